This is an optimization exercise on Yosys and OpenROAD, whose aim is small area and a short achievable clock period, not a production implementation. RTL that was checked went through simulation tests only; none was proved equivalent to the original. Order is by start time. A run may have started before the one above it ended, and the first run may already hold edits. Not every run is shown, and edits may drop behaviour that the tests do not exercise. Only the layout flow was run in runs 2 to 4, 6, 8, 9, 12 to 14 and 16; the RTL was not checked for function there.

==> flow/design.v <==
module krv_core (
	input  wire        clk,
	input  wire        rstn,
	input  wire        kplic_int,
	input  wire        core_timer_int,
	output wire        wfi,
	output wire        instr_itcm_access,
	output wire [31:0] instr_itcm_addr,
	input  wire [31:0] instr_itcm_read_data,
	input  wire        instr_itcm_read_data_valid,
	output wire        data_dtcm_access,
	input  wire        data_dtcm_ready,
	output wire        data_dtcm_rd0_wr1,
	output wire [3:0]  data_dtcm_byte_strobe,
	output wire [31:0] data_dtcm_write_data,
	output wire [31:0] data_dtcm_addr,
	input  wire [31:0] data_dtcm_read_data,
	input  wire        data_dtcm_read_data_valid,
	output wire        IAHB_access,
	output wire [31:0] IAHB_addr,
	input  wire [31:0] IAHB_read_data,
	input  wire        IAHB_read_data_valid,
	output wire        DAHB_access,
	output wire        DAHB_rd0_wr1,
	output wire [2:0]  DAHB_size,
	output wire [31:0] DAHB_write_data,
	output wire [31:0] DAHB_addr,
	input  wire        DAHB_trans_buffer_full,
	input  wire [31:0] DAHB_read_data,
	input  wire        DAHB_read_data_valid
);
core u_core (
	.cpu_clk                    (clk),
	.cpu_rstn                   (rstn),
	.boot_addr                  (32'h0000_0000),
	.pg_resetn                  (1'b1),
	.wfi                        (wfi),
	.kplic_int                  (kplic_int),
	.core_timer_int             (core_timer_int),
	.instr_itcm_access          (instr_itcm_access),
	.instr_itcm_addr            (instr_itcm_addr),
	.instr_itcm_read_data       (instr_itcm_read_data),
	.instr_itcm_read_data_valid (instr_itcm_read_data_valid),
	.itcm_auto_load             (1'b0),
	.data_dtcm_access           (data_dtcm_access),
	.data_dtcm_ready            (data_dtcm_ready),
	.data_dtcm_rd0_wr1          (data_dtcm_rd0_wr1),
	.data_dtcm_byte_strobe      (data_dtcm_byte_strobe),
	.data_dtcm_write_data       (data_dtcm_write_data),
	.data_dtcm_addr             (data_dtcm_addr),
	.data_dtcm_read_data        (data_dtcm_read_data),
	.data_dtcm_read_data_valid  (data_dtcm_read_data_valid),
	.IAHB_access                (IAHB_access),
	.IAHB_addr                  (IAHB_addr),
	.IAHB_read_data             (IAHB_read_data),
	.IAHB_read_data_valid       (IAHB_read_data_valid),
	.DAHB_access                (DAHB_access),
	.DAHB_rd0_wr1               (DAHB_rd0_wr1),
	.DAHB_size                  (DAHB_size),
	.DAHB_write_data            (DAHB_write_data),
	.DAHB_addr                  (DAHB_addr),
	.DAHB_trans_buffer_full     (DAHB_trans_buffer_full),
	.DAHB_read_data             (DAHB_read_data),
	.DAHB_read_data_valid       (DAHB_read_data_valid)
);
endmodule

module reset_comb (
input wire cpu_rstn,				 
input wire pg_resetn,				 
output wire comb_rstn				 
);
assign comb_rstn = cpu_rstn && pg_resetn;
endmodule
module en_cnt (
input wire clk,
input wire rstn,
input wire en,
output reg [31:0] cnt
);
always @ (posedge clk or negedge rstn)
begin
	if(!rstn)
	begin
		cnt <= 0;
	end
	else
	begin 
		if(en)
		begin
			cnt <= cnt + 1;
		end
	end
end
endmodule
module imem_ctrl (
input wire cpu_clk,					 
input wire cpu_rstn,					 
input wire [32 - 1 : 0] next_pc,			 
input wire [32 - 1 : 0] pc,				 
output wire [32 - 1 : 0] instr_read_data,  	 
output wire instr_read_data_valid,			 
output wire instr_itcm_access,				 
output wire [32 - 1 : 0] instr_itcm_addr,	 
input wire [32 - 1 : 0] instr_itcm_read_data,	 
input wire instr_itcm_read_data_valid,			 
input wire itcm_auto_load,			 
output wire IAHB_access,				 
output wire [32 - 1 : 0] IAHB_addr,		 
input wire [32 - 1 : 0] IAHB_read_data,	 
input wire IAHB_read_data_valid				 
);
wire addr_itcm;
assign addr_itcm =(next_pc >= 32'h0000_0000) && (next_pc < 32'h0000_0000 + 32'h0000_4000);
wire addr_AHB;
assign addr_AHB = ~(addr_itcm);
reg addr_itcm_r;
reg addr_AHB_r;
always @ (posedge cpu_clk or negedge cpu_rstn)
begin
	if(!cpu_rstn)
	begin
		addr_itcm_r <= 1'b0;
		addr_AHB_r <= 1'b0;
	end
	else
	begin
		addr_itcm_r <= addr_itcm;
		addr_AHB_r <= addr_AHB;
	end
end
assign instr_itcm_access = addr_itcm;
assign instr_itcm_addr = next_pc;
assign IAHB_access = addr_AHB_r;
assign IAHB_addr = pc;
assign instr_read_data = ({32{(addr_itcm_r & instr_itcm_read_data_valid)}} & instr_itcm_read_data)
			|({32{(!itcm_auto_load & addr_AHB_r &  IAHB_read_data_valid)}} & IAHB_read_data);
assign instr_read_data_valid = (addr_itcm_r && instr_itcm_read_data_valid) || (!itcm_auto_load && addr_AHB_r && IAHB_read_data_valid);
endmodule
module fetch (
input wire cpu_clk,					 
input wire cpu_rstn,					 
input wire [32 - 1 : 0] boot_addr,		 
input wire jal_dec, 					 
input wire jalr_ex, 					 
input wire fence_dec,					 
output reg [32 - 1 : 0] pc_dec,		 
input wire dec_ready, 					 
output reg if_valid,					 
output reg [32 - 1 : 0] instr_dec,		 
input wire signed [32 - 1 : 0] src_data1_ex,	 
input wire signed [32 - 1 : 0] imm_ex,		 
input wire signed [32 - 1 : 0] imm_dec,	 
input wire [32 - 1 : 0] pc_ex,			 
input wire branch_taken_ex,				 
output reg [32 - 1 : 0] next_pc,		 
input wire instr_read_data_valid,			 
input wire [32 - 1 : 0] instr_read_data, 	 
output reg [32 - 1 : 0] pc,	
input wire mret,					 
output wire pc_misaligned,				 
output wire [32 - 1 : 0] fault_pc,		 
input wire trap,					 
input wire  [32 - 1 : 0] vector_addr,		 
input wire [32 - 1 : 0] mepc			 
);
wire if_bubble;
wire [32 - 1 : 0] addr_adder_res;
wire flush_if_r = 1'b0;
wire jal_dec_r = 1'b0;
wire jalr_ex_r = 1'b0;
wire branch_taken_ex_r = 1'b0;
wire mret_r = 1'b0;
wire fence_dec_r = 1'b0;
wire [32 - 1 : 0] imm_dec_f = imm_dec;
wire  [32 - 1 : 0] addr_adder_res_c = addr_adder_res;
wire if_stall = 1'b0;
assign if_bubble = !instr_read_data_valid || if_stall;
wire flush_if = fence_dec || fence_dec_r || jal_dec_r || jalr_ex_r || branch_taken_ex || branch_taken_ex_r || trap | mret || mret_r
;
wire jump = jal_dec || jalr_ex || ((jal_dec_r || jalr_ex_r) && !instr_read_data_valid);
always @ (posedge cpu_clk or negedge cpu_rstn)
begin
	if (~cpu_rstn)
	begin
		instr_dec <= {32{1'b0}};
		pc_dec <= {32{1'b0}};		 
		if_valid <= 1'b0;
	end
	else
	begin
		if(flush_if || (flush_if_r && !instr_read_data_valid))
		begin
			instr_dec <= {32{1'b0}};
			if_valid <= 1'b0;
		end
		else if(dec_ready)
		begin
			if_valid <= 1'b1;
			if(if_bubble || jump)
			begin
				instr_dec <= {32{1'b0}};
			end
			else
			begin
				instr_dec <= instr_read_data;
				pc_dec <= pc;
			end
		end
	end
end
reg [32 - 1 : 0] addr_adder_src1;
reg [32 - 1 : 0] addr_adder_src2;
assign addr_adder_res = addr_adder_src1 + addr_adder_src2;
always @ *
begin
	if(branch_taken_ex || (branch_taken_ex_r))	 
	begin
		addr_adder_src1 = pc_ex;
		addr_adder_src2 = imm_ex;
	end
	else if(jalr_ex || (jalr_ex_r))			 
	begin
		addr_adder_src1 = src_data1_ex;
		addr_adder_src2 = imm_ex;
	end
	else if(jal_dec || (jal_dec_r))			 
	begin
		addr_adder_src1 = pc_dec;
		addr_adder_src2 = imm_dec_f;
	end
	else						 
	begin
		addr_adder_src1 = pc;
		addr_adder_src2 = 4;
	end
end
wire keep_pc = fence_dec || (fence_dec_r && !instr_read_data_valid) || !dec_ready || !instr_read_data_valid;
always @*
begin
	if(trap)
	begin
		next_pc = vector_addr;
	end
	else if(branch_taken_ex || jalr_ex || jal_dec || ((branch_taken_ex_r || jalr_ex_r || jal_dec_r) && !instr_read_data_valid))
	begin
		next_pc = addr_adder_res_c;
	end
	else if(mret || (mret_r))
	begin
		next_pc = mepc;
	end
	else if (keep_pc)
	begin
		next_pc = pc;
	end
	else
	begin
		next_pc = addr_adder_res_c;
	end
end
always @ (posedge cpu_clk or negedge cpu_rstn)
begin
	if (~cpu_rstn)
	begin
		pc <= {32{1'b0}};		 
	end
	else
	begin
		pc <= next_pc;
	end
end
assign pc_misaligned = (|pc[1:0]);
assign fault_pc = pc_misaligned ? pc : {32{1'b0}};
wire [31:0] branch_taken_ex_cnt;
en_cnt u_branch_taken_ex_cnt (.clk(cpu_clk), .rstn(cpu_rstn), .en(branch_taken_ex), .cnt (branch_taken_ex_cnt));
wire [31:0] jal_dec_cnt;
en_cnt u_jal_dec_cnt (.clk(cpu_clk), .rstn(cpu_rstn), .en(jal_dec), .cnt (jal_dec_cnt));
wire [31:0] jalr_ex_cnt;
en_cnt u_jalr_ex_cnt (.clk(cpu_clk), .rstn(cpu_rstn), .en(jalr_ex), .cnt (jalr_ex_cnt));
endmodule
module imm_gen (
input wire [32 - 1 : 0] instr,	 
input wire imm_is_I_type,			 
input wire imm_is_S_type,			 
input wire imm_is_B_type,			 
input wire imm_is_J_type,			 
input wire imm_is_U_type,			 
output reg [32 - 1 : 0] imm		 
);
wire [4:0] imm_type;
assign imm_type = {imm_is_I_type,imm_is_S_type,imm_is_B_type,imm_is_J_type,imm_is_U_type};
always @ *
begin
	case (imm_type)
	5'b00001: imm = {instr[31:12],12'b0};								 
	5'b00010: imm =	{{12{instr[31]}},instr[19:12],instr[20],instr[30:21],1'b0};	 		 
	5'b00100: imm = {{20{instr[31]}},instr[7],instr[30:25],instr[11:8],1'b0};	 		 
	5'b01000: imm = {{21{instr[31]}},instr[30:25],instr[11:7]};				 	 
	5'b10000: imm = {{21{instr[31]}},instr[30:20]}; 						 
	default : imm = 32'b0;
	endcase
end
endmodule
module gprs (
input cpu_clk,					 
input cpu_rstn,					 
input wr_valid,					 
input [32 - 1 : 0] wr_data, 		 
input [5 - 1 : 0] rd_wb,		 
input [5 - 1 : 0] rs1_dec,		 
output [32 - 1 : 0] gprs_data1,	 
input [5 - 1 : 0] rs2_dec,		 
output [32 - 1 : 0] gprs_data2 	 
);
wire dbg_wr = 1'b0;
wire [16 - 1 : 0]	dbg_regno = 16'h0;
wire [32 - 1 : 0]	dbg_write_data = 32'h0;
wire [32 - 1 : 0] gprs_X [31:0];
reg wr_en [31:1];
integer i;
always @ *
begin
	for(i=1; i<32; i=i+1)
	begin
		wr_en[i] = (wr_valid && (i==rd_wb)) || (dbg_wr && (i==dbg_regno[4:0]));
	end
end
wire [32 - 1 : 0] gprs_wr_data = dbg_wr ? dbg_write_data : wr_data; 		 
genvar gprs_index;
generate 
	for (gprs_index = 0; gprs_index <32; gprs_index = gprs_index + 1)
	begin : GPRS_X
		if (gprs_index == 0)
		begin
		gpr0 u_gpr0 (
			     .rd_data 	(gprs_X[gprs_index])
		);
		end
		else
		begin
		gpr u_gpr (.clk		(cpu_clk),
			   .rstn	(cpu_rstn),
			   .wr_en 	(wr_en[gprs_index]),
			   .wr_data	(gprs_wr_data),
			   .rd_data	(gprs_X[gprs_index])
				);
		end
	end
endgenerate
assign gprs_data1 = gprs_X[rs1_dec];
assign gprs_data2 = gprs_X[rs2_dec];
endmodule
module gpr0 (
output wire [32 - 1 : 0] rd_data
);
assign rd_data = {32 {1'b0}};
endmodule
module gpr (
input clk,
input rstn,
input wr_en,
input [32 - 1 : 0]wr_data,
output reg [32 - 1 : 0] rd_data
);
always @ (posedge clk or negedge rstn)
begin
	if (!rstn)
	begin
		rd_data <= {32 {1'b0}};
	end
	else
	begin
		if (wr_en)
		begin
			rd_data <= wr_data;
		end
	end
end
endmodule
module dec(
input wire cpu_clk,						 
input wire cpu_rstn,						 
input wire if_valid,						 
output wire dec_ready,						 
input wire [32 - 1 : 0] instr_dec,			 
input wire [32 - 1 : 0] pc_dec,			 
output wire fence_dec,						 
output reg jalr_ex,						 
output wire jal_dec,						 
output reg signed [32 - 1 : 0] imm_ex,			 
output wire signed [32 - 1 : 0] imm_dec,		 
output wire mret,						 
output reg dec_valid,
input wire ex_ready,
input wire[32 - 1 : 0]  alu_result_ex,			 
output reg only_src2_used_ex,					 
output reg signed [32 - 1 : 0]  src_data1_ex,		 
output reg signed [32 - 1 : 0]  src_data2_ex,		 
output reg alu_add_ex  ,					 
output reg alu_sub_ex  ,					 
output reg alu_com_ex  ,					 
output reg alu_ucom_ex ,					 
output reg alu_and_ex  ,					 
output reg alu_or_ex   ,					 
output reg alu_xor_ex  ,					 
output reg alu_sll_ex  ,					 
output reg alu_srl_ex  ,					 
output reg alu_sra_ex  ,					 
output reg alu_mul_ex  ,					 
output reg alu_mulh_ex  ,					 
output reg alu_mulhsu_ex  ,					 
output reg alu_mulhu_ex  ,					 
output reg alu_rem_ex  ,					 
output reg alu_remu_ex  ,					 
output reg alu_div_ex  ,					 
output reg alu_divu_ex  ,					 
output reg beq_ex,						 
output reg bne_ex,  						 
output reg blt_ex,  						 
output reg bge_ex,  						 
output reg bltu_ex, 						 
output reg bgeu_ex, 						 
input wire branch_taken_ex,					 
output reg load_ex, 						 
output reg store_ex, 						 
output reg [32 - 1 : 0] store_data_ex,			 
output reg mem_H_ex,						 
output reg mem_B_ex,						 
output reg mem_U_ex,						 
output reg [5:0] rd_ex, 				 
output reg [32 - 1 : 0] pc_ex,				 
output reg [32 - 1 : 0] instr_ex,			 
input wire load_wait_data,
input wire [5:0] rd_mem,				 
input wire[32 - 1 : 0]  data_mem,			 
input wire mem_wb_data_valid,
input wire wr_valid_wb,						 
input wire[32 - 1 : 0]  wr_data_wb,			 
input wire [5:0] rd_wb,					 
input wire valid_interrupt,					 
input wire exception_met,					 
output wire load_x0,						 
output wire ecall,						 
output wire ebreak,						 
output wire instr_illegal,					 
output wire mcsr_rd,						 
output wire mcsr_wr,						 
output wire valid_mcsr_rd,					 
output wire valid_mcsr_wr,					 
output wire mcsr_set,						 
output wire mcsr_clr,						 
output wire [11:0] mcsr_addr,					 
output reg [32 - 1 : 0] mcsr_write_data,		 
input wire [32 - 1 : 0] mcsr_read_data,		 
output reg wfi							 
);
wire [32 - 1 : 0]     valid_instr;
wire [7 - 1 : 0]	funct7;
wire [12 - 1 : 0]	funct12;
wire [5 - 1 : 0]	rs2;
wire [5 - 1 : 0] 	rs1;
wire [5 - 1  : 0] 	rd;
wire [3 - 1 : 0]	funct3;
wire [7 - 1 : 0]	opcode;
assign valid_instr = (if_valid) ? instr_dec : {32{1'b0}};
assign opcode 	= valid_instr[6:0] ;
assign funct3 	= valid_instr[14:12] ;
assign funct7 	= valid_instr[31:25] ;
assign funct12 	= valid_instr[31:20] ;
assign rs1 	= valid_instr[19:15] ;
assign rs2 	= valid_instr[24:20] ;
assign rd 	= valid_instr[11:7] ;
wire instruction_is_lui;
wire instruction_is_auipc;
wire instruction_is_jal; 
wire instruction_is_jalr; 
wire instruction_is_branch;
wire instruction_is_alu_rr;
wire instruction_is_alu_ir;
wire instruction_is_load;
wire instruction_is_store;
wire instruction_is_system;
wire instruction_is_fence;
wire instruction_is_ecall_brk;
assign instruction_is_lui	 = (opcode==7'b0110111);
assign instruction_is_auipc	 = (opcode==7'b0010111);
assign instruction_is_jal	 = (opcode==7'b1101111);
assign instruction_is_jalr	 = (opcode==7'b1100111);
assign instruction_is_branch	 = (opcode==7'b1100011);
assign instruction_is_load	 = (opcode==7'b0000011);
assign instruction_is_store	 = (opcode==7'b0100011);
assign instruction_is_alu_ir	 = (opcode==7'b0010011);
assign instruction_is_alu_rr	 = (opcode==7'b0110011);
assign instruction_is_system	 = (opcode==7'b1110011);
assign instruction_is_fence	 = (opcode==7'b0001111);
assign instruction_is_ecall_brk	 = (opcode==7'b1110011);
wire R_type;
wire I_type;
wire S_type;
wire B_type;
wire J_type;
wire U_type;
assign R_type = instruction_is_alu_rr;
assign I_type = instruction_is_load | instruction_is_alu_ir |
			instruction_is_jalr;
assign S_type = instruction_is_store;
assign B_type = instruction_is_branch;
assign J_type = instruction_is_jal;
assign U_type = instruction_is_lui | instruction_is_auipc;
wire funct3_000;
wire funct3_001;
wire funct3_010;
wire funct3_011;
wire funct3_100;
wire funct3_101;
wire funct3_110;
wire funct3_111;
assign funct3_000 = (funct3 == 3'b000);
assign funct3_001 = (funct3 == 3'b001);
assign funct3_010 = (funct3 == 3'b010);
assign funct3_011 = (funct3 == 3'b011);
assign funct3_100 = (funct3 == 3'b100);
assign funct3_101 = (funct3 == 3'b101);
assign funct3_110 = (funct3 == 3'b110);
assign funct3_111 = (funct3 == 3'b111);
wire funct12_mret;
wire funct12_wfi;
wire funct12_ecall;
wire funct12_ebreak;
assign funct12_mret 	= 	(funct12 == 12'b0011_0000_0010);
assign funct12_wfi	= 	(funct12 == 12'b0001_0000_0101);
assign funct12_ecall	= 	(funct12 == 12'b0000_0000_0000);
assign funct12_ebreak	= 	(funct12 == 12'b0000_0000_0001);
wire funct7_000_0000;
wire funct7_000_0001;
wire funct7_010_0000;
assign funct7_000_0000 = (funct7 == 7'b0000000);
assign funct7_000_0001 = (funct7 == 7'b0000001);
assign funct7_010_0000 = (funct7 == 7'b0100000);
wire alu_add_dec;
wire alu_sub_dec;
wire alu_com_dec;
wire alu_ucom_dec;
wire alu_and_dec;
wire alu_or_dec;
wire alu_xor_dec;
wire alu_sll_dec;
wire alu_srl_dec;
wire alu_sra_dec;
wire alu_mul_dec;
wire alu_mulh_dec;
wire alu_mulhsu_dec;
wire alu_mulhu_dec;
wire alu_div_dec;
wire alu_divu_dec;
wire alu_rem_dec;
wire alu_remu_dec;
assign alu_add_dec = instruction_is_auipc || instruction_is_load || instruction_is_store ||
		   ((instruction_is_alu_ir || (instruction_is_alu_rr && funct7_000_0000)) && funct3_000 );
assign alu_sub_dec = (((instruction_is_alu_rr ) &&
		   funct3_000 && funct7_010_0000)) || (instruction_is_branch && (funct3_000 || funct3_001));
assign alu_com_dec = (instruction_is_branch && (funct3_100 || funct3_101 )) ||
		   ((instruction_is_alu_ir || (instruction_is_alu_rr && funct7_000_0000)) && funct3_010);
assign alu_ucom_dec = (instruction_is_branch && (funct3_110 || funct3_111)) ||
		   ((instruction_is_alu_ir || (instruction_is_alu_rr && funct7_000_0000)) &&
		    funct3_011);
assign alu_and_dec = (instruction_is_alu_ir || (instruction_is_alu_rr && funct7_000_0000))&&   funct3_111;
assign alu_or_dec  = (instruction_is_alu_ir || (instruction_is_alu_rr && funct7_000_0000)) &&
		   funct3_110;
assign alu_xor_dec = (instruction_is_alu_ir || (instruction_is_alu_rr && funct7_000_0000)) &&
		   funct3_100;
assign alu_sll_dec = (instruction_is_alu_ir || (instruction_is_alu_rr && funct7_000_0000)) &&
		   funct3_001;
assign alu_srl_dec = (instruction_is_alu_ir || instruction_is_alu_rr) &&
		   funct3_101 && funct7_000_0000;
assign alu_sra_dec = (instruction_is_alu_ir || instruction_is_alu_rr) &&
		   funct3_101 && funct7_010_0000;
assign alu_mul_dec = instruction_is_alu_rr &&
		   funct3_000 && funct7_000_0001;
assign alu_mulh_dec = instruction_is_alu_rr &&
		   funct3_001 && funct7_000_0001;
assign alu_mulhsu_dec = instruction_is_alu_rr &&
		   funct3_010 && funct7_000_0001;
assign alu_mulhu_dec = instruction_is_alu_rr &&
		   funct3_011 && funct7_000_0001;
assign alu_div_dec = instruction_is_alu_rr &&
		   funct3_100 && funct7_000_0001;
assign alu_divu_dec = instruction_is_alu_rr &&
		   funct3_101 && funct7_000_0001;
assign alu_rem_dec = instruction_is_alu_rr &&
		   funct3_110 && funct7_000_0001;
assign alu_remu_dec = instruction_is_alu_rr &&
		   funct3_111 && funct7_000_0001;
wire[32 - 1 : 0]  gprs_data1;
wire[32 - 1 : 0]  gprs_data2;
gprs u_gprs(
.cpu_clk		(cpu_clk),		 
.cpu_rstn		(cpu_rstn),		 
.wr_valid		(wr_valid_wb),		 
.wr_data		(wr_data_wb), 		 
.rd_wb			(rd_wb[4:0]),		 
.rs1_dec		(rs1),			 
.rs2_dec		(rs2),			 
.gprs_data1		(gprs_data1),		 
.gprs_data2		(gprs_data2)		 
);
imm_gen imm_gen_inst (
.instr 		(valid_instr),
.imm_is_I_type 	(I_type),
.imm_is_S_type 	(S_type),
.imm_is_B_type 	(B_type),
.imm_is_J_type 	(J_type),
.imm_is_U_type 	(U_type),
.imm		(imm_dec)
);
wire alu_use_rs2;
wire alu_use_imm;
assign alu_use_rs2 = R_type || B_type ;
assign alu_use_imm = I_type || S_type || U_type;
reg signed [32 - 1 : 0]  src_data1_dec;	 
reg signed [32 - 1 : 0]  src_data2_dec;	 
wire [5  : 0] 	rs1_dec;
wire [5  : 0]	rs2_dec;
assign rs1_dec = {1'b0,rs1};
assign rs2_dec = {1'b0,rs2};
wire dec_stall;
assign jal_dec = instruction_is_jal && !dec_stall;
wire jalr_dec = instruction_is_jalr && !dec_stall;
wire only_src2_used_dec = instruction_is_lui || mcsr_rd || instruction_is_jal || instruction_is_jalr;  
wire src1_not_used_dec = instruction_is_lui || instruction_is_jal;		   
reg pre_instr_is_load;
reg pre_instr_is_load_r;
always @ *
begin
	if(instruction_is_auipc)
	begin
		src_data1_dec = pc_dec ;
	end
	else
	begin
	  if(!src1_not_used_dec)
		begin
			if(rs1_dec == 0)
			begin
				src_data1_dec = 0;
			end
			else if((!(pre_instr_is_load || pre_instr_is_load_r)) &(rs1_dec == rd_ex))
			begin
				src_data1_dec = alu_result_ex;
			end
			else if (rs1_dec == rd_mem) 
			begin
				src_data1_dec = data_mem;
			end
			else if (rs1_dec == rd_wb)
			begin
				src_data1_dec = wr_data_wb;
			end
			else
			begin
				src_data1_dec = gprs_data1;
			end
		end
	  else  
		begin
			src_data1_dec = 0;
		end
	end
end
reg [32 - 1 : 0]  gprs_data2_mux;	 
always @ *
	begin
		if(rs2_dec == 0)
		begin
			gprs_data2_mux = 0;
		end
		else if(!(pre_instr_is_load || pre_instr_is_load_r) && (rs2_dec == rd_ex))
		begin
			gprs_data2_mux = alu_result_ex;
		end
		else if (rs2_dec == rd_mem)
		begin
			gprs_data2_mux = data_mem;
		end
		else if (rs2_dec == rd_wb)
		begin
			gprs_data2_mux = wr_data_wb;
		end
		else
		begin
			gprs_data2_mux = gprs_data2;
		end
	end
always @ *
begin
	if(instruction_is_jal || instruction_is_jalr)
	begin
		src_data2_dec = pc_dec + 4;
	end
	else if(mcsr_rd)
	begin
		src_data2_dec = (mcsr_read_data
);
	end
	else if (alu_use_rs2)
	begin
		src_data2_dec = gprs_data2_mux;
	end
	else if(alu_use_imm)
	begin
		src_data2_dec = imm_dec;
	end
	else
	begin
		src_data2_dec = 32'h0;
	end
end
wire dec_bubble = !if_valid || dec_stall;
wire flush_dec = branch_taken_ex || jalr_ex || exception_met
;
always @ (posedge cpu_clk or negedge cpu_rstn)
begin
	if (!cpu_rstn)
	begin
		dec_valid    <= 1'b0;
	end
	else
	begin
		if (flush_dec)
		begin
			dec_valid    <= 1'b0;
		end
		else if(ex_ready)
		begin
			dec_valid <= 1'b1;
		end
	end
end
always @ (posedge cpu_clk or negedge cpu_rstn)
begin
	if (!cpu_rstn)
	begin
		src_data1_ex <= {32{1'b0}}; 
		src_data2_ex <= {32{1'b0}}; 
		alu_add_ex <= 1'b0;
		alu_sub_ex <= 1'b0;
		alu_com_ex <= 1'b0;
		alu_ucom_ex <= 1'b0;
		alu_and_ex <= 1'b0;
		alu_or_ex <= 1'b0;
		alu_xor_ex <= 1'b0;
		alu_sll_ex <= 1'b0;
		alu_srl_ex <= 1'b0;
		alu_sra_ex <= 1'b0;
		alu_mul_ex <= 1'b0;
		alu_mulh_ex <= 1'b0;
		alu_mulhsu_ex <= 1'b0;
		alu_mulhu_ex <= 1'b0;
		alu_div_ex <= 1'b0;
		alu_divu_ex <= 1'b0;
		alu_rem_ex <= 1'b0;
		alu_remu_ex <= 1'b0;
	end
	else
	begin
		if (flush_dec)
		begin
			alu_add_ex <= 1'b0;
			alu_sub_ex <= 1'b0;
			alu_com_ex <= 1'b0;
			alu_ucom_ex <= 1'b0;
			alu_and_ex <= 1'b0;
			alu_or_ex <= 1'b0;
			alu_xor_ex <= 1'b0;
			alu_sll_ex <= 1'b0;
			alu_srl_ex <= 1'b0;
			alu_sra_ex <= 1'b0;
			alu_mul_ex <= 1'b0;
			alu_mulh_ex <= 1'b0;
			alu_mulhsu_ex <= 1'b0;
			alu_mulhu_ex <= 1'b0;
			alu_div_ex <= 1'b0;
			alu_divu_ex <= 1'b0;
			alu_rem_ex <= 1'b0;
			alu_remu_ex <= 1'b0;
		end
		else if(ex_ready)
		begin
			if(dec_bubble)
			begin
				src_data1_ex <= {32{1'b0}}; 
				src_data2_ex <= {32{1'b0}}; 
				alu_add_ex <= 1'b0;
				alu_sub_ex <= 1'b0;
				alu_com_ex <= 1'b0;
				alu_ucom_ex <= 1'b0;
				alu_and_ex <= 1'b0;
				alu_or_ex <= 1'b0;
				alu_xor_ex <= 1'b0;
				alu_sll_ex <= 1'b0;
				alu_srl_ex <= 1'b0;
				alu_sra_ex <= 1'b0;
				alu_mul_ex <= 1'b0;
				alu_mulh_ex <= 1'b0;
				alu_mulhsu_ex <= 1'b0;
				alu_mulhu_ex <= 1'b0;
				alu_div_ex <= 1'b0;
				alu_divu_ex <= 1'b0;
				alu_rem_ex <= 1'b0;
				alu_remu_ex <= 1'b0;
			end
			else
			begin
				src_data1_ex <= src_data1_dec; 
				src_data2_ex <= src_data2_dec; 
				alu_add_ex <= alu_add_dec;
				alu_sub_ex <= alu_sub_dec;
				alu_com_ex <= alu_com_dec;
				alu_ucom_ex<= alu_ucom_dec;
				alu_and_ex <= alu_and_dec;
				alu_or_ex  <= alu_or_dec;
				alu_xor_ex <= alu_xor_dec;
				alu_sll_ex <= alu_sll_dec;
				alu_srl_ex <= alu_srl_dec;
				alu_sra_ex <= alu_sra_dec;
				alu_mul_ex <= alu_mul_dec;
				alu_mulh_ex <= alu_mulh_dec;
				alu_mulhsu_ex <= alu_mulhsu_dec;
				alu_mulhu_ex <= alu_mulhu_dec;
				alu_div_ex <= alu_div_dec;
				alu_divu_ex<= alu_divu_dec;
				alu_rem_ex <= alu_rem_dec;
				alu_remu_ex <= alu_remu_dec;
			end
		end
	end
end
always @ (posedge cpu_clk or negedge cpu_rstn)
begin
	if (!cpu_rstn)
	begin
		beq_ex <= 1'b0;
		bne_ex <= 1'b0;
		blt_ex <= 1'b0;
		bge_ex <= 1'b0;
		bltu_ex <= 1'b0;
		bgeu_ex <= 1'b0;
	end
	else
	begin
		if (jalr_ex || exception_met)
			begin
				beq_ex <= 1'b0;
				bne_ex <= 1'b0;
				blt_ex <= 1'b0;
				bge_ex <= 1'b0;
				bltu_ex <= 1'b0;
				bgeu_ex <= 1'b0;
			end
			else if(ex_ready)
			begin
				if(dec_bubble)
				begin
					beq_ex <= 1'b0;
					bne_ex <= 1'b0;
					blt_ex <= 1'b0;
					bge_ex <= 1'b0;
					bltu_ex <= 1'b0;
					bgeu_ex <= 1'b0;
				end
				else
				begin
					beq_ex <= instruction_is_branch && funct3_000;
					bne_ex <= instruction_is_branch && funct3_001;
					blt_ex <= instruction_is_branch && funct3_100;
					bge_ex <= instruction_is_branch && funct3_101;
					bltu_ex <=instruction_is_branch && funct3_110;
					bgeu_ex <=instruction_is_branch && funct3_111;
				end
			end
	end
end
wire use_rd;
assign use_rd = R_type || I_type || U_type || J_type || mcsr_rd;
always @ (posedge cpu_clk or negedge cpu_rstn)
begin
	if(!cpu_rstn)
	begin
		rd_ex <= 32;
	end
	else
	begin
		if(flush_dec)
		begin
			rd_ex <= 32;
		end
		else if(ex_ready)
		begin
			if(dec_bubble || !use_rd)
				rd_ex <= 32;
			else
				rd_ex <= {1'b0,rd};
		end
	end
end
always @ (posedge cpu_clk or negedge cpu_rstn)
begin
	if(!cpu_rstn)
	begin
		store_ex <= 1'b0;
		load_ex <= 1'b0;
		mem_H_ex <= 1'b0;
		mem_B_ex <= 1'b0;
		mem_U_ex <= 1'b0;
		pc_ex <= 0;
		instr_ex <= 0;
		imm_ex <= {32{1'b0}};
		pre_instr_is_load <= 1'b0;
	end
	else
	begin
		if (flush_dec)
		begin
			store_ex <= 1'b0;
			load_ex <= 1'b0;
			pre_instr_is_load <= 1'b0;
			mem_H_ex <= 1'b0;
			mem_B_ex <= 1'b0;
			mem_U_ex <= 1'b0;
		end
		else if(ex_ready)
		begin
			if(dec_bubble)
			begin
				store_ex <= 1'b0;
				load_ex <= 1'b0;
				pre_instr_is_load <= 1'b0;
				mem_H_ex <= 1'b0;
				mem_B_ex <= 1'b0;
				mem_U_ex <= 1'b0;
				pc_ex <= pc_ex;
				instr_ex <= instr_ex;
			end
			else
			begin
				store_ex <= instruction_is_store;
				load_ex <= instruction_is_load;
				pre_instr_is_load <= instruction_is_load;
				mem_H_ex <= (instruction_is_load || instruction_is_store) && (funct3_001 || funct3_101); 
				mem_B_ex <= (instruction_is_load || instruction_is_store) && (funct3_000 || funct3_100); 
				mem_U_ex <= (instruction_is_load || instruction_is_store) && (funct3_101 || funct3_100); 
				pc_ex <= pc_dec;
				instr_ex <= instr_dec;
				imm_ex <= imm_dec;
			end
		end
	end
end
always@(posedge cpu_clk or negedge cpu_rstn)
begin
if(!cpu_rstn)
	begin
		store_data_ex<= {32{1'b0}};
		only_src2_used_ex <= 1'b0;
	end
	else
	begin
		if (flush_dec)
		begin
			store_data_ex<= 0;
			only_src2_used_ex <= 1'b0;
		end
		else if(ex_ready)
		begin
			if(dec_bubble)
			begin
				store_data_ex<= 0;
				only_src2_used_ex <= 1'b0;
			end
			else
			begin
				store_data_ex<= gprs_data2_mux;
				only_src2_used_ex <= only_src2_used_dec || instruction_is_jalr;
			end
		end
	end
end
always@(posedge cpu_clk or negedge cpu_rstn)
begin
if(!cpu_rstn)
	begin
		jalr_ex <= 1'b0;
	end
	else 
	begin
		if(exception_met || branch_taken_ex)
		begin
			jalr_ex <= 1'b0;
		end
		else if(ex_ready)
		begin
			if(dec_bubble)
			begin
				jalr_ex <= 1'b0;
			end
			else
			begin
				jalr_ex <= jalr_dec;
			end
		end
	end
end
assign mret = (instruction_is_system && funct12_mret && funct3_000) && !branch_taken_ex;
wire illegal_dret = 1'b0;
assign instr_illegal = illegal_dret;
assign  ecall = (instruction_is_ecall_brk && funct3_000 && funct12_ecall)
;
assign  ebreak = instruction_is_ecall_brk && funct3_000 && funct12_ebreak;
reg wfi_delay1;
reg wfi_delay2;
reg wfi_stall_delay;
wire wfi_i;
assign wfi_i =  ((instruction_is_system && funct12_wfi && funct3_000) && !branch_taken_ex)
;
always @ (posedge cpu_clk or negedge cpu_rstn)
begin
	if(!cpu_rstn)
	begin
		wfi_delay1 <= 1'b0;
		wfi_delay2 <= 1'b0;
		wfi <= 1'b0;
		wfi_stall_delay <= 1'b0;
	end
	else
	begin
		if(ex_ready)
		begin
			wfi_delay1 <= wfi_i;
			wfi_delay2 <= wfi_delay1;
			wfi <= wfi_delay2;
			wfi_stall_delay <= wfi;
		end
	end
end
assign mcsr_addr = valid_instr [31:20];
assign mcsr_rd = instruction_is_system && (((funct3_001 || funct3_101)&&(rd!=0)) || funct3_010 || funct3_011 || funct3_110 || funct3_111 );
assign mcsr_wr = instruction_is_system && (funct3_001 || funct3_101 || ((funct3_010 || funct3_011 || funct3_110 || funct3_111) && (rs1!=0)));
assign valid_mcsr_rd = (!flush_dec) && (ex_ready) && !dec_bubble && mcsr_rd;
assign valid_mcsr_wr = (!flush_dec) && (ex_ready) && !dec_bubble && mcsr_wr;
always @ *
begin
	if (funct3_001 || funct3_010 || funct3_011)
	begin
 		mcsr_write_data =src_data1_dec;
	end
	else if(funct3_101 || funct3_110 || funct3_111)
	begin
		mcsr_write_data = {27'h0, rs1};
	end
	else
	begin
		mcsr_write_data = 32'h0;
	end
end
assign mcsr_set = funct3_010 || funct3_110;
assign mcsr_clr = funct3_011 || funct3_111;
assign load_x0 = instruction_is_load && (!(|rd));
wire load_hazard_1st;  
wire load_hazard_2nd;  
wire rs1_wait_load_1st = ((!src1_not_used_dec) && (rs1_dec == rd_ex)) && load_ex;
wire rs2_wait_load_1st = (rs2_dec == rd_ex) && load_ex;
wire rs1_wait_load_2nd = ((!src1_not_used_dec) && (rs1_dec == rd_mem)) && load_wait_data;
wire rs2_wait_load_2nd = (rs2_dec == rd_mem) && load_wait_data;
reg load_hazard_1st_r;
reg load_hazard_2nd_r;
wire [5:0] hazard_rd_1st =  (rs1_wait_load_1st ? rs1_dec : (rs2_wait_load_1st ? rs2_dec : 6'h32));
wire [5:0] hazard_rd_2nd =  (rs1_wait_load_2nd ? rs1_dec : (rs2_wait_load_2nd ? rs2_dec : 6'h32));
wire [5:0] hazard_rd = load_hazard_2nd ? hazard_rd_2nd : hazard_rd_1st;
reg [5:0] hazard_rd_1st_r;
reg [5:0] hazard_rd_2nd_r;
wire load_hazard_1st_clr = mem_wb_data_valid && (rd_mem == hazard_rd_1st_r);
wire load_hazard_2nd_clr = mem_wb_data_valid && (rd_mem == hazard_rd_2nd_r);
assign load_hazard_1st =(((rs1_wait_load_1st || rs2_wait_load_1st )) ) && (!mret) && !load_hazard_1st_r && !load_hazard_1st_clr;
assign load_hazard_2nd =(((rs1_wait_load_2nd || rs2_wait_load_2nd )) ) && (!mret) && !load_hazard_2nd_r && !load_hazard_1st_r && !load_hazard_2nd_clr && !load_hazard_1st_clr;
wire load_hazard_stall_1st = (load_hazard_1st || load_hazard_1st_r) && (!load_hazard_1st_clr);
wire load_hazard_stall_2nd = (load_hazard_2nd || load_hazard_2nd_r) && (!load_hazard_2nd_clr);
wire load_hazard_stall;
assign load_hazard_stall = load_hazard_stall_1st || load_hazard_stall_2nd;  
always@(posedge cpu_clk or negedge cpu_rstn)
begin
	if(!cpu_rstn)
	begin
		load_hazard_1st_r <= 1'b0;
		hazard_rd_1st_r <= 6'h32;
	end
	else if(load_hazard_1st_clr)
	begin
		load_hazard_1st_r <= 1'b0;
		hazard_rd_1st_r <= 6'h32;
	end
	else if(load_hazard_1st)
	begin
		load_hazard_1st_r <= 1'b1;
		hazard_rd_1st_r <= hazard_rd_1st;
	end
end
always@(posedge cpu_clk or negedge cpu_rstn)
begin
	if(!cpu_rstn)
	begin
		load_hazard_2nd_r <= 1'b0;
		hazard_rd_2nd_r <= 6'h32;
	end
	else if(load_hazard_2nd_clr)
	begin
		load_hazard_2nd_r <= 1'b0;
		hazard_rd_2nd_r <= 6'h32;
	end
	else if(load_hazard_2nd)
	begin
		load_hazard_2nd_r <= 1'b1;
		hazard_rd_2nd_r <= hazard_rd_2nd;
	end
end
always@(posedge cpu_clk or negedge cpu_rstn)
begin
	if(!cpu_rstn)
	begin
		pre_instr_is_load_r <= 1'b0;
	end
	else if(load_hazard_1st_clr)
	begin
		pre_instr_is_load_r <= 1'b0;
	end
	else if(load_hazard_1st && pre_instr_is_load)
	begin
		pre_instr_is_load_r <= 1'b1;
	end
end
wire wfi_stall;
assign wfi_stall = wfi_i && !valid_interrupt;
wire fence_stall;
assign fence_dec = (instruction_is_fence && (funct3_000 || funct3_001)) && !fence_stall && !fence_d2 && !fence_d3;
reg fence_d1;
reg fence_d2;
reg fence_d3;
reg fence_d4;
reg fence_d5;
reg fence_d6;
always@(posedge cpu_clk or negedge cpu_rstn)
begin
	if(!cpu_rstn)
	begin
		fence_d1 <= 1'b0;
		fence_d2 <= 1'b0;
		fence_d3 <= 1'b0;
		fence_d4 <= 1'b0;
		fence_d5 <= 1'b0;
		fence_d6 <= 1'b0;
	end
	else
	begin
		fence_d1 <= fence_dec;
		fence_d2 <= fence_d1;
		fence_d3 <= fence_d2;
		fence_d4 <= fence_d3;
		fence_d5 <= fence_d4;
		fence_d6 <= fence_d5;
	end
end
assign fence_stall = fence_d1 || fence_d2 || fence_d3 || fence_d4 || fence_d5 ;
assign dec_stall = wfi_stall || load_hazard_stall || fence_stall
;
assign dec_ready = !dec_stall && (ex_ready);
wire [31:0] wfi_stall_cnt;
en_cnt u_wfi_stall_cnt (.clk(cpu_clk), .rstn(cpu_rstn), .en(wfi_stall), .cnt (wfi_stall_cnt));
wire [31:0] load_hazard_stall_cnt;
en_cnt u_load_hazard_stall_cnt (.clk(cpu_clk), .rstn(cpu_rstn), .en(load_hazard_stall), .cnt (load_hazard_stall_cnt));
wire [31:0] fence_stall_cnt;
en_cnt u_fence_stall_cnt (.clk(cpu_clk), .rstn(cpu_rstn), .en(fence_stall), .cnt (fence_stall_cnt));
endmodule
module div_u (
input wire cpu_clk,				 
input wire cpu_rstn,				 
input wire start,				 
output wire done,				 
input wire [32 - 1 : 0] div_src_data1,	 
input wire [32 - 1 : 0] div_src_data2,	 
output wire [32 - 1 : 0] rem_result,	 
output wire [32 - 1 : 0] div_result	 
);
parameter D_DATA_WIDTH = 32 * 2;
reg [D_DATA_WIDTH - 1 : 0] hold_r;
wire data1ltdata2 = div_src_data1 < div_src_data2;
wire data2equ1 = (div_src_data2 == 1);
wire data2equ0 = (div_src_data2 == 0);
wire single_cycle_div =  data1ltdata2 | data2equ1 | data2equ0;
reg start_r;
always @ (posedge cpu_clk or negedge cpu_rstn)
begin
	if(!cpu_rstn)
	begin
		start_r <= 1'b0;
	end
	else
	begin
		start_r <= start;
	end
end
assign start_rising = start && !start_r;
reg [5:0] div_cycle_cnt;
always @ (posedge cpu_clk or negedge cpu_rstn)
begin
	if(!cpu_rstn)
	begin
		div_cycle_cnt <= 5'h0;
	end
	else
	begin
		if(start_rising && (!single_cycle_div))
		begin
			div_cycle_cnt <= 5'h0;
		end
		else if(start)
		begin
			if(div_cycle_cnt == 32)
			begin
				div_cycle_cnt <= 5'h0;
			end
			else
			begin
				div_cycle_cnt <= div_cycle_cnt + 5'h1;
			end
		end
		else
		begin
			div_cycle_cnt <= 5'h0;
		end
	end
end
always @ (posedge cpu_clk or negedge cpu_rstn)
begin
	if(!cpu_rstn)
	begin
		hold_r <= {D_DATA_WIDTH{1'b0}};
	end
	else 
	begin
		if(start_rising && (!single_cycle_div))
		begin
			hold_r[32 : 1] <= div_src_data1[32 - 1 : 0];
		end
		else if(start)
		begin
			if(div_cycle_cnt < 32)
			begin
				if(hold_r[D_DATA_WIDTH - 1 : 32] >= div_src_data2)	
				begin	
					hold_r[0] <= 1'b1;
					hold_r[D_DATA_WIDTH - 1 : 32 + 1] <= hold_r[D_DATA_WIDTH - 1 : 32] - div_src_data2 ;
					hold_r[32 : 1] <= hold_r[32 - 1 : 0];
				end
				else
				begin
					hold_r[0] <= 1'b0;
					hold_r[D_DATA_WIDTH - 1 : 1] <= hold_r[D_DATA_WIDTH - 2 : 0];
				end
			end
		end
		else 
		begin
			hold_r <= 0;
		end
	end
end
assign done = single_cycle_div | (div_cycle_cnt == 32);
assign div_result = data2equ0 ? {32{1'b1}} : (data2equ1 ? div_src_data1 :  (data1ltdata2 ? {32{1'b0}} : (done ? hold_r[32 - 1 : 0] : {32{1'b0}})));
assign rem_result = data2equ1 ? {32{1'b0}} : ((data1ltdata2 | data2equ0) ? div_src_data1 : (done ? {1'b0,hold_r[D_DATA_WIDTH - 1 : 32 + 1]} : {32{1'b0}}));
endmodule
module alu (
input wire cpu_clk,					 
input wire cpu_rstn,					 
input wire dec_valid,
output wire ex_ready,
input wire signed [32 - 1 : 0] src_data1_ex,	 
input wire signed [32 - 1 : 0] src_data2_ex,	 
input wire only_src2_used_ex,				 
input wire alu_add_ex,					 
input wire alu_sub_ex,					 
input wire alu_com_ex,					 
input wire alu_ucom_ex,					 
input wire alu_and_ex,					 
input wire alu_or_ex,					 
input wire alu_xor_ex,					 
input wire alu_sll_ex,					 
input wire alu_srl_ex,					 
input wire alu_sra_ex,					 
input wire alu_mul_ex,					 
input wire alu_mulh_ex,					 
input wire alu_mulhsu_ex,				 
input wire alu_mulhu_ex,				 
input wire alu_rem_ex,					 
input wire alu_remu_ex,					 
input wire alu_div_ex,					 
input wire alu_divu_ex,					 
output wire [32 - 1 : 0] alu_result_ex,	 
input wire beq_ex,					 
input wire bne_ex,					 
input wire blt_ex,					 
input wire bge_ex,					 
input wire bltu_ex,					 
input wire bgeu_ex,					 
output wire branch_taken_ex,				 
input wire load_ex, 	  				 
input wire store_ex, 	    				 
input wire mem_H_ex,					 
input wire mem_B_ex,					 
input wire mem_U_ex,					 
input wire [32 - 1 : 0] store_data_ex, 	 
input wire [5 : 0] rd_ex,			 
output reg ex_valid,					 
input wire mem_ready,					 
output reg [32 - 1 : 0] alu_result_mem,	 
output reg [5:0] rd_mem,			 
output reg load_mem, 					 
output reg store_mem,         				 
output reg mem_H_mem,					 
output reg mem_B_mem,					 
output reg mem_U_mem,					 
output reg [32 - 1 : 0] store_data_mem,	 
output wire [32 - 1 : 0] mem_addr_mem		 
);
wire signed [32 - 1 : 0] adder_src_data1;	 
wire signed [32 - 1 : 0] adder_src_data2;	 
wire signed [32 - 1 : 0] adder_result;		 
assign adder_src_data1 = (alu_add_ex | alu_sub_ex )? src_data1_ex : {32 {1'b0}};
assign adder_src_data2 = alu_add_ex ? src_data2_ex : (alu_sub_ex ? (~src_data2_ex + 32'h1) : {32 {1'b0}});
assign adder_result = adder_src_data1 + adder_src_data2;
wire signed [32 - 1 : 0] com_src_data1;	 
wire signed [32 - 1 : 0] com_src_data2;	 
wire signed [32 - 1 : 0] com_result;		 
assign com_src_data1 = alu_com_ex ? src_data1_ex : {32 {1'b0}};
assign com_src_data2 = alu_com_ex ? src_data2_ex : {32 {1'b0}};
assign com_result = (com_src_data1 < com_src_data2);
wire [32 - 1 : 0] ucom_src_data1;		 
wire [32 - 1 : 0] ucom_src_data2;		 
wire [32 - 1 : 0] ucom_result;			 
assign ucom_src_data1 = alu_ucom_ex ? src_data1_ex : {32 {1'b0}};
assign ucom_src_data2 = alu_ucom_ex ? src_data2_ex : {32 {1'b0}};
assign ucom_result = (ucom_src_data1 < ucom_src_data2);
wire signed [32 - 1 : 0] and_result;		 
assign and_result = alu_and_ex ? src_data1_ex & src_data2_ex : {32{1'b0}};
wire signed [32 - 1 : 0] or_result;		 
assign or_result = alu_or_ex ? src_data1_ex | src_data2_ex : {32{1'b0}};
wire signed [32 - 1 : 0] xor_result;		 
assign xor_result = alu_xor_ex ? src_data1_ex ^ src_data2_ex : {32{1'b0}};
wire [5 - 1 : 0] shamt;
assign shamt = src_data2_ex[5 - 1 : 0];
wire signed [32 - 1 : 0] sll_result;		 
assign sll_result = alu_sll_ex ? src_data1_ex << shamt : {32{1'b0}};
wire signed [32 - 1 : 0] srl_result;		 
assign srl_result = alu_srl_ex ? src_data1_ex >> shamt : {32{1'b0}};
reg signed [32 - 1 : 0] sra_result;		 
always @*
begin
	if(alu_sra_ex)
	begin
		case(shamt)
		5'd0: sra_result = {src_data1_ex};
		5'd1: sra_result = {src_data1_ex[31],src_data1_ex[31:1]};
		5'd2: sra_result = {{2{src_data1_ex[31]}},src_data1_ex[31:2]};
		5'd3: sra_result = {{3{src_data1_ex[31]}},src_data1_ex[31:3]};
		5'd4: sra_result = {{4{src_data1_ex[31]}},src_data1_ex[31:4]};
		5'd5: sra_result = {{5{src_data1_ex[31]}},src_data1_ex[31:5]};
		5'd6: sra_result = {{6{src_data1_ex[31]}},src_data1_ex[31:6]};
		5'd7: sra_result = {{7{src_data1_ex[31]}},src_data1_ex[31:7]};
		5'd8: sra_result = {{8{src_data1_ex[31]}},src_data1_ex[31:8]};
		5'd9: sra_result = {{9{src_data1_ex[31]}},src_data1_ex[31:9]};
		5'd10: sra_result = {{10{src_data1_ex[31]}},src_data1_ex[31:10]};
		5'd11: sra_result = {{11{src_data1_ex[31]}},src_data1_ex[31:11]};
		5'd12: sra_result = {{12{src_data1_ex[31]}},src_data1_ex[31:12]};
		5'd13: sra_result = {{13{src_data1_ex[31]}},src_data1_ex[31:13]};
		5'd14: sra_result = {{14{src_data1_ex[31]}},src_data1_ex[31:14]};
		5'd15: sra_result = {{15{src_data1_ex[31]}},src_data1_ex[31:15]};
		5'd16: sra_result = {{16{src_data1_ex[31]}},src_data1_ex[31:16]};
		5'd17: sra_result = {{17{src_data1_ex[31]}},src_data1_ex[31:17]};
		5'd18: sra_result = {{18{src_data1_ex[31]}},src_data1_ex[31:18]};
		5'd19: sra_result = {{19{src_data1_ex[31]}},src_data1_ex[31:19]};
		5'd20: sra_result = {{20{src_data1_ex[31]}},src_data1_ex[31:20]};
		5'd21: sra_result = {{21{src_data1_ex[31]}},src_data1_ex[31:21]};
		5'd22: sra_result = {{22{src_data1_ex[31]}},src_data1_ex[31:22]};
		5'd23: sra_result = {{23{src_data1_ex[31]}},src_data1_ex[31:23]};
		5'd24: sra_result = {{24{src_data1_ex[31]}},src_data1_ex[31:24]};
		5'd25: sra_result = {{25{src_data1_ex[31]}},src_data1_ex[31:25]};
		5'd26: sra_result = {{26{src_data1_ex[31]}},src_data1_ex[31:26]};
		5'd27: sra_result = {{27{src_data1_ex[31]}},src_data1_ex[31:27]};
		5'd28: sra_result = {{28{src_data1_ex[31]}},src_data1_ex[31:28]};
		5'd29: sra_result = {{29{src_data1_ex[31]}},src_data1_ex[31:29]};
		5'd30: sra_result = {{30{src_data1_ex[31]}},src_data1_ex[31:30]};
		5'd31: sra_result = {{31{src_data1_ex[31]}},src_data1_ex[31:31]};
		endcase
	end
	else
	begin
		sra_result = {32{1'b0}};
	end
end
parameter D_DATA_WIDTH = 2*32;
wire alu_use_mulh = alu_mulh_ex | alu_mulhsu_ex | alu_mulhu_ex;
wire mul_data1_u = alu_mulhu_ex;
wire mul_data2_u = alu_mulhu_ex | alu_mulhsu_ex;
wire mul_data1_s = alu_mul_ex | alu_mulh_ex | alu_mulhsu_ex;
wire mul_data2_s = alu_mul_ex | alu_mulh_ex;
wire [32 - 1 : 0] mul_src_data1_s = mul_data1_s ? (src_data1_ex[31] ? ~(src_data1_ex - 32'h1) : src_data1_ex) : {32 {1'b0}};	 
wire [32 - 1 : 0] mul_src_data2_s = mul_data2_s ? (src_data2_ex[31] ? ~(src_data2_ex - 32'h1) : src_data2_ex) : {32 {1'b0}};	 
wire [32 - 1 : 0] mul_src_data1_u = mul_data1_u ? src_data1_ex : {32 {1'b0}};	 
wire [32 - 1 : 0] mul_src_data2_u = mul_data2_u ? src_data2_ex : {32 {1'b0}};	 
wire [32 - 1 : 0] mul_src_data1 = mul_data1_u ? mul_src_data1_u : mul_src_data1_s;	 
wire [32 - 1 : 0] mul_src_data2 = mul_data2_u ? mul_src_data2_u : mul_src_data2_s;	 
wire [32 - 1 : 0] mul_result_h;	
wire [32 - 1 : 0] mul_result_l;	
assign {mul_result_h,mul_result_l} = (mul_src_data1) * (mul_src_data2);
wire [32 - 1 : 0] mul_result_h_s_i;	
wire [32 - 1 : 0] mul_result_l_s_i;	
assign {mul_result_h_s_i,mul_result_l_s_i} =  ((|src_data1_ex) & (|src_data2_ex) & (src_data1_ex[31] ^ src_data2_ex[31])) ? (~({mul_result_h,mul_result_l}) + 32'h1) : {mul_result_h,mul_result_l};
wire [32 - 1 : 0] mul_result_h_s = alu_mulh_ex ? mul_result_h_s_i : {D_DATA_WIDTH {1'b0}};	
wire [32 - 1 : 0] mul_result_l_s = alu_mul_ex ? mul_result_l_s_i : {D_DATA_WIDTH {1'b0}};	
wire [32 - 1 : 0] mul_result_h_u;	
wire [32 - 1 : 0] mul_result_l_u;	
assign {mul_result_h_u,mul_result_l_u} = alu_mulhu_ex ? {mul_result_h,mul_result_l} : {D_DATA_WIDTH {1'b0}};
wire signed[32 - 1 : 0] mul_result_h_su;	
wire signed[32 - 1 : 0] mul_result_l_su;	
assign {mul_result_h_su,mul_result_l_su} = alu_mulhsu_ex ?  (((|src_data1_ex) & (|src_data2_ex) & (src_data1_ex[31])) ? (~({mul_result_h,mul_result_l}) + 32'h1) : {mul_result_h,mul_result_l}): {D_DATA_WIDTH {1'b0}};
wire alu_use_div_u = alu_divu_ex | alu_remu_ex;
wire [32 - 1 : 0] div_src_data1_u;	 
wire [32 - 1 : 0] div_src_data2_u;	 
assign div_src_data1_u = alu_use_div_u ? src_data1_ex : {32 {1'b0}};
assign div_src_data2_u = alu_use_div_u ? src_data2_ex : 32'h1; 
wire alu_use_div_s = alu_div_ex | alu_rem_ex ;
wire [32 - 1 : 0] div_src_data1_s;	 
wire [32 - 1 : 0] div_src_data2_s;	 
assign div_src_data1_s = alu_use_div_s ? (src_data1_ex[31] ? ~(src_data1_ex - 32'h1) : src_data1_ex) : {32 {1'b0}};
assign div_src_data2_s = alu_use_div_s ? (src_data2_ex[31] ? ~(src_data2_ex - 32'h1) : src_data2_ex) : 32'h1; 
wire [32 - 1 : 0] div_src_data1;	 
wire [32 - 1 : 0] div_src_data2;	 
assign div_src_data1 = alu_use_div_u ? div_src_data1_u : div_src_data1_s;
assign div_src_data2 = alu_use_div_u ? div_src_data2_u : div_src_data2_s;
wire [32 - 1 : 0] div_result;		 
wire [32 - 1 : 0] rem_result;		 
wire div_start = alu_use_div_u | alu_use_div_s;
wire div_done;
div_u u_div_u (
.cpu_clk	(cpu_clk),
.cpu_rstn	(cpu_rstn),
.start		(div_start),
.done		(div_done),
.div_src_data1	(div_src_data1),	
.div_src_data2	(div_src_data2),	
.rem_result	(rem_result),
.div_result	(div_result)
);
wire [32 - 1 : 0] div_result_s_i =  ((|src_data2_ex) && (src_data1_ex[31] ^ src_data2_ex[31])) ? (~div_result + 32'h1) : div_result;
wire [32 - 1 : 0] div_result_s = alu_div_ex ? div_result_s_i : {32 {1'b0}};		
wire [32 - 1 : 0] div_result_u_i =  div_result;
wire [32 - 1 : 0] div_result_u = alu_divu_ex ? div_result_u_i : {32 {1'b0}};		
wire [32 - 1 : 0] rem_result_s_i = src_data1_ex[31] ? (~rem_result + 32'h1) : rem_result;
wire [32 - 1 : 0] rem_result_s = (alu_rem_ex) ? rem_result_s_i : {32 {1'b0}};		 
wire [32 - 1 : 0] rem_result_u_i = rem_result;
wire [32 - 1 : 0] rem_result_u = (alu_remu_ex) ? rem_result_u_i : {32 {1'b0}};		 
wire signed [32 - 1 : 0] alu_result;
assign alu_result = adder_result | com_result | ucom_result | and_result | or_result |
xor_result | sll_result | srl_result | sra_result | mul_result_h_s | mul_result_l_s | mul_result_h_u |  mul_result_h_su |  div_result_u |rem_result_u | div_result_s | rem_result_s; 
assign alu_result_ex = (only_src2_used_ex ? src_data2_ex : alu_result);
wire flush_ex = 1'b0;
wire ex_bubble = !dec_valid || ex_stall;
always@(posedge cpu_clk or negedge cpu_rstn)
begin
	if(!cpu_rstn)
	begin
		alu_result_mem <= {32{1'b0}};
		ex_valid <= 1'b0;
	end
	else
	begin
		if(flush_ex)
		begin
			ex_valid <= 1'b0;
			alu_result_mem <= {32{1'b0}};
		end
	   	else if(mem_ready)
	   	begin
	   	     	ex_valid <= 1'b1;           
			if(ex_bubble)
			begin
				alu_result_mem <= {32{1'b0}};
			end
			else
			begin
	   	     		alu_result_mem <= alu_result_ex;
			end
	   	end
	end
end
assign mem_addr_mem = (load_mem || store_mem ) ? alu_result_mem : {32{1'b0}};
always@(posedge cpu_clk or negedge cpu_rstn)
begin
	if(!cpu_rstn)
	begin
		rd_mem <= 32;
		load_mem <= 1'b0;
		store_mem <= 1'b0;
		mem_H_mem <= 1'b0;
		mem_B_mem <= 1'b0;
		mem_U_mem <= 1'b0;
		store_data_mem <= {32{1'b0}};
	end
	else
	begin
		if(flush_ex)
		begin
			rd_mem <= 32;
			load_mem <= 1'b0;
			store_mem <= 1'b0;
			mem_H_mem <= 1'b0;
			mem_B_mem <= 1'b0;
			mem_U_mem <= 1'b0;
			store_data_mem <= {32{1'b0}};
		end
	   	else if(mem_ready)
	   	begin
	   	     if(ex_bubble)
	   	     begin
	   	     	rd_mem <= 32;
	   	     	load_mem <= 1'b0;
	   	     	store_mem <= 1'b0;
	   	     	mem_H_mem <= 1'b0;
	   	     	mem_B_mem <= 1'b0;
	   	     	mem_U_mem <= 1'b0;
	   	     	store_data_mem <= {32{1'b0}};
	   	     end
	   	     else
	   	     begin
	   	     	rd_mem <= rd_ex;
	   	     	load_mem <= load_ex;
	   	     	store_mem <= store_ex;
	   	     	mem_H_mem <= mem_H_ex;
	   	     	mem_B_mem <= mem_B_ex;
	   	     	mem_U_mem <= mem_U_ex;
	   	     	store_data_mem <= store_data_ex;
	   	     end
	   	end
	end
end
wire adder_res_neq0;
assign adder_res_neq0 = alu_sub_ex && (|adder_result);
wire adder_res_equ0;
assign adder_res_equ0 = ~adder_res_neq0;
wire branch_beq_taken;
wire branch_bne_taken;
wire branch_blt_taken;
wire branch_bge_taken;
wire branch_bltu_taken;
wire branch_bgeu_taken;
assign branch_beq_taken = beq_ex & (adder_res_equ0);
assign branch_bne_taken = bne_ex & (adder_res_neq0);
assign branch_blt_taken = blt_ex & (com_result);
assign branch_bge_taken = bge_ex & (!com_result);
assign branch_bltu_taken = bltu_ex & (ucom_result);
assign branch_bgeu_taken = bgeu_ex & (!ucom_result);
assign branch_taken_ex = branch_beq_taken | branch_bne_taken | branch_blt_taken | branch_bge_taken | branch_bltu_taken | branch_bgeu_taken;
wire ex_stall = (div_start && !div_done) 
;
assign ex_ready = !ex_stall && mem_ready;
wire [31:0] ex_stall_cnt;
en_cnt u_ex_stall_cnt (.clk(cpu_clk), .rstn(cpu_rstn), .en(ex_stall), .cnt (ex_stall_cnt));
endmodule
module dmem_ctrl (
input wire cpu_clk,						 
input wire cpu_rstn,						 
input load_ex,							 
input store_ex,							 
input load_mem,							 
input store_mem,						 
input wire mem_H_mem,						 
input wire mem_B_mem,						 
input wire mem_U_mem,						 
input wire [32 - 1 : 0]  store_data_mem,		 
input wire [32 - 1 : 0] mem_addr_mem,   		 
input wire [5:0] rd_mem,				 
input wire [32 - 1 : 0] alu_result_mem,		 
input wire ex_valid,						 
output wire mem_ready,
output reg [5:0] rd_wb,					 
output reg [32 - 1 : 0] alu_result_wb,			 
output reg alu_result_valid_wb,		       			 
output reg load_wb,						 
output reg [32 - 1 : 0] load_data_wb,			 
output reg load_data_valid_wb,					 
input wire wb_ready,
output wire mem_wb_data_valid,			 		 
output wire [32 - 1 : 0] data_mem,			 
output wire load_wait_data,					 
input wire dtcm_en,						 
input wire [32 - 1 : 0] dtcm_start_addr,		 
output wire data_dtcm_access,					 
input wire data_dtcm_ready,					 
output wire data_dtcm_rd0_wr1,					 
output wire [3:0] data_dtcm_byte_strobe,			 
output wire [32 - 1 : 0]  data_dtcm_write_data,	 
output wire [32 - 1 : 0] data_dtcm_addr,		 
input wire [32 - 1 : 0] data_dtcm_read_data,		 
input wire data_dtcm_read_data_valid,				 
output wire DAHB_access,					 
output wire DAHB_rd0_wr1,					 
output wire [2:0] DAHB_size,					 
output wire [32 - 1 : 0] DAHB_write_data,		 
output wire [32 - 1 : 0] DAHB_addr,			 
input wire DAHB_trans_buffer_full,				 
input wire [32 - 1 : 0] DAHB_read_data,		 
input wire DAHB_read_data_valid					 
);
wire mem_bubble = !ex_valid || dmem_stall;
reg load_mem_r;
always @ (posedge cpu_clk or negedge cpu_rstn)
begin
	if(!cpu_rstn)
	begin
		load_mem_r <= 1'b0;
	end
	else
	begin
		if(!load_stall)
		load_mem_r <= 1'b0;
		else if(load_mem)
		load_mem_r <= 1'b1;
	end
end
wire mem_access;
assign mem_access = (load_mem || store_mem) && (!load_wait_data_r);
wire addr_dtcm;
wire addr_AHB;
assign addr_dtcm = dtcm_en && (mem_addr_mem >= dtcm_start_addr) && (mem_addr_mem < (dtcm_start_addr + 32'h0000_4000));
assign addr_AHB = ~(addr_dtcm );
reg addr_dtcm_r;
reg addr_AHB_r;
always @ (posedge cpu_clk or negedge cpu_rstn)
begin
	if(!cpu_rstn)
	begin
		addr_dtcm_r <= 1'b0;
		addr_AHB_r <= 1'b0;
	end
	else
	begin
		addr_dtcm_r <= addr_dtcm;
		addr_AHB_r <= addr_AHB;
	end
end
wire rd0_wr1;								 
reg [32 - 1 : 0]  mem_write_data;
wire [3:0] mem_byte_strobe;
assign mem_byte_strobe = mem_B_mem ? (4'b0001<<mem_addr_mem[1:0]) : 		 
			(mem_H_mem ? (4'b0011<<{mem_addr_mem[1],1'b0}) : 	 
			4'b1111);				   		 
reg mem_U_mem_r;
reg mem_B_mem_r;
reg mem_H_mem_r;
reg [3:0] mem_byte_strobe_r;
always @ (posedge cpu_clk or negedge cpu_rstn)
begin
	if(!cpu_rstn)
	begin
		mem_byte_strobe_r <= 4'h0;
		mem_U_mem_r <= 1'b0;
		mem_H_mem_r <= 1'b0;
		mem_B_mem_r <= 1'b0;
	end
	else
	begin
		mem_byte_strobe_r <= mem_byte_strobe;
		mem_U_mem_r <= mem_U_mem;
		mem_H_mem_r <= mem_H_mem;
		mem_B_mem_r <= mem_B_mem;
	end
end
assign rd0_wr1 = store_mem;
reg [32 - 1 : 0]  store_data_for_sb;
reg [32 - 1 : 0]  store_data_for_sh;
always @ *
begin
	case (mem_byte_strobe)
		4'b0001:  store_data_for_sb = {24'h0,store_data_mem[7:0]};
		4'b0010:  store_data_for_sb = {16'h0,store_data_mem[7:0], 8'h0};
		4'b0100:  store_data_for_sb = {8'h0,store_data_mem[7:0], 16'h0};
		4'b1000:  store_data_for_sb = {store_data_mem[7:0], 24'h0};
		default:  store_data_for_sb = 32'h0;
	endcase
end
always @ *
begin
	case (mem_byte_strobe)
		4'b0011:  store_data_for_sh = {16'h0,store_data_mem[15:0]};
		4'b1100:  store_data_for_sh = {store_data_mem[15:0], 16'h0};
		default:  store_data_for_sh = 32'h0;
	endcase
end
always @ *
begin
	case ({mem_H_mem,mem_B_mem})
	2'b00: mem_write_data = store_data_mem;	 	  
	2'b01: mem_write_data = store_data_for_sb;	  
	2'b10: mem_write_data = store_data_for_sh;	  
	default: mem_write_data = {32{1'b0}};
	endcase
end
assign data_dtcm_access 	= mem_access && addr_dtcm; 
assign data_dtcm_rd0_wr1 	= rd0_wr1;
assign data_dtcm_write_data 	= mem_write_data;
assign data_dtcm_addr 		= mem_addr_mem - dtcm_start_addr;
assign data_dtcm_byte_strobe 	= mem_byte_strobe;
assign DAHB_access 		= mem_access && addr_AHB; 
assign DAHB_rd0_wr1 		= rd0_wr1;
assign DAHB_write_data 		= mem_write_data;
assign DAHB_addr 		= mem_addr_mem;
assign DAHB_size 		= mem_B_mem ? 3'b000 : (mem_H_mem ? 3'b001 : 3'b010);
wire [32 - 1 : 0] mem_read_data;
assign mem_read_data = data_dtcm_read_data_valid ? data_dtcm_read_data : (DAHB_read_data_valid ? DAHB_read_data : (  {32{1'b0}}));
wire load_data_sign_bit;
assign load_data_sign_bit = mem_byte_strobe_r[3]? mem_read_data[31] : 
			   (mem_byte_strobe_r[2]? mem_read_data[23] : 
			   (mem_byte_strobe_r[1]? mem_read_data[15] :
			    			mem_read_data[7]));
reg [32 - 1 : 0] mem_wb_data;
reg [32 - 1 : 0] mem_wb_data_for_lb;
reg [32 - 1 : 0] mem_wb_data_for_lh;
reg [32 - 1 : 0] mem_wb_data_for_lbu;
reg [32 - 1 : 0] mem_wb_data_for_lhu;
always @ *
begin
	case(mem_byte_strobe_r)
		4'b0001: mem_wb_data_for_lb = {{24{load_data_sign_bit}}, mem_read_data[7:0]};
		4'b0010: mem_wb_data_for_lb = {{24{load_data_sign_bit}}, mem_read_data[15:8]};
		4'b0100: mem_wb_data_for_lb = {{24{load_data_sign_bit}}, mem_read_data[23:16]};
		4'b1000: mem_wb_data_for_lb = {{24{load_data_sign_bit}}, mem_read_data[31:24]};
		default: mem_wb_data_for_lb = {32{1'b0}};
	endcase
end
always @ *
begin
	case(mem_byte_strobe_r)
		4'b0001: mem_wb_data_for_lbu = {{24{1'b0}}, mem_read_data[7:0]};
		4'b0010: mem_wb_data_for_lbu = {{24{1'b0}}, mem_read_data[15:8]};
		4'b0100: mem_wb_data_for_lbu = {{24{1'b0}}, mem_read_data[23:16]};
		4'b1000: mem_wb_data_for_lbu = {{24{1'b0}}, mem_read_data[31:24]};
		default: mem_wb_data_for_lbu = {32{1'b0}};
	endcase
end
always @ *
begin
	case(mem_byte_strobe_r)
		4'b0011: mem_wb_data_for_lh = {{16{load_data_sign_bit}}, mem_read_data[15:0]};
		4'b1100: mem_wb_data_for_lh = {{16{load_data_sign_bit}}, mem_read_data[31:16]};
		default: mem_wb_data_for_lh = {32{1'b0}};
	endcase
end
always @ *
begin
	case(mem_byte_strobe_r)
		4'b0011: mem_wb_data_for_lhu = {{16{1'b0}}, mem_read_data[15:0]};
		4'b1100: mem_wb_data_for_lhu = {{16{1'b0}}, mem_read_data[31:16]};
		default: mem_wb_data_for_lhu = {32{1'b0}};
	endcase
end
always @ *
begin
	if (mem_U_mem_r)
	begin
		case ({mem_H_mem_r,mem_B_mem_r})
		2'b00: mem_wb_data = mem_read_data;		  
		2'b01: mem_wb_data = mem_wb_data_for_lbu;	  
		2'b10: mem_wb_data = mem_wb_data_for_lhu;	  
		default: mem_wb_data = {32{1'b0}};
		endcase
	end
	else
	begin
		case ({mem_H_mem_r,mem_B_mem_r})
		2'b00: mem_wb_data = mem_read_data;		  
		2'b01: mem_wb_data = mem_wb_data_for_lb;	  
		2'b10: mem_wb_data = mem_wb_data_for_lh;	  
		default: mem_wb_data = {32{1'b0}};
		endcase
	end
end
assign mem_wb_data_valid = (addr_dtcm_r && data_dtcm_read_data_valid) | (addr_AHB_r && DAHB_read_data_valid) ;
always@(posedge cpu_clk or negedge cpu_rstn)
begin
	if(~cpu_rstn)
	begin
		alu_result_wb <= {32{1'b0}};
		alu_result_valid_wb <= 1'b0;
		load_data_wb <= {32{1'b0}};
		load_data_valid_wb <= 1'b0;
	end
	else
	begin
		if(mem_bubble)
		begin
			alu_result_wb <= {32{1'b0}};
			alu_result_valid_wb <= 1'b0;
			load_data_wb <= {32{1'b0}};
			load_data_valid_wb <= 1'b0;
		end
		else
		begin
			alu_result_wb <= alu_result_mem;
			alu_result_valid_wb <= !(load_mem || store_mem);
			load_data_wb <= mem_wb_data;
			load_data_valid_wb <= mem_wb_data_valid;
		end
	end
end
always@(posedge cpu_clk or negedge cpu_rstn)
begin
	if(~cpu_rstn)
	begin
		rd_wb <= {1'b1,{5{1'b0}}};
	end
	else
	begin
		if(mem_bubble)
		begin
			rd_wb <= {1'b1,{5{1'b0}}};
		end
		else
		begin
			rd_wb <= rd_mem;
		end
	end
end
always@(posedge cpu_clk or negedge cpu_rstn)
begin
	if(~cpu_rstn)
	begin
		load_wb <= 1'b0;
	end
	else
	begin
		if(mem_bubble)
		begin
			load_wb <= 1'b0;
		end
		else
		begin
			load_wb <= load_mem;
		end
	end
end
assign data_mem = (load_mem || load_mem_r)? mem_wb_data : alu_result_mem;
reg load_wait_data_r;
assign load_wait_data = load_mem || load_wait_data_r;
always@(posedge cpu_clk or negedge cpu_rstn)
begin
	if(~cpu_rstn)
	begin
		load_wait_data_r <= 1'b0;
	end
	else 
	begin
		if(mem_wb_data_valid)
		begin
			load_wait_data_r <= 1'b0;
		end
		else if(load_mem)
		begin
			load_wait_data_r <= 1'b1;
		end
	end
end
wire load_stall = (load_mem & (!mem_wb_data_valid));
wire store_stall = (store_mem && ((addr_AHB && DAHB_trans_buffer_full) || (addr_dtcm && !data_dtcm_ready)));
wire dmem_stall =  (load_stall || store_stall);
assign mem_ready = !dmem_stall && wb_ready;
wire [31:0] load_stall_cnt;
en_cnt u_load_stall_cnt (.clk(cpu_clk), .rstn(cpu_rstn), .en(load_stall), .cnt (load_stall_cnt));
wire [31:0] store_stall_cnt;
en_cnt u_store_stall_cnt (.clk(cpu_clk), .rstn(cpu_rstn), .en(store_stall), .cnt (store_stall_cnt));
endmodule
module wb_ctrl (
input wire cpu_clk,				 
input wire cpu_rstn,				 
input wire [32 - 1 : 0] alu_result_wb,	 
input wire alu_result_valid_wb,		       	 
input load_wb,					 
input wire [32 - 1 : 0] load_data_wb,	 
input wire load_data_valid_wb,			 
output wire wb_ready,
output reg [32 - 1 : 0] wr_data_wb,     
output reg wr_valid_wb				 
);
wire wb_type;
assign wb_type = load_wb;
always @ *
begin
	case (wb_type)
	1'b0: begin					 
		wr_data_wb = alu_result_wb;
		wr_valid_wb = alu_result_valid_wb;
	end
	1'b1: begin					 
		wr_data_wb = load_data_wb;
		wr_valid_wb =load_data_valid_wb;
	end
	default: begin
		wr_data_wb = {32{1'b0}};
		wr_valid_wb = 1'b0;
	end
	endcase
end
assign wb_ready = 1;
endmodule
module mcsr (
input wire cpu_clk,					 
input wire cpu_rstn,					 
input  wire [32 - 1 : 0] instr_dec,		 
input wire [11:0] csr_addr,				 
input wire mcsr_rd,					 
input wire mcsr_wr,					 
input wire valid_mcsr_rd,				 
input wire valid_mcsr_wr,				 
input wire mcsr_set,					 
input wire mcsr_clr,					 
input wire [32 - 1 : 0] write_data,		 
output wire [32 - 1 : 0] read_data,		 
input wire meip,					 
input wire mtip,					 
input wire [32 - 1 : 0] mepc,			 
input wire [32 - 1 : 0] mcause,		 
input wire [32 - 1 : 0] mtval,			 
input wire valid_interrupt,				 
input wire mret,					 
output wire mepc_sel,					 
output wire mcause_sel,					 
output wire mtval_sel,					 
output wire csr_illegal_access,				 
output wire [32 - 1 : 0] illegal_instr,	 
output reg meie,					 
output reg mtie,					 
output reg mstatus_mie,					 
output reg [1:0] mtvec_mode,				 
output reg [31:0] mtvec_base,				 
output reg dtcm_en,					 
output reg [32 - 1 : 0] dtcm_start_addr	 
);
wire dbg_csrs_access = 1'b0;
wire dbg_wr = 1'b0;
wire dbg_rd = 1'b0;
wire [32 - 1 : 0]	dbg_write_data = 32'h0;
wire [11:0] dbg_addr = 12'h0;
wire [11:0] csr_access_addr = dbg_csrs_access ? dbg_addr : csr_addr;
wire mvendorid_sel 	= (csr_access_addr == 12'hF11);
wire marchid_sel 	= (csr_access_addr == 12'hF12);
wire mimpid_sel 	= (csr_access_addr == 12'hF13);
wire mhartid_sel 	= (csr_access_addr == 12'hF14);
wire mstatus_sel 	= (csr_access_addr == 12'h300);
wire misa_sel 		= (csr_access_addr == 12'h301);
wire mie_sel 		= (csr_access_addr == 12'h304);
wire mtvec_sel 		= (csr_access_addr == 12'h305);
assign mepc_sel 		= (csr_access_addr == 12'h341);
assign mcause_sel 	= (csr_access_addr == 12'h342);
assign mtval_sel 		= (csr_access_addr == 12'h343);
wire mip_sel 		= (csr_access_addr == 12'h344);
wire tcm_ctrl_sel	= (csr_access_addr == 12'h500);
wire dtcm_start_addr_sel	= (csr_access_addr == 12'h504);
wire stvec_sel			= (csr_access_addr == 12'h105);
wire satp_sel			= (csr_access_addr == 12'h180);
wire pmpcfg0_sel		= (csr_access_addr == 12'h3a0);
wire pmpaddr0_sel		= (csr_access_addr == 12'h3b0);
wire medeleg_sel		= (csr_access_addr == 12'h302);
wire mideleg_sel		= (csr_access_addr == 12'h303);
wire [20 - 1 : 0] mcsr_sel;
assign mcsr_sel = {mvendorid_sel,marchid_sel,mimpid_sel,mhartid_sel,mstatus_sel,misa_sel,mie_sel,mtvec_sel,mepc_sel,mcause_sel,mtval_sel,mip_sel,tcm_ctrl_sel,dtcm_start_addr_sel,stvec_sel, satp_sel, pmpcfg0_sel, pmpaddr0_sel, medeleg_sel, mideleg_sel};
wire non_exist_csr_access;
assign non_exist_csr_access = (mcsr_rd | mcsr_wr) & (!(|mcsr_sel));
wire wr_ro_csr;
assign wr_ro_csr = (mvendorid_sel | marchid_sel | mimpid_sel | mhartid_sel) & mcsr_wr;
assign csr_illegal_access = non_exist_csr_access | wr_ro_csr;
assign illegal_instr = csr_illegal_access ? instr_dec : {32{1'b0}};
reg [25:0] misa;
always @ (posedge cpu_clk or negedge cpu_rstn)
begin
	if(!cpu_rstn)
	begin
		misa <= 26'h000_0100;
	end
	else
	begin
		if (dbg_wr && misa_sel)
		begin
			misa = dbg_write_data[25:0];
		end
		else if (misa_sel & valid_mcsr_wr)
		begin
			if(mcsr_set)
			begin
				misa <= misa | write_data[25:0];
			end
			else if(mcsr_clr)
			begin
				misa <= misa & (~write_data[25:0]);
			end
			else
			begin
				misa <= write_data[25:0];
			end
		end
		else
		begin
			misa <= misa;
		end
	end
end
wire [32 - 1 : 0] misa_rd_data;
assign misa_rd_data = (misa_sel)? {2'h1,4'h0,misa} : {32{1'b0}};
wire [32 - 1 : 0] mvendorid_rd_data;
assign mvendorid_rd_data = {32{1'b0}};	 
wire [32 - 1 : 0] marchid_rd_data;
assign marchid_rd_data = (marchid_sel) ? {1'h0,31'h0} : {32{1'b0}};  
wire [32 - 1 : 0] mimpid_rd_data;
assign mimpid_rd_data = (mimpid_sel) ? {4'h1,28'h0} : {32{1'b0}};  
wire [32 - 1 : 0] mhartid_rd_data;
assign mhartid_rd_data = {32{1'b0}};
reg is_int;
always @ (posedge cpu_clk or negedge cpu_rstn)
begin
	if(!cpu_rstn)
	begin
		is_int <= 1'b0;
	end
	else
	begin
		if(mret)
		begin
			is_int <= 1'b0;
		end
		else if(valid_interrupt)
		begin
			is_int <= 1'b1;
		end
	end
end
reg mstatus_mpie;
always @ (posedge cpu_clk or negedge cpu_rstn)
begin
	if(!cpu_rstn)
	begin
		mstatus_mpie <= 1'b0;
	end
	else
	begin
		if (dbg_wr && mstatus_sel)
		begin
			mstatus_mpie = dbg_write_data[7];
		end
		else if(mret && is_int)
		begin
			mstatus_mpie <= 1'b1;
		end
		else if(valid_interrupt)
		begin
			mstatus_mpie <= mstatus_mie;
		end
		else if(mstatus_sel & valid_mcsr_wr)
		begin
			if(mcsr_set)
			begin
				mstatus_mpie <= mstatus_mpie | write_data[7];
			end
			else if(mcsr_clr)
			begin
				mstatus_mpie <= mstatus_mpie & (~write_data[7]);
			end
			else
			begin
				mstatus_mpie <= write_data[7];
			end
		end
	end
end
always @ (posedge cpu_clk or negedge cpu_rstn)
begin
	if(!cpu_rstn)
	begin
		mstatus_mie <= 1'b0;
	end
	else
	begin
		if (dbg_wr && mstatus_sel)
		begin
			mstatus_mie = dbg_write_data[3];
		end
		else if(mret && is_int)
		begin
			mstatus_mie <= mstatus_mpie;  
		end
		else if(valid_interrupt)
		begin
			mstatus_mie <= 1'b0;  
		end
		else if(mstatus_sel & valid_mcsr_wr)
		begin
			if(mcsr_set)
			begin
				mstatus_mie <= mstatus_mie | write_data[3];
			end
			else if(mcsr_clr)
			begin
				mstatus_mie <= mstatus_mie & (~write_data[3]);
			end
			else
			begin
				mstatus_mie <= write_data[3];
			end
		end
		else
		begin
			mstatus_mie <= mstatus_mie;
		end
	end
end
wire [32 - 1 : 0] mstatus_rd_data;
assign mstatus_rd_data = (mstatus_sel) ? {24'h0,mstatus_mpie,3'h0,mstatus_mie,3'h0} : {32{1'b0}}; 
always @ (posedge cpu_clk or negedge cpu_rstn)
begin
	if(!cpu_rstn)
	begin
		mtvec_mode <= 2'h0;
		mtvec_base <= 30'h0000_0000;
	end
	else
	begin
		if (dbg_wr && mtvec_sel)
		begin
			mtvec_mode = dbg_write_data[1:0];
			mtvec_base <= {dbg_write_data[31:2],2'h0};
		end
		else if(mtvec_sel & valid_mcsr_wr)
		begin
			if(mcsr_set)
			begin
				mtvec_mode <= mtvec_mode | write_data[1:0];
				mtvec_base <= mtvec_base | write_data[31:2];
			end
			else if(mcsr_clr)
			begin
				mtvec_mode <= mtvec_mode & (~write_data[1:0]);
				mtvec_base <= mtvec_base & (~write_data[31:2]);
			end
			else
			begin
				mtvec_mode <= write_data[1:0];
				mtvec_base <= {write_data[31:2],2'h0};
			end
		end
		else
		begin
			mtvec_mode <= mtvec_mode;
			mtvec_base <= mtvec_base;
		end
	end
end
wire [32 - 1 : 0] mtvec_rd_data;
assign mtvec_rd_data = (mtvec_sel) ? {mtvec_base[31:2], mtvec_mode} : {32{1'b0}}; 
wire [32 - 1 : 0] mip_rd_data;
assign mip_rd_data = (mip_sel) ? {20'h0, meip,3'h0, mtip, 7'h0} : {32{1'b0}}; 
always @ (posedge cpu_clk or negedge cpu_rstn)
begin
	if(!cpu_rstn)
	begin
		meie <= 1'b1;
		mtie <= 1'b1;
	end
	else
	begin
		if (dbg_wr && mie_sel)
		begin
			meie <= dbg_write_data[11];
			mtie <= dbg_write_data[7];
		end
		else if(mie_sel & valid_mcsr_wr)
		begin
			if(mcsr_set)
			begin
				meie <= meie | write_data[11];
				mtie <= mtie | write_data[7];
			end
			else if(mcsr_clr)
			begin
				meie <= meie & (~write_data[11]);
				mtie <= mtie & (~write_data[7]);
			end
			else
			begin
				meie <= write_data[11];
				mtie <= write_data[7];
			end
		end
		else
		begin
			meie <= meie;
			mtie <= mtie;
		end
	end
end
wire [32 - 1 : 0] mie_rd_data;
assign mie_rd_data = (mie_sel) ? {20'h0, meie, 3'h0, mtie, 7'h0} : {32{1'b0}}; 
wire [32 - 1 : 0] mepc_rd_data;
assign mepc_rd_data = (mepc_sel) ? mepc : {32{1'b0}}; 
wire [32 - 1 : 0] mcause_rd_data;
assign mcause_rd_data = (mcause_sel) ? mcause : {32{1'b0}}; 
wire [32 - 1 : 0] mtval_rd_data;
assign mtval_rd_data = (mtval_sel) ? mtval : {32{1'b0}}; 
always @ (posedge cpu_clk or negedge cpu_rstn)
begin
	if(!cpu_rstn)
	begin
		dtcm_start_addr <= 32'h0004_0000;
	end
	else
	begin
		if (dbg_wr && dtcm_start_addr_sel)
		begin
			dtcm_start_addr <= dbg_write_data;
		end
		else if (dtcm_start_addr_sel & valid_mcsr_wr)
		begin
			if(mcsr_set)
			begin
				dtcm_start_addr <= dtcm_start_addr | write_data;
			end
			else if(mcsr_clr)
			begin
				dtcm_start_addr <= dtcm_start_addr & (~write_data);
			end
			else
			begin
				dtcm_start_addr <= write_data;
			end
		end
		else
		begin
			dtcm_start_addr <= dtcm_start_addr;
		end
	end
end
wire [32 - 1 : 0] dtcm_start_addr_rd_data;
assign dtcm_start_addr_rd_data = (dtcm_start_addr_sel)? dtcm_start_addr : {32{1'b0}};
always @ (posedge cpu_clk or negedge cpu_rstn)
begin
	if(!cpu_rstn)
	begin
		dtcm_en <= 1'h1;
	end
	else
	begin
		if (dbg_wr && tcm_ctrl_sel)
		begin
			dtcm_en <= dbg_write_data[0];
		end
		else if (tcm_ctrl_sel & valid_mcsr_wr)
		begin
			if(mcsr_set)
			begin
				dtcm_en <= dtcm_en | write_data[0];
			end
			else if(mcsr_clr)
			begin
				dtcm_en <= dtcm_en & (~write_data[0]);
			end
			else
			begin
				dtcm_en <= write_data[0];
			end
		end
		else
		begin
			dtcm_en <= dtcm_en;
		end
	end
end
wire [32 - 1 : 0] tcm_ctrl_rd_data;
assign tcm_ctrl_rd_data = (tcm_ctrl_sel)? {31'h0, dtcm_en} : {32{1'b0}};
assign read_data = {32{valid_mcsr_rd || dbg_rd}} & 
		       (misa_rd_data |
			mvendorid_rd_data |
			marchid_rd_data |
			mimpid_rd_data |
			mhartid_rd_data |
			mstatus_rd_data |
			mtvec_rd_data |
			mip_rd_data |
			mie_rd_data |
			mepc_rd_data |
			mcause_rd_data |
			mtval_rd_data |
			dtcm_start_addr_rd_data |
			tcm_ctrl_rd_data
	   		);
endmodule
module trap_ctrl (
input wire cpu_clk,					 
input wire cpu_rstn,					 
input wire kplic_int,					 
input wire timer_int,					 
input wire pc_misaligned,				 
input wire [32 - 1 : 0] pc,			 
input wire [32 - 1 : 0] fault_pc,		 
output wire exception_met,				 
output wire trap,					 
output reg  [32 - 1 : 0] vector_addr,		 
input wire load_x0,					 
input wire ecall,
input wire instr_illegal,
input wire valid_mcsr_rd,				 
input wire valid_mcsr_wr,				 
input wire mcsr_set,					 
input wire mcsr_clr,					 
input wire [32 - 1 : 0] write_data,		 
input wire branch_taken_ex,				 
input wire csr_illegal_access,				 
input wire [32 - 1 : 0] illegal_instr,	 
input wire mepc_sel,					 
input wire mcause_sel,					 
input wire mtval_sel,					 
input wire mstatus_mie,					 
input wire meie,					 
input wire mtie,					 
input wire [1:0] mtvec_mode,				 
input wire [31:0] mtvec_base,				 
output wire valid_interrupt,				 
output reg meip,					 
output reg mtip,					 
output reg [32 - 1 : 0] mepc,			 
output reg [32 - 1 : 0] mcause,		 
output reg [32 - 1 : 0] mtval			 
);
wire [32 - 1 : 0]	dbg_write_data = {32{1'b0}};
wire 				dbg_mode = 1'b0;
wire 				dbg_wr = 1'b0;
reg kplic_int_sync1;
reg kplic_int_sync2; 
always @ (posedge cpu_clk or negedge cpu_rstn)
begin
	if (!cpu_rstn)
	begin
		kplic_int_sync1 <= 1'b0;
		kplic_int_sync2 <= 1'b0;
	end
	else
	begin
		kplic_int_sync1 <= kplic_int;
		kplic_int_sync2 <= kplic_int_sync1;
	end
end
always @ (posedge cpu_clk or negedge cpu_rstn)
begin
	if (!cpu_rstn)
	begin
		meip <= 1'b0;
	end
	else
	begin
		meip <= kplic_int_sync2;
	end
end
always @ (posedge cpu_clk or negedge cpu_rstn)
begin
	if (!cpu_rstn)
	begin
		mtip <= 1'b0;
	end
	else
	begin
		mtip <= timer_int;
	end
end
wire valid_wr;
assign valid_wr = valid_mcsr_wr;
wire valid_timer_int;
wire valid_ex_int;
always @ (posedge cpu_clk or negedge cpu_rstn)
begin
	if (!cpu_rstn)
	begin
		mepc <= {32{1'b0}};
	end
	else
	begin
		if (dbg_wr && mepc_sel)
		begin
			mepc = dbg_write_data;
		end
		else if(mepc_sel & valid_wr)	 
		begin
			if(mcsr_set)
			begin
				mepc <= mepc | write_data;
			end
			else if(mcsr_clr)
			begin
				mepc <= mepc & (~write_data);
			end
			else
			begin
				mepc <= write_data;
			end
		end
		else 		 
		begin
			if(exception_met)	 
			begin
				if(ecall)
				begin
					mepc <= pc - 4;
				end
				else
				begin
					mepc <= pc;
				end
			end
			else if (valid_ex_int)
			begin
				mepc <= pc;	 
			end
			else 			 
			begin
				mepc <= mepc;		
			end
		end
	end
end
always @ (posedge cpu_clk or negedge cpu_rstn)
begin
	if (!cpu_rstn)
	begin
		mcause <= {32{1'b1}}; 
	end
	else
	begin
		if (dbg_wr && mcause_sel)
		begin
			mcause = dbg_write_data;
		end
		else if(mcause_sel & valid_wr)	 
		begin
			if(mcsr_set)
			begin
				mcause <= mcause | write_data;
			end
			else if(mcsr_clr)
			begin
				mcause <= mcause & (~write_data);
			end
			else
			begin
				mcause <= write_data;
			end
		end
		else
		begin
			if(exception_met)	 
			begin
				if(pc_misaligned)
				begin
					mcause <= 32'h0;
				end
				else if(load_x0)
				begin
					mcause <= 32'h5;
				end
				else if(csr_illegal_access)
				begin
					mcause <= 32'h2;
				end
				else if(ecall)
				begin
					mcause <= 32'hb;
				end
			end
			else if(valid_timer_int)
			begin
				mcause <= 32'h8000_0007;
			end
			else if(valid_ex_int)
			begin
				mcause <= 32'h8000_000B;
			end
			else
			begin
				mcause <= mcause;
			end
		end
	end
end
always @ (posedge cpu_clk or negedge cpu_rstn)
begin
	if (!cpu_rstn)
	begin
		mtval <= {32{1'b0}}; 
	end
	else
	begin
		if (dbg_wr && mtval_sel)
		begin
			mtval = dbg_write_data;
		end
		else if(mtval_sel & valid_wr)	 
		begin
			if(mcsr_set)
			begin
				mtval <= mtval | write_data;
			end
			else if(mcsr_clr)
			begin
				mtval <= mtval & (~write_data);
			end
			else
			begin
				mtval <= write_data;
			end
		end
		else
		begin
			if(exception_met)	 
			begin
				if(pc_misaligned)
				begin
					mtval <= fault_pc;
				end
				else if(csr_illegal_access)
				begin
					mtval <= illegal_instr;
				end
			end
			else 
			begin
				mtval <= mtval;
			end
		end
	end
end
always @ *
begin
	case (mtvec_mode)
		2'b00: begin
			vector_addr = mtvec_base;
		end
		2'b01: begin
			if(exception_met)						 
			begin
				vector_addr = mtvec_base;
			end
			else								 
			begin
				vector_addr = mtvec_base + (mcause << 2);
			end
		end
		default: begin
			vector_addr = mtvec_base;
		end
	endcase
end
assign valid_interrupt = valid_ex_int || valid_timer_int;
assign valid_ex_int = mstatus_mie && meie && meip;
assign valid_timer_int = mstatus_mie && mtie && mtip;
assign exception_met = pc_misaligned | load_x0 | csr_illegal_access | ecall | instr_illegal;
assign trap = (exception_met | valid_interrupt)
;
endmodule
module core (
	input  wire cpu_clk,						 
	input  wire cpu_rstn,						 
	input  wire [32 - 1 : 0] boot_addr,			 
	input  wire pg_resetn,						 
	output wire wfi,						 
	input  wire kplic_int,						 
	input wire core_timer_int,					 
	output wire instr_itcm_access,					 
	output wire [32 - 1 : 0] instr_itcm_addr,		 
	input  wire [32 - 1 : 0] instr_itcm_read_data,		 
	input  wire instr_itcm_read_data_valid,				 
	input  wire itcm_auto_load,					 
	output wire data_dtcm_access,	      				 
	input  wire data_dtcm_ready,					 
	output wire data_dtcm_rd0_wr1,					 
	output wire [3:0] data_dtcm_byte_strobe,			 
	output wire [32 - 1 : 0]  data_dtcm_write_data,	 
	output wire [32 - 1 : 0] data_dtcm_addr,		 
	input  wire [32 - 1 : 0] data_dtcm_read_data,		 
	input  wire data_dtcm_read_data_valid,				 
	output wire IAHB_access,					 
	output wire [32 - 1 : 0] IAHB_addr,			 
	input  wire [32 - 1 : 0] IAHB_read_data,		 
	input  wire IAHB_read_data_valid,				 
	output wire DAHB_access,					 
	output wire DAHB_rd0_wr1,					 
	output wire [2:0] DAHB_size,					 
	output wire [32 - 1 : 0]  DAHB_write_data,		 
	output wire [32 - 1 : 0] DAHB_addr,			 
	input  wire DAHB_trans_buffer_full,				 
	input  wire [32 - 1 : 0] DAHB_read_data,		 
	input  wire DAHB_read_data_valid				 
);
wire 					jal_dec;
wire 					jalr_ex;
wire 					fence_dec;
wire [32 - 1 : 0] 		pc_dec;
wire [5:0] 			rd_ex;
wire signed [32 - 1 : 0]  	src_data1_ex;	
wire signed [32 - 1 : 0]  	src_data2_ex;	
wire signed [32 - 1 : 0] 	imm_ex;
wire signed [32 - 1 : 0] 	imm_dec;
wire					alu_add_ex  ;
wire					alu_sub_ex  ;
wire					alu_com_ex  ;
wire					alu_ucom_ex ;
wire					alu_and_ex  ;
wire					alu_or_ex   ;
wire					alu_xor_ex  ;
wire					alu_sll_ex  ;
wire					alu_srl_ex  ;
wire					alu_sra_ex  ;
wire					alu_mul_ex  ;
wire					alu_mulh_ex  ;
wire					alu_mulhsu_ex  ;
wire					alu_mulhu_ex  ;
wire					alu_rem_ex  ;
wire					alu_remu_ex  ;
wire					alu_div_ex  ;
wire					alu_divu_ex  ;
wire 					beq_ex;
wire 					bne_ex;
wire 					blt_ex;
wire 					bge_ex;
wire 					bltu_ex;
wire 					bgeu_ex;
wire 					branch_taken_ex;
wire [32 - 1 : 0]		alu_result_ex;				
wire 					load_ex;
wire 					store_ex;
wire 					mem_H_ex;
wire 					mem_B_ex;
wire 					mem_U_ex;
wire [32 - 1 : 0] 		store_data_ex;
wire 					only_src2_used_ex;	
wire [32 - 1 : 0] 		pc_ex;
wire [32 - 1 : 0]		mem_addr_ex;
wire [32 - 1 : 0]		data_mem;				
wire [5:0] 			rd_mem;
wire [32 - 1 : 0]		alu_result_mem;		
wire 					load_mem;
wire 					store_mem;
wire 					mem_H_mem;
wire 					mem_B_mem;
wire 					mem_U_mem;
wire [32 - 1 : 0]		store_data_mem;
wire [32 - 1 : 0]		mem_addr_mem;
wire 					mem_wb_data_valid;
wire 					load_wait_data;
wire [5:0] 			rd_wb;
wire signed [32 - 1 : 0]	wr_data_wb;					
wire 					wr_valid_wb;
wire [32 - 1 : 0]		alu_result_wb;				
wire 					alu_result_valid_wb;
wire 					load_wb;	
wire [32 - 1 : 0] 		load_data_wb;
wire 					load_data_valid_wb;
 wire [11:0] 				mcsr_addr;
 wire 					mcsr_rd;
 wire 					mcsr_wr;
 wire 					valid_mcsr_rd;
 wire 					valid_mcsr_wr;
 wire 					mcsr_set;
 wire 					mcsr_clr;
 wire 					meip;		
 wire 					mtip;		
 wire 					meie;		
 wire 					mtie;		
 wire [32 - 1 : 0] 		mepc;		
 wire [32 - 1 : 0] 		dpc;		
 wire [32 - 1 : 0] 		mcause;	
 wire [32 - 1 : 0] 		mtval;	
 wire [32 - 1 : 0] 		mcsr_write_data;
 wire [32 - 1 : 0] 		mcsr_read_data;
 wire 					dtcm_en;
 wire [32 - 1 : 0] 		dtcm_start_addr;
wire [32 - 1 : 0] 		pc;
wire 					pc_misaligned;
wire 					load_x0;
wire 					csr_illegal_access;
wire [32 - 1 : 0] 		fault_pc;	 
wire 					trap;
wire 					exception_met;
wire 					ecall;
wire 					instr_illegal;
wire 					ebreak;
wire  [32 - 1 : 0] 		vector_addr;
wire 					mret;
wire 					mepc_sel;
wire 					mcause_sel;
wire 					mtval_sel;
wire [32 - 1 : 0] 		illegal_instr;
wire 					valid_interrupt;
wire 					mstatus_mie;
wire [1:0] 				mtvec_mode;
wire [31:0] 				mtvec_base;
wire [32 - 1 : 0] 		instr_dec	;
wire 					instr_read_data_valid;	
wire [32 - 1 : 0] 		instr_read_data;
wire [32 - 1 : 0] 		next_pc;
wire 					if_valid;
wire 					dec_valid;
wire 					ex_valid;
wire 					dec_ready;
wire 					ex_ready;
wire 					mem_ready;
wire 					wb_ready;
wire 					comb_rstn;
reset_comb u_reset_comb (
	.cpu_rstn	(cpu_rstn),
	.pg_resetn	(pg_resetn),
	.comb_rstn	(comb_rstn)
);
imem_ctrl u_imem_ctrl(
.cpu_clk			(cpu_clk),		
.cpu_rstn			(comb_rstn),		
.next_pc			(next_pc),
.pc				(pc),	
.instr_read_data		(instr_read_data),
.instr_read_data_valid		(instr_read_data_valid),
.instr_itcm_access		(instr_itcm_access),	
.instr_itcm_addr		(instr_itcm_addr),
.instr_itcm_read_data		(instr_itcm_read_data),
.instr_itcm_read_data_valid	(instr_itcm_read_data_valid),
.itcm_auto_load			(itcm_auto_load),
.IAHB_access			(IAHB_access),	
.IAHB_addr			(IAHB_addr),
.IAHB_read_data			(IAHB_read_data),
.IAHB_read_data_valid		(IAHB_read_data_valid)
);
fetch u_fetch(
.cpu_clk		(cpu_clk),		
.cpu_rstn		(comb_rstn),		
.boot_addr		(boot_addr),
.next_pc		(next_pc),	
.pc			(pc),	
.instr_read_data	(instr_read_data),
.instr_read_data_valid	(instr_read_data_valid),	
.pc_dec			(pc_dec),
.if_valid		(if_valid ),		
.dec_ready		(dec_ready),		
.instr_dec		(instr_dec ),	
.jal_dec		(jal_dec), 
.jalr_ex		(jalr_ex), 
.fence_dec		(fence_dec),
.pc_ex			(pc_ex),
.branch_taken_ex	(branch_taken_ex),
.src_data1_ex		(src_data1_ex ),
.imm_ex			(imm_ex),
.imm_dec		(imm_dec),
.mret			(mret),
.pc_misaligned 		(pc_misaligned),
.fault_pc		(fault_pc),
.trap			(trap),
.vector_addr		(vector_addr),
.mepc			(mepc)
);
dec u_dec (
.cpu_clk		(cpu_clk ),	
.cpu_rstn		(comb_rstn ),	
.if_valid		(if_valid ),		
.dec_ready		(dec_ready),		
.instr_dec		(instr_dec ),
.pc_dec			(pc_dec),
.jal_dec		(jal_dec), 
.jalr_ex		(jalr_ex), 
.fence_dec		(fence_dec),
.dec_valid		(dec_valid ),		
.ex_ready		(ex_ready),		
.alu_result_ex		(alu_result_ex),
.only_src2_used_ex 	(only_src2_used_ex),
.src_data1_ex		(src_data1_ex ),
.src_data2_ex		(src_data2_ex ),
.alu_add_ex  		(alu_add_ex ),
.alu_sub_ex  		(alu_sub_ex ),
.alu_com_ex  		(alu_com_ex ),
.alu_ucom_ex 		(alu_ucom_ex ),
.alu_and_ex  		(alu_and_ex ),
.alu_or_ex   		(alu_or_ex ),
.alu_xor_ex  		(alu_xor_ex ),
.alu_sll_ex  		(alu_sll_ex ),
.alu_srl_ex  		(alu_srl_ex ),
.alu_sra_ex  		(alu_sra_ex ),
.alu_mul_ex  		(alu_mul_ex ),
.alu_mulh_ex  		(alu_mulh_ex ),
.alu_mulhsu_ex  	(alu_mulhsu_ex ),
.alu_mulhu_ex  		(alu_mulhu_ex ),
.alu_rem_ex  		(alu_rem_ex ),
.alu_remu_ex  		(alu_remu_ex ),
.alu_div_ex  		(alu_div_ex ),
.alu_divu_ex  		(alu_divu_ex ),
.beq_ex			(beq_ex),
.bne_ex			(bne_ex),
.blt_ex			(blt_ex),
.bge_ex			(bge_ex),
.bltu_ex		(bltu_ex),
.bgeu_ex		(bgeu_ex),
.branch_taken_ex	(branch_taken_ex),
.load_ex		(load_ex),
.store_ex		(store_ex),
.mem_H_ex		(mem_H_ex),
.mem_B_ex		(mem_B_ex),
.mem_U_ex		(mem_U_ex),
.store_data_ex		(store_data_ex),
.pc_ex			(pc_ex),
.rd_ex			(rd_ex ), 
.imm_ex			(imm_ex),
.imm_dec		(imm_dec),
.data_mem		(data_mem),
.rd_mem			(rd_mem ),	
.mem_wb_data_valid	(mem_wb_data_valid),
.load_wait_data		(load_wait_data),
.rd_wb			(rd_wb ),	
.wr_valid_wb		(wr_valid_wb ),	
.wr_data_wb		(wr_data_wb),
.mcsr_addr		(mcsr_addr),
.mcsr_rd		(mcsr_rd),
.mcsr_wr		(mcsr_wr),
.valid_mcsr_rd		(valid_mcsr_rd),
.valid_mcsr_wr		(valid_mcsr_wr),
.mcsr_set		(mcsr_set),
.mcsr_clr		(mcsr_clr),
.mcsr_write_data	(mcsr_write_data),
.mcsr_read_data		(mcsr_read_data),
.valid_interrupt	(valid_interrupt),
.exception_met		(exception_met),
.ecall			(ecall),
.ebreak			(ebreak),
.instr_illegal		(instr_illegal),
.load_x0		(load_x0),
.mret			(mret),
.wfi			(wfi)
);
alu u_alu (
.cpu_clk		(cpu_clk ),				
.cpu_rstn		(comb_rstn),				
.alu_result_ex		(alu_result_ex),
.only_src2_used_ex 	(only_src2_used_ex),
.dec_valid		(dec_valid ),		
.ex_ready		(ex_ready),		
.src_data1_ex		(src_data1_ex ),
.src_data2_ex		(src_data2_ex ),	
.alu_add_ex		(alu_add_ex ),				
.alu_sub_ex		(alu_sub_ex ),				
.alu_com_ex		(alu_com_ex ),				
.alu_ucom_ex		(alu_ucom_ex ),				
.alu_and_ex		(alu_and_ex ),				
.alu_or_ex		(alu_or_ex ),				
.alu_xor_ex		(alu_xor_ex ),				
.alu_sll_ex		(alu_sll_ex ),				
.alu_srl_ex		(alu_srl_ex ),				
.alu_sra_ex		(alu_sra_ex ),				
.alu_mul_ex  		(alu_mul_ex ),
.alu_mulh_ex  		(alu_mulh_ex ),
.alu_mulhsu_ex  	(alu_mulhsu_ex ),
.alu_mulhu_ex  		(alu_mulhu_ex ),
.alu_rem_ex  		(alu_rem_ex ),
.alu_remu_ex  		(alu_remu_ex ),
.alu_div_ex  		(alu_div_ex ),
.alu_divu_ex  		(alu_divu_ex ),
.beq_ex			(beq_ex),
.bne_ex			(bne_ex),
.blt_ex			(blt_ex),
.bge_ex			(bge_ex),
.bltu_ex		(bltu_ex),
.bgeu_ex		(bgeu_ex),
.branch_taken_ex	(branch_taken_ex),
.rd_ex			(rd_ex ),			
.load_ex		(load_ex),
.store_ex		(store_ex),
.mem_H_ex		(mem_H_ex),
.mem_B_ex		(mem_B_ex),
.mem_U_ex		(mem_U_ex),
.store_data_ex		(store_data_ex),
.alu_result_mem		(alu_result_mem ),				
.ex_valid		(ex_valid ),				
.mem_ready		(mem_ready),		
.rd_mem			(rd_mem),				
.load_mem		(load_mem),
.store_mem		(store_mem),
.mem_H_mem		(mem_H_mem),
.mem_B_mem		(mem_B_mem),
.mem_U_mem		(mem_U_mem),
.store_data_mem		(store_data_mem),
.mem_addr_mem		(mem_addr_mem)
);
dmem_ctrl u_dmem_ctrl (
.cpu_clk			(cpu_clk ),				
.cpu_rstn			(comb_rstn),				
.load_ex			(load_ex),
.store_ex			(store_ex),
.load_mem			(load_mem),
.store_mem			(store_mem),
.mem_H_mem			(mem_H_mem),
.mem_B_mem			(mem_B_mem),
.mem_U_mem			(mem_U_mem),
.store_data_mem			(store_data_mem),
.mem_addr_mem			(mem_addr_mem),
.alu_result_mem			(alu_result_mem ),		
.ex_valid			(ex_valid ),				
.mem_ready			(mem_ready),		
.data_mem			(data_mem),
.mem_wb_data_valid		(mem_wb_data_valid),
.load_wait_data			(load_wait_data),
.rd_mem				(rd_mem),		
.wb_ready			(wb_ready),		
.load_wb 			(load_wb),			
.alu_result_wb			(alu_result_wb ),				
.alu_result_valid_wb		(alu_result_valid_wb ),				
.load_data_wb			(load_data_wb ),				
.load_data_valid_wb		(load_data_valid_wb ),				
.rd_wb				(rd_wb ),	
.dtcm_en			(dtcm_en),
.dtcm_start_addr		(dtcm_start_addr),
.data_dtcm_access		(data_dtcm_access),
.data_dtcm_ready		(data_dtcm_ready),
.data_dtcm_rd0_wr1		(data_dtcm_rd0_wr1),	
.data_dtcm_byte_strobe		(data_dtcm_byte_strobe),
.data_dtcm_write_data		(data_dtcm_write_data),
.data_dtcm_addr			(data_dtcm_addr),
.data_dtcm_read_data		(data_dtcm_read_data),
.data_dtcm_read_data_valid	(data_dtcm_read_data_valid),
.DAHB_access			(DAHB_access),
.DAHB_rd0_wr1			(DAHB_rd0_wr1),	
.DAHB_size			(DAHB_size),
.DAHB_write_data		(DAHB_write_data),
.DAHB_addr			(DAHB_addr),
.DAHB_trans_buffer_full		(DAHB_trans_buffer_full),
.DAHB_read_data			(DAHB_read_data),
.DAHB_read_data_valid		(DAHB_read_data_valid)
);
wb_ctrl u_wb_ctrl (
.cpu_clk			(cpu_clk ),				
.cpu_rstn			(comb_rstn),				
.wb_ready			(wb_ready),		
.load_wb 			(load_wb),			
.alu_result_wb			(alu_result_wb ),				
.alu_result_valid_wb		(alu_result_valid_wb ),				
.load_data_wb			(load_data_wb ),				
.load_data_valid_wb		(load_data_valid_wb ),	
.wr_valid_wb			(wr_valid_wb ),	
.wr_data_wb			(wr_data_wb)
);
mcsr u_mcsr(
.cpu_clk		(cpu_clk),		
.cpu_rstn		(comb_rstn),	
.instr_dec		(instr_dec ),	
.csr_addr		(mcsr_addr),
.mcsr_rd		(mcsr_rd),
.mcsr_wr		(mcsr_wr),
.valid_mcsr_rd		(valid_mcsr_rd),
.valid_mcsr_wr		(valid_mcsr_wr),
.mcsr_set		(mcsr_set),
.mcsr_clr		(mcsr_clr),
.write_data		(mcsr_write_data),
.read_data		(mcsr_read_data),
.valid_interrupt	(valid_interrupt),
.mret			(mret),
.meip			(meip),		
.mtip			(mtip),		
.mepc			(mepc),	
.mcause			(mcause),	
.mtval			(mtval),	
.mepc_sel		(mepc_sel),
.mcause_sel		(mcause_sel),
.mtval_sel		(mtval_sel),
.csr_illegal_access	(csr_illegal_access),
.illegal_instr		(illegal_instr ),	
.mstatus_mie		(mstatus_mie),
.meie			(meie),
.mtie			(mtie),
.mtvec_mode		(mtvec_mode),
.mtvec_base		(mtvec_base),
.dtcm_en		(dtcm_en),
.dtcm_start_addr	(dtcm_start_addr)
);
trap_ctrl u_trap_ctrl (
.cpu_clk		(cpu_clk),		
.cpu_rstn		(comb_rstn),	
.branch_taken_ex	(branch_taken_ex),
.pc_misaligned 		(pc_misaligned),
.pc			(pc),	
.fault_pc		(fault_pc),
.load_x0		(load_x0),
.csr_illegal_access	(csr_illegal_access),
.illegal_instr		(illegal_instr ),	
.kplic_int		(kplic_int),
.timer_int		(core_timer_int),
.valid_mcsr_rd		(valid_mcsr_rd),
.valid_mcsr_wr		(valid_mcsr_wr),
.mcsr_set		(mcsr_set),
.mcsr_clr		(mcsr_clr),
.write_data		(mcsr_write_data),
.mepc_sel		(mepc_sel),
.mcause_sel		(mcause_sel),
.mtval_sel		(mtval_sel),
.mstatus_mie		(mstatus_mie),
.meie			(meie),
.mtie			(mtie),
.mtvec_mode		(mtvec_mode),
.mtvec_base		(mtvec_base),
.valid_interrupt	(valid_interrupt),
.meip			(meip),				
.mtip			(mtip),		
.mepc			(mepc),
.mcause			(mcause),	
.mtval			(mtval),	
.trap			(trap),
.exception_met		(exception_met),
.ecall			(ecall),
.instr_illegal		(instr_illegal),
.vector_addr		(vector_addr)
);
endmodule
==> flow/run.sh <==
#!/bin/bash
# synth_recipe.tcl (not shown) runs the flow's synth.tcl, then flattens the netlist and writes it again
# the make line also repeats each setting of config.mk as NAME=value (left out here)
make -C /OpenROAD-flow-scripts/flow DESIGN_CONFIG=/design/flow/config.mk WORK_HOME=/design/flow/orfs CLKGATE_MAP_FILE= SYNTH_SCRIPT=/design/flow/synth_recipe.tcl finish
==> flow/config.mk <==
export PLATFORM = sky130hd
export DESIGN_NAME = krv_core
export DESIGN_NICKNAME = krv_core
export VERILOG_FILES = /design/flow/design.v
export SDC_FILE = /design/flow/constraint.sdc
export NUM_CORES = 8
export LEC_CHECK = 0
export CAP_MARGIN = 35
export CORE_MARGIN = 2
export CORE_UTILIZATION = 32
export PLACE_DENSITY = 0.55
export SLEW_MARGIN = 35
==> flow/constraint.sdc <==
create_clock -name core_clock -period 25.0 [get_ports {clk}]
set_input_delay 5.0000 -clock core_clock [delete_from_list [all_inputs] [get_ports {clk}]]
set_output_delay 5.0000 -clock core_clock [all_outputs]
set_load 0.01 [all_outputs]
==> qor.yml, run 1 <==
outcome: "finished clean"
slowest_delay_ps: 660
io_pins: 344
fin_skew_ps: 140
start_util: 0.321
syn_avg_cell_area_um2: 8.20
hold_viol: 0
yosysUniqueCellTypes: 117
finalCritPeriodShare: 0.820
cts_tree: "done"
clkTransAtPathRegs_ps: 70
nets: 19900
drt-total-wl_mm: 963
rsz0062_at_grt: "no"
crit_arrival_ps: 15490
initialDrtViolationCount: 28900
ys_seq_area_frac: 0.289
core_um2: 471000
tns_ps: 0
fin_crit_ps: 20490
synth_area_um2: 151000
grt_overflow: 0
critPathLaunchType: "flop"
path_common_cell: "o21ai_0"
clockBufferDepth: 4
reg2reg_slack_ps: 8670
top_regs: "u_core.u_dec.u_gprs.GPRS_X.genblk1.u_gpr.rd_data (992), u_core.u_alu.u_div_u.hold_r (64)"
synth_edf_count: 0
ys_ff_latch: 1741
largest-register: "u_core.u_dec.u_gprs.GPRS_X.genblk1.u_gpr.rd_data"
cts-buffers-inserted: 201
insertion_delay_ps: 1030
post_cts_resized: 0
report.final.setup_viol: 0
ys_warn_count: 16
clkSinkCount: 1741
synth_top_cell_area_share: 0.281
die_area_um2: 478000
r2r_cells: 42
via_count: 165000
htreeDepth: 4
crit_path_max_fanout: 54
yosys_most_used_dff: "dfrtp_1"
synth-async-reset-ratio: 1.00
ant_nets: 0
drv_slew: 0
dpl.hpwl_mm: 693
worstHoldPathType: "flop to flop"
drive_above_1_share: 0.101
portBuffers: 342
die_h_um: 691
relSlewSlack: 0.185
grtUsageTotal: 0.388
hp-start: "u_core.u_trap_ctrl.kplic_int_sync1$_DFF_PN0_"
cts_setup_buffers: 0
end_kind: "output pin"
worst_pin_slew_ps: 1210
worstReg2RegStart: "u_core.u_dec.src_data2_ex[1]$_DFFE_PN0P_"
dr.pass1.iters: 13
max_freq_ghz: 0.0488
grt_max_degree: 168
grt_pass1_wl_mm: 1300
timing.critical_path.from: "u_core.u_dec.src_data2_ex[1]$_DFFE_PN0P_"
cp_slowest_cell: "nor3_1"
synthCells: 18400
fp-row-count: 252
cts-root-buf: "clkbuf_16"
die_x_um: 691
drc: 0
cap_viol_max_count: 0
viasPerCell: 6.68
routedWlPerCell_um: 38.9
place_congestion: 1.08
synthTopCellsByArea: "dfrtp_1 28%, fa_1 12%, nand2_1 5.9%, nor2_1 5.1%, ha_1 5.0%"
grt_antenna_before_repair: 136
grt_pass1_vias: 154000
cts_hold_buf: 0
area_growth_pct: 14.4
required_ps: 20000
criticalPathCategory: "flop to output pin"
post-synth-top-area-cell: "dfrtp_1"
min_path_cells: 0
largest_reg_flops: 992
[cells by family (layout without fill, tap and decap cells)]
family | after synthesis | after routing | synth area share
other | 1 | 89 | 0.0000248
buffers and inverters | 2666 | 2660 | 0.0676
adder cells (fa/ha/maj) | 1510 | 1510 | 0.170
AND/OR/NAND/NOR | 6119 | 6119 | 0.178
multiplexers | 331 | 331 | 0.0256
AO/OA/AOI/OAI | 5691 | 5691 | 0.249
flip-flops | 1741 | 1741 | 0.289
XOR/XNOR | 364 | 364 | 0.0211
[stage by stage]
stage | setup WS [ps] | hold WS [ps] | cells | util | instance area (um^2)
global route | 3570 | 354 | 24600 | 0.367 | 173000
finish | 4510 | 346 | 24700 | 0.367 | 173000
detailed placement | 5620 | 336 | 24300 | 0.350 | 165000
global placement | 5000 | 339 | 24200 | 0.349 | 164000
floorplan | 8370 | 331 | 18400 | - | 151000
CTS | 4650 | 350 | 24600 | 0.365 | 172000
[worst max-delay path: cells and delay by family, from the launching register on]
| kind | cells | cell delay, ps |
|---|---|---|
| AO/OA/AOI/OAI | 21 | 5230 |
| XOR/XNOR | 1 | 160 |
| adder cells (fa/ha/maj) | 4 | 1240 |
| buffers and inverters | 7 | 2430 |
| flip-flops | 1 | 550 |
| multiplexers | 3 | 920 |
| AND/OR/NAND/NOR | 13 | 3970 |
[Yosys cell counts (all sizes together), types with 67 or more instances]
library cell  count
a211oi          105
a21o            158
a21oi          1336
a221oi          333
a222oi          123
a22o            357
a22oi           672
a31oi           140
and2            184
and3             79
buf             182
clkbuf         1368
dfrtp          1695
fa              901
ha              609
inv            1105
mux2i           232
nand2          2386
nand2b           90
nand3           269
nand4           229
nor2           2046
nor2b            89
nor3            341
nor4             85
o2111ai          78
o211ai          110
o21a             68
o21ai          1371
o22ai           155
o31ai           163
or2              67
or3              96
xnor2           236
xor2            128
[worst paths after layout]
path,end
hold reg to reg,u_core.u_trap_ctrl.kplic_int_sync2$_DFF_PN0_
setup reg to reg,u_core.u_trap_ctrl.mepc[18]$_DFFE_PN0P_
setup / recovery,instr_itcm_access
min in group asynchronous,asynchronous set/reset pin
max in group asynchronous,asynchronous set/reset pin
hold / removal,u_core.u_trap_ctrl.kplic_int_sync2$_DFF_PN0_
[cell usage in the layout, fill, tap and decap left out, types with 63 or more instances in the layout]
cell type	count
nand2_1	2360
nor2_1	1949
dfrtp_1	1675
a21oi_1	1318
o21ai_0	1306
inv_1	1097
fa_1	901
buf_4	768
a22oi_1	667
ha_1	609
a22o_1	351
clkdlybuf4s50_1	340
a221oi_1	326
nor3_1	298
nand3_1	263
xnor2_1	233
nand4_1	229
clkbuf_16	204
mux2i_1	197
and2_1	177
a21o_1	156
o22ai_1	149
a31oi_1	129
o31ai_1	127
xor2_1	126
a222oi_1	123
o211ai_1	110
a211oi_1	95
or3_1	94
nand2b_1	90
diode_2	88
nor2b_1	87
o2111ai_1	78
and3_1	76
nor4_1	68
o21a_1	66
or2_2	63
[area by class of cell]
class                           count  area [um^2]
Clock buffer                      280         5860
Timing Repair Buffer             1173        10200
Sequential cell                  1741        43700
Inverter                         1116         4190
Antenna cell                       88          220
Multi-Input combinational cell  14000        99700
Fill cell                       48900       298000
Tap cell                         6223         7790
Clock inverter                     91         1220
[per-layer routing]
layer | vias to the layer above | routed length (um) | global-route usage
li1 | 65100 | - | -
met1 | 82100 | 357000 | 0.486
met2 | 14200 | 367000 | 0.517
met3 | 3712 | 154000 | 0.189
met4 | 94 | 84200 | 0.267
met5 | - | 959 | 0.00460
Power of run 1 is not shown: the default activity estimate is doubtful for this run.
==> run 2: changes to the inputs <==
==> flow/design.v (replaced) <==
module krv_core (
	input  wire        clk,
	input  wire        rstn,
	input  wire        kplic_int,
	input  wire        core_timer_int,
	output wire        wfi,
	output wire        instr_itcm_access,
	output wire [31:0] instr_itcm_addr,
	input  wire [31:0] instr_itcm_read_data,
	input  wire        instr_itcm_read_data_valid,
	output wire        data_dtcm_access,
	input  wire        data_dtcm_ready,
	output wire        data_dtcm_rd0_wr1,
	output wire [3:0]  data_dtcm_byte_strobe,
	output wire [31:0] data_dtcm_write_data,
	output wire [31:0] data_dtcm_addr,
	input  wire [31:0] data_dtcm_read_data,
	input  wire        data_dtcm_read_data_valid,
	output wire        IAHB_access,
	output wire [31:0] IAHB_addr,
	input  wire [31:0] IAHB_read_data,
	input  wire        IAHB_read_data_valid,
	output wire        DAHB_access,
	output wire        DAHB_rd0_wr1,
	output wire [2:0]  DAHB_size,
	output wire [31:0] DAHB_write_data,
	output wire [31:0] DAHB_addr,
	input  wire        DAHB_trans_buffer_full,
	input  wire [31:0] DAHB_read_data,
	input  wire        DAHB_read_data_valid
);
core u_core (
	.cpu_clk                    (clk),
	.cpu_rstn                   (rstn),
	.boot_addr                  (32'h0000_0000),
	.pg_resetn                  (1'b1),
	.wfi                        (wfi),
	.kplic_int                  (kplic_int),
	.core_timer_int             (core_timer_int),
	.instr_itcm_access          (instr_itcm_access),
	.instr_itcm_addr            (instr_itcm_addr),
	.instr_itcm_read_data       (instr_itcm_read_data),
	.instr_itcm_read_data_valid (instr_itcm_read_data_valid),
	.itcm_auto_load             (1'b0),
	.data_dtcm_access           (data_dtcm_access),
	.data_dtcm_ready            (data_dtcm_ready),
	.data_dtcm_rd0_wr1          (data_dtcm_rd0_wr1),
	.data_dtcm_byte_strobe      (data_dtcm_byte_strobe),
	.data_dtcm_write_data       (data_dtcm_write_data),
	.data_dtcm_addr             (data_dtcm_addr),
	.data_dtcm_read_data        (data_dtcm_read_data),
	.data_dtcm_read_data_valid  (data_dtcm_read_data_valid),
	.IAHB_access                (IAHB_access),
	.IAHB_addr                  (IAHB_addr),
	.IAHB_read_data             (IAHB_read_data),
	.IAHB_read_data_valid       (IAHB_read_data_valid),
	.DAHB_access                (DAHB_access),
	.DAHB_rd0_wr1               (DAHB_rd0_wr1),
	.DAHB_size                  (DAHB_size),
	.DAHB_write_data            (DAHB_write_data),
	.DAHB_addr                  (DAHB_addr),
	.DAHB_trans_buffer_full     (DAHB_trans_buffer_full),
	.DAHB_read_data             (DAHB_read_data),
	.DAHB_read_data_valid       (DAHB_read_data_valid)
);
endmodule

module reset_comb (
input wire cpu_rstn,				 
input wire pg_resetn,				 
output wire comb_rstn				 
);
assign comb_rstn = cpu_rstn && pg_resetn;
endmodule
module en_cnt (
input wire clk,
input wire rstn,
input wire en,
output reg [31:0] cnt
);
always @ (posedge clk or negedge rstn)
begin
	if(!rstn)
	begin
		cnt <= 0;
	end
	else
	begin 
		if(en)
		begin
			cnt <= cnt + 1;
		end
	end
end
endmodule
module imem_ctrl (
input wire cpu_clk,					 
input wire cpu_rstn,					 
input wire [32 - 1 : 0] next_pc,		 
input wire next_pc_itcm,				 
input wire [32 - 1 : 0] pc,			 
output wire [32 - 1 : 0] instr_read_data,  	 
output reg addr_itcm_r,
output reg addr_AHB_r,
output wire instr_itcm_access,				 
output wire [32 - 1 : 0] instr_itcm_addr,	 
input wire [32 - 1 : 0] instr_itcm_read_data,	 
input wire instr_itcm_read_data_valid,			 
output wire IAHB_access,				 
output wire [32 - 1 : 0] IAHB_addr,		 
input wire [32 - 1 : 0] IAHB_read_data,	 
input wire IAHB_read_data_valid				 
);
wire addr_itcm = next_pc_itcm;
wire addr_AHB = ~addr_itcm;
always @ (posedge cpu_clk or negedge cpu_rstn)
begin
	if(!cpu_rstn)
	begin
		addr_itcm_r <= 1'b0;
		addr_AHB_r <= 1'b0;
	end
	else
	begin
		addr_itcm_r <= addr_itcm;
		addr_AHB_r <= addr_AHB;
	end
end
assign instr_itcm_access = addr_itcm;
assign instr_itcm_addr = {18'h0, next_pc[13:0]};
assign IAHB_access = addr_AHB_r;
assign IAHB_addr = pc;
wire itcm_v = addr_itcm_r & instr_itcm_read_data_valid;
wire iahb_v = addr_AHB_r & IAHB_read_data_valid;
assign instr_read_data = ({32{itcm_v}} & instr_itcm_read_data) | ({32{iahb_v}} & IAHB_read_data);
endmodule
module fetch (
input wire cpu_clk,					 
input wire cpu_rstn,					 
input wire jal_raw,					 
input wire mret_raw,					 
input wire jalr_ex, 					 
input wire fence_dec,					 
input wire dec_stall,					 
output reg [32 - 1 : 0] pc_dec,		 
input wire dec_ready, 					 
output reg if_valid,					 
output reg [32 - 1 : 0] instr_dec,		 
input wire [32 - 1 : 0] src_data1_ex,		 
input wire [32 - 1 : 0] imm_ex,		 
input wire [32 - 1 : 0] imm_dec,		 
input wire [32 - 1 : 0] pc_ex,			 
input wire branch_taken_ex,				 
input wire ex_ready,					 
input wire [32 - 1 : 0] next_pc,		 
output wire [32 - 1 : 0] move_target,		 
output wire z_move,					 
output wire z_pc,					 
output wire early_jump,					 
input wire instr_read_data_valid,			 
input wire [32 - 1 : 0] instr_read_data, 	 
output reg [32 - 1 : 0] pc,
output wire pc_misaligned,				 
input wire trap,					 
input wire [32 - 1 : 0] vector_addr,		 
input wire [32 - 1 : 0] mepc			 
);
wire mret = mret_raw & ~branch_taken_ex;
wire jal_dec = jal_raw & ~dec_stall;
wire flush_if = fence_dec | branch_taken_ex | trap | mret;
wire jump = jal_dec | jalr_ex;
always @ (posedge cpu_clk or negedge cpu_rstn)
begin
	if (~cpu_rstn)
	begin
		instr_dec <= {32{1'b0}};
		pc_dec <= {32{1'b0}};
		if_valid <= 1'b0;
	end
	else
	begin
		if(flush_if)
		begin
			instr_dec <= {32{1'b0}};
			if_valid <= 1'b0;
		end
		else if(dec_ready)
		begin
			if_valid <= 1'b1;
			if(!instr_read_data_valid || jump)
			begin
				instr_dec <= {32{1'b0}};
			end
			else
			begin
				instr_dec <= instr_read_data;
				pc_dec <= pc;
			end
		end
	end
end
wire [32 - 1 : 0] br_target   = pc_ex + imm_ex;
wire [32 - 1 : 0] jalr_target = src_data1_ex + imm_ex;
wire [32 - 1 : 0] jal_target  = pc_dec + imm_dec;
wire [32 - 1 : 0] pc_inc      = pc + 32'h4;
assign early_jump = trap | branch_taken_ex | jalr_ex;
wire [32 - 1 : 0] early_target = trap ? vector_addr : (branch_taken_ex ? br_target : jalr_target);
wire [32 - 1 : 0] seq_target = jal_raw ? jal_target : (mret_raw ? mepc : pc_inc);
assign move_target = early_jump ? early_target : seq_target;
wire z_vec  = ~(|vector_addr[31:14]);
wire z_br   = ~(|br_target[31:14]);
wire z_jalr = ~(|jalr_target[31:14]);
wire z_jal  = ~(|jal_target[31:14]);
wire z_mepc = ~(|mepc[31:14]);
wire z_inc  = ~(|pc_inc[31:14]);
assign z_pc   = ~(|pc[31:14]);
wire z_early = trap ? z_vec : (branch_taken_ex ? z_br : z_jalr);
wire z_seq = jal_raw ? z_jal : (mret_raw ? z_mepc : z_inc);
assign z_move = early_jump ? z_early : z_seq;
always @ (posedge cpu_clk or negedge cpu_rstn)
begin
	if (~cpu_rstn)
	begin
		pc <= {32{1'b0}};
	end
	else
	begin
		pc <= next_pc;
	end
end
assign pc_misaligned = (|pc[1:0]);
endmodule
module npc_sel (
input wire [32 - 1 : 0] move_target,
input wire [32 - 1 : 0] pc,
input wire z_move,
input wire z_pc,
input wire early_jump,
input wire mret_raw,
input wire jal_raw,
input wire fence_dec,
input wire stall_v0,				 
input wire stall_v1,				 
input wire ex_stall,
input wire load_mem,
input wire store_mem,
input wire addr_dtcm,
input wire addr_dtcm_r,
input wire daddr_AHB_r,
input wire addr_itcm_r,
input wire iaddr_AHB_r,
input wire data_dtcm_read_data_valid,
input wire DAHB_read_data_valid,
input wire data_dtcm_ready,
input wire DAHB_trans_buffer_full,
input wire instr_itcm_read_data_valid,
input wire IAHB_read_data_valid,
output wire mem_wb_data_valid,
output wire instr_read_data_valid,
output wire dec_stall,
output wire mem_ready,
output wire ex_ready,
output wire dec_ready,
output wire [32 - 1 : 0] next_pc,
output wire next_pc_itcm
);
assign mem_wb_data_valid = (addr_dtcm_r & data_dtcm_read_data_valid) | (daddr_AHB_r & DAHB_read_data_valid);
assign instr_read_data_valid = (addr_itcm_r & instr_itcm_read_data_valid) | (iaddr_AHB_r & IAHB_read_data_valid);
assign dec_stall = mem_wb_data_valid ? stall_v1 : stall_v0;
wire store_stall = store_mem & (addr_dtcm ? ~data_dtcm_ready : DAHB_trans_buffer_full);
assign mem_ready = ~(load_mem & ~mem_wb_data_valid) & ~store_stall;
assign ex_ready = ~ex_stall & mem_ready;
assign dec_ready = ~dec_stall & ex_ready;
wire normal = ~jal_raw & ~mret_raw & ~fence_dec;
wire move = early_jump | mret_raw | (jal_raw & ~dec_stall) | (normal & dec_ready & instr_read_data_valid);
assign next_pc = move ? move_target : pc;
assign next_pc_itcm = move ? z_move : z_pc;
endmodule
module imm_gen (
input wire [32 - 1 : 0] instr,	 
input wire imm_is_I_type,			 
input wire imm_is_S_type,			 
input wire imm_is_B_type,			 
input wire imm_is_J_type,			 
input wire imm_is_U_type,			 
output reg [32 - 1 : 0] imm		 
);
wire [4:0] imm_type;
assign imm_type = {imm_is_I_type,imm_is_S_type,imm_is_B_type,imm_is_J_type,imm_is_U_type};
always @ *
begin
	case (imm_type)
	5'b00001: imm = {instr[31:12],12'b0};								 
	5'b00010: imm =	{{12{instr[31]}},instr[19:12],instr[20],instr[30:21],1'b0};	 		 
	5'b00100: imm = {{20{instr[31]}},instr[7],instr[30:25],instr[11:8],1'b0};	 		 
	5'b01000: imm = {{21{instr[31]}},instr[30:25],instr[11:7]};				 	 
	5'b10000: imm = {{21{instr[31]}},instr[30:20]}; 						 
	default : imm = 32'b0;
	endcase
end
endmodule
module gprs (
input cpu_clk,					 
input cpu_rstn,					 
input wr_valid,					 
input [32 - 1 : 0] wr_data, 		 
input [5 - 1 : 0] rd_wb,		 
input [5 - 1 : 0] rs1_dec,		 
output [32 - 1 : 0] gprs_data1,	 
input [5 - 1 : 0] rs2_dec,		 
output [32 - 1 : 0] gprs_data2 	 
);
reg [32 - 1 : 0] gpr_q [31:1];
genvar gi;
generate
	for (gi = 1; gi < 32; gi = gi + 1)
	begin : GPRS_X
		always @ (posedge cpu_clk or negedge cpu_rstn)
		begin
			if (!cpu_rstn)
			begin
				gpr_q[gi] <= {32 {1'b0}};
			end
			else
			begin
				if (wr_valid && (rd_wb == gi))
				begin
					gpr_q[gi] <= wr_data;
				end
			end
		end
	end
endgenerate
wire [32 - 1 : 0] gprs_X [31:0];
assign gprs_X[0] = {32 {1'b0}};
generate
	for (gi = 1; gi < 32; gi = gi + 1)
	begin : GPRS_R
		assign gprs_X[gi] = gpr_q[gi];
	end
endgenerate
assign gprs_data1 = gprs_X[rs1_dec];
assign gprs_data2 = gprs_X[rs2_dec];
endmodule
module dec(
input wire cpu_clk,						 
input wire cpu_rstn,						 
input wire if_valid,						 
input wire dec_ready,						 
input wire dec_stall,						 
output wire dec_stall_v0,					 
output wire dec_stall_v1,					 
input wire [32 - 1 : 0] instr_dec,			 
input wire [32 - 1 : 0] pc_dec,			 
output wire fence_dec,						 
output reg jalr_ex,						 
output wire jal_raw,						 
output wire mret_raw,						 
output reg [32 - 1 : 0] imm_ex,			 
output wire [32 - 1 : 0] imm_dec,			 
output wire mret,						 
output reg dec_valid,
input wire ex_ready,
input wire[32 - 1 : 0]  alu_result_ex,			 
output reg only_src2_used_ex,
output reg [32 - 1 : 0]  src_data1_ex,
output reg [32 - 1 : 0]  src_data2_ex,
output reg alu_add_ex  ,
output reg alu_sub_ex  ,
output reg alu_com_ex  ,
output reg alu_ucom_ex ,
output reg alu_and_ex  ,
output reg alu_or_ex   ,
output reg alu_xor_ex  ,
output reg alu_sll_ex  ,
output reg alu_srl_ex  ,
output reg alu_sra_ex  ,
output reg alu_mul_ex  ,
output reg alu_mulh_ex  ,
output reg alu_mulhsu_ex  ,
output reg alu_mulhu_ex  ,
output reg alu_rem_ex  ,
output reg alu_remu_ex  ,
output reg alu_div_ex  ,
output reg alu_divu_ex  ,
output reg beq_ex,
output reg bne_ex,
output reg blt_ex,
output reg bge_ex,
output reg bltu_ex,
output reg bgeu_ex,
input wire branch_taken_ex,
output reg load_ex,
output reg store_ex,
output reg [32 - 1 : 0] store_data_ex,
output reg mem_H_ex,
output reg mem_B_ex,
output reg mem_U_ex,
output reg [5:0] rd_ex,
output reg [32 - 1 : 0] pc_ex,
input wire load_wait_data,
input wire [5:0] rd_mem,
input wire[32 - 1 : 0]  data_mem,
input wire mem_wb_data_valid,
input wire wr_valid_wb,
input wire[32 - 1 : 0]  wr_data_wb,
input wire [5:0] rd_wb,
input wire valid_interrupt,
input wire exception_met,
output wire load_x0,
output wire ecall,
output wire ebreak,
output wire instr_illegal,
output wire mcsr_rd,
output wire mcsr_wr,
output wire valid_mcsr_rd,
output wire valid_mcsr_wr,
output wire mcsr_set,
output wire mcsr_clr,
output wire [11:0] mcsr_addr,
output reg [32 - 1 : 0] mcsr_write_data,
input wire [32 - 1 : 0] mcsr_read_data,
output reg wfi
);
wire [32 - 1 : 0]     valid_instr;
wire [7 - 1 : 0]	funct7;
wire [12 - 1 : 0]	funct12;
wire [5 - 1 : 0]	rs2;
wire [5 - 1 : 0] 	rs1;
wire [5 - 1  : 0] 	rd;
wire [3 - 1 : 0]	funct3;
wire [7 - 1 : 0]	opcode;
assign valid_instr = (if_valid) ? instr_dec : {32{1'b0}};
assign opcode 	= valid_instr[6:0] ;
assign funct3 	= valid_instr[14:12] ;
assign funct7 	= valid_instr[31:25] ;
assign funct12 	= valid_instr[31:20] ;
assign rs1 	= valid_instr[19:15] ;
assign rs2 	= valid_instr[24:20] ;
assign rd 	= valid_instr[11:7] ;
wire instruction_is_lui	 = (opcode==7'b0110111);
wire instruction_is_auipc	 = (opcode==7'b0010111);
wire instruction_is_jal	 = (opcode==7'b1101111);
wire instruction_is_jalr	 = (opcode==7'b1100111);
wire instruction_is_branch	 = (opcode==7'b1100011);
wire instruction_is_load	 = (opcode==7'b0000011);
wire instruction_is_store	 = (opcode==7'b0100011);
wire instruction_is_alu_ir	 = (opcode==7'b0010011);
wire instruction_is_alu_rr	 = (opcode==7'b0110011);
wire instruction_is_system	 = (opcode==7'b1110011);
wire instruction_is_fence	 = (opcode==7'b0001111);
wire R_type = instruction_is_alu_rr;
wire I_type = instruction_is_load | instruction_is_alu_ir | instruction_is_jalr;
wire S_type = instruction_is_store;
wire B_type = instruction_is_branch;
wire J_type = instruction_is_jal;
wire U_type = instruction_is_lui | instruction_is_auipc;
wire funct3_000 = (funct3 == 3'b000);
wire funct3_001 = (funct3 == 3'b001);
wire funct3_010 = (funct3 == 3'b010);
wire funct3_011 = (funct3 == 3'b011);
wire funct3_100 = (funct3 == 3'b100);
wire funct3_101 = (funct3 == 3'b101);
wire funct3_110 = (funct3 == 3'b110);
wire funct3_111 = (funct3 == 3'b111);
wire funct12_mret 	= 	(funct12 == 12'b0011_0000_0010);
wire funct12_wfi	= 	(funct12 == 12'b0001_0000_0101);
wire funct12_ecall	= 	(funct12 == 12'b0000_0000_0000);
wire funct12_ebreak	= 	(funct12 == 12'b0000_0000_0001);
wire funct7_000_0000 = (funct7 == 7'b0000000);
wire funct7_000_0001 = (funct7 == 7'b0000001);
wire funct7_010_0000 = (funct7 == 7'b0100000);
wire alu_basic = instruction_is_alu_ir || (instruction_is_alu_rr && funct7_000_0000);
wire alu_add_dec = instruction_is_auipc || instruction_is_load || instruction_is_store ||
		   (alu_basic && funct3_000);
wire alu_sub_dec = (instruction_is_alu_rr && funct3_000 && funct7_010_0000) ||
		   (instruction_is_branch && (funct3_000 || funct3_001));
wire alu_com_dec = (instruction_is_branch && (funct3_100 || funct3_101)) || (alu_basic && funct3_010);
wire alu_ucom_dec = (instruction_is_branch && (funct3_110 || funct3_111)) || (alu_basic && funct3_011);
wire alu_and_dec = alu_basic && funct3_111;
wire alu_or_dec  = alu_basic && funct3_110;
wire alu_xor_dec = alu_basic && funct3_100;
wire alu_sll_dec = alu_basic && funct3_001;
wire alu_srl_dec = (instruction_is_alu_ir || instruction_is_alu_rr) && funct3_101 && funct7_000_0000;
wire alu_sra_dec = (instruction_is_alu_ir || instruction_is_alu_rr) && funct3_101 && funct7_010_0000;
wire alu_m_dec = instruction_is_alu_rr && funct7_000_0001;
wire alu_mul_dec    = alu_m_dec && funct3_000;
wire alu_mulh_dec   = alu_m_dec && funct3_001;
wire alu_mulhsu_dec = alu_m_dec && funct3_010;
wire alu_mulhu_dec  = alu_m_dec && funct3_011;
wire alu_div_dec    = alu_m_dec && funct3_100;
wire alu_divu_dec   = alu_m_dec && funct3_101;
wire alu_rem_dec    = alu_m_dec && funct3_110;
wire alu_remu_dec   = alu_m_dec && funct3_111;
wire[32 - 1 : 0]  gprs_data1;
wire[32 - 1 : 0]  gprs_data2;
gprs u_gprs(
.cpu_clk		(cpu_clk),
.cpu_rstn		(cpu_rstn),
.wr_valid		(wr_valid_wb),
.wr_data		(wr_data_wb),
.rd_wb			(rd_wb[4:0]),
.rs1_dec		(rs1),
.rs2_dec		(rs2),
.gprs_data1		(gprs_data1),
.gprs_data2		(gprs_data2)
);
imm_gen imm_gen_inst (
.instr 		(valid_instr),
.imm_is_I_type 	(I_type),
.imm_is_S_type 	(S_type),
.imm_is_B_type 	(B_type),
.imm_is_J_type 	(J_type),
.imm_is_U_type 	(U_type),
.imm		(imm_dec)
);
wire alu_use_rs2 = R_type || B_type ;
wire alu_use_imm = I_type || S_type || U_type;
wire [5  : 0] 	rs1_dec = {1'b0,rs1};
wire [5  : 0]	rs2_dec = {1'b0,rs2};
assign jal_raw = instruction_is_jal;
wire jalr_dec = instruction_is_jalr && !dec_stall;
wire only_src2_used_dec = instruction_is_lui || mcsr_rd || instruction_is_jal || instruction_is_jalr;
wire src1_not_used_dec = instruction_is_lui || instruction_is_jal;
reg pre_instr_is_load;
reg pre_instr_is_load_r;
wire fwd_ex_ok = !(pre_instr_is_load || pre_instr_is_load_r);
wire rs1_is0 = (rs1 == 5'h0);
wire rs1_ex  = fwd_ex_ok & (rs1_dec == rd_ex);
wire rs1_mem = (rs1_dec == rd_mem);
wire rs1_wb  = (rs1_dec == rd_wb);
wire [32 - 1 : 0] src1_old = rs1_mem ? data_mem : (rs1_wb ? wr_data_wb : gprs_data1);
wire src1_zero = src1_not_used_dec | rs1_is0;
wire src1_sel_ex = ~instruction_is_auipc & ~src1_zero & rs1_ex;
wire [32 - 1 : 0] src1_other = instruction_is_auipc ? pc_dec : (src1_zero ? 32'h0 : src1_old);
wire [32 - 1 : 0] src_data1_dec = src1_sel_ex ? alu_result_ex : src1_other;
wire rs2_is0 = (rs2 == 5'h0);
wire rs2_ex  = fwd_ex_ok & (rs2_dec == rd_ex);
wire rs2_mem = (rs2_dec == rd_mem);
wire rs2_wb  = (rs2_dec == rd_wb);
wire [32 - 1 : 0] src2_old = rs2_is0 ? 32'h0 : (rs2_mem ? data_mem : (rs2_wb ? wr_data_wb : gprs_data2));
wire src2_sel_ex = ~rs2_is0 & rs2_ex;
wire [32 - 1 : 0] gprs_data2_mux = src2_sel_ex ? alu_result_ex : src2_old;
wire is_jump_link = instruction_is_jal || instruction_is_jalr;
wire [32 - 1 : 0] src2_nonreg = is_jump_link ? (pc_dec + 32'h4) :
					 (mcsr_rd ? mcsr_read_data :
					 (alu_use_imm ? imm_dec : 32'h0));
wire src2_use_reg = ~is_jump_link & ~mcsr_rd & alu_use_rs2;
wire [32 - 1 : 0] src_data2_dec = src2_use_reg ? gprs_data2_mux : src2_nonreg;
wire dec_bubble = !if_valid || dec_stall;
wire flush_dec = branch_taken_ex || jalr_ex || exception_met;
always @ (posedge cpu_clk or negedge cpu_rstn)
begin
	if (!cpu_rstn)
	begin
		dec_valid    <= 1'b0;
	end
	else
	begin
		if (flush_dec)
		begin
			dec_valid    <= 1'b0;
		end
		else if(ex_ready)
		begin
			dec_valid <= 1'b1;
		end
	end
end
always @ (posedge cpu_clk or negedge cpu_rstn)
begin
	if (!cpu_rstn)
	begin
		src_data1_ex <= {32{1'b0}};
		src_data2_ex <= {32{1'b0}};
	end
	else
	begin
		if (!flush_dec && ex_ready)
		begin
			if(dec_bubble)
			begin
				src_data1_ex <= {32{1'b0}};
				src_data2_ex <= {32{1'b0}};
			end
			else
			begin
				src_data1_ex <= src_data1_dec;
				src_data2_ex <= src_data2_dec;
			end
		end
	end
end
always @ (posedge cpu_clk or negedge cpu_rstn)
begin
	if (!cpu_rstn)
	begin
		alu_add_ex <= 1'b0;
		alu_sub_ex <= 1'b0;
		alu_com_ex <= 1'b0;
		alu_ucom_ex <= 1'b0;
		alu_and_ex <= 1'b0;
		alu_or_ex <= 1'b0;
		alu_xor_ex <= 1'b0;
		alu_sll_ex <= 1'b0;
		alu_srl_ex <= 1'b0;
		alu_sra_ex <= 1'b0;
		alu_mul_ex <= 1'b0;
		alu_mulh_ex <= 1'b0;
		alu_mulhsu_ex <= 1'b0;
		alu_mulhu_ex <= 1'b0;
		alu_div_ex <= 1'b0;
		alu_divu_ex <= 1'b0;
		alu_rem_ex <= 1'b0;
		alu_remu_ex <= 1'b0;
	end
	else
	begin
		if (flush_dec || (ex_ready && dec_bubble))
		begin
			alu_add_ex <= 1'b0;
			alu_sub_ex <= 1'b0;
			alu_com_ex <= 1'b0;
			alu_ucom_ex <= 1'b0;
			alu_and_ex <= 1'b0;
			alu_or_ex <= 1'b0;
			alu_xor_ex <= 1'b0;
			alu_sll_ex <= 1'b0;
			alu_srl_ex <= 1'b0;
			alu_sra_ex <= 1'b0;
			alu_mul_ex <= 1'b0;
			alu_mulh_ex <= 1'b0;
			alu_mulhsu_ex <= 1'b0;
			alu_mulhu_ex <= 1'b0;
			alu_div_ex <= 1'b0;
			alu_divu_ex <= 1'b0;
			alu_rem_ex <= 1'b0;
			alu_remu_ex <= 1'b0;
		end
		else if(ex_ready)
		begin
			alu_add_ex <= alu_add_dec;
			alu_sub_ex <= alu_sub_dec;
			alu_com_ex <= alu_com_dec;
			alu_ucom_ex<= alu_ucom_dec;
			alu_and_ex <= alu_and_dec;
			alu_or_ex  <= alu_or_dec;
			alu_xor_ex <= alu_xor_dec;
			alu_sll_ex <= alu_sll_dec;
			alu_srl_ex <= alu_srl_dec;
			alu_sra_ex <= alu_sra_dec;
			alu_mul_ex <= alu_mul_dec;
			alu_mulh_ex <= alu_mulh_dec;
			alu_mulhsu_ex <= alu_mulhsu_dec;
			alu_mulhu_ex <= alu_mulhu_dec;
			alu_div_ex <= alu_div_dec;
			alu_divu_ex<= alu_divu_dec;
			alu_rem_ex <= alu_rem_dec;
			alu_remu_ex <= alu_remu_dec;
		end
	end
end
always @ (posedge cpu_clk or negedge cpu_rstn)
begin
	if (!cpu_rstn)
	begin
		beq_ex <= 1'b0;
		bne_ex <= 1'b0;
		blt_ex <= 1'b0;
		bge_ex <= 1'b0;
		bltu_ex <= 1'b0;
		bgeu_ex <= 1'b0;
	end
	else
	begin
		if (jalr_ex || exception_met || (ex_ready && dec_bubble))
		begin
			beq_ex <= 1'b0;
			bne_ex <= 1'b0;
			blt_ex <= 1'b0;
			bge_ex <= 1'b0;
			bltu_ex <= 1'b0;
			bgeu_ex <= 1'b0;
		end
		else if(ex_ready)
		begin
			beq_ex <= instruction_is_branch && funct3_000;
			bne_ex <= instruction_is_branch && funct3_001;
			blt_ex <= instruction_is_branch && funct3_100;
			bge_ex <= instruction_is_branch && funct3_101;
			bltu_ex <=instruction_is_branch && funct3_110;
			bgeu_ex <=instruction_is_branch && funct3_111;
		end
	end
end
wire use_rd = R_type || I_type || U_type || J_type || mcsr_rd;
always @ (posedge cpu_clk or negedge cpu_rstn)
begin
	if(!cpu_rstn)
	begin
		rd_ex <= 32;
	end
	else
	begin
		if(flush_dec || (ex_ready && (dec_bubble || !use_rd)))
		begin
			rd_ex <= 32;
		end
		else if(ex_ready)
		begin
			rd_ex <= {1'b0,rd};
		end
	end
end
always @ (posedge cpu_clk or negedge cpu_rstn)
begin
	if(!cpu_rstn)
	begin
		store_ex <= 1'b0;
		load_ex <= 1'b0;
		mem_H_ex <= 1'b0;
		mem_B_ex <= 1'b0;
		mem_U_ex <= 1'b0;
		pre_instr_is_load <= 1'b0;
	end
	else
	begin
		if (flush_dec || (ex_ready && dec_bubble))
		begin
			store_ex <= 1'b0;
			load_ex <= 1'b0;
			pre_instr_is_load <= 1'b0;
			mem_H_ex <= 1'b0;
			mem_B_ex <= 1'b0;
			mem_U_ex <= 1'b0;
		end
		else if(ex_ready)
		begin
			store_ex <= instruction_is_store;
			load_ex <= instruction_is_load;
			pre_instr_is_load <= instruction_is_load;
			mem_H_ex <= (instruction_is_load || instruction_is_store) && (funct3_001 || funct3_101);
			mem_B_ex <= (instruction_is_load || instruction_is_store) && (funct3_000 || funct3_100);
			mem_U_ex <= (instruction_is_load || instruction_is_store) && (funct3_101 || funct3_100);
		end
	end
end
always @ (posedge cpu_clk or negedge cpu_rstn)
begin
	if(!cpu_rstn)
	begin
		pc_ex <= 0;
		imm_ex <= {32{1'b0}};
	end
	else
	begin
		if (!flush_dec && ex_ready && !dec_bubble)
		begin
			pc_ex <= pc_dec;
			imm_ex <= imm_dec;
		end
	end
end
always@(posedge cpu_clk or negedge cpu_rstn)
begin
if(!cpu_rstn)
	begin
		store_data_ex<= {32{1'b0}};
		only_src2_used_ex <= 1'b0;
	end
	else
	begin
		if (flush_dec || (ex_ready && dec_bubble))
		begin
			store_data_ex<= 0;
			only_src2_used_ex <= 1'b0;
		end
		else if(ex_ready)
		begin
			store_data_ex<= gprs_data2_mux;
			only_src2_used_ex <= only_src2_used_dec || instruction_is_jalr;
		end
	end
end
always@(posedge cpu_clk or negedge cpu_rstn)
begin
if(!cpu_rstn)
	begin
		jalr_ex <= 1'b0;
	end
	else
	begin
		if(exception_met || branch_taken_ex || (ex_ready && dec_bubble))
		begin
			jalr_ex <= 1'b0;
		end
		else if(ex_ready)
		begin
			jalr_ex <= jalr_dec;
		end
	end
end
assign mret_raw = instruction_is_system && funct12_mret && funct3_000;
assign mret = mret_raw && !branch_taken_ex;
assign instr_illegal = 1'b0;
assign  ecall = instruction_is_system && funct3_000 && funct12_ecall;
assign  ebreak = instruction_is_system && funct3_000 && funct12_ebreak;
reg wfi_delay1;
reg wfi_delay2;
wire wfi_i = instruction_is_system && funct12_wfi && funct3_000 && !branch_taken_ex;
always @ (posedge cpu_clk or negedge cpu_rstn)
begin
	if(!cpu_rstn)
	begin
		wfi_delay1 <= 1'b0;
		wfi_delay2 <= 1'b0;
		wfi <= 1'b0;
	end
	else
	begin
		if(ex_ready)
		begin
			wfi_delay1 <= wfi_i;
			wfi_delay2 <= wfi_delay1;
			wfi <= wfi_delay2;
		end
	end
end
assign mcsr_addr = valid_instr [31:20];
assign mcsr_rd = instruction_is_system && (((funct3_001 || funct3_101)&&(rd!=0)) || funct3_010 || funct3_011 || funct3_110 || funct3_111 );
assign mcsr_wr = instruction_is_system && (funct3_001 || funct3_101 || ((funct3_010 || funct3_011 || funct3_110 || funct3_111) && (rs1!=0)));
assign valid_mcsr_rd = (!flush_dec) && (ex_ready) && !dec_bubble && mcsr_rd;
assign valid_mcsr_wr = (!flush_dec) && (ex_ready) && !dec_bubble && mcsr_wr;
always @ *
begin
	if (funct3_001 || funct3_010 || funct3_011)
	begin
 		mcsr_write_data = src_data1_dec;
	end
	else if(funct3_101 || funct3_110 || funct3_111)
	begin
		mcsr_write_data = {27'h0, rs1};
	end
	else
	begin
		mcsr_write_data = 32'h0;
	end
end
assign mcsr_set = funct3_010 || funct3_110;
assign mcsr_clr = funct3_011 || funct3_111;
assign load_x0 = instruction_is_load && (!(|rd));
wire rs1_wait_load_1st = ((!src1_not_used_dec) && (rs1_dec == rd_ex)) && load_ex;
wire rs2_wait_load_1st = (rs2_dec == rd_ex) && load_ex;
wire rs1_wait_load_2nd = ((!src1_not_used_dec) && (rs1_dec == rd_mem)) && load_wait_data;
wire rs2_wait_load_2nd = (rs2_dec == rd_mem) && load_wait_data;
wire wait_1st = rs1_wait_load_1st || rs2_wait_load_1st;
wire wait_2nd = rs1_wait_load_2nd || rs2_wait_load_2nd;
reg load_hazard_1st_r;
reg load_hazard_2nd_r;
reg [5:0] hazard_rd_1st_r;
reg [5:0] hazard_rd_2nd_r;
wire [5:0] hazard_rd_1st =  (rs1_wait_load_1st ? rs1_dec : (rs2_wait_load_1st ? rs2_dec : 6'h32));
wire [5:0] hazard_rd_2nd =  (rs1_wait_load_2nd ? rs1_dec : (rs2_wait_load_2nd ? rs2_dec : 6'h32));
wire match_1st = (rd_mem == hazard_rd_1st_r);
wire match_2nd = (rd_mem == hazard_rd_2nd_r);
wire load_hazard_1st_clr = mem_wb_data_valid && match_1st;
wire load_hazard_2nd_clr = mem_wb_data_valid && match_2nd;
wire load_hazard_1st = wait_1st && (!mret) && !load_hazard_1st_r && !load_hazard_1st_clr;
wire load_hazard_2nd = wait_2nd && (!mret) && !load_hazard_2nd_r && !load_hazard_1st_r && !load_hazard_2nd_clr && !load_hazard_1st_clr;
wire lh_stall_v0 = (wait_1st && !mret) || load_hazard_1st_r ||
		   (wait_2nd && !mret && !load_hazard_1st_r) || load_hazard_2nd_r;
wire lh1_v1 = wait_1st && (!mret) && !load_hazard_1st_r && !match_1st;
wire lh2_v1 = wait_2nd && (!mret) && !load_hazard_2nd_r && !load_hazard_1st_r && !match_2nd && !match_1st;
wire lh_stall_v1 = ((lh1_v1 || load_hazard_1st_r) && !match_1st) || ((lh2_v1 || load_hazard_2nd_r) && !match_2nd);
always@(posedge cpu_clk or negedge cpu_rstn)
begin
	if(!cpu_rstn)
	begin
		load_hazard_1st_r <= 1'b0;
		hazard_rd_1st_r <= 6'h32;
	end
	else if(load_hazard_1st_clr)
	begin
		load_hazard_1st_r <= 1'b0;
		hazard_rd_1st_r <= 6'h32;
	end
	else if(load_hazard_1st)
	begin
		load_hazard_1st_r <= 1'b1;
		hazard_rd_1st_r <= hazard_rd_1st;
	end
end
always@(posedge cpu_clk or negedge cpu_rstn)
begin
	if(!cpu_rstn)
	begin
		load_hazard_2nd_r <= 1'b0;
		hazard_rd_2nd_r <= 6'h32;
	end
	else if(load_hazard_2nd_clr)
	begin
		load_hazard_2nd_r <= 1'b0;
		hazard_rd_2nd_r <= 6'h32;
	end
	else if(load_hazard_2nd)
	begin
		load_hazard_2nd_r <= 1'b1;
		hazard_rd_2nd_r <= hazard_rd_2nd;
	end
end
always@(posedge cpu_clk or negedge cpu_rstn)
begin
	if(!cpu_rstn)
	begin
		pre_instr_is_load_r <= 1'b0;
	end
	else if(load_hazard_1st_clr)
	begin
		pre_instr_is_load_r <= 1'b0;
	end
	else if(load_hazard_1st && pre_instr_is_load)
	begin
		pre_instr_is_load_r <= 1'b1;
	end
end
wire wfi_stall = wfi_i && !valid_interrupt;
reg fence_d1;
reg fence_d2;
reg fence_d3;
reg fence_d4;
reg fence_d5;
wire fence_stall = fence_d1 || fence_d2 || fence_d3 || fence_d4 || fence_d5 ;
assign fence_dec = (instruction_is_fence && (funct3_000 || funct3_001)) && !fence_stall;
always@(posedge cpu_clk or negedge cpu_rstn)
begin
	if(!cpu_rstn)
	begin
		fence_d1 <= 1'b0;
		fence_d2 <= 1'b0;
		fence_d3 <= 1'b0;
		fence_d4 <= 1'b0;
		fence_d5 <= 1'b0;
	end
	else
	begin
		fence_d1 <= fence_dec;
		fence_d2 <= fence_d1;
		fence_d3 <= fence_d2;
		fence_d4 <= fence_d3;
		fence_d5 <= fence_d4;
	end
end
wire other_stall = wfi_stall || fence_stall;
assign dec_stall_v0 = other_stall || lh_stall_v0;
assign dec_stall_v1 = other_stall || lh_stall_v1;
endmodule
module div_u (
input wire cpu_clk,				 
input wire cpu_rstn,				 
input wire start,				 
input wire signed_op,				 
output wire done,				 
input wire [32 - 1 : 0] src1,		 
input wire [32 - 1 : 0] src2,		 
output wire [32 - 1 : 0] rem_result,	 
output wire [32 - 1 : 0] div_result	 
);
parameter D_DATA_WIDTH = 32 * 2;
reg [D_DATA_WIDTH - 1 : 0] hold_r;
wire neg1 = signed_op & src1[31];
wire neg2 = signed_op & src2[31];
wire [32 - 1 : 0] div_src_data1 = neg1 ? (~src1 + 32'h1) : src1;
wire [32 - 1 : 0] div_src_data2 = neg2 ? (~src2 + 32'h1) : src2;
wire data1ltdata2 = div_src_data1 < div_src_data2;
wire data2equ0 = ~(|src2);
wire data2equ1 = (src2 == 32'h1) | (signed_op & (&src2));
wire single_cycle_div =  data1ltdata2 | data2equ1 | data2equ0;
reg start_r;
always @ (posedge cpu_clk or negedge cpu_rstn)
begin
	if(!cpu_rstn)
	begin
		start_r <= 1'b0;
	end
	else
	begin
		start_r <= start;
	end
end
wire start_rising = start && !start_r;
reg [5:0] div_cycle_cnt;
wire cnt_is_32 = div_cycle_cnt[5];	 
always @ (posedge cpu_clk or negedge cpu_rstn)
begin
	if(!cpu_rstn)
	begin
		div_cycle_cnt <= 6'h0;
	end
	else
	begin
		if(start_rising && (!single_cycle_div))
		begin
			div_cycle_cnt <= 6'h0;
		end
		else if(start)
		begin
			if(cnt_is_32)
			begin
				div_cycle_cnt <= 6'h0;
			end
			else
			begin
				div_cycle_cnt <= div_cycle_cnt + 6'h1;
			end
		end
		else
		begin
			div_cycle_cnt <= 6'h0;
		end
	end
end
wire [32 : 0] step_diff = {1'b0, hold_r[D_DATA_WIDTH - 1 : 32]} - {1'b0, div_src_data2};
wire step_ge = ~step_diff[32];
always @ (posedge cpu_clk or negedge cpu_rstn)
begin
	if(!cpu_rstn)
	begin
		hold_r <= {D_DATA_WIDTH{1'b0}};
	end
	else
	begin
		if(start_rising && (!single_cycle_div))
		begin
			hold_r[32 : 1] <= div_src_data1[32 - 1 : 0];
		end
		else if(start)
		begin
			if(!cnt_is_32)
			begin
				if(step_ge)
				begin
					hold_r[0] <= 1'b1;
					hold_r[D_DATA_WIDTH - 1 : 32 + 1] <= step_diff[32 - 2 : 0];
					hold_r[32 : 1] <= hold_r[32 - 1 : 0];
				end
				else
				begin
					hold_r[0] <= 1'b0;
					hold_r[D_DATA_WIDTH - 1 : 1] <= hold_r[D_DATA_WIDTH - 2 : 0];
				end
			end
		end
		else
		begin
			hold_r <= 0;
		end
	end
end
assign done = single_cycle_div | cnt_is_32;
assign div_result = data2equ0 ? {32{1'b1}} : (data2equ1 ? div_src_data1 :  (data1ltdata2 ? {32{1'b0}} : (done ? hold_r[32 - 1 : 0] : {32{1'b0}})));
assign rem_result = data2equ1 ? {32{1'b0}} : ((data1ltdata2 | data2equ0) ? div_src_data1 : (done ? {1'b0,hold_r[D_DATA_WIDTH - 1 : 32 + 1]} : {32{1'b0}}));
endmodule
module alu (
input wire cpu_clk,					 
input wire cpu_rstn,					 
input wire dec_valid,
input wire ex_ready,
output wire ex_stall,
input wire [32 - 1 : 0] src_data1_ex,		 
input wire [32 - 1 : 0] src_data2_ex,		 
input wire only_src2_used_ex,				 
input wire alu_add_ex,
input wire alu_sub_ex,
input wire alu_com_ex,
input wire alu_ucom_ex,
input wire alu_and_ex,
input wire alu_or_ex,
input wire alu_xor_ex,
input wire alu_sll_ex,
input wire alu_srl_ex,
input wire alu_sra_ex,
input wire alu_mul_ex,
input wire alu_mulh_ex,
input wire alu_mulhsu_ex,
input wire alu_mulhu_ex,
input wire alu_rem_ex,
input wire alu_remu_ex,
input wire alu_div_ex,
input wire alu_divu_ex,
output wire [32 - 1 : 0] alu_result_ex,	 
input wire beq_ex,
input wire bne_ex,
input wire blt_ex,
input wire bge_ex,
input wire bltu_ex,
input wire bgeu_ex,
output wire branch_taken_ex,				 
input wire load_ex,
input wire store_ex,
input wire mem_H_ex,
input wire mem_B_ex,
input wire mem_U_ex,
input wire [32 - 1 : 0] store_data_ex,
input wire [5 : 0] rd_ex,
output reg ex_valid,
input wire mem_ready,
output reg [32 - 1 : 0] alu_result_mem,
output reg [5:0] rd_mem,
output reg load_mem,
output reg store_mem,
output reg mem_H_mem,
output reg mem_B_mem,
output reg mem_U_mem,
output reg [32 - 1 : 0] store_data_mem
);
wire [31:0] s1 = src_data1_ex;
wire [31:0] s2 = src_data2_ex;
wire inv = alu_sub_ex | alu_com_ex | alu_ucom_ex;
wire [32:0] sum33 = {1'b0, s1} + {1'b0, s2 ^ {32{inv}}} + {32'h0, inv};
wire [31:0] adder_result = (alu_add_ex | alu_sub_ex) ? sum33[31:0] : 32'h0;
wire ult = ~sum33[32];
wire slt = (s1[31] ^ s2[31]) ? s1[31] : sum33[31];
wire com_result  = alu_com_ex & slt;
wire ucom_result = alu_ucom_ex & ult;
wire [31:0] logic_result = ({32{alu_and_ex}} & (s1 & s2)) |
			   ({32{alu_or_ex}}  & (s1 | s2)) |
			   ({32{alu_xor_ex}} & (s1 ^ s2));
wire [4:0] shamt = s2[4:0];
wire [31:0] s1_rev;
genvar gi;
generate
	for (gi = 0; gi < 32; gi = gi + 1)
	begin : REV_IN
		assign s1_rev[gi] = s1[31 - gi];
	end
endgenerate
wire sh_fill = alu_sra_ex & s1[31];
wire [31:0] sh_in = alu_sll_ex ? s1_rev : s1;
wire [63:0] sh_ext = {{32{sh_fill}}, sh_in};
wire [63:0] sh_ext_s = sh_ext >> shamt;
wire [31:0] sh_out = sh_ext_s[31:0];
wire [31:0] sh_out_rev;
generate
	for (gi = 0; gi < 32; gi = gi + 1)
	begin : REV_OUT
		assign sh_out_rev[gi] = sh_out[31 - gi];
	end
endgenerate
wire [31:0] shift_result = ({32{alu_sll_ex}} & sh_out_rev) | ({32{alu_srl_ex | alu_sra_ex}} & sh_out);
wire mul_a_s = (alu_mulh_ex | alu_mulhsu_ex) & s1[31];
wire mul_b_s = alu_mulh_ex & s2[31];
wire [31:0] mul_xa = mul_a_s ? s2 : 32'h0;
wire [31:0] mul_xb = mul_b_s ? s1 : 32'h0;
wire [63:0] mul_p = s1 * s2 + {~mul_xa, 32'h0} + {~mul_xb, 32'h0} + 64'h2_0000_0000;
wire mul_hi = alu_mulh_ex | alu_mulhsu_ex | alu_mulhu_ex;
wire [31:0] mul_result = ({32{alu_mul_ex}} & mul_p[31:0]) | ({32{mul_hi}} & mul_p[63:32]);
wire div_start = alu_div_ex | alu_divu_ex | alu_rem_ex | alu_remu_ex;
wire div_signed = alu_div_ex | alu_rem_ex;
wire div_done;
wire [31:0] div_result;
wire [31:0] rem_result;
div_u u_div_u (
.cpu_clk	(cpu_clk),
.cpu_rstn	(cpu_rstn),
.start		(div_start),
.signed_op	(div_signed),
.done		(div_done),
.src1		(s1),
.src2		(s2),
.rem_result	(rem_result),
.div_result	(div_result)
);
wire div_neg = alu_div_ex & (|s2) & (s1[31] ^ s2[31]);
wire rem_neg = alu_rem_ex & s1[31];
wire [31:0] dr_mag = (alu_div_ex | alu_divu_ex) ? div_result : rem_result;
wire dr_do_neg = div_neg | rem_neg;
wire [31:0] dr_val = (dr_mag ^ {32{dr_do_neg}}) + {31'h0, dr_do_neg};
wire [31:0] div_rem_result = {32{div_start}} & dr_val;
wire [32 - 1 : 0] alu_result;
assign alu_result = adder_result | {31'h0, com_result} | {31'h0, ucom_result} | logic_result |
		    shift_result | mul_result | div_rem_result;
assign alu_result_ex = only_src2_used_ex ? src_data2_ex : alu_result;
assign ex_stall = div_start & ~div_done;
wire ex_bubble = !dec_valid || ex_stall;
always@(posedge cpu_clk or negedge cpu_rstn)
begin
	if(!cpu_rstn)
	begin
		alu_result_mem <= {32{1'b0}};
		ex_valid <= 1'b0;
	end
	else
	begin
		if(mem_ready)
		begin
			ex_valid <= 1'b1;
			if(ex_bubble)
			begin
				alu_result_mem <= {32{1'b0}};
			end
			else
			begin
				alu_result_mem <= alu_result_ex;
			end
		end
	end
end
always@(posedge cpu_clk or negedge cpu_rstn)
begin
	if(!cpu_rstn)
	begin
		rd_mem <= 32;
		load_mem <= 1'b0;
		store_mem <= 1'b0;
		mem_H_mem <= 1'b0;
		mem_B_mem <= 1'b0;
		mem_U_mem <= 1'b0;
		store_data_mem <= {32{1'b0}};
	end
	else
	begin
		if(mem_ready)
		begin
			if(ex_bubble)
			begin
				rd_mem <= 32;
				load_mem <= 1'b0;
				store_mem <= 1'b0;
				mem_H_mem <= 1'b0;
				mem_B_mem <= 1'b0;
				mem_U_mem <= 1'b0;
				store_data_mem <= {32{1'b0}};
			end
			else
			begin
				rd_mem <= rd_ex;
				load_mem <= load_ex;
				store_mem <= store_ex;
				mem_H_mem <= mem_H_ex;
				mem_B_mem <= mem_B_ex;
				mem_U_mem <= mem_U_ex;
				store_data_mem <= store_data_ex;
			end
		end
	end
end
wire src_neq = |(s1 ^ s2);
wire adder_res_neq0 = alu_sub_ex & src_neq;
assign branch_taken_ex = (beq_ex & ~adder_res_neq0) | (bne_ex & adder_res_neq0) |
			 (blt_ex & com_result) | (bge_ex & ~com_result) |
			 (bltu_ex & ucom_result) | (bgeu_ex & ~ucom_result);
endmodule
module dmem_ctrl (
input wire cpu_clk,						 
input wire cpu_rstn,						 
input wire load_mem,						 
input wire store_mem,						 
input wire mem_H_mem,						 
input wire mem_B_mem,						 
input wire mem_U_mem,						 
input wire [32 - 1 : 0]  store_data_mem,		 
input wire [5:0] rd_mem,				 
input wire [32 - 1 : 0] alu_result_mem,		 
input wire ex_valid,						 
input wire mem_ready,
output wire addr_dtcm,
output reg addr_dtcm_r,
output reg addr_AHB_r,
output reg [5:0] rd_wb,					 
output reg [32 - 1 : 0] alu_result_wb,			 
output reg alu_result_valid_wb,		       			 
output reg load_wb,						 
output reg [32 - 1 : 0] load_data_wb,			 
output reg load_data_valid_wb,					 
input wire wb_ready,
input wire mem_wb_data_valid,			 		 
output wire [32 - 1 : 0] data_mem,			 
output wire load_wait_data,					 
input wire dtcm_en,						 
input wire [32 - 1 : 0] dtcm_start_addr,		 
output wire data_dtcm_access,					 
input wire data_dtcm_ready,					 
output wire data_dtcm_rd0_wr1,					 
output wire [3:0] data_dtcm_byte_strobe,			 
output wire [32 - 1 : 0]  data_dtcm_write_data,	 
output wire [32 - 1 : 0] data_dtcm_addr,		 
input wire [32 - 1 : 0] data_dtcm_read_data,		 
input wire data_dtcm_read_data_valid,				 
output wire DAHB_access,					 
output wire DAHB_rd0_wr1,					 
output wire [2:0] DAHB_size,					 
output wire [32 - 1 : 0] DAHB_write_data,		 
output wire [32 - 1 : 0] DAHB_addr,			 
input wire DAHB_trans_buffer_full,				 
input wire [32 - 1 : 0] DAHB_read_data,		 
input wire DAHB_read_data_valid					 
);
wire load_stall = (load_mem & (!mem_wb_data_valid));
wire mem_bubble = !ex_valid || !mem_ready;
reg load_mem_r;
always @ (posedge cpu_clk or negedge cpu_rstn)
begin
	if(!cpu_rstn)
	begin
		load_mem_r <= 1'b0;
	end
	else
	begin
		if(!load_stall)
		load_mem_r <= 1'b0;
		else if(load_mem)
		load_mem_r <= 1'b1;
	end
end
reg load_wait_data_r;
wire ls_mem = load_mem || store_mem;
wire mem_access = ls_mem && (!load_wait_data_r);
wire [32 - 1 : 0] mem_addr_mem = ls_mem ? alu_result_mem : {32{1'b0}};
wire [32 : 0] dtcm_offset = {1'b0, mem_addr_mem} - {1'b0, dtcm_start_addr};
wire dtcm_end_wraps = &dtcm_start_addr[32 - 1 : 14];
assign addr_dtcm = dtcm_en && !dtcm_offset[32] && !(|dtcm_offset[32 - 1 : 14]) && !dtcm_end_wraps;
wire addr_AHB = ~(addr_dtcm );
always @ (posedge cpu_clk or negedge cpu_rstn)
begin
	if(!cpu_rstn)
	begin
		addr_dtcm_r <= 1'b0;
		addr_AHB_r <= 1'b0;
	end
	else
	begin
		addr_dtcm_r <= addr_dtcm;
		addr_AHB_r <= addr_AHB;
	end
end
wire [3:0] mem_byte_strobe;
assign mem_byte_strobe = mem_B_mem ? (4'b0001<<mem_addr_mem[1:0]) :
			(mem_H_mem ? (4'b0011<<{mem_addr_mem[1],1'b0}) :
			4'b1111);
reg mem_U_mem_r;
reg mem_B_mem_r;
reg mem_H_mem_r;
reg [3:0] mem_byte_strobe_r;
always @ (posedge cpu_clk or negedge cpu_rstn)
begin
	if(!cpu_rstn)
	begin
		mem_byte_strobe_r <= 4'h0;
		mem_U_mem_r <= 1'b0;
		mem_H_mem_r <= 1'b0;
		mem_B_mem_r <= 1'b0;
	end
	else
	begin
		mem_byte_strobe_r <= mem_byte_strobe;
		mem_U_mem_r <= mem_U_mem;
		mem_H_mem_r <= mem_H_mem;
		mem_B_mem_r <= mem_B_mem;
	end
end
reg [32 - 1 : 0]  mem_write_data;
always @ *
begin
	case ({mem_H_mem,mem_B_mem})
	2'b00: mem_write_data = store_data_mem;
	2'b01: mem_write_data = {store_data_mem[7:0] & {8{mem_addr_mem[1:0] == 2'd3}},
				 store_data_mem[7:0] & {8{mem_addr_mem[1:0] == 2'd2}},
				 store_data_mem[7:0] & {8{mem_addr_mem[1:0] == 2'd1}},
				 store_data_mem[7:0] & {8{mem_addr_mem[1:0] == 2'd0}}};
	2'b10: mem_write_data = {store_data_mem[15:0] & {16{mem_addr_mem[1]}},
				 store_data_mem[15:0] & {16{~mem_addr_mem[1]}}};
	default: mem_write_data = {32{1'b0}};
	endcase
end
assign data_dtcm_access 	= mem_access && addr_dtcm;
assign data_dtcm_rd0_wr1 	= store_mem;
assign data_dtcm_write_data 	= mem_write_data;
assign data_dtcm_addr 		= {18'h0, dtcm_offset[13:0]};
assign data_dtcm_byte_strobe 	= mem_byte_strobe;
assign DAHB_access 		= mem_access && addr_AHB;
assign DAHB_rd0_wr1 		= store_mem;
assign DAHB_write_data 		= mem_write_data;
assign DAHB_addr 		= alu_result_mem;
assign DAHB_size 		= mem_B_mem ? 3'b000 : (mem_H_mem ? 3'b001 : 3'b010);
wire [32 - 1 : 0] mem_read_data;
assign mem_read_data = data_dtcm_read_data_valid ? data_dtcm_read_data : (DAHB_read_data_valid ? DAHB_read_data : {32{1'b0}});
wire load_data_sign_bit;
assign load_data_sign_bit = mem_byte_strobe_r[3]? mem_read_data[31] :
			   (mem_byte_strobe_r[2]? mem_read_data[23] :
			   (mem_byte_strobe_r[1]? mem_read_data[15] :
			    			mem_read_data[7]));
reg [32 - 1 : 0] mem_wb_data;
reg [32 - 1 : 0] mem_wb_data_for_lb;
reg [32 - 1 : 0] mem_wb_data_for_lh;
reg [32 - 1 : 0] mem_wb_data_for_lbu;
reg [32 - 1 : 0] mem_wb_data_for_lhu;
always @ *
begin
	case(mem_byte_strobe_r)
		4'b0001: mem_wb_data_for_lb = {{24{load_data_sign_bit}}, mem_read_data[7:0]};
		4'b0010: mem_wb_data_for_lb = {{24{load_data_sign_bit}}, mem_read_data[15:8]};
		4'b0100: mem_wb_data_for_lb = {{24{load_data_sign_bit}}, mem_read_data[23:16]};
		4'b1000: mem_wb_data_for_lb = {{24{load_data_sign_bit}}, mem_read_data[31:24]};
		default: mem_wb_data_for_lb = {32{1'b0}};
	endcase
end
always @ *
begin
	case(mem_byte_strobe_r)
		4'b0001: mem_wb_data_for_lbu = {{24{1'b0}}, mem_read_data[7:0]};
		4'b0010: mem_wb_data_for_lbu = {{24{1'b0}}, mem_read_data[15:8]};
		4'b0100: mem_wb_data_for_lbu = {{24{1'b0}}, mem_read_data[23:16]};
		4'b1000: mem_wb_data_for_lbu = {{24{1'b0}}, mem_read_data[31:24]};
		default: mem_wb_data_for_lbu = {32{1'b0}};
	endcase
end
always @ *
begin
	case(mem_byte_strobe_r)
		4'b0011: mem_wb_data_for_lh = {{16{load_data_sign_bit}}, mem_read_data[15:0]};
		4'b1100: mem_wb_data_for_lh = {{16{load_data_sign_bit}}, mem_read_data[31:16]};
		default: mem_wb_data_for_lh = {32{1'b0}};
	endcase
end
always @ *
begin
	case(mem_byte_strobe_r)
		4'b0011: mem_wb_data_for_lhu = {{16{1'b0}}, mem_read_data[15:0]};
		4'b1100: mem_wb_data_for_lhu = {{16{1'b0}}, mem_read_data[31:16]};
		default: mem_wb_data_for_lhu = {32{1'b0}};
	endcase
end
always @ *
begin
	if (mem_U_mem_r)
	begin
		case ({mem_H_mem_r,mem_B_mem_r})
		2'b00: mem_wb_data = mem_read_data;
		2'b01: mem_wb_data = mem_wb_data_for_lbu;
		2'b10: mem_wb_data = mem_wb_data_for_lhu;
		default: mem_wb_data = {32{1'b0}};
		endcase
	end
	else
	begin
		case ({mem_H_mem_r,mem_B_mem_r})
		2'b00: mem_wb_data = mem_read_data;
		2'b01: mem_wb_data = mem_wb_data_for_lb;
		2'b10: mem_wb_data = mem_wb_data_for_lh;
		default: mem_wb_data = {32{1'b0}};
		endcase
	end
end
always@(posedge cpu_clk or negedge cpu_rstn)
begin
	if(~cpu_rstn)
	begin
		alu_result_wb <= {32{1'b0}};
		alu_result_valid_wb <= 1'b0;
		load_data_wb <= {32{1'b0}};
		load_data_valid_wb <= 1'b0;
		rd_wb <= {1'b1,{5{1'b0}}};
		load_wb <= 1'b0;
	end
	else
	begin
		if(mem_bubble)
		begin
			alu_result_wb <= {32{1'b0}};
			alu_result_valid_wb <= 1'b0;
			load_data_wb <= {32{1'b0}};
			load_data_valid_wb <= 1'b0;
			rd_wb <= {1'b1,{5{1'b0}}};
			load_wb <= 1'b0;
		end
		else
		begin
			alu_result_wb <= alu_result_mem;
			alu_result_valid_wb <= !ls_mem;
			load_data_wb <= mem_wb_data;
			load_data_valid_wb <= mem_wb_data_valid;
			rd_wb <= rd_mem;
			load_wb <= load_mem;
		end
	end
end
assign data_mem = (load_mem || load_mem_r)? mem_wb_data : alu_result_mem;
assign load_wait_data = load_mem || load_wait_data_r;
always@(posedge cpu_clk or negedge cpu_rstn)
begin
	if(~cpu_rstn)
	begin
		load_wait_data_r <= 1'b0;
	end
	else
	begin
		if(mem_wb_data_valid)
		begin
			load_wait_data_r <= 1'b0;
		end
		else if(load_mem)
		begin
			load_wait_data_r <= 1'b1;
		end
	end
end
endmodule
module wb_ctrl (
input wire cpu_clk,				 
input wire cpu_rstn,				 
input wire [32 - 1 : 0] alu_result_wb,	 
input wire alu_result_valid_wb,		       	 
input load_wb,					 
input wire [32 - 1 : 0] load_data_wb,	 
input wire load_data_valid_wb,			 
output wire wb_ready,
output reg [32 - 1 : 0] wr_data_wb,     
output reg wr_valid_wb				 
);
wire wb_type;
assign wb_type = load_wb;
always @ *
begin
	case (wb_type)
	1'b0: begin					 
		wr_data_wb = alu_result_wb;
		wr_valid_wb = alu_result_valid_wb;
	end
	1'b1: begin					 
		wr_data_wb = load_data_wb;
		wr_valid_wb =load_data_valid_wb;
	end
	default: begin
		wr_data_wb = {32{1'b0}};
		wr_valid_wb = 1'b0;
	end
	endcase
end
assign wb_ready = 1;
endmodule
module mcsr (
input wire cpu_clk,					 
input wire cpu_rstn,					 
input  wire [32 - 1 : 0] instr_dec,		 
input wire [11:0] csr_addr,				 
input wire mcsr_rd,					 
input wire mcsr_wr,					 
input wire valid_mcsr_rd,				 
input wire valid_mcsr_wr,				 
input wire mcsr_set,					 
input wire mcsr_clr,					 
input wire [32 - 1 : 0] write_data,		 
output wire [32 - 1 : 0] read_data,		 
input wire meip,					 
input wire mtip,					 
input wire [32 - 1 : 0] mepc,			 
input wire [32 - 1 : 0] mcause,		 
input wire [32 - 1 : 0] mtval,			 
input wire valid_interrupt,				 
input wire mret,					 
output wire mepc_sel,					 
output wire mcause_sel,					 
output wire mtval_sel,					 
output wire csr_illegal_access,				 
output wire [32 - 1 : 0] illegal_instr,	 
output reg meie,					 
output reg mtie,					 
output reg mstatus_mie,					 
output reg [1:0] mtvec_mode,				 
output reg [31:0] mtvec_base,				 
output reg dtcm_en,					 
output reg [32 - 1 : 0] dtcm_start_addr	 
);
wire [11:0] csr_access_addr = csr_addr;
wire mvendorid_sel 	= (csr_access_addr == 12'hF11);
wire marchid_sel 	= (csr_access_addr == 12'hF12);
wire mimpid_sel 	= (csr_access_addr == 12'hF13);
wire mhartid_sel 	= (csr_access_addr == 12'hF14);
wire mstatus_sel 	= (csr_access_addr == 12'h300);
wire misa_sel 		= (csr_access_addr == 12'h301);
wire mie_sel 		= (csr_access_addr == 12'h304);
wire mtvec_sel 		= (csr_access_addr == 12'h305);
assign mepc_sel 		= (csr_access_addr == 12'h341);
assign mcause_sel 	= (csr_access_addr == 12'h342);
assign mtval_sel 		= (csr_access_addr == 12'h343);
wire mip_sel 		= (csr_access_addr == 12'h344);
wire tcm_ctrl_sel	= (csr_access_addr == 12'h500);
wire dtcm_start_addr_sel	= (csr_access_addr == 12'h504);
wire stvec_sel			= (csr_access_addr == 12'h105);
wire satp_sel			= (csr_access_addr == 12'h180);
wire pmpcfg0_sel		= (csr_access_addr == 12'h3a0);
wire pmpaddr0_sel		= (csr_access_addr == 12'h3b0);
wire medeleg_sel		= (csr_access_addr == 12'h302);
wire mideleg_sel		= (csr_access_addr == 12'h303);
wire [20 - 1 : 0] mcsr_sel;
assign mcsr_sel = {mvendorid_sel,marchid_sel,mimpid_sel,mhartid_sel,mstatus_sel,misa_sel,mie_sel,mtvec_sel,mepc_sel,mcause_sel,mtval_sel,mip_sel,tcm_ctrl_sel,dtcm_start_addr_sel,stvec_sel, satp_sel, pmpcfg0_sel, pmpaddr0_sel, medeleg_sel, mideleg_sel};
wire non_exist_csr_access;
assign non_exist_csr_access = (mcsr_rd | mcsr_wr) & (!(|mcsr_sel));
wire wr_ro_csr;
assign wr_ro_csr = (mvendorid_sel | marchid_sel | mimpid_sel | mhartid_sel) & mcsr_wr;
assign csr_illegal_access = non_exist_csr_access | wr_ro_csr;
assign illegal_instr = csr_illegal_access ? instr_dec : {32{1'b0}};
reg [25:0] misa;
always @ (posedge cpu_clk or negedge cpu_rstn)
begin
	if(!cpu_rstn)
	begin
		misa <= 26'h000_0100;
	end
	else
	begin
		if (misa_sel & valid_mcsr_wr)
		begin
			if(mcsr_set)
			begin
				misa <= misa | write_data[25:0];
			end
			else if(mcsr_clr)
			begin
				misa <= misa & (~write_data[25:0]);
			end
			else
			begin
				misa <= write_data[25:0];
			end
		end
		else
		begin
			misa <= misa;
		end
	end
end
wire [32 - 1 : 0] misa_rd_data;
assign misa_rd_data = (misa_sel)? {2'h1,4'h0,misa} : {32{1'b0}};
wire [32 - 1 : 0] mvendorid_rd_data;
assign mvendorid_rd_data = {32{1'b0}};	 
wire [32 - 1 : 0] marchid_rd_data;
assign marchid_rd_data = (marchid_sel) ? {1'h0,31'h0} : {32{1'b0}};  
wire [32 - 1 : 0] mimpid_rd_data;
assign mimpid_rd_data = (mimpid_sel) ? {4'h1,28'h0} : {32{1'b0}};  
wire [32 - 1 : 0] mhartid_rd_data;
assign mhartid_rd_data = {32{1'b0}};
reg is_int;
always @ (posedge cpu_clk or negedge cpu_rstn)
begin
	if(!cpu_rstn)
	begin
		is_int <= 1'b0;
	end
	else
	begin
		if(mret)
		begin
			is_int <= 1'b0;
		end
		else if(valid_interrupt)
		begin
			is_int <= 1'b1;
		end
	end
end
reg mstatus_mpie;
always @ (posedge cpu_clk or negedge cpu_rstn)
begin
	if(!cpu_rstn)
	begin
		mstatus_mpie <= 1'b0;
	end
	else
	begin
		if(mret && is_int)
		begin
			mstatus_mpie <= 1'b1;
		end
		else if(valid_interrupt)
		begin
			mstatus_mpie <= mstatus_mie;
		end
		else if(mstatus_sel & valid_mcsr_wr)
		begin
			if(mcsr_set)
			begin
				mstatus_mpie <= mstatus_mpie | write_data[7];
			end
			else if(mcsr_clr)
			begin
				mstatus_mpie <= mstatus_mpie & (~write_data[7]);
			end
			else
			begin
				mstatus_mpie <= write_data[7];
			end
		end
	end
end
always @ (posedge cpu_clk or negedge cpu_rstn)
begin
	if(!cpu_rstn)
	begin
		mstatus_mie <= 1'b0;
	end
	else
	begin
		if(mret && is_int)
		begin
			mstatus_mie <= mstatus_mpie;  
		end
		else if(valid_interrupt)
		begin
			mstatus_mie <= 1'b0;  
		end
		else if(mstatus_sel & valid_mcsr_wr)
		begin
			if(mcsr_set)
			begin
				mstatus_mie <= mstatus_mie | write_data[3];
			end
			else if(mcsr_clr)
			begin
				mstatus_mie <= mstatus_mie & (~write_data[3]);
			end
			else
			begin
				mstatus_mie <= write_data[3];
			end
		end
		else
		begin
			mstatus_mie <= mstatus_mie;
		end
	end
end
wire [32 - 1 : 0] mstatus_rd_data;
assign mstatus_rd_data = (mstatus_sel) ? {24'h0,mstatus_mpie,3'h0,mstatus_mie,3'h0} : {32{1'b0}}; 
always @ (posedge cpu_clk or negedge cpu_rstn)
begin
	if(!cpu_rstn)
	begin
		mtvec_mode <= 2'h0;
		mtvec_base <= 30'h0000_0000;
	end
	else
	begin
		if(mtvec_sel & valid_mcsr_wr)
		begin
			if(mcsr_set)
			begin
				mtvec_mode <= mtvec_mode | write_data[1:0];
				mtvec_base <= mtvec_base | write_data[31:2];
			end
			else if(mcsr_clr)
			begin
				mtvec_mode <= mtvec_mode & (~write_data[1:0]);
				mtvec_base <= mtvec_base & (~write_data[31:2]);
			end
			else
			begin
				mtvec_mode <= write_data[1:0];
				mtvec_base <= {write_data[31:2],2'h0};
			end
		end
		else
		begin
			mtvec_mode <= mtvec_mode;
			mtvec_base <= mtvec_base;
		end
	end
end
wire [32 - 1 : 0] mtvec_rd_data;
assign mtvec_rd_data = (mtvec_sel) ? {mtvec_base[31:2], mtvec_mode} : {32{1'b0}}; 
wire [32 - 1 : 0] mip_rd_data;
assign mip_rd_data = (mip_sel) ? {20'h0, meip,3'h0, mtip, 7'h0} : {32{1'b0}}; 
always @ (posedge cpu_clk or negedge cpu_rstn)
begin
	if(!cpu_rstn)
	begin
		meie <= 1'b1;
		mtie <= 1'b1;
	end
	else
	begin
		if(mie_sel & valid_mcsr_wr)
		begin
			if(mcsr_set)
			begin
				meie <= meie | write_data[11];
				mtie <= mtie | write_data[7];
			end
			else if(mcsr_clr)
			begin
				meie <= meie & (~write_data[11]);
				mtie <= mtie & (~write_data[7]);
			end
			else
			begin
				meie <= write_data[11];
				mtie <= write_data[7];
			end
		end
		else
		begin
			meie <= meie;
			mtie <= mtie;
		end
	end
end
wire [32 - 1 : 0] mie_rd_data;
assign mie_rd_data = (mie_sel) ? {20'h0, meie, 3'h0, mtie, 7'h0} : {32{1'b0}}; 
wire [32 - 1 : 0] mepc_rd_data;
assign mepc_rd_data = (mepc_sel) ? mepc : {32{1'b0}}; 
wire [32 - 1 : 0] mcause_rd_data;
assign mcause_rd_data = (mcause_sel) ? mcause : {32{1'b0}}; 
wire [32 - 1 : 0] mtval_rd_data;
assign mtval_rd_data = (mtval_sel) ? mtval : {32{1'b0}}; 
always @ (posedge cpu_clk or negedge cpu_rstn)
begin
	if(!cpu_rstn)
	begin
		dtcm_start_addr <= 32'h0004_0000;
	end
	else
	begin
		if (dtcm_start_addr_sel & valid_mcsr_wr)
		begin
			if(mcsr_set)
			begin
				dtcm_start_addr <= dtcm_start_addr | write_data;
			end
			else if(mcsr_clr)
			begin
				dtcm_start_addr <= dtcm_start_addr & (~write_data);
			end
			else
			begin
				dtcm_start_addr <= write_data;
			end
		end
		else
		begin
			dtcm_start_addr <= dtcm_start_addr;
		end
	end
end
wire [32 - 1 : 0] dtcm_start_addr_rd_data;
assign dtcm_start_addr_rd_data = (dtcm_start_addr_sel)? dtcm_start_addr : {32{1'b0}};
always @ (posedge cpu_clk or negedge cpu_rstn)
begin
	if(!cpu_rstn)
	begin
		dtcm_en <= 1'h1;
	end
	else
	begin
		if (tcm_ctrl_sel & valid_mcsr_wr)
		begin
			if(mcsr_set)
			begin
				dtcm_en <= dtcm_en | write_data[0];
			end
			else if(mcsr_clr)
			begin
				dtcm_en <= dtcm_en & (~write_data[0]);
			end
			else
			begin
				dtcm_en <= write_data[0];
			end
		end
		else
		begin
			dtcm_en <= dtcm_en;
		end
	end
end
wire [32 - 1 : 0] tcm_ctrl_rd_data;
assign tcm_ctrl_rd_data = (tcm_ctrl_sel)? {31'h0, dtcm_en} : {32{1'b0}};
assign read_data = 
		       (misa_rd_data |
			mvendorid_rd_data |
			marchid_rd_data |
			mimpid_rd_data |
			mhartid_rd_data |
			mstatus_rd_data |
			mtvec_rd_data |
			mip_rd_data |
			mie_rd_data |
			mepc_rd_data |
			mcause_rd_data |
			mtval_rd_data |
			dtcm_start_addr_rd_data |
			tcm_ctrl_rd_data
	   		);
endmodule
module trap_ctrl (
input wire cpu_clk,					 
input wire cpu_rstn,					 
input wire kplic_int,					 
input wire timer_int,					 
input wire pc_misaligned,				 
input wire [32 - 1 : 0] pc,			 
output wire exception_met,				 
output wire trap,					 
output reg  [32 - 1 : 0] vector_addr,		 
input wire load_x0,					 
input wire ecall,
input wire instr_illegal,
input wire valid_mcsr_rd,				 
input wire valid_mcsr_wr,				 
input wire mcsr_set,					 
input wire mcsr_clr,					 
input wire [32 - 1 : 0] write_data,		 
input wire branch_taken_ex,				 
input wire csr_illegal_access,				 
input wire [32 - 1 : 0] illegal_instr,	 
input wire mepc_sel,					 
input wire mcause_sel,					 
input wire mtval_sel,					 
input wire mstatus_mie,					 
input wire meie,					 
input wire mtie,					 
input wire [1:0] mtvec_mode,				 
input wire [31:0] mtvec_base,				 
output wire valid_interrupt,				 
output reg meip,					 
output reg mtip,					 
output reg [32 - 1 : 0] mepc,			 
output reg [32 - 1 : 0] mcause,		 
output reg [32 - 1 : 0] mtval			 
);
reg kplic_int_sync1;
reg kplic_int_sync2; 
always @ (posedge cpu_clk or negedge cpu_rstn)
begin
	if (!cpu_rstn)
	begin
		kplic_int_sync1 <= 1'b0;
		kplic_int_sync2 <= 1'b0;
	end
	else
	begin
		kplic_int_sync1 <= kplic_int;
		kplic_int_sync2 <= kplic_int_sync1;
	end
end
always @ (posedge cpu_clk or negedge cpu_rstn)
begin
	if (!cpu_rstn)
	begin
		meip <= 1'b0;
	end
	else
	begin
		meip <= kplic_int_sync2;
	end
end
always @ (posedge cpu_clk or negedge cpu_rstn)
begin
	if (!cpu_rstn)
	begin
		mtip <= 1'b0;
	end
	else
	begin
		mtip <= timer_int;
	end
end
wire [32 - 1 : 0] fault_pc = pc;	 
wire valid_wr;
assign valid_wr = valid_mcsr_wr;
wire valid_timer_int;
wire valid_ex_int;
always @ (posedge cpu_clk or negedge cpu_rstn)
begin
	if (!cpu_rstn)
	begin
		mepc <= {32{1'b0}};
	end
	else
	begin
		if(mepc_sel & valid_wr)	 
		begin
			if(mcsr_set)
			begin
				mepc <= mepc | write_data;
			end
			else if(mcsr_clr)
			begin
				mepc <= mepc & (~write_data);
			end
			else
			begin
				mepc <= write_data;
			end
		end
		else 		 
		begin
			if(exception_met)	 
			begin
				if(ecall)
				begin
					mepc <= pc - 4;
				end
				else
				begin
					mepc <= pc;
				end
			end
			else if (valid_ex_int)
			begin
				mepc <= pc;	 
			end
			else 			 
			begin
				mepc <= mepc;		
			end
		end
	end
end
always @ (posedge cpu_clk or negedge cpu_rstn)
begin
	if (!cpu_rstn)
	begin
		mcause <= {32{1'b1}}; 
	end
	else
	begin
		if(mcause_sel & valid_wr)	 
		begin
			if(mcsr_set)
			begin
				mcause <= mcause | write_data;
			end
			else if(mcsr_clr)
			begin
				mcause <= mcause & (~write_data);
			end
			else
			begin
				mcause <= write_data;
			end
		end
		else
		begin
			if(exception_met)	 
			begin
				if(pc_misaligned)
				begin
					mcause <= 32'h0;
				end
				else if(load_x0)
				begin
					mcause <= 32'h5;
				end
				else if(csr_illegal_access)
				begin
					mcause <= 32'h2;
				end
				else if(ecall)
				begin
					mcause <= 32'hb;
				end
			end
			else if(valid_timer_int)
			begin
				mcause <= 32'h8000_0007;
			end
			else if(valid_ex_int)
			begin
				mcause <= 32'h8000_000B;
			end
			else
			begin
				mcause <= mcause;
			end
		end
	end
end
always @ (posedge cpu_clk or negedge cpu_rstn)
begin
	if (!cpu_rstn)
	begin
		mtval <= {32{1'b0}}; 
	end
	else
	begin
		if(mtval_sel & valid_wr)	 
		begin
			if(mcsr_set)
			begin
				mtval <= mtval | write_data;
			end
			else if(mcsr_clr)
			begin
				mtval <= mtval & (~write_data);
			end
			else
			begin
				mtval <= write_data;
			end
		end
		else
		begin
			if(exception_met)	 
			begin
				if(pc_misaligned)
				begin
					mtval <= fault_pc;
				end
				else if(csr_illegal_access)
				begin
					mtval <= illegal_instr;
				end
			end
			else 
			begin
				mtval <= mtval;
			end
		end
	end
end
always @ *
begin
	case (mtvec_mode)
		2'b00: begin
			vector_addr = mtvec_base;
		end
		2'b01: begin
			if(exception_met)						 
			begin
				vector_addr = mtvec_base;
			end
			else								 
			begin
				vector_addr = mtvec_base + (mcause << 2);
			end
		end
		default: begin
			vector_addr = mtvec_base;
		end
	endcase
end
assign valid_interrupt = valid_ex_int || valid_timer_int;
assign valid_ex_int = mstatus_mie && meie && meip;
assign valid_timer_int = mstatus_mie && mtie && mtip;
assign exception_met = pc_misaligned | load_x0 | csr_illegal_access | ecall | instr_illegal;
assign trap = (exception_met | valid_interrupt)
;
endmodule
module core (
	input  wire cpu_clk,						 
	input  wire cpu_rstn,						 
	input  wire [32 - 1 : 0] boot_addr,			 
	input  wire pg_resetn,						 
	output wire wfi,						 
	input  wire kplic_int,						 
	input wire core_timer_int,					 
	output wire instr_itcm_access,
	output wire [32 - 1 : 0] instr_itcm_addr,
	input  wire [32 - 1 : 0] instr_itcm_read_data,
	input  wire instr_itcm_read_data_valid,
	input  wire itcm_auto_load,					 
	output wire data_dtcm_access,
	input  wire data_dtcm_ready,
	output wire data_dtcm_rd0_wr1,
	output wire [3:0] data_dtcm_byte_strobe,
	output wire [32 - 1 : 0]  data_dtcm_write_data,
	output wire [32 - 1 : 0] data_dtcm_addr,
	input  wire [32 - 1 : 0] data_dtcm_read_data,
	input  wire data_dtcm_read_data_valid,
	output wire IAHB_access,
	output wire [32 - 1 : 0] IAHB_addr,
	input  wire [32 - 1 : 0] IAHB_read_data,
	input  wire IAHB_read_data_valid,
	output wire DAHB_access,
	output wire DAHB_rd0_wr1,
	output wire [2:0] DAHB_size,
	output wire [32 - 1 : 0]  DAHB_write_data,
	output wire [32 - 1 : 0] DAHB_addr,
	input  wire DAHB_trans_buffer_full,
	input  wire [32 - 1 : 0] DAHB_read_data,
	input  wire DAHB_read_data_valid
);
wire 					jal_raw;
wire 					mret_raw;
wire 					jalr_ex;
wire 					fence_dec;
wire 					dec_stall;
wire [32 - 1 : 0] 		pc_dec;
wire [5:0] 			rd_ex;
wire [32 - 1 : 0]  		src_data1_ex;
wire [32 - 1 : 0]  		src_data2_ex;
wire [32 - 1 : 0] 		imm_ex;
wire [32 - 1 : 0] 		imm_dec;
wire alu_add_ex, alu_sub_ex, alu_com_ex, alu_ucom_ex, alu_and_ex, alu_or_ex, alu_xor_ex;
wire alu_sll_ex, alu_srl_ex, alu_sra_ex, alu_mul_ex, alu_mulh_ex, alu_mulhsu_ex, alu_mulhu_ex;
wire alu_rem_ex, alu_remu_ex, alu_div_ex, alu_divu_ex;
wire beq_ex, bne_ex, blt_ex, bge_ex, bltu_ex, bgeu_ex;
wire 					branch_taken_ex;
wire [32 - 1 : 0]		alu_result_ex;
wire 					load_ex;
wire 					store_ex;
wire 					mem_H_ex;
wire 					mem_B_ex;
wire 					mem_U_ex;
wire [32 - 1 : 0] 		store_data_ex;
wire 					only_src2_used_ex;
wire [32 - 1 : 0] 		pc_ex;
wire [32 - 1 : 0]		data_mem;
wire [5:0] 			rd_mem;
wire [32 - 1 : 0]		alu_result_mem;
wire 					load_mem;
wire 					store_mem;
wire 					mem_H_mem;
wire 					mem_B_mem;
wire 					mem_U_mem;
wire [32 - 1 : 0]		store_data_mem;
wire 					mem_wb_data_valid;
wire 					load_wait_data;
wire [5:0] 			rd_wb;
wire [32 - 1 : 0]		wr_data_wb;
wire 					wr_valid_wb;
wire [32 - 1 : 0]		alu_result_wb;
wire 					alu_result_valid_wb;
wire 					load_wb;
wire [32 - 1 : 0] 		load_data_wb;
wire 					load_data_valid_wb;
wire [11:0] 				mcsr_addr;
wire 					mcsr_rd;
wire 					mcsr_wr;
wire 					valid_mcsr_rd;
wire 					valid_mcsr_wr;
wire 					mcsr_set;
wire 					mcsr_clr;
wire 					meip;
wire 					mtip;
wire 					meie;
wire 					mtie;
wire [32 - 1 : 0] 		mepc;
wire [32 - 1 : 0] 		mcause;
wire [32 - 1 : 0] 		mtval;
wire [32 - 1 : 0] 		mcsr_write_data;
wire [32 - 1 : 0] 		mcsr_read_data;
wire 					dtcm_en;
wire [32 - 1 : 0] 		dtcm_start_addr;
wire [32 - 1 : 0] 		pc;
wire 					pc_misaligned;
wire 					load_x0;
wire 					csr_illegal_access;
wire 					trap;
wire 					exception_met;
wire 					ecall;
wire 					instr_illegal;
wire 					ebreak;
wire  [32 - 1 : 0] 		vector_addr;
wire 					mret;
wire 					mepc_sel;
wire 					mcause_sel;
wire 					mtval_sel;
wire [32 - 1 : 0] 		illegal_instr;
wire 					valid_interrupt;
wire 					mstatus_mie;
wire [1:0] 				mtvec_mode;
wire [31:0] 				mtvec_base;
wire [32 - 1 : 0] 		instr_dec;
wire 					instr_read_data_valid;
wire [32 - 1 : 0] 		instr_read_data;
wire [32 - 1 : 0] 		next_pc;
wire 					next_pc_itcm;
wire 					if_valid;
wire 					dec_valid;
wire 					ex_valid;
wire 					dec_ready;
wire 					ex_ready;
wire 					ex_stall;
wire 					mem_ready;
wire 					wb_ready;
wire 					comb_rstn;
wire [32 - 1 : 0] 		move_target;
wire 					z_move;
wire 					z_pc;
wire 					early_jump;
wire 					dec_stall_v0;
wire 					dec_stall_v1;
wire 					addr_dtcm;
wire 					addr_dtcm_r;
wire 					daddr_AHB_r;
wire 					addr_itcm_r;
wire 					iaddr_AHB_r;
assign comb_rstn = cpu_rstn;
imem_ctrl u_imem_ctrl(
.cpu_clk			(cpu_clk),
.cpu_rstn			(comb_rstn),
.next_pc			(next_pc),
.next_pc_itcm			(next_pc_itcm),
.pc				(pc),
.instr_read_data		(instr_read_data),
.addr_itcm_r			(addr_itcm_r),
.addr_AHB_r			(iaddr_AHB_r),
.instr_itcm_access		(instr_itcm_access),
.instr_itcm_addr		(instr_itcm_addr),
.instr_itcm_read_data		(instr_itcm_read_data),
.instr_itcm_read_data_valid	(instr_itcm_read_data_valid),
.IAHB_access			(IAHB_access),
.IAHB_addr			(IAHB_addr),
.IAHB_read_data			(IAHB_read_data),
.IAHB_read_data_valid		(IAHB_read_data_valid)
);
fetch u_fetch(
.cpu_clk		(cpu_clk),
.cpu_rstn		(comb_rstn),
.jal_raw		(jal_raw),
.mret_raw		(mret_raw),
.jalr_ex		(jalr_ex),
.fence_dec		(fence_dec),
.dec_stall		(dec_stall),
.pc_dec			(pc_dec),
.dec_ready		(dec_ready),
.if_valid		(if_valid),
.instr_dec		(instr_dec),
.src_data1_ex		(src_data1_ex),
.imm_ex			(imm_ex),
.imm_dec		(imm_dec),
.pc_ex			(pc_ex),
.branch_taken_ex	(branch_taken_ex),
.ex_ready		(ex_ready),
.next_pc		(next_pc),
.move_target		(move_target),
.z_move			(z_move),
.z_pc			(z_pc),
.early_jump		(early_jump),
.instr_read_data_valid	(instr_read_data_valid),
.instr_read_data	(instr_read_data),
.pc			(pc),
.pc_misaligned 		(pc_misaligned),
.trap			(trap),
.vector_addr		(vector_addr),
.mepc			(mepc)
);
dec u_dec (
.cpu_clk		(cpu_clk ),
.cpu_rstn		(comb_rstn ),
.if_valid		(if_valid ),
.dec_ready		(dec_ready),
.dec_stall		(dec_stall),
.dec_stall_v0		(dec_stall_v0),
.dec_stall_v1		(dec_stall_v1),
.instr_dec		(instr_dec ),
.pc_dec			(pc_dec),
.fence_dec		(fence_dec),
.jalr_ex		(jalr_ex),
.jal_raw		(jal_raw),
.mret_raw		(mret_raw),
.imm_ex			(imm_ex),
.imm_dec		(imm_dec),
.mret			(mret),
.dec_valid		(dec_valid ),
.ex_ready		(ex_ready),
.alu_result_ex		(alu_result_ex),
.only_src2_used_ex 	(only_src2_used_ex),
.src_data1_ex		(src_data1_ex ),
.src_data2_ex		(src_data2_ex ),
.alu_add_ex  		(alu_add_ex ),
.alu_sub_ex  		(alu_sub_ex ),
.alu_com_ex  		(alu_com_ex ),
.alu_ucom_ex 		(alu_ucom_ex ),
.alu_and_ex  		(alu_and_ex ),
.alu_or_ex   		(alu_or_ex ),
.alu_xor_ex  		(alu_xor_ex ),
.alu_sll_ex  		(alu_sll_ex ),
.alu_srl_ex  		(alu_srl_ex ),
.alu_sra_ex  		(alu_sra_ex ),
.alu_mul_ex  		(alu_mul_ex ),
.alu_mulh_ex  		(alu_mulh_ex ),
.alu_mulhsu_ex  	(alu_mulhsu_ex ),
.alu_mulhu_ex  		(alu_mulhu_ex ),
.alu_rem_ex  		(alu_rem_ex ),
.alu_remu_ex  		(alu_remu_ex ),
.alu_div_ex  		(alu_div_ex ),
.alu_divu_ex  		(alu_divu_ex ),
.beq_ex			(beq_ex),
.bne_ex			(bne_ex),
.blt_ex			(blt_ex),
.bge_ex			(bge_ex),
.bltu_ex		(bltu_ex),
.bgeu_ex		(bgeu_ex),
.branch_taken_ex	(branch_taken_ex),
.load_ex		(load_ex),
.store_ex		(store_ex),
.store_data_ex		(store_data_ex),
.mem_H_ex		(mem_H_ex),
.mem_B_ex		(mem_B_ex),
.mem_U_ex		(mem_U_ex),
.rd_ex			(rd_ex ),
.pc_ex			(pc_ex),
.load_wait_data		(load_wait_data),
.rd_mem			(rd_mem ),
.data_mem		(data_mem),
.mem_wb_data_valid	(mem_wb_data_valid),
.wr_valid_wb		(wr_valid_wb ),
.wr_data_wb		(wr_data_wb),
.rd_wb			(rd_wb ),
.valid_interrupt	(valid_interrupt),
.exception_met		(exception_met),
.load_x0		(load_x0),
.ecall			(ecall),
.ebreak			(ebreak),
.instr_illegal		(instr_illegal),
.mcsr_rd		(mcsr_rd),
.mcsr_wr		(mcsr_wr),
.valid_mcsr_rd		(valid_mcsr_rd),
.valid_mcsr_wr		(valid_mcsr_wr),
.mcsr_set		(mcsr_set),
.mcsr_clr		(mcsr_clr),
.mcsr_addr		(mcsr_addr),
.mcsr_write_data	(mcsr_write_data),
.mcsr_read_data		(mcsr_read_data),
.wfi			(wfi)
);
alu u_alu (
.cpu_clk		(cpu_clk ),
.cpu_rstn		(comb_rstn),
.dec_valid		(dec_valid ),
.ex_ready		(ex_ready),
.ex_stall		(ex_stall),
.src_data1_ex		(src_data1_ex ),
.src_data2_ex		(src_data2_ex ),
.only_src2_used_ex 	(only_src2_used_ex),
.alu_add_ex		(alu_add_ex ),
.alu_sub_ex		(alu_sub_ex ),
.alu_com_ex		(alu_com_ex ),
.alu_ucom_ex		(alu_ucom_ex ),
.alu_and_ex		(alu_and_ex ),
.alu_or_ex		(alu_or_ex ),
.alu_xor_ex		(alu_xor_ex ),
.alu_sll_ex		(alu_sll_ex ),
.alu_srl_ex		(alu_srl_ex ),
.alu_sra_ex		(alu_sra_ex ),
.alu_mul_ex  		(alu_mul_ex ),
.alu_mulh_ex  		(alu_mulh_ex ),
.alu_mulhsu_ex  	(alu_mulhsu_ex ),
.alu_mulhu_ex  		(alu_mulhu_ex ),
.alu_rem_ex  		(alu_rem_ex ),
.alu_remu_ex  		(alu_remu_ex ),
.alu_div_ex  		(alu_div_ex ),
.alu_divu_ex  		(alu_divu_ex ),
.alu_result_ex		(alu_result_ex),
.beq_ex			(beq_ex),
.bne_ex			(bne_ex),
.blt_ex			(blt_ex),
.bge_ex			(bge_ex),
.bltu_ex		(bltu_ex),
.bgeu_ex		(bgeu_ex),
.branch_taken_ex	(branch_taken_ex),
.load_ex		(load_ex),
.store_ex		(store_ex),
.mem_H_ex		(mem_H_ex),
.mem_B_ex		(mem_B_ex),
.mem_U_ex		(mem_U_ex),
.store_data_ex		(store_data_ex),
.rd_ex			(rd_ex ),
.ex_valid		(ex_valid ),
.mem_ready		(mem_ready),
.alu_result_mem		(alu_result_mem ),
.rd_mem			(rd_mem),
.load_mem		(load_mem),
.store_mem		(store_mem),
.mem_H_mem		(mem_H_mem),
.mem_B_mem		(mem_B_mem),
.mem_U_mem		(mem_U_mem),
.store_data_mem		(store_data_mem)
);
dmem_ctrl u_dmem_ctrl (
.cpu_clk			(cpu_clk ),
.cpu_rstn			(comb_rstn),
.load_mem			(load_mem),
.store_mem			(store_mem),
.mem_H_mem			(mem_H_mem),
.mem_B_mem			(mem_B_mem),
.mem_U_mem			(mem_U_mem),
.store_data_mem			(store_data_mem),
.rd_mem				(rd_mem),
.alu_result_mem			(alu_result_mem ),
.ex_valid			(ex_valid ),
.mem_ready			(mem_ready),
.addr_dtcm			(addr_dtcm),
.addr_dtcm_r			(addr_dtcm_r),
.addr_AHB_r			(daddr_AHB_r),
.rd_wb				(rd_wb ),
.alu_result_wb			(alu_result_wb ),
.alu_result_valid_wb		(alu_result_valid_wb ),
.load_wb 			(load_wb),
.load_data_wb			(load_data_wb ),
.load_data_valid_wb		(load_data_valid_wb ),
.wb_ready			(wb_ready),
.mem_wb_data_valid		(mem_wb_data_valid),
.data_mem			(data_mem),
.load_wait_data			(load_wait_data),
.dtcm_en			(dtcm_en),
.dtcm_start_addr		(dtcm_start_addr),
.data_dtcm_access		(data_dtcm_access),
.data_dtcm_ready		(data_dtcm_ready),
.data_dtcm_rd0_wr1		(data_dtcm_rd0_wr1),
.data_dtcm_byte_strobe		(data_dtcm_byte_strobe),
.data_dtcm_write_data		(data_dtcm_write_data),
.data_dtcm_addr			(data_dtcm_addr),
.data_dtcm_read_data		(data_dtcm_read_data),
.data_dtcm_read_data_valid	(data_dtcm_read_data_valid),
.DAHB_access			(DAHB_access),
.DAHB_rd0_wr1			(DAHB_rd0_wr1),
.DAHB_size			(DAHB_size),
.DAHB_write_data		(DAHB_write_data),
.DAHB_addr			(DAHB_addr),
.DAHB_trans_buffer_full		(DAHB_trans_buffer_full),
.DAHB_read_data			(DAHB_read_data),
.DAHB_read_data_valid		(DAHB_read_data_valid)
);
npc_sel u_npc_sel (
.move_target			(move_target),
.pc				(pc),
.z_move				(z_move),
.z_pc				(z_pc),
.early_jump			(early_jump),
.mret_raw			(mret_raw),
.jal_raw			(jal_raw),
.fence_dec			(fence_dec),
.stall_v0			(dec_stall_v0),
.stall_v1			(dec_stall_v1),
.ex_stall			(ex_stall),
.load_mem			(load_mem),
.store_mem			(store_mem),
.addr_dtcm			(addr_dtcm),
.addr_dtcm_r			(addr_dtcm_r),
.daddr_AHB_r			(daddr_AHB_r),
.addr_itcm_r			(addr_itcm_r),
.iaddr_AHB_r			(iaddr_AHB_r),
.data_dtcm_read_data_valid	(data_dtcm_read_data_valid),
.DAHB_read_data_valid		(DAHB_read_data_valid),
.data_dtcm_ready		(data_dtcm_ready),
.DAHB_trans_buffer_full		(DAHB_trans_buffer_full),
.instr_itcm_read_data_valid	(instr_itcm_read_data_valid),
.IAHB_read_data_valid		(IAHB_read_data_valid),
.mem_wb_data_valid		(mem_wb_data_valid),
.instr_read_data_valid		(instr_read_data_valid),
.dec_stall			(dec_stall),
.mem_ready			(mem_ready),
.ex_ready			(ex_ready),
.dec_ready			(dec_ready),
.next_pc			(next_pc),
.next_pc_itcm			(next_pc_itcm)
);
wb_ctrl u_wb_ctrl (
.cpu_clk			(cpu_clk ),
.cpu_rstn			(comb_rstn),
.wb_ready			(wb_ready),
.load_wb 			(load_wb),
.alu_result_wb			(alu_result_wb ),
.alu_result_valid_wb		(alu_result_valid_wb ),
.load_data_wb			(load_data_wb ),
.load_data_valid_wb		(load_data_valid_wb ),
.wr_valid_wb			(wr_valid_wb ),
.wr_data_wb			(wr_data_wb)
);
mcsr u_mcsr(
.cpu_clk		(cpu_clk),
.cpu_rstn		(comb_rstn),
.instr_dec		(instr_dec ),
.csr_addr		(mcsr_addr),
.mcsr_rd		(mcsr_rd),
.mcsr_wr		(mcsr_wr),
.valid_mcsr_rd		(valid_mcsr_rd),
.valid_mcsr_wr		(valid_mcsr_wr),
.mcsr_set		(mcsr_set),
.mcsr_clr		(mcsr_clr),
.write_data		(mcsr_write_data),
.read_data		(mcsr_read_data),
.valid_interrupt	(valid_interrupt),
.mret			(mret),
.meip			(meip),
.mtip			(mtip),
.mepc			(mepc),
.mcause			(mcause),
.mtval			(mtval),
.mepc_sel		(mepc_sel),
.mcause_sel		(mcause_sel),
.mtval_sel		(mtval_sel),
.csr_illegal_access	(csr_illegal_access),
.illegal_instr		(illegal_instr ),
.mstatus_mie		(mstatus_mie),
.meie			(meie),
.mtie			(mtie),
.mtvec_mode		(mtvec_mode),
.mtvec_base		(mtvec_base),
.dtcm_en		(dtcm_en),
.dtcm_start_addr	(dtcm_start_addr)
);
trap_ctrl u_trap_ctrl (
.cpu_clk		(cpu_clk),
.cpu_rstn		(comb_rstn),
.branch_taken_ex	(branch_taken_ex),
.pc_misaligned 		(pc_misaligned),
.pc			(pc),
.load_x0		(load_x0),
.csr_illegal_access	(csr_illegal_access),
.illegal_instr		(illegal_instr ),
.kplic_int		(kplic_int),
.timer_int		(core_timer_int),
.valid_mcsr_rd		(valid_mcsr_rd),
.valid_mcsr_wr		(valid_mcsr_wr),
.mcsr_set		(mcsr_set),
.mcsr_clr		(mcsr_clr),
.write_data		(mcsr_write_data),
.mepc_sel		(mepc_sel),
.mcause_sel		(mcause_sel),
.mtval_sel		(mtval_sel),
.mstatus_mie		(mstatus_mie),
.meie			(meie),
.mtie			(mtie),
.mtvec_mode		(mtvec_mode),
.mtvec_base		(mtvec_base),
.valid_interrupt	(valid_interrupt),
.meip			(meip),
.mtip			(mtip),
.mepc			(mepc),
.mcause			(mcause),
.mtval			(mtval),
.trap			(trap),
.exception_met		(exception_met),
.ecall			(ecall),
.instr_illegal		(instr_illegal),
.vector_addr		(vector_addr)
);
endmodule
==> qor.yml, run 2 <==
finalCritPeriodShare: 0.603  # was 0.820
io_pins: 344  # unchanged
grt_max_degree: 144  # was 168
grt_pass1_vias: 138000  # was 154000
outcome: "finished clean"  # unchanged
cts-buffers-inserted: 200  # was 201
die_h_um: 677  # was 691 um
drc: 0  # unchanged
drive_above_1_share: 0.0872  # was 0.101
r2r_cells: 33  # was 42
place_congestion: 1.07  # was 1.08
htreeDepth: 4  # unchanged
portBuffers: 306  # was 342
cap_viol_max_count: 0  # unchanged
ys_seq_area_frac: 0.301  # was 0.289
grtUsageTotal: 0.351  # was 0.388
synthTopCellsByArea: "dfrtp_1 29%, fa_1 13%, nand2_1 6.2%, ha_1 5.5%, nor2_1 4.4%"  # was dfrtp_1 28%, fa_1 12%, nand2_1 5.9%, nor2_1 5.1%, ha_1 5.0%
dpl.hpwl_mm: 579  # was 693 mm
criticalPathCategory: "input port to output pin"  # was flop to output pin
hold_viol: 0  # unchanged
tns_ps: 0  # unchanged
dp.cells: 22800  # was 24300
end_kind: "output pin"  # unchanged
relSlewSlack: 0.232  # was 0.185
core_um2: 452000  # was 471000 um^2
top_regs: "u_core.u_dec.u_gprs.gpr_q (992), u_core.u_alu.u_div_u.hold_r (64)"  # was u_core.u_dec.u_gprs.GPRS_X.genblk1.u_gpr.rd_data (992), u_core.u_alu.u_div_u.hold_r (64)
start_util: 0.321  # about the same
fin_skew_ps: 125  # was 140 ps
crit_arrival_ps: 10070  # was 15490 ps
synth_edf_count: 0  # unchanged
cts_setup_buffers: 0  # unchanged
worst_pin_slew_ps: 1150  # was 1210 ps
routedWlPerCell_um: 35.8  # was 38.9 um
largest_reg_flops: 992  # unchanged
synth-async-reset-ratio: 1.00  # unchanged
critPathLaunchType: "input port"  # was flop
regArea_um2: 43600  # was 43700 um^2
synth_area_um2: 145000  # was 151000 um^2
yosysUniqueCellTypes: 113  # was 117
clkSinkCount: 1741  # unchanged
fill_cells: 46800  # was 48900
fp-row-count: 247  # was 252
hp-start: "u_core.u_trap_ctrl.kplic_int_sync2$_DFF_PN0_"  # was u_core.u_trap_ctrl.kplic_int_sync1$_DFF_PN0_
yosys_most_used_dff: "dfrtp_1"  # unchanged
synthTopCellsByCount: "2382 x nand2_1, 1696 x nor2_1, 1695 x dfrtp_1"  # was 2386 x nand2_1, 2042 x nor2_1, 1695 x dfrtp_1
ys_warn_count: 12  # was 16
multi_input_area_um2: 92100  # was 99700 um^2
initialDrtViolationCount: 23800  # was 28900
grt_antenna_before_repair: 111  # was 136
required_ps: 20000  # about the same
synth_top_cell_area_share: 0.293  # was 0.281
die_x_um: 677  # was 691 um
largest-register: "u_core.u_dec.u_gprs.gpr_q"  # was u_core.u_dec.u_gprs.GPRS_X.genblk1.u_gpr.rd_data
final_cell_mix: "2366 x nand2_1, 1681 x dfrtp_1, 1607 x nor2_1"  # was 2360 x nand2_1, 1949 x nor2_1, 1675 x dfrtp_1
clkTransAtPathRegs_ps: 60  # was 70 ps
syn_avg_cell_area_um2: 8.43  # was 8.20 um^2
viasPerCell: 6.32  # was 6.68
grt_pass1_wl_mm: 1140  # was 1300 mm
grt_overflow: 0  # unchanged
insertion_delay_ps: 980  # was 1030 ps
clockBufferDepth: 4  # unchanged
cts_hold_buf: 0  # unchanged
stdcell_count: 23200  # was 24700
worstHoldPathType: "flop to flop"  # unchanged
die_area_um2: 458000  # was 478000 um^2
post_cts_resized: 0  # unchanged
worstReg2RegStart: "u_core.u_dec.src_data1_ex[15]$_DFFE_PN0P_"  # was u_core.u_dec.src_data2_ex[1]$_DFFE_PN0P_
rsz0062_at_grt: "no"  # unchanged
cts_tree: "done"  # unchanged
dr.pass1.iters: 9  # was 13
report.final.setup_viol: 0  # unchanged
nets: 18800  # was 19900
max_freq_ghz: 0.0664  # was 0.0488 GHz
ys_ff_latch: 1741  # unchanged
yosysMostFrequentCell: "nand2_1"  # unchanged
via_count: 147000  # was 165000
cts-root-buf: "clkbuf_16"  # unchanged
min_path_cells: 0  # unchanged
area_growth_pct: 13.1  # was 14.4%
synthCells: 17200  # was 18400
timing.critical_path.from: "DAHB_read_data_valid"  # was u_core.u_dec.src_data2_ex[1]$_DFFE_PN0P_
drt-total-wl_mm: 830  # was 963 mm
drv_slew: 0  # unchanged
post-synth-top-area-cell: "dfrtp_1"  # unchanged
ant_nets: 0  # unchanged
crit_path_max_fanout: 62  # was 54
fin_crit_ps: 15070  # was 20490 ps
final_common_cell: "nand2_1"  # unchanged
## run 2: cell types whose count changed after synthesis, moves of 104 or more
cell,delta
nor2_1,-346
o21ai_0,-156
inv_1,+241
a221oi_1,-151
clkbuf_1,-272
a22oi_1,+104
a21oi_1,-169
## run 2: critical path, stage by stage
cell	delay, ps
clkdlybuf4s50_1	830
a22oi_1	350
or4_1	700
inv_1	210
a21oi_1	130
or3_1	450
o211ai_1	260
buf_4	600
nor2_1	130
a221oi_1	690
clkdlybuf4s50_1	680
## run 2: worst paths after layout
path | to | slack [ps]
setup / recovery | instr_itcm_access | 9930
hold / removal | u_core.u_trap_ctrl.meip$_DFF_PN0_ | 350
setup reg to reg | u_core.u_mcsr.misa[15]$_DFFE_PN0P_ | 12720
hold reg to reg | u_core.u_trap_ctrl.meip$_DFF_PN0_ | 350
max in group asynchronous | u_core.u_dec.store_data_ex[13]$_DFFE_PN0P_ | 16680
min in group asynchronous | u_core.u_dec.u_gprs.gpr_q[6][10]$_DFFE_PN0P_ | 4040
## run 2: kinds of logic after synthesis
logic type / share of synthesized area
buffers and inverters: 0.0739
muxes: 0.0251
DFF: 0.301
adders and majority gates: 0.189
and+or+nand+nor: 0.163
other: 0.0000259
AOI/OAI and AO/OA: 0.221
xor gates and xnor gates: 0.0259
## run 2: layer usage
metal | share of wire | global-route usage | wire, um | vias to the layer above
met3 | 0.14 | 0.134 | 115000 | 3352
li1 | - | - | - | 59300
met4 | 0.096 | 0.266 | 79300 | 64
met1 | 0.36 | 0.433 | 302000 | 72500
met2 | 0.40 | 0.493 | 333000 | 11500
met5 | 0.00072 | 0 | 597 | -
## run 2: final cells by class
cell class / instances / area share
antenna: 66 / 0.00101
clock buffer: 267 / 0.0345
clock inverter: 92 / 0.00778
inverter: 1372 / 0.0314
multi-input combinational: 12700 / 0.562
sequential: 1741 / 0.266
tap: 5976 / 0.0456
timing repair buffer: 954 / 0.0510
## run 2: stage by stage
stage / hold slack, ps / instance area [um^2] / utilization / setup slack (ps)
floorplan: 331 / 145000 / - / 12180
finish: 347 / 164000 / 0.363 / 9930
global route: 359 / 164000 / 0.363 / 9860
CTS: 348 / 163000 / 0.362 / 10140
global placement: 333 / 156000 / 0.345 / 10090
detailed placement: 335 / 156000 / 0.346 / 10140
Power of run 2 is not shown: the default activity estimate is doubtful for this run.
==> run 3: changes to the inputs <==
--- a/flow/design.v
+++ b/flow/design.v
@@ -148,8 +148,8 @@
 output reg [32 - 1 : 0] instr_dec,		 
 input wire [32 - 1 : 0] src_data1_ex,		 
 input wire [32 - 1 : 0] imm_ex,		 
-input wire [32 - 1 : 0] imm_dec,		 
-input wire [32 - 1 : 0] pc_ex,			 
+input wire [32 - 1 : 0] br_target_ex,		 
+input wire [32 - 1 : 0] jal_target,		 
 input wire branch_taken_ex,				 
 input wire ex_ready,					 
 input wire [32 - 1 : 0] next_pc,		 
@@ -173,35 +173,41 @@
 begin
 	if (~cpu_rstn)
 	begin
-		instr_dec <= {32{1'b0}};
-		pc_dec <= {32{1'b0}};
 		if_valid <= 1'b0;
 	end
 	else
 	begin
 		if(flush_if)
 		begin
-			instr_dec <= {32{1'b0}};
 			if_valid <= 1'b0;
 		end
 		else if(dec_ready)
 		begin
 			if_valid <= 1'b1;
-			if(!instr_read_data_valid || jump)
-			begin
-				instr_dec <= {32{1'b0}};
-			end
-			else
-			begin
-				instr_dec <= instr_read_data;
-				pc_dec <= pc;
-			end
 		end
 	end
 end
-wire [32 - 1 : 0] br_target   = pc_ex + imm_ex;
+always @ (posedge cpu_clk)
+begin
+	if(flush_if)
+	begin
+		instr_dec <= {32{1'b0}};
+	end
+	else if(dec_ready)
+	begin
+		if(!instr_read_data_valid || jump)
+		begin
+			instr_dec <= {32{1'b0}};
+		end
+		else
+		begin
+			instr_dec <= instr_read_data;
+			pc_dec <= pc;
+		end
+	end
+end
+wire [32 - 1 : 0] br_target   = br_target_ex;
 wire [32 - 1 : 0] jalr_target = src_data1_ex + imm_ex;
-wire [32 - 1 : 0] jal_target  = pc_dec + imm_dec;
 wire [32 - 1 : 0] pc_inc      = pc + 32'h4;
 assign early_jump = trap | branch_taken_ex | jalr_ex;
 wire [32 - 1 : 0] early_target = trap ? vector_addr : (branch_taken_ex ? br_target : jalr_target);
@@ -311,22 +317,28 @@
 output [32 - 1 : 0] gprs_data2 	 
 );
 reg [32 - 1 : 0] gpr_q [31:1];
+reg [31:1] gpr_valid;
 genvar gi;
 generate
 	for (gi = 1; gi < 32; gi = gi + 1)
 	begin : GPRS_X
+		wire wr_en = wr_valid && (rd_wb == gi);
+		always @ (posedge cpu_clk)
+		begin
+			if (wr_en)
+			begin
+				gpr_q[gi] <= wr_data;
+			end
+		end
 		always @ (posedge cpu_clk or negedge cpu_rstn)
 		begin
 			if (!cpu_rstn)
 			begin
-				gpr_q[gi] <= {32 {1'b0}};
+				gpr_valid[gi] <= 1'b0;
 			end
-			else
+			else if (wr_en)
 			begin
-				if (wr_valid && (rd_wb == gi))
-				begin
-					gpr_q[gi] <= wr_data;
-				end
+				gpr_valid[gi] <= 1'b1;
 			end
 		end
 	end
@@ -336,7 +348,7 @@
 generate
 	for (gi = 1; gi < 32; gi = gi + 1)
 	begin : GPRS_R
-		assign gprs_X[gi] = gpr_q[gi];
+		assign gprs_X[gi] = gpr_q[gi] & {32{gpr_valid[gi]}};
 	end
 endgenerate
 assign gprs_data1 = gprs_X[rs1_dec];
@@ -397,7 +409,8 @@
 output reg mem_B_ex,
 output reg mem_U_ex,
 output reg [5:0] rd_ex,
-output reg [32 - 1 : 0] pc_ex,
+output reg [32 - 1 : 0] br_target_ex,			 
+output wire [32 - 1 : 0] jal_target,			 
 input wire load_wait_data,
 input wire [5:0] rd_mem,
 input wire[32 - 1 : 0]  data_mem,
@@ -567,28 +580,13 @@
 		end
 	end
 end
-always @ (posedge cpu_clk or negedge cpu_rstn)
+always @ (posedge cpu_clk)
 begin
-	if (!cpu_rstn)
+	if (!flush_dec && ex_ready)
 	begin
-		src_data1_ex <= {32{1'b0}};
-		src_data2_ex <= {32{1'b0}};
-	end
-	else
-	begin
-		if (!flush_dec && ex_ready)
-		begin
-			if(dec_bubble)
-			begin
-				src_data1_ex <= {32{1'b0}};
-				src_data2_ex <= {32{1'b0}};
-			end
-			else
-			begin
-				src_data1_ex <= src_data1_dec;
-				src_data2_ex <= src_data2_dec;
-			end
-		end
+		src_data1_ex <= src_data1_dec;
+		src_data2_ex <= src_data2_dec;
+		store_data_ex <= gprs_data2_mux;
 	end
 end
 always @ (posedge cpu_clk or negedge cpu_rstn)
@@ -745,39 +743,29 @@
 		end
 	end
 end
-always @ (posedge cpu_clk or negedge cpu_rstn)
+assign jal_target = pc_dec + imm_dec;
+always @ (posedge cpu_clk)
 begin
-	if(!cpu_rstn)
+	if (!flush_dec && ex_ready && !dec_bubble)
 	begin
-		pc_ex <= 0;
-		imm_ex <= {32{1'b0}};
-	end
-	else
-	begin
-		if (!flush_dec && ex_ready && !dec_bubble)
-		begin
-			pc_ex <= pc_dec;
-			imm_ex <= imm_dec;
-		end
+		br_target_ex <= jal_target;
+		imm_ex <= imm_dec;
 	end
 end
 always@(posedge cpu_clk or negedge cpu_rstn)
 begin
 if(!cpu_rstn)
 	begin
-		store_data_ex<= {32{1'b0}};
 		only_src2_used_ex <= 1'b0;
 	end
 	else
 	begin
 		if (flush_dec || (ex_ready && dec_bubble))
 		begin
-			store_data_ex<= 0;
 			only_src2_used_ex <= 1'b0;
 		end
 		else if(ex_ready)
 		begin
-			store_data_ex<= gprs_data2_mux;
 			only_src2_used_ex <= only_src2_used_dec || instruction_is_jalr;
 		end
 	end
@@ -1186,7 +1174,6 @@
 begin
 	if(!cpu_rstn)
 	begin
-		alu_result_mem <= {32{1'b0}};
 		ex_valid <= 1'b0;
 	end
 	else
@@ -1194,17 +1181,17 @@
 		if(mem_ready)
 		begin
 			ex_valid <= 1'b1;
-			if(ex_bubble)
-			begin
-				alu_result_mem <= {32{1'b0}};
-			end
-			else
-			begin
-				alu_result_mem <= alu_result_ex;
-			end
 		end
 	end
 end
+always@(posedge cpu_clk)
+begin
+	if(mem_ready)
+	begin
+		alu_result_mem <= alu_result_ex;
+		store_data_mem <= store_data_ex;
+	end
+end
 always@(posedge cpu_clk or negedge cpu_rstn)
 begin
 	if(!cpu_rstn)
@@ -1215,7 +1202,6 @@
 		mem_H_mem <= 1'b0;
 		mem_B_mem <= 1'b0;
 		mem_U_mem <= 1'b0;
-		store_data_mem <= {32{1'b0}};
 	end
 	else
 	begin
@@ -1229,7 +1215,6 @@
 				mem_H_mem <= 1'b0;
 				mem_B_mem <= 1'b0;
 				mem_U_mem <= 1'b0;
-				store_data_mem <= {32{1'b0}};
 			end
 			else
 			begin
@@ -1239,7 +1224,6 @@
 				mem_H_mem <= mem_H_ex;
 				mem_B_mem <= mem_B_ex;
 				mem_U_mem <= mem_U_ex;
-				store_data_mem <= store_data_ex;
 			end
 		end
 	end
@@ -1267,12 +1251,8 @@
 output reg addr_dtcm_r,
 output reg addr_AHB_r,
 output reg [5:0] rd_wb,					 
-output reg [32 - 1 : 0] alu_result_wb,			 
-output reg alu_result_valid_wb,		       			 
-output reg load_wb,						 
-output reg [32 - 1 : 0] load_data_wb,			 
-output reg load_data_valid_wb,					 
-input wire wb_ready,
+output reg [32 - 1 : 0] wr_data_wb,			 
+output reg wr_valid_wb,						 
 input wire mem_wb_data_valid,			 		 
 output wire [32 - 1 : 0] data_mem,			 
 output wire load_wait_data,					 
@@ -1455,35 +1435,27 @@
 begin
 	if(~cpu_rstn)
 	begin
-		alu_result_wb <= {32{1'b0}};
-		alu_result_valid_wb <= 1'b0;
-		load_data_wb <= {32{1'b0}};
-		load_data_valid_wb <= 1'b0;
+		wr_valid_wb <= 1'b0;
 		rd_wb <= {1'b1,{5{1'b0}}};
-		load_wb <= 1'b0;
 	end
 	else
 	begin
 		if(mem_bubble)
 		begin
-			alu_result_wb <= {32{1'b0}};
-			alu_result_valid_wb <= 1'b0;
-			load_data_wb <= {32{1'b0}};
-			load_data_valid_wb <= 1'b0;
+			wr_valid_wb <= 1'b0;
 			rd_wb <= {1'b1,{5{1'b0}}};
-			load_wb <= 1'b0;
 		end
 		else
 		begin
-			alu_result_wb <= alu_result_mem;
-			alu_result_valid_wb <= !ls_mem;
-			load_data_wb <= mem_wb_data;
-			load_data_valid_wb <= mem_wb_data_valid;
+			wr_valid_wb <= load_mem ? mem_wb_data_valid : !ls_mem;
 			rd_wb <= rd_mem;
-			load_wb <= load_mem;
 		end
 	end
 end
+always@(posedge cpu_clk)
+begin
+	wr_data_wb <= load_mem ? mem_wb_data : alu_result_mem;
+end
 assign data_mem = (load_mem || load_mem_r)? mem_wb_data : alu_result_mem;
 assign load_wait_data = load_mem || load_wait_data_r;
 always@(posedge cpu_clk or negedge cpu_rstn)
@@ -1505,39 +1477,6 @@
 	end
 end
 endmodule
-module wb_ctrl (
-input wire cpu_clk,				 
-input wire cpu_rstn,				 
-input wire [32 - 1 : 0] alu_result_wb,	 
-input wire alu_result_valid_wb,		       	 
-input load_wb,					 
-input wire [32 - 1 : 0] load_data_wb,	 
-input wire load_data_valid_wb,			 
-output wire wb_ready,
-output reg [32 - 1 : 0] wr_data_wb,     
-output reg wr_valid_wb				 
-);
-wire wb_type;
-assign wb_type = load_wb;
-always @ *
-begin
-	case (wb_type)
-	1'b0: begin					 
-		wr_data_wb = alu_result_wb;
-		wr_valid_wb = alu_result_valid_wb;
-	end
-	1'b1: begin					 
-		wr_data_wb = load_data_wb;
-		wr_valid_wb =load_data_valid_wb;
-	end
-	default: begin
-		wr_data_wb = {32{1'b0}};
-		wr_valid_wb = 1'b0;
-	end
-	endcase
-end
-assign wb_ready = 1;
-endmodule
 module mcsr (
 input wire cpu_clk,					 
 input wire cpu_rstn,					 
@@ -2180,11 +2119,188 @@
 	input  wire [32 - 1 : 0] DAHB_read_data,
 	input  wire DAHB_read_data_valid
 );
-wire 					jal_raw;
-wire 					mret_raw;
+wire [32 - 1 : 0] move_target;
+wire z_move;
+wire z_pc;
+wire early_jump;
+wire mret_raw;
+wire jal_raw;
+wire fence_dec;
+wire dec_stall_v0;
+wire dec_stall_v1;
+wire ex_stall;
+wire load_mem;
+wire store_mem;
+wire addr_dtcm;
+wire addr_dtcm_r;
+wire daddr_AHB_r;
+wire addr_itcm_r;
+wire iaddr_AHB_r;
+wire [32 - 1 : 0] pc;
+wire mem_wb_data_valid;
+wire instr_read_data_valid;
+wire dec_stall;
+wire mem_ready;
+wire ex_ready;
+wire dec_ready;
+wire [32 - 1 : 0] next_pc;
+wire next_pc_itcm;
+core_body u_body (
+.cpu_clk		(cpu_clk),
+.cpu_rstn		(cpu_rstn),
+.boot_addr		(boot_addr),
+.pg_resetn		(pg_resetn),
+.wfi		(wfi),
+.kplic_int		(kplic_int),
+.core_timer_int		(core_timer_int),
+.instr_itcm_access		(instr_itcm_access),
+.instr_itcm_addr		(instr_itcm_addr),
+.instr_itcm_read_data		(instr_itcm_read_data),
+.instr_itcm_read_data_valid		(instr_itcm_read_data_valid),
+.itcm_auto_load		(itcm_auto_load),
+.data_dtcm_access		(data_dtcm_access),
+.data_dtcm_ready		(data_dtcm_ready),
+.data_dtcm_rd0_wr1		(data_dtcm_rd0_wr1),
+.data_dtcm_byte_strobe		(data_dtcm_byte_strobe),
+.data_dtcm_write_data		(data_dtcm_write_data),
+.data_dtcm_addr		(data_dtcm_addr),
+.data_dtcm_read_data		(data_dtcm_read_data),
+.data_dtcm_read_data_valid		(data_dtcm_read_data_valid),
+.IAHB_access		(IAHB_access),
+.IAHB_addr		(IAHB_addr),
+.IAHB_read_data		(IAHB_read_data),
+.IAHB_read_data_valid		(IAHB_read_data_valid),
+.DAHB_access		(DAHB_access),
+.DAHB_rd0_wr1		(DAHB_rd0_wr1),
+.DAHB_size		(DAHB_size),
+.DAHB_write_data		(DAHB_write_data),
+.DAHB_addr		(DAHB_addr),
+.DAHB_trans_buffer_full		(DAHB_trans_buffer_full),
+.DAHB_read_data		(DAHB_read_data),
+.DAHB_read_data_valid		(DAHB_read_data_valid),
+.move_target		(move_target),
+.z_move		(z_move),
+.z_pc		(z_pc),
+.early_jump		(early_jump),
+.mret_raw		(mret_raw),
+.jal_raw		(jal_raw),
+.fence_dec		(fence_dec),
+.dec_stall_v0		(dec_stall_v0),
+.dec_stall_v1		(dec_stall_v1),
+.ex_stall		(ex_stall),
+.load_mem		(load_mem),
+.store_mem		(store_mem),
+.addr_dtcm		(addr_dtcm),
+.addr_dtcm_r		(addr_dtcm_r),
+.daddr_AHB_r		(daddr_AHB_r),
+.addr_itcm_r		(addr_itcm_r),
+.iaddr_AHB_r		(iaddr_AHB_r),
+.pc		(pc),
+.mem_wb_data_valid		(mem_wb_data_valid),
+.instr_read_data_valid		(instr_read_data_valid),
+.dec_stall		(dec_stall),
+.mem_ready		(mem_ready),
+.ex_ready		(ex_ready),
+.dec_ready		(dec_ready),
+.next_pc		(next_pc),
+.next_pc_itcm		(next_pc_itcm)
+);
+npc_sel u_npc_sel (
+.move_target			(move_target),
+.pc				(pc),
+.z_move				(z_move),
+.z_pc				(z_pc),
+.early_jump			(early_jump),
+.mret_raw			(mret_raw),
+.jal_raw			(jal_raw),
+.fence_dec			(fence_dec),
+.stall_v0			(dec_stall_v0),
+.stall_v1			(dec_stall_v1),
+.ex_stall			(ex_stall),
+.load_mem			(load_mem),
+.store_mem			(store_mem),
+.addr_dtcm			(addr_dtcm),
+.addr_dtcm_r			(addr_dtcm_r),
+.daddr_AHB_r			(daddr_AHB_r),
+.addr_itcm_r			(addr_itcm_r),
+.iaddr_AHB_r			(iaddr_AHB_r),
+.data_dtcm_read_data_valid	(data_dtcm_read_data_valid),
+.DAHB_read_data_valid		(DAHB_read_data_valid),
+.data_dtcm_ready		(data_dtcm_ready),
+.DAHB_trans_buffer_full		(DAHB_trans_buffer_full),
+.instr_itcm_read_data_valid	(instr_itcm_read_data_valid),
+.IAHB_read_data_valid		(IAHB_read_data_valid),
+.mem_wb_data_valid		(mem_wb_data_valid),
+.instr_read_data_valid		(instr_read_data_valid),
+.dec_stall			(dec_stall),
+.mem_ready			(mem_ready),
+.ex_ready			(ex_ready),
+.dec_ready			(dec_ready),
+.next_pc			(next_pc),
+.next_pc_itcm			(next_pc_itcm)
+);
+endmodule
+module core_body (
+	input  wire cpu_clk,						 
+	input  wire cpu_rstn,						 
+	input  wire [32 - 1 : 0] boot_addr,			 
+	input  wire pg_resetn,						 
+	output wire wfi,						 
+	input  wire kplic_int,						 
+	input wire core_timer_int,					 
+	output wire instr_itcm_access,
+	output wire [32 - 1 : 0] instr_itcm_addr,
+	input  wire [32 - 1 : 0] instr_itcm_read_data,
+	input  wire instr_itcm_read_data_valid,
+	input  wire itcm_auto_load,					 
+	output wire data_dtcm_access,
+	input  wire data_dtcm_ready,
+	output wire data_dtcm_rd0_wr1,
+	output wire [3:0] data_dtcm_byte_strobe,
+	output wire [32 - 1 : 0]  data_dtcm_write_data,
+	output wire [32 - 1 : 0] data_dtcm_addr,
+	input  wire [32 - 1 : 0] data_dtcm_read_data,
+	input  wire data_dtcm_read_data_valid,
+	output wire IAHB_access,
+	output wire [32 - 1 : 0] IAHB_addr,
+	input  wire [32 - 1 : 0] IAHB_read_data,
+	input  wire IAHB_read_data_valid,
+	output wire DAHB_access,
+	output wire DAHB_rd0_wr1,
+	output wire [2:0] DAHB_size,
+	output wire [32 - 1 : 0]  DAHB_write_data,
+	output wire [32 - 1 : 0] DAHB_addr,
+	input  wire DAHB_trans_buffer_full,
+	input  wire [32 - 1 : 0] DAHB_read_data,
+	input  wire DAHB_read_data_valid,
+	output wire [32 - 1 : 0] move_target,
+	output wire z_move,
+	output wire z_pc,
+	output wire early_jump,
+	output wire mret_raw,
+	output wire jal_raw,
+	output wire fence_dec,
+	output wire dec_stall_v0,
+	output wire dec_stall_v1,
+	output wire ex_stall,
+	output wire load_mem,
+	output wire store_mem,
+	output wire addr_dtcm,
+	output wire addr_dtcm_r,
+	output wire daddr_AHB_r,
+	output wire addr_itcm_r,
+	output wire iaddr_AHB_r,
+	output wire [32 - 1 : 0] pc,
+	input  wire mem_wb_data_valid,
+	input  wire instr_read_data_valid,
+	input  wire dec_stall,
+	input  wire mem_ready,
+	input  wire ex_ready,
+	input  wire dec_ready,
+	input  wire [32 - 1 : 0] next_pc,
+	input  wire next_pc_itcm
+);
 wire 					jalr_ex;
-wire 					fence_dec;
-wire 					dec_stall;
 wire [32 - 1 : 0] 		pc_dec;
 wire [5:0] 			rd_ex;
 wire [32 - 1 : 0]  		src_data1_ex;
@@ -2204,17 +2320,15 @@
 wire 					mem_U_ex;
 wire [32 - 1 : 0] 		store_data_ex;
 wire 					only_src2_used_ex;
-wire [32 - 1 : 0] 		pc_ex;
+wire [32 - 1 : 0] 		br_target_ex;
+wire [32 - 1 : 0] 		jal_target;
 wire [32 - 1 : 0]		data_mem;
 wire [5:0] 			rd_mem;
 wire [32 - 1 : 0]		alu_result_mem;
-wire 					load_mem;
-wire 					store_mem;
 wire 					mem_H_mem;
 wire 					mem_B_mem;
 wire 					mem_U_mem;
 wire [32 - 1 : 0]		store_data_mem;
-wire 					mem_wb_data_valid;
 wire 					load_wait_data;
 wire [5:0] 			rd_wb;
 wire [32 - 1 : 0]		wr_data_wb;
@@ -2242,7 +2356,6 @@
 wire [32 - 1 : 0] 		mcsr_read_data;
 wire 					dtcm_en;
 wire [32 - 1 : 0] 		dtcm_start_addr;
-wire [32 - 1 : 0] 		pc;
 wire 					pc_misaligned;
 wire 					load_x0;
 wire 					csr_illegal_access;
@@ -2262,30 +2375,12 @@
 wire [1:0] 				mtvec_mode;
 wire [31:0] 				mtvec_base;
 wire [32 - 1 : 0] 		instr_dec;
-wire 					instr_read_data_valid;
 wire [32 - 1 : 0] 		instr_read_data;
-wire [32 - 1 : 0] 		next_pc;
-wire 					next_pc_itcm;
 wire 					if_valid;
 wire 					dec_valid;
 wire 					ex_valid;
-wire 					dec_ready;
-wire 					ex_ready;
-wire 					ex_stall;
-wire 					mem_ready;
 wire 					wb_ready;
 wire 					comb_rstn;
-wire [32 - 1 : 0] 		move_target;
-wire 					z_move;
-wire 					z_pc;
-wire 					early_jump;
-wire 					dec_stall_v0;
-wire 					dec_stall_v1;
-wire 					addr_dtcm;
-wire 					addr_dtcm_r;
-wire 					daddr_AHB_r;
-wire 					addr_itcm_r;
-wire 					iaddr_AHB_r;
 assign comb_rstn = cpu_rstn;
 imem_ctrl u_imem_ctrl(
 .cpu_clk			(cpu_clk),
@@ -2319,8 +2414,8 @@
 .instr_dec		(instr_dec),
 .src_data1_ex		(src_data1_ex),
 .imm_ex			(imm_ex),
-.imm_dec		(imm_dec),
-.pc_ex			(pc_ex),
+.br_target_ex		(br_target_ex),
+.jal_target		(jal_target),
 .branch_taken_ex	(branch_taken_ex),
 .ex_ready		(ex_ready),
 .next_pc		(next_pc),
@@ -2391,7 +2486,8 @@
 .mem_B_ex		(mem_B_ex),
 .mem_U_ex		(mem_U_ex),
 .rd_ex			(rd_ex ),
-.pc_ex			(pc_ex),
+.br_target_ex		(br_target_ex),
+.jal_target		(jal_target),
 .load_wait_data		(load_wait_data),
 .rd_mem			(rd_mem ),
 .data_mem		(data_mem),
@@ -2486,12 +2582,8 @@
 .addr_dtcm_r			(addr_dtcm_r),
 .addr_AHB_r			(daddr_AHB_r),
 .rd_wb				(rd_wb ),
-.alu_result_wb			(alu_result_wb ),
-.alu_result_valid_wb		(alu_result_valid_wb ),
-.load_wb 			(load_wb),
-.load_data_wb			(load_data_wb ),
-.load_data_valid_wb		(load_data_valid_wb ),
-.wb_ready			(wb_ready),
+.wr_data_wb			(wr_data_wb ),
+.wr_valid_wb			(wr_valid_wb ),
 .mem_wb_data_valid		(mem_wb_data_valid),
 .data_mem			(data_mem),
 .load_wait_data			(load_wait_data),
@@ -2514,52 +2606,6 @@
 .DAHB_read_data			(DAHB_read_data),
 .DAHB_read_data_valid		(DAHB_read_data_valid)
 );
-npc_sel u_npc_sel (
-.move_target			(move_target),
-.pc				(pc),
-.z_move				(z_move),
-.z_pc				(z_pc),
-.early_jump			(early_jump),
-.mret_raw			(mret_raw),
-.jal_raw			(jal_raw),
-.fence_dec			(fence_dec),
-.stall_v0			(dec_stall_v0),
-.stall_v1			(dec_stall_v1),
-.ex_stall			(ex_stall),
-.load_mem			(load_mem),
-.store_mem			(store_mem),
-.addr_dtcm			(addr_dtcm),
-.addr_dtcm_r			(addr_dtcm_r),
-.daddr_AHB_r			(daddr_AHB_r),
-.addr_itcm_r			(addr_itcm_r),
-.iaddr_AHB_r			(iaddr_AHB_r),
-.data_dtcm_read_data_valid	(data_dtcm_read_data_valid),
-.DAHB_read_data_valid		(DAHB_read_data_valid),
-.data_dtcm_ready		(data_dtcm_ready),
-.DAHB_trans_buffer_full		(DAHB_trans_buffer_full),
-.instr_itcm_read_data_valid	(instr_itcm_read_data_valid),
-.IAHB_read_data_valid		(IAHB_read_data_valid),
-.mem_wb_data_valid		(mem_wb_data_valid),
-.instr_read_data_valid		(instr_read_data_valid),
-.dec_stall			(dec_stall),
-.mem_ready			(mem_ready),
-.ex_ready			(ex_ready),
-.dec_ready			(dec_ready),
-.next_pc			(next_pc),
-.next_pc_itcm			(next_pc_itcm)
-);
-wb_ctrl u_wb_ctrl (
-.cpu_clk			(cpu_clk ),
-.cpu_rstn			(comb_rstn),
-.wb_ready			(wb_ready),
-.load_wb 			(load_wb),
-.alu_result_wb			(alu_result_wb ),
-.alu_result_valid_wb		(alu_result_valid_wb ),
-.load_data_wb			(load_data_wb ),
-.load_data_valid_wb		(load_data_valid_wb ),
-.wr_valid_wb			(wr_valid_wb ),
-.wr_data_wb			(wr_data_wb)
-);
 mcsr u_mcsr(
 .cpu_clk		(cpu_clk),
 .cpu_rstn		(comb_rstn),
==> flow/flow/run.sh (new file) <==
#!/bin/bash
# Layout flow: the standard ORFS flow, with the timing repair steps asked
# to keep a larger setup margin (so they keep improving paths that already
# meet the clock) and plain buffers on the ports.  Every tool's output goes
# to standard.log in this folder.
set -euo pipefail
bash standard.sh SETUP_SLACK_MARGIN=13.5 "BUFFER_PORTS_ARGS=-buffer_cell sky130_fd_sc_hd__buf_2" finish > standard.log 2>&1
==> flow/standard.sh (new file) <==
#!/bin/bash
# synth_recipe.tcl (not shown) runs the flow's synth.tcl, then flattens the netlist and writes it again
# the make line also repeats each setting of config.mk as NAME=value (left out here)
make -C /OpenROAD-flow-scripts/flow DESIGN_CONFIG=/design/flow/config.mk WORK_HOME=/design/flow/orfs CLKGATE_MAP_FILE= SYNTH_SCRIPT=/design/flow/synth_recipe.tcl "${@:-finish}"
--- a/flow/config.mk
+++ b/flow/config.mk
@@ -10,3 +10,5 @@
 export CORE_UTILIZATION = 32
 export PLACE_DENSITY = 0.55
 export SLEW_MARGIN = 35
+export SYNTH_HIERARCHICAL = 1
+export SYNTH_MINIMUM_KEEP_SIZE = 2000
removed: flow/run.sh
==> qor.yml, run 3 <==
wl_met3_mm: 107  # was 115 mm
grtUsageTotal: 0.338  # was 0.351
die_h_um: 675  # was 677 um
grt_pass1_vias: 130000  # was 138000
drt-total-wl_mm: 796  # was 830 mm
path_common_cell: "buf_4"  # was clkdlybuf4s50_1
hp-start: "u_core.u_body.u_trap_ctrl.kplic_int_sync2$_DFF_PN0_"  # was u_core.u_trap_ctrl.kplic_int_sync2$_DFF_PN0_
drive_above_1_share: 0.137  # was 0.0872
synth_area_um2: 144000  # was 145000 um^2
timing.critical_path.from: "u_core.u_body.u_fetch.if_valid$_DFFE_PN0P_"  # was DAHB_read_data_valid
r2r_cells: 40  # was 33
required_ps: 20000  # about the same
largest_reg_flops: 992  # unchanged
worstHoldPathType: "flop to flop"  # unchanged
portBuffers: 306  # unchanged
drv_slew: 0  # unchanged
initialDrtViolationCount: 22400  # was 23800
finalCritPeriodShare: 0.489  # was 0.603
reg2reg_slack_ps: 13440  # was 12720 ps
crit_arrival_ps: 7230  # was 10070 ps
nets: 17400  # was 18800
cap_viol_max_count: 0  # unchanged
top_regs: "u_core.u_body.u_dec.u_gprs.gpr_q (992), u_core.u_body.u_alu.u_div_u.hold_r (64)"  # was u_core.u_dec.u_gprs.gpr_q (992), u_core.u_alu.u_div_u.hold_r (64)
worst_pin_slew_ps: 1090  # was 1150 ps
fin_crit_ps: 12230  # was 15070 ps
regArea_um2: 49600  # was 43600 um^2
grt_overflow: 0  # unchanged
fin_skew_ps: 139  # was 125 ps
clockBufferDepth: 4  # unchanged
cts_tree: "done"  # unchanged
htreeDepth: 4  # unchanged
syn_avg_cell_area_um2: 9.15  # was 8.43 um^2
io_pins: 344  # unchanged
criticalPathCategory: "flop to output pin"  # was input port to output pin
clkTransAtPathRegs_ps: 60  # about the same
ant_nets: 0  # unchanged
final_cell_mix: "2112 x nand2_1, 1352 x inv_1, 1248 x edfxtp_1"  # was 2366 x nand2_1, 1681 x dfrtp_1, 1607 x nor2_1
core_um2: 449000  # was 452000 um^2
synthCells: 15800  # was 17200
grt_pass1_wl_mm: 1070  # was 1140 mm
grt_antenna_before_repair: 75  # was 111
reg2reg_to: "u_core.u_body.u_trap_ctrl.mepc[4]$_DFFE_PN0P_"  # was u_core.u_mcsr.misa[15]$_DFFE_PN0P_
wl_met2_mm: 322  # was 333 mm
insertion_delay_ps: 1010  # was 980 ps
via_count: 139000  # was 147000
wl_met1_mm: 297  # was 302 mm
tns_ps: 0  # unchanged
worstReg2RegStart: "u_core.u_body.u_dec.src_data1_ex[14]$_DFFE_PP_"  # was u_core.u_dec.src_data1_ex[15]$_DFFE_PN0P_
largest-register: "u_core.u_body.u_dec.u_gprs.gpr_q"  # was u_core.u_dec.u_gprs.gpr_q
ys_warn_count: 17  # was 12
critPathLaunchType: "flop"  # was input port
min_path_cells: 0  # unchanged
outcome: "finished clean"  # unchanged
multi_input_area_um2: 86500  # was 92100 um^2
top_layer: "met5"  # unchanged
end_kind: "output pin"  # unchanged
cp.depth: 19  # was 11
cts_hold_buf: 0  # unchanged
grt_max_degree: 102  # was 144
path_buf_inv: 6  # was 4
final_common_cell: "nand2_1"  # unchanged
start_util: 0.321  # about the same
crit_path_max_fanout: 20  # was 62
die_x_um: 675  # was 677 um
fp-row-count: 246  # was 247
place_congestion: 1.04  # was 1.07
dr.pass1.iters: 11  # was 9
cp_slowest_cell: "nor4_1"  # was clkdlybuf4s50_1
hold_viol: 0  # unchanged
area_growth_pct: 13.2  # was 13.1%
min_to: "u_core.u_body.u_trap_ctrl.meip$_DFF_PN0_"  # was u_core.u_trap_ctrl.meip$_DFF_PN0_
fill_cells: 45900  # was 46800
die_area_um2: 456000  # was 458000 um^2
cts-root-buf: "clkbuf_16"  # unchanged
report.final.setup_viol: 0  # unchanged
relSlewSlack: 0.253  # was 0.232
max_freq_ghz: 0.0818  # was 0.0664 GHz
worstPathCellList: "buf_4 > bufbuf_16 > nand2_1 > inv_2 > nor4_1 > a21oi_1 > a31oi_1 > o31a_1 > buf_4 > and2_2 > mux2i_1 > o211a_1 > nand4_1 > o41ai_4 > nor3b_2 > nand4b_1 > o211ai_1 > buf_4 > buf_6"  # was clkdlybuf4s50_1 > a22oi_1 > or4_1 > inv_1 > a21oi_1 > or3_1 > o211ai_1 > buf_4 > nor2_1 > a221oi_1 > clkdlybuf4s50_1
cts-buffers-inserted: 199  # was 200
clkSinkCount: 1738  # was 1741
cp_top_family: "simple AND/OR/NAND/NOR gates"  # was buffers and inverters
slowest_delay_ps: 800  # was 830 ps
routedWlPerCell_um: 36.4  # was 35.8 um
viasPerCell: 6.34  # was 6.32
dpl.hpwl_mm: 539  # was 579 mm
rsz0062_at_grt: "yes"  # was no
drc: 0  # unchanged
==> run 3: cell types whose count changed in the layout (fill, tap and decap cells not counted), moves of 101 or more <==
cell / delta
a21oi_1: -382
a221oi_1: -101
a22o_1: -149
a22oi_1: -645
buf_2: +288
clkdlybuf4s50_1: -304
dfrtp_1: -1340
edfxtp_1: +1248
nand2_1: -254
nand4_1: +126
nor2_1: -373
nor4_1: +120
o21ai_0: -606
o22ai_1: +606
==> run 3: worst max path at each step <==
stage	end
2_1_floorplan	instr_itcm_access
3_3_place_gp	instr_itcm_access
3_5_place_dp	instr_itcm_access
4_1_cts	instr_itcm_access
5_1_grt	instr_itcm_access
6_report	instr_itcm_access
==> run 3: metal layers <==
layer,track usage,vias to the layer above
met2,0.478,11200
met1,0.429,68900
met5,0.00478,-
met4,0.235,43
met3,0.117,3026
li1,-,55500
==> run 3: timing repair <==
action                                  in CTS  in global routing
buffers inserted                            90                 50
pin swaps                                   58                 64
gates resized for setup                    263                197
cloned                                      18                  1
endpoints found under the setup margin     167                162
==> run 3: final cells by class <==
| class | count | area share |
|---|---|---|
| antenna | 50 | 0.000767 |
| clock buffer | 268 | 0.0338 |
| clock inverter | 105 | 0.00698 |
| inverter | 1401 | 0.0327 |
| multi-input combinational | 11400 | 0.530 |
| sequential | 1738 | 0.304 |
| tap | 5952 | 0.0456 |
| timing repair buffer | 989 | 0.0464 |
| timing repair inverter | 2 | 0.0000767 |
==> run 3: stage by stage <==
step	utilization	cells	hold WS (ps)	instance area [um^2]	setup WS [ps]
2_1_floorplan	-	15800	331	144000	13530
3_5_place_dp	0.340	21300	335	153000	11350
6_report	0.364	21900	347	163000	12770
3_3_place_gp	0.339	21300	334	152000	11510
4_1_cts	0.360	21800	347	162000	12810
5_1_grt	0.363	21800	365	163000	12690
Power of run 3 is left out: the tool's default activity adds up to more than one toggle a clock period on the data nets, which glitch-free logic cannot reach.
## Run 4: large edit since run 3, in outline
flow/design.v: 2678 -> 4481 lines; modules unchanged: 3
  mul33_array: new, 2030 lines, shown in part
  mul_fa: new, 4 lines
  mul_ha: new, 4 lines
  core_body: edited, 436 -> 2175 lines, not shown
  removed: reset_comb, en_cnt, imem_ctrl, fetch, imm_gen, gprs, dec, div_u, alu, dmem_ctrl, mcsr, trap_ctrl
==> module mul33_array as of run 4, first 52 of 2030 lines <==
module mul33_array (
input wire [31:0] a,
input wire [31:0] b,
input wire a_s,		 
input wire b_s,		 
output wire [63:0] p
);
wire [31:0] xa = ~(b & {32{a_s}});
wire [31:0] xb = ~(a & {32{b_s}});
wire [31:0] pp_0 = a & {32{b[0]}};
wire [31:0] pp_1 = a & {32{b[1]}};
wire [31:0] pp_2 = a & {32{b[2]}};
wire [31:0] pp_3 = a & {32{b[3]}};
wire [31:0] pp_4 = a & {32{b[4]}};
wire [31:0] pp_5 = a & {32{b[5]}};
wire [31:0] pp_6 = a & {32{b[6]}};
wire [31:0] pp_7 = a & {32{b[7]}};
wire [31:0] pp_8 = a & {32{b[8]}};
wire [31:0] pp_9 = a & {32{b[9]}};
wire [31:0] pp_10 = a & {32{b[10]}};
wire [31:0] pp_11 = a & {32{b[11]}};
wire [31:0] pp_12 = a & {32{b[12]}};
wire [31:0] pp_13 = a & {32{b[13]}};
wire [31:0] pp_14 = a & {32{b[14]}};
wire [31:0] pp_15 = a & {32{b[15]}};
wire [31:0] pp_16 = a & {32{b[16]}};
wire [31:0] pp_17 = a & {32{b[17]}};
wire [31:0] pp_18 = a & {32{b[18]}};
wire [31:0] pp_19 = a & {32{b[19]}};
wire [31:0] pp_20 = a & {32{b[20]}};
wire [31:0] pp_21 = a & {32{b[21]}};
wire [31:0] pp_22 = a & {32{b[22]}};
wire [31:0] pp_23 = a & {32{b[23]}};
wire [31:0] pp_24 = a & {32{b[24]}};
wire [31:0] pp_25 = a & {32{b[25]}};
wire [31:0] pp_26 = a & {32{b[26]}};
wire [31:0] pp_27 = a & {32{b[27]}};
wire [31:0] pp_28 = a & {32{b[28]}};
wire [31:0] pp_29 = a & {32{b[29]}};
wire [31:0] pp_30 = a & {32{b[30]}};
wire [31:0] pp_31 = a & {32{b[31]}};
wire s1, c2;
mul_ha u_s1 (.a(pp_0[28]), .b(pp_1[27]), .s(s1), .co(c2));
wire s3, c4;
mul_fa u_s3 (.a(pp_0[29]), .b(pp_1[28]), .ci(pp_2[27]), .s(s3), .co(c4));
wire s5, c6;
mul_ha u_s5 (.a(pp_3[26]), .b(pp_4[25]), .s(s5), .co(c6));
wire s7, c8;
mul_fa u_s7 (.a(pp_0[30]), .b(pp_1[29]), .ci(pp_2[28]), .s(s7), .co(c8));
wire s9, c10;
mul_fa u_s9 (.a(pp_3[27]), .b(pp_4[26]), .ci(pp_5[25]), .s(s9), .co(c10));
wire s11, c12;
==> module mul_fa as of run 4 <==
module mul_fa (input wire a, input wire b, input wire ci, output wire s, output wire co);
assign s = a ^ b ^ ci;
assign co = (a & b) | (a & ci) | (b & ci);
endmodule
==> module mul_ha as of run 4 <==
module mul_ha (input wire a, input wire b, output wire s, output wire co);
assign s = a ^ b;
assign co = a & b;
endmodule
--- a/flow/config.mk
+++ b/flow/config.mk
@@ -11,4 +11,3 @@
 export PLACE_DENSITY = 0.55
 export SLEW_MARGIN = 35
 export SYNTH_HIERARCHICAL = 1
-export SYNTH_MINIMUM_KEEP_SIZE = 2000
==> qor.yml, run 4 <==
outcome: "finished clean"  # unchanged
cts-root-buf: "clkbuf_16"  # unchanged
drc: 0  # unchanged
largest_reg_flops: 992  # unchanged
critPathLaunchType: "flop"  # unchanged
viasPerCell: 6.73  # was 6.34
ys_warn_count: 8  # was 17
fill_cells: 43700  # was 45900
cp_top_family: "compound AO/OA/AOI/OAI gates"  # was simple AND/OR/NAND/NOR gates
syn_avg_cell_area_um2: 9.46  # was 9.15 um^2
hold_viol: 0  # unchanged
max_freq_ghz: 0.0841  # was 0.0818 GHz
fp-row-count: 242  # was 246
drive_above_1_share: 0.144  # was 0.137
cap_viol_max_count: 0  # unchanged
path_common_cell: "nand2_4"  # was buf_4
start_util: 0.322  # was 0.321
cts_hold_buf: 0  # unchanged
synth_area_um2: 140000  # was 144000 um^2
grtUsageTotal: 0.371  # was 0.338
core_um2: 435000  # was 449000 um^2
cts-buffers-inserted: 201  # was 199
io_pins: 344  # unchanged
clkSinkCount: 1738  # unchanged
worstHoldPathType: "flop to flop"  # unchanged
drt-total-wl_mm: 854  # was 796 mm
portBuffers: 306  # unchanged
holdWs_ps: 351  # was 347 ps
die_area_um2: 443000  # was 456000 um^2
place_congestion: 1.11  # was 1.04
report.final.setup_viol: 0  # unchanged
wl_met3_mm: 122  # was 107 mm
wl_met1_mm: 310  # was 297 mm
clockBufferDepth: 4  # unchanged
grt_overflow: 0  # unchanged
wl_met2_mm: 336  # was 322 mm
relSlewSlack: 0.160  # was 0.253
clkTransAtPathRegs_ps: 60  # about the same
path_buf_inv: 4  # was 6
dr.pass1.iters: 12  # was 11
worst_pin_slew_ps: 1230  # was 1090 ps
crit_path_max_fanout: 4  # was 20
drv_slew: 0  # unchanged
grt_max_degree: 80  # was 102
initialDrtViolationCount: 26800  # was 22400
final_cell_mix: "2078 x nand3_1, 1248 x edfxtp_1, 1077 x and2_1"  # was 2112 x nand2_1, 1352 x inv_1, 1248 x edfxtp_1
criticalPathCategory: "flop to output pin"  # unchanged
synthCells: 14800  # was 15800
grt_pass1_wl_mm: 1140  # was 1070 mm
top_layer: "met5"  # unchanged
routedWlPerCell_um: 41.1  # was 36.4 um
required_ps: 20000  # about the same
cts_tree: "done"  # unchanged
tns_ps: 0  # unchanged
grt_antenna_before_repair: 124  # was 75
rsz0062_at_grt: "yes"  # unchanged
insertion_delay_ps: 1010  # about the same
finalCritPeriodShare: 0.476  # was 0.489
top_regs: "u_core.u_body.u_dec__u_gprs__gpr_q (992), u_core.u_body.u_alu__u_div_u__hold_r (64)"  # was u_core.u_body.u_dec.u_gprs.gpr_q (992), u_core.u_body.u_alu.u_div_u.hold_r (64)
grt_pass1_vias: 130000  # about the same
end_kind: "output pin"  # unchanged
ant_nets: 0  # unchanged
dpl.hpwl_mm: 578  # was 539 mm
crit_arrival_ps: 6890  # was 7230 ps
nets: 16300  # was 17400
fin_skew_ps: 137  # was 139 ps
final_common_cell: "nand3_1"  # was nand2_1
cp_slowest_cell: "or4_4"  # was nor4_1
die_x_um: 666  # was 675 um
die_h_um: 666  # was 675 um
largest-register: "u_core.u_body.u_dec__u_gprs__gpr_q"  # was u_core.u_body.u_dec.u_gprs.gpr_q
via_count: 140000  # was 139000
dp.cells: 20200  # was 21300
area_growth_pct: 14.6  # was 13.2%
htreeDepth: 4  # unchanged
slowest_delay_ps: 540  # was 800 ps
fin_crit_ps: 11890  # was 12230 ps
stdcell_count: 20800  # was 21900
## run 4: cell type report
cell class | count | area [um^2] | area share
Antenna cell | 79 | 198 | 0.00123
Clock buffer | 283 | 5850 | 0.0365
Clock inverter | 92 | 1140 | 0.00710
Inverter | 315 | 1210 | 0.00756
Multi-Input combinational cell | 11500 | 86700 | 0.540
Sequential cell | 1738 | 49500 | 0.309
Tap cell | 5734 | 7170 | 0.0447
Timing Repair Buffer | 1058 | 8630 | 0.0538
## run 4: what timing repair did
action	in CTS	in global routing
setup buffers	99	38
resized for setup	267	104
endpoints found under the hold margin	0	0
pin swaps	81	76
gates cloned	15	2
endpoints found under the setup margin	17	29
## run 4: final timing paths
| check | slack, ps | cells after the start | to | startpoint |
|---|---|---|---|---|
| worst max-delay path | 13110 | 31 | instr_itcm_access | u_core.u_body.u_fetch__if_valid$_DFFE_PN0P_ |
| max in group asynchronous | 18170 | 4 | u_core.u_body.u_alu__u_div_u__div_cycle_cnt[5]$_DFF_PN0_ | rstn |
| worst min register to register | 350 | 0 | u_core.u_body.u_trap_ctrl__meip$_DFF_PN0_ | u_core.u_body.u_trap_ctrl__kplic_int_sync2$_DFF_PN0_ |
| min in group asynchronous | 4120 | 1 | u_core.u_body.u_fetch__pc[13]$_DFF_PN0_ | rstn |
| worst max register to register | 13410 | 28 | u_core.u_body.u_trap_ctrl__mcause[1]$_DFFE_PN1P_ | u_core.u_body.u_dec__src_data2_ex[1]$_DFFE_PP_ |
| worst min-delay path | 350 | 0 | u_core.u_body.u_trap_ctrl__meip$_DFF_PN0_ | u_core.u_body.u_trap_ctrl__kplic_int_sync2$_DFF_PN0_ |
## run 4: through the flow
stage	setup WS (ps)	area, um^2	util
after floorplan	13570	140000	-
after global placement	11440	149000	0.343
after detailed placement	11790	150000	0.344
after CTS	13200	159000	0.366
after global routing	12920	160000	0.368
final	13110	160000	0.369
## run 4: worst reg2reg max path: cells and delay by family (launching register included)
| kind | cells | cell delay, ps |
|---|---|---|
| adders and majority gates | 9 | 4580 |
| AOI/OAI and AO/OA | 10 | 2030 |
| muxes | 2 | 1300 |
| buffers and inverters | 3 | 1230 |
| and+or+nand+nor | 3 | 1110 |
| xor gates and xnor gates | 1 | 810 |
| DFF | 1 | 400 |
## run 4: layer usage
layer	vias to the layer above	GRT usage
met5	-	0.00912
met4	71	0.288
met3	3489	0.144
met2	12700	0.509
met1	69500	0.463
li1	54200	-
Power of run 4 is not shown: the default activity estimate is doubtful for this run.
==> run 5: changes to the inputs <==
--- a/flow/design.v
+++ b/flow/design.v
@@ -2422,7 +2422,8 @@
 wire [32 - 1 : 0] 		dtcm_start_addr;
 wire 					pc_misaligned;
 wire 					load_x0;
-wire 					csr_illegal_access;
+wire [6:0] 				pd_dec;
+wire 					vector_in_itcm;
 wire 					trap;
 wire 					exception_met;
 wire 					ecall;
@@ -2433,7 +2434,6 @@
 wire 					mepc_sel;
 wire 					mcause_sel;
 wire 					mtval_sel;
-wire [32 - 1 : 0] 		illegal_instr;
 wire 					valid_interrupt;
 wire 					mstatus_mie;
 wire [1:0] 				mtvec_mode;
@@ -2505,6 +2505,8 @@
 assign if_valid = u_fetch__if_valid;
 reg [32 - 1 : 0] u_fetch__instr_dec;
 assign instr_dec = u_fetch__instr_dec;
+reg [6:0] u_fetch__pd_dec;
+assign pd_dec = u_fetch__pd_dec;
 wire [32 - 1 : 0] u_fetch__src_data1_ex = src_data1_ex;
 wire [32 - 1 : 0] u_fetch__imm_ex = imm_ex;
 wire [32 - 1 : 0] u_fetch__br_target_ex = br_target_ex;
@@ -2528,6 +2530,7 @@
 assign pc_misaligned = u_fetch__pc_misaligned;
 wire  u_fetch__trap = trap;
 wire [32 - 1 : 0] u_fetch__vector_addr = vector_addr;
+wire  u_fetch__vector_in_itcm = vector_in_itcm;
 wire [32 - 1 : 0] u_fetch__mepc = mepc;
 wire u_fetch__mret = u_fetch__mret_raw & ~u_fetch__branch_taken_ex;
 wire u_fetch__jal_dec = u_fetch__jal_raw & ~u_fetch__dec_stall;
@@ -2551,25 +2554,72 @@
 		end
 	end
 end
-always @ (posedge u_fetch__cpu_clk)
+wire [6:0] u_fetch__pd_in;
+wire [32 - 1 : 0] u_fetch__u_predec__instr = u_fetch__instr_read_data;
+wire [6:0] u_fetch__u_predec__flags;
+assign u_fetch__pd_in = u_fetch__u_predec__flags;
+wire [6:0] u_fetch__u_predec__opcode = u_fetch__u_predec__instr[6:0];
+wire [2:0] u_fetch__u_predec__funct3 = u_fetch__u_predec__instr[14:12];
+wire [11:0] u_fetch__u_predec__funct12 = u_fetch__u_predec__instr[31:20];
+wire [4:0] u_fetch__u_predec__rd = u_fetch__u_predec__instr[11:7];
+wire [4:0] u_fetch__u_predec__rs1 = u_fetch__u_predec__instr[19:15];
+wire u_fetch__u_predec__is_system = (u_fetch__u_predec__opcode == 7'b1110011);
+wire u_fetch__u_predec__f3_000 = (u_fetch__u_predec__funct3 == 3'b000);
+wire u_fetch__u_predec__f3_001 = (u_fetch__u_predec__funct3 == 3'b001);
+wire u_fetch__u_predec__f3_101 = (u_fetch__u_predec__funct3 == 3'b101);
+wire u_fetch__u_predec__f3_rs = (u_fetch__u_predec__funct3 == 3'b010) || (u_fetch__u_predec__funct3 == 3'b011) || (u_fetch__u_predec__funct3 == 3'b110) || (u_fetch__u_predec__funct3 == 3'b111);
+wire u_fetch__u_predec__csr_rd = u_fetch__u_predec__is_system && (((u_fetch__u_predec__f3_001 || u_fetch__u_predec__f3_101) && (u_fetch__u_predec__rd != 0)) || u_fetch__u_predec__f3_rs);
+wire u_fetch__u_predec__csr_wr = u_fetch__u_predec__is_system && (u_fetch__u_predec__f3_001 || u_fetch__u_predec__f3_101 || (u_fetch__u_predec__f3_rs && (u_fetch__u_predec__rs1 != 0)));
+wire [11:0] u_fetch__u_predec__a = u_fetch__u_predec__funct12;
+wire u_fetch__u_predec__csr_ro = (u_fetch__u_predec__a == 12'hF11) || (u_fetch__u_predec__a == 12'hF12) || (u_fetch__u_predec__a == 12'hF13) || (u_fetch__u_predec__a == 12'hF14);
+wire u_fetch__u_predec__csr_exists = u_fetch__u_predec__csr_ro || (u_fetch__u_predec__a == 12'h300) || (u_fetch__u_predec__a == 12'h301) || (u_fetch__u_predec__a == 12'h304) ||
+		  (u_fetch__u_predec__a == 12'h305) || (u_fetch__u_predec__a == 12'h341) || (u_fetch__u_predec__a == 12'h342) || (u_fetch__u_predec__a == 12'h343) ||
+		  (u_fetch__u_predec__a == 12'h344) || (u_fetch__u_predec__a == 12'h500) || (u_fetch__u_predec__a == 12'h504) ||
+		  (u_fetch__u_predec__a == 12'h105) || (u_fetch__u_predec__a == 12'h180) || (u_fetch__u_predec__a == 12'h3a0) || (u_fetch__u_predec__a == 12'h3b0) ||
+		  (u_fetch__u_predec__a == 12'h302) || (u_fetch__u_predec__a == 12'h303);
+assign u_fetch__u_predec__flags[0] = (u_fetch__u_predec__opcode == 7'b1101111);
+assign u_fetch__u_predec__flags[1] = u_fetch__u_predec__is_system && u_fetch__u_predec__f3_000 && (u_fetch__u_predec__funct12 == 12'b0011_0000_0010);
+assign u_fetch__u_predec__flags[2] = (u_fetch__u_predec__opcode == 7'b0001111) && (u_fetch__u_predec__f3_000 || u_fetch__u_predec__f3_001);
+assign u_fetch__u_predec__flags[3] = u_fetch__u_predec__is_system && u_fetch__u_predec__f3_000 && (u_fetch__u_predec__funct12 == 12'b0001_0000_0101);
+assign u_fetch__u_predec__flags[4] = (u_fetch__u_predec__opcode == 7'b0000011) && (u_fetch__u_predec__rd == 0);
+assign u_fetch__u_predec__flags[5] = u_fetch__u_predec__is_system && u_fetch__u_predec__f3_000 && (u_fetch__u_predec__funct12 == 12'b0000_0000_0000);
+assign u_fetch__u_predec__flags[6] = ((u_fetch__u_predec__csr_rd || u_fetch__u_predec__csr_wr) && !u_fetch__u_predec__csr_exists) || (u_fetch__u_predec__csr_ro && u_fetch__u_predec__csr_wr);
+always @ (posedge u_fetch__cpu_clk or negedge u_fetch__cpu_rstn)
 begin
-	if(u_fetch__flush_if)
+	if (~u_fetch__cpu_rstn)
 	begin
 		u_fetch__instr_dec <= {32{1'b0}};
+		u_fetch__pd_dec <= 7'h0;
 	end
-	else if(u_fetch__dec_ready)
+	else
 	begin
-		if(!u_fetch__instr_read_data_valid || u_fetch__jump)
+		if(u_fetch__flush_if)
 		begin
 			u_fetch__instr_dec <= {32{1'b0}};
+			u_fetch__pd_dec <= 7'h0;
 		end
-		else
+		else if(u_fetch__dec_ready)
 		begin
-			u_fetch__instr_dec <= u_fetch__instr_read_data;
-			u_fetch__pc_dec <= u_fetch__pc;
+			if(!u_fetch__instr_read_data_valid || u_fetch__jump)
+			begin
+				u_fetch__instr_dec <= {32{1'b0}};
+				u_fetch__pd_dec <= 7'h0;
+			end
+			else
+			begin
+				u_fetch__instr_dec <= u_fetch__instr_read_data;
+				u_fetch__pd_dec <= u_fetch__pd_in;
+			end
 		end
 	end
 end
+always @ (posedge u_fetch__cpu_clk)
+begin
+	if(!u_fetch__flush_if && u_fetch__dec_ready && u_fetch__instr_read_data_valid && !u_fetch__jump)
+	begin
+		u_fetch__pc_dec <= u_fetch__pc;
+	end
+end
 wire [32 - 1 : 0] u_fetch__br_target   = u_fetch__br_target_ex;
 wire [32 - 1 : 0] u_fetch__jalr_target = u_fetch__src_data1_ex + u_fetch__imm_ex;
 wire [32 - 1 : 0] u_fetch__pc_inc      = u_fetch__pc + 32'h4;
@@ -2577,7 +2627,7 @@
 wire [32 - 1 : 0] u_fetch__early_target = u_fetch__trap ? u_fetch__vector_addr : (u_fetch__branch_taken_ex ? u_fetch__br_target : u_fetch__jalr_target);
 wire [32 - 1 : 0] u_fetch__seq_target = u_fetch__jal_raw ? u_fetch__jal_target : (u_fetch__mret_raw ? u_fetch__mepc : u_fetch__pc_inc);
 assign u_fetch__move_target = u_fetch__early_jump ? u_fetch__early_target : u_fetch__seq_target;
-wire u_fetch__z_vec  = ~(|u_fetch__vector_addr[31:14]);
+wire u_fetch__z_vec  = u_fetch__vector_in_itcm;
 wire u_fetch__z_br   = ~(|u_fetch__br_target[31:14]);
 wire u_fetch__z_jalr = ~(|u_fetch__jalr_target[31:14]);
 wire u_fetch__z_jal  = ~(|u_fetch__jal_target[31:14]);
@@ -2609,6 +2659,7 @@
 wire  u_dec__dec_stall_v1;
 assign dec_stall_v1 = u_dec__dec_stall_v1;
 wire [32 - 1 : 0] u_dec__instr_dec = instr_dec;
+wire [6:0] u_dec__pd_dec = pd_dec;
 wire [32 - 1 : 0] u_dec__pc_dec = pc_dec;
 wire  u_dec__fence_dec;
 assign fence_dec = u_dec__fence_dec;
@@ -2745,7 +2796,7 @@
 wire [5 - 1  : 0] 	u_dec__rd;
 wire [3 - 1 : 0]	u_dec__funct3;
 wire [7 - 1 : 0]	u_dec__opcode;
-assign u_dec__valid_instr = (u_dec__if_valid) ? u_dec__instr_dec : {32{1'b0}};
+assign u_dec__valid_instr = u_dec__instr_dec;
 assign u_dec__opcode 	= u_dec__valid_instr[6:0] ;
 assign u_dec__funct3 	= u_dec__valid_instr[14:12] ;
 assign u_dec__funct7 	= u_dec__valid_instr[31:25] ;
@@ -2755,7 +2806,7 @@
 assign u_dec__rd 	= u_dec__valid_instr[11:7] ;
 wire u_dec__instruction_is_lui	 = (u_dec__opcode==7'b0110111);
 wire u_dec__instruction_is_auipc	 = (u_dec__opcode==7'b0010111);
-wire u_dec__instruction_is_jal	 = (u_dec__opcode==7'b1101111);
+wire u_dec__instruction_is_jal	 = u_dec__pd_dec[0];
 wire u_dec__instruction_is_jalr	 = (u_dec__opcode==7'b1100111);
 wire u_dec__instruction_is_branch	 = (u_dec__opcode==7'b1100011);
 wire u_dec__instruction_is_load	 = (u_dec__opcode==7'b0000011);
@@ -3094,13 +3145,16 @@
 		end
 	end
 end
-assign u_dec__jal_target = u_dec__pc_dec + u_dec__imm_dec;
+wire [32 - 1 : 0] u_dec__imm_j = {{12{u_dec__valid_instr[31]}}, u_dec__valid_instr[19:12], u_dec__valid_instr[20], u_dec__valid_instr[30:21], 1'b0};
+wire [32 - 1 : 0] u_dec__imm_b = {{20{u_dec__valid_instr[31]}}, u_dec__valid_instr[7], u_dec__valid_instr[30:25], u_dec__valid_instr[11:8], 1'b0};
+wire [32 - 1 : 0] u_dec__imm_i = {{21{u_dec__valid_instr[31]}}, u_dec__valid_instr[30:20]};
+assign u_dec__jal_target = u_dec__pc_dec + u_dec__imm_j;
 always @ (posedge u_dec__cpu_clk)
 begin
 	if (!u_dec__flush_dec && u_dec__ex_ready && !u_dec__dec_bubble)
 	begin
-		u_dec__br_target_ex <= u_dec__jal_target;
-		u_dec__imm_ex <= u_dec__imm_dec;
+		u_dec__br_target_ex <= u_dec__pc_dec + u_dec__imm_b;
+		u_dec__imm_ex <= u_dec__imm_i;
 	end
 end
 always@(posedge u_dec__cpu_clk or negedge u_dec__cpu_rstn)
@@ -3139,14 +3193,14 @@
 		end
 	end
 end
-assign u_dec__mret_raw = u_dec__instruction_is_system && u_dec__funct12_mret && u_dec__funct3_000;
+assign u_dec__mret_raw = u_dec__pd_dec[1];
 assign u_dec__mret = u_dec__mret_raw && !u_dec__branch_taken_ex;
 assign u_dec__instr_illegal = 1'b0;
-assign  u_dec__ecall = u_dec__instruction_is_system && u_dec__funct3_000 && u_dec__funct12_ecall;
+assign  u_dec__ecall = u_dec__pd_dec[5];
 assign  u_dec__ebreak = u_dec__instruction_is_system && u_dec__funct3_000 && u_dec__funct12_ebreak;
 reg u_dec__wfi_delay1;
 reg u_dec__wfi_delay2;
-wire u_dec__wfi_i = u_dec__instruction_is_system && u_dec__funct12_wfi && u_dec__funct3_000 && !u_dec__branch_taken_ex;
+wire u_dec__wfi_i = u_dec__pd_dec[3] && !u_dec__branch_taken_ex;
 always @ (posedge u_dec__cpu_clk or negedge u_dec__cpu_rstn)
 begin
 	if(!u_dec__cpu_rstn)
@@ -3187,7 +3241,7 @@
 end
 assign u_dec__mcsr_set = u_dec__funct3_010 || u_dec__funct3_110;
 assign u_dec__mcsr_clr = u_dec__funct3_011 || u_dec__funct3_111;
-assign u_dec__load_x0 = u_dec__instruction_is_load && (!(|u_dec__rd));
+assign u_dec__load_x0 = u_dec__pd_dec[4];
 wire u_dec__rs1_wait_load_1st = ((!u_dec__src1_not_used_dec) && (u_dec__rs1_dec == u_dec__rd_ex)) && u_dec__load_ex;
 wire u_dec__rs2_wait_load_1st = (u_dec__rs2_dec == u_dec__rd_ex) && u_dec__load_ex;
 wire u_dec__rs1_wait_load_2nd = ((!u_dec__src1_not_used_dec) && (u_dec__rs1_dec == u_dec__rd_mem)) && u_dec__load_wait_data;
@@ -3269,7 +3323,7 @@
 reg u_dec__fence_d4;
 reg u_dec__fence_d5;
 wire u_dec__fence_stall = u_dec__fence_d1 || u_dec__fence_d2 || u_dec__fence_d3 || u_dec__fence_d4 || u_dec__fence_d5 ;
-assign u_dec__fence_dec = (u_dec__instruction_is_fence && (u_dec__funct3_000 || u_dec__funct3_001)) && !u_dec__fence_stall;
+assign u_dec__fence_dec = u_dec__pd_dec[2] && !u_dec__fence_stall;
 always@(posedge u_dec__cpu_clk or negedge u_dec__cpu_rstn)
 begin
 	if(!u_dec__cpu_rstn)
@@ -3357,11 +3411,10 @@
 assign store_data_mem = u_alu__store_data_mem;
 wire [31:0] u_alu__s1 = u_alu__src_data1_ex;
 wire [31:0] u_alu__s2 = u_alu__src_data2_ex;
-wire u_alu__inv = u_alu__alu_sub_ex | u_alu__alu_com_ex | u_alu__alu_ucom_ex;
-wire [32:0] u_alu__sum33 = {1'b0, u_alu__s1} + {1'b0, u_alu__s2 ^ {32{u_alu__inv}}} + {32'h0, u_alu__inv};
+wire [32:0] u_alu__sum33 = {1'b0, u_alu__s1} + {1'b0, u_alu__s2 ^ {32{u_alu__alu_sub_ex}}} + {32'h0, u_alu__alu_sub_ex};
 wire [31:0] u_alu__adder_result = (u_alu__alu_add_ex | u_alu__alu_sub_ex) ? u_alu__sum33[31:0] : 32'h0;
-wire u_alu__ult = ~u_alu__sum33[32];
-wire u_alu__slt = (u_alu__s1[31] ^ u_alu__s2[31]) ? u_alu__s1[31] : u_alu__sum33[31];
+wire u_alu__ult = u_alu__s1 < u_alu__s2;
+wire u_alu__slt = (u_alu__s1[31] ^ u_alu__s2[31]) ? u_alu__s1[31] : u_alu__ult;
 wire u_alu__com_result  = u_alu__alu_com_ex & u_alu__slt;
 wire u_alu__ucom_result = u_alu__alu_ucom_ex & u_alu__ult;
 wire [31:0] u_alu__logic_result = ({32{u_alu__alu_and_ex}} & (u_alu__s1 & u_alu__s2)) |
@@ -3674,9 +3727,17 @@
 wire u_dmem_ctrl__ls_mem = u_dmem_ctrl__load_mem || u_dmem_ctrl__store_mem;
 wire u_dmem_ctrl__mem_access = u_dmem_ctrl__ls_mem && (!u_dmem_ctrl__load_wait_data_r);
 wire [32 - 1 : 0] u_dmem_ctrl__mem_addr_mem = u_dmem_ctrl__ls_mem ? u_dmem_ctrl__alu_result_mem : {32{1'b0}};
-wire [32 : 0] u_dmem_ctrl__dtcm_offset = {1'b0, u_dmem_ctrl__mem_addr_mem} - {1'b0, u_dmem_ctrl__dtcm_start_addr};
-wire u_dmem_ctrl__dtcm_end_wraps = &u_dmem_ctrl__dtcm_start_addr[32 - 1 : 14];
-assign u_dmem_ctrl__addr_dtcm = u_dmem_ctrl__dtcm_en && !u_dmem_ctrl__dtcm_offset[32] && !(|u_dmem_ctrl__dtcm_offset[32 - 1 : 14]) && !u_dmem_ctrl__dtcm_end_wraps;
+wire [32 - 1 : 0] u_dmem_ctrl__ma = u_dmem_ctrl__alu_result_mem;
+wire [32 - 1 : 0] u_dmem_ctrl__ds = u_dmem_ctrl__dtcm_start_addr;
+wire u_dmem_ctrl__dtcm_end_wraps = &u_dmem_ctrl__ds[32 - 1 : 14];
+wire [17:0] u_dmem_ctrl__ds_hi_inc = u_dmem_ctrl__ds[32 - 1 : 14] + 18'h1;
+wire u_dmem_ctrl__hi_eq  = (u_dmem_ctrl__ma[32 - 1 : 14] == u_dmem_ctrl__ds[32 - 1 : 14]);
+wire u_dmem_ctrl__hi_eq1 = (u_dmem_ctrl__ma[32 - 1 : 14] == u_dmem_ctrl__ds_hi_inc);
+wire u_dmem_ctrl__lo_ge  = (u_dmem_ctrl__ma[13:0] >= u_dmem_ctrl__ds[13:0]);
+assign u_dmem_ctrl__addr_dtcm = u_dmem_ctrl__dtcm_en && !u_dmem_ctrl__dtcm_end_wraps && ((u_dmem_ctrl__hi_eq && u_dmem_ctrl__lo_ge) || (u_dmem_ctrl__hi_eq1 && !u_dmem_ctrl__lo_ge));
+wire u_dmem_ctrl__addr_dtcm_idle = u_dmem_ctrl__dtcm_en && (u_dmem_ctrl__ds == {32{1'b0}});
+wire u_dmem_ctrl__addr_dtcm_reg = u_dmem_ctrl__ls_mem ? u_dmem_ctrl__addr_dtcm : u_dmem_ctrl__addr_dtcm_idle;
+wire [13:0] u_dmem_ctrl__dtcm_offset = u_dmem_ctrl__ma[13:0] - u_dmem_ctrl__ds[13:0];
 wire u_dmem_ctrl__addr_AHB = ~(u_dmem_ctrl__addr_dtcm );
 always @ (posedge u_dmem_ctrl__cpu_clk or negedge u_dmem_ctrl__cpu_rstn)
 begin
@@ -3687,8 +3748,8 @@
 	end
 	else
 	begin
-		u_dmem_ctrl__addr_dtcm_r <= u_dmem_ctrl__addr_dtcm;
-		u_dmem_ctrl__addr_AHB_r <= u_dmem_ctrl__addr_AHB;
+		u_dmem_ctrl__addr_dtcm_r <= u_dmem_ctrl__addr_dtcm_reg;
+		u_dmem_ctrl__addr_AHB_r <= ~u_dmem_ctrl__addr_dtcm_reg;
 	end
 end
 wire [3:0] u_dmem_ctrl__mem_byte_strobe;
@@ -3733,7 +3794,7 @@
 assign u_dmem_ctrl__data_dtcm_access 	= u_dmem_ctrl__mem_access && u_dmem_ctrl__addr_dtcm;
 assign u_dmem_ctrl__data_dtcm_rd0_wr1 	= u_dmem_ctrl__store_mem;
 assign u_dmem_ctrl__data_dtcm_write_data 	= u_dmem_ctrl__mem_write_data;
-assign u_dmem_ctrl__data_dtcm_addr 		= {18'h0, u_dmem_ctrl__dtcm_offset[13:0]};
+assign u_dmem_ctrl__data_dtcm_addr 		= {18'h0, u_dmem_ctrl__dtcm_offset};
 assign u_dmem_ctrl__data_dtcm_byte_strobe 	= u_dmem_ctrl__mem_byte_strobe;
 assign u_dmem_ctrl__DAHB_access 		= u_dmem_ctrl__mem_access && u_dmem_ctrl__addr_AHB;
 assign u_dmem_ctrl__DAHB_rd0_wr1 		= u_dmem_ctrl__store_mem;
@@ -3881,9 +3942,7 @@
 wire  u_mcsr__mtval_sel;
 assign mtval_sel = u_mcsr__mtval_sel;
 wire  u_mcsr__csr_illegal_access;
-assign csr_illegal_access = u_mcsr__csr_illegal_access;
 wire [32 - 1 : 0] u_mcsr__illegal_instr;
-assign illegal_instr = u_mcsr__illegal_instr;
 reg  u_mcsr__meie;
 assign meie = u_mcsr__meie;
 reg  u_mcsr__mtie;
@@ -4227,8 +4286,10 @@
 assign exception_met = u_trap_ctrl__exception_met;
 wire  u_trap_ctrl__trap;
 assign trap = u_trap_ctrl__trap;
-reg [32 - 1 : 0] u_trap_ctrl__vector_addr;
+wire [32 - 1 : 0] u_trap_ctrl__vector_addr;
 assign vector_addr = u_trap_ctrl__vector_addr;
+wire  u_trap_ctrl__vector_in_itcm;
+assign vector_in_itcm = u_trap_ctrl__vector_in_itcm;
 wire  u_trap_ctrl__load_x0 = load_x0;
 wire  u_trap_ctrl__ecall = ecall;
 wire  u_trap_ctrl__instr_illegal = instr_illegal;
@@ -4238,8 +4299,8 @@
 wire  u_trap_ctrl__mcsr_clr = mcsr_clr;
 wire [32 - 1 : 0] u_trap_ctrl__write_data = mcsr_write_data;
 wire  u_trap_ctrl__branch_taken_ex = branch_taken_ex;
-wire  u_trap_ctrl__csr_illegal_access = csr_illegal_access;
-wire [32 - 1 : 0] u_trap_ctrl__illegal_instr = illegal_instr;
+wire  u_trap_ctrl__csr_illegal_access = pd_dec[6];
+wire [32 - 1 : 0] u_trap_ctrl__illegal_instr = instr_dec;
 wire  u_trap_ctrl__mepc_sel = mepc_sel;
 wire  u_trap_ctrl__mcause_sel = mcause_sel;
 wire  u_trap_ctrl__mtval_sel = mtval_sel;
@@ -4451,27 +4512,10 @@
 		end
 	end
 end
-always @ *
-begin
-	case (u_trap_ctrl__mtvec_mode)
-		2'b00: begin
-			u_trap_ctrl__vector_addr = u_trap_ctrl__mtvec_base;
-		end
-		2'b01: begin
-			if(u_trap_ctrl__exception_met)						 
-			begin
-				u_trap_ctrl__vector_addr = u_trap_ctrl__mtvec_base;
-			end
-			else								 
-			begin
-				u_trap_ctrl__vector_addr = u_trap_ctrl__mtvec_base + (u_trap_ctrl__mcause << 2);
-			end
-		end
-		default: begin
-			u_trap_ctrl__vector_addr = u_trap_ctrl__mtvec_base;
-		end
-	endcase
-end
+wire [32 - 1 : 0] u_trap_ctrl__vector_int = u_trap_ctrl__mtvec_base + (u_trap_ctrl__mcause << 2);
+wire u_trap_ctrl__vector_sel_int = (u_trap_ctrl__mtvec_mode == 2'b01) && !u_trap_ctrl__exception_met;
+assign u_trap_ctrl__vector_addr = u_trap_ctrl__vector_sel_int ? u_trap_ctrl__vector_int : u_trap_ctrl__mtvec_base;
+assign u_trap_ctrl__vector_in_itcm = u_trap_ctrl__vector_sel_int ? ~(|u_trap_ctrl__vector_int[31:14]) : ~(|u_trap_ctrl__mtvec_base[31:14]);
 assign u_trap_ctrl__valid_interrupt = u_trap_ctrl__valid_ex_int || u_trap_ctrl__valid_timer_int;
 assign u_trap_ctrl__valid_ex_int = u_trap_ctrl__mstatus_mie && u_trap_ctrl__meie && u_trap_ctrl__meip;
 assign u_trap_ctrl__valid_timer_int = u_trap_ctrl__mstatus_mie && u_trap_ctrl__mtie && u_trap_ctrl__mtip;
--- a/flow/config.mk
+++ b/flow/config.mk
@@ -8,6 +8,8 @@
 export CAP_MARGIN = 35
 export CORE_MARGIN = 2
 export CORE_UTILIZATION = 32
+export CTS_BUF_LIST = sky130_fd_sc_hd__clkbuf_4 sky130_fd_sc_hd__clkbuf_8
+export CTS_CLUSTER_SIZE = 20
 export PLACE_DENSITY = 0.55
 export SLEW_MARGIN = 35
 export SYNTH_HIERARCHICAL = 1
==> qor.yml, run 5 <==
outcome: "finished clean"  # unchanged
reg2reg_to: "u_core.u_body.u_mcsr__mstatus_mie$_DFFE_PN0P_"  # was u_core.u_body.u_trap_ctrl__mcause[1]$_DFFE_PN1P_
ant_nets: 0  # unchanged
drive_above_1_share: 0.140  # was 0.144
min_path_cells: 0  # unchanged
finalCritPeriodShare: 0.472  # was 0.476
dpl.hpwl_mm: 532  # was 578 mm
grtUsageTotal: 0.341  # was 0.371
drt-total-wl_mm: 787  # was 854 mm
io_pins: 344  # unchanged
insertion_delay_ps: 1220  # was 1010 ps
die_x_um: 664  # was 666 um
grt_overflow: 0  # unchanged
max_freq_ghz: 0.0847  # was 0.0841 GHz
rsz0062_at_grt: "yes"  # unchanged
fp-row-count: 242  # unchanged
top_regs: "u_core.u_body.u_dec__u_gprs__gpr_q (992), u_core.u_body.u_alu__u_div_u__hold_r (64)"  # unchanged
htreeDepth: 5  # was 4
fin_skew_ps: 201  # was 137 ps
relSlewSlack: 0.248  # was 0.160
dr.pass1.iters: 10  # was 12
clkTransAtPathRegs_ps: 60  # about the same
final_cell_mix: "2104 x nand3_1, 1228 x edfxtp_1, 1112 x and2_1"  # was 2078 x nand3_1, 1248 x edfxtp_1, 1077 x and2_1
syn_avg_cell_area_um2: 9.53  # was 9.46 um^2
end_kind: "output pin"  # unchanged
worstReg2RegStart: "u_core.u_body.u_dec__src_data2_ex[4]$_DFFE_PP_"  # was u_core.u_body.u_dec__src_data2_ex[1]$_DFFE_PP_
crit_path_max_fanout: 40  # was 4
worstHoldPathType: "flop to flop"  # unchanged
largest-register: "u_core.u_body.u_dec__u_gprs__gpr_q"  # unchanged
synth_area_um2: 140000  # about the same
critPathLaunchType: "flop"  # unchanged
clockBufferDepth: 4  # unchanged
tns_ps: 0  # unchanged
grt_pass1_wl_mm: 1060  # was 1140 mm
crit_arrival_ps: 6810  # was 6890 ps
start_util: 0.321  # was 0.322
min_to: "u_core.u_body.u_alu__store_data_mem[24]$_DFFE_PP_"  # was u_core.u_body.u_trap_ctrl__meip$_DFF_PN0_
hp-start: "u_core.u_body.u_dec__store_data_ex[24]$_DFFE_PP_"  # was u_core.u_body.u_trap_ctrl__kplic_int_sync2$_DFF_PN0_
nets: 16100  # was 16300
cts-root-buf: "clkbuf_8"  # was clkbuf_16
cts_tree: "done"  # unchanged
fill_cells: 43800  # was 43700
cap_viol_max_count: 0  # unchanged
synthCells: 14700  # was 14800
drc: 0  # unchanged
via_count: 135000  # was 140000
cts-buffers-inserted: 312  # was 201
die_area_um2: 442000  # was 443000 um^2
fin_crit_ps: 11810  # was 11890 ps
drv_slew: 0  # unchanged
grt_antenna_before_repair: 73  # was 124
clkSinkCount: 1725  # was 1738
r2r_cells: 30  # was 28
place_congestion: 1.03  # was 1.11
initialDrtViolationCount: 22800  # was 26800
routedWlPerCell_um: 38.0  # was 41.1 um
worst_pin_slew_ps: 1130  # was 1230 ps
ys_warn_count: 8  # unchanged
stdcell_area_um2: 158000  # was 160000 um^2
portBuffers: 306  # unchanged
final_common_cell: "nand3_1"  # unchanged
hold_viol: 0  # unchanged
grt_pass1_vias: 127000  # was 130000
area_growth_pct: 12.9  # was 14.6%
core_um2: 435000  # about the same
place_area_um2: 149000  # was 150000 um^2
largest_reg_flops: 992  # unchanged
required_ps: 20000  # about the same
grt_max_degree: 105  # was 80
viasPerCell: 6.50  # was 6.73
report.final.setup_viol: 0  # unchanged
die_h_um: 664  # was 666 um
reg2reg_slack_ps: 13670  # was 13410 ps
criticalPathCategory: "flop to output pin"  # unchanged
[run 5: per-stage QoR]
step	instances	hold WS, ps	util	worst slack, ps
finish	20700	331	0.363	13190
global route	20700	370	0.362	13180
CTS	20600	319	0.360	13250
detailed placement	20000	338	0.343	11950
global placement	20000	333	0.341	11400
floorplan	14700	331	-	13620
[run 5: final cells by class]
cell class                      count  area, um^2  share of cell area
Inverter                          292        1130             0.00716
Timing Repair Buffer              939        7500              0.0476
Multi-Input combinational cell  11400       85800               0.544
Antenna cell                       44         110            0.000699
Tap cell                         5734        7170              0.0455
Sequential cell                  1725       49300               0.313
Clock buffer                      462        5720              0.0363
Clock inverter                    110         857             0.00544
[run 5: worst max-delay path, cell delays in order, from the launching register on]
cell and delay (ps):
edfxtp_1 340, clkbuf_8 400, inv_1 220, ha_1 410
xor2_1 340, nand4_1 170, or4_1 650, or2_1 280
o21bai_1 460, or2_2 320, a21oi_4 80, nor2_1 320
and3_1 350, buf_4 460, and4b_2 350, o211ai_1 210
buf_4 170, buf_6 100
[run 5: repair_timing]
action	CTS	global route
endpoints found under the setup margin	15	59
buffers inserted	41	23
gates resized for setup	112	122
pin swaps	22	16
gates cloned	12	2
hold buffers	0	0
[run 5: how the worst max path moves through the flow]
stage                                                                from                   to  depth (start not counted)
final                     u_core.u_body.u_dec__src_data2_ex[24]$_DFFE_PP_    instr_itcm_access                         17
after global routing       u_core.u_body.u_dec__src_data2_ex[5]$_DFFE_PP_   instr_itcm_addr[5]                         26
after CTS                                            DAHB_read_data_valid   instr_itcm_addr[3]                          9
after detailed placement                        data_dtcm_read_data_valid    instr_itcm_access                          8
after global placement                          data_dtcm_read_data_valid    instr_itcm_access                          7
after floorplan                                      DAHB_read_data_valid  instr_itcm_addr[10]                          7
[run 5: routing by layer]
| metal | vias to the layer above | global-route usage | part of all wire |
|---|---|---|---|
| met4 | 42 | 0.275 | 0.10 |
| met2 | 11100 | 0.512 | 0.43 |
| met5 | - | 0.00358 | 0.00066 |
| li1 | 53600 | - | - |
| met3 | 3369 | 0.110 | 0.12 |
| met1 | 66400 | 0.401 | 0.35 |
Power of run 5 is not shown: the default activity estimate is doubtful for this run.
--- run 6: outline of the changes from run 5 ---
flow/design.v: 4525 -> 4573 lines; modules unchanged: 5
  mul33_array: edited, 2030 -> 2060 lines, shown in part
  core_body: edited, 2219 -> 2237 lines
==> module mul33_array, changes in run 6, first 49 of 1515 lines <==
@@ -5,569 +5,588 @@
 input wire b_s,		 
 output wire [63:0] p
 );
-wire [31:0] xa = ~(b & {32{a_s}});
-wire [31:0] xb = ~(a & {32{b_s}});
-wire [31:0] pp_0 = a & {32{b[0]}};
-wire [31:0] pp_1 = a & {32{b[1]}};
-wire [31:0] pp_2 = a & {32{b[2]}};
-wire [31:0] pp_3 = a & {32{b[3]}};
-wire [31:0] pp_4 = a & {32{b[4]}};
-wire [31:0] pp_5 = a & {32{b[5]}};
-wire [31:0] pp_6 = a & {32{b[6]}};
-wire [31:0] pp_7 = a & {32{b[7]}};
-wire [31:0] pp_8 = a & {32{b[8]}};
-wire [31:0] pp_9 = a & {32{b[9]}};
-wire [31:0] pp_10 = a & {32{b[10]}};
-wire [31:0] pp_11 = a & {32{b[11]}};
-wire [31:0] pp_12 = a & {32{b[12]}};
-wire [31:0] pp_13 = a & {32{b[13]}};
-wire [31:0] pp_14 = a & {32{b[14]}};
-wire [31:0] pp_15 = a & {32{b[15]}};
-wire [31:0] pp_16 = a & {32{b[16]}};
-wire [31:0] pp_17 = a & {32{b[17]}};
-wire [31:0] pp_18 = a & {32{b[18]}};
-wire [31:0] pp_19 = a & {32{b[19]}};
-wire [31:0] pp_20 = a & {32{b[20]}};
-wire [31:0] pp_21 = a & {32{b[21]}};
-wire [31:0] pp_22 = a & {32{b[22]}};
-wire [31:0] pp_23 = a & {32{b[23]}};
-wire [31:0] pp_24 = a & {32{b[24]}};
-wire [31:0] pp_25 = a & {32{b[25]}};
-wire [31:0] pp_26 = a & {32{b[26]}};
-wire [31:0] pp_27 = a & {32{b[27]}};
-wire [31:0] pp_28 = a & {32{b[28]}};
-wire [31:0] pp_29 = a & {32{b[29]}};
-wire [31:0] pp_30 = a & {32{b[30]}};
-wire [31:0] pp_31 = a & {32{b[31]}};
+wire [31:0] xan = b & {32{a_s}};
+wire [31:0] xbn = a & {32{b_s}};
+wire [31:0] ppn_0 = ~(a & {32{b[0]}});
+wire [31:0] ppn_1 = ~(a & {32{b[1]}});
+wire [31:0] ppn_2 = ~(a & {32{b[2]}});
+wire [31:0] ppn_3 = ~(a & {32{b[3]}});
+wire [31:0] ppn_4 = ~(a & {32{b[4]}});
+wire [31:0] ppn_5 = ~(a & {32{b[5]}});
+wire [31:0] ppn_6 = ~(a & {32{b[6]}});
+wire [31:0] ppn_7 = ~(a & {32{b[7]}});
+wire [31:0] ppn_8 = ~(a & {32{b[8]}});
==> module core_body, changes in run 6 <==
@@ -592,16 +592,34 @@
 		end
 	end
 endgenerate
-wire [32 - 1 : 0] u_dec__u_gprs__gprs_X [31:0];
-assign u_dec__u_gprs__gprs_X[0] = {32 {1'b0}};
+wire [31:1] u_dec__u_gprs__sel1;
+wire [31:1] u_dec__u_gprs__sel2;
+wire [32 - 1 : 0] u_dec__u_gprs__rd1_terms [31:1];
+wire [32 - 1 : 0] u_dec__u_gprs__rd2_terms [31:1];
 generate
 	for (u_dec__u_gprs__gi = 1; u_dec__u_gprs__gi < 32; u_dec__u_gprs__gi = u_dec__u_gprs__gi + 1)
 	begin : u_dec__u_gprs__GPRS_R
-		assign u_dec__u_gprs__gprs_X[u_dec__u_gprs__gi] = u_dec__u_gprs__gpr_q[u_dec__u_gprs__gi] & {32{u_dec__u_gprs__gpr_valid[u_dec__u_gprs__gi]}};
+		assign u_dec__u_gprs__sel1[u_dec__u_gprs__gi] = (u_dec__u_gprs__rs1_dec == u_dec__u_gprs__gi) && u_dec__u_gprs__gpr_valid[u_dec__u_gprs__gi];
+		assign u_dec__u_gprs__sel2[u_dec__u_gprs__gi] = (u_dec__u_gprs__rs2_dec == u_dec__u_gprs__gi) && u_dec__u_gprs__gpr_valid[u_dec__u_gprs__gi];
+		assign u_dec__u_gprs__rd1_terms[u_dec__u_gprs__gi] = u_dec__u_gprs__gpr_q[u_dec__u_gprs__gi] & {32{u_dec__u_gprs__sel1[u_dec__u_gprs__gi]}};
+		assign u_dec__u_gprs__rd2_terms[u_dec__u_gprs__gi] = u_dec__u_gprs__gpr_q[u_dec__u_gprs__gi] & {32{u_dec__u_gprs__sel2[u_dec__u_gprs__gi]}};
 	end
 endgenerate
-assign u_dec__u_gprs__gprs_data1 = u_dec__u_gprs__gprs_X[u_dec__u_gprs__rs1_dec];
-assign u_dec__u_gprs__gprs_data2 = u_dec__u_gprs__gprs_X[u_dec__u_gprs__rs2_dec];
+reg [32 - 1 : 0] u_dec__u_gprs__rd1_or;
+reg [32 - 1 : 0] u_dec__u_gprs__rd2_or;
+integer u_dec__u_gprs__k;
+always @ *
+begin
+	u_dec__u_gprs__rd1_or = {32{1'b0}};
+	u_dec__u_gprs__rd2_or = {32{1'b0}};
+	for (u_dec__u_gprs__k = 1; u_dec__u_gprs__k < 32; u_dec__u_gprs__k = u_dec__u_gprs__k + 1)
+	begin
+		u_dec__u_gprs__rd1_or = u_dec__u_gprs__rd1_or | u_dec__u_gprs__rd1_terms[u_dec__u_gprs__k];
+		u_dec__u_gprs__rd2_or = u_dec__u_gprs__rd2_or | u_dec__u_gprs__rd2_terms[u_dec__u_gprs__k];
+	end
+end
+assign u_dec__u_gprs__gprs_data1 = u_dec__u_gprs__rd1_or;
+assign u_dec__u_gprs__gprs_data2 = u_dec__u_gprs__rd2_or;
 wire [32 - 1 : 0] u_dec__imm_gen_inst__instr = u_dec__valid_instr;
 wire  u_dec__imm_gen_inst__imm_is_I_type = u_dec__I_type;
 wire  u_dec__imm_gen_inst__imm_is_S_type = u_dec__S_type;
--- a/flow/config.mk
+++ b/flow/config.mk
@@ -8,8 +8,6 @@
 export CAP_MARGIN = 35
 export CORE_MARGIN = 2
 export CORE_UTILIZATION = 32
-export CTS_BUF_LIST = sky130_fd_sc_hd__clkbuf_4 sky130_fd_sc_hd__clkbuf_8
-export CTS_CLUSTER_SIZE = 20
 export PLACE_DENSITY = 0.55
 export SLEW_MARGIN = 35
 export SYNTH_HIERARCHICAL = 1
==> qor.yml, run 6 <==
grt_max_degree: 99  # was 105
end_kind: "output pin"  # unchanged
insertion_delay_ps: 960  # was 1220 ps
final_common_cell: "nand2_1"  # was nand3_1
fill_cells: 41000  # was 43800
grt_antenna_before_repair: 50  # was 73
ys_warn_count: 8  # unchanged
wl_met1_mm: 259  # was 274 mm
report.final.setup_viol: 0  # unchanged
tns_ps: 0  # unchanged
hold_viol: 0  # unchanged
synth_area_um2: 132000  # was 140000 um^2
clockBufferDepth: 4  # unchanged
grtUsageTotal: 0.333  # was 0.341
top_regs: "u_core.u_body.u_dec__u_gprs__gpr_q (992), u_core.u_body.u_alu__u_div_u__hold_r (64)"  # unchanged
die_h_um: 646  # was 664 um
cts-root-buf: "clkbuf_16"  # was clkbuf_8
r2r_cells: 24  # was 30
drv_slew: 0  # unchanged
viasPerCell: 6.61  # was 6.50
final_cell_mix: "1787 x nand2_1, 1228 x edfxtp_1, 968 x fa_1"  # was 2104 x nand3_1, 1228 x edfxtp_1, 1112 x and2_1
slowest_delay_ps: 630  # was 650 ps
die_x_um: 646  # was 664 um
place_congestion: 1.06  # was 1.03
cp_slowest_cell: "or3_1"  # was or4_1
cts_tree: "done"  # unchanged
max_freq_ghz: 0.0852  # was 0.0847 GHz
syn_avg_cell_area_um2: 10.1  # was 9.53 um^2
reg2reg_slack_ps: 13570  # was 13670 ps
dpl.hpwl_mm: 483  # was 532 mm
rsz0062_at_grt: "yes"  # unchanged
clkSinkCount: 1725  # unchanged
fin_crit_ps: 11740  # was 11810 ps
criticalPathCategory: "flop to output pin"  # unchanged
finalCritPeriodShare: 0.470  # was 0.472
wl_met3_mm: 99.2  # was 97.5 mm
area_growth_pct: 12.5  # was 12.9%
via_count: 124000  # was 135000
worst_pin_slew_ps: 1170  # was 1130 ps
wl_met2_mm: 294  # was 335 mm
worstReg2RegStart: "u_core.u_body.u_dec__src_data1_ex[6]$_DFFE_PP_"  # was u_core.u_body.u_dec__src_data2_ex[4]$_DFFE_PP_
largest-register: "u_core.u_body.u_dec__u_gprs__gpr_q"  # unchanged
crit_path_end: "instr_itcm_access"  # unchanged
multi_input_area_um2: 78100  # was 85800 um^2
regArea_um2: 49300  # about the same
nets: 14600  # was 16100
required_ps: 20000  # about the same
io_pins: 344  # unchanged
drt-total-wl_mm: 721  # was 787 mm
fp-row-count: 235  # was 242
cts-buffers-inserted: 190  # was 312
final.setup.worst_slack_ps: 13260  # was 13190 ps
clkTransAtPathRegs_ps: 60  # about the same
grt_overflow: 0  # unchanged
critPathLaunchType: "flop"  # unchanged
dp_slack_ps: 11790  # was 11950 ps
grt_pass1_wl_mm: 976  # was 1060 mm
relSlewSlack: 0.222  # was 0.248
timing.critical_path.from: "u_core.u_body.u_dec__src_data2_ex[16]$_DFFE_PP_"  # was u_core.u_body.u_dec__src_data2_ex[24]$_DFFE_PP_
die_area_um2: 418000  # was 442000 um^2
outcome: "finished clean"  # unchanged
start_util: 0.322  # was 0.321
crit_path_max_fanout: 37  # was 40
top_layer: "met5"  # unchanged
portBuffers: 306  # unchanged
cap_viol_max_count: 0  # unchanged
core_um2: 410000  # was 435000 um^2
grt_pass1_vias: 118000  # was 127000
largest_reg_flops: 992  # unchanged
initialDrtViolationCount: 23100  # was 22800
worstHoldPathType: "flop to flop"  # unchanged
dr.pass1.iters: 10  # unchanged
ant_nets: 0  # unchanged
drive_above_1_share: 0.129  # was 0.140
fin_skew_ps: 136  # was 201 ps
crit_arrival_ps: 6740  # was 6810 ps
synthCells: 13100  # was 14700
worstPathCellList: "buf_4 > buf_6 > xor2_1 > ha_1 > nand2_1 > nor4_1 > and2_1 > o21ai_1 > a211oi_4 > nor3_1 > or3_1 > a31oi_4 > nand2_1 > nor3_2 > buf_4 > and4b_4 > o211ai_1 > buf_4 > buf_6"  # was clkbuf_8 > inv_1 > ha_1 > xor2_1 > nand4_1 > or4_1 > or2_1 > o21bai_1 > or2_2 > a21oi_4 > nor2_1 > and3_1 > buf_4 > and4b_2 > o211ai_1 > buf_4 > buf_6
path_common_cell: "buf_4"  # unchanged
drc: 0  # unchanged
reg2reg_to: "u_core.u_body.u_dec__src_data2_ex[9]$_DFFE_PP_"  # was u_core.u_body.u_mcsr__mstatus_mie$_DFFE_PN0P_
htreeDepth: 4  # was 5
routedWlPerCell_um: 38.5  # was 38.0 um
## run 6: per-stage QoR
step / util / hold slack [ps] / std cells / cell area, um^2
2_1_floorplan: - / 331 / 13200 / 132000
3_3_place_gp: 0.341 / 336 / 18300 / 140000
3_5_place_dp: 0.342 / 339 / 18300 / 140000
4_1_cts: 0.360 / 353 / 18700 / 148000
5_1_grt: 0.362 / 366 / 18700 / 148000
6_report: 0.362 / 350 / 18700 / 148000
## run 6: area by class of cell
| cell class | count | area share |
|---|---|---|
| Timing Repair inverter | 1 | 0.0000337 |
| Timing Repair Buffer | 859 | 0.0431 |
| Clock buffer | 234 | 0.0342 |
| Tap cell | 5451 | 0.0459 |
| Sequential cell | 1725 | 0.332 |
| Clock inverter | 111 | 0.00949 |
| Inverter | 343 | 0.00872 |
| Multi-Input combinational cell | 9965 | 0.526 |
| Antenna cell | 43 | 0.000725 |
## run 6: how the worst min path moves through the flow
stage               slack, ps                                                  from                                                   end  cells after the start
global route              370  u_core.u_body.u_trap_ctrl__kplic_int_sync2$_DFF_PN0_             u_core.u_body.u_trap_ctrl__meip$_DFF_PN0_                      0
detailed placement        340  u_core.u_body.u_trap_ctrl__kplic_int_sync2$_DFF_PN0_             u_core.u_body.u_trap_ctrl__meip$_DFF_PN0_                      0
CTS                       350  u_core.u_body.u_trap_ctrl__kplic_int_sync2$_DFF_PN0_             u_core.u_body.u_trap_ctrl__meip$_DFF_PN0_                      0
finish                    350  u_core.u_body.u_trap_ctrl__kplic_int_sync2$_DFF_PN0_             u_core.u_body.u_trap_ctrl__meip$_DFF_PN0_                      0
global placement          340  u_core.u_body.u_trap_ctrl__kplic_int_sync1$_DFF_PN0_  u_core.u_body.u_trap_ctrl__kplic_int_sync2$_DFF_PN0_                      0
floorplan                 330  u_core.u_body.u_trap_ctrl__kplic_int_sync1$_DFF_PN0_  u_core.u_body.u_trap_ctrl__kplic_int_sync2$_DFF_PN0_                      0
## run 6: worst max-delay path, delay by kind of cell (launching register included)
family	cells	cell delay, ps
AOI/OAI and AO/OA	4	1070
buffers and inverters	5	1550
DFF	1	320
xor gates and xnor gates	1	150
adders and majority gates	1	420
and+or+nand+nor	8	2260
## run 6: metal layers
metal / vias up / global-route usage
met5: - / 0.000925
met3: 2903 / 0.116
li1: 48300 / -
met2: 11000 / 0.476
met1: 61600 / 0.414
met4: 34 / 0.249
## run 6: what timing repair did
item / in CTS / in global routing
setup endpoints to repair: 15 / 18
resized for setup: 82 / 78
cloned: 6 / 4
buffers inserted: 36 / 16
hold endpoints to repair: 0 / 0
hold buffers: 0 / 0
pin swaps: 23 / 20
Power of run 6 is not shown: the default activity estimate is doubtful for this run.
==> run 7: changes to the inputs <==
==> flow/design.v: back to that of run 5 <==
==> qor.yml, run 7 <==
drc: 0  # unchanged
clkTransAtPathRegs_ps: 60  # about the same
multi_input_area_um2: 85600  # was 78100 um^2
synthCells: 14700  # was 13100
crit_arrival_ps: 6790  # was 6740 ps
routedWlPerCell_um: 38.2  # was 38.5 um
syn_avg_cell_area_um2: 9.53  # was 10.1 um^2
place_congestion: 1.03  # was 1.06
fin_crit_ps: 11790  # was 11740 ps
synth_area_um2: 140000  # was 132000 um^2
report.final.setup_viol: 0  # unchanged
clockBufferDepth: 4  # unchanged
cts-buffers-inserted: 193  # was 190
drive_above_1_share: 0.122  # was 0.129
grt_pass1_vias: 126000  # was 118000
critPathLaunchType: "input port"  # was flop
cts_hold_buf: 0  # unchanged
final_common_cell: "nand3_1"  # was nand2_1
reg2reg_to: "u_core.u_body.u_mcsr__dtcm_start_addr[30]$_DFFE_PN0P_"  # was u_core.u_body.u_dec__src_data2_ex[9]$_DFFE_PP_
grt_antenna_before_repair: 61  # was 50
viasPerCell: 6.51  # was 6.61
grt_max_degree: 105  # was 99
dr.pass1.iters: 9  # was 10
nets: 16000  # was 14600
fp-row-count: 242  # was 235
ant_nets: 0  # unchanged
stdcell_count: 20500  # was 18700
die_x_um: 664  # was 646 um
relSlewSlack: 0.205  # was 0.222
worstHoldPathType: "flop to flop"  # unchanged
hold_viol: 0  # unchanged
die_h_um: 664  # was 646 um
crit_path_end: "instr_itcm_access"  # unchanged
core_um2: 435000  # was 410000 um^2
worstReg2RegStart: "u_core.u_body.u_dec__src_data2_ex[2]$_DFFE_PP_"  # was u_core.u_body.u_dec__src_data1_ex[6]$_DFFE_PP_
ys_warn_count: 8  # unchanged
worst_pin_slew_ps: 1180  # was 1170 ps
insertion_delay_ps: 1010  # was 960 ps
reg2reg_slack_ps: 13460  # was 13570 ps
htreeDepth: 4  # unchanged
crit_path_max_fanout: 4  # was 37
rsz0062_at_grt: "yes"  # unchanged
via_count: 133000  # was 124000
criticalPathCategory: "input port to output pin"  # was flop to output pin
drt-total-wl_mm: 782  # was 721 mm
end_kind: "output pin"  # unchanged
regArea_um2: 49300  # about the same
grt_pass1_wl_mm: 1050  # was 976 mm
tns_ps: 0  # unchanged
initialDrtViolationCount: 22700  # was 23100
required_ps: 20000  # about the same
cts-root-buf: "clkbuf_16"  # unchanged
io_pins: 344  # unchanged
final_cell_mix: "2105 x nand3_1, 1228 x edfxtp_1, 1112 x and2_1"  # was 1787 x nand2_1, 1228 x edfxtp_1, 968 x fa_1
cts_tree: "done"  # unchanged
fill_cells: 43700  # was 41000
top_regs: "u_core.u_body.u_dec__u_gprs__gpr_q (992), u_core.u_body.u_alu__u_div_u__hold_r (64)"  # unchanged
die_area_um2: 442000  # was 418000 um^2
dpl.hpwl_mm: 532  # was 483 mm
grtUsageTotal: 0.340  # was 0.333
fin_skew_ps: 153  # was 136 ps
start_util: 0.321  # was 0.322
timing.critical_path.from: "DAHB_read_data_valid"  # was u_core.u_body.u_dec__src_data2_ex[16]$_DFFE_PP_
portBuffers: 306  # unchanged
largest_reg_flops: 992  # unchanged
drv_slew: 0  # unchanged
largest-register: "u_core.u_body.u_dec__u_gprs__gpr_q"  # unchanged
outcome: "finished clean"  # unchanged
r2r_cells: 27  # was 24
max_freq_ghz: 0.0848  # was 0.0852 GHz
dp.cells: 20000  # was 18300
clkSinkCount: 1725  # unchanged
cap_viol_max_count: 0  # unchanged
finalCritPeriodShare: 0.472  # was 0.470
area_growth_pct: 12.4  # was 12.5%
grt_overflow: 0  # unchanged
run 7: changes by cell type in the layout (fill, tap and decap cells not counted), moves of 228 or more:
| cell | before | now |
|---|---|---|
| nand2_1 | 1787 | 915 |
| nand3_1 | 341 | 2105 |
| a22oi_1 | 561 | 128 |
| a22o_1 | 342 | 114 |
| and2_1 | 212 | 1112 |
| nand4_1 | 215 | 509 |
run 7: repair_timing:
action / 4_1_cts / 5_1_grt
buffers inserted: 26 / 12
setup endpoints to repair: 15 / 45
gates cloned: 10 / 0
pin swaps: 18 / 9
gates resized for setup: 103 / 61
run 7: worst max-delay path, stage by stage:
cell and delay [ps]:
buf_8 100, a22oi_4 180, buf_12 230, mux2i_4 350
buf_16 150, and4b_2 310, o211ai_1 130, buf_4 170
buf_2 140
run 7: worst min path at each step:
| stage | from | to | slack, ps | cells past startpoint |
|---|---|---|---|---|
| after global placement | u_core.u_body.u_trap_ctrl__kplic_int_sync1$_DFF_PN0_ | u_core.u_body.u_trap_ctrl__kplic_int_sync2$_DFF_PN0_ | 330 | 0 |
| after global routing | u_core.u_body.u_dec__fence_d3$_DFF_PN0_ | u_core.u_body.u_dec__fence_d4$_DFF_PN0_ | 370 | 0 |
| after CTS | u_core.u_body.u_trap_ctrl__kplic_int_sync2$_DFF_PN0_ | u_core.u_body.u_trap_ctrl__meip$_DFF_PN0_ | 350 | 0 |
| after floorplan | u_core.u_body.u_trap_ctrl__kplic_int_sync1$_DFF_PN0_ | u_core.u_body.u_trap_ctrl__kplic_int_sync2$_DFF_PN0_ | 330 | 0 |
| final | u_core.u_body.u_trap_ctrl__kplic_int_sync2$_DFF_PN0_ | u_core.u_body.u_trap_ctrl__meip$_DFF_PN0_ | 350 | 0 |
| after detailed placement | u_core.u_body.u_trap_ctrl__kplic_int_sync2$_DFF_PN0_ | u_core.u_body.u_trap_ctrl__meip$_DFF_PN0_ | 340 | 0 |
run 7: final cells by class:
cell class              instances  share of cell area
diodes                         41            0.000654
clock buffers                 244              0.0335
clock inverters               116             0.00795
inverters                     292             0.00709
multi-input cells           11400               0.546
flip-flops and latches       1725               0.314
well taps                    5734              0.0457
repair buffers                911              0.0450
run 7: metrics by stage:
step,util,hold WS (ps),area (um^2),setup WS [ps]
6_report,0.361,351,157000,13210
4_1_cts,0.359,351,156000,13250
3_3_place_gp,0.341,333,148000,11400
2_1_floorplan,-,331,140000,13620
5_1_grt,0.361,367,157000,13200
3_5_place_dp,0.343,338,149000,11950
run 7: routing by layer:
| metal | wire [um] | vias to the layer above | global-route usage |
|---|---|---|---|
| met4 | 80000 | 36 | 0.275 |
| met5 | 504 | - | 0.00488 |
| li1 | - | 53200 | - |
| met1 | 272000 | 65800 | 0.401 |
| met3 | 97300 | 3282 | 0.106 |
| met2 | 332000 | 10900 | 0.508 |
Power of run 7 is not shown: the default activity estimate is doubtful for this run.
==> run 8: too many edits to list; what changed since run 7 <==
flow/design.v: 4525 -> 4605 lines; modules unchanged: 3
  mul33_array: edited, 2030 -> 2060 lines, shown in part
  core: edited, 155 -> 162 lines
  npc_sel: edited, 46 -> 47 lines
  core_body: edited, 2219 -> 2261 lines, not shown
==> module mul33_array, changes in run 8, first 49 of 1515 lines <==
@@ -5,569 +5,588 @@
 input wire b_s,		 
 output wire [63:0] p
 );
-wire [31:0] xa = ~(b & {32{a_s}});
-wire [31:0] xb = ~(a & {32{b_s}});
-wire [31:0] pp_0 = a & {32{b[0]}};
-wire [31:0] pp_1 = a & {32{b[1]}};
-wire [31:0] pp_2 = a & {32{b[2]}};
-wire [31:0] pp_3 = a & {32{b[3]}};
-wire [31:0] pp_4 = a & {32{b[4]}};
-wire [31:0] pp_5 = a & {32{b[5]}};
-wire [31:0] pp_6 = a & {32{b[6]}};
-wire [31:0] pp_7 = a & {32{b[7]}};
-wire [31:0] pp_8 = a & {32{b[8]}};
-wire [31:0] pp_9 = a & {32{b[9]}};
-wire [31:0] pp_10 = a & {32{b[10]}};
-wire [31:0] pp_11 = a & {32{b[11]}};
-wire [31:0] pp_12 = a & {32{b[12]}};
-wire [31:0] pp_13 = a & {32{b[13]}};
-wire [31:0] pp_14 = a & {32{b[14]}};
-wire [31:0] pp_15 = a & {32{b[15]}};
-wire [31:0] pp_16 = a & {32{b[16]}};
-wire [31:0] pp_17 = a & {32{b[17]}};
-wire [31:0] pp_18 = a & {32{b[18]}};
-wire [31:0] pp_19 = a & {32{b[19]}};
-wire [31:0] pp_20 = a & {32{b[20]}};
-wire [31:0] pp_21 = a & {32{b[21]}};
-wire [31:0] pp_22 = a & {32{b[22]}};
-wire [31:0] pp_23 = a & {32{b[23]}};
-wire [31:0] pp_24 = a & {32{b[24]}};
-wire [31:0] pp_25 = a & {32{b[25]}};
-wire [31:0] pp_26 = a & {32{b[26]}};
-wire [31:0] pp_27 = a & {32{b[27]}};
-wire [31:0] pp_28 = a & {32{b[28]}};
-wire [31:0] pp_29 = a & {32{b[29]}};
-wire [31:0] pp_30 = a & {32{b[30]}};
-wire [31:0] pp_31 = a & {32{b[31]}};
+wire [31:0] xan = b & {32{a_s}};
+wire [31:0] xbn = a & {32{b_s}};
+wire [31:0] ppn_0 = ~(a & {32{b[0]}});
+wire [31:0] ppn_1 = ~(a & {32{b[1]}});
+wire [31:0] ppn_2 = ~(a & {32{b[2]}});
+wire [31:0] ppn_3 = ~(a & {32{b[3]}});
+wire [31:0] ppn_4 = ~(a & {32{b[4]}});
+wire [31:0] ppn_5 = ~(a & {32{b[5]}});
+wire [31:0] ppn_6 = ~(a & {32{b[6]}});
+wire [31:0] ppn_7 = ~(a & {32{b[7]}});
+wire [31:0] ppn_8 = ~(a & {32{b[8]}});
==> module core, changes in run 8 <==
@@ -58,6 +58,7 @@
 wire dec_ready;
 wire [32 - 1 : 0] next_pc;
 wire next_pc_itcm;
+wire move_e, move_a1, move_a0, move_b1, move_b0;
 core_body u_body (
 .cpu_clk		(cpu_clk),
 .cpu_rstn		(cpu_rstn),
@@ -116,17 +117,23 @@
 .ex_ready		(ex_ready),
 .dec_ready		(dec_ready),
 .next_pc		(next_pc),
-.next_pc_itcm		(next_pc_itcm)
+.next_pc_itcm		(next_pc_itcm),
+.move_e		(move_e),
+.move_a1		(move_a1),
+.move_a0		(move_a0),
+.move_b1		(move_b1),
+.move_b0		(move_b0)
 );
 npc_sel u_npc_sel (
 .move_target			(move_target),
 .pc				(pc),
 .z_move				(z_move),
 .z_pc				(z_pc),
-.early_jump			(early_jump),
-.mret_raw			(mret_raw),
-.jal_raw			(jal_raw),
-.fence_dec			(fence_dec),
+.move_e			(move_e),
+.move_a1			(move_a1),
+.move_a0			(move_a0),
+.move_b1			(move_b1),
+.move_b0			(move_b0),
 .stall_v0			(dec_stall_v0),
 .stall_v1			(dec_stall_v1),
 .ex_stall			(ex_stall),
==> module npc_sel as of run 8 <==
module npc_sel (
input wire [32 - 1 : 0] move_target,
input wire [32 - 1 : 0] pc,
input wire z_move,
input wire z_pc,
input wire move_e,				 
input wire move_a1,				 
input wire move_a0,				 
input wire move_b1,				 
input wire move_b0,				 
input wire stall_v0,				 
input wire stall_v1,				 
input wire ex_stall,
input wire load_mem,
input wire store_mem,
input wire addr_dtcm,
input wire addr_dtcm_r,
input wire daddr_AHB_r,
input wire addr_itcm_r,
input wire iaddr_AHB_r,
input wire data_dtcm_read_data_valid,
input wire DAHB_read_data_valid,
input wire data_dtcm_ready,
input wire DAHB_trans_buffer_full,
input wire instr_itcm_read_data_valid,
input wire IAHB_read_data_valid,
output wire mem_wb_data_valid,
output wire instr_read_data_valid,
output wire dec_stall,
output wire mem_ready,
output wire ex_ready,
output wire dec_ready,
output wire [32 - 1 : 0] next_pc,
output wire next_pc_itcm
);
assign mem_wb_data_valid = (addr_dtcm_r & data_dtcm_read_data_valid) | (daddr_AHB_r & DAHB_read_data_valid);
assign instr_read_data_valid = (addr_itcm_r & instr_itcm_read_data_valid) | (iaddr_AHB_r & IAHB_read_data_valid);
wire store_stall = store_mem & (addr_dtcm ? ~data_dtcm_ready : DAHB_trans_buffer_full);
assign dec_stall = mem_wb_data_valid ? stall_v1 : stall_v0;
assign mem_ready = ~(load_mem & ~mem_wb_data_valid) & ~store_stall;
assign ex_ready = ~ex_stall & mem_ready;
assign dec_ready = ~dec_stall & ex_ready;
wire move = move_e | (mem_wb_data_valid ? move_a1 : move_a0) |
	    (instr_read_data_valid & ~store_stall & (mem_wb_data_valid ? move_b1 : move_b0));
assign next_pc = move ? move_target : pc;
assign next_pc_itcm = move ? z_move : z_pc;
endmodule
==> qor.yml, run 8 <==
criticalPathCategory: "input port to output pin"  # unchanged
routedWlPerCell_um: 38.4  # was 38.2 um
worstHoldPathType: "flop to flop"  # unchanged
start_util: 0.322  # was 0.321
rsz0062_at_grt: "yes"  # unchanged
cts_hold_buf: 0  # unchanged
critPathLaunchType: "input port"  # unchanged
drive_above_1_share: 0.135  # was 0.122
drt-total-wl_mm: 738  # was 782 mm
dpl.hpwl_mm: 498  # was 532 mm
crit_arrival_ps: 6660  # was 6790 ps
path_buf_inv: 5  # unchanged
grt_pass1_wl_mm: 996  # was 1050 mm
required_ps: 20000  # about the same
largest_reg_flops: 992  # unchanged
crit_path_max_fanout: 8  # was 4
worst_pin_slew_ps: 1100  # was 1180 ps
die_area_um2: 429000  # was 442000 um^2
final_cell_mix: "1759 x nand2_1, 1292 x edfxtp_1, 968 x fa_1"  # was 2105 x nand3_1, 1228 x edfxtp_1, 1112 x and2_1
clockBufferDepth: 4  # unchanged
drv_slew: 0  # unchanged
ys_warn_count: 8  # unchanged
syn_avg_cell_area_um2: 10.1  # was 9.53 um^2
place_congestion: 1.06  # was 1.03
synthCells: 13400  # was 14700
via_count: 126000  # was 133000
fill_cells: 42000  # was 43700
hold_viol: 0  # unchanged
drc: 0  # unchanged
grt_overflow: 0  # unchanged
nets: 14900  # was 16000
path_common_cell: "buf_12"
grt_pass1_vias: 119000  # was 126000
dr.pass1.iters: 14  # was 9
finalCritPeriodShare: 0.466  # was 0.472
initialDrtViolationCount: 22600  # was 22700
cap_viol_max_count: 0  # unchanged
clkTransAtPathRegs_ps: 50  # was 60 ps
cp_top_family: "buffers and inverters"  # unchanged
worstPathCellList: "buf_16 > a22oi_4 > buf_12 > mux2i_4 > o22ai_4 > buf_12 > buf_12 > mux2_4 > buf_6"  # was buf_8 > a22oi_4 > buf_12 > mux2i_4 > buf_16 > and4b_2 > o211ai_1 > buf_4 > buf_2
fin_skew_ps: 147  # was 153 ps
clkSinkCount: 1789  # was 1725
fin_crit_ps: 11660  # was 11790 ps
cts-buffers-inserted: 205  # was 193
grt_antenna_before_repair: 69  # was 61
final_common_cell: "nand2_1"  # was nand3_1
report.final.setup_viol: 0  # unchanged
die_h_um: 655  # was 664 um
max_freq_ghz: 0.0858  # was 0.0848 GHz
portBuffers: 306  # unchanged
grtUsageTotal: 0.332  # was 0.340
outcome: "finished clean"  # unchanged
relSlewSlack: 0.267  # was 0.205
fp-row-count: 238  # was 242
ant_nets: 0  # unchanged
cts-root-buf: "clkbuf_16"  # unchanged
grt_max_degree: 115  # was 105
end_kind: "output pin"  # unchanged
cp_slowest_cell: "mux2_4"  # was mux2i_4
slowest_delay_ps: 350  # about the same
insertion_delay_ps: 1000  # was 1010 ps
cts_tree: "done"  # unchanged
largest-register: "u_core.u_body.u_dec__u_gprs__gpr_q"  # unchanged
die_x_um: 655  # was 664 um
top_regs: "u_core.u_body.u_dec__u_gprs__gpr_q (992), u_core.u_body.u_alu__u_div_u__hold_r (64)"  # unchanged
io_pins: 344  # unchanged
htreeDepth: 4  # unchanged
tns_ps: 0  # unchanged
synth_area_um2: 135000  # was 140000 um^2
area_growth_pct: 12.9  # was 12.4%
finalCoreUtilization: 0.363  # was 0.361
viasPerCell: 6.56  # was 6.51
core_um2: 421000  # was 435000 um^2
==> run 8: cell count changes in the layout (fill, tap and decap cells not counted), sizes merged, moves of 64 or more <==
cell    before   now
a22o       114   378
a222oi      35   123
a31oi      194   113
nand2      920  1765
a22oi      130   488
a211oi     158    89
edfxtp    1228  1292
nor3       145   225
inv        296   371
nand4      509   211
and2      1114   207
nand3     2112   334
a221oi      54   309
==> run 8: per-layer routing <==
| metal | part of all wire | track usage | up-vias |
|---|---|---|---|
| met1 | 0.35 | 0.402 | 62800 |
| li1 | - | - | 49300 |
| met2 | 0.42 | 0.482 | 10900 |
| met4 | 0.096 | 0.253 | 54 |
| met3 | 0.13 | 0.118 | 2853 |
| met5 | 0.00079 | 0.00283 | - |
==> run 8: stage by stage <==
stage          instances  hold WS (ps)  instance area (um^2)  worst slack (ps)
2_1_floorplan      13400           331                136000             13710
3_5_place_dp       18700           339                144000             11870
4_1_cts            19100           349                152000             13310
3_3_place_gp       18700           334                144000             11960
5_1_grt            19200           355                153000             13290
6_report           19200           348                153000             13340
==> run 8: area by class of cell <==
type | instances | area (um^2) | area share
Clock buffer | 251 | 5480 | 0.0358
Clock inverter | 130 | 1430 | 0.00936
Sequential cell | 1789 | 51200 | 0.335
Timing Repair Buffer | 882 | 6670 | 0.0436
Multi-Input combinational cell | 10100 | 79500 | 0.520
Tap cell | 5640 | 7060 | 0.0462
Antenna cell | 51 | 128 | 0.000835
Inverter | 369 | 1420 | 0.00926
==> run 8: path summary, 6_finish.rpt <==
kind | from | to | slack [ps] | cells past startpoint
min in group asynchronous | rstn | u_core.u_body.u_fetch__pc[16]$_DFF_PN0_ | 3970 | 1
hold / removal | u_core.u_body.u_trap_ctrl__kplic_int_sync1$_DFF_PN0_ | u_core.u_body.u_trap_ctrl__kplic_int_sync2$_DFF_PN0_ | 350 | 0
hold reg to reg | u_core.u_body.u_trap_ctrl__kplic_int_sync1$_DFF_PN0_ | u_core.u_body.u_trap_ctrl__kplic_int_sync2$_DFF_PN0_ | 350 | 0
setup / recovery | data_dtcm_read_data_valid | instr_itcm_addr[4] | 13340 | 9
max in group asynchronous | rstn | u_core.u_body.u_dec__rd_ex[5]$_DFFE_PN1P_ | 18660 | 5
setup reg to reg | u_core.u_body.u_dec__mul_src1_ex[22]$_DFFE_PP_ | u_core.u_body.u_trap_ctrl__mtval[11]$_DFFE_PN0P_ | 13750 | 27
==> run 8: worst reg2reg max path, stage by stage, from the launching register on <==
cell,delay (ps)
edfxtp_1,570
buf_6,260
buf_4,450
nand2_1,150
fa_1,520
fa_1,530
fa_1,450
fa_1,640
fa_1,470
fa_1,580
fa_1,610
fa_1,460
ha_1,420
nand2_1,100
nor3_1,560
a41oi_2,330
o21ai_1,350
xnor2_1,220
a221oi_1,290
o21ai_0,380
a21oi_1,250
a32oi_1,110
buf_4,230
o21ai_0,760
inv_1,520
a21oi_1,670
nand2_1,130
a31oi_1,190
==> run 8: what timing repair did <==
item,in CTS,in global routing
resized for setup,92,50
pin swaps,7,16
gates cloned,6,5
endpoints found under the setup margin,15,16
setup buffers,25,31
endpoints found under the hold margin,0,0
Power of run 8 is not shown: the default activity estimate is doubtful for this run.
==> run 9: changes to the inputs <==
--- a/flow/design.v
+++ b/flow/design.v
@@ -2472,8 +2472,6 @@
 wire 					pc_misaligned;
 wire 					load_x0;
 wire [6:0] 				pd_dec;
-wire [32 - 1 : 0]  		mul_src1_ex;
-wire [32 - 1 : 0]  		mul_src2_ex;
 wire 					vector_in_itcm;
 wire 					trap;
 wire 					exception_met;
@@ -2736,10 +2734,6 @@
 assign src_data1_ex = u_dec__src_data1_ex;
 reg [32 - 1 : 0] u_dec__src_data2_ex;
 assign src_data2_ex = u_dec__src_data2_ex;
-reg [32 - 1 : 0] u_dec__mul_src1_ex;
-assign mul_src1_ex = u_dec__mul_src1_ex;
-reg [32 - 1 : 0] u_dec__mul_src2_ex;
-assign mul_src2_ex = u_dec__mul_src2_ex;
 reg  u_dec__alu_add_ex;
 assign alu_add_ex = u_dec__alu_add_ex;
 reg  u_dec__alu_sub_ex;
@@ -3064,15 +3058,6 @@
 		u_dec__store_data_ex <= u_dec__gprs_data2_mux;
 	end
 end
-wire u_dec__alu_mul_any_dec = u_dec__alu_mul_dec | u_dec__alu_mulh_dec | u_dec__alu_mulhsu_dec | u_dec__alu_mulhu_dec;
-always @ (posedge u_dec__cpu_clk)
-begin
-	if (!u_dec__flush_dec && u_dec__ex_ready && u_dec__alu_mul_any_dec)
-	begin
-		u_dec__mul_src1_ex <= u_dec__src_data1_dec;
-		u_dec__mul_src2_ex <= u_dec__src_data2_dec;
-	end
-end
 always @ (posedge u_dec__cpu_clk or negedge u_dec__cpu_rstn)
 begin
 	if (!u_dec__cpu_rstn)
@@ -3230,12 +3215,12 @@
 wire [32 - 1 : 0] u_dec__imm_j = {{12{u_dec__valid_instr[31]}}, u_dec__valid_instr[19:12], u_dec__valid_instr[20], u_dec__valid_instr[30:21], 1'b0};
 wire [32 - 1 : 0] u_dec__imm_b = {{20{u_dec__valid_instr[31]}}, u_dec__valid_instr[7], u_dec__valid_instr[30:25], u_dec__valid_instr[11:8], 1'b0};
 wire [32 - 1 : 0] u_dec__imm_i = {{21{u_dec__valid_instr[31]}}, u_dec__valid_instr[30:20]};
-assign u_dec__jal_target = u_dec__pc_dec + u_dec__imm_j;
+assign u_dec__jal_target = u_dec__pc_dec + (u_dec__pd_dec[0] ? u_dec__imm_j : u_dec__imm_b);
 always @ (posedge u_dec__cpu_clk)
 begin
 	if (!u_dec__flush_dec && u_dec__ex_ready && !u_dec__dec_bubble)
 	begin
-		u_dec__br_target_ex <= u_dec__pc_dec + u_dec__imm_b;
+		u_dec__br_target_ex <= u_dec__jal_target;
 		u_dec__imm_ex <= u_dec__imm_i;
 	end
 end
@@ -3436,8 +3421,6 @@
 assign ex_stall = u_alu__ex_stall;
 wire [32 - 1 : 0] u_alu__src_data1_ex = src_data1_ex;
 wire [32 - 1 : 0] u_alu__src_data2_ex = src_data2_ex;
-wire [32 - 1 : 0] u_alu__mul_src1_ex = mul_src1_ex;
-wire [32 - 1 : 0] u_alu__mul_src2_ex = mul_src2_ex;
 wire  u_alu__only_src2_used_ex = only_src2_used_ex;
 wire  u_alu__alu_add_ex = alu_add_ex;
 wire  u_alu__alu_sub_ex = alu_sub_ex;
@@ -3526,12 +3509,12 @@
 	end
 endgenerate
 wire [31:0] u_alu__shift_result = ({32{u_alu__alu_sll_ex}} & u_alu__sh_out_rev) | ({32{u_alu__alu_srl_ex | u_alu__alu_sra_ex}} & u_alu__sh_out);
-wire u_alu__mul_a_s = (u_alu__alu_mulh_ex | u_alu__alu_mulhsu_ex) & u_alu__mul_src1_ex[31];
-wire u_alu__mul_b_s = u_alu__alu_mulh_ex & u_alu__mul_src2_ex[31];
+wire u_alu__mul_a_s = (u_alu__alu_mulh_ex | u_alu__alu_mulhsu_ex) & u_alu__s1[31];
+wire u_alu__mul_b_s = u_alu__alu_mulh_ex & u_alu__s2[31];
 wire [63:0] u_alu__mul_p;
 mul33_array u_mul (
-.a	(u_alu__mul_src1_ex),
-.b	(u_alu__mul_src2_ex),
+.a	(u_alu__s1),
+.b	(u_alu__s2),
 .a_s	(u_alu__mul_a_s),
 .b_s	(u_alu__mul_b_s),
 .p	(u_alu__mul_p)
@@ -3541,26 +3524,25 @@
 wire u_alu__div_start = u_alu__alu_div_ex | u_alu__alu_divu_ex | u_alu__alu_rem_ex | u_alu__alu_remu_ex;
 wire u_alu__div_signed = u_alu__alu_div_ex | u_alu__alu_rem_ex;
 wire u_alu__div_done;
-wire [31:0] u_alu__div_result;
-wire [31:0] u_alu__rem_result;
+wire [31:0] u_alu__div_rem_result;
 wire  u_alu__u_div_u__cpu_clk = u_alu__cpu_clk;
 wire  u_alu__u_div_u__cpu_rstn = u_alu__cpu_rstn;
 wire  u_alu__u_div_u__start = u_alu__div_start;
 wire  u_alu__u_div_u__signed_op = u_alu__div_signed;
+wire  u_alu__u_div_u__op_div = u_alu__alu_div_ex;
+wire  u_alu__u_div_u__op_divu = u_alu__alu_divu_ex;
+wire  u_alu__u_div_u__op_rem = u_alu__alu_rem_ex;
 wire  u_alu__u_div_u__done;
 assign u_alu__div_done = u_alu__u_div_u__done;
 wire [32 - 1 : 0] u_alu__u_div_u__src1 = u_alu__s1;
 wire [32 - 1 : 0] u_alu__u_div_u__src2 = u_alu__s2;
-wire [32 - 1 : 0] u_alu__u_div_u__rem_result;
-assign u_alu__rem_result = u_alu__u_div_u__rem_result;
-wire [32 - 1 : 0] u_alu__u_div_u__div_result;
-assign u_alu__div_result = u_alu__u_div_u__div_result;
+wire [32 - 1 : 0] u_alu__u_div_u__result;
+assign u_alu__div_rem_result = u_alu__u_div_u__result;
 parameter u_alu__u_div_u__D_DATA_WIDTH = 32 * 2;
 reg [u_alu__u_div_u__D_DATA_WIDTH - 1 : 0] u_alu__u_div_u__hold_r;
 wire u_alu__u_div_u__neg1 = u_alu__u_div_u__signed_op & u_alu__u_div_u__src1[31];
 wire u_alu__u_div_u__neg2 = u_alu__u_div_u__signed_op & u_alu__u_div_u__src2[31];
-wire [32 - 1 : 0] u_alu__u_div_u__div_src_data1 = u_alu__u_div_u__neg1 ? (~u_alu__u_div_u__src1 + 32'h1) : u_alu__u_div_u__src1;
-wire [32 - 1 : 0] u_alu__u_div_u__div_src_data2 = u_alu__u_div_u__neg2 ? (~u_alu__u_div_u__src2 + 32'h1) : u_alu__u_div_u__src2;
+wire [32 - 1 : 0] u_alu__u_div_u__div_src_data1;	 
 wire [31:0] u_alu__u_div_u__sum0_req = {u_alu__u_div_u__src1[30:0] | u_alu__u_div_u__src2[30:0], 1'b0};
 wire u_alu__u_div_u__sum_is0 = &(~(u_alu__u_div_u__src1 ^ u_alu__u_div_u__src2 ^ u_alu__u_div_u__sum0_req));
 wire [31:0] u_alu__u_div_u__cmp_p = u_alu__u_div_u__neg2 ? (u_alu__u_div_u__src2 ^ {32{~u_alu__u_div_u__neg1}}) : (u_alu__u_div_u__src1 ^ {32{u_alu__u_div_u__neg1}});
@@ -3614,7 +3596,7 @@
 		end
 	end
 end
-wire [32 : 0] u_alu__u_div_u__step_diff = {1'b0, u_alu__u_div_u__hold_r[u_alu__u_div_u__D_DATA_WIDTH - 1 : 32]} - {1'b0, u_alu__u_div_u__div_src_data2};
+wire [32 : 0] u_alu__u_div_u__step_diff = {1'b0, u_alu__u_div_u__hold_r[u_alu__u_div_u__D_DATA_WIDTH - 1 : 32]} + {1'b1, u_alu__u_div_u__src2 ^ {32{~u_alu__u_div_u__neg2}}} + {32'h0, ~u_alu__u_div_u__neg2};
 wire u_alu__u_div_u__step_ge = ~u_alu__u_div_u__step_diff[32];
 always @ (posedge u_alu__u_div_u__cpu_clk or negedge u_alu__u_div_u__cpu_rstn)
 begin
@@ -3652,14 +3634,18 @@
 	end
 end
 assign u_alu__u_div_u__done = u_alu__u_div_u__single_cycle_div | u_alu__u_div_u__cnt_is_32;
-assign u_alu__u_div_u__div_result = u_alu__u_div_u__data2equ0 ? {32{1'b1}} : (u_alu__u_div_u__data2equ1 ? u_alu__u_div_u__div_src_data1 :  (u_alu__u_div_u__data1ltdata2 ? {32{1'b0}} : (u_alu__u_div_u__done ? u_alu__u_div_u__hold_r[32 - 1 : 0] : {32{1'b0}})));
-assign u_alu__u_div_u__rem_result = u_alu__u_div_u__data2equ1 ? {32{1'b0}} : ((u_alu__u_div_u__data1ltdata2 | u_alu__u_div_u__data2equ0) ? u_alu__u_div_u__div_src_data1 : (u_alu__u_div_u__done ? {1'b0,u_alu__u_div_u__hold_r[u_alu__u_div_u__D_DATA_WIDTH - 1 : 32 + 1]} : {32{1'b0}}));
-wire u_alu__div_neg = u_alu__alu_div_ex & (|u_alu__s2) & (u_alu__s1[31] ^ u_alu__s2[31]);
-wire u_alu__rem_neg = u_alu__alu_rem_ex & u_alu__s1[31];
-wire [31:0] u_alu__dr_mag = (u_alu__alu_div_ex | u_alu__alu_divu_ex) ? u_alu__div_result : u_alu__rem_result;
-wire u_alu__dr_do_neg = u_alu__div_neg | u_alu__rem_neg;
-wire [31:0] u_alu__dr_val = (u_alu__dr_mag ^ {32{u_alu__dr_do_neg}}) + {31'h0, u_alu__dr_do_neg};
-wire [31:0] u_alu__div_rem_result = {32{u_alu__div_start}} & u_alu__dr_val;
+wire u_alu__u_div_u__load_cycle = u_alu__u_div_u__start_rising && !u_alu__u_div_u__single_cycle_div;
+wire u_alu__u_div_u__is_div = u_alu__u_div_u__op_div | u_alu__u_div_u__op_divu;
+wire [32 - 1 : 0] u_alu__u_div_u__single_val = u_alu__u_div_u__is_div ? (u_alu__u_div_u__data2equ0 ? {32{1'b1}} : (u_alu__u_div_u__data2equ1 ? u_alu__u_div_u__src1 : {32{1'b0}}))
+						: (u_alu__u_div_u__data2equ1 ? {32{1'b0}} : u_alu__u_div_u__src1);
+wire u_alu__u_div_u__single_neg = u_alu__u_div_u__op_div & u_alu__u_div_u__data2equ1 & u_alu__u_div_u__src2[31];
+wire [32 - 1 : 0] u_alu__u_div_u__hold_val = u_alu__u_div_u__is_div ? u_alu__u_div_u__hold_r[32 - 1 : 0] : {1'b0, u_alu__u_div_u__hold_r[u_alu__u_div_u__D_DATA_WIDTH - 1 : 32 + 1]};
+wire u_alu__u_div_u__hold_neg = (u_alu__u_div_u__op_div & (|u_alu__u_div_u__src2) & (u_alu__u_div_u__src1[31] ^ u_alu__u_div_u__src2[31])) | (u_alu__u_div_u__op_rem & u_alu__u_div_u__src1[31]);
+wire [32 - 1 : 0] u_alu__u_div_u__neg_in = u_alu__u_div_u__load_cycle ? u_alu__u_div_u__src1 : (u_alu__u_div_u__single_cycle_div ? u_alu__u_div_u__single_val : u_alu__u_div_u__hold_val);
+wire u_alu__u_div_u__neg_do = u_alu__u_div_u__load_cycle ? u_alu__u_div_u__neg1 : (u_alu__u_div_u__single_cycle_div ? u_alu__u_div_u__single_neg : u_alu__u_div_u__hold_neg);
+wire [32 - 1 : 0] u_alu__u_div_u__neg_out = (u_alu__u_div_u__neg_in ^ {32{u_alu__u_div_u__neg_do}}) + {31'h0, u_alu__u_div_u__neg_do};
+assign u_alu__u_div_u__div_src_data1 = u_alu__u_div_u__neg_out;	 
+assign u_alu__u_div_u__result = {32{u_alu__u_div_u__start}} & u_alu__u_div_u__neg_out;
 wire [32 - 1 : 0] u_alu__alu_result;
 assign u_alu__alu_result = u_alu__adder_result | {31'h0, u_alu__com_result} | {31'h0, u_alu__ucom_result} | u_alu__logic_result |
 		    u_alu__shift_result | u_alu__mul_result | u_alu__div_rem_result;
==> qor.yml, run 9 <==
fp-row-count: 235  # was 238
wl_met3_mm: 97.9  # was 99.6 mm
portBuffers: 306  # unchanged
required_ps: 20000  # about the same
drt-total-wl_mm: 713  # was 738 mm
fin_skew_ps: 114  # was 147 ps
place_congestion: 1.08  # was 1.06
wl_met2_mm: 292  # was 306 mm
fin_crit_ps: 11790  # was 11660 ps
via_count: 122000  # was 126000
relSlewSlack: 0.252  # was 0.267
multi_input_area_um2: 77300  # was 79500 um^2
cts_tree: "done"  # unchanged
synthCells: 12900  # was 13400
reg2reg_slack_ps: 13620  # was 13750 ps
regArea_um2: 49300  # was 51200 um^2
grt_pass1_vias: 116000  # was 119000
ant_nets: 0  # unchanged
min_path_cells: 0  # unchanged
die_x_um: 645  # was 655 um
htreeDepth: 4  # unchanged
area_growth_pct: 11.9  # was 12.9%
io_pins: 344  # unchanged
finalCritPeriodShare: 0.472  # was 0.466
largest_reg_flops: 992  # unchanged
clkSinkCount: 1725  # was 1789
final_cell_mix: "1778 x nand2_1, 1228 x edfxtp_1, 967 x fa_1"  # was 1759 x nand2_1, 1292 x edfxtp_1, 968 x fa_1
dp.cells: 18100  # was 18700
worstReg2RegStart: "u_core.u_body.u_dec__src_data1_ex[18]$_DFFE_PP_"  # was u_core.u_body.u_dec__mul_src1_ex[22]$_DFFE_PP_
synth_area_um2: 131000  # was 135000 um^2
dr.pass1.iters: 11  # was 14
die_h_um: 645  # was 655 um
cts-root-buf: "clkbuf_16"  # unchanged
holdWs_ps: 347  # was 348 ps
worst_pin_slew_ps: 1110  # was 1100 ps
insertion_delay_ps: 950  # was 1000 ps
clockBufferDepth: 4  # unchanged
drc: 0  # unchanged
wl_met1_mm: 252  # was 260 mm
grt_max_degree: 123  # was 115
min_to: "u_core.u_body.u_trap_ctrl__kplic_int_sync2$_DFF_PN0_"  # unchanged
routedWlPerCell_um: 38.5  # was 38.4 um
syn_avg_cell_area_um2: 10.2  # was 10.1 um^2
rsz0062_at_grt: "yes"  # unchanged
max_freq_ghz: 0.0848  # was 0.0858 GHz
outcome: "finished clean"  # unchanged
critPathLaunchType: "input port"  # unchanged
hold_viol: 0  # unchanged
tns_ps: 0  # unchanged
nets: 14400  # was 14900
largest-register: "u_core.u_body.u_dec__u_gprs__gpr_q"  # unchanged
clkTransAtPathRegs_ps: 60  # was 50 ps
hp-start: "u_core.u_body.u_trap_ctrl__kplic_int_sync1$_DFF_PN0_"  # unchanged
crit_path_max_fanout: 8  # unchanged
ys_warn_count: 8  # unchanged
viasPerCell: 6.59  # was 6.56
drive_above_1_share: 0.125  # was 0.135
report.final.setup_viol: 0  # unchanged
reg2reg_to: "u_core.u_body.u_trap_ctrl__mepc[20]$_DFFE_PN0P_"  # was u_core.u_body.u_trap_ctrl__mtval[11]$_DFFE_PN0P_
die_area_um2: 416000  # was 429000 um^2
final_common_cell: "nand2_1"  # unchanged
grt_pass1_wl_mm: 965  # was 996 mm
fill_cells: 41100  # was 42000
stdcell_count: 18500  # was 19200
top_layer: "met5"  # unchanged
grt_antenna_before_repair: 62  # was 69
top_regs: "u_core.u_body.u_dec__u_gprs__gpr_q (992), u_core.u_body.u_alu__u_div_u__hold_r (64)"  # unchanged
initialDrtViolationCount: 22400  # was 22600
drv_slew: 0  # unchanged
grtUsageTotal: 0.331  # was 0.332
r2r_cells: 27  # unchanged
cap_viol_max_count: 0  # unchanged
criticalPathCategory: "input port to output pin"  # unchanged
crit_arrival_ps: 6790  # was 6660 ps
dpl.hpwl_mm: 476  # was 498 mm
cts-buffers-inserted: 195  # was 205
start_util: 0.321  # was 0.322
end_kind: "output pin"  # unchanged
worstHoldPathType: "flop to flop"  # unchanged
core_um2: 409000  # was 421000 um^2
grt_overflow: 0  # unchanged
[run 9: worst max path at each step]
| stage | from | endpoint | slack, ps |
|---|---|---|---|
| CTS | data_dtcm_read_data_valid | instr_itcm_access | 13190 |
| finish | data_dtcm_read_data_valid | instr_itcm_access | 13210 |
| detailed placement | data_dtcm_read_data_valid | instr_itcm_access | 12470 |
| global placement | data_dtcm_read_data_valid | instr_itcm_access | 12470 |
| global route | u_core.u_body.u_dec__src_data1_ex[4]$_DFFE_PP_ | instr_itcm_access | 13180 |
| floorplan | data_dtcm_read_data_valid | instr_itcm_addr[10] | 13720 |
[run 9: what timing repair did]
item / 4_1_cts / 5_1_grt
endpoints found under the setup margin: 15 / 25
buffers inserted: 25 / 7
cloned: 8 / 1
hold buffers: 0 / 0
hold endpoints to repair: 0 / 0
pin swaps: 5 / 4
resized for setup: 76 / 29
[run 9: routing by layer]
metal  track usage  vias to the layer above
li1              -                    47700
met1         0.401                    60500
met2         0.476                    10800
met3         0.119                     2963
met4         0.258                       42
met5       0.00613                        -
[run 9: final cells by class]
type | instances | area share
multi-input cells | 9796 | 0.526
flip-flops and latches | 1725 | 0.335
well taps | 5451 | 0.0464
repair buffers | 793 | 0.0397
clock buffers | 245 | 0.0357
inverters | 340 | 0.00881
clock inverters | 106 | 0.00790
diodes | 52 | 0.000885
repair inverters | 2 | 0.0000681
[run 9: per-stage QoR]
step | worst slack, ps | instance area [um^2] | util
after floorplan | 13720 | 132000 | -
after global routing | 13180 | 147000 | 0.359
final | 13210 | 147000 | 0.359
after CTS | 13190 | 146000 | 0.358
after global placement | 12470 | 139000 | 0.340
after detailed placement | 12470 | 139000 | 0.341
[run 9: worst max-delay path: stages]
cell	delay, ps
buf_16	100
buf_12	120
a22oi_4	310
mux2i_2	310
o22ai_4	100
buf_12	160
buf_12	150
mux2_4	360
buf_6	140
Power of run 9 is left out: the tool's default activity adds up to more than one toggle a clock period on the data nets, which glitch-free logic cannot reach.
==> run 10: too many edits to list; what changed since run 9 <==
flow/design.v: 4591 -> 4591 lines; modules unchanged: 6
  mul33_array: edited, 2060 -> 2060 lines, shown in part
==> module mul33_array, changes in run 10, first 39 of 2078 lines <==
@@ -238,7 +238,7 @@
 wire s183, c184;
 mul_fa u_s183 (.a(ppn_26[3]), .b(ppn_27[2]), .ci(ppn_28[1]), .s(s183), .co(c184));
 wire s185, c186;
-mul_fa u_s185 (.a(ppn_29[0]), .b(s3), .ci(s5), .s(s185), .co(c186));
+mul_fa u_s185 (.a(ppn_29[0]), .b(c2), .ci(s5), .s(s185), .co(c186));
 wire s187, c188;
 mul_fa u_s187 (.a(ppn_8[22]), .b(ppn_9[21]), .ci(ppn_10[20]), .s(s187), .co(c188));
 wire s189, c190;
@@ -254,9 +254,9 @@
 wire s199, c200;
 mul_fa u_s199 (.a(ppn_26[4]), .b(ppn_27[3]), .ci(ppn_28[2]), .s(s199), .co(c200));
 wire s201, c202;
-mul_fa u_s201 (.a(ppn_29[1]), .b(ppn_30[0]), .ci(s7), .s(s201), .co(c202));
+mul_fa u_s201 (.a(ppn_29[1]), .b(ppn_30[0]), .ci(c6), .s(s201), .co(c202));
 wire s203, c204;
-mul_fa u_s203 (.a(s9), .b(s11), .ci(c4), .s(s203), .co(c204));
+mul_fa u_s203 (.a(s11), .b(c4), .ci(s7), .s(s203), .co(c204));
 wire s205, c206;
 mul_fa u_s205 (.a(ppn_11[20]), .b(ppn_12[19]), .ci(ppn_13[18]), .s(s205), .co(c206));
 wire s207, c208;
@@ -272,9 +272,9 @@
 wire s217, c218;
 mul_fa u_s217 (.a(ppn_29[2]), .b(ppn_30[1]), .ci(ppn_31[0]), .s(s217), .co(c218));
 wire s219, c220;
-mul_fa u_s219 (.a(s13), .b(s15), .ci(s17), .s(s219), .co(c220));
+mul_fa u_s219 (.a(c12), .b(s19), .ci(c8), .s(s219), .co(c220));
 wire s221, c222;
-mul_fa u_s221 (.a(s19), .b(c8), .ci(c10), .s(s221), .co(c222));
+mul_fa u_s221 (.a(c10), .b(s13), .ci(s15), .s(s221), .co(c222));
 wire s223, c224;
 mul_fa u_s223 (.a(ppn_15[17]), .b(ppn_16[16]), .ci(ppn_17[15]), .s(s223), .co(c224));
 wire s225, c226;
@@ -288,11 +288,11 @@
 wire s233, c234;
 mul_fa u_s233 (.a(ppn_30[2]), .b(ppn_31[1]), .ci(xan[0]), .s(s233), .co(c234));
 wire s235, c236;
-mul_fa u_s235 (.a(xbn[0]), .b(s21), .ci(s23), .s(s235), .co(c236));
+mul_fa u_s235 (.a(xbn[0]), .b(c20), .ci(s29), .s(s235), .co(c236));
==> flow/flow/run.sh (replaced) <==
#!/bin/bash
# Layout flow: the standard ORFS flow, with the timing repair steps asked
# to keep a larger setup margin (so they keep improving paths that already
# meet the clock) and plain buffers on the ports.  Every tool's output goes
# to standard.log in this folder.
set -euo pipefail
bash standard.sh SETUP_SLACK_MARGIN=14.5 "BUFFER_PORTS_ARGS=-buffer_cell sky130_fd_sc_hd__buf_2" finish > standard.log 2>&1
--- a/flow/config.mk
+++ b/flow/config.mk
@@ -8,6 +8,8 @@
 export CAP_MARGIN = 35
 export CORE_MARGIN = 2
 export CORE_UTILIZATION = 32
+export CTS_CLUSTER_DIAMETER = 90
+export CTS_CLUSTER_SIZE = 25
 export PLACE_DENSITY = 0.55
 export SLEW_MARGIN = 35
 export SYNTH_HIERARCHICAL = 1
==> qor.yml, run 10 <==
dp.cells: 18000  # was 18100
fill_cells: 41400  # was 41100
grt_util_met3: 0.125  # was 0.119
ys_warn_count: 8  # unchanged
drc: 0  # unchanged
start_util: 0.321  # unchanged
grt_pass1_wl_mm: 954  # was 965 mm
grt_max_degree: 81  # was 123
multi_input_area_um2: 77400  # was 77300 um^2
drive_above_1_share: 0.115  # was 0.125
grt_pass1_vias: 115000  # was 116000
routedWlPerCell_um: 38.5  # about the same
use_met1: 0.394  # was 0.401
synth_area_um2: 131000  # unchanged
drt-total-wl_mm: 705  # was 713 mm
end_kind: "output pin"  # unchanged
viasPerCell: 6.63  # was 6.59
portBuffers: 306  # unchanged
core_um2: 409000  # unchanged
clkTransAtPathRegs_ps: 110  # was 60 ps
stdcell_count: 18300  # was 18500
relSlewSlack: 0.187  # was 0.252
outcome: "finished clean"  # unchanged
fp-row-count: 235  # unchanged
max_freq_ghz: 0.0840  # was 0.0848 GHz
via_count: 121000  # was 122000
die_h_um: 645  # unchanged
cp_slowest_cell: "a22oi_4"  # was mux2_4
fin_crit_ps: 11900  # was 11790 ps
grt_antenna_before_repair: 67  # was 62
cts-root-buf: "clkbuf_16"  # unchanged
initialDrtViolationCount: 22800  # was 22400
required_ps: 20000  # about the same
final_common_cell: "nand2_1"  # unchanged
place_congestion: 1.06  # was 1.08
final_cell_mix: "1778 x nand2_1, 1228 x edfxtp_1, 967 x fa_1"  # unchanged
report.final.setup_viol: 0  # unchanged
synthCells: 12900  # unchanged
worstPathCellList: "buf_16 > buf_12 > a22oi_4 > buf_4 > nor3_2 > o22ai_4 > buf_12 > buf_16 > mux2_4 > buf_6"  # was buf_16 > buf_12 > a22oi_4 > mux2i_2 > o22ai_4 > buf_12 > buf_12 > mux2_4 > buf_6
dr.pass1.iters: 14  # was 11
area_growth_pct: 9.44  # was 11.9%
rsz0062_at_grt: "yes"  # unchanged
largest-register: "u_core.u_body.u_dec__u_gprs__gpr_q"  # unchanged
clkSinkCount: 1725  # unchanged
fin_skew_ps: 134  # was 114 ps
syn_avg_cell_area_um2: 10.2  # unchanged
die_area_um2: 416000  # unchanged
worst_pin_slew_ps: 1220  # was 1110 ps
worstHoldPathType: "flop to flop"  # unchanged
ant_nets: 0  # unchanged
hold_viol: 0  # unchanged
cts_tree: "done"  # unchanged
cap_viol_max_count: 0  # unchanged
cts-buffers-inserted: 95  # was 195
crit_path_max_fanout: 8  # unchanged
nets: 14200  # was 14400
slowest_delay_ps: 420  # was 360 ps
insertion_delay_ps: 880  # was 950 ps
finalCritPeriodShare: 0.476  # was 0.472
top_regs: "u_core.u_body.u_dec__u_gprs__gpr_q (992), u_core.u_body.u_alu__u_div_u__hold_r (64)"  # unchanged
die_x_um: 645  # unchanged
clockBufferDepth: 3  # was 4
regArea_um2: 49300  # about the same
io_pins: 344  # unchanged
use_met2: 0.471  # was 0.476
drv_slew: 0  # unchanged
critPathLaunchType: "input port"  # unchanged
grt.busiest_layer: "met2"  # unchanged
htreeDepth: 3  # was 4
criticalPathCategory: "input port to output pin"  # unchanged
tns_ps: 0  # unchanged
crit_arrival_ps: 6900  # was 6790 ps
dpl.hpwl_mm: 468  # was 476 mm
grtUsageTotal: 0.327  # was 0.331
largest_reg_flops: 992  # unchanged
grt_overflow: 0  # unchanged
run 10: cell types whose count changed in the layout (fill, tap and decap cells not counted), sizes merged, moves of 12 or more:
cell,delta
inv,+12
buf,-19
clkinvlp,-12
clkinv,-45
bufinv,-19
clkbuf,-113
run 10: area by class of cell:
class | count | share of cell area
multi-input combinational | 9795 | 0.538
sequential | 1725 | 0.343
tap | 5451 | 0.0474
timing repair buffer | 773 | 0.0390
clock buffer | 132 | 0.0179
inverter | 340 | 0.00897
clock inverter | 44 | 0.00519
antenna | 49 | 0.000853
run 10: worst paths after layout:
path / startpoint / end / slack [ps] / depth (start not counted)
max: data_dtcm_read_data_valid / instr_itcm_addr[0] / 13100 / 10
min: u_core.u_body.u_trap_ctrl__kplic_int_sync2$_DFF_PN0_ / u_core.u_body.u_trap_ctrl__meip$_DFF_PN0_ / 370 / 0
max reg2reg: u_core.u_body.u_dec__src_data1_ex[12]$_DFFE_PP_ / u_core.u_body.u_trap_ctrl__mtval[9]$_DFFE_PN0P_ / 14590 / 29
min reg2reg: u_core.u_body.u_trap_ctrl__kplic_int_sync2$_DFF_PN0_ / u_core.u_body.u_trap_ctrl__meip$_DFF_PN0_ / 370 / 0
max in group asynchronous: rstn / u_core.u_body.u_fetch__instr_dec[13]$_DFFE_PN0P_ / 18280 / 4
min in group asynchronous: rstn / u_core.u_body.u_fetch__pc[16]$_DFF_PN0_ / 4220 / 1
run 10: repair_timing:
action | CTS | global route
resized for setup | 78 | 39
hold buffers | 0 | 0
setup endpoints to repair | 32 | 96
pin swaps | 3 | 4
buffers inserted | 12 | 4
gates cloned | 4 | 1
run 10: worst max-delay path: cells and delay by family:
kind / cells / cell delay [ps]
mux: 1 / 310
compound gates: 2 / 630
buf+inv: 6 / 880
simple gates: 1 / 40
run 10: metal layers:
metal	wire [um]	vias up
met5	959	-
li1	-	47300
met2	289000	10700
met1	248000	60300
met3	100000	2928
met4	67000	48
run 10: metrics by stage:
stage | hold slack, ps | instance area [um^2] | util | setup WS, ps
2_1_floorplan | 331 | 132000 | - | 13770
3_5_place_dp | 342 | 139000 | 0.340 | 12460
4_1_cts | 367 | 143000 | 0.350 | 13240
3_3_place_gp | 338 | 139000 | 0.339 | 12490
6_report | 366 | 144000 | 0.351 | 13100
5_1_grt | 374 | 144000 | 0.351 | 13070
Power of run 10 is left out for the same reason.
==> run 11: changes to the inputs <==
==> flow/flow/run.sh (replaced) <==
#!/bin/bash
# Layout flow: the standard ORFS flow, with the timing repair steps asked
# to keep a larger setup margin (so they keep improving paths that already
# meet the clock) and plain buffers on the ports.  Every tool's output goes
# to standard.log in this folder.
set -euo pipefail
bash standard.sh SETUP_SLACK_MARGIN=13.5 "BUFFER_PORTS_ARGS=-buffer_cell sky130_fd_sc_hd__buf_2" finish > standard.log 2>&1
==> qor.yml, run 11 <==
min_path_cells: 0  # unchanged
max_freq_ghz: 0.0857  # was 0.0840 GHz
worst_pin_slew_ps: 1110  # was 1220 ps
required_ps: 20000  # about the same
clkSinkCount: 1725  # unchanged
worstPathCellList: "buf_16 > a22oi_4 > mux2i_2 > o22ai_4 > buf_12 > buf_12 > mux2_4 > buf_6"  # was buf_16 > buf_12 > a22oi_4 > buf_4 > nor3_2 > o22ai_4 > buf_12 > buf_16 > mux2_4 > buf_6
worstHoldPathType: "flop to flop"  # unchanged
dr.pass1.iters: 14  # unchanged
grtUsageTotal: 0.330  # was 0.327
htreeDepth: 3  # unchanged
tns_ps: 0  # unchanged
largest_reg_flops: 992  # unchanged
clkTransAtPathRegs_ps: 110  # about the same
drive_above_1_share: 0.114  # was 0.115
final_common_cell: "nand2_1"  # unchanged
fin_skew_ps: 133  # was 134 ps
final_cell_mix: "1778 x nand2_1, 1228 x edfxtp_1, 967 x fa_1"  # unchanged
dpl.hpwl_mm: 477  # was 468 mm
fill_cells: 41100  # was 41400
die_x_um: 645  # unchanged
top_regs: "u_core.u_body.u_dec__u_gprs__gpr_q (992), u_core.u_body.u_alu__u_div_u__hold_r (64)"  # unchanged
path_buf_inv: 4  # was 6
ant_nets: 0  # unchanged
via_count: 121000  # about the same
cts-buffers-inserted: 94  # was 95
routedWlPerCell_um: 38.9  # was 38.5 um
grt_pass1_wl_mm: 961  # was 954 mm
cp_top_family: "multiplexers"  # was buffers and inverters
fin_crit_ps: 11670  # was 11900 ps
place_congestion: 1.05  # was 1.06
nets: 14200  # about the same
insertion_delay_ps: 910  # was 880 ps
crit_path_max_fanout: 6  # was 8
core_um2: 409000  # unchanged
fp-row-count: 235  # unchanged
grt_max_degree: 150  # was 81
drt-total-wl_mm: 712  # was 705 mm
cts_tree: "done"  # unchanged
initialDrtViolationCount: 22800  # about the same
drv_slew: 0  # unchanged
clockBufferDepth: 3  # unchanged
end_kind: "output pin"  # unchanged
cts-root-buf: "clkbuf_16"  # unchanged
synthCells: 12900  # unchanged
slowest_delay_ps: 360  # was 420 ps
relSlewSlack: 0.256  # was 0.187
die_h_um: 645  # unchanged
crit_arrival_ps: 6670  # was 6900 ps
io_pins: 344  # unchanged
syn_avg_cell_area_um2: 10.2  # unchanged
cap_viol_max_count: 0  # unchanged
worstReg2RegStart: "u_core.u_body.u_dec__src_data2_ex[3]$_DFFE_PP_"  # was u_core.u_body.u_dec__src_data1_ex[12]$_DFFE_PP_
largest-register: "u_core.u_body.u_dec__u_gprs__gpr_q"  # unchanged
critPathLaunchType: "input port"  # unchanged
drc: 0  # unchanged
reg2reg_slack_ps: 13620  # was 14590 ps
stdcell_count: 18300  # about the same
area_growth_pct: 9.60  # was 9.44%
reg2reg_to: "u_core.u_body.u_dec__src_data1_ex[11]$_DFFE_PP_"  # was u_core.u_body.u_trap_ctrl__mtval[9]$_DFFE_PN0P_
rsz0062_at_grt: "yes"  # unchanged
dp.cells: 18100  # was 18000
hp-start: "u_core.u_body.u_trap_ctrl__kplic_int_sync1$_DFF_PN0_"  # was u_core.u_body.u_trap_ctrl__kplic_int_sync2$_DFF_PN0_
criticalPathCategory: "input port to output pin"  # unchanged
outcome: "finished clean"  # unchanged
finalCritPeriodShare: 0.467  # was 0.476
r2r_cells: 23  # was 29
die_area_um2: 416000  # unchanged
viasPerCell: 6.63  # about the same
portBuffers: 306  # unchanged
cp_slowest_cell: "a22oi_4"  # unchanged
synth_area_um2: 131000  # unchanged
grt_antenna_before_repair: 59  # was 67
path_common_cell: "buf_12"
hold_viol: 0  # unchanged
min_to: "u_core.u_body.u_trap_ctrl__kplic_int_sync2$_DFF_PN0_"  # was u_core.u_body.u_trap_ctrl__meip$_DFF_PN0_
report.final.setup_viol: 0  # unchanged
start_util: 0.321  # unchanged
ys_warn_count: 8  # unchanged
grt_overflow: 0  # unchanged
grt_pass1_vias: 114000  # was 115000
==> run 11: cell types whose count changed in the layout (fill, tap and decap cells not counted), sizes merged <==
cell,change
clkbuf,+5
inv,+1
clkinv,-2
buf,+3
bufbuf,+1
diode,+2
==> run 11: cell type report <==
type	count	area, um^2	area share
Multi-Input combinational cell	9795	77400	0.538
Sequential cell	1725	49300	0.342
Tap cell	5451	6820	0.0474
Timing Repair Buffer	779	5870	0.0407
Clock buffer	135	2520	0.0175
Inverter	340	1300	0.00903
Clock inverter	43	714	0.00496
Antenna cell	51	128	0.000886
==> run 11: routing by layer <==
layer | vias up | wire (um) | track usage
li1 | 47300 | - | -
met1 | 60600 | 257000 | 0.408
met2 | 10700 | 289000 | 0.471
met3 | 2733 | 96300 | 0.114
met4 | 42 | 69300 | 0.253
met5 | - | 549 | 0.00613
==> run 11: how the worst max path moves through the flow <==
stage | from | end | slack (ps) | cells after the start
after floorplan | data_dtcm_read_data_valid | instr_itcm_addr[10] | 13720 | 6
after global placement | data_dtcm_read_data_valid | instr_itcm_access | 12230 | 7
after detailed placement | data_dtcm_read_data_valid | instr_itcm_access | 12160 | 7
after CTS | data_dtcm_read_data_valid | instr_itcm_addr[12] | 13340 | 8
after global routing | u_core.u_body.u_dec__src_data2_ex[15]$_DFFE_PP_ | instr_itcm_addr[10] | 13300 | 24
final | data_dtcm_read_data_valid | instr_itcm_addr[12] | 13330 | 8
==> run 11: metrics by stage <==
| step | utilization | area (um^2) | setup WS [ps] | hold WS (ps) |
|---|---|---|---|---|
| 2_1_floorplan | - | 132000 | 13720 | 331 |
| 3_3_place_gp | 0.340 | 139000 | 12230 | 337 |
| 3_5_place_dp | 0.341 | 139000 | 12160 | 359 |
| 4_1_cts | 0.350 | 143000 | 13340 | 379 |
| 5_1_grt | 0.352 | 144000 | 13300 | 371 |
| 6_report | 0.352 | 144000 | 13330 | 371 |
==> run 11: what timing repair did <==
action	CTS	global route
resized for setup	88	47
pin swaps	4	3
setup buffers	20	8
cloned	5	2
endpoints found under the setup margin	15	15
hold buffers	0	0
Power of run 11 is left out for the same reason.
==> run 12: changes to the inputs <==
--- a/flow/design.v
+++ b/flow/design.v
@@ -2431,7 +2431,6 @@
 wire 					mem_H_ex;
 wire 					mem_B_ex;
 wire 					mem_U_ex;
-wire [32 - 1 : 0] 		store_data_ex;
 wire 					only_src2_used_ex;
 wire [32 - 1 : 0] 		br_target_ex;
 wire [32 - 1 : 0] 		jal_target;
@@ -2787,8 +2786,6 @@
 assign load_ex = u_dec__load_ex;
 reg  u_dec__store_ex;
 assign store_ex = u_dec__store_ex;
-reg [32 - 1 : 0] u_dec__store_data_ex;
-assign store_data_ex = u_dec__store_data_ex;
 reg  u_dec__mem_H_ex;
 assign mem_H_ex = u_dec__mem_H_ex;
 reg  u_dec__mem_B_ex;
@@ -3027,7 +3024,7 @@
 wire [32 - 1 : 0] u_dec__src2_nonreg = u_dec__is_jump_link ? (u_dec__pc_dec + 32'h4) :
 					 (u_dec__mcsr_rd ? u_dec__mcsr_read_data :
 					 (u_dec__alu_use_imm ? u_dec__imm_dec : 32'h0));
-wire u_dec__src2_use_reg = ~u_dec__is_jump_link & ~u_dec__mcsr_rd & u_dec__alu_use_rs2;
+wire u_dec__src2_use_reg = ~u_dec__is_jump_link & ~u_dec__mcsr_rd & (u_dec__alu_use_rs2 | u_dec__S_type);
 wire [32 - 1 : 0] u_dec__src_data2_dec = u_dec__src2_use_reg ? u_dec__gprs_data2_mux : u_dec__src2_nonreg;
 wire u_dec__dec_bubble = !u_dec__if_valid || u_dec__dec_stall;
 wire u_dec__flush_dec = u_dec__branch_taken_ex || u_dec__jalr_ex || u_dec__exception_met;
@@ -3055,7 +3052,6 @@
 	begin
 		u_dec__src_data1_ex <= u_dec__src_data1_dec;
 		u_dec__src_data2_ex <= u_dec__src_data2_dec;
-		u_dec__store_data_ex <= u_dec__gprs_data2_mux;
 	end
 end
 always @ (posedge u_dec__cpu_clk or negedge u_dec__cpu_rstn)
@@ -3215,13 +3211,14 @@
 wire [32 - 1 : 0] u_dec__imm_j = {{12{u_dec__valid_instr[31]}}, u_dec__valid_instr[19:12], u_dec__valid_instr[20], u_dec__valid_instr[30:21], 1'b0};
 wire [32 - 1 : 0] u_dec__imm_b = {{20{u_dec__valid_instr[31]}}, u_dec__valid_instr[7], u_dec__valid_instr[30:25], u_dec__valid_instr[11:8], 1'b0};
 wire [32 - 1 : 0] u_dec__imm_i = {{21{u_dec__valid_instr[31]}}, u_dec__valid_instr[30:20]};
+wire [32 - 1 : 0] u_dec__imm_s = {{21{u_dec__valid_instr[31]}}, u_dec__valid_instr[30:25], u_dec__valid_instr[11:7]};
 assign u_dec__jal_target = u_dec__pc_dec + (u_dec__pd_dec[0] ? u_dec__imm_j : u_dec__imm_b);
 always @ (posedge u_dec__cpu_clk)
 begin
 	if (!u_dec__flush_dec && u_dec__ex_ready && !u_dec__dec_bubble)
 	begin
 		u_dec__br_target_ex <= u_dec__jal_target;
-		u_dec__imm_ex <= u_dec__imm_i;
+		u_dec__imm_ex <= u_dec__S_type ? u_dec__imm_s : u_dec__imm_i;
 	end
 end
 always@(posedge u_dec__cpu_clk or negedge u_dec__cpu_rstn)
@@ -3455,7 +3452,7 @@
 wire  u_alu__mem_H_ex = mem_H_ex;
 wire  u_alu__mem_B_ex = mem_B_ex;
 wire  u_alu__mem_U_ex = mem_U_ex;
-wire [32 - 1 : 0] u_alu__store_data_ex = store_data_ex;
+wire [32 - 1 : 0] u_alu__imm_ex = imm_ex;
 wire [5 : 0] u_alu__rd_ex = rd_ex;
 reg  u_alu__ex_valid;
 assign ex_valid = u_alu__ex_valid;
@@ -3478,7 +3475,8 @@
 assign store_data_mem = u_alu__store_data_mem;
 wire [31:0] u_alu__s1 = u_alu__src_data1_ex;
 wire [31:0] u_alu__s2 = u_alu__src_data2_ex;
-wire [32:0] u_alu__sum33 = {1'b0, u_alu__s1} + {1'b0, u_alu__s2 ^ {32{u_alu__alu_sub_ex}}} + {32'h0, u_alu__alu_sub_ex};
+wire [31:0] u_alu__add_b = u_alu__store_ex ? u_alu__imm_ex : u_alu__s2;
+wire [32:0] u_alu__sum33 = {1'b0, u_alu__s1} + {1'b0, u_alu__add_b ^ {32{u_alu__alu_sub_ex}}} + {32'h0, u_alu__alu_sub_ex};
 wire [31:0] u_alu__adder_result = (u_alu__alu_add_ex | u_alu__alu_sub_ex) ? u_alu__sum33[31:0] : 32'h0;
 wire u_alu__ult = u_alu__s1 < u_alu__s2;
 wire u_alu__slt = (u_alu__s1[31] ^ u_alu__s2[31]) ? u_alu__s1[31] : u_alu__ult;
@@ -3671,7 +3669,7 @@
 	if(u_alu__mem_ready)
 	begin
 		u_alu__alu_result_mem <= u_alu__alu_result_ex;
-		u_alu__store_data_mem <= u_alu__store_data_ex;
+		u_alu__store_data_mem <= u_alu__s2;
 	end
 end
 always@(posedge u_alu__cpu_clk or negedge u_alu__cpu_rstn)
==> qor.yml, run 12 <==
clkTransAtPathRegs_ps: 100  # was 110 ps
die_x_um: 642  # was 645 um
criticalPathCategory: "flop to output pin"  # was input port to output pin
clockBufferDepth: 3  # unchanged
drc: 0  # unchanged
via_count: 122000  # was 121000
final_cell_mix: "1916 x nand2_1, 1196 x edfxtp_1, 966 x fa_1"  # was 1778 x nand2_1, 1228 x edfxtp_1, 967 x fa_1
relSlewSlack: 0.227  # was 0.256
dpl.hpwl_mm: 475  # was 477 mm
ys_warn_count: 8  # unchanged
fin_skew_ps: 112  # was 133 ps
clkSinkCount: 1693  # was 1725
cts_tree: "done"  # unchanged
drive_above_1_share: 0.120  # was 0.114
drv_slew: 0  # unchanged
place_congestion: 1.05  # about the same
syn_avg_cell_area_um2: 10.0  # was 10.2 um^2
area_growth_pct: 10.3  # was 9.60%
die_area_um2: 412000  # was 416000 um^2
routedWlPerCell_um: 38.6  # was 38.9 um
finalCoreUtilization: 0.354  # was 0.352
fp-row-count: 234  # was 235
grt_overflow: 0  # unchanged
dr.pass1.iters: 10  # was 14
cap_viol_max_count: 0  # unchanged
insertion_delay_ps: 900  # was 910 ps
fin_crit_ps: 12000  # was 11670 ps
nets: 14400  # was 14200
cts_hold_buf: 0  # unchanged
end_kind: "output pin"  # unchanged
initialDrtViolationCount: 23100  # was 22800
io_pins: 344  # unchanged
grt_max_degree: 79  # was 150
required_ps: 20000  # about the same
outcome: "finished clean"  # unchanged
finalCritPeriodShare: 0.480  # was 0.467
viasPerCell: 6.62  # was 6.63
stdcell_area_um2: 144000  # about the same
cts-buffers-inserted: 92  # was 94
die_h_um: 642  # was 645 um
largest_reg_flops: 992  # unchanged
largest-register: "u_core.u_body.u_dec__u_gprs__gpr_q"  # unchanged
grt_pass1_vias: 115000  # was 114000
place_area_um2: 139000  # about the same
report.final.setup_viol: 0  # unchanged
grt_antenna_before_repair: 82  # was 59
rsz0062_at_grt: "yes"  # unchanged
final_common_cell: "nand2_1"  # unchanged
fill_cells: 41300  # was 41100
worstHoldPathType: "flop to flop"  # unchanged
worst_pin_slew_ps: 1150  # was 1110 ps
max_freq_ghz: 0.0833  # was 0.0857 GHz
top_regs: "u_core.u_body.u_dec__u_gprs__gpr_q (992), u_core.u_body.u_alu__u_div_u__hold_r (64)"  # unchanged
portBuffers: 306  # unchanged
start_util: 0.321  # about the same
core_um2: 406000  # was 409000 um^2
drt-total-wl_mm: 711  # was 712 mm
tns_ps: 0  # unchanged
htreeDepth: 3  # unchanged
synth_area_um2: 130000  # was 131000 um^2
cts-root-buf: "clkbuf_16"  # unchanged
grt_pass1_wl_mm: 962  # was 961 mm
synthCells: 13000  # was 12900
crit_arrival_ps: 7000  # was 6670 ps
ant_nets: 0  # unchanged
grtUsageTotal: 0.331  # was 0.330
hold_viol: 0  # unchanged
crit_path_max_fanout: 19  # was 6
critPathLaunchType: "flop"  # was input port
## run 12: changes by cell type in the layout (fill, tap and decap cells not counted), moves of 22 or more
cell	change
nand2_1	+138
o21ai_0	+108
buf_4	+69
nor2_1	-46
nor3_1	-41
edfxtp_1	-32
a222oi_1	-30
o32ai_1	+22
## run 12: through the flow
step,cells,hold WS [ps],worst slack [ps]
after floorplan,13000,331,13650
after global placement,18100,333,12250
after detailed placement,18100,337,12530
after CTS,18400,369,13030
after global routing,18400,389,12890
final,18400,367,13000
## run 12: cell type report
type	instances	area, um^2	area share
tap	5428	6790	0.0472
inverter	334	1300	0.00901
clock inverter	39	651	0.00452
sequential	1693	48300	0.336
antenna	42	105	0.000731
multi-input combinational	9890	77400	0.538
timing repair buffer	863	6820	0.0474
clock buffer	132	2470	0.0172
timing repair inverter	2	13.8	0.0000957
## run 12: worst paths after layout
kind                       slack [ps]                                                  end  depth (start not counted)                                                 start
max                             13000                                    instr_itcm_access                         20       u_core.u_body.u_dec__src_data2_ex[31]$_DFFE_PP_
min                               370            u_core.u_body.u_trap_ctrl__meip$_DFF_PN0_                          0  u_core.u_body.u_trap_ctrl__kplic_int_sync2$_DFF_PN0_
min reg2reg                       370            u_core.u_body.u_trap_ctrl__meip$_DFF_PN0_                          0  u_core.u_body.u_trap_ctrl__kplic_int_sync2$_DFF_PN0_
max reg2reg                     13800     u_core.u_body.u_mcsr__mtvec_base[10]$_DFFE_PN0P_                         28        u_core.u_body.u_dec__src_data2_ex[1]$_DFFE_PP_
max in group asynchronous       17720  u_core.u_body.u_dec__hazard_rd_1st_r[5]$_DFFE_PN1P_                          6                                                  rstn
min in group asynchronous        4040      u_core.u_body.u_trap_ctrl__mepc[31]$_DFFE_PN0P_                          1                                                  rstn
## run 12: metal layers
layer / vias to the layer above / share of wire / GRT usage
li1: 47400 / - / -
met1: 60900 / 0.36 / 0.415
met2: 11000 / 0.41 / 0.470
met3: 2624 / 0.14 / 0.114
met4: 40 / 0.095 / 0.245
met5: - / 0.00037 / 0
## run 12: worst max-delay path, cell delays in order, from the launching register on
cell and delay [ps]:
edfxtp_1 330, buf_4 360, inv_1 170, ha_1 430, nor4_1 470, nand2_1 250, o31ai_4 480, mux2i_1 270
nand2b_1 120, mux2i_4 160, and4_1 220, buf_6 160, nor3b_2 160, or4b_4 480, or4_1 400, or4_1 390
or3_1 310, or4_1 410, o211ai_1 180, mux2_4 280, buf_6 120
## run 12: what timing repair did
item                                   in CTS  in global routing
setup buffers                              52                 15
pin swaps                                  15                 11
setup endpoints to repair                  15                 15
gates cloned                               18                  1
resized for setup                         126                 21
endpoints found under the hold margin       0                  0
Power of run 12 is not shown: the default activity estimate is doubtful for this run.
==> run 13: changes to the inputs <==
--- a/flow/design.v
+++ b/flow/design.v
@@ -2434,6 +2434,7 @@
 wire 					only_src2_used_ex;
 wire [32 - 1 : 0] 		br_target_ex;
 wire [32 - 1 : 0] 		jal_target;
+wire [32 - 1 : 0] 		jalr_target;
 wire [32 - 1 : 0]		data_mem;
 wire [5:0] 			rd_mem;
 wire [32 - 1 : 0]		alu_result_mem;
@@ -2555,8 +2556,7 @@
 assign instr_dec = u_fetch__instr_dec;
 reg [6:0] u_fetch__pd_dec;
 assign pd_dec = u_fetch__pd_dec;
-wire [32 - 1 : 0] u_fetch__src_data1_ex = src_data1_ex;
-wire [32 - 1 : 0] u_fetch__imm_ex = imm_ex;
+wire [32 - 1 : 0] u_fetch__jalr_target = jalr_target;
 wire [32 - 1 : 0] u_fetch__br_target_ex = br_target_ex;
 wire [32 - 1 : 0] u_fetch__jal_target = jal_target;
 wire  u_fetch__branch_taken_ex = branch_taken_ex;
@@ -2669,7 +2669,6 @@
 	end
 end
 wire [32 - 1 : 0] u_fetch__br_target   = u_fetch__br_target_ex;
-wire [32 - 1 : 0] u_fetch__jalr_target = u_fetch__src_data1_ex + u_fetch__imm_ex;
 wire [32 - 1 : 0] u_fetch__pc_inc      = u_fetch__pc + 32'h4;
 assign u_fetch__early_jump = u_fetch__trap | u_fetch__branch_taken_ex | u_fetch__jalr_ex;
 wire [32 - 1 : 0] u_fetch__early_target = u_fetch__trap ? u_fetch__vector_addr : (u_fetch__branch_taken_ex ? u_fetch__br_target : u_fetch__jalr_target);
@@ -3453,6 +3452,9 @@
 wire  u_alu__mem_B_ex = mem_B_ex;
 wire  u_alu__mem_U_ex = mem_U_ex;
 wire [32 - 1 : 0] u_alu__imm_ex = imm_ex;
+wire  u_alu__jalr_ex = jalr_ex;
+wire [32 - 1 : 0] u_alu__jalr_target;
+assign jalr_target = u_alu__jalr_target;
 wire [5 : 0] u_alu__rd_ex = rd_ex;
 reg  u_alu__ex_valid;
 assign ex_valid = u_alu__ex_valid;
@@ -3475,9 +3477,10 @@
 assign store_data_mem = u_alu__store_data_mem;
 wire [31:0] u_alu__s1 = u_alu__src_data1_ex;
 wire [31:0] u_alu__s2 = u_alu__src_data2_ex;
-wire [31:0] u_alu__add_b = u_alu__store_ex ? u_alu__imm_ex : u_alu__s2;
+wire [31:0] u_alu__add_b = (u_alu__store_ex | u_alu__jalr_ex) ? u_alu__imm_ex : u_alu__s2;
 wire [32:0] u_alu__sum33 = {1'b0, u_alu__s1} + {1'b0, u_alu__add_b ^ {32{u_alu__alu_sub_ex}}} + {32'h0, u_alu__alu_sub_ex};
 wire [31:0] u_alu__adder_result = (u_alu__alu_add_ex | u_alu__alu_sub_ex) ? u_alu__sum33[31:0] : 32'h0;
+assign u_alu__jalr_target = u_alu__sum33[31:0];
 wire u_alu__ult = u_alu__s1 < u_alu__s2;
 wire u_alu__slt = (u_alu__s1[31] ^ u_alu__s2[31]) ? u_alu__s1[31] : u_alu__ult;
 wire u_alu__com_result  = u_alu__alu_com_ex & u_alu__slt;
--- a/flow/config.mk
+++ b/flow/config.mk
@@ -5,6 +5,7 @@
 export SDC_FILE = /design/flow/constraint.sdc
 export NUM_CORES = 8
 export LEC_CHECK = 0
+export ABC_AREA = 1
 export CAP_MARGIN = 35
 export CORE_MARGIN = 2
 export CORE_UTILIZATION = 32
==> qor.yml, run 13 <==
end_kind: "output pin"  # unchanged
max_freq_ghz: 0.0863  # was 0.0833 GHz
path_buf_inv: 8  # was 4
largest-register: "u_core.u_body.u_dec__u_gprs__gpr_q"  # unchanged
routedWlPerCell_um: 33.6  # was 38.6 um
criticalPathCategory: "flop to output pin"  # unchanged
nets: 17900  # was 14400
ys_warn_count: 8  # unchanged
start_util: 0.321  # about the same
via_count: 133000  # was 122000
fin_crit_ps: 11590  # was 12000 ps
die_x_um: 654  # was 642 um
grtUsageTotal: 0.337  # was 0.331
critPathLaunchType: "flop"  # unchanged
die_h_um: 654  # was 642 um
fin_skew_ps: 131  # was 112 ps
crit_path_max_fanout: 28  # was 19
worstHoldPathType: "flop to flop"  # unchanged
initialDrtViolationCount: 22400  # was 23100
drc: 0  # unchanged
cts-root-buf: "clkbuf_16"  # unchanged
final_cell_mix: "4511 x nand2_1, 1953 x inv_1, 1196 x edfxtp_1"  # was 1916 x nand2_1, 1196 x edfxtp_1, 966 x fa_1
finalCoreUtilization: 0.356  # was 0.354
finalCritPeriodShare: 0.464  # was 0.480
grt_pass1_wl_mm: 1010  # was 962 mm
clockBufferDepth: 4  # was 3
relSlewSlack: 0.253  # was 0.227
stdcell_count: 22200  # was 18400
grt_overflow: 0  # unchanged
core_um2: 420000  # was 406000 um^2
portBuffers: 306  # unchanged
cap_viol_max_count: 0  # unchanged
cts_tree: "done"  # unchanged
cp_top_family: "buffers and inverters"  # was simple AND/OR/NAND/NOR gates
drive_above_1_share: 0.0923  # was 0.120
clkTransAtPathRegs_ps: 100  # about the same
synth_area_um2: 135000  # was 130000 um^2
worst_pin_slew_ps: 1090  # was 1150 ps
clkSinkCount: 1693  # unchanged
grt_antenna_before_repair: 82  # unchanged
outcome: "finished clean"  # unchanged
ant_nets: 0  # unchanged
required_ps: 20000  # about the same
cp_slowest_cell: "a21oi_1"  # was o31ai_4
worstPathCellList: "nor2_4 > inv_1 > nor2_1 > inv_1 > nor3_1 > buf_4 > inv_1 > nor2_2 > buf_4 > clkinv_1 > buf_4 > a21oi_1 > o21ai_0 > a31oi_1 > nand2_1 > nand2_1 > buf_2"  # was buf_4 > inv_1 > ha_1 > nor4_1 > nand2_1 > o31ai_4 > mux2i_1 > nand2b_1 > mux2i_4 > and4_1 > buf_6 > nor3b_2 > or4b_4 > or4_1 > or4_1 > or3_1 > or4_1 > o211ai_1 > mux2_4 > buf_6
place_congestion: 1.09  # was 1.05
drt-total-wl_mm: 746  # was 711 mm
grt_pass1_vias: 124000  # was 115000
fp-row-count: 238  # was 234
syn_avg_cell_area_um2: 8.25  # was 10.0 um^2
crit_arrival_ps: 6590  # was 7000 ps
drv_slew: 0  # unchanged
grt_max_degree: 135  # was 79
hold_viol: 0  # unchanged
report.final.setup_viol: 0  # unchanged
slowest_delay_ps: 640  # was 480 ps
io_pins: 344  # unchanged
die_area_um2: 427000  # was 412000 um^2
insertion_delay_ps: 1020  # was 900 ps
top_regs: "u_core.u_body.u_dec__u_gprs__gpr_q (992), u_core.u_body.u_alu__u_div_u__hold_r (64)"  # unchanged
final_common_cell: "nand2_1"  # unchanged
dpl.hpwl_mm: 543  # was 475 mm
largest_reg_flops: 992  # unchanged
tns_ps: 0  # unchanged
cts-buffers-inserted: 105  # was 92
htreeDepth: 3  # unchanged
synthCells: 16400  # was 13000
rsz0062_at_grt: "no"  # was yes
area_growth_pct: 10.9  # was 10.3%
viasPerCell: 6.01  # was 6.62
cts_hold_buf: 0  # unchanged
dp.cells: 21900  # was 18100
dr.pass1.iters: 7  # was 10
-- run 13: stage by stage --
step | area, um^2 | hold WS [ps] | worst slack [ps]
floorplan | 135000 | 331 | 14120
global placement | 144000 | 348 | 12340
detailed placement | 145000 | 347 | 12320
CTS | 149000 | 371 | 13500
global route | 150000 | 388 | 13490
finish | 150000 | 367 | 13410
-- run 13: routing by layer --
| metal | share of wire | global-route usage | up-vias |
|---|---|---|---|
| met5 | 0.00054 | 0.00340 | - |
| met3 | 0.14 | 0.116 | 2363 |
| met1 | 0.36 | 0.419 | 65600 |
| met4 | 0.090 | 0.246 | 36 |
| li1 | - | - | 54800 |
| met2 | 0.41 | 0.482 | 10500 |
-- run 13: layout make-up --
class	instances	area, um^2
Fill cell	43800	270000
Inverter	2026	7660
Sequential cell	1693	48300
Antenna cell	60	150
Multi-Input combinational cell	11700	76600
Timing Repair inverter	3	18.8
Timing Repair Buffer	875	6300
Clock inverter	52	865
Tap cell	5640	7060
Clock buffer	140	2840
-- run 13: path summary, 6_finish.rpt --
check / depth (start not counted) / to / from / slack, ps
max: 17 / instr_itcm_addr[1] / u_core.u_body.u_fetch__pc[0]$_DFF_PN0_ / 13410
min: 0 / u_core.u_body.u_trap_ctrl__kplic_int_sync2$_DFF_PN0_ / u_core.u_body.u_trap_ctrl__kplic_int_sync1$_DFF_PN0_ / 370
max reg2reg: 31 / u_core.u_body.u_mcsr__dtcm_start_addr[1]$_DFFE_PN0P_ / u_core.u_body.u_dec__src_data2_ex[0]$_DFFE_PP_ / 14290
min reg2reg: 0 / u_core.u_body.u_trap_ctrl__kplic_int_sync2$_DFF_PN0_ / u_core.u_body.u_trap_ctrl__kplic_int_sync1$_DFF_PN0_ / 370
max in group asynchronous: 4 / u_core.u_body.u_dec__hazard_rd_2nd_r[3]$_DFFE_PN0P_ / rstn / 18510
min in group asynchronous: 1 / u_core.u_body.u_alu__u_div_u__hold_r[62]$_DFFE_PN0P_ / rstn / 3980
-- run 13: worst reg2reg max path: cells and delay by family, from the launching register on --
kind	cells	cell delay (ps)
fa+ha+maj	8	3880
simple gates	13	2450
compound gates	5	1720
buf+inv	4	1390
xor+xnor	1	750
flops	1	400
-- run 13: timing repair --
action	CTS	global route
gates cloned	9	7
setup buffers	14	17
resized for setup	80	80
pin swaps	8	13
setup endpoints to repair	15	15
Power of run 13 is not shown: default switching activity piles up to over one toggle a cycle in this logic, so the estimate is an artifact.
==> run 14: changes to the inputs <==
--- a/flow/design.v
+++ b/flow/design.v
@@ -2202,8 +2202,8 @@
 .wfi		(wfi),
 .kplic_int		(kplic_int),
 .core_timer_int		(core_timer_int),
-.instr_itcm_access		(instr_itcm_access),
-.instr_itcm_addr		(instr_itcm_addr),
+.instr_itcm_access		(),
+.instr_itcm_addr		(),
 .instr_itcm_read_data		(instr_itcm_read_data),
 .instr_itcm_read_data_valid		(instr_itcm_read_data_valid),
 .itcm_auto_load		(itcm_auto_load),
@@ -2294,6 +2294,43 @@
 .next_pc			(next_pc),
 .next_pc_itcm			(next_pc_itcm)
 );
+wire [32 - 1 : 0] port_next_pc;
+npc_sel u_npc_port (
+.move_target			(move_target),
+.pc				(pc),
+.z_move				(z_move),
+.z_pc				(z_pc),
+.move_e			(move_e),
+.move_a1			(move_a1),
+.move_a0			(move_a0),
+.move_b1			(move_b1),
+.move_b0			(move_b0),
+.stall_v0			(dec_stall_v0),
+.stall_v1			(dec_stall_v1),
+.ex_stall			(ex_stall),
+.load_mem			(load_mem),
+.store_mem			(store_mem),
+.addr_dtcm			(addr_dtcm),
+.addr_dtcm_r			(addr_dtcm_r),
+.daddr_AHB_r			(daddr_AHB_r),
+.addr_itcm_r			(addr_itcm_r),
+.iaddr_AHB_r			(iaddr_AHB_r),
+.data_dtcm_read_data_valid	(data_dtcm_read_data_valid),
+.DAHB_read_data_valid		(DAHB_read_data_valid),
+.data_dtcm_ready		(data_dtcm_ready),
+.DAHB_trans_buffer_full		(DAHB_trans_buffer_full),
+.instr_itcm_read_data_valid	(instr_itcm_read_data_valid),
+.IAHB_read_data_valid		(IAHB_read_data_valid),
+.mem_wb_data_valid		(),
+.instr_read_data_valid		(),
+.dec_stall			(),
+.mem_ready			(),
+.ex_ready			(),
+.dec_ready			(),
+.next_pc			(port_next_pc),
+.next_pc_itcm			(instr_itcm_access)
+);
+assign instr_itcm_addr = {18'h0, port_next_pc[13:0]};
 endmodule
 module npc_sel (
 input wire [32 - 1 : 0] move_target,
--- a/flow/config.mk
+++ b/flow/config.mk
@@ -5,7 +5,6 @@
 export SDC_FILE = /design/flow/constraint.sdc
 export NUM_CORES = 8
 export LEC_CHECK = 0
-export ABC_AREA = 1
 export CAP_MARGIN = 35
 export CORE_MARGIN = 2
 export CORE_UTILIZATION = 32
==> qor.yml, run 14 <==
outcome: "finished clean"  # unchanged
clkTransAtPathRegs_ps: 100  # about the same
drv_slew: 0  # unchanged
start_util: 0.321  # about the same
grt_pass1_wl_mm: 969  # was 1010 mm
clkSinkCount: 1693  # unchanged
place_congestion: 1.06  # was 1.09
dpl.hpwl_mm: 483  # was 543 mm
die_x_um: 640  # was 654 um
fin_skew_ps: 116  # was 131 ps
initialDrtViolationCount: 24400  # was 22400
cap_viol_max_count: 0  # unchanged
cts_tree: "done"  # unchanged
cts-root-buf: "clkbuf_16"  # unchanged
r2r_cells: 26  # was 31
grt_pass1_vias: 113000  # was 124000
reg2reg_to: "u_core.u_body.u_mcsr__dtcm_start_addr[17]$_DFFE_PN0P_"  # was u_core.u_body.u_mcsr__dtcm_start_addr[1]$_DFFE_PN0P_
largest_reg_flops: 992  # unchanged
max_freq_ghz: 0.0838  # was 0.0863 GHz
crit_arrival_ps: 6940  # was 6590 ps
cp_slowest_cell: "or4_4"  # was a21oi_1
nets: 14100  # was 17900
cts_hold_buf: 0  # unchanged
final_cell_mix: "1773 x nand2_1, 1196 x edfxtp_1, 965 x fa_1"  # was 4511 x nand2_1, 1953 x inv_1, 1196 x edfxtp_1
critPathLaunchType: "flop"  # unchanged
via_count: 122000  # was 133000
required_ps: 20000  # about the same
rsz0062_at_grt: "yes"  # was no
fp-row-count: 233  # was 238
finalCoreUtilization: 0.357  # was 0.356
path_common_cell: "or4_1"
stdcell_count: 18200  # was 22200
end_kind: "output pin"  # unchanged
worstPathCellList: "buf_12 > clkinvlp_4 > ha_4 > or4_4 > nor2_4 > nand2_2 > nor4_4 > nor4b_4 > a32oi_2 > a31o_1 > and2_4 > a2111oi_4 > buf_6 > buf_16 > nand3b_1 > buf_12 > or3_1 > or4_1 > or4_1 > or4_1 > o211ai_1 > buf_4 > mux2_4 > buf_6"  # was nor2_4 > inv_1 > nor2_1 > inv_1 > nor3_1 > buf_4 > inv_1 > nor2_2 > buf_4 > clkinv_1 > buf_4 > a21oi_1 > o21ai_0 > a31oi_1 > nand2_1 > nand2_1 > buf_2
viasPerCell: 6.69  # was 6.01
dp.cells: 17800  # was 21900
drive_above_1_share: 0.131  # was 0.0923
relSlewSlack: 0.248  # was 0.253
fin_crit_ps: 11940  # was 11590 ps
drc: 0  # unchanged
routedWlPerCell_um: 39.7  # was 33.6 um
worstReg2RegStart: "u_core.u_body.u_dec__src_data1_ex[6]$_DFFE_PP_"  # was u_core.u_body.u_dec__src_data2_ex[0]$_DFFE_PP_
crit_path_max_fanout: 3  # was 28
worst_pin_slew_ps: 1120  # was 1090 ps
top_regs: "u_core.u_body.u_dec__u_gprs__gpr_q (992), u_core.u_body.u_alu__u_div_u__hold_r (64)"  # unchanged
io_pins: 344  # unchanged
die_h_um: 640  # was 654 um
dr.pass1.iters: 12  # was 7
insertion_delay_ps: 880  # was 1020 ps
grtUsageTotal: 0.341  # was 0.337
area_growth_pct: 11.2  # was 10.9%
die_area_um2: 409000  # was 427000 um^2
finalCritPeriodShare: 0.478  # was 0.464
hp-start: "u_core.u_body.u_trap_ctrl__kplic_int_sync1$_DFF_PN0_"  # unchanged
drt-total-wl_mm: 722  # was 746 mm
ant_nets: 0  # unchanged
reg2reg_slack_ps: 13420  # was 14290 ps
grt_max_degree: 73  # was 135
synth_area_um2: 129000  # was 135000 um^2
grt_overflow: 0  # unchanged
hold_viol: 0  # unchanged
grt_antenna_before_repair: 87  # was 82
tns_ps: 0  # unchanged
largest-register: "u_core.u_body.u_dec__u_gprs__gpr_q"  # unchanged
min_to: "u_core.u_body.u_trap_ctrl__kplic_int_sync2$_DFF_PN0_"  # unchanged
synthCells: 12800  # was 16400
worstHoldPathType: "flop to flop"  # unchanged
cts-buffers-inserted: 95  # was 105
core_um2: 403000  # was 420000 um^2
htreeDepth: 3  # unchanged
min_path_cells: 0  # unchanged
report.final.setup_viol: 0  # unchanged
portBuffers: 306  # unchanged
syn_avg_cell_area_um2: 10.1  # was 8.25 um^2
ys_warn_count: 8  # unchanged
clockBufferDepth: 3  # was 4
criticalPathCategory: "flop to output pin"  # unchanged
slowest_delay_ps: 550  # was 640 ps
final_common_cell: "nand2_1"  # unchanged
==> run 14: worst max path at each step <==
stage,endpoint,slack [ps],startpoint,cells past startpoint
finish,instr_itcm_access,13060,u_core.u_body.u_dec__src_data2_ex[30]$_DFFE_PP_,24
global route,instr_itcm_access,12950,u_core.u_body.u_dec__src_data2_ex[0]$_DFFE_PP_,24
CTS,instr_itcm_access,13220,u_core.u_body.u_dec__src_data2_ex[24]$_DFFE_PP_,24
detailed placement,instr_itcm_access,12160,u_core.u_body.u_dec__src_data2_ex[26]$_DFFE_PP_,23
global placement,instr_itcm_access,12200,u_core.u_body.u_dec__src_data2_ex[26]$_DFFE_PP_,23
floorplan,instr_itcm_addr[10],13930,data_dtcm_read_data_valid,5
==> run 14: area by class of cell <==
cell class | instances | area (um^2)
clock inverters | 45 | 787
diodes | 69 | 173
clock buffers | 131 | 2560
well taps | 5405 | 6760
inverters | 346 | 1330
repair buffers | 896 | 7380
multi-input cells | 9624 | 76500
fillers | 40300 | 259000
flip-flops and latches | 1693 | 48300
==> run 14: critical path: cells and delay by family, from the launching register on <==
family	cells	cell delay (ps)
simple gates	11	3200
buf+inv	7	1080
compound gates	4	960
flops	1	410
fa+ha+maj	1	260
mux	1	170
==> run 14: stage by stage <==
step | cell area (um^2) | setup WS [ps] | hold WS (ps)
2_1_floorplan | 130000 | 13930 | 331
3_3_place_gp | 137000 | 12200 | 334
3_5_place_dp | 138000 | 12160 | 342
4_1_cts | 143000 | 13220 | 364
5_1_grt | 144000 | 12950 | 367
6_report | 144000 | 13060 | 361
==> run 14: repair_timing <==
action | in CTS | in global routing
pin swaps | 13 | 15
gates cloned | 26 | 2
gates resized for setup | 160 | 64
endpoints found under the setup margin | 15 | 15
buffers inserted | 71 | 19
==> run 14: per-layer routing <==
metal	global-route usage	share of wire
met5	0.00236	0.00055
met4	0.264	0.098
met3	0.130	0.15
met2	0.479	0.40
met1	0.419	0.35
Power of run 14 is not shown: the default activity estimate is doubtful for this run.
==> run 15: changes to the inputs <==
--- a/flow/design.v
+++ b/flow/design.v
@@ -2379,6 +2379,38 @@
 assign next_pc = move ? move_target : pc;
 assign next_pc_itcm = move ? z_move : z_pc;
 endmodule
+module npc_tgt (
+input wire trap,
+input wire branch_taken_ex,
+input wire jalr_ex,
+input wire jal_raw,
+input wire mret_raw,
+input wire [32 - 1 : 0] vector_addr,
+input wire vector_in_itcm,
+input wire [32 - 1 : 0] br_target_ex,
+input wire [32 - 1 : 0] jalr_target,
+input wire [32 - 1 : 0] jal_target,
+input wire [32 - 1 : 0] mepc,
+input wire [32 - 1 : 0] pc_inc,
+input wire [32 - 1 : 0] pc,
+output wire [32 - 1 : 0] move_target,
+output wire z_move,
+output wire z_pc
+);
+wire early_jump = trap | branch_taken_ex | jalr_ex;
+wire [32 - 1 : 0] early_target = trap ? vector_addr : (branch_taken_ex ? br_target_ex : jalr_target);
+wire [32 - 1 : 0] seq_target = jal_raw ? jal_target : (mret_raw ? mepc : pc_inc);
+wire z_br   = ~(|br_target_ex[31:14]);
+wire z_jalr = ~(|jalr_target[31:14]);
+wire z_jal  = ~(|jal_target[31:14]);
+wire z_mepc = ~(|mepc[31:14]);
+wire z_inc  = ~(|pc_inc[31:14]);
+assign z_pc = ~(|pc[31:14]);
+wire z_early = trap ? vector_in_itcm : (branch_taken_ex ? z_br : z_jalr);
+wire z_seq = jal_raw ? z_jal : (mret_raw ? z_mepc : z_inc);
+assign move_target = early_jump ? early_target : seq_target;
+assign z_move = early_jump ? z_early : z_seq;
+endmodule
 module core_body (
 	input  wire cpu_clk,						 
 	input  wire cpu_rstn,						 
@@ -2705,22 +2737,26 @@
 		u_fetch__pc_dec <= u_fetch__pc;
 	end
 end
-wire [32 - 1 : 0] u_fetch__br_target   = u_fetch__br_target_ex;
 wire [32 - 1 : 0] u_fetch__pc_inc      = u_fetch__pc + 32'h4;
 assign u_fetch__early_jump = u_fetch__trap | u_fetch__branch_taken_ex | u_fetch__jalr_ex;
-wire [32 - 1 : 0] u_fetch__early_target = u_fetch__trap ? u_fetch__vector_addr : (u_fetch__branch_taken_ex ? u_fetch__br_target : u_fetch__jalr_target);
-wire [32 - 1 : 0] u_fetch__seq_target = u_fetch__jal_raw ? u_fetch__jal_target : (u_fetch__mret_raw ? u_fetch__mepc : u_fetch__pc_inc);
-assign u_fetch__move_target = u_fetch__early_jump ? u_fetch__early_target : u_fetch__seq_target;
-wire u_fetch__z_vec  = u_fetch__vector_in_itcm;
-wire u_fetch__z_br   = ~(|u_fetch__br_target[31:14]);
-wire u_fetch__z_jalr = ~(|u_fetch__jalr_target[31:14]);
-wire u_fetch__z_jal  = ~(|u_fetch__jal_target[31:14]);
-wire u_fetch__z_mepc = ~(|u_fetch__mepc[31:14]);
-wire u_fetch__z_inc  = ~(|u_fetch__pc_inc[31:14]);
-assign u_fetch__z_pc   = ~(|u_fetch__pc[31:14]);
-wire u_fetch__z_early = u_fetch__trap ? u_fetch__z_vec : (u_fetch__branch_taken_ex ? u_fetch__z_br : u_fetch__z_jalr);
-wire u_fetch__z_seq = u_fetch__jal_raw ? u_fetch__z_jal : (u_fetch__mret_raw ? u_fetch__z_mepc : u_fetch__z_inc);
-assign u_fetch__z_move = u_fetch__early_jump ? u_fetch__z_early : u_fetch__z_seq;
+npc_tgt u_npc_tgt (
+.trap			(u_fetch__trap),
+.branch_taken_ex	(u_fetch__branch_taken_ex),
+.jalr_ex		(u_fetch__jalr_ex),
+.jal_raw		(u_fetch__jal_raw),
+.mret_raw		(u_fetch__mret_raw),
+.vector_addr		(u_fetch__vector_addr),
+.vector_in_itcm		(u_fetch__vector_in_itcm),
+.br_target_ex		(u_fetch__br_target_ex),
+.jalr_target		(u_fetch__jalr_target),
+.jal_target		(u_fetch__jal_target),
+.mepc			(u_fetch__mepc),
+.pc_inc			(u_fetch__pc_inc),
+.pc			(u_fetch__pc),
+.move_target		(u_fetch__move_target),
+.z_move			(u_fetch__z_move),
+.z_pc			(u_fetch__z_pc)
+);
 always @ (posedge u_fetch__cpu_clk or negedge u_fetch__cpu_rstn)
 begin
 	if (~u_fetch__cpu_rstn)
==> qor.yml, run 15 <==
dp.cells: 17900  # was 17800
hp-start: "u_core.u_body.u_trap_ctrl__kplic_int_sync1$_DFF_PN0_"  # unchanged
min_path_cells: 0  # unchanged
grt_antenna_before_repair: 71  # was 87
routedWlPerCell_um: 38.7  # was 39.7 um
insertion_delay_ps: 890  # was 880 ps
fin_crit_ps: 11570  # was 11940 ps
grt.busiest_layer: "met2"  # unchanged
cts-buffers-inserted: 100  # was 95
final_common_cell: "nand2_1"  # unchanged
via_count: 120000  # was 122000
grt_max_degree: 158  # was 73
dp_slack_ps: 12200  # was 12160 ps
drc: 0  # unchanged
use_met1: 0.409  # was 0.419
grt_pass1_vias: 113000  # about the same
tns_ps: 0  # unchanged
criticalPathCategory: "input port to output pin"  # was flop to output pin
start_util: 0.321  # about the same
grt_util_met3: 0.113  # was 0.130
path_common_cell: "buf_12"  # was or4_1
dpl.hpwl_mm: 482  # was 483 mm
stdcell_count: 18200  # about the same
outcome: "finished clean"  # unchanged
end_kind: "output pin"  # unchanged
relSlewSlack: 0.221  # was 0.248
cap_viol_max_count: 0  # unchanged
syn_avg_cell_area_um2: 10.1  # about the same
required_ps: 20000  # about the same
viasPerCell: 6.59  # was 6.69
reg2reg_slack_ps: 13890  # was 13420 ps
grt_pass1_wl_mm: 950  # was 969 mm
grt_overflow: 0  # unchanged
slowest_delay_ps: 320  # was 550 ps
r2r_cells: 27  # was 26
clkSinkCount: 1693  # unchanged
final.setup.worst_slack_ps: 13430  # was 13060 ps
grtUsageTotal: 0.332  # was 0.341
drive_above_1_share: 0.128  # was 0.131
drv_slew: 0  # unchanged
initialDrtViolationCount: 21600  # was 24400
finalCritPeriodShare: 0.463  # was 0.478
core_um2: 403000  # unchanged
die_x_um: 640  # about the same
critPathLaunchType: "input port"  # was flop
dr.pass1.iters: 10  # was 12
multi_input_area_um2: 76900  # was 76500 um^2
clkTransAtPathRegs_ps: 90  # was 100 ps
largest-register: "u_core.u_body.u_dec__u_gprs__gpr_q"  # unchanged
worstHoldPathType: "flop to flop"  # unchanged
fp-row-count: 233  # unchanged
die_h_um: 640  # about the same
synth_area_um2: 129000  # about the same
area_growth_pct: 10.8  # was 11.2%
min_to: "u_core.u_body.u_trap_ctrl__kplic_int_sync2$_DFF_PN0_"  # unchanged
hold_viol: 0  # unchanged
worst_pin_slew_ps: 1160  # was 1120 ps
portBuffers: 306  # unchanged
crit_path_max_fanout: 8  # was 3
regArea_um2: 48300  # about the same
cts-root-buf: "clkbuf_16"  # unchanged
largest_reg_flops: 992  # unchanged
synthCells: 12800  # about the same
ys_warn_count: 8  # unchanged
report.final.setup_viol: 0  # unchanged
drt-total-wl_mm: 704  # was 722 mm
worstPathCellList: "buf_16 > a22oi_4 > mux2i_2 > o22ai_4 > buf_12 > buf_12 > mux2_4 > buf_6"  # was buf_12 > clkinvlp_4 > ha_4 > or4_4 > nor2_4 > nand2_2 > nor4_4 > nor4b_4 > a32oi_2 > a31o_1 > and2_4 > a2111oi_4 > buf_6 > buf_16 > nand3b_1 > buf_12 > or3_1 > or4_1 > or4_1 > or4_1 > o211ai_1 > buf_4 > mux2_4 > buf_6
crit_arrival_ps: 6570  # was 6940 ps
clockBufferDepth: 3  # unchanged
worstReg2RegStart: "u_core.u_body.u_dec__src_data1_ex[27]$_DFFE_PP_"  # was u_core.u_body.u_dec__src_data1_ex[6]$_DFFE_PP_
max_freq_ghz: 0.0864  # was 0.0838 GHz
fin_skew_ps: 113  # was 116 ps
cp_slowest_cell: "mux2_4"  # was or4_4
io_pins: 344  # unchanged
rsz0062_at_grt: "yes"  # unchanged
cts_hold_buf: 0  # unchanged
place_congestion: 1.06  # about the same
htreeDepth: 3  # unchanged
die_area_um2: 409000  # about the same
ant_nets: 0  # unchanged
reg2reg_to: "u_core.u_body.u_trap_ctrl__mepc[19]$_DFFE_PN0P_"  # was u_core.u_body.u_mcsr__dtcm_start_addr[17]$_DFFE_PN0P_
cts_tree: "done"  # unchanged
use_met2: 0.484  # was 0.479
final_cell_mix: "1854 x nand2_1, 1196 x edfxtp_1, 964 x fa_1"  # was 1773 x nand2_1, 1196 x edfxtp_1, 965 x fa_1
fill_cells: 40400  # was 40300
nets: 14100  # about the same
top_regs: "u_core.u_body.u_dec__u_gprs__gpr_q (992), u_core.u_body.u_alu__u_div_u__hold_r (64)"  # unchanged
run 15: worst max-delay path by stage:
stage	cells after the start	end	slack (ps)	start
3_3_place_gp	19	instr_itcm_access	11940	u_core.u_body.u_dec__alu_div_ex$_DFFE_PN0P_
2_1_floorplan	5	instr_itcm_addr[10]	13930	data_dtcm_read_data_valid
4_1_cts	8	instr_itcm_addr[7]	13430	data_dtcm_read_data_valid
5_1_grt	24	instr_itcm_access	13340	u_core.u_body.u_dec__store_ex$_DFFE_PN0P_
6_report	8	instr_itcm_addr[7]	13430	data_dtcm_read_data_valid
3_5_place_dp	20	instr_itcm_addr[0]	12200	u_core.u_body.u_dec__alu_div_ex$_DFFE_PN0P_
run 15: layout make-up:
type / count / area share
Timing Repair inverter: 1 / 0.0000349
Inverter: 333 / 0.00888
Timing Repair Buffer: 852 / 0.0444
Tap cell: 5405 / 0.0472
Clock buffer: 140 / 0.0188
Clock inverter: 49 / 0.00627
Multi-Input combinational cell: 9666 / 0.537
Antenna cell: 49 / 0.000856
Sequential cell: 1693 / 0.337
run 15: worst max-delay path, delay by kind of cell:
kind	cells	cell delay [ps]
muxes	2	620
buffers and inverters	4	530
AOI/OAI and AO/OA	2	390
run 15: metrics by stage:
stage	util	hold slack, ps	cell area [um^2]
6_report	0.356	356	143000
5_1_grt	0.356	376	143000
4_1_cts	0.353	358	142000
3_5_place_dp	0.342	338	138000
3_3_place_gp	0.341	334	137000
2_1_floorplan	-	331	130000
run 15: metal layers:
layer | share of wire | wire, um
met1 | 0.36 | 252000
met3 | 0.14 | 95700
met2 | 0.42 | 293000
met5 | 0.00067 | 471
met4 | 0.089 | 62900
run 15: timing repair:
action | 4_1_cts | 5_1_grt
pin swaps | 10 | 41
buffers inserted | 14 | 40
cloned | 7 | 4
resized for setup | 105 | 79
setup endpoints to repair | 15 | 15
Power of run 15 is not shown: default switching activity piles up to over one toggle a cycle in this logic, so the estimate is an artifact.
==> run 16: changes to the inputs <==
--- a/flow/design.v
+++ b/flow/design.v
@@ -2133,6 +2133,31 @@
 assign s = a ^ b;
 assign co = a & b;
 endmodule
+module br_cmp (
+input wire [31:0] s1,
+input wire [31:0] s2,
+input wire alu_sub_ex,
+input wire alu_com_ex,
+input wire alu_ucom_ex,
+input wire beq_ex,
+input wire bne_ex,
+input wire blt_ex,
+input wire bge_ex,
+input wire bltu_ex,
+input wire bgeu_ex,
+output wire com_result,
+output wire ucom_result,
+output wire branch_taken_ex
+);
+wire ult = s1 < s2;
+wire slt = (s1[31] ^ s2[31]) ? s1[31] : ult;
+assign com_result  = alu_com_ex & slt;
+assign ucom_result = alu_ucom_ex & ult;
+wire adder_res_neq0 = alu_sub_ex & (|(s1 ^ s2));
+assign branch_taken_ex = (beq_ex & ~adder_res_neq0) | (bne_ex & adder_res_neq0) |
+			 (blt_ex & com_result) | (bge_ex & ~com_result) |
+			 (bltu_ex & ucom_result) | (bgeu_ex & ~ucom_result);
+endmodule
 module core (
 	input  wire cpu_clk,						 
 	input  wire cpu_rstn,						 
@@ -3554,10 +3579,24 @@
 wire [32:0] u_alu__sum33 = {1'b0, u_alu__s1} + {1'b0, u_alu__add_b ^ {32{u_alu__alu_sub_ex}}} + {32'h0, u_alu__alu_sub_ex};
 wire [31:0] u_alu__adder_result = (u_alu__alu_add_ex | u_alu__alu_sub_ex) ? u_alu__sum33[31:0] : 32'h0;
 assign u_alu__jalr_target = u_alu__sum33[31:0];
-wire u_alu__ult = u_alu__s1 < u_alu__s2;
-wire u_alu__slt = (u_alu__s1[31] ^ u_alu__s2[31]) ? u_alu__s1[31] : u_alu__ult;
-wire u_alu__com_result  = u_alu__alu_com_ex & u_alu__slt;
-wire u_alu__ucom_result = u_alu__alu_ucom_ex & u_alu__ult;
+wire u_alu__com_result;
+wire u_alu__ucom_result;
+br_cmp u_br_cmp (
+.s1			(u_alu__s1),
+.s2			(u_alu__s2),
+.alu_sub_ex		(u_alu__alu_sub_ex),
+.alu_com_ex		(u_alu__alu_com_ex),
+.alu_ucom_ex		(u_alu__alu_ucom_ex),
+.beq_ex			(u_alu__beq_ex),
+.bne_ex			(u_alu__bne_ex),
+.blt_ex			(u_alu__blt_ex),
+.bge_ex			(u_alu__bge_ex),
+.bltu_ex		(u_alu__bltu_ex),
+.bgeu_ex		(u_alu__bgeu_ex),
+.com_result		(u_alu__com_result),
+.ucom_result		(u_alu__ucom_result),
+.branch_taken_ex	(u_alu__branch_taken_ex)
+);
 wire [31:0] u_alu__logic_result = ({32{u_alu__alu_and_ex}} & (u_alu__s1 & u_alu__s2)) |
 			   ({32{u_alu__alu_or_ex}}  & (u_alu__s1 | u_alu__s2)) |
 			   ({32{u_alu__alu_xor_ex}} & (u_alu__s1 ^ u_alu__s2));
@@ -3784,11 +3823,6 @@
 		end
 	end
 end
-wire u_alu__src_neq = |(u_alu__s1 ^ u_alu__s2);
-wire u_alu__adder_res_neq0 = u_alu__alu_sub_ex & u_alu__src_neq;
-assign u_alu__branch_taken_ex = (u_alu__beq_ex & ~u_alu__adder_res_neq0) | (u_alu__bne_ex & u_alu__adder_res_neq0) |
-			 (u_alu__blt_ex & u_alu__com_result) | (u_alu__bge_ex & ~u_alu__com_result) |
-			 (u_alu__bltu_ex & u_alu__ucom_result) | (u_alu__bgeu_ex & ~u_alu__ucom_result);
 wire  u_dmem_ctrl__cpu_clk = cpu_clk;
 wire  u_dmem_ctrl__cpu_rstn = comb_rstn;
 wire  u_dmem_ctrl__load_mem = load_mem;
==> qor.yml, run 16 <==
outcome: "finished clean"  # unchanged
grt_overflow: 0  # unchanged
insertion_delay_ps: 970  # was 890 ps
final_cell_mix: "1844 x nand2_1, 1196 x edfxtp_1, 966 x fa_1"  # was 1854 x nand2_1, 1196 x edfxtp_1, 964 x fa_1
cts_tree: "done"  # unchanged
rsz0062_at_grt: "yes"  # unchanged
die_x_um: 642  # was 640 um
crit_path_max_fanout: 4  # was 8
synthCells: 12800  # about the same
htreeDepth: 3  # unchanged
cap_viol_max_count: 0  # unchanged
clkSinkCount: 1693  # unchanged
io_pins: 344  # unchanged
synth_area_um2: 130000  # was 129000 um^2
cts_hold_buf: 0  # unchanged
end_kind: "output pin"  # unchanged
grt_max_degree: 102  # was 158
largest-register: "u_core.u_body.u_dec__u_gprs__gpr_q"  # unchanged
required_ps: 20000  # about the same
final_common_cell: "nand2_1"  # unchanged
portBuffers: 306  # unchanged
largest_reg_flops: 992  # unchanged
dpl.hpwl_mm: 479  # was 482 mm
nets: 14200  # was 14100
grt_antenna_before_repair: 61  # was 71
relSlewSlack: 0.224  # was 0.221
tns_ps: 0  # unchanged
fp-row-count: 234  # was 233
fin_skew_ps: 126  # was 113 ps
drc: 0  # unchanged
drv_slew: 0  # unchanged
cts-root-buf: "clkbuf_16"  # unchanged
routedWlPerCell_um: 38.8  # was 38.7 um
grt_pass1_vias: 115000  # was 113000
initialDrtViolationCount: 22900  # was 21600
finalCritPeriodShare: 0.468  # was 0.463
hold_viol: 0  # unchanged
grt_pass1_wl_mm: 959  # was 950 mm
grtUsageTotal: 0.329  # was 0.332
crit_arrival_ps: 6690  # was 6570 ps
die_area_um2: 412000  # was 409000 um^2
top_regs: "u_core.u_body.u_dec__u_gprs__gpr_q (992), u_core.u_body.u_alu__u_div_u__hold_r (64)"  # unchanged
drive_above_1_share: 0.128  # about the same
drt-total-wl_mm: 709  # was 704 mm
via_count: 122000  # was 120000
dr.pass1.iters: 11  # was 10
die_h_um: 642  # was 640 um
start_util: 0.321  # about the same
area_growth_pct: 10.2  # was 10.8%
fin_crit_ps: 11690  # was 11570 ps
worstHoldPathType: "flop to flop"  # unchanged
syn_avg_cell_area_um2: 10.1  # about the same
critPathLaunchType: "flop"  # was input port
clkTransAtPathRegs_ps: 110  # was 90 ps
max_freq_ghz: 0.0855  # was 0.0864 GHz
ant_nets: 0  # unchanged
criticalPathCategory: "flop to output pin"  # was input port to output pin
report.final.setup_viol: 0  # unchanged
cts-buffers-inserted: 103  # was 100
place_congestion: 1.03  # was 1.06
clockBufferDepth: 4  # was 3
viasPerCell: 6.66  # was 6.59
ys_warn_count: 8  # unchanged
worst_pin_slew_ps: 1160  # about the same
core_um2: 406000  # was 403000 um^2
==> run 16: changes by cell type in the layout (fill, tap and decap cells not counted), moves of 21 or more <==
cell	previous run	this run
a221oi_1	323	357
o21ai_0	568	525
o211ai_1	100	135
a22o_1	353	395
a21oi_1	607	653
a31oi_1	53	76
buf_4	474	453
nand3_1	329	291
nor2_1	594	551
a222oi_1	137	56
inv_1	316	354
a22oi_1	453	479
==> run 16: worst paths after layout <==
check | startpoint | depth (start not counted) | endpoint | slack [ps]
min in group asynchronous | rstn | 1 | u_core.u_body.u_trap_ctrl__mepc[30]$_DFFE_PN0P_ | 3960
max in group asynchronous | rstn | 5 | u_core.u_body.u_fetch__instr_dec[8]$_DFFE_PN0P_ | 18240
worst min register to register | u_core.u_body.u_trap_ctrl__kplic_int_sync2$_DFF_PN0_ | 0 | u_core.u_body.u_trap_ctrl__meip$_DFF_PN0_ | 370
worst min-delay path | u_core.u_body.u_trap_ctrl__kplic_int_sync2$_DFF_PN0_ | 0 | u_core.u_body.u_trap_ctrl__meip$_DFF_PN0_ | 370
worst max-delay path | u_core.u_body.u_mcsr__mtvec_base[7]$_DFFE_PN0P_ | 23 | instr_itcm_access | 13310
worst max register to register | u_core.u_body.u_dec__src_data1_ex[24]$_DFFE_PP_ | 29 | u_core.u_body.u_trap_ctrl__mepc[23]$_DFFE_PN0P_ | 13720
==> run 16: final cells by class <==
| cell class | instances | area, um^2 |
|---|---|---|
| Tap cell | 5428 | 6790 |
| Sequential cell | 1693 | 48300 |
| Clock inverter | 45 | 612 |
| Inverter | 366 | 1380 |
| Multi-Input combinational cell | 9694 | 77100 |
| Timing Repair Buffer | 840 | 6440 |
| Antenna cell | 40 | 100 |
| Clock buffer | 143 | 2840 |
| Fill cell | 40800 | 262000 |
==> run 16: what timing repair did <==
item	CTS	global route
gates resized for setup	125	41
buffers inserted	20	12
endpoints found under the setup margin	15	15
pin swaps	9	15
cloned	6	3
==> run 16: per-layer routing <==
layer / track usage / vias to the layer above / wire [um]
met5: 0.00301 / - / 383
met4: 0.242 / 38 / 66500
met3: 0.112 / 3080 / 99200
met2: 0.475 / 11000 / 291000
met1: 0.407 / 60500 / 252000
li1: - / 47000 / -
==> run 16: stage by stage <==
stage | instance area [um^2] | util | setup WS, ps | cells | hold slack [ps]
floorplan | 130000 | - | 13930 | 12900 | 331
global placement | 138000 | 0.340 | 12760 | 18000 | 334
detailed placement | 139000 | 0.342 | 12790 | 18000 | 340
CTS | 143000 | 0.352 | 13470 | 18200 | 364
global route | 143000 | 0.354 | 13000 | 18200 | 377
finish | 144000 | 0.354 | 13310 | 18200 | 369
==> run 16: worst max-delay path: stages (launching register included) <==
cell       delay [ps]
dfrtp_1           480
ha_1              350
o21ai_0           300
inv_1              60
o21ai_0           210
a22oi_2           170
a41o_1            310
o41a_1            440
a211oi_2          340
o31ai_1           150
or4_1             410
a31o_2            270
a21o_1            190
a21oi_2           170
xor2_1            170
and4_1            200
a41o_1            240
nor2b_1            80
or3_1             320
nor4_2            190
a2111oi_2          80
a31oi_4           320
mux2_4            220
buf_6             100
Power of run 16 is left out for the same reason.
==> run 17: changes to the inputs <==
--- a/flow/design.v
+++ b/flow/design.v
@@ -2133,31 +2133,6 @@
 assign s = a ^ b;
 assign co = a & b;
 endmodule
-module br_cmp (
-input wire [31:0] s1,
-input wire [31:0] s2,
-input wire alu_sub_ex,
-input wire alu_com_ex,
-input wire alu_ucom_ex,
-input wire beq_ex,
-input wire bne_ex,
-input wire blt_ex,
-input wire bge_ex,
-input wire bltu_ex,
-input wire bgeu_ex,
-output wire com_result,
-output wire ucom_result,
-output wire branch_taken_ex
-);
-wire ult = s1 < s2;
-wire slt = (s1[31] ^ s2[31]) ? s1[31] : ult;
-assign com_result  = alu_com_ex & slt;
-assign ucom_result = alu_ucom_ex & ult;
-wire adder_res_neq0 = alu_sub_ex & (|(s1 ^ s2));
-assign branch_taken_ex = (beq_ex & ~adder_res_neq0) | (bne_ex & adder_res_neq0) |
-			 (blt_ex & com_result) | (bge_ex & ~com_result) |
-			 (bltu_ex & ucom_result) | (bgeu_ex & ~ucom_result);
-endmodule
 module core (
 	input  wire cpu_clk,						 
 	input  wire cpu_rstn,						 
@@ -3579,24 +3554,10 @@
 wire [32:0] u_alu__sum33 = {1'b0, u_alu__s1} + {1'b0, u_alu__add_b ^ {32{u_alu__alu_sub_ex}}} + {32'h0, u_alu__alu_sub_ex};
 wire [31:0] u_alu__adder_result = (u_alu__alu_add_ex | u_alu__alu_sub_ex) ? u_alu__sum33[31:0] : 32'h0;
 assign u_alu__jalr_target = u_alu__sum33[31:0];
-wire u_alu__com_result;
-wire u_alu__ucom_result;
-br_cmp u_br_cmp (
-.s1			(u_alu__s1),
-.s2			(u_alu__s2),
-.alu_sub_ex		(u_alu__alu_sub_ex),
-.alu_com_ex		(u_alu__alu_com_ex),
-.alu_ucom_ex		(u_alu__alu_ucom_ex),
-.beq_ex			(u_alu__beq_ex),
-.bne_ex			(u_alu__bne_ex),
-.blt_ex			(u_alu__blt_ex),
-.bge_ex			(u_alu__bge_ex),
-.bltu_ex		(u_alu__bltu_ex),
-.bgeu_ex		(u_alu__bgeu_ex),
-.com_result		(u_alu__com_result),
-.ucom_result		(u_alu__ucom_result),
-.branch_taken_ex	(u_alu__branch_taken_ex)
-);
+wire u_alu__ult = u_alu__s1 < u_alu__s2;
+wire u_alu__slt = (u_alu__s1[31] ^ u_alu__s2[31]) ? u_alu__s1[31] : u_alu__ult;
+wire u_alu__com_result  = u_alu__alu_com_ex & u_alu__slt;
+wire u_alu__ucom_result = u_alu__alu_ucom_ex & u_alu__ult;
 wire [31:0] u_alu__logic_result = ({32{u_alu__alu_and_ex}} & (u_alu__s1 & u_alu__s2)) |
 			   ({32{u_alu__alu_or_ex}}  & (u_alu__s1 | u_alu__s2)) |
 			   ({32{u_alu__alu_xor_ex}} & (u_alu__s1 ^ u_alu__s2));
@@ -3711,39 +3672,32 @@
 end
 wire [32 : 0] u_alu__u_div_u__step_diff = {1'b0, u_alu__u_div_u__hold_r[u_alu__u_div_u__D_DATA_WIDTH - 1 : 32]} + {1'b1, u_alu__u_div_u__src2 ^ {32{~u_alu__u_div_u__neg2}}} + {32'h0, ~u_alu__u_div_u__neg2};
 wire u_alu__u_div_u__step_ge = ~u_alu__u_div_u__step_diff[32];
-always @ (posedge u_alu__u_div_u__cpu_clk or negedge u_alu__u_div_u__cpu_rstn)
+always @ (posedge u_alu__u_div_u__cpu_clk)
 begin
-	if(!u_alu__u_div_u__cpu_rstn)
+	if(u_alu__u_div_u__start_rising && (!u_alu__u_div_u__single_cycle_div))
 	begin
-		u_alu__u_div_u__hold_r <= {u_alu__u_div_u__D_DATA_WIDTH{1'b0}};
+		u_alu__u_div_u__hold_r[32 : 1] <= u_alu__u_div_u__div_src_data1[32 - 1 : 0];
 	end
-	else
+	else if(u_alu__u_div_u__start)
 	begin
-		if(u_alu__u_div_u__start_rising && (!u_alu__u_div_u__single_cycle_div))
-		begin
-			u_alu__u_div_u__hold_r[32 : 1] <= u_alu__u_div_u__div_src_data1[32 - 1 : 0];
-		end
-		else if(u_alu__u_div_u__start)
+		if(!u_alu__u_div_u__cnt_is_32)
 		begin
-			if(!u_alu__u_div_u__cnt_is_32)
+			if(u_alu__u_div_u__step_ge)
 			begin
-				if(u_alu__u_div_u__step_ge)
-				begin
-					u_alu__u_div_u__hold_r[0] <= 1'b1;
-					u_alu__u_div_u__hold_r[u_alu__u_div_u__D_DATA_WIDTH - 1 : 32 + 1] <= u_alu__u_div_u__step_diff[32 - 2 : 0];
-					u_alu__u_div_u__hold_r[32 : 1] <= u_alu__u_div_u__hold_r[32 - 1 : 0];
-				end
-				else
-				begin
-					u_alu__u_div_u__hold_r[0] <= 1'b0;
-					u_alu__u_div_u__hold_r[u_alu__u_div_u__D_DATA_WIDTH - 1 : 1] <= u_alu__u_div_u__hold_r[u_alu__u_div_u__D_DATA_WIDTH - 2 : 0];
-				end
+				u_alu__u_div_u__hold_r[0] <= 1'b1;
+				u_alu__u_div_u__hold_r[u_alu__u_div_u__D_DATA_WIDTH - 1 : 32 + 1] <= u_alu__u_div_u__step_diff[32 - 2 : 0];
+				u_alu__u_div_u__hold_r[32 : 1] <= u_alu__u_div_u__hold_r[32 - 1 : 0];
+			end
+			else
+			begin
+				u_alu__u_div_u__hold_r[0] <= 1'b0;
+				u_alu__u_div_u__hold_r[u_alu__u_div_u__D_DATA_WIDTH - 1 : 1] <= u_alu__u_div_u__hold_r[u_alu__u_div_u__D_DATA_WIDTH - 2 : 0];
 			end
 		end
-		else
-		begin
-			u_alu__u_div_u__hold_r <= 0;
-		end
+	end
+	else
+	begin
+		u_alu__u_div_u__hold_r <= 0;
 	end
 end
 assign u_alu__u_div_u__done = u_alu__u_div_u__single_cycle_div | u_alu__u_div_u__cnt_is_32;
@@ -3823,6 +3777,11 @@
 		end
 	end
 end
+wire u_alu__src_neq = |(u_alu__s1 ^ u_alu__s2);
+wire u_alu__adder_res_neq0 = u_alu__alu_sub_ex & u_alu__src_neq;
+assign u_alu__branch_taken_ex = (u_alu__beq_ex & ~u_alu__adder_res_neq0) | (u_alu__bne_ex & u_alu__adder_res_neq0) |
+			 (u_alu__blt_ex & u_alu__com_result) | (u_alu__bge_ex & ~u_alu__com_result) |
+			 (u_alu__bltu_ex & u_alu__ucom_result) | (u_alu__bgeu_ex & ~u_alu__ucom_result);
 wire  u_dmem_ctrl__cpu_clk = cpu_clk;
 wire  u_dmem_ctrl__cpu_rstn = comb_rstn;
 wire  u_dmem_ctrl__load_mem = load_mem;
==> qor.yml, run 17 <==
largest-register: "u_core.u_body.u_dec__u_gprs__gpr_q"  # unchanged
fin_crit_ps: 11620  # was 11690 ps
path_common_cell: "fa_1"
largest_reg_flops: 992  # unchanged
clockBufferDepth: 3  # was 4
place_congestion: 1.04  # was 1.03
cts-buffers-inserted: 93  # was 103
fill_cells: 40400  # was 40800
syn_avg_cell_area_um2: 10.2  # was 10.1 um^2
hold_viol: 0  # unchanged
fin_skew_ps: 98.3  # was 126 ps
drv_slew: 0  # unchanged
worstReg2RegStart: "u_core.u_body.u_dec__src_data2_ex[6]$_DFFE_PP_"  # was u_core.u_body.u_dec__src_data1_ex[24]$_DFFE_PP_
relSlewSlack: 0.230  # was 0.224
tns_ps: 0  # unchanged
criticalPathCategory: "flop to flop"  # was flop to output pin
die_x_um: 639  # was 642 um
io_pins: 344  # unchanged
rsz0062_at_grt: "yes"  # unchanged
grt_overflow: 0  # unchanged
clkTransAtPathRegs_ps: 110  # about the same
start_util: 0.321  # about the same
portBuffers: 306  # unchanged
final_cell_mix: "1767 x nand2_1, 1260 x edfxtp_1, 966 x fa_1"  # was 1844 x nand2_1, 1196 x edfxtp_1, 966 x fa_1
final.setup.worst_slack_ps: 13380  # was 13310 ps
required_ps: 25440  # was 20000 ps
finalCritPeriodShare: 0.465  # was 0.468
cts_tree: "done"  # unchanged
dp_slack_ps: 13150  # was 12790 ps
grtUsageTotal: 0.338  # was 0.329
report.final.setup_viol: 0  # unchanged
final_common_cell: "nand2_1"  # unchanged
crit_arrival_ps: 12050  # was 6690 ps
cts-root-buf: "clkbuf_16"  # unchanged
routedWlPerCell_um: 39.8  # was 38.8 um
end_kind: "flop"  # was output pin
slowest_delay_ps: 990  # was 480 ps
core_um2: 402000  # was 406000 um^2
via_count: 121000  # was 122000
fp-row-count: 233  # was 234
cts_hold_buf: 0  # unchanged
max_freq_ghz: 0.0861  # was 0.0855 GHz
htreeDepth: 3  # unchanged
cap_viol_max_count: 0  # unchanged
grt_pass1_vias: 113000  # was 115000
die_area_um2: 408000  # was 412000 um^2
worstHoldPathType: "flop to flop"  # unchanged
viasPerCell: 6.71  # was 6.66
worst_pin_slew_ps: 1150  # was 1160 ps
dpl.hpwl_mm: 483  # was 479 mm
area_growth_pct: 10.5  # was 10.2%
grt_antenna_before_repair: 69  # was 61
drt-total-wl_mm: 715  # was 709 mm
grt_max_degree: 146  # was 102
die_h_um: 639  # was 642 um
drive_above_1_share: 0.127  # was 0.128
critPathLaunchType: "flop"  # unchanged
synth_area_um2: 129000  # was 130000 um^2
ys_warn_count: 8  # unchanged
crit_path_max_fanout: 31  # was 4
initialDrtViolationCount: 23000  # was 22900
dr.pass1.iters: 13  # was 11
outcome: "finished clean"  # unchanged
drc: 0  # unchanged
nets: 14000  # was 14200
grt_pass1_wl_mm: 961  # was 959 mm
cp_slowest_cell: "o32ai_1"  # was dfrtp_1
clkSinkCount: 1693  # unchanged
top_regs: "u_core.u_body.u_dec__u_gprs__gpr_q (992), u_core.u_body.u_alu__u_div_u__hold_r (64)"  # unchanged
timing.critical_path.from: "u_core.u_body.u_dec__src_data2_ex[6]$_DFFE_PP_"  # was u_core.u_body.u_mcsr__mtvec_base[7]$_DFFE_PN0P_
insertion_delay_ps: 890  # was 970 ps
synthCells: 12600  # was 12800
hp-start: "u_core.u_body.u_trap_ctrl__kplic_int_sync2$_DFF_PN0_"  # unchanged
ant_nets: 0  # unchanged
run 17: area by class of cell:
type                            instances  area (um^2)  share of cell area
Multi-Input combinational cell       9572        75900               0.533
Sequential cell                      1693        48600               0.342
Timing Repair Buffer                  857         6620              0.0465
Tap cell                             5287         6620              0.0465
Clock buffer                          135         2490              0.0175
Inverter                              334         1280             0.00903
Clock inverter                         41          683             0.00480
Antenna cell                           47          118            0.000826
run 17: worst max-delay path, delay by kind of cell (launching register included):
family,cells,cell delay (ps)
fa+ha+maj,9,4410
simple gates,6,1160
flops,1,670
compound gates,7,3630
buf+inv,3,1260
run 17: final timing paths:
kind / to / slack (ps) / depth (start not counted)
min in group asynchronous: u_core.u_body.u_fetch__pc[28]$_DFF_PN0_ / 4230 / 1
worst max register to register: u_core.u_body.u_dec__src_data2_ex[24]$_DFFE_PP_ / 13380 / 25
max in group asynchronous: u_core.u_body.u_mcsr__is_int$_DFFE_PN0P_ / 18670 / 4
worst min-delay path: u_core.u_body.u_trap_ctrl__meip$_DFF_PN0_ / 360 / 0
worst max-delay path: u_core.u_body.u_dec__src_data2_ex[24]$_DFFE_PP_ / 13380 / 25
worst min register to register: u_core.u_body.u_trap_ctrl__meip$_DFF_PN0_ / 360 / 0
run 17: metal layers:
layer,vias up,part of all wire,global-route usage
li1,46400,-,-
met1,60200,0.36,0.425
met2,11200,0.41,0.477
met3,2812,0.15,0.119
met4,52,0.091,0.245
met5,-,0.00046,0
run 17: per-stage QoR:
| step | util | hold WS [ps] | cell area [um^2] | cells |
|---|---|---|---|---|
| 6_report | 0.354 | 360 | 142000 | 18000 |
| 2_1_floorplan | - | 331 | 129000 | 12700 |
| 3_3_place_gp | 0.340 | 331 | 137000 | 17600 |
| 5_1_grt | 0.354 | 375 | 142000 | 17900 |
| 4_1_cts | 0.351 | 360 | 141000 | 17900 |
| 3_5_place_dp | 0.341 | 336 | 137000 | 17700 |
run 17: repair_timing:
item / 4_1_cts / 5_1_grt
resized for setup: 103 / 101
pin swaps: 10 / 20
buffers inserted: 29 / 34
cloned: 4 / 5
endpoints found under the setup margin: 15 / 15
Power of run 17 is not shown: the default activity estimate is doubtful for this run.
==> run 18: changes to the inputs <==
--- a/flow/config.mk
+++ b/flow/config.mk
@@ -10,6 +10,6 @@
 export CORE_UTILIZATION = 32
 export CTS_CLUSTER_DIAMETER = 90
 export CTS_CLUSTER_SIZE = 25
-export PLACE_DENSITY = 0.55
+export PLACE_DENSITY = 0.65
 export SLEW_MARGIN = 35
 export SYNTH_HIERARCHICAL = 1
==> qor.yml, run 18 <==
outcome: "finished clean"  # unchanged
syn_avg_cell_area_um2: 10.2  # unchanged
reg2reg_to: "u_core.u_body.u_mcsr__mtvec_base[9]$_DFFE_PN0P_"  # was u_core.u_body.u_dec__src_data2_ex[24]$_DFFE_PP_
fp-row-count: 233  # unchanged
io_pins: 344  # unchanged
slowest_delay_ps: 830  # was 990 ps
htreeDepth: 3  # unchanged
clkTransAtPathRegs_ps: 110  # about the same
worstHoldPathType: "flop to flop"  # unchanged
grt_pass1_vias: 114000  # was 113000
max_freq_ghz: 0.0868  # was 0.0861 GHz
clockBufferDepth: 3  # unchanged
critPathLaunchType: "flop"  # unchanged
die_h_um: 639  # unchanged
fin_crit_ps: 11530  # was 11620 ps
drv_slew: 0  # unchanged
worstReg2RegStart: "u_core.u_body.u_dec__src_data1_ex[21]$_DFFE_PP_"  # was u_core.u_body.u_dec__src_data2_ex[6]$_DFFE_PP_
drt-total-wl_mm: 684  # was 715 mm
final_common_cell: "nand2_1"  # unchanged
cp.depth: 21  # was 25
finalCritPeriodShare: 0.461  # was 0.465
dr.pass1.iters: 15  # was 13
r2r_cells: 27  # was 25
relSlewSlack: 0.228  # was 0.230
crit_arrival_ps: 6530  # was 12050 ps
worst_pin_slew_ps: 1150  # about the same
grt_overflow: 0  # unchanged
die_x_um: 639  # unchanged
area_growth_pct: 10.3  # was 10.5%
initialDrtViolationCount: 25900  # was 23000
cap_viol_max_count: 0  # unchanged
drc: 0  # unchanged
start_util: 0.321  # unchanged
cts_hold_buf: 0  # unchanged
hold_viol: 0  # unchanged
report.final.setup_viol: 0  # unchanged
criticalPathCategory: "flop to output pin"  # was flop to flop
synthCells: 12600  # unchanged
timing.critical_path.from: "u_core.u_body.u_dec__src_data1_ex[21]$_DFFE_PP_"  # was u_core.u_body.u_dec__src_data2_ex[6]$_DFFE_PP_
largest_reg_flops: 992  # unchanged
cts_tree: "done"  # unchanged
path_buf_inv: 5  # was 3
viasPerCell: 6.77  # was 6.71
tns_ps: 0  # unchanged
multi_input_area_um2: 75800  # was 75900 um^2
required_ps: 20000  # was 25440 ps
final_cell_mix: "1766 x nand2_1, 1260 x edfxtp_1, 965 x fa_1"  # was 1767 x nand2_1, 1260 x edfxtp_1, 966 x fa_1
portBuffers: 306  # unchanged
grtUsageTotal: 0.321  # was 0.338
cp_top_family: "simple AND/OR/NAND/NOR gates"  # was adder cells
crit_path_max_fanout: 8  # was 31
end_kind: "output pin"  # was flop
crit_path_end: "instr_itcm_addr[0]"  # was u_core.u_body.u_dec__src_data2_ex[24]$_DFFE_PP_
clkSinkCount: 1693  # unchanged
core_um2: 402000  # unchanged
rsz0062_at_grt: "yes"  # unchanged
insertion_delay_ps: 880  # was 890 ps
regArea_um2: 48600  # about the same
place_congestion: 1.06  # was 1.04
die_area_um2: 408000  # unchanged
routedWlPerCell_um: 38.1  # was 39.8 um
synth_area_um2: 129000  # unchanged
ys_warn_count: 8  # unchanged
dpl.hpwl_mm: 455  # was 483 mm
top_regs: "u_core.u_body.u_dec__u_gprs__gpr_q (992), u_core.u_body.u_alu__u_div_u__hold_r (64)"  # unchanged
path_common_cell: "nand2_1"  # was fa_1
worstPathCellList: "inv_1 > ha_1 > nor3_1 > nand2_1 > or3_1 > o21ai_0 > mux2i_1 > o211ai_1 > nor2b_2 > buf_6 > nand2_1 > o21ai_2 > nand2_1 > or4_4 > nor3_4 > mux2i_4 > o22ai_4 > buf_12 > buf_16 > mux2_2 > buf_2"
cp_slowest_cell: "edfxtp_1"  # was o32ai_1
nets: 14000  # about the same
grt_pass1_wl_mm: 924  # was 961 mm
ant_nets: 0  # unchanged
via_count: 121000  # about the same
grt_max_degree: 133  # was 146
cts-root-buf: "clkbuf_16"  # unchanged
fill_cells: 40100  # was 40400
drive_above_1_share: 0.125  # was 0.127
fin_skew_ps: 99.2  # was 98.3 ps
grt_antenna_before_repair: 72  # was 69
cts-buffers-inserted: 93  # unchanged
reg2reg_slack_ps: 13910  # was 13380 ps
largest-register: "u_core.u_body.u_dec__u_gprs__gpr_q"  # unchanged
[run 18: how the worst min path moves through the flow]
| stage | from | to | slack [ps] | depth (start not counted) |
|---|---|---|---|---|
| 2_1_floorplan | u_core.u_body.u_trap_ctrl__kplic_int_sync1$_DFF_PN0_ | u_core.u_body.u_trap_ctrl__kplic_int_sync2$_DFF_PN0_ | 330 | 0 |
| 3_3_place_gp | u_core.u_body.u_trap_ctrl__kplic_int_sync2$_DFF_PN0_ | u_core.u_body.u_trap_ctrl__meip$_DFF_PN0_ | 340 | 0 |
| 3_5_place_dp | u_core.u_body.u_trap_ctrl__kplic_int_sync2$_DFF_PN0_ | u_core.u_body.u_trap_ctrl__meip$_DFF_PN0_ | 340 | 0 |
| 4_1_cts | u_core.u_body.u_trap_ctrl__kplic_int_sync1$_DFF_PN0_ | u_core.u_body.u_trap_ctrl__kplic_int_sync2$_DFF_PN0_ | 360 | 0 |
| 5_1_grt | u_core.u_body.u_trap_ctrl__kplic_int_sync2$_DFF_PN0_ | u_core.u_body.u_trap_ctrl__meip$_DFF_PN0_ | 370 | 0 |
| 6_report | u_core.u_body.u_trap_ctrl__kplic_int_sync1$_DFF_PN0_ | u_core.u_body.u_trap_ctrl__kplic_int_sync2$_DFF_PN0_ | 350 | 0 |
[run 18: area by class of cell]
class                      instances  share of cell area
antenna                           50            0.000881
sequential                      1693               0.342
inverter                         334             0.00909
clock buffer                     138              0.0176
clock inverter                    37             0.00508
multi-input combinational       9572               0.534
timing repair buffer             838              0.0446
tap                             5287              0.0466
[run 18: layer usage]
metal / vias to the layer above / share of wire / GRT usage / wire length, um
met2: 12200 / 0.40 / 0.452 / 274000
met1: 59500 / 0.34 / 0.388 / 232000
met3: 3314 / 0.16 / 0.129 / 108000
li1: 46300 / - / - / -
met5: - / 0.00065 / 0.00177 / 442
met4: 58 / 0.10 / 0.252 / 69000
[run 18: per-stage QoR]
step	hold WS (ps)	instance area (um^2)	utilization	cells	setup WS, ps
6_report	351	142000	0.354	17900	13470
5_1_grt	374	142000	0.353	17900	13290
4_1_cts	357	141000	0.350	17800	13460
3_5_place_dp	339	137000	0.341	17600	12890
2_1_floorplan	331	129000	-	12700	13560
3_3_place_gp	336	136000	0.340	17600	12400
[run 18: repair_timing]
action | 4_1_cts | 5_1_grt
pin swaps | 11 | 28
cloned | 3 | 5
resized for setup | 98 | 103
setup buffers | 25 | 37
endpoints found under the setup margin | 15 | 15
[run 18: worst register-to-register path: cells and delay by family, from the launching register on]
family / cells / cell delay (ps)
adders and majority gates: 8 / 3910
AOI/OAI and AO/OA: 11 / 3730
buffers and inverters: 4 / 1680
DFF: 1 / 830
and+or+nand+nor: 3 / 620
xor gates and xnor gates: 1 / 160
Power of run 18 is not shown: the default activity estimate is doubtful for this run.
==> run 19: changes to the inputs <==
==> flow/flow/run.sh (replaced) <==
#!/bin/bash
# Layout flow: the standard ORFS flow, with the timing repair steps asked
# to keep a larger setup margin (so they keep improving paths that already
# meet the clock) and plain buffers on the ports.  Every tool's output goes
# to standard.log in this folder.
set -euo pipefail
bash standard.sh SETUP_SLACK_MARGIN=14.0 "BUFFER_PORTS_ARGS=-buffer_cell sky130_fd_sc_hd__buf_2" finish > standard.log 2>&1
--- a/flow/config.mk
+++ b/flow/config.mk
@@ -8,8 +8,8 @@
 export CAP_MARGIN = 35
 export CORE_MARGIN = 2
 export CORE_UTILIZATION = 32
-export CTS_CLUSTER_DIAMETER = 90
-export CTS_CLUSTER_SIZE = 25
+export CTS_CLUSTER_DIAMETER = 85
+export CTS_CLUSTER_SIZE = 22
 export PLACE_DENSITY = 0.65
 export SLEW_MARGIN = 35
 export SYNTH_HIERARCHICAL = 1
==> qor.yml, run 19 <==
final_cell_mix: "1765 x nand2_1, 1260 x edfxtp_1, 964 x fa_1"  # was 1766 x nand2_1, 1260 x edfxtp_1, 965 x fa_1
cts_hold_buf: 0  # unchanged
clkSinkCount: 1693  # unchanged
synth_area_um2: 129000  # unchanged
required_ps: 20000  # about the same
largest-register: "u_core.u_body.u_dec__u_gprs__gpr_q"  # unchanged
core_um2: 402000  # unchanged
clockBufferDepth: 3  # unchanged
worst_pin_slew_ps: 1190  # was 1150 ps
finalCoreUtilization: 0.355  # was 0.354
die_x_um: 639  # unchanged
crit_arrival_ps: 6490  # was 6530 ps
grt_pass1_wl_mm: 934  # was 924 mm
hp-start: "u_core.u_body.u_trap_ctrl__kplic_int_sync2$_DFF_PN0_"  # was u_core.u_body.u_trap_ctrl__kplic_int_sync1$_DFF_PN0_
grt_pass1_vias: 115000  # was 114000
ant_nets: 0  # unchanged
place_area_um2: 137000  # about the same
start_util: 0.321  # unchanged
finalCritPeriodShare: 0.459  # was 0.461
die_h_um: 639  # unchanged
cts_tree: "done"  # unchanged
reg2reg_slack_ps: 13780  # was 13910 ps
area_growth_pct: 10.5  # was 10.3%
worstReg2RegStart: "u_core.u_body.u_dec__src_data2_ex[5]$_DFFE_PP_"  # was u_core.u_body.u_dec__src_data1_ex[21]$_DFFE_PP_
reg2reg_to: "u_core.u_body.u_trap_ctrl__mtval[4]$_DFFE_PN0P_"  # was u_core.u_body.u_mcsr__mtvec_base[9]$_DFFE_PN0P_
relSlewSlack: 0.205  # was 0.228
portBuffers: 306  # unchanged
final_common_cell: "nand2_1"  # unchanged
cts-root-buf: "clkbuf_16"  # unchanged
viasPerCell: 6.80  # was 6.77
io_pins: 344  # unchanged
grt_max_degree: 136  # was 133
clkTransAtPathRegs_ps: 90  # was 110 ps
worstHoldPathType: "flop to flop"  # unchanged
dr.pass1.iters: 13  # was 15
drv_slew: 0  # unchanged
syn_avg_cell_area_um2: 10.2  # unchanged
criticalPathCategory: "input port to output pin"  # was flop to output pin
fp-row-count: 233  # unchanged
drc: 0  # unchanged
min_to: "u_core.u_body.u_trap_ctrl__meip$_DFF_PN0_"  # was u_core.u_body.u_trap_ctrl__kplic_int_sync2$_DFF_PN0_
top_regs: "u_core.u_body.u_dec__u_gprs__gpr_q (992), u_core.u_body.u_alu__u_div_u__hold_r (64)"  # unchanged
ys_warn_count: 8  # unchanged
fin_skew_ps: 112  # was 99.2 ps
rsz0062_at_grt: "yes"  # unchanged
end_kind: "output pin"  # unchanged
nets: 14000  # about the same
grt_antenna_before_repair: 77  # was 72
grtUsageTotal: 0.326  # was 0.321
crit_path_max_fanout: 8  # unchanged
outcome: "finished clean"  # unchanged
r2r_cells: 26  # was 27
max_freq_ghz: 0.0871  # was 0.0868 GHz
report.final.setup_viol: 0  # unchanged
initialDrtViolationCount: 25400  # was 25900
stdcell_area_um2: 142000  # about the same
insertion_delay_ps: 890  # was 880 ps
fin_crit_ps: 11490  # was 11530 ps
tns_ps: 0  # unchanged
synthCells: 12600  # unchanged
timing.critical_path.from: "data_dtcm_read_data_valid"  # was u_core.u_body.u_dec__src_data1_ex[21]$_DFFE_PP_
htreeDepth: 3  # unchanged
drt-total-wl_mm: 692  # was 684 mm
min_path_cells: 0  # unchanged
routedWlPerCell_um: 38.5  # was 38.1 um
critPathLaunchType: "input port"  # was flop
largest_reg_flops: 992  # unchanged
drive_above_1_share: 0.126  # was 0.125
hold_viol: 0  # unchanged
grt_overflow: 0  # unchanged
cts-buffers-inserted: 100  # was 93
via_count: 122000  # was 121000
cap_viol_max_count: 0  # unchanged
dpl.hpwl_mm: 463  # was 455 mm
die_area_um2: 408000  # unchanged
place_congestion: 1.08  # was 1.06
-- run 19: worst max-delay path, cell delays in order --
cell,delay (ps)
buf_16,110
a22oi_4,220
mux2i_2,290
o22ai_4,100
buf_12,170
buf_12,160
mux2_4,310
buf_6,120
-- run 19: worst max path at each step --
| stage | cells after the start | slack, ps | endpoint |
|---|---|---|---|
| 2_1_floorplan | 5 | 13970 | instr_itcm_addr[10] |
| 3_3_place_gp | 7 | 12610 | instr_itcm_access |
| 3_5_place_dp | 7 | 12950 | instr_itcm_addr[0] |
| 4_1_cts | 8 | 13480 | instr_itcm_addr[12] |
| 5_1_grt | 8 | 13470 | instr_itcm_addr[12] |
| 6_report | 8 | 13510 | instr_itcm_addr[12] |
-- run 19: final cells by class --
type / instances / area, um^2
antenna: 50 / 125
clock buffer: 155 / 2740
clock inverter: 35 / 569
fill: 40300 / 259000
inverter: 334 / 1290
multi-input combinational: 9571 / 75900
sequential: 1693 / 48600
tap: 5287 / 6620
timing repair buffer: 841 / 6530
-- run 19: stage by stage --
step / hold slack (ps) / worst slack [ps] / std cells
2_1_floorplan: 331 / 13970 / 12700
3_3_place_gp: 333 / 12610 / 17600
3_5_place_dp: 336 / 12950 / 17700
4_1_cts: 358 / 13480 / 17900
5_1_grt: 362 / 13470 / 17900
6_report: 363 / 13510 / 18000
-- run 19: what timing repair did --
item / 4_1_cts / 5_1_grt
endpoints found under the setup margin: 15 / 32
pin swaps: 13 / 32
gates resized for setup: 116 / 116
gates cloned: 3 / 7
buffers inserted: 24 / 32
-- run 19: layer usage --
| layer | routed length [um] | share of wire | global-route usage |
|---|---|---|---|
| met5 | 478 | 0.00069 | 0.00295 |
| met4 | 73200 | 0.11 | 0.267 |
| met2 | 276000 | 0.40 | 0.457 |
| met3 | 111000 | 0.16 | 0.130 |
| met1 | 231000 | 0.33 | 0.391 |
Power of run 19 is not shown: the default activity estimate is doubtful for this run.
==> run 20: changes to the inputs <==
--- a/flow/config.mk
+++ b/flow/config.mk
@@ -8,8 +8,8 @@
 export CAP_MARGIN = 35
 export CORE_MARGIN = 2
 export CORE_UTILIZATION = 32
-export CTS_CLUSTER_DIAMETER = 85
-export CTS_CLUSTER_SIZE = 22
-export PLACE_DENSITY = 0.65
+export CTS_CLUSTER_DIAMETER = 90
+export CTS_CLUSTER_SIZE = 20
+export PLACE_DENSITY = 0.55
 export SLEW_MARGIN = 35
 export SYNTH_HIERARCHICAL = 1
==> qor.yml, run 20 <==
outcome: "finished clean"  # unchanged
dpl.hpwl_mm: 475  # was 463 mm
cp_slowest_cell: "mux2_4"  # unchanged
insertion_delay_ps: 900  # was 890 ps
nets: 14000  # about the same
path_common_cell: "buf_16"  # was buf_12
report.final.setup_viol: 0  # unchanged
largest_reg_flops: 992  # unchanged
syn_avg_cell_area_um2: 10.2  # unchanged
clockBufferDepth: 3  # unchanged
grt_pass1_vias: 113000  # was 115000
reg2reg_slack_ps: 13890  # was 13780 ps
max_freq_ghz: 0.0873  # was 0.0871 GHz
start_util: 0.321  # unchanged
synth_area_um2: 129000  # unchanged
fin_crit_ps: 11460  # was 11490 ps
critPathLaunchType: "input port"  # unchanged
place_congestion: 1.03  # was 1.08
die_h_um: 639  # unchanged
holdWs_ps: 353  # was 363 ps
io_pins: 344  # unchanged
end_kind: "output pin"  # unchanged
fp-row-count: 233  # unchanged
htreeDepth: 3  # unchanged
path_buf_inv: 4  # unchanged
via_count: 120000  # was 122000
initialDrtViolationCount: 23300  # was 25400
cts_hold_buf: 0  # unchanged
relSlewSlack: 0.248  # was 0.205
dr.pass1.iters: 13  # unchanged
tns_ps: 0  # unchanged
drive_above_1_share: 0.125  # was 0.126
grt_max_degree: 156  # was 136
required_ps: 20000  # about the same
worstReg2RegStart: "u_core.u_body.u_dec__src_data2_ex[31]$_DFFE_PP_"  # was u_core.u_body.u_dec__src_data2_ex[5]$_DFFE_PP_
drv_slew: 0  # unchanged
hold_viol: 0  # unchanged
cp.depth: 8  # unchanged
grt_antenna_before_repair: 71  # was 77
worstPathCellList: "buf_16 > a22oi_4 > mux2i_2 > o22ai_4 > buf_12 > buf_16 > mux2_4 > buf_6"  # was buf_16 > a22oi_4 > mux2i_2 > o22ai_4 > buf_12 > buf_12 > mux2_4 > buf_6
largest-register: "u_core.u_body.u_dec__u_gprs__gpr_q"  # unchanged
fin_skew_ps: 150  # was 112 ps
cts-buffers-inserted: 104  # was 100
ys_warn_count: 8  # unchanged
criticalPathCategory: "input port to output pin"  # unchanged
worst_pin_slew_ps: 1130  # was 1190 ps
worstHoldPathType: "flop to flop"  # unchanged
grt_overflow: 0  # unchanged
final_common_cell: "nand2_1"  # unchanged
cap_viol_max_count: 0  # unchanged
grt_pass1_wl_mm: 953  # was 934 mm
portBuffers: 306  # unchanged
die_x_um: 639  # unchanged
reg2reg_to: "u_core.u_body.u_mcsr__mtvec_base[9]$_DFFE_PN0P_"  # was u_core.u_body.u_trap_ctrl__mtval[4]$_DFFE_PN0P_
clkSinkCount: 1693  # unchanged
synthCells: 12600  # unchanged
r2r_cells: 28  # was 26
clkTransAtPathRegs_ps: 90  # about the same
grtUsageTotal: 0.333  # was 0.326
multi_input_area_um2: 75900  # about the same
core_um2: 402000  # unchanged
rsz0062_at_grt: "yes"  # unchanged
cts_tree: "done"  # unchanged
drc: 0  # unchanged
final_cell_mix: "1765 x nand2_1, 1260 x edfxtp_1, 964 x fa_1"  # unchanged
fill_cells: 40400  # was 40300
regArea_um2: 48600  # about the same
die_area_um2: 408000  # unchanged
crit_arrival_ps: 6460  # was 6490 ps
cp_top_family: "multiplexers"  # unchanged
area_growth_pct: 10.3  # was 10.5%
hp-start: "u_core.u_body.u_trap_ctrl__kplic_int_sync2$_DFF_PN0_"  # unchanged
crit_path_max_fanout: 5  # was 8
drt-total-wl_mm: 706  # was 692 mm
ant_nets: 0  # unchanged
viasPerCell: 6.69  # was 6.80
timing.critical_path.from: "data_dtcm_read_data_valid"  # unchanged
cts-root-buf: "clkbuf_16"  # unchanged
routedWlPerCell_um: 39.3  # was 38.5 um
finalCritPeriodShare: 0.458  # was 0.459
crit_path_end: "instr_itcm_access"  # was instr_itcm_addr[12]
top_regs: "u_core.u_body.u_dec__u_gprs__gpr_q (992), u_core.u_body.u_alu__u_div_u__hold_r (64)"  # unchanged
slowest_delay_ps: 300  # was 310 ps
## run 20: what timing repair did
| item | CTS | global route |
|---|---|---|
| setup buffers | 19 | 29 |
| cloned | 2 | 5 |
| endpoints found under the setup margin | 15 | 41 |
| pin swaps | 10 | 36 |
| resized for setup | 82 | 119 |
## run 20: worst min path at each step
| stage | end | cells after the start |
|---|---|---|
| CTS | u_core.u_body.u_trap_ctrl__meip$_DFF_PN0_ | 0 |
| global placement | u_core.u_body.u_trap_ctrl__meip$_DFF_PN0_ | 0 |
| finish | u_core.u_body.u_trap_ctrl__meip$_DFF_PN0_ | 0 |
| floorplan | u_core.u_body.u_trap_ctrl__kplic_int_sync2$_DFF_PN0_ | 0 |
| detailed placement | u_core.u_body.u_trap_ctrl__meip$_DFF_PN0_ | 0 |
| global route | u_core.u_body.u_trap_ctrl__meip$_DFF_PN0_ | 0 |
## run 20: per-stage QoR
step	instances	worst slack [ps]	cell area (um^2)	utilization
2_1_floorplan	12700	13970	129000	-
3_3_place_gp	17600	12420	137000	0.340
3_5_place_dp	17700	12870	137000	0.341
4_1_cts	17900	13500	141000	0.351
5_1_grt	17900	13450	142000	0.353
6_report	18000	13540	142000	0.354
## run 20: layout make-up
class / count / area share
antenna: 55 / 0.000969
clock buffer: 166 / 0.0203
multi-input combinational: 9571 / 0.534
timing repair buffer: 835 / 0.0438
tap: 5287 / 0.0466
sequential: 1693 / 0.342
clock inverter: 31 / 0.00335
inverter: 334 / 0.00901
## run 20: layer usage
layer	global-route usage	vias up	routed length, um
li1	-	46300	-
met5	0.000827	-	387
met4	0.246	52	65000
met2	0.470	11100	286000
met3	0.111	2738	101000
met1	0.423	60100	254000
Power of run 20 is not shown: the default activity estimate is doubtful for this run.
==> run 21: changes to the inputs <==
--- a/flow/config.mk
+++ b/flow/config.mk
@@ -7,7 +7,7 @@
 export LEC_CHECK = 0
 export CAP_MARGIN = 35
 export CORE_MARGIN = 2
-export CORE_UTILIZATION = 32
+export CORE_UTILIZATION = 40
 export CTS_CLUSTER_DIAMETER = 90
 export CTS_CLUSTER_SIZE = 20
 export PLACE_DENSITY = 0.55
==> qor.yml, run 21 <==
relSlewSlack: 0.209  # was 0.248
grt_antenna_before_repair: 64  # was 71
fin_crit_ps: 11590  # was 11460 ps
top_regs: "u_core.u_body.u_dec__u_gprs__gpr_q (992), u_core.u_body.u_alu__u_div_u__hold_r (64)"  # unchanged
die_area_um2: 327000  # was 408000 um^2
core_um2: 321000  # was 402000 um^2
ys_warn_count: 8  # unchanged
die_h_um: 572  # was 639 um
end_kind: "output pin"  # unchanged
required_ps: 20000  # about the same
cts-buffers-inserted: 118  # was 104
path_buf_inv: 5  # was 4
finalCoreUtilization: 0.442  # was 0.354
cts-root-buf: "clkbuf_16"  # unchanged
routedWlPerCell_um: 42.9  # was 39.3 um
drt-total-wl_mm: 729  # was 706 mm
htreeDepth: 3  # unchanged
place_congestion: 1.05  # was 1.03
cp.depth: 9  # was 8
syn_avg_cell_area_um2: 10.2  # unchanged
worst_pin_slew_ps: 1180  # was 1130 ps
cts_hold_buf: 0  # unchanged
cts_tree: "done"  # unchanged
cp_slowest_cell: "mux2_2"  # was mux2_4
worstHoldPathType: "flop to flop"  # unchanged
initialDrtViolationCount: 22700  # was 23300
clkTransAtPathRegs_ps: 90  # about the same
synthCells: 12600  # unchanged
fin_skew_ps: 79.0  # was 150 ps
grt_overflow: 0  # unchanged
min_path_cells: 0  # unchanged
rsz0062_at_grt: "yes"  # unchanged
final_common_cell: "nand2_1"  # unchanged
grt_pass1_vias: 116000  # was 113000
grt_max_degree: 156  # unchanged
outcome: "finished clean"  # unchanged
hold_viol: 0  # unchanged
dpl.hpwl_mm: 498  # was 475 mm
r2r_cells: 28  # unchanged
portBuffers: 306  # unchanged
criticalPathCategory: "input port to output pin"  # unchanged
final_cell_mix: "1766 x nand2_1, 1260 x edfxtp_1, 965 x fa_1"  # was 1765 x nand2_1, 1260 x edfxtp_1, 964 x fa_1
start_util: 0.402  # was 0.321
worstPathCellList: "buf_16 > a22oi_4 > buf_4 > nor3_1 > o22ai_4 > buf_12 > buf_16 > mux2_2 > buf_2"  # was buf_16 > a22oi_4 > mux2i_2 > o22ai_4 > buf_12 > buf_16 > mux2_4 > buf_6
finalCritPeriodShare: 0.463  # was 0.458
nets: 14000  # about the same
report.final.setup_viol: 0  # unchanged
drv_slew: 0  # unchanged
viasPerCell: 7.16  # was 6.69
grt_pass1_wl_mm: 976  # was 953 mm
io_pins: 344  # unchanged
slowest_delay_ps: 320  # was 300 ps
crit_arrival_ps: 6590  # was 6460 ps
reg2reg_slack_ps: 14040  # was 13890 ps
critPathLaunchType: "input port"  # unchanged
max_freq_ghz: 0.0863  # was 0.0873 GHz
via_count: 122000  # was 120000
drc: 0  # unchanged
synth_area_um2: 129000  # unchanged
clkSinkCount: 1693  # unchanged
grtUsageTotal: 0.432  # was 0.333
crit_path_max_fanout: 5  # unchanged
tns_ps: 0  # unchanged
largest_reg_flops: 992  # unchanged
drive_above_1_share: 0.128  # was 0.125
dr.pass1.iters: 13  # unchanged
fill_cells: 30300  # was 40400
clockBufferDepth: 3  # unchanged
ant_nets: 0  # unchanged
cap_viol_max_count: 0  # unchanged
cp_top_family: "buffers and inverters"  # was multiplexers
path_common_cell: "buf_16"  # unchanged
die_x_um: 572  # was 639 um
area_growth_pct: 10.1  # was 10.3%
largest-register: "u_core.u_body.u_dec__u_gprs__gpr_q"  # unchanged
insertion_delay_ps: 890  # was 900 ps
fp-row-count: 208  # was 233
## run 21: final cells by class
cell class	instances	area [um^2]	share of cell area
Timing Repair Buffer	848	6390	0.0450
Inverter	334	1270	0.00894
Sequential cell	1693	48600	0.343
Antenna cell	39	97.6	0.000688
Multi-Input combinational cell	9571	76000	0.536
Tap cell	4305	5390	0.0380
Clock inverter	56	888	0.00626
Clock buffer	169	3150	0.0222
## run 21: final timing paths
| check | from | endpoint |
|---|---|---|
| max in group asynchronous | rstn | u_core.u_body.u_dec__alu_sub_ex$_DFFE_PN0P_ |
| hold reg to reg | u_core.u_body.u_trap_ctrl__kplic_int_sync2$_DFF_PN0_ | u_core.u_body.u_trap_ctrl__meip$_DFF_PN0_ |
| setup / recovery | data_dtcm_read_data_valid | instr_itcm_access |
| hold / removal | u_core.u_body.u_trap_ctrl__kplic_int_sync2$_DFF_PN0_ | u_core.u_body.u_trap_ctrl__meip$_DFF_PN0_ |
| setup reg to reg | u_core.u_body.u_dec__src_data1_ex[18]$_DFFE_PP_ | u_core.u_body.u_trap_ctrl__mcause[21]$_DFFE_PN1P_ |
| min in group asynchronous | rstn | u_core.u_body.u_fetch__pc[26]$_DFF_PN0_ |
## run 21: per-layer routing
| metal | up-vias | global-route usage | routed length [um] |
|---|---|---|---|
| met5 | - | 0 | 257 |
| met4 | 36 | 0.307 | 64600 |
| met3 | 2819 | 0.142 | 98300 |
| met2 | 11400 | 0.626 | 303000 |
| met1 | 61100 | 0.541 | 262000 |
| li1 | 46400 | - | - |
## run 21: repair_timing
item	in CTS	in global routing
setup buffers	26	19
pin swaps	11	25
resized for setup	98	57
gates cloned	3	5
endpoints found under the setup margin	15	18
hold endpoints to repair	0	0
## run 21: per-stage QoR
step	std cells	hold WS, ps	instance area [um^2]	setup slack (ps)
after floorplan	12700	331	129000	13970
after global placement	16700	334	136000	12750
after detailed placement	16700	335	136000	12790
after CTS	16900	355	141000	13410
after global routing	17000	374	142000	13370
final	17000	354	142000	13410
Power of run 21 is not shown: the default activity estimate is doubtful for this run.
==> run 22: changes to the inputs <==
--- a/flow/config.mk
+++ b/flow/config.mk
@@ -7,9 +7,9 @@
 export LEC_CHECK = 0
 export CAP_MARGIN = 35
 export CORE_MARGIN = 2
-export CORE_UTILIZATION = 40
+export CORE_UTILIZATION = 32
 export CTS_CLUSTER_DIAMETER = 90
 export CTS_CLUSTER_SIZE = 20
-export PLACE_DENSITY = 0.55
+export PLACE_DENSITY = 0.6
 export SLEW_MARGIN = 35
 export SYNTH_HIERARCHICAL = 1
==> qor.yml, run 22 <==
crit_path_max_fanout: 6  # was 5
criticalPathCategory: "input port to output pin"  # unchanged
drv_slew: 0  # unchanged
min_to: "u_core.u_body.u_trap_ctrl__kplic_int_sync2$_DFF_PN0_"  # was u_core.u_body.u_trap_ctrl__meip$_DFF_PN0_
syn_avg_cell_area_um2: 10.2  # unchanged
cts_hold_buf: 0  # unchanged
clockBufferDepth: 3  # unchanged
dpl.hpwl_mm: 465  # was 498 mm
grt_antenna_before_repair: 81  # was 64
synth_area_um2: 129000  # unchanged
core_um2: 402000  # was 321000 um^2
tns_ps: 0  # unchanged
crit_arrival_ps: 6600  # was 6590 ps
die_area_um2: 408000  # was 327000 um^2
initialDrtViolationCount: 24400  # was 22700
required_ps: 20000  # about the same
htreeDepth: 3  # unchanged
portBuffers: 306  # unchanged
nets: 14000  # about the same
cts_tree: "done"  # unchanged
grt_max_degree: 149  # was 156
relSlewSlack: 0.223  # was 0.209
final_cell_mix: "1766 x nand2_1, 1260 x edfxtp_1, 965 x fa_1"  # unchanged
start_util: 0.321  # was 0.402
final_common_cell: "nand2_1"  # unchanged
via_count: 121000  # was 122000
drive_above_1_share: 0.123  # was 0.128
ant_nets: 0  # unchanged
clkTransAtPathRegs_ps: 90  # about the same
reg2reg_to: "u_core.u_body.u_trap_ctrl__mtval[4]$_DFFE_PN0P_"  # was u_core.u_body.u_trap_ctrl__mcause[21]$_DFFE_PN1P_
dr.pass1.iters: 11  # was 13
drt-total-wl_mm: 695  # was 729 mm
synthCells: 12600  # unchanged
fill_cells: 40200  # was 30300
fin_crit_ps: 11600  # was 11590 ps
largest-register: "u_core.u_body.u_dec__u_gprs__gpr_q"  # unchanged
io_pins: 344  # unchanged
min_path_cells: 0  # unchanged
die_x_um: 639  # was 572 um
cap_viol_max_count: 0  # unchanged
max_freq_ghz: 0.0862  # was 0.0863 GHz
top_regs: "u_core.u_body.u_dec__u_gprs__gpr_q (992), u_core.u_body.u_alu__u_div_u__hold_r (64)"  # unchanged
viasPerCell: 6.73  # was 7.16
reg2reg_slack_ps: 14060  # was 14040 ps
report.final.setup_viol: 0  # unchanged
grtUsageTotal: 0.328  # was 0.432
worstReg2RegStart: "u_core.u_body.u_dec__src_data2_ex[6]$_DFFE_PP_"  # was u_core.u_body.u_dec__src_data1_ex[18]$_DFFE_PP_
grt_pass1_wl_mm: 940  # was 976 mm
die_h_um: 639  # was 572 um
largest_reg_flops: 992  # unchanged
cts-root-buf: "clkbuf_16"  # unchanged
hold_viol: 0  # unchanged
area_growth_pct: 10.2  # was 10.1%
cts-buffers-inserted: 104  # was 118
place_congestion: 1.06  # was 1.05
rsz0062_at_grt: "yes"  # unchanged
hp-start: "u_core.u_body.u_trap_ctrl__kplic_int_sync1$_DFF_PN0_"  # was u_core.u_body.u_trap_ctrl__kplic_int_sync2$_DFF_PN0_
routedWlPerCell_um: 38.7  # was 42.9 um
r2r_cells: 26  # was 28
worst_pin_slew_ps: 1170  # was 1180 ps
clkSinkCount: 1693  # unchanged
fin_skew_ps: 102  # was 79.0 ps
outcome: "finished clean"  # unchanged
fp-row-count: 233  # was 208
grt_pass1_vias: 114000  # was 116000
drc: 0  # unchanged
insertion_delay_ps: 900  # was 890 ps
worstHoldPathType: "flop to flop"  # unchanged
grt_overflow: 0  # unchanged
end_kind: "output pin"  # unchanged
critPathLaunchType: "input port"  # unchanged
finalCritPeriodShare: 0.464  # was 0.463
ys_warn_count: 8  # unchanged
## run 22: final cells by class
cell class                      count  area, um^2  area share
Multi-Input combinational cell   9571       75800       0.534
Clock inverter                     26         434     0.00306
Sequential cell                  1693       48600       0.343
Tap cell                         5287        6620      0.0466
Inverter                          334        1280     0.00903
Clock buffer                      170        2900      0.0205
Timing Repair Buffer              819        6110      0.0431
Antenna cell                       53         133    0.000934
## run 22: how the worst max path moves through the flow
stage / from / endpoint / slack, ps / depth (start not counted)
6_report: data_dtcm_read_data_valid / instr_itcm_addr[13] / 13400 / 9
5_1_grt: u_core.u_body.u_trap_ctrl__mcause[0]$_DFFE_PN1P_ / instr_itcm_access / 13340 / 28
4_1_cts: data_dtcm_read_data_valid / instr_itcm_addr[13] / 13360 / 9
3_5_place_dp: data_dtcm_read_data_valid / instr_itcm_addr[0] / 12810 / 8
3_3_place_gp: data_dtcm_read_data_valid / instr_itcm_access / 12620 / 7
2_1_floorplan: data_dtcm_read_data_valid / instr_itcm_addr[10] / 13970 / 5
## run 22: layer usage
metal | GRT usage | vias to the layer above | wire, um
met3 | 0.131 | 3064 | 108000
met5 | 0.00201 | - | 445
li1 | - | 46300 | -
met4 | 0.252 | 52 | 67400
met2 | 0.464 | 11900 | 280000
met1 | 0.396 | 59500 | 238000
## run 22: timing repair
item / CTS / global route
gates resized for setup: 77 / 74
endpoints found under the setup margin: 15 / 15
gates cloned: 3 / 0
pin swaps: 7 / 20
setup buffers: 19 / 15
## run 22: metrics by stage
stage | hold WS, ps | utilization | worst slack [ps] | instance area (um^2) | cells
final | 358 | 0.353 | 13400 | 142000 | 18000
after floorplan | 331 | - | 13970 | 129000 | 12700
after global placement | 337 | 0.340 | 12620 | 137000 | 17600
after CTS | 361 | 0.351 | 13360 | 141000 | 17900
after detailed placement | 340 | 0.341 | 12810 | 137000 | 17700
after global routing | 373 | 0.353 | 13340 | 142000 | 17900
## run 22: critical path: stages
cell and delay [ps]:
buf_16 110, buf_12 110, a22oi_4 220, mux2i_2 290, o22ai_4 100, buf_12 160
buf_12 160, mux2_4 300, buf_6 120
Power of run 22 is not shown: the default activity estimate is doubtful for this run.
==> run 23: changes to the inputs <==
==> flow/flow/run.sh (replaced) <==
#!/bin/bash
# Layout flow: the standard ORFS flow, with the timing repair steps asked
# to keep a larger setup margin (so they keep improving paths that already
# meet the clock) and plain buffers on the ports.  Every tool's output goes
# to standard.log in this folder.
set -euo pipefail
bash standard.sh SETUP_SLACK_MARGIN=14.3 "BUFFER_PORTS_ARGS=-buffer_cell sky130_fd_sc_hd__buf_2" finish > standard.log 2>&1
--- a/flow/config.mk
+++ b/flow/config.mk
@@ -10,6 +10,6 @@
 export CORE_UTILIZATION = 32
 export CTS_CLUSTER_DIAMETER = 90
 export CTS_CLUSTER_SIZE = 20
-export PLACE_DENSITY = 0.6
+export PLACE_DENSITY = 0.55
 export SLEW_MARGIN = 35
 export SYNTH_HIERARCHICAL = 1
==> qor.yml, run 23 <==
drv_slew: 0  # unchanged
htreeDepth: 3  # unchanged
grt_pass1_vias: 113000  # was 114000
cts-root-buf: "clkbuf_16"  # unchanged
final_common_cell: "nand2_1"  # unchanged
die_h_um: 639  # unchanged
stdcell_area_um2: 142000  # about the same
hp-start: "u_core.u_body.u_trap_ctrl__kplic_int_sync2$_DFF_PN0_"  # was u_core.u_body.u_trap_ctrl__kplic_int_sync1$_DFF_PN0_
finalCritPeriodShare: 0.461  # was 0.464
clockBufferDepth: 3  # unchanged
relSlewSlack: 0.200  # was 0.223
min_to: "u_core.u_body.u_trap_ctrl__meip$_DFF_PN0_"  # was u_core.u_body.u_trap_ctrl__kplic_int_sync2$_DFF_PN0_
fp-row-count: 233  # unchanged
synth_area_um2: 129000  # unchanged
critPathLaunchType: "flop"  # was input port
hold_viol: 0  # unchanged
portBuffers: 306  # unchanged
insertion_delay_ps: 940  # was 900 ps
start_util: 0.321  # unchanged
worst_pin_slew_ps: 1190  # was 1170 ps
ant_nets: 0  # unchanged
required_ps: 20000  # about the same
grt_pass1_wl_mm: 953  # was 940 mm
fin_crit_ps: 11520  # was 11600 ps
drive_above_1_share: 0.124  # was 0.123
die_area_um2: 408000  # unchanged
grtUsageTotal: 0.334  # was 0.328
cts_hold_buf: 0  # unchanged
clkTransAtPathRegs_ps: 90  # about the same
worstReg2RegStart: "u_core.u_body.u_dec__src_data2_ex[31]$_DFFE_PP_"  # was u_core.u_body.u_dec__src_data2_ex[6]$_DFFE_PP_
grt_max_degree: 156  # was 149
drc: 0  # unchanged
grt_antenna_before_repair: 68  # was 81
core_um2: 402000  # unchanged
routedWlPerCell_um: 39.3  # was 38.7 um
nets: 14000  # about the same
synthCells: 12600  # unchanged
drt-total-wl_mm: 705  # was 695 mm
largest_reg_flops: 992  # unchanged
end_kind: "output pin"  # unchanged
viasPerCell: 6.67  # was 6.73
cts_tree: "done"  # unchanged
crit_arrival_ps: 6520  # was 6600 ps
reg2reg_to: "u_core.u_body.u_dec__src_data2_ex[18]$_DFFE_PP_"  # was u_core.u_body.u_trap_ctrl__mtval[4]$_DFFE_PN0P_
grt_overflow: 0  # unchanged
worstHoldPathType: "flop to flop"  # unchanged
tns_ps: 0  # unchanged
top_regs: "u_core.u_body.u_dec__u_gprs__gpr_q (992), u_core.u_body.u_alu__u_div_u__hold_r (64)"  # unchanged
ys_warn_count: 8  # unchanged
dpl.hpwl_mm: 475  # was 465 mm
cap_viol_max_count: 0  # unchanged
place_congestion: 1.03  # was 1.06
io_pins: 344  # unchanged
area_growth_pct: 10.2  # about the same
criticalPathCategory: "flop to output pin"  # was input port to output pin
dr.pass1.iters: 14  # was 11
cts-buffers-inserted: 104  # unchanged
syn_avg_cell_area_um2: 10.2  # unchanged
outcome: "finished clean"  # unchanged
place_area_um2: 137000  # about the same
crit_path_max_fanout: 45  # was 6
initialDrtViolationCount: 22800  # was 24400
final_cell_mix: "1765 x nand2_1, 1260 x edfxtp_1, 964 x fa_1"  # was 1766 x nand2_1, 1260 x edfxtp_1, 965 x fa_1
fin_skew_ps: 149  # was 102 ps
report.final.setup_viol: 0  # unchanged
largest-register: "u_core.u_body.u_dec__u_gprs__gpr_q"  # unchanged
r2r_cells: 27  # was 26
die_x_um: 639  # unchanged
via_count: 120000  # was 121000
reg2reg_slack_ps: 14230  # was 14060 ps
rsz0062_at_grt: "yes"  # unchanged
min_path_cells: 0  # unchanged
clkSinkCount: 1693  # unchanged
max_freq_ghz: 0.0868  # was 0.0862 GHz
run 23: worst max-delay path by stage:
stage                                                     start  cells after the start                   to  slack [ps]
2_1_floorplan                         data_dtcm_read_data_valid                      5  instr_itcm_addr[10]       13970
4_1_cts                               data_dtcm_read_data_valid                      8   instr_itcm_addr[9]       13500
5_1_grt        u_core.u_body.u_trap_ctrl__mcause[0]$_DFFE_PN1P_                     28    instr_itcm_access       13430
3_5_place_dp                          data_dtcm_read_data_valid                      7   instr_itcm_addr[0]       12870
6_report        u_core.u_body.u_dec__src_data1_ex[21]$_DFFE_PP_                     22   instr_itcm_addr[0]       13480
3_3_place_gp                          data_dtcm_read_data_valid                      6    instr_itcm_access       12420
run 23: what timing repair did:
| action | CTS | global route |
|---|---|---|
| gates cloned | 2 | 3 |
| pin swaps | 10 | 35 |
| gates resized for setup | 87 | 118 |
| endpoints found under the setup margin | 25 | 43 |
| setup buffers | 19 | 28 |
run 23: stage by stage:
step	setup slack [ps]	util	instances	hold WS [ps]
5_1_grt	13430	0.353	17900	373
3_3_place_gp	12420	0.340	17600	336
6_report	13480	0.354	18000	353
3_5_place_dp	12870	0.341	17700	335
4_1_cts	13500	0.351	17900	358
2_1_floorplan	13970	-	12700	331
run 23: metal layers:
metal,global-route usage,wire (um),share of wire,vias to the layer above
met5,0.000827,290,0.00041,-
met4,0.247,65100,0.092,46
met3,0.111,99700,0.14,2672
met2,0.469,285000,0.40,11100
met1,0.424,255000,0.36,59800
li1,-,-,-,46300
run 23: cell type report:
| type | instances | area (um^2) |
|---|---|---|
| Antenna cell | 45 | 113 |
| Inverter | 334 | 1280 |
| Sequential cell | 1693 | 48600 |
| Clock inverter | 31 | 477 |
| Timing Repair Buffer | 831 | 6180 |
| Multi-Input combinational cell | 9571 | 75900 |
| Fill cell | 40400 | 260000 |
| Tap cell | 5287 | 6620 |
| Clock buffer | 166 | 2890 |
run 23: critical path, cell delays in order (launching register included):
cell and delay [ps]:
edfxtp_1 360, buf_6 620, inv_1 220, ha_1 400, nor3_1 300, nand2_1 80
or3_1 460, o211ai_1 380, a21o_1 230, a21oi_2 80, nor2b_4 140, buf_6 160
buf_4 150, nand2_1 80, o21ai_0 160, or4_4 560, nor3_4 200, mux2i_2 110
o22ai_4 190, buf_12 180, buf_16 130, mux2_2 340, buf_6 120
Power of run 23 is not shown: the default activity estimate is doubtful for this run.

==> afterwards: timing with drivers on the ports <==
In the flow no input, the clock included, has a driving cell. The finished layouts below were timed again as built, in two steps.
Step 1 assumes that a clkbuf_16 drives the clock port and a buf_2 every other input.
Step 2 moves the port delays by t, midway between the first and last clock arrival at a register: inputs arrive t later, outputs are due t later. That takes back most of the time a late clock gives input paths.
a / b / c = ideal / step 1 / step 2; a / b = the first two.
| run | shift t [ns] | setup slack, ns | worst setup path after step 2 | cell pins on the clock port's net |
|---|---|---|---|---|
| run 1 | 1.072 | 4.507 / 4.397 / 5.469 | register to output | 1 |
| run 2 | 1.042 | 9.929 / 9.893 / 9.893 | input to output | 1 |
| run 3 | 1.079 | 12.773 / 12.641 / 12.837 | input to output | 1 |
| run 4 | 1.050 | 13.112 / 13.004 / 13.046 | input to output | 1 |
| run 5 | 1.190 | 13.190 / 13.107 / 13.018 | input to register | 1 |
| run 6 | 0.983 | 13.257 / 13.162 / 13.186 | input to output | 1 |
| run 7 | 1.034 | 13.211 / 13.127 / 12.928 | input to register | 1 |
| run 8 | 1.034 | 13.342 / 13.241 / 13.241 | input to output | 1 |
| run 9 | 1.000 | 13.205 / 13.128 / 13.145 | input to output | 1 |
| run 10 | 0.922 | 13.099 / 13.039 / 13.039 | input to output | 1 |
| run 11 | 0.931 | 13.327 / 13.007 / 13.007 | input to output | 1 |
| run 12 | 0.968 | 13.001 / 12.876 / 13.056 | input to output | 1 |
| run 13 | 1.061 | 13.406 / 13.301 / 13.492 | input to output | 1 |
| run 14 | 0.935 | 13.060 / 12.949 / 13.215 | input to output | 1 |
| run 15 | 0.953 | 13.428 / 13.338 / 13.338 | input to output | 1 |
| run 16 | 1.016 | 13.306 / 13.192 / 13.428 | input to output | 1 |
| run 17 | 0.959 | 13.383 / 13.212 / 13.212 | input to output | 1 |
| run 18 | 0.944 | 13.474 / 13.105 / 13.105 | input to output | 1 |
| run 19 | 0.935 | 13.514 / 13.228 / 13.228 | input to output | 1 |
| run 20 | 0.955 | 13.539 / 13.291 / 13.291 | input to output | 1 |
| run 21 | 0.956 | 13.413 / 13.329 / 13.329 | input to output | 1 |
| run 22 | 0.970 | 13.397 / 13.317 / 13.317 | input to output | 1 |
| run 23 | 0.956 | 13.481 / 13.286 / 13.286 | input to output | 1 |
After both steps every run listed still meets setup and hold. The setup slack of run 18, which loses most, moves by -0.369 ns with the drivers and by -0.369 ns with both steps.
